This is an optimization exercise on Yosys and OpenROAD, whose aim is small area, a short achievable clock period and few clock cycles per item, not a production implementation. At most, simulation tests tie the RTL to the original design; equivalence was not proved. Order is by start time. A run may have started before the one above it ended, and the first run may already hold edits. Some runs may be left out. An edit can pass the tests and still lose a function that they never use. No functional check of the RTL was part of runs 3 to 11, 18, 19, 23, 24, 34, 42, 51, 52, 55 to 58, 60, 62, 63, 70 and 71.

[design/flow/run.sh]
#!/bin/bash
# synth_recipe.tcl (not shown) runs the flow's synth.tcl, then flattens the netlist and writes it again
# the make line also repeats each setting of config.mk as NAME=value (left out here)
make -C /OpenROAD-flow-scripts/flow DESIGN_CONFIG=/design/flow/config.mk WORK_HOME=/design/flow/orfs CLKGATE_MAP_FILE= SYNTH_SCRIPT=/design/flow/synth_recipe.tcl finish
[design/flow/config.mk]
export PLATFORM = sky130hd
export DESIGN_NAME = sqrt_binary_search
export DESIGN_NICKNAME = sqrt_binary_search
export VERILOG_FILES = /design/flow/design.v
export SDC_FILE = /design/flow/constraint.sdc
export NUM_CORES = 4
export LEC_CHECK = 0
export CAP_MARGIN = 20
export CORE_MARGIN = 2
export CORE_UTILIZATION = 40
export SLEW_MARGIN = 20
[design/flow/constraint.sdc]
create_clock -name core_clock -period 11.0 [get_ports {clk}]
set_input_delay 2.2000 -clock core_clock [delete_from_list [all_inputs] [get_ports {clk}]]
set_output_delay 2.2000 -clock core_clock [all_outputs]
set_load 0.01 [all_outputs]
[design/flow/design.v]
module sqrt_binary_search (
    input  logic        clk,
    input  logic        rst,         
    input  logic        valid_in,
    input  logic [15:0] x,           
    output logic [15:0] x_sqrt,      
    output logic        valid_out
);
    typedef enum logic [1:0] {IDLE, PROCESSING, DONE} state_t;
    state_t c_state;
    localparam ITERATIONS = 12;
    logic          [15:0] low, high, mid;
    logic          [23:0] x_reg;       
    logic          [31:0] mid_sq;
    logic unsigned [4:0]  iterations;
    assign mid    = (high + low) >> 1;
    assign mid_sq = mid * mid;
    always_ff @(posedge clk) begin
        if (rst) begin
            c_state   <= IDLE;
            valid_out <= 1'b0;
        end else begin
            case (c_state)
                IDLE: begin
                    valid_out  <= 1'b0;
                    iterations <= 0;
                    if (valid_in) begin
                        x_reg   <= {x, 8'd0};
                        high    <= 16'd4096;
                        low     <= 16'd0;
                        c_state <= PROCESSING;
                    end
                end
                PROCESSING: begin
                    iterations <= iterations + 1;
                    if (mid_sq == {8'd0, x_reg}) begin
                        low     <= mid;
                        c_state <= DONE;
                    end else begin
                        if (mid_sq < {8'd0, x_reg}) begin
                            low <= mid;
                        end else begin
                            high <= mid;
                        end
                        if (iterations == ITERATIONS - 1) begin
                            c_state <= DONE;
                        end
                    end
                end
                DONE: begin
                    valid_out <= 1'b1;
                    x_sqrt    <= low;
                    c_state   <= IDLE;
                end
                default: c_state <= IDLE;
            endcase
        end
    end
endmodule
==> results of run 1 <==
==> synthesized netlist by cell type (all sizes together), types with 6 or more instances <==
cell type and instances:
inv 211, fa 140, ha 120, nor2 108, nand2 90, edfxtp 66, a21oi 49, xnor2 29
o21ai 21, nand3 17, a21o 15, xor2 14, buf 9, clkbuf 8, and2 7, nand4 7
nor3 7, a31oi 6, and3 6, o21a 6, o31ai 6
==> metrics by stage <==
stage | utilization, % | area [um2] | cells
2_1_floorplan | - | 9700 | 1003
3_3_place_gp | 44.4 | 10500 | 1356
3_5_place_dp | 44.4 | 10500 | 1356
4_1_cts | 45.9 | 10800 | 1372
5_1_grt | 45.9 | 10800 | 1372
6_report | 45.9 | 10800 | 1372
==> routing by layer <==
| metal | track usage [%] | vias to the layer above |
|---|---|---|
| met4 | 5.50 | 0 |
| li1 | - | 3314 |
| met2 | 29.4 | 185 |
| met5 | 0 | - |
| met1 | 24.7 | 3329 |
| met3 | 2.34 | 33 |
==> area by class of cell <==
| type | instances | area share (%) |
|---|---|---|
| repair buffers | 51 | 4.32 |
| well taps | 319 | 3.68 |
| inverters | 215 | 7.45 |
| clock inverters | 7 | 1.12 |
| clock buffers | 9 | 2.08 |
| multi-input cells | 702 | 62.5 |
| flip-flops and latches | 69 | 18.8 |
==> path summary, 6_finish.rpt <==
| kind | end | slack (ns) |
|---|---|---|
| setup / recovery | low[12] | 0.93 |
| hold / removal | x_sqrt[4] | 0.46 |
| setup reg to reg | low[12] | 0.93 |
| hold reg to reg | x_sqrt[4] | 0.46 |
==> worst max-delay path, delay by kind of cell, from the launching register on <==
family                     cells  cell delay, ns
adders and majority gates      9            4.07
AOI/OAI and AO/OA             10            2.17
DFF                            1            0.41
buffers and inverters          5            0.87
xor gates and xnor gates       2            0.59
and+or+nand+nor               11            1.65
==> kinds of logic after synthesis <==
group	Yosys count
DFF	69
other	1
buffers and inverters	232
adders and majority gates	260
and+or+nand+nor	263
muxes	3
AOI/OAI and AO/OA	132
xor gates and xnor gates	43
==> flow_results.org, run 1 <==
** STA
- Of the available clock period, the critical path in the final layout requires 91.6%.
- Minimum setup slack in the final design :: between 0.9 and 1 ns
- Max-Slew Margin vs Limit :: 32.8%
- For the pin with the worst max-slew slack, the measured transition is roughly 1.0 ns.
- Setup Skew :: around 0.015 ns
- Clock period minus final worst setup slack :: 10.07 ns
- Maximum operating frequency :: between 0.09 and 0.1 GHz
- Setup repair after global routing left no endpoint under its margin.
- Number of endpoints with negative hold slack in the final report :: 0
- Hold timing on the final database bottoms out at a slack of 0.457 ns.
- Final-report max-slew violation count :: 0
- Setup violators final :: 0
- Adding up every negative setup slack in the final design gives 0 ns.

** Route
- The final layout contains routed wiring with a total length of 21700 um.
- Routed metal-1 wirelength :: approximately 10000 um
- In the routed design, unresolved DRC markers number 0.
- Antenna violation net count after detailed routing :: 0
- Uppermost layer routed :: met4
- The routed layout has a little under 7k vias.
- Initial DRT Pass Iterations :: 5
- Amount of wire on met2 after detailed routing :: around 10000 um
- Via-per-instance ratio :: ~5
- Detailed-route wire length per cell :: 15.9 um
- The detailed router finished its first iteration with between 400 and 500 violations.
- The routed design uses ~1000 um of met3 wire.

** Die
- Effective utilization at floorplan :: roughly two fifths
- The die covers roughly 26000 um2.
- Total core area :: ~24000 um2
- Chip Height :: approximately 160 um
- Top-level I/O count :: 36
- Row count :: 56
- Measured along the x axis, the die boundary spans 160 um.

** Finish
- Total area of sequential cells :: 2040 um2
- The register with the most flip-flops in the layout has 16 of them.
- Cells with a size suffix above 1 make up 5.60% of the layout.
- The repair_antennas step left the layout with diodes totalling 0.
- Summing all multi-input logic gate instances after layout gives a little under 7000 um2.
- Leading cell type in the layout, fill and taps excluded :: sky130_fd_sc_hd__inv_1
- Area added between synthesis and finish :: 11.7%
- Net count of the finished layout :: approximately 1.3k
- The library cells used most frequently in the layout, excluding fill and tap cells, are sky130_fd_sc_hd__inv_1 (205), sky130_fd_sc_hd__fa_1 (140), sky130_fd_sc_hd__ha_1 (120).
- FILL cells :: approximately 2.2k

** Yosys
- Prevailing post-synth register cell :: sky130_fd_sc_hd__edfxtp_1
- Share of synthesized flip-flops with an asynchronous set or reset :: 0%
- Synthesized flop and latch total :: around 70
- Summing the areas of all xor and xnor instances in the mapped netlist gives roughly 4.0% of the synthesized area.
- Top-area cell type share of the netlist area :: ~29%
- Compound-cell area share of the yosys netlist :: under 10%
- Combinational family with the most area after synthesis :: adder cells
- After Yosys synthesis, and, or, nand and nor cells account for 11.9% of the synthesized area.
- Counting every instance in the synthesized netlist gives about 1.0k.
- The synthesized netlist contains between 60 and 70 unique library cells.
- Sequential element share of the synthesized area :: around a fifth
- Share of cell area taken by muxes after synthesis :: 0.335%
- Total standard cell area after synthesis :: around 9700 um2
- A synthesized cell averages slightly below 10 um2.
- For this run, the number of Yosys warnings is 1.
- In the post-synthesis netlist, the biggest area contributors are sky130_fd_sc_hd__fa_1 (29%), sky130_fd_sc_hd__edfxtp_1 (20%), sky130_fd_sc_hd__ha_1 (15%).
- Counting flops with a built-in enable in the synthesized netlist gives 66.
- Of all cell types, the one taking the most synthesized area is sky130_fd_sc_hd__fa_1.
- The synthesized netlist devotes ~44% of its cell area to adder and majority cells.

** Critical path
- By instance count, the cell type seen most on the critical path is sky130_fd_sc_hd__fa_1.
- The number of cells on the worst reg-to-reg path is 37.
- In this run the worst path has a maximum fanout of 15.
- Critical-path top delay cell :: sky130_fd_sc_hd__fa_1
- On the worst path, the slowest cell contributes a delay of between 0.5 and 0.6 ns.
- Data arrives at the worst endpoint at a little over 10 ns.
- In this run the worst setup path begins at low[0].
- Critical path required time :: 11.02 ns
- R2R Path Start :: low[0]
- STA classifies the critical path startpoint as a register.
- Critical setup path kind :: register to register
- The worst setup path is captured at a register.

** Global route
- Number of global-route vias before repair :: 7100
- Largest net degree at the start of global routing :: 21
- Antenna violations before repair :: 0
- Summed over all layers, the global routing overflow is 0.
- Overall routing resource usage :: between 10% and 20%
- The first global-routing pass estimated between 30000 and 40000 um of wire.

** Hold path
- Hold WC Path Type :: register to register
- Hold depth :: 0
- In this run the most critical hold path is launched from low[4].

** CTS
- TritonCTS built the clock tree.
- TritonCTS created 9 clock buffers.
- Hold-fix buffers at CTS :: 0
- Number of gates resized after CTS :: 0
- After clock tree synthesis, the clock-pin slew on the worst setup and hold paths is roughly 0.060 ns.
- In this run the deepest clock path goes through 2 buffers.
- The number of setup buffers added after CTS is 0.
- CTS H-Tree Depth :: 3
- CTS saw roughly 70 sinks.
- Cell chosen for the clock root :: sky130_fd_sc_hd__clkbuf_16
- Skew-Pair Late Insertion Delay :: about 0.35 ns

** Run
- Across the run, the number of max-cap violations was 0.

** Place
- OpenSTA, run right after detailed placement, puts the worst setup slack at approximately 1.0 ns.
- The count of buffers added on input and output ports is 34.
- Detailed placement HPWL :: around 18000 um
- At the end of routability-driven placement, the weighted congestion stood at between 0.8 and 0.9.

** Outcome
- Result of the run :: timing/DRC/antenna clean
Testbench counts, summed over its fixed seeds: cycles 3,664,952, items 262,144.
Power of run 1 is not shown: default switching activity piles up to over one toggle a cycle in this logic, so the estimate is an artifact.
==> run 2: changes to the inputs <==
==> design/flow/design.v (replaced) <==
module sqrt_binary_search (
    input  logic        clk,
    input  logic        rst,         
    input  logic        valid_in,
    input  logic [15:0] x,           
    output logic [15:0] x_sqrt,      
    output logic        valid_out
);
    wire [2:0] s_a0 = {1'b0, x[15:14]};
    wire [3:0] s_d0 = {1'b0, s_a0} - {2'b00, 2'b01};
    wire s_g0 = ~s_d0[3];
    wire [0:0] s_q1 = s_g0;
    wire [1:0] s_r1 = s_g0 ? s_d0[1:0] : s_a0[1:0];
    wire [3:0] s_a1 = {s_r1, x[13:12]};
    wire [4:0] s_d1 = {1'b0, s_a1} - {2'b00, {s_q1, 2'b01}};
    wire s_g1 = ~s_d1[4];
    wire [1:0] s_q2 = {s_q1, s_g1};
    wire [2:0] s_r2 = s_g1 ? s_d1[2:0] : s_a1[2:0];
    wire [4:0] s_a2 = {s_r2, x[11:10]};
    wire [5:0] s_d2 = {1'b0, s_a2} - {2'b00, {s_q2, 2'b01}};
    wire s_g2 = ~s_d2[5];
    wire [2:0] s_q3 = {s_q2, s_g2};
    wire [3:0] s_r3 = s_g2 ? s_d2[3:0] : s_a2[3:0];
    wire [5:0] s_a3 = {s_r3, x[9:8]};
    wire [6:0] s_d3 = {1'b0, s_a3} - {2'b00, {s_q3, 2'b01}};
    wire s_g3 = ~s_d3[6];
    wire [3:0] s_q4 = {s_q3, s_g3};
    wire [4:0] s_r4 = s_g3 ? s_d3[4:0] : s_a3[4:0];
    wire [6:0] s_a4 = {s_r4, x[7:6]};
    wire [7:0] s_d4 = {1'b0, s_a4} - {2'b00, {s_q4, 2'b01}};
    wire s_g4 = ~s_d4[7];
    wire [4:0] s_q5 = {s_q4, s_g4};
    wire [5:0] s_r5 = s_g4 ? s_d4[5:0] : s_a4[5:0];
    wire [7:0] s_a5 = {s_r5, x[5:4]};
    wire [8:0] s_d5 = {1'b0, s_a5} - {2'b00, {s_q5, 2'b01}};
    wire s_g5 = ~s_d5[8];
    wire [5:0] s_q6 = {s_q5, s_g5};
    wire [6:0] s_r6 = s_g5 ? s_d5[6:0] : s_a5[6:0];
    logic [5:0] q_r;
    logic [6:0] r_r;
    logic [3:0] x_r;
    logic v_r;
    always_ff @(posedge clk) begin
        if (rst) v_r <= 1'b0;
        else     v_r <= valid_in;
        q_r <= s_q6;
        r_r <= s_r6;
        x_r <= x[3:0];
    end
    wire [8:0] t_a6 = {r_r, x_r[3:2]};
    wire [9:0] t_d6 = {1'b0, t_a6} - {2'b00, {q_r, 2'b01}};
    wire t_g6 = ~t_d6[9];
    wire [6:0] t_q7 = {q_r, t_g6};
    wire [7:0] t_r7 = t_g6 ? t_d6[7:0] : t_a6[7:0];
    wire [9:0] t_a7 = {t_r7, x_r[1:0]};
    wire [10:0] t_d7 = {1'b0, t_a7} - {2'b00, {t_q7, 2'b01}};
    wire t_g7 = ~t_d7[10];
    wire [7:0] t_q8 = {t_q7, t_g7};
    wire [8:0] t_r8 = t_g7 ? t_d7[8:0] : t_a7[8:0];
    wire [10:0] t_a8 = {t_r8, 2'b00};
    wire [11:0] t_d8 = {1'b0, t_a8} - {2'b00, {t_q8, 2'b01}};
    wire t_g8 = ~t_d8[11];
    wire [8:0] t_q9 = {t_q8, t_g8};
    wire [9:0] t_r9 = t_g8 ? t_d8[9:0] : t_a8[9:0];
    wire [11:0] t_a9 = {t_r9, 2'b00};
    wire [12:0] t_d9 = {1'b0, t_a9} - {2'b00, {t_q9, 2'b01}};
    wire t_g9 = ~t_d9[12];
    wire [9:0] t_q10 = {t_q9, t_g9};
    wire [10:0] t_r10 = t_g9 ? t_d9[10:0] : t_a9[10:0];
    wire [12:0] t_a10 = {t_r10, 2'b00};
    wire [13:0] t_d10 = {1'b0, t_a10} - {2'b00, {t_q10, 2'b01}};
    wire t_g10 = ~t_d10[13];
    wire [10:0] t_q11 = {t_q10, t_g10};
    wire [11:0] t_r11 = t_g10 ? t_d10[11:0] : t_a10[11:0];
    wire [13:0] t_a11 = {t_r11, 2'b00};
    wire [14:0] t_d11 = {1'b0, t_a11} - {2'b00, {t_q11, 2'b01}};
    wire t_g11 = ~t_d11[14];
    wire [11:0] t_q12 = {t_q11, t_g11};
    assign x_sqrt    = {4'd0, t_q12};
    assign valid_out = v_r;
endmodule
==> flow_results.org, run 2 <==
** Die
- The initial core utilization is 40.8% (-0.25 points).

** STA
- Period utilization :: 106% (+14 points)
- Clock period minus final worst setup slack :: 11.65 ns (+1.58 ns)
- Setup violators final :: 1 (+1)
- The count of final hold-check violations came to 0 (unchanged).
- Final-report max-slew violation count :: 0 (unchanged)
- The post-route worst hold slack is 2.35 ns (+1.90 ns).
- The post-route worst setup slack came to -0.654 ns (-1.58 ns).
- Maximum operating frequency :: 0.0858 GHz (-14%)

** Place
- The count of port buffers added during placement is 31 (-8.8%).
- Instance area after placement :: 5830 um2 (-44%)
- The global placement routability congestion came to 0.850 (-3.1%).

** Yosys
- Post-synth EDFFs :: 0 (-100%)
- The number of library cell types mapped by synthesis came to 73 (+7.4%).
- Yosys attributes the largest share of cell area to sky130_fd_sc_hd__ha_1 (20%), sky130_fd_sc_hd__dfxtp_1 (8.7%), sky130_fd_sc_hd__a21oi_1 (5.9%).
- The synthesized area per cell was 7.80 um2 (-19%).
- Instance count of the mapped netlist :: 533 (-47%)
- Top-area cell type share of the netlist area :: 20.5% (-8.4 points)
- The most common cell in the synthesized netlist is sky130_fd_sc_hd__ha_1.
- Total standard cell area after synthesis :: 4160 um2 (-57%)
- Sequential element share of the synthesized area :: 8.67% (-12 points)
- Share of synthesized flip-flops with an asynchronous set or reset :: 0% (unchanged)
- The biggest area contributor in the post-synthesis netlist is sky130_fd_sc_hd__ha_1.

** Finish
- The share of the core filled with cells in the final layout was 60.9% (+15 points).
- The library cell used most frequently in the layout, excluding fill and tap cells, is sky130_fd_sc_hd__buf_4.
- Fraction of layout cells with a size suffix above 1 :: 37.2% (+32 points)
- Total inserted antenna cells :: 0 (unchanged)

** CTS
- TritonCTS built the clock tree.
- Clock buffer count from CTS :: 3 (-6)
- The level count of the clock H-tree came to 1 (-2).

** Route
- Via count :: 4423 (-36%)
- The number of remaining DRC errors came to 0 (unchanged).
- The mean number of vias per cell was 5.35 (+6.9%).
- Initial DRT Pass Iterations :: 4 (-1)
- Detailed-route wire length per cell :: 14.9 um (-5.9%)
- Antenna violation net count after detailed routing :: 0 (unchanged)

** Critical path
- The worst setup path is launched from a register.
- In this design, the critical path's most frequently occurring cell is sky130_fd_sc_hd__ha_4.
- Critical setup path kind :: register to output pin
- The peak per-stage delay on the critical path came to 0.36 ns (-0.19 ns).
- Kind of capture point of the worst setup path :: output pin
- The largest fanout of any net on the critical path was 8 (-7).

** Global route
- Wire length of the first global-routing pass :: 20900 um (-42%)
- The total global-route track usage is 22.5% (+4.6 points).
- The pin count of the biggest net entering global routing came to 13 (-38%).
- Number of global-route vias before repair :: 4598 (-35%)
- The initial antenna violation count is 0 (unchanged).

** Outcome
- Result of the run :: finished with violations
- Layout Check Fails :: setup timing
==> run 2: cell count changes after synthesis, moves of 8 or more <==
cell                       before  now
sky130_fd_sc_hd__fa_1         140    2
sky130_fd_sc_hd__buf_4          2   10
sky130_fd_sc_hd__inv_1        205   47
sky130_fd_sc_hd__mux2_4         0    8
sky130_fd_sc_hd__o21ai_0       16   24
sky130_fd_sc_hd__mux2_2         2   12
sky130_fd_sc_hd__nor2_1       104   43
sky130_fd_sc_hd__dfxtp_1        3   18
sky130_fd_sc_hd__edfxtp_1      66    0
sky130_fd_sc_hd__ha_1         120   68
sky130_fd_sc_hd__nand2_1       90   20
==> run 2: final timing paths <==
| kind | from | end | slack [ns] | cells after the start |
|---|---|---|---|---|
| max | q_r[1] | x_sqrt[0] | -0.65 | 51 |
| min | x[2] | x_r[2] | 2.35 | 1 |
==> run 2: layout make-up <==
| type | instances | area, um2 |
|---|---|---|
| tap | 136 | 170 |
| fill | 891 | 3980 |
| clock buffer | 4 | 45.0 |
| multi-input combinational | 450 | 4010 |
| sequential | 18 | 378 |
| inverter | 49 | 218 |
| timing repair buffer | 170 | 1390 |
==> run 2: repair_timing <==
item	in CTS	in global routing
setup buffers	7	3
endpoints found under the setup margin	2	2
pin swaps	13	21
gates cloned	1	0
gates resized for setup	30	19
==> run 2: cell families after synthesis <==
logic type	synth area share, %
compound gates	27.2
xor+xnor	8.85
fa+ha+maj	21.4
buf+inv	7.79
flops	8.67
mux	7.91
other cells	0.0902
simple gates	18.0
==> run 2: layer usage <==
metal  up-vias  GRT usage, %  wire length [um]
li1       2266             -                 -
met1      2077          27.1              5570
met2        64          42.6              6240
met3        16          1.96               307
met4         0          5.92               206
met5         -             0                 0
Testbench counts for the RTL of run 2, summed over its fixed seeds: cycles 262,148, items 262,144.
Power of run 2 is left out for the same reason.
==> run 3: changes to the inputs <==
--- a/design/flow/design.v
+++ b/design/flow/design.v
@@ -37,24 +37,24 @@
     wire [5:0] s_q6 = {s_q5, s_g5};
     wire [6:0] s_r6 = s_g5 ? s_d5[6:0] : s_a5[6:0];
-    logic [5:0] q_r;
-    logic [6:0] r_r;
-    logic [3:0] x_r;
+    wire [8:0] s_a6 = {s_r6, x[3:2]};
+    wire [9:0] s_d6 = {1'b0, s_a6} - {2'b00, {s_q6, 2'b01}};
+    wire s_g6 = ~s_d6[9];
+    wire [6:0] s_q7 = {s_q6, s_g6};
+    wire [7:0] s_r7 = s_g6 ? s_d6[7:0] : s_a6[7:0];
+    logic [6:0] q_r;
+    logic [7:0] r_r;
+    logic [1:0] x_r;
     logic v_r;
     always_ff @(posedge clk) begin
         if (rst) v_r <= 1'b0;
         else     v_r <= valid_in;
-        q_r <= s_q6;
-        r_r <= s_r6;
-        x_r <= x[3:0];
+        q_r <= s_q7;
+        r_r <= s_r7;
+        x_r <= x[1:0];
     end
-    wire [8:0] t_a6 = {r_r, x_r[3:2]};
-    wire [9:0] t_d6 = {1'b0, t_a6} - {2'b00, {q_r, 2'b01}};
-    wire t_g6 = ~t_d6[9];
-    wire [6:0] t_q7 = {q_r, t_g6};
-    wire [7:0] t_r7 = t_g6 ? t_d6[7:0] : t_a6[7:0];
-    wire [9:0] t_a7 = {t_r7, x_r[1:0]};
-    wire [10:0] t_d7 = {1'b0, t_a7} - {2'b00, {t_q7, 2'b01}};
+    wire [9:0] t_a7 = {r_r, x_r[1:0]};
+    wire [10:0] t_d7 = {1'b0, t_a7} - {2'b00, {q_r, 2'b01}};
     wire t_g7 = ~t_d7[10];
-    wire [7:0] t_q8 = {t_q7, t_g7};
+    wire [7:0] t_q8 = {q_r, t_g7};
     wire [8:0] t_r8 = t_g7 ? t_d7[8:0] : t_a7[8:0];
     wire [10:0] t_a8 = {t_r8, 2'b00};
--- a/design/flow/config.mk
+++ b/design/flow/config.mk
@@ -9,3 +9,4 @@
 export CORE_MARGIN = 2
 export CORE_UTILIZATION = 40
+export SETUP_SLACK_MARGIN = 3
 export SLEW_MARGIN = 20
==> flow_results.org, run 3 <==
** Yosys
- The share of async-settable or async-resettable flops after synthesis was 0% (unchanged).
- The biggest area contributor in the post-synthesis netlist is sky130_fd_sc_hd__ha_1.
- The number of enable flip-flop cells after synthesis was 0 (unchanged).
- Mean cell area of the mapped netlist :: 7.48 um2 (-4.1%)
- The fraction of synthesized cell area taken by the top area cell type is 21.7% (+1.2 points).
- Sequential element share of the synthesized area :: 9.19% (+0.53 points)
- In the post-synthesis netlist, the biggest area contributors are sky130_fd_sc_hd__ha_1 (22%), sky130_fd_sc_hd__dfxtp_1 (9.2%), sky130_fd_sc_hd__a21oi_1 (5.2%).
- Most frequently used cell type in the post-synthesis netlist :: sky130_fd_sc_hd__ha_1
- Yosys cell types :: 66 (-9.6%)
- The number of standard cells after synthesis came to 524 (-1.7%).

** Critical path
- STA classifies the critical path startpoint as a register.
- The most numerous cell type found on the critical path is sky130_fd_sc_hd__buf_4.
- STA classifies the critical path endpoint as an output pin.
- Critical setup path kind :: register to output pin
- The largest fanout of any net on the critical path came to 7 (-1).
- The peak per-stage delay on the critical path is 0.37 ns (about the same).

** STA
- The top achievable clock speed is 0.0948 GHz (+11%).
- The minimum clock period after layout came to 10.54 ns (-1.11 ns).
- The final worst-path cycle share is 95.9% (-10 points).
- Final-report max-slew violation count :: 0 (unchanged)
- The final setup violation count was 0 (-1).
- Number of endpoints with negative hold slack in the final report :: 0 (unchanged)
- Hold Slack :: 2.32 ns (-0.0308 ns)

** Global route
- The total global-route track usage was 22.6% (+0.11 points).
- Antenna violations before repair :: 0 (unchanged)
- The pin count of the biggest net entering global routing was 12 (-1).
- Wire length of the first global-routing pass :: 19500 um (-7.0%)

** Place
- Port Buf Inserts :: 31 (unchanged)
- Instance area after placement :: 4760 um2 (-18%)
- The global placement routability congestion is 0.829 (-2.4%).

** Route
- The number of remaining DRC errors came to 0 (unchanged).
- Via count :: 4331 (-2.1%)
- The mean number of vias per cell came to 5.44 (+1.7%).
- The final routed wire length divided by cell count came to 15.9 um (+6.8%).
- Initial DRT Pass Iterations :: 4 (unchanged)
- For this block, the initial DRC count from the detailed router was about 120.
- The remaining antenna violation count after routing is 0 (unchanged).

** CTS
- Setup bufs post-CTS :: 81 (+74)
- Clock buffer count from CTS :: 3 (unchanged)
- Number of gates resized after CTS :: 110 (+270%)
- TritonCTS built the clock tree.
- CTS H-Tree Depth :: 1 (unchanged)

** Outcome
- Result of the run :: timing/DRC/antenna clean

** Die
- Die area :: 10600 um2
- Effective utilization at floorplan :: 40.7% (-0.16 points)

** Finish
- Fraction of layout cells with a size suffix above 1 :: 42.1% (+4.9 points)
- Leaving out fill and tap cells, the most frequent cell in the layout is sky130_fd_sc_hd__buf_4.

** Hold path
- Hold_sp :: x[14]
- The depth of the worst hold-timing path was 2 (+1).
==> run 3: metrics by stage <==
stage	cells	utilization (%)	setup slack, ns
detailed placement	691	49.4	-0.0238
floorplan	527	-	1.07
CTS	776	60.1	0.695
global placement	691	49.4	0.159
global route	796	64.5	0.0700
finish	796	64.5	0.456
==> run 3: cell families (layout without fill, tap and decap cells) <==
family                   after synthesis  after routing  share of synthesized area [%]
other                                  1              4                         0.0957
XOR/XNOR                              38             38                           8.49
AO/OA/AOI/OAI                        154            154                           26.9
multiplexers                          16             16                           4.69
flip-flops                            18             18                           9.19
buffers and inverters                 70            206                           7.88
adder cells (fa/ha/maj)               70             70                           22.7
AND/OR/NAND/NOR                      157            157                           20.0
==> run 3: worst max path at each step <==
| stage | start | end | slack [ns] | depth (start not counted) |
|---|---|---|---|---|
| after floorplan | q_r[5] | x_sqrt[0] | 1.07 | 47 |
| after global placement | x[12] | r_r[6] | 0.16 | 40 |
| after detailed placement | x[12] | r_r[6] | -0.02 | 42 |
| after CTS | q_r[5] | x_sqrt[0] | 0.70 | 45 |
| after global routing | q_r[5] | x_sqrt[0] | 0.07 | 43 |
| final | q_r[5] | x_sqrt[0] | 0.46 | 49 |
==> run 3: layout make-up <==
| class | count | area (um2) |
|---|---|---|
| clock buffer | 4 | 55.1 |
| fill | 811 | 3420 |
| sequential | 18 | 372 |
| tap | 133 | 166 |
| timing repair buffer | 149 | 1270 |
| inverter | 53 | 251 |
| multi-input combinational | 439 | 4110 |
==> run 3: per-layer routing <==
layer	track usage [%]	up-vias	part of all wire [%]
li1	-	2158	-
met1	27.1	2076	43
met2	42.6	77	53
met3	2.85	20	2.7
met4	5.36	0	1.9
met5	0	-	0
Power of run 3 is left out for the same reason.
==> run 4: changes to the inputs <==
--- a/design/flow/config.mk
+++ b/design/flow/config.mk
@@ -9,4 +9,3 @@
 export CORE_MARGIN = 2
 export CORE_UTILIZATION = 40
-export SETUP_SLACK_MARGIN = 3
 export SLEW_MARGIN = 20
==> flow_results.org, run 4 <==
** Outcome
- The run finished with no timing, DRC or antenna violations.

** Yosys
- Sequential element share of the synthesized area :: 9.19% (unchanged)
- Instance count of the mapped netlist :: 524 (unchanged)
- Most frequently used cell type in the post-synthesis netlist :: sky130_fd_sc_hd__ha_1
- The synthesized area per cell was 7.48 um2 (unchanged).
- Post-synth EDFFs :: 0 (unchanged)

** Finish
- Signal buffers :: 78 (-48%)
- The non-clock inverter count in the final layout is 53 (unchanged).
- Layout sequential cell count :: 18 (unchanged)
- The number of multi-input combinational cells was 439 (unchanged).
- Total area of sequential cells :: 362 um2 (-2.7%)
- The share of the core filled with cells in the final layout was 50.5% (-14 points).
- The area used by multi-input combinational logic was 3410 um2 (-17%).
- The share of cells above drive strength 1 was 18.8% (-23 points).
- The fraction of area in registers came to 7.43% (+1.5 points).
- Clock Buffer Count :: 4 (unchanged)
- The total of fill cells in the finished design is 982 (+21%).
- Largest class :: multi-input combinational cells

** Place
- The count of port buffers added during placement came to 31 (unchanged).

** Global route
- The pin count of the biggest net entering global routing was 14 (+2).
- Overall routing resource usage :: 20.7% (-1.9 points)
- Antenna violations before repair :: 0 (unchanged)

** CTS
- CTS tree :: yes
- The clock buffer count from CTS is 3 (unchanged).

** Critical path
- Largest incremental delay on the critical path :: 0.34 ns (-0.03 ns)
- Most frequent CP cell :: sky130_fd_sc_hd__a21oi_2
- CP Max Fanout :: 6 (-1)
- Kind of launch point of the worst setup path :: register
- The worst setup path is captured at an output pin.

** Route
- The total routed wire length on the met1 layer came to 5070 um (-6.1%).
- Via-per-instance ratio :: 5.37 (-1.4%)
- # DRC :: 0 (unchanged)
- Uppermost layer routed :: met4
- The met2 wire length came to 5370 um (-20%).
- The final routed wire length divided by cell count is 14.9 um (-6.4%).
- The total iterations of the first detailed-routing run came to 4 (unchanged).
- Iteration-0 DRC count of the detailed router :: 126 (+6.8%)
- Antenna violation net count after detailed routing :: 0 (unchanged)
- Via count :: 3891 (-10%)

** Die
- The initial core utilization came to 40.7% (unchanged).
- The number of well taps came to 133 (unchanged).
- Die area :: 10600 um2 (unchanged)

** STA
- The top achievable clock speed was 0.0958 GHz (+0.98%).
- Final-report max-slew violation count :: 0 (unchanged)
- The minimum clock period after layout came to 10.44 ns (-0.102 ns).
- The final worst-path cycle share is 94.9% (-0.93 points).
- Number of endpoints with negative hold slack in the final report :: 0 (unchanged)
- The final setup violation count is 0 (unchanged).

** Hold path
- The depth of the worst hold-timing path came to 1 (-1).
[run 4: what timing repair did]
item | CTS | global route
pin swaps | 5 | 10
gates resized for setup | 12 | 29
gates cloned | 0 | 0
setup endpoints to repair | 1 | 10
setup buffers | 4 | 5
[run 4: metal layers]
metal,up-vias,global-route usage (%)
li1,2012,-
met1,1823,26.0
met2,40,37.8
met3,16,2.51
met4,0,4.45
met5,-,0
[run 4: through the flow]
| stage | hold slack, ns | cell area [um2] | std cells | worst slack (ns) |
|---|---|---|---|---|
| 2_1_floorplan | 2.23 | 3930 | 527 | 0.0220 |
| 3_3_place_gp | 2.66 | 4590 | 712 | 0.0120 |
| 3_5_place_dp | 2.67 | 4590 | 712 | -0.0701 |
| 4_1_cts | 2.39 | 4720 | 720 | 0.00620 |
| 5_1_grt | 2.39 | 4870 | 725 | 0.000590 |
| 6_report | 2.38 | 4870 | 725 | 0.558 |
[run 4: cells by family after synthesis]
group | after synthesis | synth area share, %
xor gates and xnor gates | 38 | 8.49
adders and majority gates | 70 | 22.7
muxes | 16 | 4.69
DFF | 18 | 9.19
and+or+nand+nor | 157 | 20.0
buffers and inverters | 70 | 7.88
AOI/OAI and AO/OA | 154 | 26.9
other | 1 | 0.0957
[run 4: worst max-delay path by stage]
stage	start	end	depth (start not counted)	slack [ns]
6_report	q_r[1]	x_sqrt[0]	45	0.56
4_1_cts	q_r[5]	x_sqrt[0]	44	0.006
3_5_place_dp	q_r[5]	x_sqrt[0]	43	-0.07
2_1_floorplan	q_r[0]	x_sqrt[0]	47	0.02
5_1_grt	x[13]	r_r[6]	44	0.0006
3_3_place_gp	x[12]	r_r[2]	41	0.01
Power of run 4 is left out for the same reason.
==> run 5: changes to the inputs <==
--- a/design/flow/config.mk
+++ b/design/flow/config.mk
@@ -6,4 +6,5 @@
 export NUM_CORES = 4
 export LEC_CHECK = 0
+export ABC_AREA = 1
 export CAP_MARGIN = 20
 export CORE_MARGIN = 2
==> flow_results.org, run 5 <==
** Route
- The total iterations of the first detailed-routing run was 6 (+2).
- The via count is 3675 (-5.6%).
- The detailed router's first-iteration violation count is 136 (+7.9%).
- # DRC :: 0 (unchanged)
- Detailed-route wire length per cell :: 12.5 um (-16%)
- The remaining antenna violation count after routing came to 0 (unchanged).
- The mean number of vias per cell was 4.91 (-8.5%).

** Yosys
- Post-synth EDFFs :: 0 (unchanged)
- Sequential element share of the synthesized area :: 9.35% (+0.16 points)
- Instance count of the mapped netlist :: 574 (+9.5%)
- Most frequently used cell type in the post-synthesis netlist :: sky130_fd_sc_hd__nand2_1
- Share of synthesized flip-flops with an asynchronous set or reset :: 0%
- Total standard cell area after synthesis :: approximately 3900 um2
- Mean cell area of the mapped netlist :: 6.71 um2 (-10%)

** CTS
- TritonCTS built the clock tree.
- CTS clk-pin slew, worst paths :: around 0.06 ns
- Clock buffer count from CTS :: 3 (unchanged)

** Place
- The setup slack at placement is 0.327 ns (+0.397 ns).
- The count of port buffers added during placement came to 31 (unchanged).
- The post-placement cell area came to 4330 um2 (-5.7%).
- Instance count after placement with tap cells included :: 734 (+3.1%)

** Finish
- Final design instance area without fill :: 4610 um2 (-5.3%)
- Final Util :: 49.6% (-0.87 points)
- The final cell count without fillers is 748 (+3.2%).
- In the layout the commonest cells are sky130_fd_sc_hd__nand2_1 (122), sky130_fd_sc_hd__inv_1 (79), sky130_fd_sc_hd__ha_1 (63).
- The share of cells above drive strength 1 is 16.2% (-2.6 points).
- FILL cells :: 968 (-1.4%)
- Flip-flop count of the largest register after layout :: 8

** STA
- The top achievable clock speed is 0.0973 GHz (+1.6%).
- The count of pins over their slew limit came to 0 (unchanged).
- Setup violators final :: 0 (unchanged)
- Minimum setup slack in the final design :: 0.721 ns (+0.163 ns)
- Number of endpoints with negative hold slack in the final report :: 0 (unchanged)
- Period utilization :: 93.4% (-1.5 points)
- Hold Slack :: 2.41 ns (+0.0303 ns)
- The minimum clock period after layout was 10.28 ns (-0.163 ns).

** Die
- Die width :: between 100 and 150 um
- The initial core utilization came to 41.5% (+0.83 points).
- Die area :: 10400 um2 (-1.7%)
- Chip Height :: about 100 um

** Critical path
- Most frequent CP cell :: sky130_fd_sc_hd__nand2_1
- STA classifies the critical path endpoint as an output pin.
- STA classifies the critical path startpoint as a register.
- Largest incremental delay on the critical path :: 0.47 ns (+0.13 ns)
- CP Max Fanout :: 13 (+7)

** Global route
- Largest net degree at the start of global routing :: 15 (+1)
- The total global-route track usage is 18.7% (-1.9 points).
- The initial antenna violation count is 0 (unchanged).

** Outcome
- The run finished with no timing, DRC or antenna violations.
[run 5: logic make-up after synthesis]
group           count (synthesis)  share of synthesized area (%)
other cells                     1                         0.0973
flops                          18                           9.35
fa+ha+maj                      70                           23.1
buf+inv                       107                           11.7
xor+xnor                       34                           7.92
mux                             1                          0.260
compound gates                108                           16.1
simple gates                  235                           31.4
[run 5: worst max-delay path, delay by kind of cell, from the launching register on]
| kind | cells | cell delay [ns] |
|---|---|---|
| AOI/OAI and AO/OA | 14 | 2.05 |
| and+or+nand+nor | 23 | 1.91 |
| buffers and inverters | 11 | 1.63 |
| adders and majority gates | 5 | 1.60 |
| DFF | 1 | 0.36 |
| xor gates and xnor gates | 1 | 0.28 |
[run 5: worst paths after layout]
kind                from  cells past startpoint  slack, ns         to
setup / recovery  q_r[3]                     54       0.72  x_sqrt[0]
hold / removal      x[0]                      1       2.41     x_r[0]
[run 5: what timing repair did]
action | in CTS | in global routing
setup endpoints to repair | 0 | 1
gates resized for setup | 0 | 37
buffers inserted | 0 | 10
[run 5: layer usage]
layer  GRT usage [%]  wire [um]  vias up
met5               0          0        -
li1                -          -     1974
met1            21.7       4030     1657
met4            4.10        128        0
met2            37.4       5040       36
met3            1.03        157        8
[run 5: final cells by class]
class / count / area, um2 / share of cell area [%]
Sequential cell: 18 / 360 / 7.82
Clock buffer: 4 / 55.1 / 1.20
Multi-Input combinational cell: 452 / 3190 / 69.3
Timing Repair Buffer: 51 / 460 / 9.99
Tap cell: 129 / 161 / 3.50
Inverter: 94 / 379 / 8.23
Power of run 5 is left out for the same reason.
==> run 6: changes to the inputs <==
--- a/design/flow/design.v
+++ b/design/flow/design.v
@@ -42,24 +42,22 @@
     wire [6:0] s_q7 = {s_q6, s_g6};
     wire [7:0] s_r7 = s_g6 ? s_d6[7:0] : s_a6[7:0];
-    logic [6:0] q_r;
-    logic [7:0] r_r;
-    logic [1:0] x_r;
+    wire [9:0] s_a7 = {s_r7, x[1:0]};
+    wire [10:0] s_d7 = {1'b0, s_a7} - {2'b00, {s_q7, 2'b01}};
+    wire s_g7 = ~s_d7[10];
+    wire [7:0] s_q8 = {s_q7, s_g7};
+    wire [8:0] s_r8 = s_g7 ? s_d7[8:0] : s_a7[8:0];
+    logic [7:0] q_r;
+    logic [8:0] r_r;
     logic v_r;
     always_ff @(posedge clk) begin
         if (rst) v_r <= 1'b0;
         else     v_r <= valid_in;
-        q_r <= s_q7;
-        r_r <= s_r7;
-        x_r <= x[1:0];
+        q_r <= s_q8;
+        r_r <= s_r8;
     end
-    wire [9:0] t_a7 = {r_r, x_r[1:0]};
-    wire [10:0] t_d7 = {1'b0, t_a7} - {2'b00, {q_r, 2'b01}};
-    wire t_g7 = ~t_d7[10];
-    wire [7:0] t_q8 = {q_r, t_g7};
-    wire [8:0] t_r8 = t_g7 ? t_d7[8:0] : t_a7[8:0];
-    wire [10:0] t_a8 = {t_r8, 2'b00};
-    wire [11:0] t_d8 = {1'b0, t_a8} - {2'b00, {t_q8, 2'b01}};
+    wire [10:0] t_a8 = {r_r, 2'b00};
+    wire [11:0] t_d8 = {1'b0, t_a8} - {2'b00, {q_r, 2'b01}};
     wire t_g8 = ~t_d8[11];
-    wire [8:0] t_q9 = {t_q8, t_g8};
+    wire [8:0] t_q9 = {q_r, t_g8};
     wire [9:0] t_r9 = t_g8 ? t_d8[9:0] : t_a8[9:0];
     wire [11:0] t_a9 = {t_r9, 2'b00};
==> flow_results.org, run 6 <==
** CTS
- The clock-pin slew of the registers on the worst-case setup and hold paths is 0.06 ns (about the same).
- Clock buffer count from CTS :: 3 (unchanged)
- TritonCTS built the clock tree.

** Die
- Die area :: 10800 um2 (+3.2%)
- Effective utilization at floorplan :: 40.9% (-0.59 points)
- Chip Height :: 104 um (+1.6%)
- Top-level I/O count :: 36
- The width of the die came to 104 um (+1.6%).

** Place
- The post-placement cell area came to 4400 um2 (+1.6%).
- Instance count after placement with tap cells included :: 795 (+8.3%)
- Post-Place Worst Slack :: -0.204 ns (-0.531 ns)

** Yosys
- After synthesis, the largest family of logic cells by area is simple AND/OR/NAND/NOR gates.
- Instance count of the mapped netlist :: 639 (+11%)
- Share of synthesized flip-flops with an asynchronous set or reset :: 0% (unchanged)
- Xor/xnor share of the synthesized area :: 7.92% (about the same)
- The area fraction in compound gates after synthesis was 13.7% (-2.4 points).
- The total standard cell area after synthesis came to 3980 um2 (+3.3%).
- Share of synthesized cell area in and, or, nand and nor gates :: 34.1% (+2.7 points)
- Most frequently used cell type in the post-synthesis netlist :: sky130_fd_sc_hd__nand2_1
- Share of cell area taken by muxes after synthesis :: 0.251% (-0.0083 points)
- The number of enable flip-flop cells after synthesis was 0 (unchanged).
- The arithmetic-cell share of the synthesized area counting full adders, half adders and majority gates is 22.4% (-0.74 points).
- Ranking of synthesized cells by area :: sky130_fd_sc_hd__ha_1 (21%), sky130_fd_sc_hd__nand2_1 (15%), sky130_fd_sc_hd__inv_1 (9.8%)
- Mean cell area of the mapped netlist :: 6.23 um2 (-7.2%)

** STA
- Setup violators final :: 0 (unchanged)
- The post-route worst setup slack came to 0.858 ns (+0.137 ns).
- Maximum operating frequency :: 0.0986 GHz (+1.3%)
- Number of endpoints with negative hold slack in the final report :: 0 (unchanged)

** Global route
- Antenna violations before repair :: 0 (unchanged)
- The total global-route track usage is 17.6% (-1.2 points).

** Outcome
- The run finished with no timing, DRC or antenna violations.

** Critical path
- Largest incremental delay on the critical path :: 0.45 ns (-0.02 ns)
- Kind of capture point of the worst setup path :: register
- Kind of launch point of the worst setup path :: input port
- Most frequent CP cell :: sky130_fd_sc_hd__nand2_1
- CP Max Fanout :: 12 (-1)

** Route
- The total iterations of the first detailed-routing run is 4 (-2).
- The mean number of vias per cell was 4.81 (-2.0%).
- The final routed wire length divided by cell count was 11.8 um (-5.8%).
- The detailed router's first-iteration violation count was 112 (-18%).
- The number of remaining DRC errors is 0 (unchanged).
- The via count is 3967 (+7.9%).

** Finish
- Final design instance area without fill :: 4710 um2 (+2.2%)
- Highest-count cells in the layout ignoring fill and taps :: sky130_fd_sc_hd__nand2_1 (164), sky130_fd_sc_hd__inv_1 (98), sky130_fd_sc_hd__ha_1 (66)
- The share of cells above drive strength 1 is 12.4% (-3.7 points).
- The number of flip-flops under the largest register name was 9 (+1).
- The share of the core filled with cells in the final layout is 48.4% (-1.2 points).

** Hold path
- Hold depth :: 3 (+2)

** Run
- Number of violations of the max-capacitance limit :: 0
[run 6: cell count changes in the layout (fill, tap and decap cells not counted), moves of 7 or more]
cell	before	now
sky130_fd_sc_hd__nand2_1	122	164
sky130_fd_sc_hd__inv_1	79	98
sky130_fd_sc_hd__o21ai_0	27	43
sky130_fd_sc_hd__nor2_1	24	38
sky130_fd_sc_hd__nand3_1	32	42
sky130_fd_sc_hd__o21ai_1	17	8
sky130_fd_sc_hd__xor2_1	20	28
sky130_fd_sc_hd__o21bai_1	7	0
[run 6: repair_timing]
| action | 4_1_cts | 5_1_grt |
|---|---|---|
| endpoints found under the setup margin | 0 | 11 |
| resized for setup | 0 | 23 |
| buffers inserted | 0 | 24 |
[run 6: final cells by class]
| class | instances | area, um2 | share of cell area [%] |
|---|---|---|---|
| clock buffer | 4 | 55.1 | 1.17 |
| inverter | 109 | 430 | 9.14 |
| multi-input combinational | 502 | 3180 | 67.6 |
| sequential | 18 | 360 | 7.65 |
| tap | 133 | 166 | 3.53 |
| timing repair buffer | 57 | 508 | 10.8 |
| timing repair inverter | 1 | 5.00 | 0.106 |
[run 6: final timing paths]
path / start / end / slack [ns]
max: x[13] / r_r[1] / 0.86
min: valid_in / v_r / 2.47
[run 6: critical path, delay by kind of cell]
kind / cells / cell delay, ns
adder cells (fa/ha/maj): 7 / 2.23
buffers and inverters: 17 / 2.05
AND/OR/NAND/NOR: 29 / 2.63
AO/OA/AOI/OAI: 8 / 1.14
[run 6: layer usage]
metal	global-route usage (%)	part of all wire (%)	vias up	wire, um
met5	0	0	-	0
met4	2.99	1.4	0	134
met3	1.01	1.6	12	152
met2	34.2	51	45	4930
met1	21.3	46	1750	4490
li1	-	-	2160	-
Power of run 6 is left out for the same reason.
--- run 7: outline of the changes from run 6 ---
design/flow/design.v: 79 -> 892 lines; modules unchanged: 0
  sqrt_binary_search: edited, 79 -> 892 lines, shown in part
==> module sqrt_binary_search, changes in run 7, first 44 of 938 lines <==
@@ -8,71 +8,884 @@
 );
     wire [2:0] s_a0 = {1'b0, x[15:14]};
-    wire [3:0] s_d0 = {1'b0, s_a0} - {2'b00, 2'b01};
-    wire s_g0 = ~s_d0[3];
-    wire [0:0] s_q1 = s_g0;
-    wire [1:0] s_r1 = s_g0 ? s_d0[1:0] : s_a0[1:0];
+    wire [2:0] s_t0 = {1'd0, 2'b01};
+    wire [2:0] s_g0_0 = ~s_a0 & s_t0;
+    wire [2:0] s_p0_0 = ~s_a0 | s_t0;
+    wire [2:0] s_g0_1, s_p0_1;
+    assign s_g0_1[0] = s_g0_0[0];
+    assign s_p0_1[0] = s_p0_0[0];
+    assign s_g0_1[1] = s_g0_0[1] | (s_p0_0[1] & s_g0_0[0]);
+    assign s_p0_1[1] = s_p0_0[1] & s_p0_0[0];
+    assign s_g0_1[2] = s_g0_0[2];
+    assign s_p0_1[2] = s_p0_0[2];
+    wire [2:0] s_g0_2, s_p0_2;
+    assign s_g0_2[0] = s_g0_1[0];
+    assign s_p0_2[0] = s_p0_1[0];
+    assign s_g0_2[1] = s_g0_1[1];
+    assign s_p0_2[1] = s_p0_1[1];
+    assign s_g0_2[2] = s_g0_1[2] | (s_p0_1[2] & s_g0_1[1]);
+    assign s_p0_2[2] = s_p0_1[2] & s_p0_1[1];
+    wire s_ge0 = ~s_g0_2[2];
+    wire [0:0] s_q1 = s_ge0;
+    wire [1:0] s_b0 = {s_g0_2[0:0], 1'b0};
+    wire [1:0] s_r1 = s_ge0 ? (s_a0[1:0] ^ (s_t0[1:0] ^ s_b0)) : s_a0[1:0];
     wire [3:0] s_a1 = {s_r1, x[13:12]};
-    wire [4:0] s_d1 = {1'b0, s_a1} - {2'b00, {s_q1, 2'b01}};
-    wire s_g1 = ~s_d1[4];
-    wire [1:0] s_q2 = {s_q1, s_g1};
-    wire [2:0] s_r2 = s_g1 ? s_d1[2:0] : s_a1[2:0];
+    wire [3:0] s_t1 = {1'b0, s_q1, 2'b01};
+    wire [3:0] s_g1_0 = ~s_a1 & s_t1;
+    wire [3:0] s_p1_0 = ~s_a1 | s_t1;
+    wire [3:0] s_g1_1, s_p1_1;
+    assign s_g1_1[0] = s_g1_0[0];
+    assign s_p1_1[0] = s_p1_0[0];
+    assign s_g1_1[1] = s_g1_0[1] | (s_p1_0[1] & s_g1_0[0]);
+    assign s_p1_1[1] = s_p1_0[1] & s_p1_0[0];
+    assign s_g1_1[2] = s_g1_0[2];
+    assign s_p1_1[2] = s_p1_0[2];
+    assign s_g1_1[3] = s_g1_0[3] | (s_p1_0[3] & s_g1_0[2]);
==> flow_results.org, run 7 <==
** Outcome
- The run finished with no timing, DRC or antenna violations.

** Die
- The number of I/O pins was 36 (unchanged).
- The width of the die came to 107 um (+2.8%).
- The die height is 107 um (+2.8%).
- Die area :: 11400 um2 (+5.6%)
- Effective utilization at floorplan :: 41.0% (+0.083 points)

** STA
- Number of endpoints with negative hold slack in the final report :: 0 (unchanged)
- The top achievable clock speed was 0.112 GHz (+13%).

** Hold path
- Hold_sp :: x[1]
- For hold timing, the worst endpoint is x_r[1].
- The depth of the worst hold-timing path was 1 (-2).

** Yosys
- Compound-cell area share of the yosys netlist :: 8.23% (-5.5 points)
- Post-synth EDFFs :: 0 (unchanged)
- Total standard cell area after synthesis :: 4210 um2 (+5.8%)
- The share of async-settable or async-resettable flops after synthesis is 0% (unchanged).
- Mean cell area of the mapped netlist :: 5.87 um2 (-5.8%)
- For this run, the number of Yosys warnings is 1.
- Xor/xnor share of the synthesized area :: 8.70% (+0.78 points)
- Share of cell area taken by muxes after synthesis :: 0% (-0.25 points)
- Among all cell types in the netlist, the one instantiated most often is sky130_fd_sc_hd__nand2_1.
- By area the synthesized netlist is led by sky130_fd_sc_hd__nand2_1 (22%), sky130_fd_sc_hd__nand3_1 (11%), sky130_fd_sc_hd__inv_1 (8.7%).
- The number of standard cells after synthesis was 718 (+12%).
- Synthesized-area fraction occupied by adder cells :: 10.8% (-12 points)
- Share of synthesized cell area in and, or, nand and nor gates :: 49.0% (+15 points)

** Finish
- The number of flip-flops under the largest register name came to 8 (-1).
- Fraction of layout cells with a size suffix above 1 :: 13.1% (+0.70 points)
- Total inserted antenna cells :: 0
- The largest registers in the layout are r_r x8, q_r x7, x_r x2.
- The top cell types in the final layout, fill and taps aside, are sky130_fd_sc_hd__nand2_1 (246), sky130_fd_sc_hd__inv_1 (98), sky130_fd_sc_hd__nand3_1 (89).

** Critical path
- Kind of capture point of the worst setup path :: output pin
- Kind of launch point of the worst setup path :: register
- In this design, the largest share of critical-path delay is due to simple AND/OR/NAND/NOR gates.
- CP Max Fanout :: 17 (+5)
- Worst path bufs/invs :: 9 (-8)
- Most frequent CP cell :: sky130_fd_sc_hd__nand2_1
- The peak per-stage delay on the critical path was 0.52 ns (+0.07 ns).

** Route
- Via-per-instance ratio :: 4.97 (+3.3%)
- The via count was 4345 (+9.5%).
- Initial DRT Pass Iterations :: 5 (+1)
- The number of remaining DRC errors was 0 (unchanged).
- The final routed wire length divided by cell count came to 12.0 um (+2.0%).

** CTS
- The clock-pin slew of the registers on the worst-case setup and hold paths came to 0.07 ns (about the same).
- The post-cts resize count came to 0 (unchanged).
- Clock buffer count from CTS :: 3 (unchanged)
- Setup bufs post-CTS :: 0 (unchanged)
- TritonCTS built the clock tree.

** Global route
- Antenna violations before repair :: 0 (unchanged)
- Overall routing resource usage :: 18.7% (+1.2 points)

** Place
- Instance count after placement with tap cells included :: 871 (+9.6%)
==> run 7: logic make-up after synthesis <==
kind of cell | count (synthesis)
AOI/OAI and AO/OA | 52
xor gates and xnor gates | 41
adders and majority gates | 32
buffers and inverters | 136
DFF | 18
other | 1
and+or+nand+nor | 438
==> run 7: final cells by class <==
| cell class | count | area, um2 | share of cell area, % |
|---|---|---|---|
| Sequential cell | 18 | 360 | 7.86 |
| Timing Repair Buffer | 31 | 310 | 6.77 |
| Clock buffer | 3 | 41.3 | 0.901 |
| Multi-Input combinational cell | 567 | 3250 | 70.9 |
| Tap cell | 136 | 170 | 3.71 |
| Inverter | 119 | 452 | 9.85 |
==> run 7: worst max path at each step <==
stage               startpoint         to  cells after the start
floorplan               q_r[4]  x_sqrt[0]                     43
global placement         x[12]     r_r[5]                     43
detailed placement       x[12]     r_r[5]                     43
CTS                     x_r[0]  x_sqrt[0]                     46
global route            q_r[5]  x_sqrt[0]                     41
finish                  x_r[0]  x_sqrt[0]                     46
==> run 7: metrics by stage <==
step	utilization, %	setup WS (ns)	cell area (um2)
6_report	44.6	2.04	4580
4_1_cts	44.6	2.04	4580
2_1_floorplan	-	3.40	4220
3_5_place_dp	44.2	1.93	4540
5_1_grt	44.6	1.44	4580
3_3_place_gp	44.2	2.00	4540
==> run 7: per-layer routing <==
| layer | vias to the layer above | share of wire [%] | GRT usage (%) |
|---|---|---|---|
| li1 | 2280 | - | - |
| met1 | 1956 | 46 | 23.8 |
| met2 | 105 | 49 | 35.6 |
| met3 | 4 | 4.4 | 2.01 |
| met4 | 0 | 0.27 | 0.835 |
| met5 | - | 0 | 0 |
Power of run 7 is left out for the same reason.
--- run 8: outline of the changes from run 7 ---
design/flow/design.v: 892 -> 890 lines; modules unchanged: 0
  sqrt_binary_search: edited, 892 -> 890 lines, shown in part
==> module sqrt_binary_search, changes in run 8, first 41 of 1090 lines <==
@@ -16,6 +16,6 @@
     assign s_g0_1[1] = s_g0_0[1] | (s_p0_0[1] & s_g0_0[0]);
     assign s_p0_1[1] = s_p0_0[1] & s_p0_0[0];
-    assign s_g0_1[2] = s_g0_0[2];
-    assign s_p0_1[2] = s_p0_0[2];
+    assign s_g0_1[2] = s_g0_0[2] | (s_p0_0[2] & s_g0_0[1]);
+    assign s_p0_1[2] = s_p0_0[2] & s_p0_0[1];
     wire [2:0] s_g0_2, s_p0_2;
     assign s_g0_2[0] = s_g0_1[0];
@@ -23,6 +23,6 @@
     assign s_g0_2[1] = s_g0_1[1];
     assign s_p0_2[1] = s_p0_1[1];
-    assign s_g0_2[2] = s_g0_1[2] | (s_p0_1[2] & s_g0_1[1]);
-    assign s_p0_2[2] = s_p0_1[2] & s_p0_1[1];
+    assign s_g0_2[2] = s_g0_1[2] | (s_p0_1[2] & s_g0_1[0]);
+    assign s_p0_2[2] = s_p0_1[2] & s_p0_1[0];
     wire s_ge0 = ~s_g0_2[2];
     wire [0:0] s_q1 = s_ge0;
@@ -38,6 +38,6 @@
     assign s_g1_1[1] = s_g1_0[1] | (s_p1_0[1] & s_g1_0[0]);
     assign s_p1_1[1] = s_p1_0[1] & s_p1_0[0];
-    assign s_g1_1[2] = s_g1_0[2];
-    assign s_p1_1[2] = s_p1_0[2];
+    assign s_g1_1[2] = s_g1_0[2] | (s_p1_0[2] & s_g1_0[1]);
+    assign s_p1_1[2] = s_p1_0[2] & s_p1_0[1];
     assign s_g1_1[3] = s_g1_0[3] | (s_p1_0[3] & s_g1_0[2]);
     assign s_p1_1[3] = s_p1_0[3] & s_p1_0[2];
@@ -47,6 +47,6 @@
     assign s_g1_2[1] = s_g1_1[1];
     assign s_p1_2[1] = s_p1_1[1];
-    assign s_g1_2[2] = s_g1_1[2] | (s_p1_1[2] & s_g1_1[1]);
-    assign s_p1_2[2] = s_p1_1[2] & s_p1_1[1];
+    assign s_g1_2[2] = s_g1_1[2] | (s_p1_1[2] & s_g1_1[0]);
+    assign s_p1_2[2] = s_p1_1[2] & s_p1_1[0];
     assign s_g1_2[3] = s_g1_1[3] | (s_p1_1[3] & s_g1_1[1]);
     assign s_p1_2[3] = s_p1_1[3] & s_p1_1[1];
@@ -64,10 +64,10 @@
     assign s_g2_1[1] = s_g2_0[1] | (s_p2_0[1] & s_g2_0[0]);
     assign s_p2_1[1] = s_p2_0[1] & s_p2_0[0];
-    assign s_g2_1[2] = s_g2_0[2];
-    assign s_p2_1[2] = s_p2_0[2];
==> flow_results.org, run 8 <==
** Yosys
- Share of cell area taken by muxes after synthesis :: 0.226% (+0.23 points)
- The commonest cells after synthesis are sky130_fd_sc_hd__nand2_1 (265), sky130_fd_sc_hd__inv_1 (110), sky130_fd_sc_hd__nand3_1 (81).
- The yosys synthesis warning count came to 1 (unchanged).
- The total standard cell area after synthesis came to 4440 um2 (+5.3%).
- The number of enable flip-flop cells after synthesis was 0 (unchanged).
- Share of synthesized cell area in and, or, nand and nor gates :: 53.1% (+4.1 points)
- Yosys instantiated no cell more often than sky130_fd_sc_hd__nand2_1.
- Compound-cell area share of the yosys netlist :: 9.92% (+1.7 points)
- The share of async-settable or async-resettable flops after synthesis came to 0% (unchanged).
- Instance count of the mapped netlist :: 807 (+12%)
- The synthesized area per cell came to 5.50 um2 (-6.3%).
- The xor and xnor area share after synthesis came to 8.37% (-0.33 points).
- Synthesized-area fraction occupied by adder cells :: 6.20% (-4.6 points)

** Route
- Detailed-route wire length per cell :: 12.7 um (+6.1%)
- Antenna violation net count after detailed routing :: 0
- The mean number of vias per cell was 5.11 (+2.8%).
- The via count is 4949 (+14%).
- The number of remaining DRC errors is 0 (unchanged).
- The total iterations of the first detailed-routing run came to 5 (unchanged).

** Critical path
- Kind of launch point of the worst setup path :: register
- The peak per-stage delay on the critical path came to 0.59 ns (+0.07 ns).
- CP Max Fanout :: 17 (unchanged)
- STA classifies the critical path endpoint as an output pin.

** STA
- The post-route worst setup slack is 1.55 ns (-0.492 ns).
- Number of endpoints with negative hold slack in the final report :: 0 (unchanged)
- The top achievable clock speed is 0.106 GHz (-5.2%).

** Die
- The initial core utilization was 40.9% (-0.051 points).
- The width of the die was 109 um (+2.5%).
- Die area :: 12000 um2 (+5.1%)
- The die height came to 109 um (+2.5%).
- The number of I/O pins is 36 (unchanged).

** Place
- The number of placed cells counting well taps came to 964 (+11%).
- Port Buf Inserts :: 31
- Post-Place Worst Slack :: 1.72 ns (-0.218 ns)

** Finish
- Flip-flop count of the largest register after layout :: 9 (+1)
- The area occupied by registers came to 360 um2 (unchanged).
- Fraction of layout cells with a size suffix above 1 :: 11.4% (-1.8 points)
- Total inserted antenna cells :: 0 (unchanged)
- Leaving out fill and tap cells, the most frequent cells in the layout are sky130_fd_sc_hd__nand2_1 (265), sky130_fd_sc_hd__inv_1 (110), sky130_fd_sc_hd__nand3_1 (81).
- Multi-input gate area :: 3470 um2 (+6.7%)
- The largest registers in the layout are r_r x9, q_r x8, v_r x1.

** Outcome
- Result of the run :: timing/DRC/antenna clean

** CTS
- Number of gates resized after CTS :: 0 (unchanged)
- The count of buffers added by post-CTS timing repair for setup was 0 (unchanged).
- CTS clk-pin slew, worst paths :: 0.08 ns (about the same)
- Clock buffer count from CTS :: 3 (unchanged)

** Global route
- The total global-route track usage is 21.5% (+2.8 points).
- Largest net degree at the start of global routing :: 18
- Antenna violations before repair :: 0 (unchanged)
run 8: cell count changes after synthesis, sizes merged, moves of 8 or more:
cell   previous run  this run
fa                8         0
nand2           289       308
or2               0        10
nor2             33        74
o21ai            28        44
run 8: worst paths after layout:
path | startpoint | to | slack [ns] | cells after the start
min | valid_in | v_r | 2.45 | 3
max | q_r[3] | x_sqrt[0] | 1.55 | 29
run 8: metrics by stage:
stage,util [%],area [um2],hold WS [ns]
2_1_floorplan,-,4450,2.27
3_3_place_gp,44.2,4790,2.72
3_5_place_dp,44.2,4790,2.73
4_1_cts,44.7,4840,2.44
5_1_grt,44.7,4840,2.49
6_report,44.7,4840,2.45
run 8: kinds of logic after synthesis:
family | after synthesis
and+or+nand+nor | 506
buffers and inverters | 141
AOI/OAI and AO/OA | 78
xor gates and xnor gates | 40
adders and majority gates | 22
DFF | 18
other | 1
muxes | 1
run 8: routing by layer:
metal	track usage, %	wire (um)	up-vias	share of wire [%]
li1	-	-	2568	-
met1	29.2	5920	2243	48
met2	37.8	5710	124	46
met3	2.19	621	14	5.0
met4	2.71	93	0	0.75
met5	0	0	-	0
run 8: area by class of cell:
cell class / count / share of cell area [%]
inverter: 124 / 9.77
timing repair buffer: 31 / 6.41
clock buffer: 4 / 1.14
multi-input combinational: 651 / 71.6
tap: 140 / 3.62
sequential: 18 / 7.44
run 8: critical path, delay by kind of cell (launching register included):
family / cells / cell delay, ns
compound gates: 6 / 1.93
flops: 1 / 0.59
simple gates: 17 / 2.52
buf+inv: 6 / 1.95
Power of run 8 is left out for the same reason.
==> run 9: changes to the inputs <==
==> design/flow/design.v: back to that of run 7 <==
--- a/design/flow/config.mk
+++ b/design/flow/config.mk
@@ -9,4 +9,4 @@
 export CAP_MARGIN = 20
 export CORE_MARGIN = 2
-export CORE_UTILIZATION = 40
+export CORE_UTILIZATION = 55
 export SLEW_MARGIN = 20
==> flow_results.org, run 9 <==
** Outcome
- Result of the run :: timing/DRC/antenna clean

** Route
- Routed metal-1 wirelength :: 4230 um (-29%)
- Routed signal wires occupy layers up through met4.
- Detailed-route wire length per cell :: 12.7 um (-0.16%)
- Antenna violation net count after detailed routing :: 0 (unchanged)
- The mean number of vias per cell is 5.22 (+2.1%).
- The met2 wire length was 5610 um (-1.8%).
- WL met3 :: 301 um (-52%)
- Via count :: 4369 (-12%)

** Finish
- Total inserted antenna cells :: 0 (unchanged)
- Registers with the highest flip-flop counts :: r_r x8, q_r x7, x_r x2
- Number of cells in the finished layout apart from fillers :: roughly 840
- The area used by multi-input combinational logic was 3250 um2 (-6.3%).
- Fraction of layout cells with a size suffix above 1 :: 13.1% (+1.8 points)
- The number of flip-flops under the largest register name came to 8 (-1).
- The library cells used most frequently in the layout, excluding fill and tap cells, are sky130_fd_sc_hd__nand2_1 (246), sky130_fd_sc_hd__inv_1 (98), sky130_fd_sc_hd__nand3_1 (89).
- Total area of sequential cells :: 360 um2 (unchanged)

** Global route
- The fraction of met3 tracks used by global routing is 0.996% (-1.2 points).
- In this run the most used layer during global routing was met2.
- The initial antenna violation count was 0 (unchanged).
- Met1 usage :: 28.0% (-1.1 points)
- Overall routing resource usage :: 26.6% (+5.0 points)
- The met2 track demand over resource is 52.3% (+15 points).
- Largest net degree at the start of global routing :: 18 (unchanged)

** CTS
- The count of buffers added by post-CTS timing repair for setup came to 0 (unchanged).
- Number of gates resized after CTS :: 0 (unchanged)
- The clock-pin slew of the registers on the worst-case setup and hold paths was 0.06 ns (-0.02 ns).
- Clock buffer count from CTS :: 3 (unchanged)

** STA
- The count of final hold-check violations came to 0 (unchanged).
- The top achievable clock speed came to 0.111 GHz (+5.4%).

** Yosys
- The yosys synthesis warning count was 1 (unchanged).
- The number of standard cells after synthesis was 718 (-11%).
- The synthesized area per cell is 5.87 um2 (+6.7%).
- The share of async-settable or async-resettable flops after synthesis was 0% (unchanged).
- Post-synth EDFFs :: 0 (unchanged)
- Commonest cells in the synthesized netlist :: sky130_fd_sc_hd__nand2_1 (246), sky130_fd_sc_hd__inv_1 (98), sky130_fd_sc_hd__nand3_1 (89)

** Die
- The die height came to 91.5 um (-16%).
- Row count :: 31
- The width of the die was 91.5 um (-16%).
- Top-level I/O count :: 36 (unchanged)
- The die area came to 8380 um2 (-30%).

** Place
- Instance count after placement with tap cells included :: 834 (-13%)
- The setup slack at placement is 1.86 ns (+0.149 ns).

** Critical path
- The worst setup path is launched from a register.
- Kind of capture point of the worst setup path :: output pin
- Largest incremental delay on the critical path :: 0.52 ns (-0.07 ns)
- In this run the worst setup path begins at q_r[3].
- CP Max Fanout :: 14 (-3)

** Hold path
- The worst hold path begins at x[1].
run 9: cells by family after synthesis:
logic type / count (synthesis) / synth area share, %
AND/OR/NAND/NOR: 438 / 49.0
buffers and inverters: 136 / 14.6
AO/OA/AOI/OAI: 52 / 8.23
XOR/XNOR: 41 / 8.70
adder cells (fa/ha/maj): 32 / 10.8
flip-flops: 18 / 8.55
other: 1 / 0.0890
run 9: worst min-delay path by stage:
stage | cells after the start | slack [ns] | end
after global placement | 1 | 2.67 | x_r[0]
after detailed placement | 1 | 2.65 | x_r[1]
after floorplan | 0 | 2.23 | x_r[0]
after global routing | 1 | 2.39 | x_r[0]
after CTS | 1 | 2.39 | x_r[1]
final | 1 | 2.39 | x_r[1]
run 9: per-stage QoR:
| stage | area (um2) | util, % | hold WS [ns] |
|---|---|---|---|
| global route | 4540 | 61.9 | 2.39 |
| floorplan | 4220 | - | 2.23 |
| global placement | 4500 | 61.3 | 2.67 |
| detailed placement | 4500 | 61.3 | 2.65 |
| CTS | 4540 | 61.9 | 2.39 |
| finish | 4540 | 61.9 | 2.39 |
run 9: critical path: cells and delay by family (launching register included):
| family | cells | cell delay (ns) |
|---|---|---|
| adders and majority gates | 5 | 1.55 |
| DFF | 1 | 0.47 |
| and+or+nand+nor | 25 | 2.55 |
| buffers and inverters | 6 | 1.09 |
| AOI/OAI and AO/OA | 3 | 0.50 |
| xor gates and xnor gates | 2 | 0.33 |
run 9: cell type report:
| type | count | area share (%) |
|---|---|---|
| well taps | 99 | 2.73 |
| multi-input cells | 567 | 71.6 |
| clock buffers | 3 | 0.910 |
| flip-flops and latches | 18 | 7.94 |
| inverters | 119 | 9.95 |
| repair buffers | 31 | 6.84 |
Power of run 9 is left out for the same reason.
==> run 10: changes to the inputs <==
--- a/design/flow/config.mk
+++ b/design/flow/config.mk
@@ -9,4 +9,4 @@
 export CAP_MARGIN = 20
 export CORE_MARGIN = 2
-export CORE_UTILIZATION = 55
+export CORE_UTILIZATION = 75
 export SLEW_MARGIN = 20
==> flow_results.org, run 10 <==
** Outcome
- Result of the run :: timing/DRC/antenna clean

** Die
- Die area :: 6230 um2 (-26%)
- Top-level I/O count :: 36 (unchanged)
- Row count :: 27 (-13%)
- Chip Height :: 78.9 um (-14%)
- Die width :: 78.9 um (-14%)

** Place
- The number of placed cells counting well taps was 807 (-3.2%).
- Instance area after placement :: 4460 um2 (-0.75%)
- Detailed placement HPWL :: 9180 um
- Post-Place Worst Slack :: 1.95 ns (+0.0816 ns)

** STA
- Maximum operating frequency :: 0.111 GHz (-0.31%)
- Hold Slack :: 2.39 ns (+0.00152 ns)
- Number of endpoints with negative hold slack in the final report :: 0 (unchanged)

** Global route
- The pin count of the biggest net entering global routing was 18 (unchanged).
- Wire length of the first global-routing pass :: between 15000 and 20000 um
- Antenna violations before repair :: 0 (unchanged)
- Overall routing resource usage :: 36.5% (+9.9 points)
- For this run the aggregate overflow at the end of global routing stands at 0.

** Yosys
- Instance count of the mapped netlist :: 718 (unchanged)
- Warning count from the yosys run :: 1 (unchanged)
- Post-synth EDFFs :: 0 (unchanged)
- sky130_fd_sc_hd__nand2_1 takes more of the synthesized area than any other cell.
- By count the netlist is led by sky130_fd_sc_hd__nand2_1 (246), sky130_fd_sc_hd__inv_1 (98), sky130_fd_sc_hd__nand3_1 (89).
- The synthesized area per cell is 5.87 um2 (unchanged).
- The share of async-settable or async-resettable flops after synthesis came to 0% (unchanged).

** Finish
- The share of cells above drive strength 1 came to 13.1% (unchanged).
- Final design instance area without fill :: 4500 um2 (-0.74%)
- Highest-count cells in the layout ignoring fill and taps :: sky130_fd_sc_hd__nand2_1 (246), sky130_fd_sc_hd__inv_1 (98), sky130_fd_sc_hd__nand3_1 (89)
- The number of flip-flops under the largest register name is 8 (unchanged).
- In the final layout, the registers with the most flip-flops are r_r x8, q_r x7, x_r x2.
- Total inserted antenna cells :: 0 (unchanged)
- The final cell count without fillers came to 810 (-3.2%).
- Final Util :: 82.3% (+20 points)

** Critical path
- The largest fanout of any net on the critical path came to 17 (+3).
- Largest incremental delay on the critical path :: 0.52 ns (about the same)
- The critical path in this run is classified as register to output pin.
- Kind of launch point of the worst setup path :: register
- Kind of capture point of the worst setup path :: output pin

** Hold path
- Hold depth :: 1 (unchanged)
- For hold timing, the worst endpoint is x_r[0].
- Hold_sp :: x[0]

** CTS
- The clock buffer count from CTS was 3 (unchanged).
- Setup bufs post-CTS :: 0 (unchanged)
- For this design, the CTS-stage hold fixing added 0 buffers.
- CTS clk-pin slew, worst paths :: 0.06 ns (about the same)

** Route
- The final routed wire length divided by cell count was 13.4 um (+5.1%).
- Iteration-0 DRC count of the detailed router :: 260
- The mean number of vias per cell was 5.69 (+9.1%).
- The via count is 4612 (+5.6%).
## run 10: worst max path at each step
stage,start,endpoint,depth (start not counted)
floorplan,q_r[4],x_sqrt[0],43
global route,x_r[0],x_sqrt[0],46
detailed placement,x[12],r_r[5],43
CTS,x_r[0],x_sqrt[0],46
global placement,x[12],r_r[5],43
finish,x_r[0],x_sqrt[0],46
## run 10: final cells by class
type                            instances  area (um2)  share of cell area, %
Multi-Input combinational cell        567        3250                   72.2
Inverter                              119         452                   10.0
Sequential cell                        18         360                   8.00
Timing Repair Buffer                   31         310                   6.89
Tap cell                               72        90.1                   2.00
Clock buffer                            3        41.3                  0.917
## run 10: critical path: cells and delay by family (launching register included)
kind | cells | cell delay (ns)
AND/OR/NAND/NOR | 29 | 3.01
AO/OA/AOI/OAI | 1 | 0.21
adder cells (fa/ha/maj) | 6 | 1.60
buffers and inverters | 9 | 1.17
XOR/XNOR | 1 | 0.17
flip-flops | 1 | 0.37
## run 10: logic make-up (layout without fill, tap and decap cells)
| family | count (synthesis) | count (layout) | share of synthesized area, % |
|---|---|---|---|
| simple gates | 438 | 438 | 49.0 |
| buf+inv | 136 | 153 | 14.6 |
| compound gates | 52 | 52 | 8.23 |
| xor+xnor | 41 | 41 | 8.70 |
| fa+ha+maj | 32 | 32 | 10.8 |
| flops | 18 | 18 | 8.55 |
| other cells | 1 | 4 | 0.0890 |
## run 10: routing by layer
layer  track usage [%]  up-vias  routed length, um
met2              70.2      207               5460
li1                  -     2279                  -
met5                 0        -                  0
met3              3.52       80                499
met4              27.1        0                889
met1              35.8     2046               3990
Power of run 10 is left out for the same reason.
--- run 11: outline of the changes from run 10 ---
design/flow/design.v: 892 -> 882 lines; modules unchanged: 0
  sqrt_binary_search: edited, 892 -> 882 lines, shown in part
==> module sqrt_binary_search, changes in run 11, first 45 of 1173 lines <==
@@ -8,7 +8,7 @@
 );
     wire [2:0] s_a0 = {1'b0, x[15:14]};
-    wire [2:0] s_t0 = {1'd0, 2'b01};
-    wire [2:0] s_g0_0 = ~s_a0 & s_t0;
-    wire [2:0] s_p0_0 = ~s_a0 | s_t0;
+    wire [2:0] s_o0 = 3'b111;
+    wire [2:0] s_g0_0 = s_a0 & s_o0;
+    wire [2:0] s_p0_0 = s_a0 | s_o0;
     wire [2:0] s_g0_1, s_p0_1;
     assign s_g0_1[0] = s_g0_0[0];
@@ -16,6 +16,6 @@
     assign s_g0_1[1] = s_g0_0[1] | (s_p0_0[1] & s_g0_0[0]);
     assign s_p0_1[1] = s_p0_0[1] & s_p0_0[0];
-    assign s_g0_1[2] = s_g0_0[2];
-    assign s_p0_1[2] = s_p0_0[2];
+    assign s_g0_1[2] = s_g0_0[2] | (s_p0_0[2] & s_g0_0[1]);
+    assign s_p0_1[2] = s_p0_0[2] & s_p0_0[1];
     wire [2:0] s_g0_2, s_p0_2;
     assign s_g0_2[0] = s_g0_1[0];
@@ -23,14 +23,13 @@
     assign s_g0_2[1] = s_g0_1[1];
     assign s_p0_2[1] = s_p0_1[1];
-    assign s_g0_2[2] = s_g0_1[2] | (s_p0_1[2] & s_g0_1[1]);
-    assign s_p0_2[2] = s_p0_1[2] & s_p0_1[1];
-    wire s_ge0 = ~s_g0_2[2];
-    wire [0:0] s_q1 = s_ge0;
-    wire [1:0] s_b0 = {s_g0_2[0:0], 1'b0};
-    wire [1:0] s_r1 = s_ge0 ? (s_a0[1:0] ^ (s_t0[1:0] ^ s_b0)) : s_a0[1:0];
-    wire [3:0] s_a1 = {s_r1, x[13:12]};
-    wire [3:0] s_t1 = {1'b0, s_q1, 2'b01};
-    wire [3:0] s_g1_0 = ~s_a1 & s_t1;
-    wire [3:0] s_p1_0 = ~s_a1 | s_t1;
+    assign s_g0_2[2] = s_g0_1[2] | (s_p0_1[2] & s_g0_1[0]);
+    assign s_p0_2[2] = s_p0_1[2] & s_p0_1[0];
+    wire [2:0] s_c0 = {s_g0_2[1:0], 1'b0};
+    wire [2:0] s_r1 = s_a0 ^ (s_o0 ^ s_c0);
+    wire [0:0] s_q1 = ~s_r1[2];
+    wire [3:0] s_a1 = {s_r1[1:0], x[13:12]};
+    wire [3:0] s_o1 = {s_q1[0], s_q1 ^ {1{s_q1[0]}}, 2'b11};
+    wire [3:0] s_g1_0 = s_a1 & s_o1;
+    wire [3:0] s_p1_0 = s_a1 | s_o1;
     wire [3:0] s_g1_1, s_p1_1;
     assign s_g1_1[0] = s_g1_0[0];
@@ -38,6 +37,6 @@
--- a/design/flow/config.mk
+++ b/design/flow/config.mk
@@ -9,4 +9,4 @@
 export CAP_MARGIN = 20
 export CORE_MARGIN = 2
-export CORE_UTILIZATION = 75
+export CORE_UTILIZATION = 40
 export SLEW_MARGIN = 20
==> flow_results.org, run 11 <==
** Finish
- Leaving out fill and tap cells, the most frequent cells in the layout are sky130_fd_sc_hd__nand2_1 (274), sky130_fd_sc_hd__inv_1 (98), sky130_fd_sc_hd__nand3_1 (76).
- The number of antenna cells inserted is 0 (unchanged).
- The share of cells above drive strength 1 came to 13.4% (+0.27 points).
- In the final layout, the registers with the most flip-flops are r_r x8, q_r x7, x_r x2.
- Total area of sequential cells :: 360 um2 (unchanged)
- The number of flip-flops under the largest register name is 8 (unchanged).
- Compared with the post-synthesis result, the final layout area differs by 9.19%.
- Leaving out fill and tap cells, the most frequent cell in the layout is sky130_fd_sc_hd__nand2_1.
- The area used by multi-input combinational logic was 3320 um2 (+2.2%).

** Yosys
- Post-synth EDFFs :: 0 (unchanged)
- The synthesized area per cell was 5.70 um2 (-2.9%).
- Instance count of the mapped netlist :: 745 (+3.8%)
- Commonest cells in the synthesized netlist :: sky130_fd_sc_hd__nand2_1 (274), sky130_fd_sc_hd__inv_1 (98), sky130_fd_sc_hd__nand3_1 (76)
- Share of synthesized flip-flops with an asynchronous set or reset :: 0% (unchanged)
- Most frequently used cell type in the post-synthesis netlist :: sky130_fd_sc_hd__nand2_1
- Cell type contributing the most total cell area after synthesis :: sky130_fd_sc_hd__nand2_1
- Warning count from the yosys run :: 1 (unchanged)

** Die
- Die area :: 11500 um2 (+84%)
- The number of I/O pins came to 36 (unchanged).
- The number of rows in the core area was 37 (+37%).
- Die width :: 107 um (+36%)
- After floorplanning, the core was sized to cover about 10000 um2.
- The die height is 107 um (+36%).

** Route
- The mean number of vias per cell came to 4.87 (-15%).
- The detailed router's first-iteration violation count came to 279 (+7.3%).
- The final routed wire length divided by cell count came to 12.6 um (-5.9%).
- The via count came to 4400 (-4.6%).

** Critical path
- The critical path is of the register to output pin type.
- The worst setup path is captured at an output pin.
- Largest incremental delay on the critical path :: 0.81 ns (+0.29 ns)
- CP Max Fanout :: 17 (unchanged)
- The sum of buffers and inverters on the critical path came to 4 (-5).
- Kind of launch point of the worst setup path :: register
- On the critical path the largest part of the delay comes from simple AND/OR/NAND/NOR gates.

** CTS
- CTS built an H-tree with a depth of 1.
- The number of hold buffers added after cts was 0 (unchanged).
- The clock-pin slew of the registers on the worst-case setup and hold paths came to 0.07 ns (about the same).
- The clock buffer count from CTS is 3 (unchanged).
- The count of buffers added by post-CTS timing repair for setup is 0 (unchanged).

** Global route
- The initial antenna violation count is 0 (unchanged).
- Wire length of the first global-routing pass :: 19400 um (+3.8%)
- The leftover overflow at the end of global routing was 0 (unchanged).
- Largest net degree at the start of global routing :: 18 (unchanged)
- Overall routing resource usage :: 20.7% (-16 points)

** STA
- Adding up every negative setup slack in the final design gives 0 ns.
- The top achievable clock speed was 0.110 GHz (-1.4%).
- Number of endpoints with negative hold slack in the final report :: 0 (unchanged)

** Outcome
- Result of the run :: timing/DRC/antenna clean

** Place
- Detailed placement HPWL :: 9250 um (+0.80%)
==> run 11: final timing paths <==
check	slack (ns)	end	cells past startpoint	from
worst max-delay path	1.87	x_sqrt[0]	45	q_r[0]
worst min-delay path	2.39	x_r[0]	1	x[0]
==> run 11: final cells by class <==
cell class	instances	share of cell area, %
clock buffers	4	1.19
inverters	111	9.04
multi-input cells	604	71.6
flip-flops and latches	18	7.77
well taps	136	3.67
repair buffers	31	6.69
==> run 11: metal layers <==
| metal | up-vias | GRT usage (%) | part of all wire, % |
|---|---|---|---|
| met1 | 1978 | 27.5 | 48 |
| met4 | 0 | 3.71 | 1.3 |
| met2 | 66 | 36.3 | 47 |
| li1 | 2342 | - | - |
| met3 | 14 | 2.37 | 3.7 |
| met5 | - | 0 | 0 |
==> run 11: cell families after synthesis <==
logic type | Yosys count | synth area share [%]
buffers and inverters | 126 | 13.6
AND/OR/NAND/NOR | 493 | 57.0
adder cells (fa/ha/maj) | 10 | 3.12
flip-flops | 18 | 8.49
other | 1 | 0.0883
AO/OA/AOI/OAI | 41 | 5.98
XOR/XNOR | 56 | 11.7
==> run 11: through the flow <==
step	area (um2)	hold slack, ns	cells	utilization, %	setup slack, ns
2_1_floorplan	4260	2.23	748	-	3.79
3_3_place_gp	4580	2.67	900	44.4	2.36
3_5_place_dp	4580	2.66	900	44.4	2.20
4_1_cts	4640	2.38	904	44.9	1.91
5_1_grt	4640	2.40	904	44.9	1.20
6_report	4640	2.39	904	44.9	1.87
Power of run 11 is left out for the same reason.
--- run 12: outline of the changes from run 11 ---
design/flow/design.v: 882 -> 882 lines; modules unchanged: 0
  sqrt_binary_search: edited, 882 -> 882 lines, shown in part
==> module sqrt_binary_search, changes in run 12, first 40 of 980 lines <==
@@ -16,6 +16,6 @@
     assign s_g0_1[1] = s_g0_0[1] | (s_p0_0[1] & s_g0_0[0]);
     assign s_p0_1[1] = s_p0_0[1] & s_p0_0[0];
-    assign s_g0_1[2] = s_g0_0[2] | (s_p0_0[2] & s_g0_0[1]);
-    assign s_p0_1[2] = s_p0_0[2] & s_p0_0[1];
+    assign s_g0_1[2] = s_g0_0[2];
+    assign s_p0_1[2] = s_p0_0[2];
     wire [2:0] s_g0_2, s_p0_2;
     assign s_g0_2[0] = s_g0_1[0];
@@ -23,6 +23,6 @@
     assign s_g0_2[1] = s_g0_1[1];
     assign s_p0_2[1] = s_p0_1[1];
-    assign s_g0_2[2] = s_g0_1[2] | (s_p0_1[2] & s_g0_1[0]);
-    assign s_p0_2[2] = s_p0_1[2] & s_p0_1[0];
+    assign s_g0_2[2] = s_g0_1[2] | (s_p0_1[2] & s_g0_1[1]);
+    assign s_p0_2[2] = s_p0_1[2] & s_p0_1[1];
     wire [2:0] s_c0 = {s_g0_2[1:0], 1'b0};
     wire [2:0] s_r1 = s_a0 ^ (s_o0 ^ s_c0);
@@ -37,6 +37,6 @@
     assign s_g1_1[1] = s_g1_0[1] | (s_p1_0[1] & s_g1_0[0]);
     assign s_p1_1[1] = s_p1_0[1] & s_p1_0[0];
-    assign s_g1_1[2] = s_g1_0[2] | (s_p1_0[2] & s_g1_0[1]);
-    assign s_p1_1[2] = s_p1_0[2] & s_p1_0[1];
+    assign s_g1_1[2] = s_g1_0[2];
+    assign s_p1_1[2] = s_p1_0[2];
     assign s_g1_1[3] = s_g1_0[3] | (s_p1_0[3] & s_g1_0[2]);
     assign s_p1_1[3] = s_p1_0[3] & s_p1_0[2];
@@ -46,6 +46,6 @@
     assign s_g1_2[1] = s_g1_1[1];
     assign s_p1_2[1] = s_p1_1[1];
-    assign s_g1_2[2] = s_g1_1[2] | (s_p1_1[2] & s_g1_1[0]);
-    assign s_p1_2[2] = s_p1_1[2] & s_p1_1[0];
+    assign s_g1_2[2] = s_g1_1[2] | (s_p1_1[2] & s_g1_1[1]);
+    assign s_p1_2[2] = s_p1_1[2] & s_p1_1[1];
     assign s_g1_2[3] = s_g1_1[3] | (s_p1_1[3] & s_g1_1[1]);
     assign s_p1_2[3] = s_p1_1[3] & s_p1_1[1];
@@ -62,10 +62,10 @@
     assign s_g2_1[1] = s_g2_0[1] | (s_p2_0[1] & s_g2_0[0]);
     assign s_p2_1[1] = s_p2_0[1] & s_p2_0[0];
-    assign s_g2_1[2] = s_g2_0[2] | (s_p2_0[2] & s_g2_0[1]);
==> flow_results.org, run 12 <==
** Global route
- The leftover overflow at the end of global routing was 0 (unchanged).
- The global routing usage on met1 was 23.9% (-3.6 points).
- After global routing, the most crowded layer is met2.
- The pin count of the biggest net entering global routing was 16 (-2).
- Antenna violations before repair :: 0 (unchanged)
- Overall routing resource usage :: 18.9% (-1.8 points)

** Finish
- Clock buffers and inverters, area share :: 1.34% (+0.15 points)
- The area occupied by registers came to 360 um2 (unchanged).
- Compared with the post-synthesis result, the final layout area differs by 12.2%.
- In the layout the commonest cells are sky130_fd_sc_hd__nand2_1 (194), sky130_fd_sc_hd__inv_1 (102), sky130_fd_sc_hd__nand3_1 (69).
- Clock Buffer Count :: 4 (unchanged)
- Layout sequential cell count :: 18 (unchanged)
- The number of antenna cells inserted is 0 (unchanged).
- Multi-input gate area :: 2830 um2 (-15%)
- Share of cell area taken by multi-input logic gates :: 68.8% (-2.9 points)
- The non-clock inverter count in the final layout was 113 (+1.8%).
- Multi-input combinational cell count :: 471 (-22%)
- The number of signal-net buffers in the layout was 31 (unchanged).
- Leaving out fill and tap cells, the most frequent cell in the layout is sky130_fd_sc_hd__nand2_1.

** Yosys
- Share of synthesized flip-flops with an asynchronous set or reset :: 0% (unchanged)
- The number of enable flip-flop cells after synthesis was 0 (unchanged).
- Most frequently used cell type in the post-synthesis netlist :: sky130_fd_sc_hd__nand2_1
- Instance count of the mapped netlist :: 606 (-19%)
- The largest total area in the synthesized netlist belongs to sky130_fd_sc_hd__nand2_1.

** Route
- The mean number of vias per cell came to 4.78 (-1.7%).
- The met2 wire length came to 4300 um (-19%).
- Via count :: 3564 (-19%)
- Detailed-route wire length per cell :: 11.7 um (-6.8%)
- WL met3 :: 180 um (-57%)
- Routed metal-1 wirelength :: 4100 um (-26%)

** STA
- Fin Setup TNS :: 0 ns (unchanged)
- The top achievable clock speed came to 0.106 GHz (-3.3%).
- The count of final hold-check violations came to 0 (unchanged).

** Die
- The width of the die was 99.8 um (-6.7%).
- The die area is 9970 um2 (-13%).
- The number of well taps was 108 (-21%).
- Chip Height :: 99.8 um (-6.7%)
- Row count :: 34 (-8.1%)
- The area of the core region is 8810 um2 (-15%).

** Critical path
- CP Max Fanout :: 15 (-2)
- STA classifies the critical path endpoint as an output pin.
- STA classifies the critical path startpoint as a register.

** CTS
- The level count of the clock H-tree came to 1 (unchanged).
- The number of hold buffers added after cts came to 0 (unchanged).
- Setup bufs post-CTS :: 0 (unchanged)
- CTS clk-pin slew, worst paths :: 0.07 ns (about the same)
- Clock buffer count from CTS :: 3 (unchanged)

** Outcome
- Result of the run :: timing/DRC/antenna clean

** Hold path
- The worst hold path terminates at x_r[1].
run 12: per-stage QoR:
stage                     hold WS [ns]  area, um2  util (%)  worst slack (ns)  instances
after global routing              2.38       4120      46.8             0.678        745
after detailed placement          2.66       4070      46.2              1.84        741
after floorplan                   2.23       3680         -              3.18        609
after global placement            2.66       4070      46.2              2.05        741
final                             2.39       4120      46.8              1.56        745
after CTS                         2.39       4120      46.8              1.56        745
run 12: worst max-delay path by stage:
stage               startpoint        end  slack (ns)  cells after the start
floorplan               q_r[0]  x_sqrt[0]        3.18                     40
global placement        q_r[0]  x_sqrt[0]        2.05                     43
detailed placement      q_r[0]  x_sqrt[0]        1.84                     45
CTS                     q_r[0]  x_sqrt[0]        1.56                     45
global route            q_r[0]  x_sqrt[0]        0.68                     45
finish                  q_r[0]  x_sqrt[0]        1.56                     45
run 12: critical path: cells and delay by family (launching register included):
family                   cells  cell delay [ns]
AND/OR/NAND/NOR             31             3.38
adder cells (fa/ha/maj)      2             0.62
buffers and inverters        6             0.89
flip-flops                   1             0.69
XOR/XNOR                     2             0.57
AO/OA/AOI/OAI                4             0.83
run 12: logic make-up (layout without fill, tap and decap cells):
kind of cell               count (synthesis)  after routing  share of synthesized area (%)
and+or+nand+nor                          360            360                           48.4
buffers and inverters                    120            148                           13.4
AOI/OAI and AO/OA                         34             34                           5.76
adders and majority gates                 24             24                           10.2
xor gates and xnor gates                  49             49                           12.4
DFF                                       18             18                           9.81
other                                      1              4                          0.102
Testbench counts for the RTL of run 12, summed over its fixed seeds: cycles 262,148, items 262,144.
Power of run 12 is left out for the same reason.
==> run 13: changes to the inputs <==
==> design/flow/flow/run.sh (new file) <==
#!/bin/bash
set -e
cp standard.sh standard_sh.log
cp synth_recipe.tcl synth_recipe_tcl.log
export BUFFER_PORTS_ARGS="-buffer_cell sky130_fd_sc_hd__buf_2"
bash standard.sh > standard.log 2>&1
==> design/flow/standard.sh (new file) <==
#!/bin/bash
# synth_recipe.tcl (not shown) runs the flow's synth.tcl, then flattens the netlist and writes it again
# the make line also repeats each setting of config.mk as NAME=value (left out here)
make -C /OpenROAD-flow-scripts/flow DESIGN_CONFIG=/design/flow/config.mk WORK_HOME=/design/flow/orfs CLKGATE_MAP_FILE= SYNTH_SCRIPT=/design/flow/synth_recipe.tcl "${@:-finish}"
removed: design/flow/run.sh
==> flow_results.org, run 13 <==
** Outcome
- The flow ran to the end and the layout has no timing, DRC or antenna violations.

** Place
- The post-placement cell area was 3910 um2 (-3.8%).

** Finish
- Fraction of layout cells with a size suffix above 1 :: about 17%
- Highest-count cells in the layout ignoring fill and taps :: sky130_fd_sc_hd__nand2_1 (194), sky130_fd_sc_hd__inv_1 (102), sky130_fd_sc_hd__nand3_1 (69)
- Total inserted antenna cells :: 0 (unchanged)
- The area occupied by registers was 360 um2 (unchanged).
- Area added between synthesis and finish :: 7.97%
- Counting the fill cells in the layout gives slightly above 900.
- Leading cell type in the layout, fill and taps excluded :: sky130_fd_sc_hd__nand2_1
- The area used by multi-input combinational logic is 2830 um2 (unchanged).
- The design area is 3970 um2 (-3.8%).

** CTS
- The clock buffer count from CTS came to 3 (unchanged).
- CTS H-Tree Depth :: 1 (unchanged)
- Setup bufs post-CTS :: 0 (unchanged)
- The number of hold buffers added after cts came to 0 (unchanged).
- TritonCTS sink count :: 18
- The clock-pin slew of the registers on the worst-case setup and hold paths is 0.07 ns (about the same).
- The root buffer cell chosen for the clock tree is sky130_fd_sc_hd__clkbuf_8.
- CTS max path bufs :: 2

** Global route
- The initial antenna violation count came to 0 (unchanged).
- The pin count of the biggest net entering global routing came to 16 (unchanged).
- The total global-route track usage came to 18.8% (-0.11 points).
- The leftover overflow at the end of global routing is 0 (unchanged).
- Wire length of the first global-routing pass :: 15500 um

** Yosys
- The share of async-settable or async-resettable flops after synthesis was 0% (unchanged).
- The number of standard cells after synthesis is 606 (unchanged).
- The number of enable flip-flop cells after synthesis was 0 (unchanged).
- Cell type contributing the most total cell area after synthesis :: sky130_fd_sc_hd__nand2_1
- Most frequently used cell type in the post-synthesis netlist :: sky130_fd_sc_hd__nand2_1
- Synthesized flop and latch total :: 18

** Hold path
- Worst hold endpoint :: x_r[1]

** Route
- Via count :: 3610 (+1.3%)
- The mean number of vias per cell was 4.85 (+1.3%).
- After detailed routing, the number of remaining DRC violations is 0.
- Detailed-route wire length per cell :: 11.6 um (-0.83%)

** Die
- The die area is 9970 um2 (unchanged).
- The area of the core region was 8810 um2 (unchanged).
- The width of the die is 99.8 um (unchanged).
- Row count :: 34 (unchanged)
- The die height came to 99.8 um (unchanged).

** STA
- Number of endpoints with negative hold slack in the final report :: 0 (unchanged)
- Maximum operating frequency :: 0.111 GHz (+4.5%)
- Fin Setup TNS :: 0 ns (unchanged)

** Critical path
- Start point of the critical path :: q_r[0]
- Capturing instance or port of the critical path :: x_sqrt[0]
- Kind of capture point of the worst setup path :: output pin
- Kind of launch point of the worst setup path :: register
- CP Max Fanout :: 15 (unchanged)

** Run
- Number of violations of the max-capacitance limit :: 0
## run 13: changes by cell type in the layout (fill, tap and decap cells not counted)
| cell | delta |
|---|---|
| sky130_fd_sc_hd__buf_2 | +31 |
| sky130_fd_sc_hd__clkdlybuf4s50_1 | -31 |
## run 13: stage by stage
stage / worst slack [ns] / cells / utilization (%) / hold slack (ns)
2_1_floorplan: 3.18 / 609 / - / 2.23
3_3_place_gp: 2.47 / 741 / 44.4 / 2.31
3_5_place_dp: 2.28 / 741 / 44.4 / 2.30
4_1_cts: 1.98 / 745 / 45.0 / 2.04
5_1_grt: 1.02 / 745 / 45.0 / 2.03
6_report: 1.97 / 745 / 45.0 / 2.04
## run 13: cells by family (layout without fill, tap and decap cells)
group           Yosys count  after routing  synth area share (%)
other cells               1              4                 0.102
xor+xnor                 49             49                  12.4
simple gates            360            360                  48.4
fa+ha+maj                24             24                  10.2
compound gates           34             34                  5.76
flops                    18             18                  9.81
buf+inv                 120            148                  13.4
## run 13: area by class of cell
class / instances / share of cell area, %
Clock buffer: 4 / 1.39
Sequential cell: 18 / 9.09
Tap cell: 108 / 3.41
Inverter: 113 / 10.8
Multi-Input combinational cell: 471 / 71.5
Timing Repair Buffer: 31 / 3.91
## run 13: per-layer routing
layer	vias up	wire length, um	global-route usage, %
met4	0	157	5.90
met2	51	4260	34.2
met3	13	194	1.11
li1	1928	-	-
met5	-	0	0
met1	1618	4060	23.8
## run 13: worst max-delay path: cells and delay by family (launching register included)
family / cells / cell delay [ns]
xor+xnor: 6 / 1.55
flops: 1 / 0.70
compound gates: 2 / 0.36
simple gates: 25 / 2.48
buf+inv: 4 / 0.41
fa+ha+maj: 3 / 1.07
Power of run 13 is left out for the same reason.
==> run 14: changes to the inputs <==
--- a/design/flow/config.mk
+++ b/design/flow/config.mk
@@ -10,3 +10,4 @@
 export CORE_MARGIN = 2
 export CORE_UTILIZATION = 40
+export SETUP_SLACK_MARGIN = 2
 export SLEW_MARGIN = 20
==> flow_results.org, run 14 <==
** Route
- The final routed wire length divided by cell count is 11.8 um (+1.4%).
- The number of remaining DRC errors came to 0 (unchanged).
- Via-per-instance ratio :: 4.85 (+0.13%)
- The via count was 3673 (+1.7%).

** Finish
- Area added between synthesis and finish :: 12.9%
- In the final design, more cell area goes to multi-input combinational cells than to any other class.
- Layout sequential cell count :: 18 (unchanged)
- The total of fill cells in the finished design is 925 (-0.43%).
- Highest-count cells in the layout ignoring fill and taps :: sky130_fd_sc_hd__nand2_1 (194), sky130_fd_sc_hd__inv_1 (100), sky130_fd_sc_hd__nand3_1 (69)
- The number of multi-input combinational cells came to 472 (+0.21%).
- Multi-input gate area :: 2910 um2 (+2.5%)
- The area occupied by registers is 369 um2 (+2.4%).
- Number of cells in the finished layout apart from fillers :: 757 (+1.6%)
- The design area was 4150 um2 (+4.5%).
- Clock buffers and inverters, area share :: 1.33% (-0.060 points)
- Logic inverters :: 113 (unchanged)
- The portion of the layout cell area used by non-clock buffers came to 6.03% (+2.1 points).
- The number of antenna cells inserted was 0 (unchanged).
- Clock Buffer Count :: 4 (unchanged)
- Share of cell area taken by multi-input logic gates :: 70.1% (-1.4 points)

** CTS
- Clock buffer count from CTS :: 3 (unchanged)
- CTS clk-pin slew, worst paths :: 0.07 ns (about the same)
- Cell chosen for the clock root :: sky130_fd_sc_hd__clkbuf_8
- Hold-fix buffers at CTS :: 0 (unchanged)
- CTS H-Tree Depth :: 1 (unchanged)
- TritonCTS sink count :: 18 (unchanged)

** Global route
- The pin count of the biggest net entering global routing came to 16 (unchanged).
- Antenna violations before repair :: 0 (unchanged)
- Overall overflow remaining after global route :: 0 (unchanged)
- The wire length of the first global-routing pass is 15500 um (unchanged).

** Die
- Die area :: 9970 um2 (unchanged)
- The width of the die is 99.8 um (unchanged).
- The area of the core region is 8810 um2 (unchanged).
- The number of well taps came to 108 (unchanged).
- The die height came to 99.8 um (unchanged).

** Run
- Number of violations of the max-capacitance limit :: 0 (unchanged)

** Critical path
- The largest fanout of any net on the critical path came to 8 (-7).
- STA classifies the critical path endpoint as an output pin.

** Yosys
- Synthesized flop and latch total :: 18 (unchanged)
- Instance count of the mapped netlist :: 606 (unchanged)
- Post-synth EDFFs :: 0 (unchanged)
- The share of async-settable or async-resettable flops after synthesis came to 0% (unchanged).

** STA
- Hold Slack :: 2.04 ns (-0.000350 ns)
- Maximum operating frequency :: 0.118 GHz (+6.9%)
- Fin Setup TNS :: 0 ns (unchanged)
- Number of endpoints with negative hold slack in the final report :: 0 (unchanged)

** Place
- The post-placement cell area is 3910 um2 (unchanged).
- Instance count after placement with tap cells included :: 741 (unchanged)

** Outcome
- The flow ran to the end and the layout has no timing, DRC or antenna violations.
-- run 14: kinds of logic after synthesis --
| kind of cell | Yosys count | synth area share [%] |
|---|---|---|
| AND/OR/NAND/NOR | 360 | 48.4 |
| buffers and inverters | 120 | 13.4 |
| XOR/XNOR | 49 | 12.4 |
| AO/OA/AOI/OAI | 34 | 5.76 |
| adder cells (fa/ha/maj) | 24 | 10.2 |
| flip-flops | 18 | 9.81 |
| other | 1 | 0.102 |
-- run 14: layer usage --
layer / track usage [%] / vias up / routed length (um)
met3: 1.11 / 12 / 334
met5: 0 / - / 0
met2: 34.2 / 80 / 4430
met4: 5.90 / 0 / 140
met1: 23.8 / 1631 / 4030
li1: - / 1950 / -
-- run 14: stage by stage --
step | setup slack (ns) | utilization, %
after floorplan | 3.18 | -
after global placement | 2.47 | 44.4
after detailed placement | 2.28 | 44.4
after CTS | 2.12 | 45.1
after global routing | 1.98 | 47.1
final | 2.55 | 47.1
-- run 14: repair_timing --
item | CTS | global route
resized for setup | 1 | 20
pin swaps | 0 | 10
setup buffers | 0 | 11
endpoints found under the setup margin | 1 | 2
cloned | 0 | 1
-- run 14: worst max-delay path, delay by kind of cell (launching register included) --
kind                       cells  cell delay, ns
and+or+nand+nor               30            2.89
xor gates and xnor gates       2            0.48
DFF                            1            0.39
AOI/OAI and AO/OA              3            0.27
adders and majority gates      3            1.40
buffers and inverters          5            0.57
-- run 14: worst paths after layout --
kind / cells after the start / slack (ns) / to / from
worst max-delay path: 43 / 2.55 / x_sqrt[0] / q_r[3]
worst min-delay path: 1 / 2.04 / x_r[1] / x[1]
Power of run 14 is left out for the same reason.
==> run 15: changes to the inputs <==
--- a/design/flow/config.mk
+++ b/design/flow/config.mk
@@ -10,4 +10,4 @@
 export CORE_MARGIN = 2
 export CORE_UTILIZATION = 40
-export SETUP_SLACK_MARGIN = 2
+export SETUP_SLACK_MARGIN = 3
 export SLEW_MARGIN = 20
==> flow_results.org, run 15 <==
** Yosys
- Instance count of the mapped netlist :: 606 (unchanged)
- In the post-synthesis netlist, the biggest area contributors are sky130_fd_sc_hd__nand2_1 (20%), sky130_fd_sc_hd__inv_1 (10%), sky130_fd_sc_hd__dfxtp_1 (9.8%).
- Share of synthesized flip-flops with an asynchronous set or reset :: 0% (unchanged)
- The number of enable flip-flop cells after synthesis came to 0 (unchanged).
- Synthesized flop and latch total :: 18 (unchanged)
- For this run, the leading register cell type out of synthesis is sky130_fd_sc_hd__dfxtp_1.

** Hold path
- The depth of the worst hold-timing path was 1 (unchanged).
- Hold_sp :: x[1]
- For hold timing, the worst endpoint is x_r[1].

** Global route
- Largest net degree at the start of global routing :: 12 (-4)
- Met2 Resource Use GR :: 36.2% (+2.0 points)
- Met1 usage :: 24.8% (+1.0 points)
- The wire length of the first global-routing pass was 16600 um (+6.8%).
- The fraction of met3 tracks used by global routing is 0.975% (-0.14 points).
- Antenna violations before repair :: 0 (unchanged)
- The leftover overflow at the end of global routing came to 0 (unchanged).

** Route
- Detailed-route wire length per cell :: 13.1 um (+11%)
- The met2 wire length came to 5540 um (+25%).
- Via-per-instance ratio :: 5.02 (+3.5%)
- Routed metal-1 wirelength :: 4400 um (+9.1%)
- In this run the top signal layer used is met4.
- WL met3 :: 258 um (-23%)
- # DRC :: 0 (unchanged)
- The via count came to 4028 (+9.7%).

** Critical path
- The largest fanout of any net on the critical path came to 8 (unchanged).
- The worst setup path is captured at an output pin.
- Among cell families on the critical path, the largest total delay comes from simple AND/OR/NAND/NOR gates.
- Worst path bufs/invs :: 11 (+6)

** CTS
- The clock buffer count from CTS is 3 (unchanged).
- Hold-fix buffers at CTS :: 0 (unchanged)
- The number of clock sinks came to 18 (unchanged).
- The tree is rooted in a sky130_fd_sc_hd__clkbuf_8.
- The clock-pin slew of the registers on the worst-case setup and hold paths is 0.06 ns (about the same).

** Finish
- Area added between synthesis and finish :: 40.7%
- The design area came to 5170 um2 (+25%).
- Leading cell type in the layout, fill and taps excluded :: sky130_fd_sc_hd__nand2_1
- FILL cells :: 779 (-16%)
- Highest-count cells in the layout ignoring fill and taps :: sky130_fd_sc_hd__nand2_1 (146), sky130_fd_sc_hd__inv_1 (90), sky130_fd_sc_hd__nand2_2 (62)

** Die
- Die width :: 99.8 um (unchanged)
- The area of the core region was 8810 um2 (unchanged).
- The die area came to 9970 um2 (unchanged).

** STA
- The top achievable clock speed is 0.124 GHz (+4.5%).
- The summed negative setup slack over all endpoints is 0 ns (unchanged).
- The post-route worst setup slack came to 2.91 ns (+0.361 ns).
- The count of final hold-check violations came to 0 (unchanged).

** Outcome
- Result of the run :: timing/DRC/antenna clean

** Run
- The max capacitance violation total was 0 (unchanged).

** Place
- The post-placement cell area is 3910 um2 (unchanged).
- Post-Place Worst Slack :: 2.28 ns (unchanged)
## run 15: cell counts after synthesis
Identical to the previous run, type by type.
## run 15: worst max-delay path by stage
stage	cells after the start	end	from	slack, ns
6_report	42	x_sqrt[0]	q_r[0]	2.91
3_3_place_gp	39	x_sqrt[0]	q_r[0]	2.47
5_1_grt	44	x_sqrt[0]	q_r[0]	2.59
2_1_floorplan	40	x_sqrt[0]	q_r[0]	3.18
4_1_cts	46	x_sqrt[0]	q_r[0]	2.98
3_5_place_dp	40	x_sqrt[0]	q_r[0]	2.28
## run 15: timing repair
item / 4_1_cts / 5_1_grt
cloned: 2 / 1
pin swaps: 31 / 71
resized for setup: 61 / 126
endpoints found under the setup margin: 3 / 6
setup buffers: 25 / 29
## run 15: stage by stage
step	std cells	hold slack (ns)	util, %
floorplan	609	2.23	-
global placement	741	2.31	44.4
detailed placement	741	2.30	44.4
CTS	772	2.04	50.2
global route	802	2.03	58.7
finish	802	2.05	58.7
## run 15: cell families (layout without fill, tap and decap cells)
family | Yosys count | count (layout) | synth area share [%]
AOI/OAI and AO/OA | 34 | 34 | 5.76
xor gates and xnor gates | 49 | 49 | 12.4
adders and majority gates | 24 | 24 | 10.2
buffers and inverters | 120 | 202 | 13.4
DFF | 18 | 18 | 9.81
other | 1 | 4 | 0.102
and+or+nand+nor | 360 | 363 | 48.4
## run 15: layout make-up
cell class	count	area, um2	area share (%)
inverters	113	447	8.64
multi-input cells	474	3550	68.7
repair buffers	85	599	11.6
well taps	108	135	2.61
clock buffers	4	55.1	1.06
flip-flops and latches	18	382	7.38
Power of run 15 is left out for the same reason.
==> run 16: changes to the inputs <==
--- a/design/flow/config.mk
+++ b/design/flow/config.mk
@@ -10,4 +10,4 @@
 export CORE_MARGIN = 2
 export CORE_UTILIZATION = 40
-export SETUP_SLACK_MARGIN = 3
+export SETUP_SLACK_MARGIN = 2.5
 export SLEW_MARGIN = 20
==> flow_results.org, run 16 <==
** Critical path
- Kind of capture point of the worst setup path :: output pin
- The largest fanout of any net on the critical path came to 8 (unchanged).
- Critical setup path kind :: register to output pin

** Global route
- Largest net degree at the start of global routing :: 16 (+4)
- Met2 Resource Use GR :: 34.7% (-1.5 points)
- The leftover overflow at the end of global routing is 0 (unchanged).
- The global routing usage on met1 is 24.0% (-0.76 points).
- Antenna violations before repair :: 0 (unchanged)
- The wire length of the first global-routing pass was 15700 um (-5.5%).

** Finish
- The largest registers in the layout are r_r x8, q_r x7, x_r x2.
- FILL cells :: 878 (+13%)
- Area added between synthesis and finish :: 23.4%
- Final Util :: 51.5% (-7.2 points)
- Leading cell type in the layout, fill and taps excluded :: sky130_fd_sc_hd__nand2_1

** Outcome
- Result of the run :: timing/DRC/antenna clean

** Route
- Detailed-route wire length per cell :: 12.2 um (-6.8%)
- Initial DRT Pass Iterations :: 4
- Uppermost layer routed :: met4
- The number of remaining DRC errors came to 0 (unchanged).
- Via-per-instance ratio :: 4.90 (-2.5%)
- Amount of wire on met2 after detailed routing :: 4750 um (-14%)
- The wire length on met3 was 318 um (+23%).
- The via count is 3790 (-5.9%).

** Hold path
- Worst hold endpoint :: x_r[1]
- The startpoint identified for the worst hold timing path is x[1].
- The depth of the worst hold-timing path was 1 (unchanged).

** Yosys
- Warning count from the yosys run :: 1
- For this run, the leading register cell type out of synthesis is sky130_fd_sc_hd__dfxtp_1.
- The number of enable flip-flop cells after synthesis is 0 (unchanged).
- The number of standard cells after synthesis came to 606 (unchanged).
- The share of async-settable or async-resettable flops after synthesis came to 0% (unchanged).
- Yosys attributes the largest share of cell area to sky130_fd_sc_hd__nand2_1 (20%), sky130_fd_sc_hd__inv_1 (10%), sky130_fd_sc_hd__dfxtp_1 (9.8%).
- Yosys cell types :: between 40 and 50
- The register bit count reported by yosys came to 18 (unchanged).

** STA
- The post-route worst hold slack came to 2.04 ns (-0.00835 ns).
- Max-Slew Margin vs Limit :: between 40% and 50%
- The top achievable clock speed came to 0.122 GHz (-1.4%).
- The count of final hold-check violations was 0 (unchanged).

** CTS
- Hold-fix buffers at CTS :: 0 (unchanged)
- The longest clock path from root to sink contains 2 buffers.
- The clock buffer count from CTS was 3 (unchanged).
- The clock-pin slew of the registers on the worst-case setup and hold paths is 0.07 ns (about the same).
- TritonCTS sink count :: 18 (unchanged)
- Cell chosen for the clock root :: sky130_fd_sc_hd__clkbuf_8

** Die
- The die area was 9970 um2 (unchanged).
- Total core area :: 8810 um2 (unchanged)
- The width of the die came to 99.8 um (unchanged).
- The initialized floorplan defines 34 standard-cell rows.

** Run
- Number of violations of the max-capacitance limit :: 0 (unchanged)
run 16: worst max path at each step:
stage | end | slack (ns) | depth (start not counted)
after floorplan | x_sqrt[0] | 3.18 | 40
after global placement | x_sqrt[0] | 2.47 | 39
after detailed placement | x_sqrt[0] | 2.28 | 40
after CTS | x_sqrt[0] | 2.52 | 42
after global routing | x_sqrt[0] | 2.39 | 46
final | x_sqrt[0] | 2.80 | 42
run 16: cell type report:
cell class	count	area (um2)	area share, %
clock buffer	4	55.1	1.21
tap	108	135	2.98
inverter	113	437	9.63
timing repair buffer	59	398	8.77
sequential	18	382	8.42
multi-input combinational	472	3130	69.0
run 16: through the flow:
step                      instance area, um2  worst slack, ns  cells
after global routing                    4530             2.39    774
after CTS                               4050             2.52    748
after floorplan                         3680             3.18    609
final                                   4530             2.80    774
after global placement                  3910             2.47    741
after detailed placement                3910             2.28    741
run 16: worst max-delay path: cells and delay by family, from the launching register on:
family          cells  cell delay [ns]
xor+xnor            3             0.59
fa+ha+maj           2             0.72
simple gates       27             2.72
compound gates      4             0.56
flops               1             0.43
buf+inv             6             0.70
run 16: what timing repair did:
item                                    in CTS  in global routing
endpoints found under the setup margin       1                  4
pin swaps                                    5                 33
gates cloned                                 0                  1
resized for setup                           17                 63
setup buffers                                3                 25
run 16: cell families after synthesis:
kind of cell             after synthesis  synth area share [%]
AND/OR/NAND/NOR                      360                  48.4
buffers and inverters                120                  13.4
XOR/XNOR                              49                  12.4
AO/OA/AOI/OAI                         34                  5.76
adder cells (fa/ha/maj)               24                  10.2
flip-flops                            18                  9.81
other                                  1                 0.102
Power of run 16 is left out for the same reason.
==> run 17: changes to the inputs <==
--- a/design/flow/config.mk
+++ b/design/flow/config.mk
@@ -10,4 +10,4 @@
 export CORE_MARGIN = 2
 export CORE_UTILIZATION = 40
-export SETUP_SLACK_MARGIN = 2.5
+export SETUP_SLACK_MARGIN = 1.5
 export SLEW_MARGIN = 20
==> flow_results.org, run 17 <==
** STA
- The worst max-slew margin expressed relative to the limit came to 56.3% (+8.6 points).
- Number of endpoints with negative hold slack in the final report :: 0 (unchanged)
- Clock period minus final worst setup slack :: between 8 and 9 ns
- Maximum operating frequency :: 0.115 GHz (-5.7%)
- Setup violations remaining at the end of the flow were counted as 0.

** Global route
- Overall overflow remaining after global route :: 0 (unchanged)
- Met1 usage :: 23.8% (-0.28 points)
- Largest net degree at the start of global routing :: 16 (unchanged)
- The met2 track demand over resource is 34.2% (-0.52 points).
- Wire length of the first global-routing pass :: 15500 um (-0.96%)
- Antenna violations before repair :: 0 (unchanged)

** CTS
- The clock tree buffer depth came to 2 (unchanged).
- The number of hold buffers added after cts was 0 (unchanged).
- Cell chosen for the clock root :: sky130_fd_sc_hd__clkbuf_8
- The clock buffer count from CTS came to 3 (unchanged).
- Number of gates resized after CTS :: 0 (-17)
- The clock-pin slew of the registers on the worst-case setup and hold paths came to 0.07 ns (about the same).
- TritonCTS sink count :: 18 (unchanged)
- The count of buffers added by post-CTS timing repair for setup came to 0 (-3).

** Finish
- The total of fill cells in the finished design is 929 (+5.8%).
- The largest registers in the layout are r_r x8, q_r x7, x_r x2.
- Leading cell type in the layout, fill and taps excluded :: sky130_fd_sc_hd__nand2_1
- Relative to the synthesized area, the layout overhead comes to 8.55%.

** Critical path
- The largest fanout of any net on the critical path was 15 (+7).
- Kind of capture point of the worst setup path :: output pin
- Critical setup path kind :: register to output pin
- The sum of buffers and inverters on the critical path came to 3 (-3).
- Top Family by Delay on Critical Path :: simple AND/OR/NAND/NOR gates

** Yosys
- Ranking of synthesized cells by area :: sky130_fd_sc_hd__nand2_1 (20%), sky130_fd_sc_hd__inv_1 (10%), sky130_fd_sc_hd__dfxtp_1 (9.8%)
- Instance count of the mapped netlist :: 606 (unchanged)
- A synthesized cell averages between 6 and 7 um2.
- The register bit count reported by yosys is 18 (unchanged).
- Share of synthesized flip-flops with an asynchronous set or reset :: 0% (unchanged)
- The yosys synthesis warning count is 1 (unchanged).
- Most frequently used cell type in the post-synthesis netlist :: sky130_fd_sc_hd__nand2_1
- The number of enable flip-flop cells after synthesis came to 0 (unchanged).
- Yosys cell types :: 41 (unchanged)
- Among all flip-flop cells after synthesis, the most frequent one is sky130_fd_sc_hd__dfxtp_1.

** Outcome
- Result of the run :: timing/DRC/antenna clean

** Route
- Via-per-instance ratio :: 4.84 (-1.1%)
- Via count :: 3608 (-4.8%)
- Initial DRT Pass Iterations :: 4 (unchanged)
- The final routed wire length divided by cell count is 11.6 um (-5.1%).
- The number of remaining DRC errors is 0 (unchanged).

** Die
- Total core area :: 8810 um2 (unchanged)
- Die area :: 9970 um2 (unchanged)
- Die width :: 99.8 um (unchanged)
- The number of rows in the core area was 34 (unchanged).

** Run
- The max capacitance violation total was 0 (unchanged).
[run 17: cell counts after synthesis]
No cell type changed its count.
[run 17: cell families after synthesis]
logic type               count (synthesis)  synth area share (%)
AND/OR/NAND/NOR                        360                  48.4
buffers and inverters                  120                  13.4
XOR/XNOR                                49                  12.4
AO/OA/AOI/OAI                           34                  5.76
adder cells (fa/ha/maj)                 24                  10.2
flip-flops                              18                  9.81
other                                    1                 0.102
[run 17: metrics by stage]
step / std cells / setup slack, ns / area [um2] / utilization [%] / hold WS (ns)
CTS: 745 / 1.98 / 3970 / 45.0 / 2.04
detailed placement: 741 / 2.28 / 3910 / 44.4 / 2.30
finish: 745 / 2.30 / 3990 / 45.3 / 2.04
global placement: 741 / 2.47 / 3910 / 44.4 / 2.31
global route: 745 / 1.50 / 3990 / 45.3 / 2.03
floorplan: 609 / 3.18 / 3680 / - / 2.23
[run 17: layout make-up]
type	count	area, um2	share of cell area (%)
timing repair buffer	31	155	3.89
clock buffer	4	55.1	1.38
sequential	18	369	9.26
multi-input combinational	471	2850	71.4
inverter	113	427	10.7
tap	108	135	3.39
[run 17: worst paths after layout]
kind	startpoint	end	slack [ns]	cells after the start
max	q_r[0]	x_sqrt[0]	2.30	39
min	x[1]	x_r[1]	2.04	1
[run 17: routing by layer]
metal	wire [um]	part of all wire, %
met3	241	2.8
met1	3970	46
met4	121	1.4
met5	0	0
met2	4310	50
Power of run 17 is left out for the same reason.
==> run 18: changes to the inputs <==
--- a/design/flow/design.v
+++ b/design/flow/design.v
@@ -332,5 +332,6 @@
     wire [8:0] s_r7 = s_a6 ^ (s_o6 ^ s_c6);
     wire [6:0] s_q7 = {s_q6, ~s_r7[8]};
-    logic [6:0] q_r;
+    logic s_r;                
+    logic [5:0] o_r;      
     logic [8:0] r_r;
     logic [1:0] x_r;
@@ -339,10 +340,12 @@
         if (rst) v_r <= 1'b0;
         else     v_r <= valid_in;
-        q_r <= s_q7;
+        s_r <= s_q7[0];
+        o_r <= s_q7[6:1] ^ {6{s_q7[0]}};
         r_r <= s_r7;
         x_r <= x[1:0];
     end
+    wire [6:0] q_r = {o_r ^ {6{s_r}}, s_r};
     wire [9:0] t_a7 = {r_r[7:0], x_r[1:0]};
-    wire [9:0] t_o7 = {q_r[0], q_r ^ {7{q_r[0]}}, 2'b11};
+    wire [9:0] t_o7 = {s_r, o_r, 1'b0, 2'b11};
     wire [9:0] t_g7_0 = t_a7 & t_o7;
     wire [9:0] t_p7_0 = t_a7 | t_o7;
==> flow_results.org, run 18 <==
** CTS
- Number of gates resized after CTS :: 0 (unchanged)
- TritonCTS sink count :: 18 (unchanged)
- Cell chosen for the clock root :: sky130_fd_sc_hd__clkbuf_8
- The clock-pin slew of the registers on the worst-case setup and hold paths came to 0.06 ns (about the same).
- The clock buffer count from CTS came to 3 (unchanged).
- The number of hold buffers added after cts is 0 (unchanged).

** Die
- The area of the core region is 9280 um2 (+5.4%).
- Die area :: 10400 um2 (+4.3%)
- Chip Height :: approximately 100 um
- 36 I/O pins were placed.
- Row count :: 35 (+2.9%)
- Die width :: 102 um (+2.1%)

** Finish
- Area added between synthesis and finish :: 8.58% (about the same)
- In the final layout, the registers with the most flip-flops are r_r x8, o_r x6, x_r x2.
- FILL cells :: 1034 (+11%)
- Leading cell type in the layout, fill and taps excluded :: sky130_fd_sc_hd__nand2_1
- The design area is 4170 um2 (+4.5%).

** STA
- The minimum clock period after layout came to 8.65 ns (-0.0519 ns).
- Number of endpoints with negative hold slack in the final report :: 0 (unchanged)
- Max-Slew Margin vs Limit :: 48.9% (-7.5 points)
- The top achievable clock speed was 0.116 GHz (+0.60%).
- The final setup violation count was 0 (unchanged).

** Outcome
- The run finished with no timing, DRC or antenna violations.

** Route
- The mean number of vias per cell was 4.63 (-4.4%).
- Detailed-route wire length per cell :: 11.0 um (-5.1%)
- The via count is 3770 (+4.5%).
- Initial DRT Pass Iterations :: 4 (unchanged)
- The number of remaining DRC errors came to 0 (unchanged).

** Yosys
- Ranking of synthesized cells by area :: sky130_fd_sc_hd__nand2_1 (22%), sky130_fd_sc_hd__inv_1 (12%), sky130_fd_sc_hd__nand3_1 (11%)
- The most used flip-flop cell after synthesis is sky130_fd_sc_hd__dfxtp_1.
- Commonest cells in the synthesized netlist :: sky130_fd_sc_hd__nand2_1 (221), sky130_fd_sc_hd__inv_1 (120), sky130_fd_sc_hd__nand3_1 (83)
- Synthesized flop and latch total :: 18 (unchanged)
- Warning count from the yosys run :: 1 (unchanged)
- Share of synthesized flip-flops with an asynchronous set or reset :: 0% (unchanged)
- Mean cell area of the mapped netlist :: 5.87 um2 (-3.2%)
- Most frequently used cell type in the post-synthesis netlist :: sky130_fd_sc_hd__nand2_1
- The number of enable flip-flop cells after synthesis is 0 (unchanged).
- Instance count of the mapped netlist :: 654 (+7.9%)
- The number of library cell types mapped by synthesis came to 41 (unchanged).

** Critical path
- Kind of capture point of the worst setup path :: output pin
- By startpoint and endpoint, the worst setup path is classified as register to output pin.
- The largest fanout of any net on the critical path was 11 (-4).

** Place
- Instance area after placement :: 4110 um2 (+5.1%)

** Hold path
- The depth of the worst hold-timing path was 1 (unchanged).

** Run
- The max capacitance violation total came to 0 (unchanged).

** Global route
- Largest net degree at the start of global routing :: 16 (unchanged)
- The wire length of the first global-routing pass was 15800 um (+2.0%).
- The initial antenna violation count was 0 (unchanged).
- The leftover overflow at the end of global routing was 0 (unchanged).
==> run 18: path summary, 6_finish.rpt <==
path,end,slack [ns],start
worst min-delay path,x_r[1],2.05,x[1]
worst max-delay path,x_sqrt[0],2.35,x_r[0]
==> run 18: logic make-up after synthesis <==
logic type	count (synthesis)	synth area share, %
adders and majority gates	25	10.0
xor gates and xnor gates	49	11.4
and+or+nand+nor	399	50.4
DFF	18	9.39
buffers and inverters	133	13.9
other	1	0.0978
AOI/OAI and AO/OA	29	4.79
==> run 18: final cells by class <==
type	instances	area share, %
multi-input cells	506	70.9
inverters	125	11.3
flip-flops and latches	18	8.65
repair buffers	32	3.91
well taps	129	3.88
clock buffers	4	1.32
==> run 18: per-stage QoR <==
step / util (%) / instances / setup WS (ns)
after floorplan: - / 657 / 3.33
after global placement: 44.3 / 810 / 2.84
after detailed placement: 44.3 / 810 / 2.64
after CTS: 44.9 / 814 / 2.35
after global routing: 44.9 / 814 / 1.60
final: 44.9 / 814 / 2.35
==> run 18: worst max-delay path: cells and delay by family (launching register included) <==
family | cells | cell delay, ns
flip-flops | 1 | 0.35
AND/OR/NAND/NOR | 24 | 2.35
buffers and inverters | 9 | 0.82
AO/OA/AOI/OAI | 2 | 0.28
XOR/XNOR | 3 | 0.72
adder cells (fa/ha/maj) | 5 | 1.67
==> run 18: per-layer routing <==
metal / GRT usage, % / share of wire [%] / vias to the layer above
met5: 0 / 0 / -
met4: 2.15 / 0.99 / 0
met3: 2.05 / 3.5 / 8
met2: 31.3 / 45 / 54
met1: 26.0 / 50 / 1659
li1: - / - / 2049
Power of run 18 is left out for the same reason.
==> run 19: changes to the inputs <==
--- a/design/flow/design.v
+++ b/design/flow/design.v
@@ -332,111 +332,109 @@
     wire [8:0] s_r7 = s_a6 ^ (s_o6 ^ s_c6);
     wire [6:0] s_q7 = {s_q6, ~s_r7[8]};
+    wire [9:0] s_a7 = {s_r7[7:0], x[1:0]};
+    wire [9:0] s_o7 = {s_q7[0], s_q7 ^ {7{s_q7[0]}}, 2'b11};
+    wire [9:0] s_g7_0 = s_a7 & s_o7;
+    wire [9:0] s_p7_0 = s_a7 | s_o7;
+    wire [9:0] s_g7_1, s_p7_1;
+    assign s_g7_1[0] = s_g7_0[0];
+    assign s_p7_1[0] = s_p7_0[0];
+    assign s_g7_1[1] = s_g7_0[1] | (s_p7_0[1] & s_g7_0[0]);
+    assign s_p7_1[1] = s_p7_0[1] & s_p7_0[0];
+    assign s_g7_1[2] = s_g7_0[2];
+    assign s_p7_1[2] = s_p7_0[2];
+    assign s_g7_1[3] = s_g7_0[3] | (s_p7_0[3] & s_g7_0[2]);
+    assign s_p7_1[3] = s_p7_0[3] & s_p7_0[2];
+    assign s_g7_1[4] = s_g7_0[4];
+    assign s_p7_1[4] = s_p7_0[4];
+    assign s_g7_1[5] = s_g7_0[5] | (s_p7_0[5] & s_g7_0[4]);
+    assign s_p7_1[5] = s_p7_0[5] & s_p7_0[4];
+    assign s_g7_1[6] = s_g7_0[6];
+    assign s_p7_1[6] = s_p7_0[6];
+    assign s_g7_1[7] = s_g7_0[7] | (s_p7_0[7] & s_g7_0[6]);
+    assign s_p7_1[7] = s_p7_0[7] & s_p7_0[6];
+    assign s_g7_1[8] = s_g7_0[8];
+    assign s_p7_1[8] = s_p7_0[8];
+    assign s_g7_1[9] = s_g7_0[9] | (s_p7_0[9] & s_g7_0[8]);
+    assign s_p7_1[9] = s_p7_0[9] & s_p7_0[8];
+    wire [9:0] s_g7_2, s_p7_2;
+    assign s_g7_2[0] = s_g7_1[0];
+    assign s_p7_2[0] = s_p7_1[0];
+    assign s_g7_2[1] = s_g7_1[1];
+    assign s_p7_2[1] = s_p7_1[1];
+    assign s_g7_2[2] = s_g7_1[2] | (s_p7_1[2] & s_g7_1[1]);
+    assign s_p7_2[2] = s_p7_1[2] & s_p7_1[1];
+    assign s_g7_2[3] = s_g7_1[3] | (s_p7_1[3] & s_g7_1[1]);
+    assign s_p7_2[3] = s_p7_1[3] & s_p7_1[1];
+    assign s_g7_2[4] = s_g7_1[4];
+    assign s_p7_2[4] = s_p7_1[4];
+    assign s_g7_2[5] = s_g7_1[5];
+    assign s_p7_2[5] = s_p7_1[5];
+    assign s_g7_2[6] = s_g7_1[6] | (s_p7_1[6] & s_g7_1[5]);
+    assign s_p7_2[6] = s_p7_1[6] & s_p7_1[5];
+    assign s_g7_2[7] = s_g7_1[7] | (s_p7_1[7] & s_g7_1[5]);
+    assign s_p7_2[7] = s_p7_1[7] & s_p7_1[5];
+    assign s_g7_2[8] = s_g7_1[8];
+    assign s_p7_2[8] = s_p7_1[8];
+    assign s_g7_2[9] = s_g7_1[9];
+    assign s_p7_2[9] = s_p7_1[9];
+    wire [9:0] s_g7_3, s_p7_3;
+    assign s_g7_3[0] = s_g7_2[0];
+    assign s_p7_3[0] = s_p7_2[0];
+    assign s_g7_3[1] = s_g7_2[1];
+    assign s_p7_3[1] = s_p7_2[1];
+    assign s_g7_3[2] = s_g7_2[2];
+    assign s_p7_3[2] = s_p7_2[2];
+    assign s_g7_3[3] = s_g7_2[3];
+    assign s_p7_3[3] = s_p7_2[3];
+    assign s_g7_3[4] = s_g7_2[4] | (s_p7_2[4] & s_g7_2[3]);
+    assign s_p7_3[4] = s_p7_2[4] & s_p7_2[3];
+    assign s_g7_3[5] = s_g7_2[5] | (s_p7_2[5] & s_g7_2[3]);
+    assign s_p7_3[5] = s_p7_2[5] & s_p7_2[3];
+    assign s_g7_3[6] = s_g7_2[6] | (s_p7_2[6] & s_g7_2[3]);
+    assign s_p7_3[6] = s_p7_2[6] & s_p7_2[3];
+    assign s_g7_3[7] = s_g7_2[7] | (s_p7_2[7] & s_g7_2[3]);
+    assign s_p7_3[7] = s_p7_2[7] & s_p7_2[3];
+    assign s_g7_3[8] = s_g7_2[8];
+    assign s_p7_3[8] = s_p7_2[8];
+    assign s_g7_3[9] = s_g7_2[9];
+    assign s_p7_3[9] = s_p7_2[9];
+    wire [9:0] s_g7_4, s_p7_4;
+    assign s_g7_4[0] = s_g7_3[0];
+    assign s_p7_4[0] = s_p7_3[0];
+    assign s_g7_4[1] = s_g7_3[1];
+    assign s_p7_4[1] = s_p7_3[1];
+    assign s_g7_4[2] = s_g7_3[2];
+    assign s_p7_4[2] = s_p7_3[2];
+    assign s_g7_4[3] = s_g7_3[3];
+    assign s_p7_4[3] = s_p7_3[3];
+    assign s_g7_4[4] = s_g7_3[4];
+    assign s_p7_4[4] = s_p7_3[4];
+    assign s_g7_4[5] = s_g7_3[5];
+    assign s_p7_4[5] = s_p7_3[5];
+    assign s_g7_4[6] = s_g7_3[6];
+    assign s_p7_4[6] = s_p7_3[6];
+    assign s_g7_4[7] = s_g7_3[7];
+    assign s_p7_4[7] = s_p7_3[7];
+    assign s_g7_4[8] = s_g7_3[8] | (s_p7_3[8] & s_g7_3[7]);
+    assign s_p7_4[8] = s_p7_3[8] & s_p7_3[7];
+    assign s_g7_4[9] = s_g7_3[9] | (s_p7_3[9] & s_g7_3[7]);
+    assign s_p7_4[9] = s_p7_3[9] & s_p7_3[7];
+    wire [9:0] s_c7 = {s_g7_4[8:0], 1'b0};
+    wire [9:0] s_r8 = s_a7 ^ (s_o7 ^ s_c7);
+    wire [7:0] s_q8 = {s_q7, ~s_r8[9]};
     logic s_r;                
-    logic [5:0] o_r;      
-    logic [8:0] r_r;
-    logic [1:0] x_r;
+    logic [6:0] o_r;      
+    logic [9:0] r_r;
     logic v_r;
     always_ff @(posedge clk) begin
         if (rst) v_r <= 1'b0;
         else     v_r <= valid_in;
-        s_r <= s_q7[0];
-        o_r <= s_q7[6:1] ^ {6{s_q7[0]}};
-        r_r <= s_r7;
-        x_r <= x[1:0];
+        s_r <= s_q8[0];
+        o_r <= s_q8[7:1] ^ {7{s_q8[0]}};
+        r_r <= s_r8;
     end
-    wire [6:0] q_r = {o_r ^ {6{s_r}}, s_r};
-    wire [9:0] t_a7 = {r_r[7:0], x_r[1:0]};
-    wire [9:0] t_o7 = {s_r, o_r, 1'b0, 2'b11};
-    wire [9:0] t_g7_0 = t_a7 & t_o7;
-    wire [9:0] t_p7_0 = t_a7 | t_o7;
-    wire [9:0] t_g7_1, t_p7_1;
-    assign t_g7_1[0] = t_g7_0[0];
-    assign t_p7_1[0] = t_p7_0[0];
-    assign t_g7_1[1] = t_g7_0[1] | (t_p7_0[1] & t_g7_0[0]);
-    assign t_p7_1[1] = t_p7_0[1] & t_p7_0[0];
-    assign t_g7_1[2] = t_g7_0[2];
-    assign t_p7_1[2] = t_p7_0[2];
-    assign t_g7_1[3] = t_g7_0[3] | (t_p7_0[3] & t_g7_0[2]);
-    assign t_p7_1[3] = t_p7_0[3] & t_p7_0[2];
-    assign t_g7_1[4] = t_g7_0[4];
-    assign t_p7_1[4] = t_p7_0[4];
-    assign t_g7_1[5] = t_g7_0[5] | (t_p7_0[5] & t_g7_0[4]);
-    assign t_p7_1[5] = t_p7_0[5] & t_p7_0[4];
-    assign t_g7_1[6] = t_g7_0[6];
-    assign t_p7_1[6] = t_p7_0[6];
-    assign t_g7_1[7] = t_g7_0[7] | (t_p7_0[7] & t_g7_0[6]);
-    assign t_p7_1[7] = t_p7_0[7] & t_p7_0[6];
-    assign t_g7_1[8] = t_g7_0[8];
-    assign t_p7_1[8] = t_p7_0[8];
-    assign t_g7_1[9] = t_g7_0[9] | (t_p7_0[9] & t_g7_0[8]);
-    assign t_p7_1[9] = t_p7_0[9] & t_p7_0[8];
-    wire [9:0] t_g7_2, t_p7_2;
-    assign t_g7_2[0] = t_g7_1[0];
-    assign t_p7_2[0] = t_p7_1[0];
-    assign t_g7_2[1] = t_g7_1[1];
-    assign t_p7_2[1] = t_p7_1[1];
-    assign t_g7_2[2] = t_g7_1[2] | (t_p7_1[2] & t_g7_1[1]);
-    assign t_p7_2[2] = t_p7_1[2] & t_p7_1[1];
-    assign t_g7_2[3] = t_g7_1[3] | (t_p7_1[3] & t_g7_1[1]);
-    assign t_p7_2[3] = t_p7_1[3] & t_p7_1[1];
-    assign t_g7_2[4] = t_g7_1[4];
-    assign t_p7_2[4] = t_p7_1[4];
-    assign t_g7_2[5] = t_g7_1[5];
-    assign t_p7_2[5] = t_p7_1[5];
-    assign t_g7_2[6] = t_g7_1[6] | (t_p7_1[6] & t_g7_1[5]);
-    assign t_p7_2[6] = t_p7_1[6] & t_p7_1[5];
-    assign t_g7_2[7] = t_g7_1[7] | (t_p7_1[7] & t_g7_1[5]);
-    assign t_p7_2[7] = t_p7_1[7] & t_p7_1[5];
-    assign t_g7_2[8] = t_g7_1[8];
-    assign t_p7_2[8] = t_p7_1[8];
-    assign t_g7_2[9] = t_g7_1[9];
-    assign t_p7_2[9] = t_p7_1[9];
-    wire [9:0] t_g7_3, t_p7_3;
-    assign t_g7_3[0] = t_g7_2[0];
-    assign t_p7_3[0] = t_p7_2[0];
-    assign t_g7_3[1] = t_g7_2[1];
-    assign t_p7_3[1] = t_p7_2[1];
-    assign t_g7_3[2] = t_g7_2[2];
-    assign t_p7_3[2] = t_p7_2[2];
-    assign t_g7_3[3] = t_g7_2[3];
-    assign t_p7_3[3] = t_p7_2[3];
-    assign t_g7_3[4] = t_g7_2[4] | (t_p7_2[4] & t_g7_2[3]);
-    assign t_p7_3[4] = t_p7_2[4] & t_p7_2[3];
-    assign t_g7_3[5] = t_g7_2[5] | (t_p7_2[5] & t_g7_2[3]);
-    assign t_p7_3[5] = t_p7_2[5] & t_p7_2[3];
-    assign t_g7_3[6] = t_g7_2[6] | (t_p7_2[6] & t_g7_2[3]);
-    assign t_p7_3[6] = t_p7_2[6] & t_p7_2[3];
-    assign t_g7_3[7] = t_g7_2[7] | (t_p7_2[7] & t_g7_2[3]);
-    assign t_p7_3[7] = t_p7_2[7] & t_p7_2[3];
-    assign t_g7_3[8] = t_g7_2[8];
-    assign t_p7_3[8] = t_p7_2[8];
-    assign t_g7_3[9] = t_g7_2[9];
-    assign t_p7_3[9] = t_p7_2[9];
-    wire [9:0] t_g7_4, t_p7_4;
-    assign t_g7_4[0] = t_g7_3[0];
-    assign t_p7_4[0] = t_p7_3[0];
-    assign t_g7_4[1] = t_g7_3[1];
-    assign t_p7_4[1] = t_p7_3[1];
-    assign t_g7_4[2] = t_g7_3[2];
-    assign t_p7_4[2] = t_p7_3[2];
-    assign t_g7_4[3] = t_g7_3[3];
-    assign t_p7_4[3] = t_p7_3[3];
-    assign t_g7_4[4] = t_g7_3[4];
-    assign t_p7_4[4] = t_p7_3[4];
-    assign t_g7_4[5] = t_g7_3[5];
-    assign t_p7_4[5] = t_p7_3[5];
-    assign t_g7_4[6] = t_g7_3[6];
-    assign t_p7_4[6] = t_p7_3[6];
-    assign t_g7_4[7] = t_g7_3[7];
-    assign t_p7_4[7] = t_p7_3[7];
-    assign t_g7_4[8] = t_g7_3[8] | (t_p7_3[8] & t_g7_3[7]);
-    assign t_p7_4[8] = t_p7_3[8] & t_p7_3[7];
-    assign t_g7_4[9] = t_g7_3[9] | (t_p7_3[9] & t_g7_3[7]);
-    assign t_p7_4[9] = t_p7_3[9] & t_p7_3[7];
-    wire [9:0] t_c7 = {t_g7_4[8:0], 1'b0};
-    wire [9:0] t_r8 = t_a7 ^ (t_o7 ^ t_c7);
-    wire [7:0] t_q8 = {q_r, ~t_r8[9]};
-    wire [10:0] t_a8 = {t_r8[8:0], 2'b00};
-    wire [10:0] t_o8 = {t_q8[0], t_q8 ^ {8{t_q8[0]}}, 2'b11};
+    wire [7:0] q_r = {o_r ^ {7{s_r}}, s_r};
+    wire [10:0] t_a8 = {r_r[8:0], 2'b00};
+    wire [10:0] t_o8 = {s_r, o_r, 1'b0, 2'b11};
     wire [10:0] t_g8_0 = t_a8 & t_o8;
     wire [10:0] t_p8_0 = t_a8 | t_o8;
@@ -535,5 +533,5 @@
     wire [10:0] t_c8 = {t_g8_4[9:0], 1'b0};
     wire [10:0] t_r9 = t_a8 ^ (t_o8 ^ t_c8);
-    wire [8:0] t_q9 = {t_q8, ~t_r9[10]};
+    wire [8:0] t_q9 = {q_r, ~t_r9[10]};
     wire [11:0] t_a9 = {t_r9[9:0], 2'b00};
     wire [11:0] t_o9 = {t_q9[0], t_q9 ^ {9{t_q9[0]}}, 2'b11};
==> flow_results.org, run 19 <==
** Yosys
- Sorting the synthesized cells by how often they occur yields sky130_fd_sc_hd__nand2_1 (203), sky130_fd_sc_hd__inv_1 (109), sky130_fd_sc_hd__nand3_1 (68).
- The number of enable flip-flop cells after synthesis came to 0 (unchanged).
- The synthesized area per cell was 6.11 um2 (+4.2%).
- Synthesized flop and latch total :: 18 (unchanged)
- Ranked by total cell area, the synthesized netlist is headed by sky130_fd_sc_hd__nand2_1 (19%), sky130_fd_sc_hd__inv_1 (10%), sky130_fd_sc_hd__dfxtp_1 (9.2%).
- Instance count of the mapped netlist :: 640 (-2.1%)
- The number of library cell types mapped by synthesis came to 44 (+7.3%).
- Prevailing post-synth register cell :: sky130_fd_sc_hd__dfxtp_1
- Among all cell types in the netlist, the one instantiated most often is sky130_fd_sc_hd__nand2_1.
- The yosys synthesis warning count was 1 (unchanged).
- The share of async-settable or async-resettable flops after synthesis was 0% (unchanged).

** Place
- In this run the tool buffered the top-level ports with 31 buffer cells.

** Route
- Routed metal-1 wirelength :: 4360 um (-3.5%)
- The number of remaining DRC errors came to 0 (unchanged).
- Via-per-instance ratio :: 4.75 (+2.5%)
- The met2 wire length was 4150 um (+2.6%).
- The wire length on met3 was 296 um (-6.3%).
- Via count :: 3813 (+1.1%)
- The final routed wire length divided by cell count is 11.0 um (about the same).
- Uppermost layer routed :: met4

** STA
- Number of endpoints with negative hold slack in the final report :: 0 (unchanged)
- Maximum operating frequency :: 0.113 GHz (-2.6%)
- Max-Slew Margin vs Limit :: 53.6% (+4.7 points)
- The minimum clock period after layout came to 8.88 ns (+0.229 ns).
- Worst Tran Pin Value :: 0.694 ns
- The final setup violation count came to 0 (unchanged).

** Run
- Number of violations of the max-capacitance limit :: 0 (unchanged)

** Die
- The die area is 10600 um2 (+1.9%).
- Total core area :: 9640 um2 (+3.8%)
- Row count :: 36 (+2.9%)
- The number of I/O pins was 36 (unchanged).

** Finish
- In the final layout, the registers with the most flip-flops are r_r x9, o_r x7.
- Total inserted antenna cells :: 0
- The library cell used most frequently in the layout, excluding fill and tap cells, is sky130_fd_sc_hd__nand2_1.

** Critical path
- The worst setup path is captured at a register.
- The largest fanout of any net on the critical path was 9 (-2).
- The setup path with the least slack is of type input port to register.
- Kind of launch point of the worst setup path :: input port
- Start point of the critical path :: x[12]

** CTS
- The number of hold buffers added after cts is 0 (unchanged).
- TritonCTS sink count :: 18 (unchanged)
- Clock buffer count from CTS :: 3 (unchanged)
- Cell chosen for the clock root :: sky130_fd_sc_hd__clkbuf_8

** Global route
- Largest net degree at the start of global routing :: 15 (-1)
- Antenna violations before repair :: 0 (unchanged)
- The wire length of the first global-routing pass came to 15000 um (-5.1%).
- The leftover overflow at the end of global routing is 0 (unchanged).

** Hold path
- The startpoint identified for the worst hold timing path is rst.

** Outcome
- The flow ran to the end and the layout has no timing, DRC or antenna violations.
[run 19: area by class of cell]
class	count	area (um2)
clock buffers	4	55.1
repair buffers	31	155
fillers	1054	5380
multi-input cells	503	3090
flip-flops and latches	18	360
inverters	114	428
well taps	133	166
[run 19: kinds of logic after synthesis]
kind of cell | Yosys count | synth area share, %
adders and majority gates | 26 | 10.4
and+or+nand+nor | 391 | 49.9
AOI/OAI and AO/OA | 25 | 4.03
buffers and inverters | 122 | 12.6
other | 1 | 0.0958
xor gates and xnor gates | 57 | 13.8
DFF | 18 | 9.21
[run 19: metrics by stage]
step	utilization [%]	instance area [um2]	hold slack, ns	instances	worst slack (ns)
after floorplan	-	3920	2.27	643	2.53
after global placement	43.4	4180	2.35	799	1.93
after detailed placement	43.4	4180	2.36	799	1.70
after CTS	43.9	4240	2.09	803	1.94
after global routing	44.2	4260	2.09	803	1.52
final	44.2	4260	2.10	803	2.12
[run 19: critical path: cells and delay by family]
kind | cells | cell delay [ns]
xor gates and xnor gates | 5 | 1.14
adders and majority gates | 5 | 1.90
buffers and inverters | 3 | 0.25
and+or+nand+nor | 38 | 3.54
[run 19: worst paths after layout]
kind	cells after the start	slack, ns	endpoint
setup / recovery	51	2.12	o_r[4]
hold / removal	2	2.10	v_r
[run 19: layer usage]
metal	GRT usage (%)	vias to the layer above
li1	-	2016
met1	23.9	1727
met2	30.4	66
met3	1.49	4
met4	1.62	0
met5	0	-
[run 19: timing repair]
action,CTS,global route
endpoints found under the hold margin,0,0
resized for setup,0,5
setup endpoints to repair,0,8
Power of run 19 is left out for the same reason.
==> run 20: changes to the inputs <==
--- a/design/flow/design.v
+++ b/design/flow/design.v
@@ -423,6 +423,5 @@
     wire [9:0] s_r8 = s_a7 ^ (s_o7 ^ s_c7);
     wire [7:0] s_q8 = {s_q7, ~s_r8[9]};
-    logic s_r;                
-    logic [6:0] o_r;      
+    logic [7:0] q_r;
     logic [9:0] r_r;
     logic v_r;
@@ -430,11 +429,9 @@
         if (rst) v_r <= 1'b0;
         else     v_r <= valid_in;
-        s_r <= s_q8[0];
-        o_r <= s_q8[7:1] ^ {7{s_q8[0]}};
+        q_r <= s_q8;
         r_r <= s_r8;
     end
-    wire [7:0] q_r = {o_r ^ {7{s_r}}, s_r};
     wire [10:0] t_a8 = {r_r[8:0], 2'b00};
-    wire [10:0] t_o8 = {s_r, o_r, 1'b0, 2'b11};
+    wire [10:0] t_o8 = {q_r[0], q_r ^ {8{q_r[0]}}, 2'b11};
     wire [10:0] t_g8_0 = t_a8 & t_o8;
     wire [10:0] t_p8_0 = t_a8 | t_o8;
==> flow_results.org, run 20 <==
** Yosys
- Compound-cell area share of the yosys netlist :: 4.74% (+0.71 points)
- Share of synthesized flip-flops with an asynchronous set or reset :: 0% (unchanged)
- The yosys synthesis warning count came to 1 (unchanged).
- Share of cell area taken by muxes after synthesis :: 0% (unchanged)
- Sorting the synthesized cells by how often they occur yields sky130_fd_sc_hd__nand2_1 (203), sky130_fd_sc_hd__inv_1 (107), sky130_fd_sc_hd__nand3_1 (78).
- Ranking of synthesized cells by area :: sky130_fd_sc_hd__nand2_1 (21%), sky130_fd_sc_hd__inv_1 (11%), sky130_fd_sc_hd__nand3_1 (11%)
- The register bit count reported by yosys came to 18 (unchanged).
- The arithmetic-cell share of the synthesized area counting full adders, half adders and majority gates came to 10.2% (-0.21 points).
- In the post-synthesis netlist, the cell with the most instances is sky130_fd_sc_hd__nand2_1.
- Share of synthesized cell area in and, or, nand and nor gates :: 47.9% (-2.0 points)
- Among all flip-flop cells after synthesis, the most frequent one is sky130_fd_sc_hd__dfxtp_1.
- The synthesized area per cell is 5.93 um2 (-2.9%).
- Xor/xnor share of the synthesized area :: 13.5% (-0.28 points)

** STA
- Worst Tran Pin Value :: 0.614 ns (-0.0793 ns)
- The count of final hold-check violations is 0 (unchanged).
- Max-Slew Margin vs Limit :: 59.0% (+5.4 points)
- The top achievable clock speed is 0.115 GHz (+2.4%).
- Clock period minus final worst setup slack :: 8.67 ns (-0.205 ns)
- Minimum setup slack in the final design :: 2.33 ns (+0.205 ns)

** Route
- # DRC :: 0 (unchanged)
- Detailed-route wire length per cell :: 10.6 um (-3.8%)
- Via count :: 3682 (-3.4%)
- Via-per-instance ratio :: 4.83 (+1.6%)

** Place
- Instance area after placement :: 3910 um2 (-6.4%)
- Post-Place Worst Slack :: 2.14 ns (+0.438 ns)
- The count of port buffers added during placement came to 31 (unchanged).

** Critical path
- Critical setup path kind :: input port to register
- Broken down by cell family, the worst path's largest delay share belongs to simple AND/OR/NAND/NOR gates.
- Total number of cells along the worst setup path :: 46 (-9.8%)
- The largest fanout of any net on the critical path is 8 (-1).
- The critical path ends at q_r[0].
- The worst setup path is captured at a register.
- The sum of buffers and inverters on the critical path came to 5 (+2).

** Global route
- The leftover overflow at the end of global routing came to 0 (unchanged).
- The initial antenna violation count was 0 (unchanged).
- Largest net degree at the start of global routing :: 14 (-1)
- The wire length of the first global-routing pass came to 14400 um (-4.0%).

** Die
- The die area was 10000 um2 (-5.3%).
- Top-level I/O count :: 36 (unchanged)
- Row count :: 35 (-2.8%)

** Outcome
- The flow ran to the end and the layout has no timing, DRC or antenna violations.

** CTS
- Clock buffer count from CTS :: 3 (unchanged)
- Cell chosen for the clock root :: sky130_fd_sc_hd__clkbuf_8
- TritonCTS sink count :: 18 (unchanged)
- Number of gates resized after CTS :: 0 (unchanged)

** Finish
- Total inserted antenna cells :: 0 (unchanged)
- Leading cell type in the layout, fill and taps excluded :: sky130_fd_sc_hd__nand2_1
- The largest registers in the layout are r_r x9, q_r x8, v_r x1.

** Run
- Number of violations of the max-capacitance limit :: 0 (unchanged)
run 20: per-stage QoR:
| step | util [%] | std cells | hold WS [ns] |
|---|---|---|---|
| 2_1_floorplan | - | 626 | 2.27 |
| 6_report | 43.5 | 763 | 2.09 |
| 3_3_place_gp | 42.9 | 759 | 2.35 |
| 5_1_grt | 43.5 | 763 | 2.10 |
| 3_5_place_dp | 42.9 | 759 | 2.36 |
| 4_1_cts | 43.5 | 763 | 2.09 |
run 20: worst min path at each step:
stage,start,end,slack (ns),depth (start not counted)
3_3_place_gp,rst,v_r,2.35,2
5_1_grt,rst,v_r,2.10,2
6_report,rst,v_r,2.09,2
4_1_cts,rst,v_r,2.09,2
3_5_place_dp,rst,v_r,2.36,2
2_1_floorplan,rst,v_r,2.27,1
run 20: final cells by class:
| cell class | count | area, um2 |
|---|---|---|
| clock buffers | 4 | 55.1 |
| fillers | 989 | 5140 |
| inverters | 112 | 420 |
| multi-input cells | 487 | 2840 |
| flip-flops and latches | 18 | 360 |
| well taps | 111 | 139 |
| repair buffers | 31 | 155 |
run 20: routing by layer:
layer  track usage (%)  part of all wire (%)  up-vias  routed length, um
met5                 0                     0        -                  0
met4              4.95                   1.6        0                131
met3             0.836                   2.1       12                173
li1                  -                     -     1968                  -
met1              21.1                    46     1641               3680
met2              31.6                    51       61               4100
Testbench counts for the RTL of run 20, summed over its fixed seeds: cycles 262,148, items 262,144.
Power of run 20 is left out for the same reason.
==> run 21: changes to the inputs <==
==> design/flow/design.v: back to that of run 12 <==
==> design/flow/flow/run.sh (replaced) <==
#!/bin/bash
# The standard layout (standard.sh), with two changes:
#  - no adder-cell mapping in synthesis (ADDER_MAP_FILE empty): ABC maps the
#    adders from plain gates instead of the slow ha/fa cells;
#  - buf_2 cells as the port buffers (buffer_ports otherwise picks the slow
#    clkdlybuf4s50_1).
set -e
export ADDER_MAP_FILE=
export BUFFER_PORTS_ARGS="-buffer_cell sky130_fd_sc_hd__buf_2"
bash standard.sh > standard.log 2>&1
==> flow_results.org, run 21 <==
** Outcome
- Result of the run :: timing/DRC/antenna clean

** Critical path
- Kind of capture point of the worst setup path :: output pin
- Critical path required time :: 8.80 ns
- STA classifies the critical path startpoint as a register.
- Critical setup path kind :: register to output pin
- CP Max Fanout :: 16 (+8)

** Finish
- From synthesis to final layout, the design area changed by 6.88%.
- The largest registers in the layout are r_r x8, q_r x7, x_r x2.
- Leaving out fill and tap cells, the most frequent cell in the layout is sky130_fd_sc_hd__nand2_1.
- Highest-count cells in the layout ignoring fill and taps :: sky130_fd_sc_hd__nand2_1 (240), sky130_fd_sc_hd__inv_1 (80), sky130_fd_sc_hd__nand3_1 (77)
- Total inserted antenna cells :: 0 (unchanged)

** Place
- The count of port buffers added during placement came to 31 (unchanged).

** Die
- The number of I/O pins was 36 (unchanged).
- Row count :: 35 (unchanged)
- Die area :: 10400 um2 (+3.7%)

** Route
- The via count was 3921 (+6.5%).
- The final routed wire length divided by cell count came to 11.5 um (+8.5%).
- # DRC :: 0 (unchanged)
- Via-per-instance ratio :: 4.75 (-1.5%)
- Iteration-0 DRC count of the detailed router :: 140

** Global route
- The leftover overflow at the end of global routing came to 0 (unchanged).
- The pin count of the biggest net entering global routing came to 17 (+3).
- Antenna violations before repair :: 0 (unchanged)
- The number of global-route vias before repair came to 3765.
- The wire length of the first global-routing pass was 16600 um (+15%).

** Yosys
- Instance count of the mapped netlist :: 669
- Warning count from the yosys run :: 1 (unchanged)
- For this run, the leading register cell type out of synthesis is sky130_fd_sc_hd__dfxtp_1.
- Mean cell area of the mapped netlist :: 5.74 um2 (-3.3%)
- The register bit count reported by yosys came to 18 (unchanged).
- sky130_fd_sc_hd__nand2_1 is the most common cell in the netlist.
- Sequential element share of the synthesized area :: 9.39%
- By area the synthesized netlist is led by sky130_fd_sc_hd__nand2_1 (23%), sky130_fd_sc_hd__nand3_1 (10%), sky130_fd_sc_hd__dfxtp_1 (9.4%).
- The synthesized netlist occupies a cell area of about 3800 um2.
- The share of async-settable or async-resettable flops after synthesis is 0% (unchanged).
- By count the netlist is led by sky130_fd_sc_hd__nand2_1 (240), sky130_fd_sc_hd__inv_1 (80), sky130_fd_sc_hd__nand3_1 (77).

** STA
- Max-Slew Margin vs Limit :: 53.2% (-5.8 points)
- RSZ-0062 raised after global routing :: no
- Worst Tran Pin Value :: 0.701 ns (+0.0869 ns)
- Maximum operating frequency :: 0.122 GHz (+5.6%)
- Number of endpoints with negative hold slack in the final report :: 0 (unchanged)
- The minimum clock period after layout was 8.21 ns (-0.463 ns).

** CTS
- The clock passes through at most 2 buffers.
- CTS built an H-tree with a depth of 1.
- The clock buffer count from CTS was 3 (unchanged).
- TritonCTS sink count :: 18 (unchanged)
- Number of gates resized after CTS :: 0 (unchanged)
- Cell chosen for the clock root :: sky130_fd_sc_hd__clkbuf_8

** Run
- The max capacitance violation total is 0 (unchanged).
[run 21: path summary, 6_finish.rpt]
kind / startpoint / to / slack [ns] / cells past startpoint
max: q_r[0] / x_sqrt[0] / 2.79 / 50
min: x[0] / x_r[0] / 2.04 / 1
[run 21: final cells by class]
| class | count | area, um2 |
|---|---|---|
| Inverter | 93 | 353 |
| Clock buffer | 4 | 55.1 |
| Tap cell | 129 | 161 |
| Multi-Input combinational cell | 550 | 3020 |
| Timing Repair Buffer | 31 | 155 |
| Sequential cell | 18 | 360 |
| Fill cell | 1009 | 5180 |
[run 21: stage by stage]
step	cell area (um2)	setup slack [ns]	instances	util (%)	hold slack, ns
CTS	4100	2.82	825	44.2	2.04
finish	4100	2.79	825	44.2	2.04
floorplan	3850	4.24	672	-	2.23
global placement	4050	3.26	821	43.6	2.31
global route	4100	2.11	825	44.2	2.04
detailed placement	4050	3.11	821	43.6	2.30
[run 21: cell families after synthesis]
kind of cell    after synthesis  share of synthesized area [%]
fa+ha+maj                     1                          0.261
compound gates               29                           4.92
buf+inv                     104                           12.3
flops                        18                           9.39
other cells                   1                         0.0977
xor+xnor                     61                           14.5
simple gates                455                           58.5
[run 21: routing by layer]
metal | GRT usage, % | vias to the layer above | routed length [um]
met4 | 5.54 | 0 | 207
met1 | 24.1 | 1706 | 4290
li1 | - | 2112 | -
met2 | 35.9 | 84 | 4600
met5 | 0 | - | 0
met3 | 1.78 | 19 | 383
[run 21: critical path, delay by kind of cell, from the launching register on]
family	cells	cell delay [ns]
buffers and inverters	5	0.67
and+or+nand+nor	44	4.14
DFF	1	0.77
AOI/OAI and AO/OA	1	0.19
Testbench counts for the RTL of run 21, summed over its fixed seeds: cycles 262,148, items 262,144.
Power of run 21 is left out for the same reason.
==> run 22: changes to the inputs <==
==> design/flow/design.v: back to that of run 20 <==
==> flow_results.org, run 22 <==
** STA
- Maximum operating frequency :: 0.127 GHz (+4.5%)
- Clock period minus final worst setup slack :: 7.86 ns (-0.352 ns)
- Max-Slew Margin vs Limit :: 59.9% (+6.7 points)
- Number of endpoints with negative hold slack in the final report :: 0 (unchanged)
- The worst-margin pin slew is 0.600 ns (-0.101 ns).

** Critical path
- Kind of capture point of the worst setup path :: output pin
- The worst setup path is of the register to output pin kind.
- STA classifies the critical path startpoint as a register.
- The cell family contributing the most delay on the critical path is simple AND/OR/NAND/NOR gates.

** Yosys
- The register bit count reported by yosys was 18 (unchanged).
- The portion of the post-synthesis area used by sequential elements was 9.58% (+0.20 points).
- The most common cell in the synthesized netlist is sky130_fd_sc_hd__nand2_1.
- The area fraction in compound gates after synthesis was 8.19% (+3.3 points).
- Share of cell area taken by muxes after synthesis :: 0% (unchanged)
- Share of synthesized flip-flops with an asynchronous set or reset :: 0% (unchanged)
- The yosys synthesis warning count came to 1 (unchanged).
- Ranking of synthesized cells by area :: sky130_fd_sc_hd__nand2_1 (25%), sky130_fd_sc_hd__xor2_1 (12%), sky130_fd_sc_hd__nand3_1 (9.7%)
- In the synthesized netlist, the cells that appear most often are sky130_fd_sc_hd__nand2_1 (249), sky130_fd_sc_hd__inv_1 (86), sky130_fd_sc_hd__nand3_1 (73).
- Total standard cell area after synthesis :: 3760 um2 (-2.1%)
- The number of standard cells after synthesis came to 675 (+0.90%).
- In the synthesized netlist the dominant register cell turns out to be sky130_fd_sc_hd__dfxtp_1.
- The share of synthesized cell area in and, or, nand and nor gates is 52.1% (-6.4 points).
- The xor and xnor area share after synthesis is 18.5% (+4.0 points).

** Finish
- The total of fill cells in the finished design came to 1017 (+0.79%).
- The library cell used most frequently in the layout, excluding fill and tap cells, is sky130_fd_sc_hd__nand2_1.
- The area used by multi-input combinational logic is 2980 um2 (-1.4%).
- Area added between synthesis and finish :: 7.52%
- Total inserted antenna cells :: 0 (unchanged)

** CTS
- The post-cts resize count is 0 (unchanged).
- The number of clock sinks is 18 (unchanged).
- Clock buffer count from CTS :: 3 (unchanged)
- The clock tree buffer depth was 2 (unchanged).
- Cell chosen for the clock root :: sky130_fd_sc_hd__clkbuf_8
- CTS H-Tree Depth :: 1 (unchanged)

** Global route
- Number of global-route vias before repair :: 3761 (-0.11%)
- The pin count of the biggest net entering global routing was 16 (-1).
- The initial antenna violation count was 0 (unchanged).
- Overall overflow remaining after global route :: 0 (unchanged)
- The wire length of the first global-routing pass was 16200 um (-2.5%).

** Outcome
- The flow ran to the end and the layout has no timing, DRC or antenna violations.

** Route
- Via-per-instance ratio :: 4.88 (+2.7%)
- Iteration-0 DRC count of the detailed router :: 81 (-42%)
- Detailed-route wire length per cell :: 11.4 um (-0.80%)
- # DRC :: 0 (unchanged)
- The via count is 3972 (+1.3%).

** Hold path
- The path with the worst hold slack has its endpoint at v_r.

** Place
- The count of port buffers added during placement is 31 (unchanged).

** Run
- Number of violations of the max-capacitance limit :: 0 (unchanged)

** Die
- The number of rows in the core area came to 35 (unchanged).
## run 22: cell types whose count changed in the layout (fill, tap and decap cells not counted), sizes merged, moves of 2 or more
| cell | change |
|---|---|
| o21bai | -2 |
| a31oi | +2 |
| xnor2 | +2 |
| nand2 | -27 |
| nor2 | +8 |
| nand3b | -3 |
| nand4 | +3 |
| nand3 | -11 |
| o21ai | +11 |
| xor2 | +12 |
| a21oi | +10 |
| inv | +3 |
## run 22: how the worst max path moves through the flow
stage,cells after the start,endpoint
global placement,42,x_sqrt[0]
finish,42,x_sqrt[0]
detailed placement,42,x_sqrt[0]
floorplan,42,x_sqrt[0]
global route,45,x_sqrt[0]
CTS,42,x_sqrt[0]
## run 22: area by class of cell
type | count | share of cell area (%)
tap | 111 | 3.44
multi-input combinational | 555 | 73.6
timing repair buffer | 31 | 3.84
sequential | 18 | 8.91
inverter | 95 | 8.82
clock buffer | 4 | 1.36
## run 22: per-stage QoR
step	utilization [%]	hold WS, ns	instance area, um2	instances	worst slack [ns]
6_report	44.0	2.09	4040	814	3.14
5_1_grt	44.0	2.10	4040	814	2.35
4_1_cts	44.0	2.08	4040	814	3.11
3_5_place_dp	43.4	2.36	3990	810	3.38
3_3_place_gp	43.4	2.35	3990	810	3.59
2_1_floorplan	-	2.26	3770	678	4.44
## run 22: routing by layer
metal	GRT usage (%)	vias up	share of wire [%]	routed length, um
met5	0	-	0	0
met4	6.96	0	2.7	255
met3	0.693	18	1.9	178
met2	37.3	60	51	4730
met1	22.2	1751	44	4120
li1	-	2143	-	-
Testbench counts for the RTL of run 22, summed over its fixed seeds: cycles 262,148, items 262,144.
Power of run 22 is left out for the same reason.
==> run 23: changes to the inputs <==
--- a/design/flow/design.v
+++ b/design/flow/design.v
@@ -423,114 +423,114 @@
     wire [9:0] s_r8 = s_a7 ^ (s_o7 ^ s_c7);
     wire [7:0] s_q8 = {s_q7, ~s_r8[9]};
-    logic [7:0] q_r;
-    logic [9:0] r_r;
+    wire [10:0] s_a8 = {s_r8[8:0], 2'b00};
+    wire [10:0] s_o8 = {s_q8[0], s_q8 ^ {8{s_q8[0]}}, 2'b11};
+    wire [10:0] s_g8_0 = s_a8 & s_o8;
+    wire [10:0] s_p8_0 = s_a8 | s_o8;
+    wire [10:0] s_g8_1, s_p8_1;
+    assign s_g8_1[0] = s_g8_0[0];
+    assign s_p8_1[0] = s_p8_0[0];
+    assign s_g8_1[1] = s_g8_0[1] | (s_p8_0[1] & s_g8_0[0]);
+    assign s_p8_1[1] = s_p8_0[1] & s_p8_0[0];
+    assign s_g8_1[2] = s_g8_0[2];
+    assign s_p8_1[2] = s_p8_0[2];
+    assign s_g8_1[3] = s_g8_0[3] | (s_p8_0[3] & s_g8_0[2]);
+    assign s_p8_1[3] = s_p8_0[3] & s_p8_0[2];
+    assign s_g8_1[4] = s_g8_0[4];
+    assign s_p8_1[4] = s_p8_0[4];
+    assign s_g8_1[5] = s_g8_0[5] | (s_p8_0[5] & s_g8_0[4]);
+    assign s_p8_1[5] = s_p8_0[5] & s_p8_0[4];
+    assign s_g8_1[6] = s_g8_0[6];
+    assign s_p8_1[6] = s_p8_0[6];
+    assign s_g8_1[7] = s_g8_0[7] | (s_p8_0[7] & s_g8_0[6]);
+    assign s_p8_1[7] = s_p8_0[7] & s_p8_0[6];
+    assign s_g8_1[8] = s_g8_0[8];
+    assign s_p8_1[8] = s_p8_0[8];
+    assign s_g8_1[9] = s_g8_0[9] | (s_p8_0[9] & s_g8_0[8]);
+    assign s_p8_1[9] = s_p8_0[9] & s_p8_0[8];
+    assign s_g8_1[10] = s_g8_0[10];
+    assign s_p8_1[10] = s_p8_0[10];
+    wire [10:0] s_g8_2, s_p8_2;
+    assign s_g8_2[0] = s_g8_1[0];
+    assign s_p8_2[0] = s_p8_1[0];
+    assign s_g8_2[1] = s_g8_1[1];
+    assign s_p8_2[1] = s_p8_1[1];
+    assign s_g8_2[2] = s_g8_1[2] | (s_p8_1[2] & s_g8_1[1]);
+    assign s_p8_2[2] = s_p8_1[2] & s_p8_1[1];
+    assign s_g8_2[3] = s_g8_1[3] | (s_p8_1[3] & s_g8_1[1]);
+    assign s_p8_2[3] = s_p8_1[3] & s_p8_1[1];
+    assign s_g8_2[4] = s_g8_1[4];
+    assign s_p8_2[4] = s_p8_1[4];
+    assign s_g8_2[5] = s_g8_1[5];
+    assign s_p8_2[5] = s_p8_1[5];
+    assign s_g8_2[6] = s_g8_1[6] | (s_p8_1[6] & s_g8_1[5]);
+    assign s_p8_2[6] = s_p8_1[6] & s_p8_1[5];
+    assign s_g8_2[7] = s_g8_1[7] | (s_p8_1[7] & s_g8_1[5]);
+    assign s_p8_2[7] = s_p8_1[7] & s_p8_1[5];
+    assign s_g8_2[8] = s_g8_1[8];
+    assign s_p8_2[8] = s_p8_1[8];
+    assign s_g8_2[9] = s_g8_1[9];
+    assign s_p8_2[9] = s_p8_1[9];
+    assign s_g8_2[10] = s_g8_1[10] | (s_p8_1[10] & s_g8_1[9]);
+    assign s_p8_2[10] = s_p8_1[10] & s_p8_1[9];
+    wire [10:0] s_g8_3, s_p8_3;
+    assign s_g8_3[0] = s_g8_2[0];
+    assign s_p8_3[0] = s_p8_2[0];
+    assign s_g8_3[1] = s_g8_2[1];
+    assign s_p8_3[1] = s_p8_2[1];
+    assign s_g8_3[2] = s_g8_2[2];
+    assign s_p8_3[2] = s_p8_2[2];
+    assign s_g8_3[3] = s_g8_2[3];
+    assign s_p8_3[3] = s_p8_2[3];
+    assign s_g8_3[4] = s_g8_2[4] | (s_p8_2[4] & s_g8_2[3]);
+    assign s_p8_3[4] = s_p8_2[4] & s_p8_2[3];
+    assign s_g8_3[5] = s_g8_2[5] | (s_p8_2[5] & s_g8_2[3]);
+    assign s_p8_3[5] = s_p8_2[5] & s_p8_2[3];
+    assign s_g8_3[6] = s_g8_2[6] | (s_p8_2[6] & s_g8_2[3]);
+    assign s_p8_3[6] = s_p8_2[6] & s_p8_2[3];
+    assign s_g8_3[7] = s_g8_2[7] | (s_p8_2[7] & s_g8_2[3]);
+    assign s_p8_3[7] = s_p8_2[7] & s_p8_2[3];
+    assign s_g8_3[8] = s_g8_2[8];
+    assign s_p8_3[8] = s_p8_2[8];
+    assign s_g8_3[9] = s_g8_2[9];
+    assign s_p8_3[9] = s_p8_2[9];
+    assign s_g8_3[10] = s_g8_2[10];
+    assign s_p8_3[10] = s_p8_2[10];
+    wire [10:0] s_g8_4, s_p8_4;
+    assign s_g8_4[0] = s_g8_3[0];
+    assign s_p8_4[0] = s_p8_3[0];
+    assign s_g8_4[1] = s_g8_3[1];
+    assign s_p8_4[1] = s_p8_3[1];
+    assign s_g8_4[2] = s_g8_3[2];
+    assign s_p8_4[2] = s_p8_3[2];
+    assign s_g8_4[3] = s_g8_3[3];
+    assign s_p8_4[3] = s_p8_3[3];
+    assign s_g8_4[4] = s_g8_3[4];
+    assign s_p8_4[4] = s_p8_3[4];
+    assign s_g8_4[5] = s_g8_3[5];
+    assign s_p8_4[5] = s_p8_3[5];
+    assign s_g8_4[6] = s_g8_3[6];
+    assign s_p8_4[6] = s_p8_3[6];
+    assign s_g8_4[7] = s_g8_3[7];
+    assign s_p8_4[7] = s_p8_3[7];
+    assign s_g8_4[8] = s_g8_3[8] | (s_p8_3[8] & s_g8_3[7]);
+    assign s_p8_4[8] = s_p8_3[8] & s_p8_3[7];
+    assign s_g8_4[9] = s_g8_3[9] | (s_p8_3[9] & s_g8_3[7]);
+    assign s_p8_4[9] = s_p8_3[9] & s_p8_3[7];
+    assign s_g8_4[10] = s_g8_3[10] | (s_p8_3[10] & s_g8_3[7]);
+    assign s_p8_4[10] = s_p8_3[10] & s_p8_3[7];
+    wire [10:0] s_c8 = {s_g8_4[9:0], 1'b0};
+    wire [10:0] s_r9 = s_a8 ^ (s_o8 ^ s_c8);
+    wire [8:0] s_q9 = {s_q8, ~s_r9[10]};
+    logic [8:0] q_r;
+    logic [10:0] r_r;
     logic v_r;
     always_ff @(posedge clk) begin
         if (rst) v_r <= 1'b0;
         else     v_r <= valid_in;
-        q_r <= s_q8;
-        r_r <= s_r8;
+        q_r <= s_q9;
+        r_r <= s_r9;
     end
-    wire [10:0] t_a8 = {r_r[8:0], 2'b00};
-    wire [10:0] t_o8 = {q_r[0], q_r ^ {8{q_r[0]}}, 2'b11};
-    wire [10:0] t_g8_0 = t_a8 & t_o8;
-    wire [10:0] t_p8_0 = t_a8 | t_o8;
-    wire [10:0] t_g8_1, t_p8_1;
-    assign t_g8_1[0] = t_g8_0[0];
-    assign t_p8_1[0] = t_p8_0[0];
-    assign t_g8_1[1] = t_g8_0[1] | (t_p8_0[1] & t_g8_0[0]);
-    assign t_p8_1[1] = t_p8_0[1] & t_p8_0[0];
-    assign t_g8_1[2] = t_g8_0[2];
-    assign t_p8_1[2] = t_p8_0[2];
-    assign t_g8_1[3] = t_g8_0[3] | (t_p8_0[3] & t_g8_0[2]);
-    assign t_p8_1[3] = t_p8_0[3] & t_p8_0[2];
-    assign t_g8_1[4] = t_g8_0[4];
-    assign t_p8_1[4] = t_p8_0[4];
-    assign t_g8_1[5] = t_g8_0[5] | (t_p8_0[5] & t_g8_0[4]);
-    assign t_p8_1[5] = t_p8_0[5] & t_p8_0[4];
-    assign t_g8_1[6] = t_g8_0[6];
-    assign t_p8_1[6] = t_p8_0[6];
-    assign t_g8_1[7] = t_g8_0[7] | (t_p8_0[7] & t_g8_0[6]);
-    assign t_p8_1[7] = t_p8_0[7] & t_p8_0[6];
-    assign t_g8_1[8] = t_g8_0[8];
-    assign t_p8_1[8] = t_p8_0[8];
-    assign t_g8_1[9] = t_g8_0[9] | (t_p8_0[9] & t_g8_0[8]);
-    assign t_p8_1[9] = t_p8_0[9] & t_p8_0[8];
-    assign t_g8_1[10] = t_g8_0[10];
-    assign t_p8_1[10] = t_p8_0[10];
-    wire [10:0] t_g8_2, t_p8_2;
-    assign t_g8_2[0] = t_g8_1[0];
-    assign t_p8_2[0] = t_p8_1[0];
-    assign t_g8_2[1] = t_g8_1[1];
-    assign t_p8_2[1] = t_p8_1[1];
-    assign t_g8_2[2] = t_g8_1[2] | (t_p8_1[2] & t_g8_1[1]);
-    assign t_p8_2[2] = t_p8_1[2] & t_p8_1[1];
-    assign t_g8_2[3] = t_g8_1[3] | (t_p8_1[3] & t_g8_1[1]);
-    assign t_p8_2[3] = t_p8_1[3] & t_p8_1[1];
-    assign t_g8_2[4] = t_g8_1[4];
-    assign t_p8_2[4] = t_p8_1[4];
-    assign t_g8_2[5] = t_g8_1[5];
-    assign t_p8_2[5] = t_p8_1[5];
-    assign t_g8_2[6] = t_g8_1[6] | (t_p8_1[6] & t_g8_1[5]);
-    assign t_p8_2[6] = t_p8_1[6] & t_p8_1[5];
-    assign t_g8_2[7] = t_g8_1[7] | (t_p8_1[7] & t_g8_1[5]);
-    assign t_p8_2[7] = t_p8_1[7] & t_p8_1[5];
-    assign t_g8_2[8] = t_g8_1[8];
-    assign t_p8_2[8] = t_p8_1[8];
-    assign t_g8_2[9] = t_g8_1[9];
-    assign t_p8_2[9] = t_p8_1[9];
-    assign t_g8_2[10] = t_g8_1[10] | (t_p8_1[10] & t_g8_1[9]);
-    assign t_p8_2[10] = t_p8_1[10] & t_p8_1[9];
-    wire [10:0] t_g8_3, t_p8_3;
-    assign t_g8_3[0] = t_g8_2[0];
-    assign t_p8_3[0] = t_p8_2[0];
-    assign t_g8_3[1] = t_g8_2[1];
-    assign t_p8_3[1] = t_p8_2[1];
-    assign t_g8_3[2] = t_g8_2[2];
-    assign t_p8_3[2] = t_p8_2[2];
-    assign t_g8_3[3] = t_g8_2[3];
-    assign t_p8_3[3] = t_p8_2[3];
-    assign t_g8_3[4] = t_g8_2[4] | (t_p8_2[4] & t_g8_2[3]);
-    assign t_p8_3[4] = t_p8_2[4] & t_p8_2[3];
-    assign t_g8_3[5] = t_g8_2[5] | (t_p8_2[5] & t_g8_2[3]);
-    assign t_p8_3[5] = t_p8_2[5] & t_p8_2[3];
-    assign t_g8_3[6] = t_g8_2[6] | (t_p8_2[6] & t_g8_2[3]);
-    assign t_p8_3[6] = t_p8_2[6] & t_p8_2[3];
-    assign t_g8_3[7] = t_g8_2[7] | (t_p8_2[7] & t_g8_2[3]);
-    assign t_p8_3[7] = t_p8_2[7] & t_p8_2[3];
-    assign t_g8_3[8] = t_g8_2[8];
-    assign t_p8_3[8] = t_p8_2[8];
-    assign t_g8_3[9] = t_g8_2[9];
-    assign t_p8_3[9] = t_p8_2[9];
-    assign t_g8_3[10] = t_g8_2[10];
-    assign t_p8_3[10] = t_p8_2[10];
-    wire [10:0] t_g8_4, t_p8_4;
-    assign t_g8_4[0] = t_g8_3[0];
-    assign t_p8_4[0] = t_p8_3[0];
-    assign t_g8_4[1] = t_g8_3[1];
-    assign t_p8_4[1] = t_p8_3[1];
-    assign t_g8_4[2] = t_g8_3[2];
-    assign t_p8_4[2] = t_p8_3[2];
-    assign t_g8_4[3] = t_g8_3[3];
-    assign t_p8_4[3] = t_p8_3[3];
-    assign t_g8_4[4] = t_g8_3[4];
-    assign t_p8_4[4] = t_p8_3[4];
-    assign t_g8_4[5] = t_g8_3[5];
-    assign t_p8_4[5] = t_p8_3[5];
-    assign t_g8_4[6] = t_g8_3[6];
-    assign t_p8_4[6] = t_p8_3[6];
-    assign t_g8_4[7] = t_g8_3[7];
-    assign t_p8_4[7] = t_p8_3[7];
-    assign t_g8_4[8] = t_g8_3[8] | (t_p8_3[8] & t_g8_3[7]);
-    assign t_p8_4[8] = t_p8_3[8] & t_p8_3[7];
-    assign t_g8_4[9] = t_g8_3[9] | (t_p8_3[9] & t_g8_3[7]);
-    assign t_p8_4[9] = t_p8_3[9] & t_p8_3[7];
-    assign t_g8_4[10] = t_g8_3[10] | (t_p8_3[10] & t_g8_3[7]);
-    assign t_p8_4[10] = t_p8_3[10] & t_p8_3[7];
-    wire [10:0] t_c8 = {t_g8_4[9:0], 1'b0};
-    wire [10:0] t_r9 = t_a8 ^ (t_o8 ^ t_c8);
-    wire [8:0] t_q9 = {q_r, ~t_r9[10]};
-    wire [11:0] t_a9 = {t_r9[9:0], 2'b00};
-    wire [11:0] t_o9 = {t_q9[0], t_q9 ^ {9{t_q9[0]}}, 2'b11};
+    wire [11:0] t_a9 = {r_r[9:0], 2'b00};
+    wire [11:0] t_o9 = {q_r[0], q_r ^ {9{q_r[0]}}, 2'b11};
     wire [11:0] t_g9_0 = t_a9 & t_o9;
     wire [11:0] t_p9_0 = t_a9 | t_o9;
@@ -637,5 +637,5 @@
     wire [11:0] t_c9 = {t_g9_4[10:0], 1'b0};
     wire [11:0] t_r10 = t_a9 ^ (t_o9 ^ t_c9);
-    wire [9:0] t_q10 = {t_q9, ~t_r10[11]};
+    wire [9:0] t_q10 = {q_r, ~t_r10[11]};
     wire [12:0] t_a10 = {t_r10[10:0], 2'b00};
     wire [12:0] t_o10 = {t_q10[0], t_q10 ^ {10{t_q10[0]}}, 2'b11};
==> flow_results.org, run 23 <==
** Outcome
- Result of the run :: timing/DRC/antenna clean

** Yosys
- The total standard cell area after synthesis is 3640 um2 (-3.1%).
- Most frequently used cell type in the post-synthesis netlist :: sky130_fd_sc_hd__nand2_1
- Synthesized flop and latch total :: 18 (unchanged)
- Ranked by instance count, the synthesized netlist is headed by sky130_fd_sc_hd__nand2_1 (187), sky130_fd_sc_hd__inv_1 (79), sky130_fd_sc_hd__xor2_1 (60).
- Warning count from the yosys run :: 1 (unchanged)
- The share of async-settable or async-resettable flops after synthesis was 0% (unchanged).
- Ranking of synthesized cells by area :: sky130_fd_sc_hd__nand2_1 (19%), sky130_fd_sc_hd__xor2_1 (14%), sky130_fd_sc_hd__dfxtp_1 (9.9%)

** Global route
- The wire length of the first global-routing pass is 14800 um (-8.6%).
- Met1 usage :: 22.0% (-0.24 points)
- Antenna violations before repair :: 0 (unchanged)
- The fraction of met3 tracks used by global routing came to 0.492% (-0.20 points).
- Largest net degree at the start of global routing :: 16 (unchanged)
- Number of global-route vias before repair :: 3355 (-11%)
- GRT busiest layer :: met2
- Met2 Resource Use GR :: 34.3% (-3.1 points)

** Place
- The setup slack at placement is 2.23 ns (-1.15 ns).
- The number of placed cells counting well taps was 738 (-8.9%).
- The count of port buffers added during placement is 31 (unchanged).
- Instance area after placement :: 3870 um2 (-2.8%)

** Finish
- The layout clock buffer count came to 4 (unchanged).
- Final design instance area without fill :: 3930 um2 (-2.7%)
- The count of flip-flops and latches came to 18 (unchanged).
- Share of cell area taken by multi-input logic gates :: 73.2% (-0.48 points)
- Leading cell type in the layout, fill and taps excluded :: sky130_fd_sc_hd__nand2_1
- The final cell count without fillers was 742 (-8.8%).
- The number of antenna cells inserted was 0 (unchanged).
- The portion of the layout cell area used by non-clock buffers was 3.94% (+0.11 points).
- Signal buffers :: 31 (unchanged)
- Final Util :: 44.9% (+0.93 points)
- Clock buffers and inverters, area share :: 1.40% (+0.038 points)

** Route
- The total routed wire length on the met1 layer came to 3770 um (-8.4%).
- After detailed routing, no signal wire sits above met4.
- The met2 wire length is 4350 um (-8.2%).
- The detailed router's first-iteration violation count came to 103 (+27%).
- WL met3 :: 223 um (+25%)
- The number of remaining DRC errors came to 0 (unchanged).
- Via-per-instance ratio :: 4.83 (-1.0%)
- Via count :: 3583 (-9.8%)

** Die
- Row count :: 34 (-2.9%)
- The number of well taps was 108 (-2.7%).

** Run
- Number of violations of the max-capacitance limit :: 0 (unchanged)

** CTS
- CTS H-Tree Depth :: 1 (unchanged)
- The root buffer cell chosen for the clock tree is sky130_fd_sc_hd__clkbuf_8.
- The post-cts resize count is 0 (unchanged).
- The clock tree buffer depth was 2 (unchanged).

** Critical path
- STA classifies the critical path startpoint as a register.
- Top Family by Delay on Critical Path :: simple AND/OR/NAND/NOR gates

** STA
- Hold Slack :: 2.09 ns (+0.00536 ns)
==> run 23: cell types whose count changed after synthesis, moves of 3 or more <==
| cell | previous run | this run |
|---|---|---|
| sky130_fd_sc_hd__o21ai_1 | 5 | 1 |
| sky130_fd_sc_hd__xnor2_1 | 19 | 26 |
| sky130_fd_sc_hd__inv_1 | 86 | 79 |
| sky130_fd_sc_hd__nand3_1 | 73 | 55 |
| sky130_fd_sc_hd__nand2_1 | 249 | 187 |
| sky130_fd_sc_hd__o21ai_0 | 12 | 6 |
| sky130_fd_sc_hd__xor2_1 | 51 | 60 |
| sky130_fd_sc_hd__inv_4 | 0 | 3 |
| sky130_fd_sc_hd__nand3_4 | 1 | 4 |
| sky130_fd_sc_hd__nand2_2 | 14 | 26 |
| sky130_fd_sc_hd__nor2_1 | 45 | 39 |
| sky130_fd_sc_hd__a22oi_1 | 0 | 3 |
==> run 23: worst max-delay path by stage <==
| stage | start | end | depth (start not counted) |
|---|---|---|---|
| floorplan | q_r[0] | x_sqrt[0] | 48 |
| global placement | q_r[0] | x_sqrt[0] | 47 |
| detailed placement | q_r[0] | x_sqrt[0] | 47 |
| CTS | q_r[0] | x_sqrt[0] | 47 |
| global route | q_r[2] | x_sqrt[0] | 48 |
| finish | q_r[2] | x_sqrt[0] | 47 |
==> run 23: logic make-up (layout without fill, tap and decap cells) <==
logic type      after synthesis  count (layout)  synth area share (%)
other cells                   1               4                 0.103
xor+xnor                     90              90                  22.8
simple gates                354             354                  48.2
compound gates               42              42                  7.59
flops                        18              18                  9.89
buf+inv                     100             126                  11.5
Power of run 23 is left out for the same reason.
==> run 24: changes to the inputs <==
==> design/flow/design.v: back to that of run 19 <==
==> flow_results.org, run 24 <==
** Outcome
- The run finished with no timing, DRC or antenna violations.

** Route
- Iteration-0 DRC count of the detailed router :: 131 (+27%)
- The mean number of vias per cell is 4.82 (-0.28%).
- The via count came to 4016 (+12%).
- Antenna violation net count after detailed routing :: 0
- The number of remaining DRC errors was 0 (unchanged).

** Die
- Chip Height :: roughly 100 um
- The number of rows in the core area came to 36 (+5.9%).
- Die area :: approximately 11000 um2

** Yosys
- The yosys synthesis warning count was 1 (unchanged).
- Yosys cell types :: 42
- Total standard cell area after synthesis :: 3890 um2 (+6.9%)
- The share of async-settable or async-resettable flops after synthesis was 0% (unchanged).
- Most frequently used cell type in the post-synthesis netlist :: sky130_fd_sc_hd__nand2_1
- Commonest cells in the synthesized netlist :: sky130_fd_sc_hd__nand2_1 (226), sky130_fd_sc_hd__inv_1 (85), sky130_fd_sc_hd__nand3_1 (73)
- Sequential element share of the synthesized area :: just over 9%
- Instance count of the mapped netlist :: between 600 and 700
- The register bit count reported by yosys is 18 (unchanged).
- Ranking of synthesized cells by area :: sky130_fd_sc_hd__nand2_1 (22%), sky130_fd_sc_hd__xor2_1 (10%), sky130_fd_sc_hd__nand3_1 (9.4%)
- After synthesis, the mean cell area works out to a little under 6 um2.

** Global route
- The initial antenna violation count was 0 (unchanged).
- For this run the aggregate overflow at the end of global routing stands at 0.
- The number of global-route vias before repair came to 3636 (+8.4%).
- Largest net degree at the start of global routing :: 14 (-2)
- The wire length of the first global-routing pass was 15900 um (+7.0%).

** Critical path
- Kind of launch point of the worst setup path :: register
- On the critical path the largest part of the delay comes from simple AND/OR/NAND/NOR gates.
- In this run the worst path has a maximum fanout of 13.
- In this run the worst setup path begins at o_r[0].
- Counting stages on the worst path, the most repeated cell is sky130_fd_sc_hd__nand2_1.

** CTS
- Cell chosen for the clock root :: sky130_fd_sc_hd__clkbuf_8
- TritonCTS built the clock tree.
- The level count of the clock H-tree came to 1 (unchanged).
- The post-cts resize count was 0 (unchanged).
- Hold-fix buffers at CTS :: 0
- The clock tree buffer depth came to 2 (unchanged).

** STA
- Hold Slack :: 2.09 ns (-0.000350 ns)
- Period utilization :: just over 70%
- At the pin with the least slew margin, the transition time is about 0.57 ns.
- The count of final hold-check violations came to 0.

** Place
- Weighted congestion reported at the end of routability-driven placement :: about 0.9
- Port Buf Inserts :: 31 (unchanged)
- The post-placement cell area came to 4130 um2 (+6.6%).

** Finish
- The register with the most flip-flops in the layout has 9 of them.
- The design area was 4180 um2 (+6.4%).
- After the last flow step, the layout net total stands at around 720.
- The number of antenna cells inserted was 0 (unchanged).
- Leading cell type in the layout, fill and taps excluded :: sky130_fd_sc_hd__nand2_1

** Run
- Number of violations of the max-capacitance limit :: 0 (unchanged)
run 24: cell count changes in the layout (fill, tap and decap cells not counted), moves of 4 or more:
cell / previous run / this run
sky130_fd_sc_hd__xor2_1: 60 / 46
sky130_fd_sc_hd__o21ai_1: 1 / 5
sky130_fd_sc_hd__nand3_1: 55 / 73
sky130_fd_sc_hd__nor2_2: 2 / 7
sky130_fd_sc_hd__nor2_1: 39 / 43
sky130_fd_sc_hd__nand2_1: 186 / 226
sky130_fd_sc_hd__nand3b_1: 3 / 9
sky130_fd_sc_hd__inv_1: 79 / 85
run 24: through the flow:
step	util, %	setup slack [ns]	cells
floorplan	-	4.54	676
global placement	43.0	3.54	830
detailed placement	43.0	3.36	830
CTS	43.6	3.06	834
global route	43.6	2.34	834
finish	43.6	3.04	834
run 24: per-layer routing:
layer  up-vias  wire, um  track usage (%)
met2        73      4680             34.1
met3         7       364            0.475
li1       2149         -                -
met4         0        76             3.18
met1      1787      4480             24.4
met5         -         0                0
run 24: logic make-up (layout without fill, tap and decap cells):
group	after synthesis	in the layout	synth area share, %
buffers and inverters	106	131	12.1
DFF	18	18	9.25
and+or+nand+nor	427	427	52.4
AOI/OAI and AO/OA	43	43	6.94
xor gates and xnor gates	78	78	19.2
other	1	4	0.0963
run 24: layout make-up:
type / count / area [um2] / area share, %
Multi-Input combinational cell: 552 / 3070 / 73.4
Clock buffer: 4 / 55.1 / 1.32
Inverter: 96 / 374 / 8.94
Timing Repair Buffer: 31 / 155 / 3.71
Tap cell: 133 / 166 / 3.98
Sequential cell: 18 / 360 / 8.61
run 24: final timing paths:
check	end	slack (ns)	cells after the start
max	x_sqrt[0]	3.04	44
min	v_r	2.09	2
Power of run 24 is left out for the same reason.
==> run 25: changes to the inputs <==
--- a/design/flow/design.v
+++ b/design/flow/design.v
@@ -423,6 +423,5 @@
     wire [9:0] s_r8 = s_a7 ^ (s_o7 ^ s_c7);
     wire [7:0] s_q8 = {s_q7, ~s_r8[9]};
-    logic s_r;                
-    logic [6:0] o_r;      
+    logic [7:0] q_r;
     logic [9:0] r_r;
     logic v_r;
@@ -430,11 +429,9 @@
         if (rst) v_r <= 1'b0;
         else     v_r <= valid_in;
-        s_r <= s_q8[0];
-        o_r <= s_q8[7:1] ^ {7{s_q8[0]}};
+        q_r <= s_q8;
         r_r <= s_r8;
     end
-    wire [7:0] q_r = {o_r ^ {7{s_r}}, s_r};
     wire [10:0] t_a8 = {r_r[8:0], 2'b00};
-    wire [10:0] t_o8 = {s_r, o_r, 1'b0, 2'b11};
+    wire [10:0] t_o8 = {q_r[0], q_r ^ {8{q_r[0]}}, 2'b11};
     wire [10:0] t_g8_0 = t_a8 & t_o8;
     wire [10:0] t_p8_0 = t_a8 | t_o8;
--- a/design/flow/config.mk
+++ b/design/flow/config.mk
@@ -10,4 +10,4 @@
 export CORE_MARGIN = 2
 export CORE_UTILIZATION = 40
-export SETUP_SLACK_MARGIN = 1.5
+export SETUP_SLACK_MARGIN = 4.5
 export SLEW_MARGIN = 20
==> flow_results.org, run 25 <==
** Outcome
- Result of the run :: timing/DRC/antenna clean

** Place
- Instance count after placement with tap cells included :: 810 (-2.4%)
- The global placement routability congestion was 0.874 (-3.8%).
- The post-placement cell area came to 4000 um2 (-3.1%).
- Port Buf Inserts :: 31 (unchanged)
- Detailed placement HPWL :: between 7000 and 8000 um

** Global route
- Largest net degree at the start of global routing :: 11 (-3)
- GRT busiest layer :: met2
- The wire length of the first global-routing pass came to 17600 um (+11%).
- GR Layer Usage met3 :: 2.64% (+2.2 points)
- The met2 track demand over resource is 38.1% (+4.0 points).
- Overall overflow remaining after global route :: 0 (unchanged)
- Number of global-route vias before repair :: 4045 (+11%)
- The global routing usage on met1 is 26.1% (+1.7 points).
- Global routing used between 20% and 30% of the available tracks across all layers.

** Yosys
- Commonest cells in the synthesized netlist :: sky130_fd_sc_hd__nand2_1 (249), sky130_fd_sc_hd__inv_1 (86), sky130_fd_sc_hd__nand3_1 (73)
- The number of standard cells after synthesis was 675 (+0.30%).
- The register bit count reported by yosys is 18 (unchanged).
- Most frequently used cell type in the post-synthesis netlist :: sky130_fd_sc_hd__nand2_1
- Sorting the synthesized cells by area gives the leading types as sky130_fd_sc_hd__nand2_1 (25%), sky130_fd_sc_hd__xor2_1 (12%), sky130_fd_sc_hd__nand3_1 (9.7%).
- The synthesized area per cell came to 5.57 um2 (-3.7%).
- The yosys synthesis warning count came to 1 (unchanged).
- Sequential element share of the synthesized area :: 9.58% (+0.33 points)
- Total standard cell area after synthesis :: 3760 um2 (-3.4%)

** Finish
- Net count of the finished layout :: 799 (+11%)
- Flip-flop count of the largest register after layout :: 9 (unchanged)
- Leading cell type in the layout, fill and taps excluded :: sky130_fd_sc_hd__nand2_1
- Final design instance area without fill :: 5700 um2 (+36%)
- The share of the core filled with cells in the final layout came to 62.0% (+18 points).
- Total inserted antenna cells :: 0 (unchanged)
- The final cell count without fillers is 890 (+6.7%).

** Die
- The number of rows in the core area came to 35 (-2.8%).
- Chip Height :: 101 um (-1.7%)

** STA
- Period utilization :: 64.8% (-7.6 points)
- The count of final hold-check violations came to 0 (unchanged).

** Critical path
- Top Family by Delay on Critical Path :: simple AND/OR/NAND/NOR gates
- The largest fanout of any net on the critical path was 6 (-7).
- Most frequent CP cell :: sky130_fd_sc_hd__nand2_1
- The worst setup path is launched from a register.

** Route
- The detailed router's first-iteration violation count came to 134 (+2.3%).
- The via count was 4485 (+12%).
- Via-per-instance ratio :: 5.04 (+4.7%)
- Antenna violation net count after detailed routing :: 0 (unchanged)
- # DRC :: 0 (unchanged)

** CTS
- TritonCTS built the clock tree.
- CTS max path bufs :: 2 (unchanged)
- The tree is rooted in a sky130_fd_sc_hd__clkbuf_8.
- The number of hold buffers added after cts came to 0 (unchanged).

** Run
- Number of violations of the max-capacitance limit :: 0 (unchanged)
-- run 25: metrics by stage --
step	hold WS, ns	setup slack, ns
6_report	2.08	3.88
3_3_place_gp	2.36	3.63
3_5_place_dp	2.36	3.43
5_1_grt	2.08	3.43
2_1_floorplan	2.26	4.45
4_1_cts	2.08	3.91
-- run 25: final cells by class --
type	count	area, um2
inverters	95	362
well taps	111	139
flip-flops and latches	18	375
repair buffers	104	774
fillers	793	3500
multi-input cells	558	3990
clock buffers	4	55.1
-- run 25: path summary, 6_finish.rpt --
path / to / from / depth (start not counted)
worst max-delay path: x_sqrt[0] / q_r[0] / 41
worst min-delay path: v_r / rst / 2
-- run 25: cells by family (layout without fill, tap and decap cells) --
family	Yosys count	in the layout	share of synthesized area [%]
xor gates and xnor gates	75	75	18.5
buffers and inverters	105	203	11.5
AOI/OAI and AO/OA	48	48	8.19
DFF	18	18	9.58
other	1	4	0.0997
and+or+nand+nor	428	431	52.1
-- run 25: repair_timing --
item / CTS / global route
cloned: 3 / 0
hold endpoints to repair: 0 / 0
setup buffers: 36 / 37
setup endpoints to repair: 7 / 9
gates resized for setup: 77 / 178
pin swaps: 44 / 107
-- run 25: layer usage --
metal  share of wire (%)  routed length [um]
met1                  43                5140
met2                  52                6210
met3                 3.2                 382
met4                 1.7                 202
met5                   0                   0
Testbench counts for the RTL of run 25, summed over its fixed seeds: cycles 262,148, items 262,144.
Power of run 25 is left out for the same reason.
==> run 26: changes to the inputs <==
--- a/design/flow/config.mk
+++ b/design/flow/config.mk
@@ -10,4 +10,4 @@
 export CORE_MARGIN = 2
 export CORE_UTILIZATION = 40
-export SETUP_SLACK_MARGIN = 4.5
+export SETUP_SLACK_MARGIN = 3.5
 export SLEW_MARGIN = 20
==> flow_results.org, run 26 <==
** STA
- The count of final hold-check violations was 0 (unchanged).
- Period utilization :: 67.0% (+2.2 points)
- The post-route worst setup slack came to 3.64 ns (-0.241 ns).
- The post-route worst hold slack is 2.09 ns (+0.00420 ns).

** Global route
- The wire length of the first global-routing pass came to 16300 um (-7.5%).
- Number of global-route vias before repair :: 3771 (-6.8%)
- The total global-route track usage was 19.3% (-1.6 points).
- The leftover overflow at the end of global routing is 0 (unchanged).

** Yosys
- The number of standard cells after synthesis was 675 (unchanged).
- Ranked by total cell area, the synthesized netlist is headed by sky130_fd_sc_hd__nand2_1 (25%), sky130_fd_sc_hd__xor2_1 (12%), sky130_fd_sc_hd__nand3_1 (9.7%).
- Commonest cells in the synthesized netlist :: sky130_fd_sc_hd__nand2_1 (249), sky130_fd_sc_hd__inv_1 (86), sky130_fd_sc_hd__nand3_1 (73)
- The synthesized area per cell was 5.57 um2 (unchanged).
- The portion of the post-synthesis area used by sequential elements is 9.58% (unchanged).
- Warning count from the yosys run :: 1 (unchanged)
- Total standard cell area after synthesis :: 3760 um2 (unchanged)
- The synthesized design devotes to its leading area cell type around 25% of total area.
- Most frequently used cell type in the post-synthesis netlist :: sky130_fd_sc_hd__nand2_1

** Critical path
- Kind of launch point of the worst setup path :: register
- The largest fanout of any net on the critical path is 8 (+2).
- Most frequent CP cell :: sky130_fd_sc_hd__nand2_1

** Run
- Number of violations of the max-capacitance limit :: 0 (unchanged)

** Finish
- The area occupied by registers came to 370 um2 (-1.3%).
- Leaving out fill and tap cells, the most frequent cell in the layout is sky130_fd_sc_hd__nand2_1.
- Final Util :: 49.7% (-12 points)
- Area added between synthesis and finish :: 21.5%
- Net count of the finished layout :: 753 (-5.8%)
- The number of flip-flops under the largest register name came to 9 (unchanged).
- Total inserted antenna cells :: 0 (unchanged)
- FILL cells :: 953 (+20%)
- Multi-input gate area :: 3290 um2 (-18%)
- The design area is 4570 um2 (-20%).

** Route
- The remaining antenna violation count after routing came to 0 (unchanged).
- Iteration-0 DRC count of the detailed router :: 120 (-10%)
- Via-per-instance ratio :: 4.90 (-2.8%)
- Via count :: 4136 (-7.8%)

** Hold path
- The startpoint identified for the worst hold timing path is rst.
- Hold depth :: 2 (unchanged)

** CTS
- TritonCTS built the clock tree.
- CTS H-Tree Depth :: 1
- The tree is rooted in a sky130_fd_sc_hd__clkbuf_8.
- CTS max path bufs :: 2 (unchanged)

** Place
- The count of port buffers added during placement came to 31 (unchanged).
- Post-Place Worst Slack :: 3.38 ns (-0.0487 ns)
- The number of placed cells counting well taps is 810 (unchanged).
- Weighted congestion reported at the end of routability-driven placement :: 0.832 (-4.9%)
- Instance area after placement :: 3990 um2 (-0.34%)

** Die
- Row count :: 35 (unchanged)
- The region available for standard cell placement spans roughly 9000 um2.

** Outcome
- The run finished with no timing, DRC or antenna violations.
-- run 26: layout make-up --
cell class | instances | area share (%)
Multi-Input combinational cell | 558 | 72.0
Sequential cell | 18 | 8.11
Timing Repair Buffer | 58 | 7.83
Inverter | 95 | 7.81
Tap cell | 111 | 3.04
Clock buffer | 4 | 1.21
-- run 26: cell families (layout without fill, tap and decap cells) --
family                 Yosys count  count (layout)  share of synthesized area (%)
AND/OR/NAND/NOR                428             431                           52.1
buffers and inverters          105             157                           11.5
XOR/XNOR                        75              75                           18.5
AO/OA/AOI/OAI                   48              48                           8.19
flip-flops                      18              18                           9.58
other                            1               4                         0.0997
-- run 26: critical path, delay by kind of cell, from the launching register on --
family	cells	cell delay, ns
simple gates	33	3.10
flops	1	0.41
compound gates	4	0.61
buf+inv	7	0.60
xor+xnor	1	0.18
-- run 26: worst max path at each step --
stage	startpoint	end	slack [ns]	depth (start not counted)
6_report	q_r[0]	x_sqrt[0]	3.64	45
5_1_grt	q_r[0]	x_sqrt[0]	3.26	46
4_1_cts	q_r[3]	x_sqrt[0]	3.52	44
3_5_place_dp	q_r[0]	x_sqrt[0]	3.38	42
3_3_place_gp	q_r[0]	x_sqrt[0]	3.59	42
2_1_floorplan	q_r[1]	x_sqrt[0]	4.44	42
-- run 26: repair_timing --
item	4_1_cts	5_1_grt
pin swaps	0	26
hold buffers	0	0
endpoints found under the setup margin	1	3
buffers inserted	0	27
gates cloned	0	3
resized for setup	4	63
-- run 26: layer usage --
layer	track usage, %	vias up	part of all wire (%)
li1	-	2207	-
met3	0.693	14	2.5
met1	22.2	1849	42
met2	37.5	66	54
met5	0	-	0
met4	6.96	0	1.8
Power of run 26 is left out for the same reason.
==> run 27: changes to the inputs <==
--- a/design/flow/config.mk
+++ b/design/flow/config.mk
@@ -9,5 +9,6 @@
 export CAP_MARGIN = 20
 export CORE_MARGIN = 2
-export CORE_UTILIZATION = 40
-export SETUP_SLACK_MARGIN = 3.5
+export CORE_UTILIZATION = 65
+export PLACE_DENSITY = 0.85
+export SETUP_SLACK_MARGIN = 1.5
 export SLEW_MARGIN = 20
==> flow_results.org, run 27 <==
** CTS
- Setup bufs post-CTS :: 0 (unchanged)
- The number of hold buffers added after cts was 0 (unchanged).
- The clock tree buffer depth came to 2 (unchanged).
- Number of gates resized after CTS :: 0 (-4)
- Cell chosen for the clock root :: sky130_fd_sc_hd__clkbuf_8
- CTS tree :: yes

** STA
- The post-route worst hold slack is 2.10 ns (+0.0113 ns).
- Final-report max-slew violation count :: 0
- The post-route worst setup slack is 2.97 ns (-0.664 ns).
- Setup violations remaining at the end of the flow were counted as 0.
- The count of final hold-check violations was 0 (unchanged).
- Fin Setup TNS :: 0 ns

** Place
- Post-Place Worst Slack :: 3.36 ns (-0.0199 ns)
- Instance area after placement :: 3940 um2 (-1.2%)
- The count of port buffers added during placement came to 31 (unchanged).
- Weighted congestion reported at the end of routability-driven placement :: 0.951 (+14%)

** Finish
- The number of flip-flops under the largest register name was 9 (unchanged).
- The total of fill cells in the finished design came to 506 (-47%).
- The net count of the finished layout was 723 (-4.0%).
- Final design instance area without fill :: 3980 um2 (-13%)
- Total inserted antenna cells :: 0 (unchanged)
- Leading cell type in the layout, fill and taps excluded :: sky130_fd_sc_hd__nand2_1

** Critical path
- Kind of capture point of the worst setup path :: output pin
- The critical path starts at q_r[0].
- Capturing instance or port of the critical path :: x_sqrt[0]
- The largest fanout of any net on the critical path is 15 (+7).

** Yosys
- The number of standard cells after synthesis came to 675 (unchanged).
- Ranked by total cell area, the synthesized netlist is headed by sky130_fd_sc_hd__nand2_1 (25%), sky130_fd_sc_hd__xor2_1 (12%), sky130_fd_sc_hd__nand3_1 (9.7%).
- Mean cell area of the mapped netlist :: 5.57 um2 (unchanged)
- Total standard cell area after synthesis :: 3760 um2 (unchanged)
- Warning count from the yosys run :: 1 (unchanged)
- Most frequently used cell type in the post-synthesis netlist :: sky130_fd_sc_hd__nand2_1
- Share of synthesized flip-flops with an asynchronous set or reset :: 0%
- The commonest cells after synthesis are sky130_fd_sc_hd__nand2_1 (249), sky130_fd_sc_hd__inv_1 (86), sky130_fd_sc_hd__nand3_1 (73).
- The fraction of synthesized cell area taken by the top area cell type was 24.9% (unchanged).
- Sequential element share of the synthesized area :: 9.58% (unchanged)

** Global route
- The wire length of the first global-routing pass is 15500 um (-4.5%).
- The leftover overflow at the end of global routing came to 0 (unchanged).
- After global routing, the most crowded layer is met2.
- The global routing usage on met1 came to 29.8% (+7.5 points).
- The fraction of met3 tracks used by global routing came to 1.80% (+1.1 points).
- Overall routing resource usage :: 29.5% (+10 points)

** Route
- Via count :: 4134 (-0.048%)
- Antenna violation net count after detailed routing :: 0 (unchanged)
- Via-per-instance ratio :: 5.34 (+9.0%)

** Outcome
- Result of the run :: timing/DRC/antenna clean

** Die
- The number of rows in the core area came to 27 (-23%).
- The area of the core region is 5540 um2 (-40%).

** Run
- The max capacitance violation total is 0 (unchanged).
==> run 27: stage by stage <==
step | cells | utilization [%]
2_1_floorplan | 678 | -
3_3_place_gp | 771 | 71.1
3_5_place_dp | 771 | 71.1
4_1_cts | 774 | 71.8
5_1_grt | 774 | 71.8
6_report | 774 | 71.8
==> run 27: per-layer routing <==
| layer | up-vias | wire (um) |
|---|---|---|
| met5 | - | 0 |
| met3 | 47 | 305 |
| met1 | 1809 | 3590 |
| met4 | 0 | 481 |
| met2 | 128 | 4700 |
| li1 | 2150 | - |
==> run 27: kinds of logic after synthesis <==
logic type             Yosys count  share of synthesized area, %
buffers and inverters          105                          11.5
AO/OA/AOI/OAI                   48                          8.19
XOR/XNOR                        75                          18.5
other                            1                        0.0997
AND/OR/NAND/NOR                428                          52.1
flip-flops                      18                          9.58
==> run 27: worst max-delay path: cells and delay by family, from the launching register on <==
kind / cells / cell delay (ns)
AO/OA/AOI/OAI: 3 / 0.44
buffers and inverters: 7 / 0.47
flip-flops: 1 / 0.74
AND/OR/NAND/NOR: 34 / 3.93
==> run 27: area by class of cell <==
cell class | count | area, um2 | share of cell area, %
repair buffers | 31 | 155 | 3.90
flip-flops and latches | 18 | 360 | 9.05
clock buffers | 3 | 41.3 | 1.04
multi-input cells | 555 | 2980 | 74.8
inverters | 95 | 357 | 8.96
well taps | 72 | 90.1 | 2.26
==> run 27: worst min path at each step <==
stage	startpoint	to	slack, ns	cells after the start
2_1_floorplan	x[0]	r_r[0]	2.26	1
3_3_place_gp	rst	v_r	2.35	2
3_5_place_dp	rst	v_r	2.36	2
4_1_cts	rst	v_r	2.09	2
5_1_grt	rst	v_r	2.11	2
6_report	rst	v_r	2.10	2
Power of run 27 is left out for the same reason.
==> run 28: changes to the inputs <==
--- a/design/flow/config.mk
+++ b/design/flow/config.mk
@@ -9,5 +9,5 @@
 export CAP_MARGIN = 20
 export CORE_MARGIN = 2
-export CORE_UTILIZATION = 65
+export CORE_UTILIZATION = 40
 export PLACE_DENSITY = 0.85
 export SETUP_SLACK_MARGIN = 1.5
==> flow_results.org, run 28 <==
** Outcome
- The run finished with no timing, DRC or antenna violations.

** Critical path
- The worst setup path is of the register to output pin kind.
- The sum of buffers and inverters on the critical path is 6 (-1).
- CP Max Fanout :: 15 (unchanged)
- Kind of capture point of the worst setup path :: output pin

** Yosys
- Synthesized flop and latch total :: 18
- Mean cell area of the mapped netlist :: 5.57 um2 (unchanged)
- The yosys synthesis warning count came to 1 (unchanged).
- Xor/xnor share of the synthesized area :: 18.5% (unchanged)
- Share of cell area taken by muxes after synthesis :: 0% (unchanged)
- By area, the combinational part of the netlist is dominated by simple AND/OR/NAND/NOR gates.
- Share of synthesized flip-flops with an asynchronous set or reset :: 0% (unchanged)
- The fraction of synthesized cell area taken by the top area cell type was 24.9% (unchanged).
- Most frequently used cell type in the post-synthesis netlist :: sky130_fd_sc_hd__nand2_1
- Ranking of synthesized cells by area :: sky130_fd_sc_hd__nand2_1 (25%), sky130_fd_sc_hd__xor2_1 (12%), sky130_fd_sc_hd__nand3_1 (9.7%)
- Instance count of the mapped netlist :: 675 (unchanged)
- The share of synthesized cell area in and, or, nand and nor gates was 52.1% (unchanged).
- The portion of the post-synthesis area used by sequential elements was 9.58% (unchanged).
- Compound-cell area share of the yosys netlist :: 8.19% (unchanged)
- The total standard cell area after synthesis was 3760 um2 (unchanged).
- Synthesized-area fraction occupied by adder cells :: 0% (unchanged)

** STA
- The final setup violation count was 0 (unchanged).
- The count of pins over their slew limit is 0 (unchanged).
- The count of final hold-check violations is 0 (unchanged).
- Hold Slack :: 2.10 ns (-0.00148 ns)

** Finish
- The library cell used most frequently in the layout, excluding fill and tap cells, is sky130_fd_sc_hd__nand2_1.
- Flip-flop count of the largest register after layout :: 9 (unchanged)
- The net count of the finished layout came to 723 (unchanged).
- The number of antenna cells inserted was 0 (unchanged).
- Number of cells in the finished layout apart from fillers :: 813 (+5.0%)

** Run
- The max capacitance violation total came to 0 (unchanged).

** Global route
- The number of global-route vias before repair was around 3.4k.
- Entering global routing, the biggest net connects 16 pins.
- Overall routing resource usage :: 16.7% (-13 points)
- The wire length of the first global-routing pass is 14300 um (-7.7%).
- Overall overflow remaining after global route :: 0 (unchanged)

** Route
- The remaining antenna violation count after routing is 0 (unchanged).
- The via count was 3949 (-4.5%).

** CTS
- The count of buffers added by post-CTS timing repair for setup is 0 (unchanged).
- After clock tree synthesis, the clock-pin slew on the worst setup and hold paths is roughly 0.060 ns.
- Clock tree synthesis selected as its root buffer the cell sky130_fd_sc_hd__clkbuf_8.
- Number of gates resized after CTS :: 0 (unchanged)
- TritonCTS built the clock tree.
- Hold-fix buffers at CTS :: 0 (unchanged)

** Place
- The number of placed cells counting well taps is 810 (+5.1%).
- The count of port buffers added during placement came to 31 (unchanged).
- Post-Place Worst Slack :: 3.52 ns (+0.161 ns)
- The global placement routability congestion was 0.938 (-1.3%).

** Die
- The number of rows in the core area came to 35 (+30%).
==> run 28: cell counts after synthesis <==
No cell type changed its count.
==> run 28: layout make-up <==
type	count	area [um2]
inverters	95	357
clock buffers	3	41.3
fillers	985	5170
well taps	111	139
multi-input cells	555	2980
flip-flops and latches	18	360
repair buffers	31	155
==> run 28: kinds of logic (layout without fill, tap and decap cells) <==
logic type / count (synthesis) / after routing
AO/OA/AOI/OAI: 48 / 48
XOR/XNOR: 75 / 75
buffers and inverters: 105 / 129
flip-flops: 18 / 18
other: 1 / 4
AND/OR/NAND/NOR: 428 / 428
==> run 28: worst paths after layout <==
check  cells after the start    from        end  slack, ns
max                       45  q_r[0]  x_sqrt[0]       3.25
min                        2     rst        v_r       2.10
==> run 28: stage by stage <==
stage               util, %  cell area [um2]
finish                 43.8             4030
global placement       43.4             3990
CTS                    43.8             4030
global route           43.8             4030
floorplan                 -             3770
detailed placement     43.4             3990
==> run 28: routing by layer <==
layer | track usage (%) | part of all wire [%]
met5 | 0 | 0
met4 | 5.41 | 1.8
met3 | 0.624 | 5.2
met2 | 30.7 | 47
met1 | 20.9 | 46
Power of run 28 is left out for the same reason.
==> run 29: changes to the inputs <==
--- a/design/flow/config.mk
+++ b/design/flow/config.mk
@@ -11,4 +11,5 @@
 export CORE_UTILIZATION = 40
 export PLACE_DENSITY = 0.85
-export SETUP_SLACK_MARGIN = 1.5
+export SETUP_SLACK_MARGIN = 3.5
 export SLEW_MARGIN = 20
+export TNS_END_PERCENT = 5
==> flow_results.org, run 29 <==
** Outcome
- The run finished with no timing, DRC or antenna violations.

** Global route
- The wire length of the first global-routing pass came to 14400 um (+0.29%).
- The leftover overflow at the end of global routing is 0 (unchanged).
- Met1 usage :: 20.8% (-0.084 points)
- Met2 Resource Use GR :: 30.9% (+0.21 points)
- The number of global-route vias before repair is 3450 (+0.26%).
- The fraction of met3 tracks used by global routing was 0.763% (+0.14 points).
- The pin count of the biggest net entering global routing came to 16 (unchanged).
- After global routing, the most crowded layer is met2.
- Overall routing resource usage :: 16.7% (+0.043 points)

** Hold path
- Hold depth :: 2 (unchanged)

** Yosys
- Ranking of synthesized cells by area :: sky130_fd_sc_hd__nand2_1 (25%), sky130_fd_sc_hd__xor2_1 (12%), sky130_fd_sc_hd__nand3_1 (9.7%)
- Warning count from the yosys run :: 1 (unchanged)
- The portion of the post-synthesis area used by sequential elements is 9.58% (unchanged).
- The total standard cell area after synthesis came to 3760 um2 (unchanged).
- Share of synthesized flip-flops with an asynchronous set or reset :: 0% (unchanged)
- Instance count of the mapped netlist :: 675 (unchanged)
- Synthesized flop and latch total :: 18 (unchanged)
- The fraction of synthesized cell area taken by the top area cell type is 24.9% (unchanged).
- Mean cell area of the mapped netlist :: 5.57 um2 (unchanged)

** Finish
- The area occupied by registers came to 370 um2 (+2.8%).
- Multi-input gate area :: 3290 um2 (+11%)
- The share of the core filled with cells in the final layout was 49.1% (+5.3 points).
- The final cell count without fillers is 838 (+3.1%).
- Flip-flop count of the largest register after layout :: 9 (unchanged)
- In the layout the commonest cells are sky130_fd_sc_hd__nand2_1 (230), sky130_fd_sc_hd__inv_1 (86), sky130_fd_sc_hd__nand3_1 (67).
- The library cell used most frequently in the layout, excluding fill and tap cells, is sky130_fd_sc_hd__nand2_1.
- The total of fill cells in the finished design was 912 (-7.4%).
- The number of antenna cells inserted came to 0 (unchanged).
- Net count of the finished layout :: 748 (+3.5%)

** Place
- Instance count after placement with tap cells included :: 810 (unchanged)
- Port Buf Inserts :: 31 (unchanged)

** CTS
- The number of hold buffers added after cts came to 0 (unchanged).
- Clock tree synthesis selected as its root buffer the cell sky130_fd_sc_hd__clkbuf_8.
- Counting every sink on the clock net gives 18.
- CTS tree :: yes
- The clock-pin slew of the registers on the worst-case setup and hold paths was 0.06 ns (about the same).

** STA
- The final setup violation count came to 0 (unchanged).
- The count of pins over their slew limit came to 0 (unchanged).
- Number of endpoints with negative hold slack in the final report :: 0 (unchanged)

** Route
- The via count was 4222 (+6.9%).
- In this run the top signal layer used is met4.
- Routed metal-1 wirelength :: 4070 um (+7.7%)
- WL met3 :: 468 um (+9.6%)
- The remaining antenna violation count after routing was 0 (unchanged).

** Critical path
- The largest fanout of any net on the critical path came to 9 (-6).
- The worst setup path is captured at an output pin.

** Die
- The number of rows in the core area was 35 (unchanged).

** Run
- Number of violations of the max-capacitance limit :: 0 (unchanged)
==> run 29: cell counts after synthesis <==
Identical to the previous run, type by type.
==> run 29: worst max-delay path, delay by kind of cell, from the launching register on <==
family | cells | cell delay (ns)
buffers and inverters | 8 | 0.83
AO/OA/AOI/OAI | 5 | 0.89
flip-flops | 1 | 0.41
AND/OR/NAND/NOR | 23 | 2.34
XOR/XNOR | 2 | 0.60
==> run 29: cell families after synthesis <==
group                  synth area share [%]
XOR/XNOR                               18.5
flip-flops                             9.58
other                                0.0997
buffers and inverters                  11.5
AO/OA/AOI/OAI                          8.19
AND/OR/NAND/NOR                        52.1
==> run 29: timing repair <==
action,CTS,global route
setup buffers,0,21
cloned,0,4
endpoints found under the hold margin,0,0
endpoints found under the setup margin,1,1
gates resized for setup,3,64
pin swaps,0,25
==> run 29: final cells by class <==
| class | count | area share [%] |
|---|---|---|
| clock buffer | 3 | 0.915 |
| inverter | 95 | 7.90 |
| multi-input combinational | 559 | 72.9 |
| sequential | 18 | 8.20 |
| tap | 111 | 3.08 |
| timing repair buffer | 52 | 7.01 |
==> run 29: worst paths after layout <==
kind,from,to,slack (ns)
max,q_r[0],x_sqrt[0],3.46
min,rst,v_r,2.09
==> run 29: metrics by stage <==
step                      worst slack, ns  instance area, um2  hold WS (ns)
after floorplan                      4.44                3770          2.26
final                                3.46                4510          2.09
after CTS                            3.55                4030          2.09
after detailed placement             3.52                3990          2.36
after global routing                 3.12                4510          2.09
after global placement               3.71                3990          2.35
Power of run 29 is left out for the same reason.
==> run 30: changes to the inputs <==
--- a/design/flow/flow/run.sh
+++ b/design/flow/flow/run.sh
@@ -8,3 +8,4 @@
 export ADDER_MAP_FILE=
 export BUFFER_PORTS_ARGS="-buffer_cell sky130_fd_sc_hd__buf_2"
+export RECOVER_POWER=100
 bash standard.sh > standard.log 2>&1
--- a/design/flow/config.mk
+++ b/design/flow/config.mk
@@ -11,5 +11,4 @@
 export CORE_UTILIZATION = 40
 export PLACE_DENSITY = 0.85
-export SETUP_SLACK_MARGIN = 3.5
+export SETUP_SLACK_MARGIN = 3.0
 export SLEW_MARGIN = 20
-export TNS_END_PERCENT = 5
==> flow_results.org, run 30 <==
** Outcome
- Result of the run :: timing/DRC/antenna clean

** Die
- The number of rows in the core area was 35 (unchanged).
- After floorplanning, the core was sized to cover a little over 9000 um2.

** Route
- After detailed routing, the number of remaining DRC violations is 0.
- The via count came to 3907 (-7.5%).
- After the first detailed-routing iteration, the DRC count stood at between 100 and 150.
- Antenna violation net count after detailed routing :: 0 (unchanged)

** Finish
- The number of flip-flops under the largest register name is 9 (unchanged).
- The number of antenna cells inserted is 0 (unchanged).
- The net count of the finished layout came to 723 (-3.3%).
- Leaving out fill and tap cells, the most frequent cell in the layout is sky130_fd_sc_hd__nand2_1.
- Highest-count cells in the layout ignoring fill and taps :: sky130_fd_sc_hd__nand2_1 (260), sky130_fd_sc_hd__inv_1 (86), sky130_fd_sc_hd__nand3_1 (76)

** Yosys
- The area fraction in compound gates after synthesis is 8.19% (unchanged).
- Share of cell area taken by muxes after synthesis :: 0% (unchanged)
- After synthesis, the largest family of logic cells by area is simple AND/OR/NAND/NOR gates.
- Xor/xnor share of the synthesized area :: 18.5% (unchanged)
- The total standard cell area after synthesis is 3760 um2 (unchanged).
- By area the synthesized netlist is led by sky130_fd_sc_hd__nand2_1 (25%), sky130_fd_sc_hd__xor2_1 (12%), sky130_fd_sc_hd__nand3_1 (9.7%).
- Share of synthesized flip-flops with an asynchronous set or reset :: 0% (unchanged)
- Mean cell area of the mapped netlist :: 5.57 um2 (unchanged)
- The arithmetic-cell share of the synthesized area counting full adders, half adders and majority gates was 0% (unchanged).
- The yosys synthesis warning count is 1 (unchanged).
- The share of synthesized cell area in and, or, nand and nor gates came to 52.1% (unchanged).
- The fraction of synthesized cell area taken by the top area cell type was 24.9% (unchanged).
- Synthesized flop and latch total :: 18 (unchanged)
- Sequential element share of the synthesized area :: 9.58% (unchanged)

** Critical path
- The largest fanout of any net on the critical path came to 15 (+6).
- Kind of capture point of the worst setup path :: output pin
- Critical setup path kind :: register to output pin
- Most frequent CP cell :: sky130_fd_sc_hd__nand2_1
- Critical path required time :: between 8 and 9 ns

** STA
- The count of pins over their slew limit came to 0 (unchanged).
- The count of final hold-check violations came to 0 (unchanged).
- Hold Slack :: 2.09 ns (-0.000340 ns)
- Setup violators final :: 0 (unchanged)

** CTS
- The number of clock sinks is 18 (unchanged).
- The clock-pin slew of the registers on the worst-case setup and hold paths was 0.06 ns (about the same).
- The number of hold buffers added after cts was 0 (unchanged).
- The cell sitting at the root of the clock tree is a sky130_fd_sc_hd__clkbuf_8.

** Place
- The count of port buffers added during placement was 31 (unchanged).
- Routability-driven placement finished with a final weighted congestion of between 0.9 and 1.

** Global route
- The pin count of the biggest net entering global routing came to 16 (unchanged).
- Overall routing resource usage :: 16.7% (-0.043 points)
- The leftover overflow at the end of global routing is 0 (unchanged).
- Number of global-route vias before repair :: 3441 (-0.26%)
- The wire length of the first global-routing pass is 14300 um (-0.29%).

** Hold path
- The path class of the tightest hold or removal check is input port to register.
- Hold depth :: 2 (unchanged)

** Run
- The max capacitance violation total was 0 (unchanged).
==> run 30: cell counts after synthesis <==
No cell type changed its count.
==> run 30: stage by stage <==
stage / worst slack, ns / std cells / utilization [%] / cell area [um2]
2_1_floorplan: 4.44 / 678 / - / 3770
3_3_place_gp: 3.71 / 810 / 43.4 / 3990
3_5_place_dp: 3.52 / 810 / 43.4 / 3990
4_1_cts: 3.24 / 813 / 43.8 / 4030
5_1_grt: 2.09 / 813 / 43.1 / 3960
6_report: 2.84 / 813 / 43.1 / 3960
==> run 30: worst max-delay path, delay by kind of cell (launching register included) <==
family	cells	cell delay (ns)
flops	1	0.75
compound gates	3	0.43
simple gates	38	4.20
buf+inv	5	0.31
==> run 30: layout make-up <==
class | instances | area [um2]
fillers | 1009 | 5240
inverters | 95 | 357
flip-flops and latches | 18 | 360
clock buffers | 3 | 41.3
repair buffers | 31 | 146
well taps | 111 | 139
multi-input cells | 555 | 2920
==> run 30: routing by layer <==
layer | GRT usage, % | routed length, um | vias up
met2 | 30.7 | 3890 | 84
met5 | 0 | 0 | -
met1 | 20.9 | 3910 | 1663
met3 | 0.624 | 340 | 10
met4 | 5.41 | 135 | 0
li1 | - | - | 2150
==> run 30: worst paths after layout <==
check	start	endpoint
min	rst	v_r
max	q_r[0]	x_sqrt[0]
==> run 30: repair_timing <==
| item | in CTS | in global routing |
|---|---|---|
| buffers inserted | 0 | 0 |
| gates resized for setup | 0 | 7 |
| setup endpoints to repair | 0 | 1 |
==> run 30: kinds of logic after synthesis <==
| logic type | count (synthesis) |
|---|---|
| compound gates | 48 |
| xor+xnor | 75 |
| buf+inv | 105 |
| flops | 18 |
| other cells | 1 |
| simple gates | 428 |
Power of run 30 is left out for the same reason.
==> run 31: changes to the inputs <==
--- a/design/flow/flow/run.sh
+++ b/design/flow/flow/run.sh
@@ -8,4 +8,4 @@
 export ADDER_MAP_FILE=
 export BUFFER_PORTS_ARGS="-buffer_cell sky130_fd_sc_hd__buf_2"
-export RECOVER_POWER=100
+export SETUP_MOVE_SEQUENCE=sizeup,swap
 bash standard.sh > standard.log 2>&1
--- a/design/flow/config.mk
+++ b/design/flow/config.mk
@@ -11,4 +11,4 @@
 export CORE_UTILIZATION = 40
 export PLACE_DENSITY = 0.85
-export SETUP_SLACK_MARGIN = 3.0
+export SETUP_SLACK_MARGIN = 3.5
 export SLEW_MARGIN = 20
==> flow_results.org, run 31 <==
** Finish
- Final Util :: 46.4% (+3.4 points)
- The final cell count without fillers is 813 (unchanged).
- The number of flip-flops under the largest register name was 9 (unchanged).
- In the layout the commonest cells are sky130_fd_sc_hd__nand2_1 (231), sky130_fd_sc_hd__inv_1 (86), sky130_fd_sc_hd__nand3_1 (69).
- Leading cell type in the layout, fill and taps excluded :: sky130_fd_sc_hd__nand2_1
- Total inserted antenna cells :: 0 (unchanged)
- Net count of the finished layout :: 723 (unchanged)

** STA
- Setup violators final :: 0 (unchanged)
- The post-route worst setup slack is 3.66 ns (+0.821 ns).
- The count of pins over their slew limit came to 0 (unchanged).

** CTS
- Setup bufs post-CTS :: 0 (unchanged)
- In this run the clock root is driven by a sky130_fd_sc_hd__clkbuf_8.
- The clock-pin slew of the registers on the worst-case setup and hold paths is 0.06 ns (about the same).
- Hold-fix buffers at CTS :: 0 (unchanged)

** Critical path
- The path length in cells of the critical path was 42 (-8.7%).
- Kind of capture point of the worst setup path :: output pin
- Capturing instance or port of the critical path :: x_sqrt[0]
- The cell that appears most often on the critical path is sky130_fd_sc_hd__nand2_1.
- The largest fanout of any net on the critical path is 15 (unchanged).
- Worst path bufs/invs :: 6 (+1)
- Top Family by Delay on Critical Path :: simple AND/OR/NAND/NOR gates
- Critical path required time :: 8.80 ns (about the same)

** Place
- The setup slack at placement came to 3.52 ns (unchanged).
- The count of port buffers added during placement came to 31 (unchanged).
- Weighted congestion reported at the end of routability-driven placement :: 0.938 (unchanged)
- The number of placed cells counting well taps was 810 (unchanged).

** Global route
- Overall overflow remaining after global route :: 0 (unchanged)
- The pin count of the biggest net entering global routing is 16 (unchanged).
- After global routing, the most crowded layer is met2.
- Number of global-route vias before repair :: 3450 (+0.26%)
- The wire length of the first global-routing pass was 14400 um (+0.29%).
- GR Layer Usage met3 :: 0.763% (+0.14 points)
- Met1 usage :: 20.8% (-0.084 points)
- Overall routing resource usage :: 16.7% (+0.043 points)

** Route
- The via count came to 4009 (+2.6%).
- The detailed router's first-iteration violation count is 131 (-9.0%).
- Antenna violation net count after detailed routing :: 0 (unchanged)

** Yosys
- Synthesized flop and latch total :: 18 (unchanged)
- The share of async-settable or async-resettable flops after synthesis was 0% (unchanged).
- Total standard cell area after synthesis :: 3760 um2 (unchanged)
- Sequential element share of the synthesized area :: 9.58% (unchanged)
- Ranking of synthesized cells by area :: sky130_fd_sc_hd__nand2_1 (25%), sky130_fd_sc_hd__xor2_1 (12%), sky130_fd_sc_hd__nand3_1 (9.7%)
- The synthesized area per cell was 5.57 um2 (unchanged).
- The fraction of synthesized cell area taken by the top area cell type was 24.9% (unchanged).
- Warning count from the yosys run :: 1 (unchanged)

** Die
- The area of the core region was 9200 um2 (unchanged).

** Hold path
- Hold depth :: 2 (unchanged)

** Outcome
- Result of the run :: timing/DRC/antenna clean

** Run
- The max capacitance violation total came to 0 (unchanged).
==> run 31: cell counts after synthesis <==
No cell type changed its count.
==> run 31: final cells by class <==
class	count	area (um2)
Clock buffer	3	41.3
Fill cell	955	4930
Timing Repair Buffer	31	155
Tap cell	111	139
Inverter	95	359
Sequential cell	18	368
Multi-Input combinational cell	555	3210
==> run 31: metrics by stage <==
stage	cell area, um2	hold WS [ns]
after floorplan	3770	2.26
after global placement	3990	2.35
after detailed placement	3990	2.36
after CTS	4030	2.09
after global routing	4270	2.09
final	4270	2.10
==> run 31: how the worst min path moves through the flow <==
stage / from / end / slack, ns
2_1_floorplan: x[0] / r_r[0] / 2.26
3_3_place_gp: rst / v_r / 2.35
3_5_place_dp: rst / v_r / 2.36
4_1_cts: rst / v_r / 2.09
5_1_grt: rst / v_r / 2.09
6_report: rst / v_r / 2.10
==> run 31: per-layer routing <==
layer  vias up  share of wire [%]
met5         -                  0
met4         0                2.2
met3        17                4.3
met2        99                 48
met1      1736                 45
li1       2157                  -
==> run 31: timing repair <==
action / in CTS / in global routing
pin swaps: 0 / 27
resized for setup: 3 / 53
setup endpoints to repair: 1 / 1
==> run 31: cells by family (layout without fill, tap and decap cells) <==
group           after synthesis  in the layout  synth area share (%)
compound gates               48             48                  8.19
xor+xnor                     75             75                  18.5
buf+inv                     105            129                  11.5
flops                        18             18                  9.58
other cells                   1              4                0.0997
simple gates                428            428                  52.1
Power of run 31 is left out for the same reason.
==> run 32: changes to the inputs <==
--- a/design/flow/config.mk
+++ b/design/flow/config.mk
@@ -11,4 +11,4 @@
 export CORE_UTILIZATION = 40
 export PLACE_DENSITY = 0.85
-export SETUP_SLACK_MARGIN = 3.5
+export SETUP_SLACK_MARGIN = 4.2
 export SLEW_MARGIN = 20
==> flow_results.org, run 32 <==
** STA
- Maximum operating frequency :: roughly 0.14 GHz
- Setup violators final :: 0 (unchanged)
- The count of pins over their slew limit came to 0 (unchanged).

** Place
- Port Buf Inserts :: 31 (unchanged)
- Weighted congestion reported at the end of routability-driven placement :: 0.938 (unchanged)

** Finish
- The net count of the finished layout was 723 (unchanged).
- The number of flip-flops under the largest register name came to 9 (unchanged).
- FILL cells :: 873 (-8.6%)
- Leading cell type in the layout, fill and taps excluded :: sky130_fd_sc_hd__nand2_1
- Highest-count cells in the layout ignoring fill and taps :: sky130_fd_sc_hd__nand2_1 (183), sky130_fd_sc_hd__inv_1 (82), sky130_fd_sc_hd__nand2_2 (57)
- Final Util :: 52.0% (+5.6 points)
- The number of antenna cells inserted was 0 (unchanged).

** Run
- Number of violations of the max-capacitance limit :: 0 (unchanged)

** Critical path
- The largest fanout of any net on the critical path is 15 (unchanged).
- Worst path bufs/invs :: 4 (-2)
- The required time at the endpoint of the critical path is 8.80 ns (about the same).
- The worst setup path is captured at an output pin.
- The path length in cells of the critical path is 42 (unchanged).
- Most frequent CP cell :: sky130_fd_sc_hd__nand2_1

** Route
- Aggregate routed wire length :: 9830 um
- The met2 wire length came to 5110 um (+23%).
- Uppermost layer routed :: met4
- Routed metal-1 wirelength :: 4150 um (+6.9%)
- The detailed router's first-iteration violation count was 118 (-9.9%).
- The via count came to 4140 (+3.3%).
- WL met3 :: 395 um (+7.6%)
- The remaining antenna violation count after routing is 0 (unchanged).

** Yosys
- Top-area cell type share of the netlist area :: 24.9% (unchanged)
- Synthesized flop and latch total :: 18 (unchanged)
- sky130_fd_sc_hd__nand2_1 takes more of the synthesized area than any other cell.
- Share of synthesized flip-flops with an asynchronous set or reset :: 0% (unchanged)
- Ranking of synthesized cells by area :: sky130_fd_sc_hd__nand2_1 (25%), sky130_fd_sc_hd__xor2_1 (12%), sky130_fd_sc_hd__nand3_1 (9.7%)
- The most used flip-flop cell after synthesis is sky130_fd_sc_hd__dfxtp_1.
- The synthesized area per cell came to 5.57 um2 (unchanged).
- The total standard cell area after synthesis was 3760 um2 (unchanged).
- The yosys synthesis warning count came to 1 (unchanged).
- The portion of the post-synthesis area used by sequential elements came to 9.58% (unchanged).

** Global route
- The number of global-route vias before repair is 3483 (+0.96%).
- The total global-route track usage came to 17.0% (+0.23 points).
- The wire length of the first global-routing pass is 14600 um (+1.6%).
- The global routing usage on met1 is 21.1% (+0.34 points).
- The leftover overflow at the end of global routing is 0 (unchanged).
- The fraction of met3 tracks used by global routing was 0.693% (-0.069 points).
- Largest net degree at the start of global routing :: 16 (unchanged)

** Outcome
- The run finished with no timing, DRC or antenna violations.

** CTS
- Hold-fix buffers at CTS :: 0 (unchanged)
- Cell chosen for the clock root :: sky130_fd_sc_hd__clkbuf_8
- The clock-pin slew of the registers on the worst-case setup and hold paths came to 0.06 ns (about the same).

** Die
- The area of the core region is 9200 um2 (unchanged).
run 32: layout make-up:
| type | count | area [um2] | share of cell area (%) |
|---|---|---|---|
| inverters | 95 | 363 | 7.58 |
| clock buffers | 3 | 41.3 | 0.863 |
| well taps | 111 | 139 | 2.90 |
| repair buffers | 31 | 158 | 3.29 |
| multi-input cells | 555 | 3720 | 77.7 |
| flip-flops and latches | 18 | 368 | 7.69 |
run 32: logic make-up (layout without fill, tap and decap cells):
family | Yosys count | in the layout | synth area share [%]
AOI/OAI and AO/OA | 48 | 48 | 8.19
xor gates and xnor gates | 75 | 75 | 18.5
buffers and inverters | 105 | 129 | 11.5
DFF | 18 | 18 | 9.58
other | 1 | 4 | 0.0997
and+or+nand+nor | 428 | 428 | 52.1
run 32: timing repair:
action                                 in CTS  in global routing
resized for setup                          16                168
endpoints found under the hold margin       0                  0
pin swaps                                   8                 63
setup endpoints to repair                   2                  9
gates cloned                                0                  0
run 32: path summary, 6_finish.rpt:
kind | slack (ns) | endpoint | startpoint
max | 3.77 | x_sqrt[0] | q_r[0]
min | 2.09 | v_r | rst
run 32: metrics by stage:
step / worst slack [ns] / instances / hold WS, ns / cell area [um2]
after global routing: 3.32 / 813 / 2.09 / 4790
after detailed placement: 3.52 / 810 / 2.36 / 3990
after floorplan: 4.44 / 678 / 2.26 / 3770
after global placement: 3.71 / 810 / 2.35 / 3990
final: 3.77 / 813 / 2.09 / 4790
after CTS: 3.76 / 813 / 2.09 / 4090
Power of run 32 is left out for the same reason.
==> run 33: changes to the inputs <==
--- a/design/flow/flow/run.sh
+++ b/design/flow/flow/run.sh
@@ -8,4 +8,4 @@
 export ADDER_MAP_FILE=
 export BUFFER_PORTS_ARGS="-buffer_cell sky130_fd_sc_hd__buf_2"
-export SETUP_MOVE_SEQUENCE=sizeup,swap
+export SETUP_MOVE_SEQUENCE=sizeup
 bash standard.sh > standard.log 2>&1
--- a/design/flow/config.mk
+++ b/design/flow/config.mk
@@ -11,4 +11,5 @@
 export CORE_UTILIZATION = 40
 export PLACE_DENSITY = 0.85
-export SETUP_SLACK_MARGIN = 4.2
+export SETUP_SLACK_MARGIN = 3.5
 export SLEW_MARGIN = 20
+export TNS_END_PERCENT = 10
==> flow_results.org, run 33 <==
** CTS
- TritonCTS built the clock tree.
- CTS clk-pin slew, worst paths :: 0.06 ns (about the same)

** Die
- The area of the core region came to 9200 um2 (unchanged).
- From bottom edge to top edge, the die measures a little over 100 um.

** Global route
- The leftover overflow at the end of global routing is 0 (unchanged).
- Largest net degree at the start of global routing :: 16 (unchanged)
- The total global-route track usage was 16.7% (-0.23 points).
- The wire length of the first global-routing pass came to 14400 um (-1.6%).
- The number of global-route vias before repair was 3450 (-0.95%).

** Hold path
- Hold_sp :: rst
- Worst hold endpoint :: v_r

** Route
- Aggregate routed wire length :: 8770 um (-11%)
- The remaining antenna violation count after routing is 0 (unchanged).
- The via count was 4019 (-2.9%).
- Iteration-0 DRC count of the detailed router :: 118 (unchanged)

** STA
- The top achievable clock speed came to 0.139 GHz (+0.46%).
- Final-report max-slew violation count :: 0 (unchanged)
- Hold Slack :: 2.10 ns (+0.00403 ns)
- Setup violators final :: 0 (unchanged)
- The post-route worst setup slack came to 3.80 ns (+0.0331 ns).

** Finish
- Total area of sequential cells :: 368 um2 (unchanged)
- The number of flip-flops under the largest register name is 9 (unchanged).
- In the layout the commonest cells are sky130_fd_sc_hd__nand2_1 (222), sky130_fd_sc_hd__inv_1 (86), sky130_fd_sc_hd__nand3_1 (66).
- FILL cells :: 951 (+8.9%)
- The library cell used most frequently in the layout, excluding fill and tap cells, is sky130_fd_sc_hd__nand2_1.
- Total inserted antenna cells :: 0 (unchanged)

** Place
- Post-Place Worst Slack :: 3.52 ns (unchanged)
- Weighted congestion reported at the end of routability-driven placement :: 0.938 (unchanged)
- Port Buf Inserts :: 31 (unchanged)

** Yosys
- The total standard cell area after synthesis came to 3760 um2 (unchanged).
- The portion of the post-synthesis area used by sequential elements came to 9.58% (unchanged).
- The register bit count reported by yosys is 18 (unchanged).
- The fraction of synthesized cell area taken by the top area cell type is 24.9% (unchanged).
- Most frequently used cell type in the post-synthesis netlist :: sky130_fd_sc_hd__nand2_1
- The synthesized area per cell came to 5.57 um2 (unchanged).
- sky130_fd_sc_hd__nand2_1 takes more of the synthesized area than any other cell.
- Post-synth EDFFs :: 0
- Sorting the synthesized cells by area gives the leading types as sky130_fd_sc_hd__nand2_1 (25%), sky130_fd_sc_hd__xor2_1 (12%), sky130_fd_sc_hd__nand3_1 (9.7%).
- For this run, the leading register cell type out of synthesis is sky130_fd_sc_hd__dfxtp_1.
- The yosys synthesis warning count is 1 (unchanged).

** Critical path
- Top Family by Delay on Critical Path :: simple AND/OR/NAND/NOR gates
- Critical path required time :: 8.80 ns (about the same)
- Total number of cells along the worst setup path :: 41 (-2.4%)
- Most frequent CP cell :: sky130_fd_sc_hd__nand2_1
- The sum of buffers and inverters on the critical path was 7 (+3).
- The worst setup path is of the register to output pin kind.
- The worst setup path is captured at an output pin.
- CP Max Fanout :: 15 (unchanged)

** Outcome
- The flow ran to the end and the layout has no timing, DRC or antenna violations.
## run 33: cell counts after synthesis
Identical to the previous run, type by type.
## run 33: worst max path at each step
stage | from | to
floorplan | q_r[1] | x_sqrt[0]
global placement | q_r[0] | x_sqrt[0]
detailed placement | q_r[0] | x_sqrt[0]
CTS | q_r[0] | x_sqrt[0]
global route | q_r[0] | x_sqrt[0]
finish | q_r[0] | x_sqrt[0]
## run 33: metrics by stage
step                instances  area (um2)  util (%)
global route              813        4340      47.2
detailed placement        810        3990      43.4
finish                    813        4340      47.2
floorplan                 678        3770         -
global placement          810        3990      43.4
CTS                       813        4030      43.9
## run 33: layout make-up
class / count / area share (%)
clock buffers: 3 / 0.951
inverters: 95 / 8.21
multi-input cells: 555 / 75.6
flip-flops and latches: 18 / 8.47
well taps: 111 / 3.20
repair buffers: 31 / 3.57
## run 33: cells by family after synthesis
logic type / Yosys count / synth area share (%)
buffers and inverters: 105 / 11.5
and+or+nand+nor: 428 / 52.1
AOI/OAI and AO/OA: 48 / 8.19
other: 1 / 0.0997
DFF: 18 / 9.58
xor gates and xnor gates: 75 / 18.5
## run 33: repair_timing
item	CTS	global route
setup endpoints to repair	1	1
resized for setup	3	71
hold buffers	0	0
pin swaps	0	0
## run 33: metal layers
metal  vias to the layer above  part of all wire (%)  GRT usage [%]
li1                       2161                     -              -
met1                      1742                    44           20.8
met2                       102                    49           30.9
met3                        14                   4.9          0.763
met4                         0                   2.0           5.30
met5                         -                     0              0
Power of run 33 is left out for the same reason.
==> run 34: changes to the inputs <==
--- a/design/flow/design.v
+++ b/design/flow/design.v
@@ -423,5 +423,6 @@
     wire [9:0] s_r8 = s_a7 ^ (s_o7 ^ s_c7);
     wire [7:0] s_q8 = {s_q7, ~s_r8[9]};
-    logic [7:0] q_r;
+    logic s_r;                
+    logic [6:0] o_r;      
     logic [9:0] r_r;
     logic v_r;
@@ -429,9 +430,11 @@
         if (rst) v_r <= 1'b0;
         else     v_r <= valid_in;
-        q_r <= s_q8;
+        s_r <= s_q8[0];
+        o_r <= s_q8[7:1] ^ {7{s_q8[0]}};
         r_r <= s_r8;
     end
+    wire [7:0] q_r = {o_r ^ {7{s_r}}, s_r};
     wire [10:0] t_a8 = {r_r[8:0], 2'b00};
-    wire [10:0] t_o8 = {q_r[0], q_r ^ {8{q_r[0]}}, 2'b11};
+    wire [10:0] t_o8 = {s_r, o_r, 1'b0, 2'b11};
     wire [10:0] t_g8_0 = t_a8 & t_o8;
     wire [10:0] t_p8_0 = t_a8 | t_o8;
==> flow_results.org, run 34 <==
** STA
- Maximum operating frequency :: 0.139 GHz (about the same)
- Setup violators final :: 0 (unchanged)
- The count of pins over their slew limit was 0 (unchanged).
- Fin Setup TNS :: 0 ns
- The post-route worst hold slack came to 2.09 ns (-0.00280 ns).
- Minimum setup slack in the final design :: 3.81 ns (+0.00646 ns)

** Finish
- Leading cell type in the layout, fill and taps excluded :: sky130_fd_sc_hd__nand2_1
- Fraction of layout cells with a size suffix above 1 :: 23.0%
- Final Util :: 46.3% (-0.95 points)
- Total inserted antenna cells :: 0 (unchanged)
- In the layout the commonest cells are sky130_fd_sc_hd__nand2_1 (206), sky130_fd_sc_hd__inv_1 (84), sky130_fd_sc_hd__nand3_1 (68).
- Number of cells in the finished layout apart from fillers :: 834 (+2.6%)
- Registers with the highest flip-flop counts :: r_r x9, o_r x7
- The number of flip-flops under the largest register name was 9 (unchanged).

** Yosys
- Share of synthesized cell area in and, or, nand and nor gates :: 52.4% (+0.30 points)
- The total standard cell area after synthesis is 3890 um2 (+3.6%).
- After synthesis, the cell types taking the most area are sky130_fd_sc_hd__nand2_1 (22%), sky130_fd_sc_hd__xor2_1 (10%), sky130_fd_sc_hd__nand3_1 (9.4%).
- Xor/xnor share of the synthesized area :: 19.2% (+0.71 points)
- The share of synthesized area spent on multiplexers was 0% (unchanged).
- Mean cell area of the mapped netlist :: 5.79 um2 (+3.9%)
- Combinational family with the most area after synthesis :: simple AND/OR/NAND/NOR gates
- Most frequently used cell type in the post-synthesis netlist :: sky130_fd_sc_hd__nand2_1
- The portion of the post-synthesis area used by sequential elements is 9.25% (-0.33 points).
- Warning count from the yosys run :: 1 (unchanged)
- Prevailing post-synth register cell :: sky130_fd_sc_hd__dfxtp_1
- Cell type contributing the most total cell area after synthesis :: sky130_fd_sc_hd__nand2_1
- The number of enable flip-flop cells after synthesis was 0 (unchanged).

** Critical path
- STA classifies the critical path endpoint as an output pin.
- Critical path required time :: 8.80 ns (about the same)
- Critical setup path kind :: register to output pin
- Most frequent CP cell :: sky130_fd_sc_hd__nand2_2

** Place
- Detailed placement ended at an HPWL of 7290 um.
- Port Buf Inserts :: 31 (unchanged)
- Instance count after placement with tap cells included :: 830 (+2.5%)
- Weighted congestion reported at the end of routability-driven placement :: 0.945 (+0.78%)

** CTS
- Hold-fix buffers at CTS :: 0 (unchanged)
- TritonCTS built the clock tree.

** Route
- Antenna violation net count after detailed routing :: 0 (unchanged)
- Aggregate routed wire length :: 9110 um (+3.8%)
- Via count :: 4084 (+1.6%)
- The detailed router's first-iteration violation count was 141 (+19%).

** Global route
- The wire length of the first global-routing pass came to 15000 um (+4.3%).
- The number of global-route vias before repair is 3629 (+5.2%).
- The total global-route track usage was 17.0% (+0.26 points).
- Overall overflow remaining after global route :: 0 (unchanged)

** Die
- Total core area :: 9590 um2 (+4.3%)
- 36 I/O pins were placed.
- Chip Height :: 103 um (+1.7%)

** Outcome
- Result of the run :: timing/DRC/antenna clean
-- run 34: changes by cell type after synthesis, moves of 5 or more --
cell                       delta
sky130_fd_sc_hd__nand3b_1     +6
sky130_fd_sc_hd__nor2_2       +6
sky130_fd_sc_hd__nand2_1     -23
sky130_fd_sc_hd__xnor2_1      +6
sky130_fd_sc_hd__xor2_1       -5
sky130_fd_sc_hd__nand2_2     +15
-- run 34: what timing repair did --
action                                  4_1_cts  5_1_grt
resized for setup                             5       61
endpoints found under the hold margin         0        0
endpoints found under the setup margin        1        9
-- run 34: worst max-delay path, delay by kind of cell, from the launching register on --
kind / cells / cell delay, ns
buf+inv: 5 / 0.32
xor+xnor: 1 / 0.27
flops: 1 / 0.39
simple gates: 29 / 2.91
compound gates: 6 / 0.84
-- run 34: final timing paths --
kind / start / endpoint / slack (ns) / cells after the start
worst min-delay path: rst / v_r / 2.09 / 2
worst max-delay path: o_r[0] / x_sqrt[0] / 3.81 / 41
-- run 34: layout make-up --
cell class | instances | area [um2]
fillers | 1003 | 5150
flip-flops and latches | 18 | 367
repair buffers | 31 | 155
clock buffers | 4 | 55.1
inverters | 96 | 384
well taps | 133 | 166
multi-input cells | 552 | 3310
-- run 34: routing by layer --
metal / vias up / GRT usage [%] / share of wire, % / wire, um
met5: - / 0 / 0 / 0
met1: 1859 / 20.7 / 44 / 3980
li1: 2135 / - / - / -
met3: 12 / 0.542 / 2.9 / 263
met2: 78 / 31.9 / 52 / 4740
met4: 0 / 5.74 / 1.4 / 127
Power of run 34 is left out for the same reason.
==> run 35: changes to the inputs <==
--- a/design/flow/design.v
+++ b/design/flow/design.v
@@ -423,6 +423,5 @@
     wire [9:0] s_r8 = s_a7 ^ (s_o7 ^ s_c7);
     wire [7:0] s_q8 = {s_q7, ~s_r8[9]};
-    logic s_r;                
-    logic [6:0] o_r;      
+    logic [7:0] q_r;
     logic [9:0] r_r;
     logic v_r;
@@ -430,11 +429,9 @@
         if (rst) v_r <= 1'b0;
         else     v_r <= valid_in;
-        s_r <= s_q8[0];
-        o_r <= s_q8[7:1] ^ {7{s_q8[0]}};
+        q_r <= s_q8;
         r_r <= s_r8;
     end
-    wire [7:0] q_r = {o_r ^ {7{s_r}}, s_r};
     wire [10:0] t_a8 = {r_r[8:0], 2'b00};
-    wire [10:0] t_o8 = {s_r, o_r, 1'b0, 2'b11};
+    wire [10:0] t_o8 = {q_r[0], q_r ^ {8{q_r[0]}}, 2'b11};
     wire [10:0] t_g8_0 = t_a8 & t_o8;
     wire [10:0] t_p8_0 = t_a8 | t_o8;
--- a/design/flow/config.mk
+++ b/design/flow/config.mk
@@ -6,5 +6,5 @@
 export NUM_CORES = 4
 export LEC_CHECK = 0
-export ABC_AREA = 1
+export ABC_AREA = 0
 export CAP_MARGIN = 20
 export CORE_MARGIN = 2
==> flow_results.org, run 35 <==
** Outcome
- The flow ran to the end and the layout has no timing, DRC or antenna violations.

** Finish
- Number of cells in the finished layout apart from fillers :: 961 (+15%)
- The share of cells above drive strength 1 was 17.5% (-5.4 points).
- In the final layout, the registers with the most flip-flops are r_r x9, q_r x8, v_r x1.
- Total inserted antenna cells :: 0 (unchanged)
- The area occupied by registers is 378 um2 (+3.1%).
- The number of flip-flops under the largest register name came to 9 (unchanged).
- The top cell types in the final layout, fill and taps aside, are sky130_fd_sc_hd__xnor2_1 (89), sky130_fd_sc_hd__nor2_1 (69), sky130_fd_sc_hd__nand2_1 (61).
- Leaving out fill and tap cells, the most frequent cell in the layout is sky130_fd_sc_hd__xnor2_1.
- Multi-input gate area :: 5010 um2 (+51%)

** Yosys
- The yosys synthesis warning count came to 1 (unchanged).
- Mean cell area of the mapped netlist :: 7.08 um2 (+22%)
- Sorting the synthesized cells by area gives the leading types as sky130_fd_sc_hd__xnor2_1 (14%), sky130_fd_sc_hd__dfxtp_1 (6.3%), sky130_fd_sc_hd__nor2_1 (4.6%).
- The number of enable flip-flop cells after synthesis was 0 (unchanged).
- The share of synthesized area spent on multiplexers is 5.25% (+5.3 points).
- Share of synthesized cell area in and, or, nand and nor gates :: 28.6% (-24 points)
- Most frequently used cell type in the post-synthesis netlist :: sky130_fd_sc_hd__xnor2_1
- Xor/xnor share of the synthesized area :: 18.1% (-1.0 points)
- The synthesized netlist devotes between 30% and 40% of its cell area to compound gates.
- By area, the combinational part of the netlist is dominated by compound AO/OA/AOI/OAI gates.
- Cell type contributing the most total cell area after synthesis :: sky130_fd_sc_hd__xnor2_1
- The portion of the post-synthesis area used by sequential elements came to 6.33% (-2.9 points).

** Critical path
- The critical path is of the register to output pin type.
- Kind of capture point of the worst setup path :: output pin
- By instance count, the cell type seen most on the critical path is sky130_fd_sc_hd__or4_4.
- Top Family by Delay on Critical Path :: compound AO/OA/AOI/OAI gates
- The sum of buffers and inverters on the critical path was 3 (-2).

** Place
- The global placement routability congestion was 0.922 (-2.4%).
- Instance count after placement with tap cells included :: 957 (+15%)
- Port Buf Inserts :: 31 (unchanged)
- The detailed placement HPWL was 10600 um (+45%).

** STA
- Final-report max-slew violation count :: 0 (unchanged)
- Maximum operating frequency :: 0.104 GHz (-25%)
- The summed negative setup slack over all endpoints was 0 ns (unchanged).
- The final setup violation count was 0 (unchanged).

** Global route
- Overall routing resource usage :: 18.0% (+0.97 points)
- Number of global-route vias before repair :: 5139 (+42%)
- Largest net degree at the start of global routing :: 31
- The leftover overflow at the end of global routing was 0 (unchanged).

** Die
- Total core area :: 13900 um2 (+45%)
- Top-level I/O count :: 36 (unchanged)
- The die height is 123 um (+20%).

** CTS
- Cell chosen for the clock root :: sky130_fd_sc_hd__clkbuf_16
- TritonCTS built the clock tree.
- Hold-fix buffers at CTS :: 0 (unchanged)

** Route
- Via count :: 5764 (+41%)
- The detailed router's first-iteration violation count is 431 (+210%).
- The remaining antenna violation count after routing is 0 (unchanged).
- The post-detailed-routing wire length is 14100 um (+55%).
## run 35: cell types whose count changed in the layout (fill, tap and decap cells not counted), sizes merged, moves of 14 or more
| cell | previous run | this run |
|---|---|---|
| mux2i | 0 | 22 |
| nand2b | 0 | 20 |
| a21oi | 18 | 52 |
| nor2 | 51 | 73 |
| nand2 | 263 | 62 |
| nor3 | 0 | 35 |
| inv | 95 | 28 |
| xnor2 | 25 | 94 |
| a211oi | 0 | 17 |
| nand3 | 87 | 23 |
| o21ai | 16 | 41 |
| or3 | 0 | 14 |
| xor2 | 53 | 17 |
## run 35: cell type report
class                      count  area share (%)
multi-input combinational    694            83.6
sequential                    18            6.31
tap                          180            3.76
timing repair buffer          32            2.71
inverter                      33            2.30
clock buffer                   4            1.32
## run 35: what timing repair did
item,in CTS,in global routing
resized for setup,16,7
endpoints found under the setup margin,9,10
hold endpoints to repair,0,0
## run 35: worst paths after layout
path	start	end	slack [ns]	cells past startpoint
min	rst	v_r	2.10	2
max	q_r[0]	x_sqrt[0]	1.38	24
## run 35: metal layers
metal / share of wire (%) / GRT usage [%]
met4: 1.9 / 4.19
met2: 49 / 31.7
met5: 0 / 0
met1: 45 / 23.7
met3: 4.1 / 1.48
## run 35: per-stage QoR
step           utilization, %  hold slack [ns]  setup slack, ns
5_1_grt                  43.2             2.11             1.06
6_report                 43.2             2.10             1.38
2_1_floorplan               -             2.26             2.65
4_1_cts                  42.9             2.10             1.46
3_5_place_dp             41.9             2.36             1.36
3_3_place_gp             41.9             2.36             1.60
Testbench counts for the RTL of run 35, summed over its fixed seeds: cycles 262,148, items 262,144.
Power of run 35 is left out for the same reason.
==> run 36: changes to the inputs <==
--- a/design/flow/flow/run.sh
+++ b/design/flow/flow/run.sh
@@ -9,3 +9,3 @@
 export BUFFER_PORTS_ARGS="-buffer_cell sky130_fd_sc_hd__buf_2"
 export SETUP_MOVE_SEQUENCE=sizeup
-bash standard.sh > standard.log 2>&1
+bash standard.sh ABC_LOAD_IN_FF=15 finish > standard.log 2>&1
--- a/design/flow/config.mk
+++ b/design/flow/config.mk
@@ -6,5 +6,5 @@
 export NUM_CORES = 4
 export LEC_CHECK = 0
-export ABC_AREA = 0
+export ABC_AREA = 1
 export CAP_MARGIN = 20
 export CORE_MARGIN = 2
==> flow_results.org, run 36 <==
** Critical path
- The most critical setup path has its endpoint at x_sqrt[0].
- Most frequent CP cell :: sky130_fd_sc_hd__nand2_1
- The critical path is of the register to output pin type.
- The sum of buffers and inverters on the critical path is 4 (+1).
- Start point of the critical path :: q_r[0]
- STA puts the critical path data required time at around 8.8 ns.
- Kind of capture point of the worst setup path :: output pin

** Die
- The die height is 104 um (-16%).
- Top-level I/O count :: 36 (unchanged)
- Total core area :: 9680 um2 (-30%)

** STA
- The post-route worst hold slack came to 2.09 ns (-0.00643 ns).
- Minimum setup slack in the final design :: 3.69 ns (+2.31 ns)
- The final setup violation count was 0 (unchanged).
- The summed negative setup slack over all endpoints was 0 ns (unchanged).
- The top achievable clock speed was 0.137 GHz (+32%).
- The count of pins over their slew limit is 0 (unchanged).

** Route
- The detailed router's first-iteration violation count came to 160 (-63%).
- Via count :: 4062 (-30%)

** Finish
- The share of the core filled with cells in the final layout came to 48.2% (+5.0 points).
- Registers with the highest flip-flop counts :: r_r x9, q_r x8, v_r x1
- The number of flip-flops under the largest register name is 9 (unchanged).
- Leading cell type in the layout, fill and taps excluded :: sky130_fd_sc_hd__nand2_1
- The final cell count without fillers came to 835 (-13%).
- The number of antenna cells inserted is 0 (unchanged).
- Total area of sequential cells :: 368 um2 (-2.6%)
- Highest-count cells in the layout ignoring fill and taps :: sky130_fd_sc_hd__nand2_1 (201), sky130_fd_sc_hd__inv_1 (78), sky130_fd_sc_hd__nand3_1 (60)

** Yosys
- The portion of the post-synthesis area used by sequential elements was 9.09% (+2.8 points).
- The number of enable flip-flop cells after synthesis was 0 (unchanged).
- Mean cell area of the mapped netlist :: 5.88 um2 (-17%)
- Cell type contributing the most total cell area after synthesis :: sky130_fd_sc_hd__nand2_1
- By area the synthesized netlist is led by sky130_fd_sc_hd__nand2_1 (22%), sky130_fd_sc_hd__xor2_1 (11%), sky130_fd_sc_hd__dfxtp_1 (9.1%).
- The yosys synthesis warning count is 1 (unchanged).
- By instance count, the leading cell after synthesis is sky130_fd_sc_hd__nand2_1.

** CTS
- The tree is rooted in a sky130_fd_sc_hd__clkbuf_8.
- The number of hold buffers added after cts is 0 (unchanged).
- TritonCTS built the clock tree.

** Place
- The placed instances occupy a cell area of 4200 um2.
- The number of placed cells counting well taps came to 832 (-13%).
- The global placement routability congestion came to 0.920 (-0.29%).
- The count of port buffers added during placement was 31 (unchanged).
- The setup slack at placement came to 3.61 ns (+2.25 ns).
- The detailed placement HPWL is 7240 um (-32%).

** Global route
- The number of global-route vias before repair was 3643 (-29%).
- Overall overflow remaining after global route :: 0 (unchanged)
- Largest net degree at the start of global routing :: 16 (-48%)
- The total global-route track usage came to 16.3% (-1.7 points).

** Hold path
- Hold_sp :: rst
- The depth of the worst hold-timing path is 2 (unchanged).

** Outcome
- Result of the run :: timing/DRC/antenna clean
-- run 36: changes by cell type after synthesis, moves of 18 or more --
cell and delta:
sky130_fd_sc_hd__o21ai_0 -25, sky130_fd_sc_hd__nand2b_1 -19, sky130_fd_sc_hd__a21oi_1 -37, sky130_fd_sc_hd__nor3_1 -31, sky130_fd_sc_hd__nor2_1 -29, sky130_fd_sc_hd__buf_2 -18
sky130_fd_sc_hd__nand2_2 +26, sky130_fd_sc_hd__xnor2_1 -73, sky130_fd_sc_hd__inv_1 +56, sky130_fd_sc_hd__nand3_1 +45, sky130_fd_sc_hd__nand2_1 +170, sky130_fd_sc_hd__clkbuf_1 -22
sky130_fd_sc_hd__xor2_1 +37, sky130_fd_sc_hd__mux2i_1 -22
-- run 36: timing repair --
action | in CTS | in global routing
endpoints found under the setup margin | 1 | 1
resized for setup | 1 | 95
gates cloned | 0 | 0
-- run 36: layout make-up --
type                    count  area share (%)
multi-input cells         555            76.4
well taps                 133            3.57
repair buffers             31            3.46
flip-flops and latches     18            7.88
clock buffers               3           0.885
inverters                  95            7.80
-- run 36: cell families after synthesis --
kind of cell	count (synthesis)	share of synthesized area, %
flip-flops	18	9.09
buffers and inverters	105	11.6
AND/OR/NAND/NOR	428	53.2
other	1	0.0945
AO/OA/AOI/OAI	48	8.49
XOR/XNOR	75	17.5
-- run 36: layer usage --
layer | share of wire (%) | GRT usage (%) | vias to the layer above
li1 | - | - | 2156
met1 | 44 | 20.6 | 1796
met2 | 50 | 29.3 | 85
met3 | 3.3 | 0.944 | 25
met4 | 2.7 | 5.98 | 0
met5 | 0 | 0 | -
Power of run 36 is left out for the same reason.
==> run 37: changes to the inputs <==
--- a/design/flow/flow/run.sh
+++ b/design/flow/flow/run.sh
@@ -9,3 +9,3 @@
 export BUFFER_PORTS_ARGS="-buffer_cell sky130_fd_sc_hd__buf_2"
 export SETUP_MOVE_SEQUENCE=sizeup
-bash standard.sh ABC_LOAD_IN_FF=15 finish > standard.log 2>&1
+bash standard.sh ABC_LOAD_IN_FF=15 ABC_DRIVER_CELL=sky130_fd_sc_hd__buf_2 finish > standard.log 2>&1
==> flow_results.org, run 37 <==
** Critical path
- Kind of capture point of the worst setup path :: output pin
- Start point of the critical path :: q_r[0]
- The most numerous cell type found on the critical path is sky130_fd_sc_hd__nand2_2.
- The sum of buffers and inverters on the critical path came to 5 (+1).
- For this run, the slowest stage of the critical path takes about 0.5 ns.
- Critical setup path kind :: register to output pin
- Critical-path top delay cell :: sky130_fd_sc_hd__dfxtp_4
- Critical path required time :: 8.80 ns (about the same)

** Finish
- The number of flip-flops under the largest register name was 9 (unchanged).
- Leading cell type in the layout, fill and taps excluded :: sky130_fd_sc_hd__nand2_1
- FILL cells :: approximately 1.0k
- Highest-count cells in the layout ignoring fill and taps :: sky130_fd_sc_hd__nand2_1 (193), sky130_fd_sc_hd__inv_1 (77), sky130_fd_sc_hd__nand3_1 (60)
- The largest registers in the layout are r_r x9, q_r x8, v_r x1.
- The number of antenna cells inserted came to 0 (unchanged).

** Die
- In this run the core area contains 36 standard-cell rows.
- The number of I/O pins came to 36 (unchanged).
- Chip Height :: 105 um (+1.3%)
- The area of the core region is 9820 um2 (+1.4%).
- Effective utilization at floorplan :: 41.5%

** Global route
- Number of global-route vias before repair :: 3572 (-1.9%)
- Overall overflow remaining after global route :: 0 (unchanged)
- Largest net degree at the start of global routing :: 16 (unchanged)
- The total global-route track usage is 15.9% (-0.44 points).

** CTS
- TritonCTS built the clock tree.
- Hold-fix buffers at CTS :: 0 (unchanged)
- CTS placed an instance of sky130_fd_sc_hd__clkbuf_8 at the clock tree root.

** STA
- The final setup violation count is 0 (unchanged).
- The top achievable clock speed came to 0.137 GHz (about the same).
- Max-Slew Margin vs Limit :: about two thirds
- The count of pins over their slew limit came to 0 (unchanged).
- The summed negative setup slack over all endpoints was 0 ns (unchanged).

** Yosys
- Sequential element share of the synthesized area :: 8.84% (-0.24 points)
- Mean cell area of the mapped netlist :: 5.97 um2 (+1.5%)
- Summed over all instances, the cell type with the most area after synthesis is sky130_fd_sc_hd__nand2_1.
- The yosys synthesis warning count came to 1 (unchanged).
- Yosys instantiated no cell more often than sky130_fd_sc_hd__nand2_1.
- Top-area cell type share of the netlist area :: about a fifth
- The number of enable flip-flop cells after synthesis is 0 (unchanged).
- Sorting the synthesized cells by area gives the leading types as sky130_fd_sc_hd__nand2_1 (20%), sky130_fd_sc_hd__xor2_1 (11%), sky130_fd_sc_hd__dfxtp_1 (8.8%).
- Commonest cells in the synthesized netlist :: sky130_fd_sc_hd__nand2_1 (222), sky130_fd_sc_hd__inv_1 (79), sky130_fd_sc_hd__nand3_1 (67)

** Place
- Weighted congestion reported at the end of routability-driven placement :: 0.899 (-2.2%)
- Detailed placement HPWL :: 7260 um (+0.28%)
- The count of port buffers added during placement came to 31 (unchanged).

** Route
- The detailed router's first-iteration violation count is 173 (+8.1%).
- Antenna violation net count after detailed routing :: 0
- Via count :: 4073 (+0.27%)

** Hold path
- Hold depth :: 2 (unchanged)
- The startpoint identified for the worst hold timing path is rst.

** Outcome
- Result of the run :: timing/DRC/antenna clean
-- run 37: area by class of cell --
| type | instances | area, um2 | area share (%) |
|---|---|---|---|
| clock buffers | 4 | 55.1 | 1.18 |
| inverters | 95 | 364 | 7.82 |
| multi-input cells | 555 | 3540 | 76.1 |
| flip-flops and latches | 18 | 368 | 7.90 |
| well taps | 133 | 166 | 3.57 |
| repair buffers | 31 | 161 | 3.47 |
-- run 37: logic make-up after synthesis --
family          share of synthesized area, %
xor+xnor                                17.6
other cells                           0.0920
buf+inv                                 12.5
compound gates                          8.08
simple gates                            52.9
flops                                   8.84
-- run 37: through the flow --
stage | cells | worst slack [ns] | instance area (um2) | util [%] | hold WS (ns)
4_1_cts | 836 | 3.62 | 4320 | 43.9 | 2.10
3_5_place_dp | 832 | 3.69 | 4260 | 43.4 | 2.36
2_1_floorplan | 686 | 4.50 | 4090 | - | 2.26
5_1_grt | 836 | 3.35 | 4660 | 47.4 | 2.09
6_report | 836 | 3.69 | 4660 | 47.4 | 2.10
3_3_place_gp | 832 | 3.82 | 4260 | 43.4 | 2.36
-- run 37: repair_timing --
item                       4_1_cts  5_1_grt
pin swaps                        0        0
gates resized for setup          1       81
setup endpoints to repair        1        1
-- run 37: how the worst max path moves through the flow --
stage	end
floorplan	x_sqrt[0]
global placement	x_sqrt[0]
detailed placement	x_sqrt[0]
CTS	x_sqrt[0]
global route	x_sqrt[0]
finish	x_sqrt[0]
-- run 37: layer usage --
metal / vias to the layer above / routed length (um) / global-route usage, %
met2: 84 / 4770 / 28.8
met1: 1826 / 4050 / 20.9
met4: 0 / 119 / 3.52
met3: 8 / 384 / 0.437
li1: 2155 / - / -
met5: - / 0 / 0
Power of run 37 is left out for the same reason.
==> run 38: changes to the inputs <==
--- a/design/flow/flow/run.sh
+++ b/design/flow/flow/run.sh
@@ -9,3 +9,3 @@
 export BUFFER_PORTS_ARGS="-buffer_cell sky130_fd_sc_hd__buf_2"
 export SETUP_MOVE_SEQUENCE=sizeup
-bash standard.sh ABC_LOAD_IN_FF=15 ABC_DRIVER_CELL=sky130_fd_sc_hd__buf_2 finish > standard.log 2>&1
+bash standard.sh ABC_LOAD_IN_FF=1 finish > standard.log 2>&1
==> flow_results.org, run 38 <==
** Critical path
- The worst setup path is of the register to output pin kind.
- Largest incremental delay on the critical path :: 0.50 ns (about the same)
- The largest individual stage delay along the critical path comes from the cell sky130_fd_sc_hd__dfxtp_4.
- Start point of the critical path :: q_r[0]
- Most frequent CP cell :: sky130_fd_sc_hd__nand2_1
- STA classifies the critical path endpoint as an output pin.
- The most critical setup path has its endpoint at x_sqrt[0].

** Global route
- The number of global-route vias before repair was 3509 (-1.8%).
- The leftover overflow at the end of global routing is 0 (unchanged).
- Overall routing resource usage :: 17.2% (+1.3 points)
- The pin count of the biggest net entering global routing came to 16 (unchanged).

** Yosys
- The biggest area contributor in the post-synthesis netlist is sky130_fd_sc_hd__nand2_1.
- In the post-synthesis netlist, the cell with the most instances is sky130_fd_sc_hd__nand2_1.
- The yosys synthesis warning count is 1 (unchanged).
- The commonest cells after synthesis are sky130_fd_sc_hd__nand2_1 (247), sky130_fd_sc_hd__inv_1 (88), sky130_fd_sc_hd__nand3_1 (78).
- Sequential element share of the synthesized area :: 9.69% (+0.84 points)
- The synthesized area per cell came to 5.51 um2 (-7.6%).
- The number of enable flip-flop cells after synthesis was 0 (unchanged).
- The fraction of synthesized cell area taken by the top area cell type came to 24.9% (+4.5 points).

** Route
- Via count :: 4024 (-1.2%)
- Iteration-0 DRC count of the detailed router :: 134 (-23%)
- Antenna violation net count after detailed routing :: 0 (unchanged)

** STA
- The final setup violation count was 0 (unchanged).
- The worst max-slew margin expressed relative to the limit is 64.6% (-2.1 points).
- The count of pins over their slew limit came to 0 (unchanged).
- The top achievable clock speed came to 0.137 GHz (+0.23%).
- For the pin with the worst max-slew slack, the measured transition is 0.531 ns.
- Fin Setup TNS :: 0 ns (unchanged)

** Die
- The initial core utilization came to 40.8% (-0.66 points).
- Chip Height :: 100 um (-4.3%)
- Row count :: 35 (-2.8%)
- Total core area :: 9110 um2 (-7.2%)
- Top-level I/O count :: 36 (unchanged)

** Hold path
- Hold_sp :: rst
- Hold depth :: 2 (unchanged)

** CTS
- Hold-fix buffers at CTS :: 0 (unchanged)
- Cell chosen for the clock root :: sky130_fd_sc_hd__clkbuf_8
- Clock buffer count from CTS :: 3
- TritonCTS built the clock tree.
- Number of gates resized after CTS :: 4 (+3)

** Outcome
- The run finished with no timing, DRC or antenna violations.

** Place
- Port Buf Inserts :: 31 (unchanged)
- The detailed placement HPWL was 7040 um (-3.1%).
- The global placement routability congestion was 0.907 (+0.86%).

** Finish
- Highest-count cells in the layout ignoring fill and taps :: sky130_fd_sc_hd__nand2_1 (220), sky130_fd_sc_hd__inv_1 (86), sky130_fd_sc_hd__nand3_1 (69)
- The number of antenna cells inserted came to 0 (unchanged).
- The library cell used most frequently in the layout, excluding fill and tap cells, is sky130_fd_sc_hd__nand2_1.
- Registers with the highest flip-flop counts :: r_r x9, q_r x8, v_r x1
- Flip-flop count of the largest register after layout :: 9 (unchanged)
-- run 38: cell types whose count changed after synthesis, sizes merged --
| cell | delta |
|---|---|
| buf | -3 |
| clkbuf | -5 |
| clkinv | +1 |
| inv | -1 |
-- run 38: worst max-delay path, delay by kind of cell, from the launching register on --
kind	cells	cell delay (ns)
flops	1	0.50
buf+inv	7	0.41
simple gates	33	3.31
xor+xnor	1	0.19
compound gates	3	0.42
-- run 38: metrics by stage --
stage	setup slack [ns]	hold WS [ns]	utilization (%)	instances	cell area (um2)
after floorplan	4.45	2.26	-	678	3730
after global placement	3.60	2.35	43.3	810	3950
after detailed placement	3.45	2.36	43.3	810	3950
after CTS	3.59	2.10	44.0	814	4010
after global routing	3.30	2.11	48.0	814	4370
final	3.71	2.10	48.0	814	4370
-- run 38: cell families (layout without fill, tap and decap cells) --
logic type / count (synthesis) / in the layout / synth area share [%]
AOI/OAI and AO/OA: 48 / 48 / 8.07
other: 1 / 4 / 0.101
and+or+nand+nor: 428 / 428 / 52.1
DFF: 18 / 18 / 9.69
buffers and inverters: 105 / 130 / 11.7
xor gates and xnor gates: 75 / 75 / 18.3
-- run 38: layout make-up --
| class | count | area (um2) |
|---|---|---|
| clock buffers | 4 | 55.1 |
| fillers | 904 | 4740 |
| inverters | 95 | 359 |
| multi-input cells | 555 | 3290 |
| flip-flops and latches | 18 | 368 |
| well taps | 111 | 139 |
| repair buffers | 31 | 161 |
-- run 38: routing by layer --
metal | vias up | track usage (%) | part of all wire (%)
met5 | - | 0 | 0
met2 | 103 | 33.1 | 51
met1 | 1757 | 20.8 | 42
met3 | 12 | 0.487 | 4.8
li1 | 2152 | - | -
met4 | 0 | 4.53 | 1.6
Power of run 38 is left out for the same reason.
==> run 39: changes to the inputs <==
--- a/design/flow/flow/run.sh
+++ b/design/flow/flow/run.sh
@@ -9,3 +9,3 @@
 export BUFFER_PORTS_ARGS="-buffer_cell sky130_fd_sc_hd__buf_2"
 export SETUP_MOVE_SEQUENCE=sizeup
-bash standard.sh ABC_LOAD_IN_FF=1 finish > standard.log 2>&1
+bash standard.sh  finish > standard.log 2>&1
--- a/design/flow/config.mk
+++ b/design/flow/config.mk
@@ -10,4 +10,6 @@
 export CORE_MARGIN = 2
 export CORE_UTILIZATION = 40
+export CTS_CLUSTER_DIAMETER = 200
+export CTS_CLUSTER_SIZE = 40
 export PLACE_DENSITY = 0.85
 export SETUP_SLACK_MARGIN = 3.5
==> flow_results.org, run 39 <==
** Outcome
- Result of the run :: timing/DRC/antenna clean

** Route
- Via count :: 4019 (-0.12%)
- The detailed router's first-iteration violation count came to 118 (-12%).

** Place
- The post-placement cell area came to 3990 um2 (+1.1%).
- Weighted congestion reported at the end of routability-driven placement :: 0.938 (+3.4%)
- The count of port buffers added during placement is 31 (unchanged).
- Post-Place Worst Slack :: 3.52 ns (+0.0722 ns)

** CTS
- The longest clock path from root to sink contains 2 buffers.
- TritonCTS built the clock tree.
- Number of gates resized after CTS :: 3 (-1)
- CTS placed an instance of sky130_fd_sc_hd__clkbuf_8 at the clock tree root.
- Clock buffer count from CTS :: 3 (unchanged)

** STA
- The count of pins over their slew limit is 0 (unchanged).
- Maximum operating frequency :: 0.139 GHz (+1.3%)
- Max-Slew Margin vs Limit :: 62.6% (-2.0 points)
- Fin Setup TNS :: 0 ns (unchanged)
- Worst Tran Pin Value :: 0.559 ns (+0.0285 ns)
- The post-route worst setup slack was 3.80 ns (+0.0944 ns).
- The final setup violation count is 0 (unchanged).

** Global route
- After global routing, the most crowded layer is met2.
- The pin count of the biggest net entering global routing is 16 (unchanged).
- Met2 Resource Use GR :: 30.9% (-2.2 points)
- The fraction of met3 tracks used by global routing is 0.763% (+0.28 points).
- The leftover overflow at the end of global routing was 0 (unchanged).
- Met1 usage :: 20.8% (about the same)
- Number of global-route vias before repair :: 3450 (-1.7%)
- Overall routing resource usage :: 16.7% (-0.45 points)

** Finish
- FILL cells :: 951 (+5.2%)
- The area used by multi-input combinational logic came to 3280 um2 (-0.15%).
- Leading cell type in the layout, fill and taps excluded :: sky130_fd_sc_hd__nand2_1
- Flip-flop count of the largest register after layout :: 9 (unchanged)
- Final design instance area without fill :: 4340 um2 (-0.63%)
- The largest registers in the layout are r_r x9, q_r x8, v_r x1.
- The number of antenna cells inserted came to 0 (unchanged).
- The library cells used most frequently in the layout, excluding fill and tap cells, are sky130_fd_sc_hd__nand2_1 (222), sky130_fd_sc_hd__inv_1 (86), sky130_fd_sc_hd__nand3_1 (66).

** Die
- Total core area :: 9200 um2 (+0.96%)
- Row count :: 35 (unchanged)
- Effective utilization at floorplan :: 40.9% (+0.046 points)
- Top-level I/O count :: 36 (unchanged)

** Critical path
- Counting stages on the worst path, the most repeated cell is sky130_fd_sc_hd__nand2_1.
- Critical-path top delay cell :: sky130_fd_sc_hd__dfxtp_4
- Largest incremental delay on the critical path :: 0.50 ns (about the same)

** Yosys
- The portion of the post-synthesis area used by sequential elements was 9.58% (-0.10 points).
- Among all cell types in the netlist, the one instantiated most often is sky130_fd_sc_hd__nand2_1.
- Top-area cell type share of the netlist area :: 24.9% (-0.066 points)
- The number of enable flip-flop cells after synthesis came to 0 (unchanged).
- The largest total area in the synthesized netlist belongs to sky130_fd_sc_hd__nand2_1.
- The synthesized area per cell came to 5.57 um2 (+1.1%).
- Commonest cells in the synthesized netlist :: sky130_fd_sc_hd__nand2_1 (249), sky130_fd_sc_hd__inv_1 (86), sky130_fd_sc_hd__nand3_1 (73)
run 39: cell families (layout without fill, tap and decap cells):
family          count (synthesis)  after routing  synth area share [%]
other cells                     1              4                0.0997
flops                          18             18                  9.58
compound gates                 48             48                  8.19
xor+xnor                       75             75                  18.5
buf+inv                       105            129                  11.5
simple gates                  428            428                  52.1
run 39: layer usage:
| layer | vias up | routed length (um) |
|---|---|---|
| met5 | - | 0 |
| met1 | 1742 | 3840 |
| met4 | 0 | 172 |
| li1 | 2161 | - |
| met3 | 14 | 430 |
| met2 | 102 | 4340 |
run 39: stage by stage:
stage	cells	hold WS, ns	util [%]
final	813	2.10	47.2
after global routing	813	2.09	47.2
after CTS	813	2.09	43.9
after detailed placement	810	2.36	43.4
after global placement	810	2.35	43.4
after floorplan	678	2.26	-
run 39: final timing paths:
path                         to  startpoint  slack, ns
worst max-delay path  x_sqrt[0]      q_r[0]       3.80
worst min-delay path        v_r         rst       2.10
run 39: layout make-up:
class	count	share of cell area (%)
multi-input cells	555	75.6
clock buffers	3	0.951
repair buffers	31	3.57
well taps	111	3.20
flip-flops and latches	18	8.47
inverters	95	8.21
run 39: critical path: cells and delay by family, from the launching register on:
kind                   cells  cell delay [ns]
XOR/XNOR                   2             0.37
flip-flops                 1             0.50
AO/OA/AOI/OAI              4             0.60
buffers and inverters      7             0.41
AND/OR/NAND/NOR           28             2.87
Power of run 39 is left out for the same reason.
==> run 40: changes to the inputs <==
==> design/flow/flow/run.sh (replaced) <==
#!/bin/bash
# The standard layout (standard.sh), with these changes:
#  - synthesis: no adder-cell mapping (ADDER_MAP_FILE empty), so ABC maps the
#    adders from plain gates instead of the slow ha/fa cells, and the final ABC
#    mapping uses flow/abc_iter.script (see flow/synth_iter.tcl);
#  - buf_2 cells as the port buffers (buffer_ports otherwise picks the slow
#    clkdlybuf4s50_1);
#  - setup repair only resizes cells (SETUP_MOVE_SEQUENCE=sizeup).
set -e
here=$(pwd)
export ADDER_MAP_FILE=
export BUFFER_PORTS_ARGS="-buffer_cell sky130_fd_sc_hd__buf_2"
export SETUP_MOVE_SEQUENCE=sizeup
bash standard.sh SYNTH_SCRIPT=$here/flow/synth_iter.tcl finish > standard.log 2>&1
==> design/flow/flow/abc_iter.script (new file) <==
strash
dch
map -B 0.9
strash
dch
map -B 0.9
strash
dch
map -B 0.9
strash
dch
map -B 0.9
strash
dch
map -B 0.9
strash
dch
map -B 0.9
topo
stime -c
buffer -c
upsize -c
dnsize -c
==> design/flow/flow/synth_iter.tcl (new file) <==
# The standard flow's synthesis (synth_recipe.tcl, which sources ORFS's synth.tcl) with one
# change: the final technology mapping runs ABC with abc_iter.script, which
# repeats ORFS's area script's strash/dch/map round six times before sizing.
# Everything before it (synth -nofsm -noshare, flip-flop mapping) and after it
# (flatten, renames) is the standard flow's own, so the registers are the standard ones.
set ::abc_iter_script [file normalize [file join [file dirname [info script]] abc_iter.script]]
set ::synth_recipe_tcl [file normalize [file join [file dirname [info script]] .. synth_recipe.tcl]]
proc abc {args} {
  set i [lsearch -exact $args -script]
  if {$i >= 0} { lset args [expr {$i + 1}] $::abc_iter_script }
  yosys abc {*}$args
}
source $::synth_recipe_tcl
--- a/design/flow/config.mk
+++ b/design/flow/config.mk
@@ -10,6 +10,4 @@
 export CORE_MARGIN = 2
 export CORE_UTILIZATION = 40
-export CTS_CLUSTER_DIAMETER = 200
-export CTS_CLUSTER_SIZE = 40
 export PLACE_DENSITY = 0.85
 export SETUP_SLACK_MARGIN = 3.5
==> flow_results.org, run 40 <==
** Outcome
- The flow ran to the end and the layout has no timing, DRC or antenna violations.

** Critical path
- The most numerous cell type found on the critical path is sky130_fd_sc_hd__nand2_1.
- Critical-path top delay cell :: sky130_fd_sc_hd__dfxtp_4
- Largest incremental delay on the critical path :: 0.45 ns (-0.05 ns)
- The sum of buffers and inverters on the critical path is 2 (-5).

** Yosys
- Compound-cell area share of the yosys netlist :: 3.99% (-4.2 points)
- Ranked by total cell area, the synthesized netlist is headed by sky130_fd_sc_hd__nand2_1 (28%), sky130_fd_sc_hd__nand3_1 (12%), sky130_fd_sc_hd__dfxtp_1 (9.6%).
- After synthesis, the largest family of logic cells by area is simple AND/OR/NAND/NOR gates.
- Synthesized-area fraction occupied by adder cells :: 0% (unchanged)
- The share of synthesized area spent on multiplexers came to 0% (unchanged).
- The number of enable flip-flop cells after synthesis was 0 (unchanged).
- Xor/xnor share of the synthesized area :: 11.2% (-7.3 points)
- Most frequently used cell type in the post-synthesis netlist :: sky130_fd_sc_hd__nand2_1
- Sequential element share of the synthesized area :: 9.65% (+0.064 points)
- The fraction of synthesized cell area taken by the top area cell type was 28.3% (+3.5 points).

** CTS
- TritonCTS built the clock tree.
- Clock buffer count from CTS :: 3 (unchanged)
- In this run the clock root is driven by a sky130_fd_sc_hd__clkbuf_8.

** Place
- Weighted congestion reported at the end of routability-driven placement :: 0.920 (-1.9%)
- Port Buf Inserts :: 31 (unchanged)

** Route
- The highest layer touched by signal routing is met4.
- The wire length on met3 came to 207 um (-52%).
- Using the TritonRoute via totals, the vias-per-cell ratio works out to slightly below 5.
- # DRC :: 0
- The detailed router's first-iteration violation count was 145 (+23%).
- Amount of wire on met2 after detailed routing :: 4070 um (-6.2%)
- Via count :: 3952 (-1.7%)

** STA
- Worst Tran Pin Value :: 0.574 ns (+0.0146 ns)
- Final-report max-slew violation count :: 0 (unchanged)
- The summed negative setup slack over all endpoints is 0 ns (unchanged).
- Setup violators final :: 0 (unchanged)
- The top achievable clock speed is 0.146 GHz (+5.0%).

** Die
- Top-level I/O count :: 36 (unchanged)
- The number of rows in the core area is 35 (unchanged).

** Finish
- Multi-input gate area :: 3010 um2 (-8.5%)
- The number of antenna cells inserted was 0 (unchanged).
- In the layout the commonest cells are sky130_fd_sc_hd__nand2_1 (282), sky130_fd_sc_hd__nand3_1 (91), sky130_fd_sc_hd__inv_1 (71).
- Leading cell type in the layout, fill and taps excluded :: sky130_fd_sc_hd__nand2_1
- The number of flip-flops under the largest register name is 9 (unchanged).
- In the final layout, the registers with the most flip-flops are r_r x9, q_r x8, v_r x1.

** Global route
- GRT busiest layer :: met2
- Number of global-route vias before repair :: 3402 (-1.4%)
- The leftover overflow at the end of global routing came to 0 (unchanged).
- GR Layer Usage met3 :: 0.832% (+0.069 points)
- Met1 usage :: 20.1% (-0.63 points)
- The met2 track demand over resource was 31.3% (+0.36 points).
- The pin count of the biggest net entering global routing was 14 (-2).
- The total global-route track usage is 16.6% (-0.18 points).

** Hold path
- Hold depth :: 2
[run 40: changes by cell type after synthesis, moves of 8 or more]
| cell | before | now |
|---|---|---|
| sky130_fd_sc_hd__nand2_2 | 14 | 27 |
| sky130_fd_sc_hd__nor2_1 | 45 | 36 |
| sky130_fd_sc_hd__nand3_2 | 13 | 24 |
| sky130_fd_sc_hd__xor2_1 | 51 | 29 |
| sky130_fd_sc_hd__inv_1 | 86 | 71 |
| sky130_fd_sc_hd__a21oi_1 | 16 | 7 |
| sky130_fd_sc_hd__nand3_1 | 73 | 91 |
| sky130_fd_sc_hd__nand2_1 | 249 | 282 |
| sky130_fd_sc_hd__o21ai_0 | 12 | 4 |
[run 40: cell type report]
cell class,count,area share (%)
timing repair buffer,31,3.85
clock buffer,4,1.37
sequential,18,9.03
multi-input combinational,570,74.5
inverter,82,7.76
tap,111,3.45
[run 40: kinds of logic (layout without fill, tap and decap cells)]
family                    count (synthesis)  count (layout)
DFF                                      18              18
and+or+nand+nor                         497             497
other                                     1               4
buffers and inverters                    89             117
AOI/OAI and AO/OA                        23              23
xor gates and xnor gates                 46              46
[run 40: metrics by stage]
stage | worst slack (ns) | std cells | cell area [um2] | utilization [%]
floorplan | 4.96 | 677 | 3750 | -
global placement | 4.30 | 812 | 3970 | 43.4
detailed placement | 4.13 | 812 | 3970 | 43.4
CTS | 3.84 | 816 | 4030 | 44.0
global route | 3.53 | 816 | 4030 | 44.0
finish | 4.14 | 816 | 4030 | 44.0
[run 40: worst paths after layout]
kind,startpoint,endpoint
setup / recovery,q_r[0],x_sqrt[0]
hold / removal,rst,v_r
Power of run 40 is left out for the same reason.
==> run 41: changes to the inputs <==
==> design/flow/flow/abc_iter.script (replaced) <==
strash
dch
map -B 0.9
strash
dch
map -B 0.9
strash
dch
map -B 0.9
strash
dch
map -B 0.9
topo
stime -c
buffer -c
upsize -c
dnsize -c
--- a/design/flow/flow/synth_iter.tcl
+++ b/design/flow/flow/synth_iter.tcl
@@ -1,5 +1,5 @@
 # The standard flow's synthesis (synth_recipe.tcl, which sources ORFS's synth.tcl) with one
 # change: the final technology mapping runs ABC with abc_iter.script, which
-# repeats ORFS's area script's strash/dch/map round six times before sizing.
+# repeats ORFS's area script's strash/dch/map round 4 times before sizing.
 # Everything before it (synth -nofsm -noshare, flip-flop mapping) and after it
 # (flatten, renames) is the standard flow's own, so the registers are the standard ones.
@@ -9,4 +9,5 @@
   set i [lsearch -exact $args -script]
   if {$i >= 0} { lset args [expr {$i + 1}] $::abc_iter_script }
+  puts "abc: mapping with $::abc_iter_script"
   yosys abc {*}$args
 }
==> flow_results.org, run 41 <==
** CTS
- Clock-pin slew was measured on the worst setup and hold paths at ~0.060 ns.
- In this run, post-CTS hold repair placed 0 buffers.
- The clock buffer count from CTS is 3 (unchanged).
- TritonCTS built the clock tree.
- Cell chosen for the clock root :: sky130_fd_sc_hd__clkbuf_8

** STA
- Final-report max-slew violation count :: 0 (unchanged)
- Fin Setup TNS :: 0 ns (unchanged)
- Maximum operating frequency :: 0.147 GHz (+0.60%)
- The final setup violation count was 0 (unchanged).

** Finish
- FILL cells :: between 900 and 1k
- Highest-count cells in the layout ignoring fill and taps :: sky130_fd_sc_hd__nand2_1 (267), sky130_fd_sc_hd__nand3_1 (94), sky130_fd_sc_hd__inv_1 (68)
- The final layout contains 710 nets.
- The number of flip-flops under the largest register name is 9 (unchanged).
- Registers with the highest flip-flop counts :: r_r x9, q_r x8, v_r x1
- The area used by multi-input combinational logic is 2980 um2 (-0.83%).
- The library cell used most frequently in the layout, excluding fill and tap cells, is sky130_fd_sc_hd__nand2_1.
- Total inserted antenna cells :: 0 (unchanged)
- Final Util :: 45.1% (+1.1 points)
- Across the whole layout, storage elements account for about 360 um2.

** Yosys
- Summed over all instances, the cell type with the most area after synthesis is sky130_fd_sc_hd__nand2_1.
- Post-synth EDFFs :: 0 (unchanged)
- Warning count from the yosys run :: 1
- Sequential element share of the synthesized area :: 9.87% (+0.22 points)
- Ranking of synthesized cells by area :: sky130_fd_sc_hd__nand2_1 (27%), sky130_fd_sc_hd__nand3_1 (13%), sky130_fd_sc_hd__dfxtp_1 (9.9%)
- The fraction of synthesized cell area taken by the top area cell type was 27.4% (-0.90 points).
- Among all cell types in the netlist, the one instantiated most often is sky130_fd_sc_hd__nand2_1.
- Synthesized flop and latch total :: 18

** Place
- Weighted congestion reported at the end of routability-driven placement :: 0.962 (+4.5%)
- Port Buf Inserts :: 31 (unchanged)

** Die
- Chip Height :: 99.6 um
- Top-level I/O count :: 36 (unchanged)
- Row count :: 34 (-2.9%)
- Total core area :: 8810 um2

** Outcome
- The flow ran to the end and the layout has no timing, DRC or antenna violations.

** Global route
- Number of global-route vias before repair :: 3576 (+5.1%)
- Largest net degree at the start of global routing :: 13 (-1)
- The initial antenna violation count was 0.
- The total global-route track usage was 17.5% (+0.94 points).
- Overall overflow remaining after global route :: 0 (unchanged)

** Route
- Iteration-0 DRC count of the detailed router :: 137 (-5.5%)
- The mean number of vias per cell was 4.94 (+2.0%).
- Aggregate routed wire length :: 8580 um
- The via count was 3942 (-0.25%).
- The number of remaining DRC errors was 0 (unchanged).
- Detailed-route wire length per cell :: 10.7 um

** Critical path
- The largest individual stage delay along the critical path comes from the cell sky130_fd_sc_hd__dfxtp_1.
- By instance count, the cell type seen most on the critical path is sky130_fd_sc_hd__nand2_1.
- The peak per-stage delay on the critical path was 0.40 ns (-0.05 ns).
- Worst path bufs/invs :: 4 (+2)
run 41: kinds of logic after synthesis:
kind of cell    count (synthesis)  synth area share (%)
simple gates                  485                  65.0
buf+inv                        82                  9.04
xor+xnor                       48                  11.9
compound gates                 24                  4.08
flops                          18                  9.87
other cells                     1                 0.103
run 41: final cells by class:
cell class / instances / area share [%]
inverters: 76 / 7.18
well taps: 108 / 3.40
repair buffers: 31 / 3.90
clock buffers: 4 / 1.38
flip-flops and latches: 18 / 9.16
multi-input cells: 561 / 75.0
run 41: stage by stage:
stage,area (um2),setup WS [ns],cells
3_5_place_dp,3910,4.22,794
4_1_cts,3960,3.90,798
6_report,3980,4.18,798
3_3_place_gp,3910,4.33,794
5_1_grt,3980,3.54,798
2_1_floorplan,3660,4.97,661
run 41: worst paths after layout:
path	cells after the start	endpoint	startpoint
setup / recovery	42	x_sqrt[0]	q_r[1]
hold / removal	2	v_r	rst
run 41: layer usage:
layer  up-vias  part of all wire, %  GRT usage (%)
met5         -                    0              0
met4         0                  2.4           6.85
met3        21                  3.6           1.41
met2        82                   49           32.6
met1      1710                   45           20.6
li1       2129                    -              -
Power of run 41 is left out for the same reason.
==> run 42: changes to the inputs <==
--- a/design/flow/design.v
+++ b/design/flow/design.v
@@ -423,5 +423,6 @@
     wire [9:0] s_r8 = s_a7 ^ (s_o7 ^ s_c7);
     wire [7:0] s_q8 = {s_q7, ~s_r8[9]};
-    logic [7:0] q_r;
+    logic s_r;                
+    logic [6:0] o_r;      
     logic [9:0] r_r;
     logic v_r;
@@ -429,9 +430,11 @@
         if (rst) v_r <= 1'b0;
         else     v_r <= valid_in;
-        q_r <= s_q8;
+        s_r <= s_q8[0];
+        o_r <= s_q8[7:1] ^ {7{s_q8[0]}};
         r_r <= s_r8;
     end
+    wire [7:0] q_r = {o_r ^ {7{s_r}}, s_r};
     wire [10:0] t_a8 = {r_r[8:0], 2'b00};
-    wire [10:0] t_o8 = {q_r[0], q_r ^ {8{q_r[0]}}, 2'b11};
+    wire [10:0] t_o8 = {s_r, o_r, 1'b0, 2'b11};
     wire [10:0] t_g8_0 = t_a8 & t_o8;
     wire [10:0] t_p8_0 = t_a8 | t_o8;
--- a/design/flow/flow/abc_iter.script
+++ b/design/flow/flow/abc_iter.script
@@ -1,2 +1,14 @@
+strash
+dch
+map -B 0.9
+strash
+dch
+map -B 0.9
+strash
+dch
+map -B 0.9
+strash
+dch
+map -B 0.9
 strash
 dch
--- a/design/flow/flow/synth_iter.tcl
+++ b/design/flow/flow/synth_iter.tcl
@@ -1,5 +1,5 @@
 # The standard flow's synthesis (synth_recipe.tcl, which sources ORFS's synth.tcl) with one
 # change: the final technology mapping runs ABC with abc_iter.script, which
-# repeats ORFS's area script's strash/dch/map round 4 times before sizing.
+# repeats ORFS's area script's strash/dch/map round 8 times before sizing.
 # Everything before it (synth -nofsm -noshare, flip-flop mapping) and after it
 # (flatten, renames) is the standard flow's own, so the registers are the standard ones.
==> flow_results.org, run 42 <==
** Critical path
- Start point of the critical path :: o_r[0]
- Worst path bufs/invs :: 2 (-2)
- Most frequent CP cell :: sky130_fd_sc_hd__nand2_1
- The peak per-stage delay on the critical path came to 0.35 ns (-0.05 ns).
- Critical-path top delay cell :: sky130_fd_sc_hd__xor2_4
- Capturing instance or port of the critical path :: x_sqrt[0]
- CP Max Fanout :: 9

** Die
- For this configuration, the core starts out at a cell density of about two fifths.
- Top-level I/O count :: 36 (unchanged)
- Chip Height :: 98.8 um (-0.78%)
- The area of the core region is 8720 um2 (-0.97%).

** Hold path
- The path with the worst hold slack has its endpoint at v_r.
- The startpoint identified for the worst hold timing path is rst.
- Hold depth :: 2 (unchanged)

** Run
- Number of violations of the max-capacitance limit :: 0

** Place
- The number of placed cells counting well taps was 763 (-3.9%).
- Weighted congestion reported at the end of routability-driven placement :: 0.882 (-8.3%)
- Port Buf Inserts :: 31 (unchanged)

** Global route
- The number of global-route vias before repair was 3088 (-14%).
- The pin count of the biggest net entering global routing came to 13 (unchanged).
- The leftover overflow at the end of global routing was 0 (unchanged).

** Finish
- Number of cells in the finished layout apart from fillers :: 766 (-4.0%)
- The number of antenna cells inserted is 0 (unchanged).
- Leaving out fill and tap cells, the most frequent cell in the layout is sky130_fd_sc_hd__nand2_1.
- Net count of the finished layout :: 679 (-4.4%)
- The total of fill cells in the finished design was 899 (-0.22%).
- Registers with the highest flip-flop counts :: r_r x9, o_r x7
- The number of flip-flops under the largest register name is 9 (unchanged).

** Yosys
- The portion of the post-synthesis area used by sequential elements was 10.0% (+0.16 points).
- Cell type contributing the most total cell area after synthesis :: sky130_fd_sc_hd__nand2_1
- Yosys instantiated no cell more often than sky130_fd_sc_hd__nand2_1.
- Counting instances in the post-synthesis netlist gives the leading cell types as sky130_fd_sc_hd__nand2_1 (250), sky130_fd_sc_hd__inv_1 (68), sky130_fd_sc_hd__nand3_1 (67).
- The yosys synthesis warning count came to 1 (unchanged).
- Post-synth EDFFs :: 0 (unchanged)
- Synthesized flop and latch total :: 18 (unchanged)

** CTS
- CTS clk-pin slew, worst paths :: 0.06 ns (about the same)
- Clock buffer count from CTS :: 3 (unchanged)
- CTS tree :: yes
- The number of hold buffers added after cts is 0 (unchanged).
- Cell chosen for the clock root :: sky130_fd_sc_hd__clkbuf_8

** Outcome
- Result of the run :: timing/DRC/antenna clean

** Route
- Via-per-instance ratio :: 4.70 (-4.8%)
- Detailed-route wire length per cell :: 9.78 um (-9.0%)
- The post-detailed-routing wire length came to 7490 um (-13%).
- The via count was 3603 (-8.6%).
- # DRC :: 0 (unchanged)

** STA
- The summed negative setup slack over all endpoints is 0 ns (unchanged).
- Setup violators final :: 0 (unchanged)
- Final-report max-slew violation count :: 0 (unchanged)
==> run 42: final cells by class <==
cell class / instances / area, um2 / area share [%]
Clock buffer: 3 / 41.3 / 1.05
Multi-Input combinational cell: 533 / 2970 / 75.4
Sequential cell: 18 / 362 / 9.19
Inverter: 73 / 277 / 7.02
Tap cell: 108 / 135 / 3.43
Timing Repair Buffer: 31 / 155 / 3.94
==> run 42: metal layers <==
| metal | track usage (%) | part of all wire [%] | up-vias |
|---|---|---|---|
| met5 | 0 | 0 | - |
| met4 | 5.48 | 1.5 | 0 |
| met3 | 0.496 | 2.1 | 7 |
| met2 | 27.9 | 50 | 50 |
| met1 | 18.6 | 46 | 1551 |
| li1 | - | - | 1995 |
==> run 42: kinds of logic (layout without fill, tap and decap cells) <==
logic type             count (synthesis)  in the layout  share of synthesized area (%)
AO/OA/AOI/OAI                         24             24                           4.39
XOR/XNOR                              62             62                           15.8
buffers and inverters                 79            107                           8.95
flip-flops                            18             18                           10.0
other                                  1              4                          0.104
AND/OR/NAND/NOR                      443            443                           60.7
==> run 42: through the flow <==
stage | util [%] | setup slack, ns | cell area, um2
5_1_grt | 45.1 | 3.44 | 3940
3_5_place_dp | 44.1 | 4.23 | 3850
3_3_place_gp | 44.1 | 4.29 | 3850
4_1_cts | 44.6 | 3.94 | 3890
2_1_floorplan | - | 4.70 | 3600
6_report | 45.1 | 4.02 | 3940
Power of run 42 is left out for the same reason.
==> run 43: changes to the inputs <==
--- a/design/flow/design.v
+++ b/design/flow/design.v
@@ -423,6 +423,5 @@
     wire [9:0] s_r8 = s_a7 ^ (s_o7 ^ s_c7);
     wire [7:0] s_q8 = {s_q7, ~s_r8[9]};
-    logic s_r;                
-    logic [6:0] o_r;      
+    logic [7:0] q_r;
     logic [9:0] r_r;
     logic v_r;
@@ -430,11 +429,9 @@
         if (rst) v_r <= 1'b0;
         else     v_r <= valid_in;
-        s_r <= s_q8[0];
-        o_r <= s_q8[7:1] ^ {7{s_q8[0]}};
+        q_r <= s_q8;
         r_r <= s_r8;
     end
-    wire [7:0] q_r = {o_r ^ {7{s_r}}, s_r};
     wire [10:0] t_a8 = {r_r[8:0], 2'b00};
-    wire [10:0] t_o8 = {s_r, o_r, 1'b0, 2'b11};
+    wire [10:0] t_o8 = {q_r[0], q_r ^ {8{q_r[0]}}, 2'b11};
     wire [10:0] t_g8_0 = t_a8 & t_o8;
     wire [10:0] t_p8_0 = t_a8 | t_o8;
--- a/design/flow/config.mk
+++ b/design/flow/config.mk
@@ -11,5 +11,5 @@
 export CORE_UTILIZATION = 40
 export PLACE_DENSITY = 0.85
-export SETUP_SLACK_MARGIN = 3.5
+export SETUP_SLACK_MARGIN = 4.4
 export SLEW_MARGIN = 20
 export TNS_END_PERCENT = 10
==> flow_results.org, run 43 <==
** Outcome
- Result of the run :: timing/DRC/antenna clean

** CTS
- TritonCTS built the clock tree.
- The clock buffer count from CTS came to 3 (unchanged).
- CTS clk-pin slew, worst paths :: 0.06 ns (about the same)
- Cell chosen for the clock root :: sky130_fd_sc_hd__clkbuf_8

** Yosys
- The yosys synthesis warning count was 1 (unchanged).
- Sequential element share of the synthesized area :: 10.1% (+0.081 points)
- Cell type contributing the most total cell area after synthesis :: sky130_fd_sc_hd__nand2_1
- The synthesized design devotes to its leading area cell type slightly below 30% of total area.
- Post-synth EDFFs :: 0 (unchanged)
- The register bit count reported by yosys is 18 (unchanged).
- In the post-synthesis netlist, the cell with the most instances is sky130_fd_sc_hd__nand2_1.

** Critical path
- Most frequent CP cell :: sky130_fd_sc_hd__nand2_1
- The largest fanout of any net on the critical path was 12 (+3).
- Kind of launch point of the worst setup path :: register
- For this design, the slowest cell found on the critical path is sky130_fd_sc_hd__dfxtp_4.
- The sum of buffers and inverters on the critical path is 3 (+1).
- The critical path in this run is classified as register to output pin.
- The peak per-stage delay on the critical path is 0.47 ns (+0.12 ns).
- Capturing instance or port of the critical path :: x_sqrt[0]
- In this design, the largest share of critical-path delay is due to simple AND/OR/NAND/NOR gates.

** Global route
- The pin count of the biggest net entering global routing was 13 (unchanged).
- Number of global-route vias before repair :: 3736 (+21%)
- The leftover overflow at the end of global routing is 0 (unchanged).

** Die
- Top-level I/O count :: 36 (unchanged)
- Chip Height :: 98.4 um (-0.38%)
- The initial core utilization is 41.1% (-0.13 points).
- Total core area :: 8680 um2 (-0.49%)

** Route
- The final routed wire length divided by cell count is 12.3 um (+26%).
- The mean number of vias per cell was 5.16 (+9.8%).
- The via count was 4125 (+14%).
- The post-detailed-routing wire length came to 9840 um (+31%).
- The number of remaining DRC errors came to 0 (unchanged).

** Place
- Detailed placement ended at an HPWL of 7170 um.
- Weighted congestion reported at the end of routability-driven placement :: 0.909 (+3.0%)
- The count of port buffers added during placement was 31 (unchanged).

** STA
- RSZ-0062 raised after global routing :: yes
- The final setup violation count is 0 (unchanged).
- Final-report max-slew violation count :: 0 (unchanged)

** Finish
- The number of antenna cells inserted is 0 (unchanged).
- Compared with the post-synthesis result, the final layout area differs by 21.8%.
- The largest registers in the layout are r_r x9, q_r x8, v_r x1.
- The top cell types in the final layout, fill and taps aside, are sky130_fd_sc_hd__nand2_1 (248), sky130_fd_sc_hd__inv_1 (72), sky130_fd_sc_hd__nand3_1 (64).
- Flip-flop count of the largest register after layout :: 9 (unchanged)
- Net count of the finished layout :: 711 (+4.7%)

** Hold path
- The startpoint identified for the worst hold timing path is rst.
- The path with the worst hold slack has its endpoint at v_r.
- Hold depth :: 2 (unchanged)

** Run
- Number of violations of the max-capacitance limit :: 0 (unchanged)
## run 43: final cells by class
class                           count  area, um2
Timing Repair Buffer               31        155
Multi-Input combinational cell    555       3300
Clock buffer                        4       55.1
Inverter                           83        317
Tap cell                          108        135
Fill cell                         894       4340
Sequential cell                    18        375
## run 43: per-layer routing
metal / GRT usage [%] / wire length [um] / vias to the layer above
li1: - / - / 2118
met1: 22.1 / 3850 / 1816
met2: 34.6 / 5110 / 142
met3: 1.15 / 459 / 49
met4: 7.59 / 423 / 0
met5: 0 / 0 / -
## run 43: cell families (layout without fill, tap and decap cells)
group | count (synthesis) | in the layout | synth area share (%)
and+or+nand+nor | 484 | 484 | 64.6
buffers and inverters | 88 | 118 | 9.79
xor gates and xnor gates | 48 | 48 | 11.8
AOI/OAI and AO/OA | 19 | 19 | 3.58
DFF | 18 | 18 | 10.1
other | 1 | 4 | 0.105
## run 43: metrics by stage
step	hold slack, ns	instances	setup slack (ns)	area (um2)	util (%)
after floorplan	2.26	661	5.10	3580	-
after global placement	2.36	795	4.47	3830	44.1
final	2.10	799	4.24	4340	50.0
after CTS	2.10	799	4.42	4060	46.8
after detailed placement	2.36	795	4.33	3830	44.1
after global routing	2.10	799	3.92	4340	50.0
## run 43: what timing repair did
action	CTS	global route
gates cloned	0	0
setup endpoints to repair	1	1
hold buffers	0	0
gates resized for setup	44	58
Testbench counts for the RTL of run 43, summed over its fixed seeds: cycles 262,148, items 262,144.
Power of run 43 is left out for the same reason.
==> run 44: changes to the inputs <==
--- a/design/flow/config.mk
+++ b/design/flow/config.mk
@@ -11,5 +11,5 @@
 export CORE_UTILIZATION = 40
 export PLACE_DENSITY = 0.85
-export SETUP_SLACK_MARGIN = 4.4
+export SETUP_SLACK_MARGIN = 0.0
 export SLEW_MARGIN = 20
 export TNS_END_PERCENT = 10
==> flow_results.org, run 44 <==
** Finish
- Total inserted antenna cells :: 0 (unchanged)
- Highest-count cells in the layout ignoring fill and taps :: sky130_fd_sc_hd__nand2_1 (275), sky130_fd_sc_hd__nand3_1 (85), sky130_fd_sc_hd__inv_1 (74)
- The total of fill cells in the finished design is 975 (+9.1%).
- Net count of the finished layout :: 711 (unchanged)
- The largest registers in the layout are r_r x9, q_r x8, v_r x1.
- Flip-flop count of the largest register after layout :: 9 (unchanged)
- The area growth from synthesis to layout is 8.95%.

** Yosys
- Top-area cell type share of the netlist area :: 29.0% (unchanged)
- Share of synthesized flip-flops with an asynchronous set or reset :: 0%
- sky130_fd_sc_hd__nand2_1 takes more of the synthesized area than any other cell.
- Post-synth EDFFs :: 0 (unchanged)
- The register bit count reported by yosys is 18 (unchanged).
- Commonest cells in the synthesized netlist :: sky130_fd_sc_hd__nand2_1 (275), sky130_fd_sc_hd__nand3_1 (85), sky130_fd_sc_hd__inv_1 (74)
- Most frequently used cell type in the post-synthesis netlist :: sky130_fd_sc_hd__nand2_1
- The portion of the post-synthesis area used by sequential elements came to 10.1% (unchanged).
- Warning count from the yosys run :: 1 (unchanged)

** Die
- The area of the core region came to 8680 um2 (unchanged).
- Top-level I/O count :: 36 (unchanged)
- Effective utilization at floorplan :: 41.1% (unchanged)
- Die width :: just under 100 um
- The die height came to 98.4 um (unchanged).

** CTS
- Hold-fix buffers at CTS :: 0 (unchanged)
- The clock-pin slew of the registers on the worst-case setup and hold paths is 0.06 ns (about the same).
- The clock buffer count from CTS came to 3 (unchanged).
- TritonCTS built the clock tree.
- The post-cts resize count came to 0 (-100%).
- The root buffer cell chosen for the clock tree is sky130_fd_sc_hd__clkbuf_8.

** Route
- Detailed-route wire length per cell :: 10.6 um (-14%)
- The mean number of vias per cell is 4.87 (-5.7%).
- The via count is 3891 (-5.7%).
- The number of remaining DRC errors was 0 (unchanged).

** Hold path
- Hold_sp :: rst

** STA
- Setup repair after global routing left no endpoint under its margin.
- The post-route worst hold slack came to 2.10 ns (-0.000310 ns).
- The final setup violation count came to 0 (unchanged).
- Final-report max-slew violation count :: 0 (unchanged)

** Critical path
- The largest fanout of any net on the critical path is 12 (unchanged).
- Critical setup path kind :: register to output pin
- On the critical path, the stage with the largest delay is an instance of sky130_fd_sc_hd__dfxtp_1.
- Most frequent CP cell :: sky130_fd_sc_hd__nand2_1
- Kind of launch point of the worst setup path :: register

** Global route
- Largest net degree at the start of global routing :: 13 (unchanged)
- Overall overflow remaining after global route :: 0 (unchanged)
- Number of global-route vias before repair :: 3587 (-4.0%)

** Run
- The max capacitance violation total is 0 (unchanged).

** Place
- Detailed placement HPWL :: 7170 um (unchanged)
- The global placement routability congestion was 0.909 (unchanged).
- Port Buf Inserts :: 31 (unchanged)

** Outcome
- The run finished with no timing, DRC or antenna violations.
run 44: path summary, 6_finish.rpt:
kind | endpoint | cells after the start
setup / recovery | x_sqrt[0] | 41
hold / removal | v_r | 2
run 44: metal layers:
| metal | vias to the layer above | routed length [um] | track usage (%) |
|---|---|---|---|
| met3 | 14 | 371 | 0.644 |
| met1 | 1681 | 3660 | 21.7 |
| met4 | 0 | 189 | 5.90 |
| met5 | - | 0 | 0 |
| li1 | 2105 | - | - |
| met2 | 91 | 4280 | 32.5 |
run 44: cell families (layout without fill, tap and decap cells):
family,count (synthesis),in the layout,synth area share (%)
AND/OR/NAND/NOR,484,484,64.6
buffers and inverters,88,118,9.79
XOR/XNOR,48,48,11.8
AO/OA/AOI/OAI,19,19,3.58
flip-flops,18,18,10.1
other,1,4,0.105
run 44: area by class of cell:
cell class | count | area (um2) | share of cell area, %
inverter | 83 | 312 | 8.02
timing repair buffer | 31 | 155 | 3.99
sequential | 18 | 360 | 9.28
multi-input combinational | 555 | 2870 | 73.8
tap | 108 | 135 | 3.48
clock buffer | 4 | 55.1 | 1.42
run 44: worst max-delay path: cells and delay by family (launching register included):
kind / cells / cell delay (ns)
DFF: 1 / 0.61
and+or+nand+nor: 37 / 3.55
buffers and inverters: 4 / 0.40
run 44: metrics by stage:
stage          cell area (um2)  worst slack, ns  util (%)  instances
2_1_floorplan             3580             5.10         -        661
3_3_place_gp              3830             4.47      44.1        795
3_5_place_dp              3830             4.33      44.1        795
4_1_cts                   3880             4.04      44.8        799
5_1_grt                   3880             3.35      44.8        799
6_report                  3880             3.99      44.8        799
Power of run 44 is left out for the same reason.
==> run 45: changes to the inputs <==
--- a/design/flow/config.mk
+++ b/design/flow/config.mk
@@ -11,5 +11,5 @@
 export CORE_UTILIZATION = 40
 export PLACE_DENSITY = 0.85
-export SETUP_SLACK_MARGIN = 0.0
+export SETUP_SLACK_MARGIN = 2.5
 export SLEW_MARGIN = 20
 export TNS_END_PERCENT = 10
==> flow_results.org, run 45 <==
** Outcome
- The run finished with no timing, DRC or antenna violations.

** Yosys
- The area fraction in compound gates after synthesis came to 3.58% (unchanged).
- The xor and xnor area share after synthesis was 11.8% (unchanged).
- Warning count from the yosys run :: 1 (unchanged)
- Sequential element share of the synthesized area :: 10.1% (unchanged)
- Combinational family with the most area after synthesis :: simple AND/OR/NAND/NOR gates
- The fraction of synthesized cell area taken by the top area cell type is 29.0% (unchanged).
- Share of synthesized flip-flops with an asynchronous set or reset :: 0% (unchanged)
- Share of synthesized cell area in and, or, nand and nor gates :: 64.6% (unchanged)
- Share of cell area taken by muxes after synthesis :: 0% (unchanged)
- The most common cell in the synthesized netlist is sky130_fd_sc_hd__nand2_1.
- Cell type contributing the most total cell area after synthesis :: sky130_fd_sc_hd__nand2_1
- Post-synth EDFFs :: 0 (unchanged)
- Synthesized flop and latch total :: 18 (unchanged)

** Finish
- In the final layout, the registers with the most flip-flops are r_r x9, q_r x8, v_r x1.
- Multi-input gate area :: 2870 um2 (unchanged)
- The area occupied by registers is 360 um2 (unchanged).
- The total of fill cells in the finished design was 975 (unchanged).
- Flip-flop count of the largest register after layout :: 9 (unchanged)
- Highest-count cells in the layout ignoring fill and taps :: sky130_fd_sc_hd__nand2_1 (275), sky130_fd_sc_hd__nand3_1 (85), sky130_fd_sc_hd__inv_1 (74)
- The number of antenna cells inserted is 0 (unchanged).
- The net count of the finished layout was 711 (unchanged).

** Critical path
- The worst setup path is launched from a register.
- CP Max Fanout :: 12 (unchanged)
- The critical path is of the register to output pin type.
- Total number of cells along the worst setup path :: 41 (unchanged)
- The slowest stage of the critical path is the sky130_fd_sc_hd__dfxtp_1 cell.
- Worst path bufs/invs :: 4 (unchanged)

** Place
- Port Buf Inserts :: 31 (unchanged)
- Detailed placement HPWL :: 7170 um (unchanged)
- The global placement routability congestion is 0.909 (unchanged).

** Die
- The area of the core region was 8680 um2 (unchanged).
- The initial core utilization came to 41.1% (unchanged).
- The width of the die came to 98.4 um (unchanged).
- The number of I/O pins came to 36 (unchanged).

** CTS
- The tree is rooted in a sky130_fd_sc_hd__clkbuf_8.
- The clock buffer count from CTS was 3 (unchanged).
- TritonCTS built the clock tree.
- The number of hold buffers added after cts is 0 (unchanged).

** Global route
- Largest net degree at the start of global routing :: 13 (unchanged)
- The leftover overflow at the end of global routing came to 0 (unchanged).

** Hold path
- Hold depth :: 2 (unchanged)

** STA
- The count of pins over their slew limit is 0 (unchanged).
- Setup repair after global routing left no endpoint under its margin.
- The post-route worst setup slack came to 3.99 ns (unchanged).

** Route
- Via-per-instance ratio :: 4.87 (unchanged)
- The number of remaining DRC errors came to 0 (unchanged).
- Detailed-route wire length per cell :: 10.6 um (unchanged)

** Run
- Number of violations of the max-capacitance limit :: 0 (unchanged)
[run 45: path summary, 6_finish.rpt]
check | from | endpoint | slack (ns)
hold / removal | rst | v_r | 2.10
setup / recovery | q_r[0] | x_sqrt[0] | 3.99
[run 45: cell type report]
type	count	share of cell area, %
multi-input combinational	555	73.8
inverter	83	8.02
tap	108	3.48
timing repair buffer	31	3.99
sequential	18	9.28
clock buffer	4	1.42
[run 45: cells by family (layout without fill, tap and decap cells)]
group | count (synthesis) | after routing
AND/OR/NAND/NOR | 484 | 484
flip-flops | 18 | 18
AO/OA/AOI/OAI | 19 | 19
other | 1 | 4
buffers and inverters | 88 | 118
XOR/XNOR | 48 | 48
[run 45: through the flow]
stage               hold slack (ns)  instance area [um2]  std cells
floorplan                      2.26                 3580        661
global placement               2.36                 3830        795
detailed placement             2.36                 3830        795
CTS                            2.10                 3880        799
global route                   2.10                 3880        799
finish                         2.10                 3880        799
[run 45: per-layer routing]
layer  global-route usage [%]  part of all wire (%)  vias to the layer above
met5                        0                     0                        -
met4                     5.90                   2.2                        0
met3                    0.644                   4.4                       14
met2                     32.5                    50                       91
met1                     21.7                    43                     1681
li1                         -                     -                     2105
Power of run 45 is left out for the same reason.
==> run 46: changes to the inputs <==
--- a/design/flow/config.mk
+++ b/design/flow/config.mk
@@ -11,5 +11,5 @@
 export CORE_UTILIZATION = 40
 export PLACE_DENSITY = 0.85
-export SETUP_SLACK_MARGIN = 2.5
+export SETUP_SLACK_MARGIN = 3.5
 export SLEW_MARGIN = 20
 export TNS_END_PERCENT = 10
==> flow_results.org, run 46 <==
** CTS
- CTS placed an instance of sky130_fd_sc_hd__clkbuf_8 at the clock tree root.
- Clock buffer count from CTS :: 3 (unchanged)
- TritonCTS built the clock tree.
- The number of hold buffers added after cts is 0 (unchanged).
- CTS built an H-tree with a depth of 1.

** Finish
- Area added between synthesis and finish :: 8.99%
- The final cell count without fillers is 799 (unchanged).
- The number of antenna cells inserted came to 0 (unchanged).
- Flip-flop count of the largest register after layout :: 9 (unchanged)
- The total of fill cells in the finished design was 975 (unchanged).
- The design area was 3880 um2 (about the same).
- In the final layout, the registers with the most flip-flops are r_r x9, q_r x8, v_r x1.
- Highest-count cells in the layout ignoring fill and taps :: sky130_fd_sc_hd__nand2_1 (275), sky130_fd_sc_hd__nand3_1 (85), sky130_fd_sc_hd__inv_1 (74)
- Net count of the finished layout :: 711 (unchanged)

** Hold path
- The depth of the worst hold-timing path came to 2 (unchanged).

** Route
- Detailed-route wire length per cell :: 10.6 um (-0.52%)
- # DRC :: 0 (unchanged)
- The mean number of vias per cell is 4.89 (+0.44%).

** Global route
- The pin count of the biggest net entering global routing came to 13 (unchanged).
- The met2 track demand over resource came to 32.5% (unchanged).
- Met1 usage :: 21.7% (unchanged)

** Outcome
- Result of the run :: timing/DRC/antenna clean

** Critical path
- The slowest stage of the critical path is the sky130_fd_sc_hd__dfxtp_1 cell.
- CP Max Fanout :: 7 (-5)
- The critical path is of the register to output pin type.
- The worst setup path is launched from a register.
- Start point of the critical path :: q_r[1]
- The path length in cells of the critical path came to 41 (unchanged).
- Capturing instance or port of the critical path :: x_sqrt[0]

** Yosys
- Of all cell types, the one taking the most synthesized area is sky130_fd_sc_hd__nand2_1.
- The portion of the post-synthesis area used by sequential elements was 10.1% (unchanged).
- The number of enable flip-flop cells after synthesis was 0 (unchanged).
- The yosys synthesis warning count was 1 (unchanged).
- Share of synthesized flip-flops with an asynchronous set or reset :: 0% (unchanged)
- The fraction of synthesized cell area taken by the top area cell type was 29.0% (unchanged).
- Most frequently used cell type in the post-synthesis netlist :: sky130_fd_sc_hd__nand2_1
- The register bit count reported by yosys came to 18 (unchanged).

** Run
- The max capacitance violation total was 0 (unchanged).

** Die
- Die area :: about 9700 um2
- The number of I/O pins is 36 (unchanged).
- The width of the die is 98.4 um (unchanged).
- The area of the core region is 8680 um2 (unchanged).
- The initial core utilization is 41.1% (unchanged).

** Place
- Port Buf Inserts :: 31 (unchanged)
- The post-placement cell area is 3830 um2 (unchanged).
- Detailed placement HPWL :: 7170 um (unchanged)
- Instance count after placement with tap cells included :: 795 (unchanged)

** STA
- Final-report max-slew violation count :: 0 (unchanged)
- Setup repair after global routing left no endpoint under its margin.
[run 46: worst min path at each step]
stage / from / slack [ns] / to
final: rst / 2.10 / v_r
after global placement: rst / 2.36 / v_r
after CTS: rst / 2.10 / v_r
after detailed placement: rst / 2.36 / v_r
after global routing: rst / 2.10 / v_r
after floorplan: x[0] / 2.26 / r_r[0]
[run 46: final cells by class]
class	instances	area (um2)	share of cell area, %
multi-input combinational	555	2870	73.8
sequential	18	362	9.31
inverter	83	312	8.02
timing repair buffer	31	155	3.99
tap	108	135	3.48
clock buffer	4	55.1	1.42
[run 46: routing by layer]
metal | routed length [um] | vias to the layer above | share of wire (%)
met3 | 392 | 22 | 4.6
met5 | 0 | - | 0
li1 | - | 2105 | -
met4 | 216 | 0 | 2.6
met1 | 3610 | 1676 | 43
met2 | 4240 | 105 | 50
[run 46: per-stage QoR]
stage	hold WS, ns	setup WS, ns
4_1_cts	2.10	4.04
2_1_floorplan	2.26	5.10
5_1_grt	2.10	3.56
6_report	2.10	4.17
3_5_place_dp	2.36	4.33
3_3_place_gp	2.36	4.47
[run 46: cells by family after synthesis]
logic type      count (synthesis)  synth area share [%]
flops                          18                  10.1
compound gates                 19                  3.58
xor+xnor                       48                  11.8
simple gates                  484                  64.6
buf+inv                        88                  9.79
other cells                     1                 0.105
Power of run 46 is left out for the same reason.
==> run 47: too many edits to list; what changed since run 46 <==
design/flow/design.v: 880 -> 886 lines; modules unchanged: 0
  sqrt_head: new, 416 lines, not shown
  sqrt_tail: new, 447 lines, shown in part
  sqrt_binary_search: edited, 880 -> 23 lines
==> module sqrt_tail as of run 47, first 50 of 447 lines <==
module sqrt_tail (
    input  logic [7:0] q,
    input  logic [9:0] r,
    output logic [11:0] root
);
    wire [10:0] a8 = {r[8:0], 2'b00};
    wire [10:0] o8 = {q[0], q ^ {8{q[0]}}, 2'b11};
    wire [10:0] g8_0 = a8 & o8;
    wire [10:0] p8_0 = a8 | o8;
    wire [10:0] g8_1, p8_1;
    assign g8_1[0] = g8_0[0];
    assign p8_1[0] = p8_0[0];
    assign g8_1[1] = g8_0[1] | (p8_0[1] & g8_0[0]);
    assign p8_1[1] = p8_0[1] & p8_0[0];
    assign g8_1[2] = g8_0[2];
    assign p8_1[2] = p8_0[2];
    assign g8_1[3] = g8_0[3] | (p8_0[3] & g8_0[2]);
    assign p8_1[3] = p8_0[3] & p8_0[2];
    assign g8_1[4] = g8_0[4];
    assign p8_1[4] = p8_0[4];
    assign g8_1[5] = g8_0[5] | (p8_0[5] & g8_0[4]);
    assign p8_1[5] = p8_0[5] & p8_0[4];
    assign g8_1[6] = g8_0[6];
    assign p8_1[6] = p8_0[6];
    assign g8_1[7] = g8_0[7] | (p8_0[7] & g8_0[6]);
    assign p8_1[7] = p8_0[7] & p8_0[6];
    assign g8_1[8] = g8_0[8];
    assign p8_1[8] = p8_0[8];
    assign g8_1[9] = g8_0[9] | (p8_0[9] & g8_0[8]);
    assign p8_1[9] = p8_0[9] & p8_0[8];
    assign g8_1[10] = g8_0[10];
    assign p8_1[10] = p8_0[10];
    wire [10:0] g8_2, p8_2;
    assign g8_2[0] = g8_1[0];
    assign p8_2[0] = p8_1[0];
    assign g8_2[1] = g8_1[1];
    assign p8_2[1] = p8_1[1];
    assign g8_2[2] = g8_1[2] | (p8_1[2] & g8_1[1]);
    assign p8_2[2] = p8_1[2] & p8_1[1];
    assign g8_2[3] = g8_1[3] | (p8_1[3] & g8_1[1]);
    assign p8_2[3] = p8_1[3] & p8_1[1];
    assign g8_2[4] = g8_1[4];
    assign p8_2[4] = p8_1[4];
    assign g8_2[5] = g8_1[5];
    assign p8_2[5] = p8_1[5];
    assign g8_2[6] = g8_1[6] | (p8_1[6] & g8_1[5]);
    assign p8_2[6] = p8_1[6] & p8_1[5];
    assign g8_2[7] = g8_1[7] | (p8_1[7] & g8_1[5]);
    assign p8_2[7] = p8_1[7] & p8_1[5];
    assign g8_2[8] = g8_1[8];
==> module sqrt_binary_search as of run 47 <==
module sqrt_binary_search (
    input  logic        clk,
    input  logic        rst,         
    input  logic        valid_in,
    input  logic [15:0] x,           
    output logic [15:0] x_sqrt,      
    output logic        valid_out
);
    logic [7:0] q_d, q_r;
    logic [9:0] r_d, r_r;
    logic        v_r;
    logic [11:0] root;
    sqrt_head head (.x(x), .q(q_d), .r(r_d));
    always_ff @(posedge clk) begin
        if (rst) v_r <= 1'b0;
        else     v_r <= valid_in;
        q_r <= q_d;
        r_r <= r_d;
    end
    sqrt_tail tail (.q(q_r), .r(r_r), .root(root));
    assign x_sqrt    = {4'd0, root};
    assign valid_out = v_r;
endmodule
--- a/design/flow/config.mk
+++ b/design/flow/config.mk
@@ -13,3 +13,4 @@
 export SETUP_SLACK_MARGIN = 3.5
 export SLEW_MARGIN = 20
+export SYNTH_HIERARCHICAL = 1
 export TNS_END_PERCENT = 10
==> flow_results.org, run 47 <==
** Outcome
- The flow ran to the end and the layout has no timing, DRC or antenna violations.

** Global route
- The number of global-route vias before repair was 4094.
- Overall overflow remaining after global route :: 0
- The initial antenna violation count was 0.
- Overall routing resource usage :: between 10% and 20%
- Wire length of the first global-routing pass :: 17100 um
- Largest net degree at the start of global routing :: 14 (+1)

** Finish
- Flip-flop count of the largest register after layout :: 9 (unchanged)
- In the layout the commonest cells are sky130_fd_sc_hd__nand2_1 (275), sky130_fd_sc_hd__nand3_1 (114), sky130_fd_sc_hd__inv_1 (80).
- The largest registers in the layout are r_r x9, q_r x8, v_r x1.
- Net count of the finished layout :: 770 (+8.3%)
- Leading cell type in the layout, fill and taps excluded :: sky130_fd_sc_hd__nand2_1
- Total inserted antenna cells :: 0 (unchanged)
- Area added between synthesis and finish :: 6.69%
- The post-route netlist has 19.2% of its cells at a drive strength greater than 1.

** Critical path
- The worst setup path is launched from a register.
- The largest fanout of any net on the critical path is 13 (+6).
- Kind of capture point of the worst setup path :: output pin
- The slowest stage of the critical path belongs to the cell sky130_fd_sc_hd__dfxtp_1.
- The cell that appears most often on the critical path is sky130_fd_sc_hd__nand2_1.
- Crit path DAT :: between 4 and 5 ns
- Critical setup path kind :: register to output pin
- For this run, the slowest stage of the critical path takes 0.61 ns.
- STA puts the critical path data required time at 8.80 ns.

** STA
- RSZ-0062 raised after global routing :: no
- Dividing the final minimum period by the clock period gives roughly three fifths.
- The count of pins over their slew limit was 0 (unchanged).
- Fin Setup TNS :: 0 ns
- For this run, the top clock speed supported by timing is ~0.15 GHz.
- Clock period minus final worst setup slack :: 6.75 ns
- Setup violators final :: 0
- Number of endpoints with negative hold slack in the final report :: 0

** Route
- The number of remaining DRC errors was 0 (unchanged).
- The mean number of vias per cell was 4.88 (-0.27%).
- For this block, the initial DRC count from the detailed router was 217.
- Initial DRT Pass Iterations :: 5
- Via count :: about 4.3k
- For this block, the routed nets add up to between 9000 and 10000 um of wire.
- Antenna violation net count after detailed routing :: 0
- The final routed wire length divided by cell count is 11.0 um (+3.8%).

** Place
- Detailed placement HPWL :: 8010 um (+12%)
- Port Buf Inserts :: 31 (unchanged)
- Routability-driven placement finished with a final weighted congestion of 0.982.

** Die
- The area of the core region was 9820 um2 (+13%).
- Top-level I/O count :: 36 (unchanged)
- Effective utilization at floorplan :: 41.5% (+0.45 points)
- The die is about 100 um tall.
- The die area was 11000 um2 (+14%).
- The floorplan has 36 rows.
- The width of the die came to 105 um (+6.7%).

** Run
- Number of violations of the max-capacitance limit :: 0 (unchanged)

** Hold path
- Hold depth :: 2 (unchanged)
- The min-delay analysis places its worst path in the category input port to register.

** Yosys
- Mean cell area of the mapped netlist :: roughly 5.6 um2
- Total standard cell area after synthesis :: approximately 4100 um2
- After technology mapping, the gate count stands at 728.
- The yosys synthesis warning count is 7 (+6).

** CTS
- CTS placed an instance of sky130_fd_sc_hd__clkbuf_8 at the clock tree root.
- TritonCTS built the clock tree.
- TritonCTS sink count :: 18
- CTS max path bufs :: 2
- Post-CTS timing repair inserted 0 buffers for setup.
- Hold-fix buffers at CTS :: 0 (unchanged)
- After clock tree synthesis, the clock-pin slew on the worst setup and hold paths is approximately 0.06 ns.
- The number of gates resized after CTS was 0.
- The clock buffer count from CTS was 3 (unchanged).
- The level count of the clock H-tree came to 1 (unchanged).
==> run 47: cell count changes in the layout (fill, tap and decap cells not counted), sizes merged, moves of 4 or more <==
cell    before  now
nand4        7    2
inv         82   97
a21o         1    5
nand2      317  326
a21boi       0    4
nand3      102  135
nor2        42   50
xor2        31   22
==> run 47: final timing paths <==
kind	from	end	slack, ns
worst max-delay path	q_r[0]	x_sqrt[0]	4.25
worst min-delay path	rst	v_r	2.10
==> run 47: metrics by stage <==
step	instance area (um2)	util, %	setup WS, ns	hold WS, ns	cells
after detailed placement	4300	43.7	4.55	2.37	879
after global placement	4300	43.7	4.67	2.36	879
after global routing	4350	44.3	3.66	2.10	883
after floorplan	4090	-	5.37	2.26	731
after CTS	4350	44.3	4.27	2.09	883
final	4350	44.3	4.25	2.10	883
==> run 47: worst max-delay path: cells and delay by family (launching register included) <==
family,cells,cell delay (ns)
AO/OA/AOI/OAI,1,0.06
buffers and inverters,3,0.40
flip-flops,1,0.61
AND/OR/NAND/NOR,32,3.19
==> run 47: cell type report <==
class                           instances  area, um2
Multi-Input combinational cell        600       3250
Sequential cell                        18        360
Clock buffer                            4       55.1
Inverter                               97        364
Timing Repair Buffer                   31        155
Tap cell                              133        166
Fill cell                            1062       5470
==> run 47: routing by layer <==
layer	wire length (um)	track usage, %	share of wire [%]	vias up
met3	627	1.75	6.5	31
li1	-	-	-	2305
met2	4550	31.8	47	120
met1	4250	22.6	44	1851
met5	0	0	0	-
met4	274	7.52	2.8	0
Testbench counts for the RTL of run 47, summed over its fixed seeds: cycles 262,148, items 262,144.
Power of run 47 is left out for the same reason.
==> run 48: changes to the inputs <==
--- a/design/flow/config.mk
+++ b/design/flow/config.mk
@@ -10,7 +10,7 @@
 export CORE_MARGIN = 2
 export CORE_UTILIZATION = 40
-export PLACE_DENSITY = 0.85
+export GPL_ROUTABILITY_DRIVEN = 0
+export PLACE_DENSITY = 0.95
 export SETUP_SLACK_MARGIN = 3.5
 export SLEW_MARGIN = 20
-export SYNTH_HIERARCHICAL = 1
 export TNS_END_PERCENT = 10
==> flow_results.org, run 48 <==
** Critical path
- Kind of capture point of the worst setup path :: output pin
- On the critical path, the stage with the largest delay is an instance of sky130_fd_sc_hd__dfxtp_4.
- Kind of launch point of the worst setup path :: register
- Critical path required time :: 8.80 ns (about the same)
- Critical setup path kind :: register to output pin
- Crit path DAT :: 4.87 ns (+0.32 ns)
- Largest incremental delay on the critical path :: 0.46 ns (-0.15 ns)

** Die
- Effective utilization at floorplan :: 41.9% (+0.32 points)
- The width of the die is 97.2 um (-7.4%).
- The number of rows in the core area came to 33 (-8.3%).
- The area of the core region was 8300 um2 (-15%).

** CTS
- The clock-pin slew of the registers on the worst-case setup and hold paths was 0.07 ns (about the same).
- The post-cts resize count came to 0 (unchanged).
- The root buffer cell chosen for the clock tree is sky130_fd_sc_hd__clkbuf_8.
- CTS H-Tree Depth :: 1 (unchanged)
- CTS max path bufs :: 2 (unchanged)

** Global route
- The number of global-route vias before repair is 3570 (-13%).
- Overall routing resource usage :: 17.3% (-0.85 points)
- The pin count of the biggest net entering global routing came to 15 (+1).
- Met1 usage :: 20.3% (-2.2 points)
- The global routing stage identified its most utilized layer as met2.
- The leftover overflow at the end of global routing is 0 (unchanged).
- The wire length of the first global-routing pass is 14300 um (-16%).

** Route
- Iteration-0 DRC count of the detailed router :: 139 (-36%)
- The number of remaining DRC errors came to 0 (unchanged).
- Initial DRT Pass Iterations :: 4 (-1)
- Detailed-route wire length per cell :: 10.6 um (-3.4%)

** Place
- Port Buf Inserts :: 31 (unchanged)

** Finish
- Final Util :: 46.1% (+1.8 points)
- The area occupied by registers came to 365 um2 (+1.4%).
- The area used by multi-input combinational logic came to 2820 um2 (-13%).
- In the final layout, the registers with the most flip-flops are r_r x9, q_r x8, v_r x1.
- The number of flip-flops under the largest register name came to 9 (unchanged).
- Total inserted antenna cells :: 0 (unchanged)
- Highest-count cells in the layout ignoring fill and taps :: sky130_fd_sc_hd__nand2_1 (268), sky130_fd_sc_hd__nand3_1 (80), sky130_fd_sc_hd__inv_1 (75)
- Area added between synthesis and finish :: 10.2%

** STA
- Hold Slack :: 2.09 ns (-0.0127 ns)
- The minimum clock period after layout came to 7.07 ns (+0.317 ns).
- Number of endpoints with negative hold slack in the final report :: 0 (unchanged)
- RSZ-0062 raised after global routing :: no
- Setup violators final :: 0 (unchanged)
- Fin Setup TNS :: 0 ns (unchanged)
- Maximum operating frequency :: 0.142 GHz (-4.5%)
- The final worst-path cycle share is 64.2% (+2.9 points).

** Outcome
- The flow ran to the end and the layout has no timing, DRC or antenna violations.

** Hold path
- The tightest min-delay check is of the input port to register type.

** Yosys
- Total standard cell area after synthesis :: 3470 um2 (-15%)
- The number of standard cells after synthesis was 645 (-11%).

** Run
- Number of violations of the max-capacitance limit :: 0 (unchanged)
==> run 48: final timing paths <==
kind	slack, ns	cells after the start	endpoint	from
setup / recovery	3.93	38	x_sqrt[0]	q_r[0]
hold / removal	2.09	2	v_r	rst
==> run 48: cells by family (layout without fill, tap and decap cells) <==
kind of cell,Yosys count,in the layout,synth area share (%)
and+or+nand+nor,456,456,60.1
xor gates and xnor gates,57,57,14.6
buffers and inverters,87,115,10.3
DFF,18,18,10.4
AOI/OAI and AO/OA,26,26,4.54
other,1,4,0.108
==> run 48: area by class of cell <==
type	instances	area share [%]
clock buffers	4	1.44
inverters	80	7.88
multi-input cells	543	73.6
flip-flops and latches	18	9.55
well taps	105	3.43
repair buffers	31	4.05
==> run 48: metrics by stage <==
| step | area, um2 | setup slack [ns] | instances |
|---|---|---|---|
| 2_1_floorplan | 3480 | 4.81 | 648 |
| 3_3_place_gp | 3710 | 4.21 | 777 |
| 3_5_place_dp | 3710 | 3.91 | 777 |
| 4_1_cts | 3770 | 3.60 | 781 |
| 5_1_grt | 3830 | 3.40 | 781 |
| 6_report | 3830 | 3.93 | 781 |
==> run 48: layer usage <==
| layer | routed length [um] | part of all wire, % | vias to the layer above |
|---|---|---|---|
| met2 | 4050 | 49 | 125 |
| met4 | 208 | 2.5 | 0 |
| met5 | 0 | 0 | - |
| met3 | 461 | 5.6 | 20 |
| met1 | 3580 | 43 | 1690 |
| li1 | - | - | 2075 |
==> run 48: critical path, delay by kind of cell, from the launching register on <==
family | cells | cell delay (ns)
and+or+nand+nor | 32 | 3.42
xor gates and xnor gates | 1 | 0.18
buffers and inverters | 2 | 0.17
DFF | 1 | 0.46
AOI/OAI and AO/OA | 3 | 0.35
Power of run 48 is left out for the same reason.
==> run 49: changes to the inputs <==
--- a/design/flow/config.mk
+++ b/design/flow/config.mk
@@ -9,5 +9,5 @@
 export CAP_MARGIN = 20
 export CORE_MARGIN = 2
-export CORE_UTILIZATION = 40
+export CORE_UTILIZATION = 60
 export GPL_ROUTABILITY_DRIVEN = 0
 export PLACE_DENSITY = 0.95
==> flow_results.org, run 49 <==
** Outcome
- The flow ran to the end and the layout has no timing, DRC or antenna violations.

** Route
- Iteration-0 DRC count of the detailed router :: 300 (+120%)
- The highest metal layer carrying signal wires in the routed design is met4.
- The total iterations of the first detailed-routing run was 5 (+1).
- WL met3 :: 594 um (+29%)
- The met2 wire length came to 4460 um (+10%).
- Antenna violation net count after detailed routing :: 0
- # DRC :: 0 (unchanged)
- The total routed wire length on the met1 layer was 3610 um (+0.98%).

** Critical path
- The required time at the endpoint of the critical path came to 8.80 ns (about the same).
- Kind of capture point of the worst setup path :: output pin
- Kind of launch point of the worst setup path :: register
- Critical setup path kind :: register to output pin
- The peak per-stage delay on the critical path came to 0.45 ns (about the same).
- The critical path arrival is 5.01 ns (+0.14 ns).
- Among all stages on the critical path, the largest delay is contributed by sky130_fd_sc_hd__dfxtp_4.
- Top Family by Delay on Critical Path :: simple AND/OR/NAND/NOR gates

** STA
- Fin Setup TNS :: 0 ns (unchanged)
- Period utilization :: 65.6% (+1.3 points)
- The top achievable clock speed was 0.139 GHz (-2.0%).
- Number of endpoints with negative hold slack in the final report :: 0 (unchanged)
- Setup violators final :: 0 (unchanged)
- Setup repair after global routing left no endpoint under its margin.
- Clock period minus final worst setup slack :: 7.21 ns (+0.148 ns)
- Hold Slack :: 2.09 ns (+0.00550 ns)

** Global route
- The total global-route track usage was 29.7% (+12 points).
- The pin count of the biggest net entering global routing came to 15 (unchanged).
- The wire length of the first global-routing pass came to 15500 um (+8.2%).
- The leftover overflow at the end of global routing was 0 (unchanged).

** Die
- Die width :: 80.1 um (-18%)
- The number of rows in the core area came to 27 (-18%).
- Effective utilization at floorplan :: 62.7% (+21 points)

** Place
- The count of port buffers added during placement was 31 (unchanged).
- The post-placement cell area is 3670 um2 (-1.1%).
- Detailed placement HPWL :: about 7000 um
- The setup slack at placement is 3.80 ns (-0.109 ns).
- The number of placed cells counting well taps was 744 (-4.2%).

** CTS
- CTS H-Tree Depth :: 1 (unchanged)
- CTS max path bufs :: 2 (unchanged)
- Cell chosen for the clock root :: sky130_fd_sc_hd__clkbuf_8
- The clock-pin slew of the registers on the worst-case setup and hold paths was 0.07 ns (about the same).

** Finish
- Number of cells in the finished layout apart from fillers :: 748 (-4.2%)
- Relative to the synthesized area, the layout overhead comes to 8.72%.
- The number of flip-flops under the largest register name came to 9 (unchanged).
- The number of antenna cells inserted came to 0 (unchanged).
- The share of the core filled with cells in the final layout was 68.2% (+22 points).

** Hold path
- Hold WC Path Type :: input port to register

** Yosys
- The number of standard cells after synthesis was 645 (unchanged).

** Run
- Number of violations of the max-capacitance limit :: 0 (unchanged)
[run 49: changes by cell type in the layout (fill, tap and decap cells not counted)]
cell	before	now
sky130_fd_sc_hd__nand3_2	14	12
sky130_fd_sc_hd__nand2_2	16	17
sky130_fd_sc_hd__a21oi_2	2	1
sky130_fd_sc_hd__a21oi_1	5	6
sky130_fd_sc_hd__o21ai_4	0	1
sky130_fd_sc_hd__o21ai_2	3	2
sky130_fd_sc_hd__xor2_1	27	28
sky130_fd_sc_hd__nand3_1	80	82
sky130_fd_sc_hd__xor2_2	2	1
sky130_fd_sc_hd__nor2_1	35	34
sky130_fd_sc_hd__nor2_2	6	7
sky130_fd_sc_hd__nand2_1	268	267
[run 49: layer usage]
layer	global-route usage, %	up-vias
met3	3.26	39
li1	-	2064
met2	55.6	188
met4	17.1	0
met1	31.8	1832
met5	0	-
[run 49: area by class of cell]
class,instances,area (um2)
multi-input combinational,543,2810
fill,502,1760
sequential,18,365
inverter,80,302
timing repair buffer,31,155
tap,72,90.1
clock buffer,4,55.1
[run 49: worst paths after layout]
| check | from | endpoint | slack (ns) | depth (start not counted) |
|---|---|---|---|---|
| setup / recovery | q_r[0] | x_sqrt[0] | 3.79 | 41 |
| hold / removal | rst | v_r | 2.09 | 2 |
[run 49: kinds of logic after synthesis]
logic type | Yosys count | share of synthesized area [%]
other cells | 1 | 0.108
flops | 18 | 10.4
compound gates | 26 | 4.54
simple gates | 456 | 60.1
xor+xnor | 57 | 14.6
buf+inv | 87 | 10.3
[run 49: timing repair]
action | CTS | global route
resized for setup | 0 | 15
buffers inserted | 0 | 0
setup endpoints to repair | 0 | 1
Power of run 49 is left out for the same reason.
==> run 50: changes to the inputs <==
--- a/design/flow/config.mk
+++ b/design/flow/config.mk
@@ -9,7 +9,6 @@
 export CAP_MARGIN = 20
 export CORE_MARGIN = 2
-export CORE_UTILIZATION = 60
-export GPL_ROUTABILITY_DRIVEN = 0
-export PLACE_DENSITY = 0.95
+export CORE_UTILIZATION = 40
+export PLACE_DENSITY = 0.85
 export SETUP_SLACK_MARGIN = 3.5
 export SLEW_MARGIN = 20
==> flow_results.org, run 50 <==
** Die
- Number of well taps :: 105 (+46%)
- The number of rows in the core area was 33 (+22%).
- Effective utilization at floorplan :: 41.9% (-21 points)

** Route
- The total iterations of the first detailed-routing run is 5 (unchanged).
- The detailed router's first-iteration violation count is 137 (-54%).
- The total routed wire length on the met1 layer came to 3460 um (-4.1%).
- Antenna violation net count after detailed routing :: 0 (unchanged)
- Uppermost layer routed :: met4

** Global route
- The fraction of met3 tracks used by global routing came to 0.719% (-2.5 points).
- In this run the most used layer during global routing was met2.
- Overall routing resource usage :: 16.0% (-14 points)
- The pin count of the biggest net entering global routing was 15 (unchanged).
- The leftover overflow at the end of global routing was 0 (unchanged).

** STA
- Period utilization :: 62.8% (-2.8 points)
- Clock period minus final worst setup slack :: 6.91 ns (-0.305 ns)
- Setup repair after global routing left no endpoint under its margin.
- Maximum operating frequency :: 0.145 GHz (+4.4%)
- The final setup violation count came to 0 (unchanged).
- The count of final hold-check violations came to 0 (unchanged).

** Place
- The count of port buffers added during placement is 31 (unchanged).
- The detailed placement HPWL was 6430 um (-9.8%).

** Finish
- Sequential fraction of total cell area :: 9.59% (-0.083 points)
- The number of flip-flops under the largest register name came to 9 (unchanged).
- Multi-input combinational cell count :: 543 (unchanged)
- Area added between synthesis and finish :: 9.65%
- The area used by multi-input combinational logic is 2800 um2 (-0.31%).
- Largest class :: multi-input combinational cells
- The multi-input combinational area share is 73.5% (-0.87 points).
- The non-clock inverter count in the final layout was 80 (unchanged).
- Clock Buffer Count :: 4 (unchanged)
- Total inserted antenna cells :: 0 (unchanged)
- Signal buffers :: 31 (unchanged)
- The count of flip-flops and latches is 18 (unchanged).
- The area occupied by registers came to 365 um2 (unchanged).
- Clock buffers and inverters, area share :: 1.45% (-0.012 points)

** Critical path
- Critical path required time :: 8.80 ns (about the same)
- Critical-path top delay cell :: sky130_fd_sc_hd__dfxtp_4
- In this design, the largest share of critical-path delay is due to simple AND/OR/NAND/NOR gates.
- The critical path arrival was 4.71 ns (-0.30 ns).
- STA classifies the critical path startpoint as a register.
- Critical setup path kind :: register to output pin
- The worst setup path is captured at an output pin.

** Hold path
- The worst hold path terminates at v_r.
- The path class of the tightest hold or removal check is input port to register.
- In this run the most critical hold path is launched from rst.
- Hold depth :: 2 (unchanged)

** Outcome
- The flow ran to the end and the layout has no timing, DRC or antenna violations.

** CTS
- The clock-pin slew of the registers on the worst-case setup and hold paths is 0.06 ns (about the same).
- Setup bufs post-CTS :: 0 (unchanged)
[run 50: cell types whose count changed in the layout (fill, tap and decap cells not counted)]
cell	change
sky130_fd_sc_hd__nand2_1	+3
sky130_fd_sc_hd__nand2_2	-3
sky130_fd_sc_hd__nor2_1	-1
sky130_fd_sc_hd__o21ai_2	+1
sky130_fd_sc_hd__o21ai_4	-1
sky130_fd_sc_hd__nor2_2	+1
sky130_fd_sc_hd__a21oi_2	+1
sky130_fd_sc_hd__a21oi_1	-1
[run 50: per-stage QoR]
stage	hold WS (ns)	setup slack [ns]	util (%)	cells	cell area, um2
floorplan	2.26	4.81	-	648	3480
global placement	2.35	4.15	44.8	777	3710
detailed placement	2.36	3.92	44.8	777	3710
CTS	2.09	3.61	45.4	781	3770
global route	2.10	3.50	45.9	781	3810
finish	2.10	4.09	45.9	781	3810
[run 50: logic make-up (layout without fill, tap and decap cells)]
kind of cell / Yosys count / count (layout) / share of synthesized area, %
and+or+nand+nor: 456 / 456 / 60.1
buffers and inverters: 87 / 115 / 10.3
other: 1 / 4 / 0.108
AOI/OAI and AO/OA: 26 / 26 / 4.54
DFF: 18 / 18 / 10.4
xor gates and xnor gates: 57 / 57 / 14.6
[run 50: how the worst max path moves through the flow]
stage | start | end | slack, ns | cells after the start
global placement | q_r[0] | x_sqrt[0] | 4.15 | 40
floorplan | q_r[0] | x_sqrt[0] | 4.81 | 40
finish | q_r[0] | x_sqrt[0] | 4.09 | 41
global route | q_r[0] | x_sqrt[0] | 3.50 | 41
detailed placement | q_r[0] | x_sqrt[0] | 3.92 | 40
CTS | q_r[0] | x_sqrt[0] | 3.61 | 40
Power of run 50 is left out for the same reason.
==> run 51: changes to the inputs <==
--- a/design/flow/design.v
+++ b/design/flow/design.v
@@ -1,6 +1,6 @@
 module sqrt_head (
     input  logic [15:0] x,
-    output logic [7:0] q,      
-    output logic [9:0] r       
+    output logic [8:0] q,      
+    output logic [10:0] r       
 );
     wire [2:0] a0 = {1'b0, x[15:14]};
@@ -412,14 +412,6 @@
     wire [9:0] r8 = a7 ^ o7 ^ {g7_4[8:0], 1'b0};
     wire [7:0] q8 = {q7, ~r8[9]};
-    assign q = q8;
-    assign r = r8;
-endmodule
-module sqrt_tail (
-    input  logic [7:0] q,
-    input  logic [9:0] r,
-    output logic [11:0] root
-);
-    wire [10:0] a8 = {r[8:0], 2'b00};
-    wire [10:0] o8 = {q[0], q ^ {8{q[0]}}, 2'b11};
+    wire [10:0] a8 = {r8[8:0], 2'b00};
+    wire [10:0] o8 = {q8[0], q8 ^ {8{q8[0]}}, 2'b11};
     wire [10:0] g8_0 = a8 & o8;
     wire [10:0] p8_0 = a8 | o8;
@@ -517,7 +509,15 @@
     assign p8_4[10] = p8_3[10] & p8_3[7];
     wire [10:0] r9 = a8 ^ o8 ^ {g8_4[9:0], 1'b0};
-    wire [8:0] q9 = {q, ~r9[10]};
-    wire [11:0] a9 = {r9[9:0], 2'b00};
-    wire [11:0] o9 = {q9[0], q9 ^ {9{q9[0]}}, 2'b11};
+    wire [8:0] q9 = {q8, ~r9[10]};
+    assign q = q9;
+    assign r = r9;
+endmodule
+module sqrt_tail (
+    input  logic [8:0] q,
+    input  logic [10:0] r,
+    output logic [11:0] root
+);
+    wire [11:0] a9 = {r[9:0], 2'b00};
+    wire [11:0] o9 = {q[0], q ^ {9{q[0]}}, 2'b11};
     wire [11:0] g9_0 = a9 & o9;
     wire [11:0] p9_0 = a9 | o9;
@@ -623,5 +623,5 @@
     assign p9_4[11] = p9_3[11] & p9_3[7];
     wire [11:0] r10 = a9 ^ o9 ^ {g9_4[10:0], 1'b0};
-    wire [9:0] q10 = {q9, ~r10[11]};
+    wire [9:0] q10 = {q, ~r10[11]};
     wire [12:0] a10 = {r10[10:0], 2'b00};
     wire [12:0] o10 = {q10[0], q10 ^ {10{q10[0]}}, 2'b11};
@@ -870,6 +870,6 @@
     output logic        valid_out
 );
-    logic [7:0] q_d, q_r;
-    logic [9:0] r_d, r_r;
+    logic [8:0] q_d, q_r;
+    logic [10:0] r_d, r_r;
     logic        v_r;
     logic [11:0] root;
==> flow_results.org, run 51 <==
** Yosys
- Synthesized-area fraction occupied by adder cells :: 0% (unchanged)
- The xor and xnor area share after synthesis was 18.5% (+3.9 points).
- Of the synthesized area, sequential elements account for between 10% and 20%.
- Post-synth EDFFs :: 0
- Combinational family with the most area after synthesis :: simple AND/OR/NAND/NOR gates
- Compound-cell area share of the yosys netlist :: 5.52% (+0.98 points)
- The share of synthesized cell area in and, or, nand and nor gates is 54.5% (-5.6 points).
- Summed over all instances, the cell type with the most area after synthesis is sky130_fd_sc_hd__nand2_1.
- Share of cell area taken by muxes after synthesis :: 0.331% (+0.33 points)
- For this run, the number of Yosys warnings is 1.
- Prevailing post-synth register cell :: sky130_fd_sc_hd__dfxtp_1

** Global route
- Largest net degree at the start of global routing :: 15 (unchanged)
- The leftover overflow at the end of global routing was 0 (unchanged).
- The total global-route track usage is 16.2% (+0.23 points).

** STA
- The minimum clock period after layout is 7.08 ns (+0.174 ns).
- Setup repair after global routing could not meet its margin everywhere.
- The post-route worst hold slack was 2.09 ns (-0.00364 ns).
- The top achievable clock speed was 0.141 GHz (-2.5%).
- The final setup violation count was 0 (unchanged).
- Period utilization :: 64.4% (+1.6 points)
- Number of endpoints with negative hold slack in the final report :: 0 (unchanged)

** Place
- Detailed placement HPWL :: 6050 um (-5.9%)
- The count of port buffers added during placement was 31 (unchanged).
- The post-placement cell area was 3640 um2 (-1.9%).

** Finish
- Final Util :: 47.5% (+1.6 points)
- Final design instance area without fill :: 3900 um2 (+2.5%)
- From synthesis to final layout, the design area changed by 14.7%.
- The number of antenna cells inserted is 0 (unchanged).
- Flip-flop count of the largest register after layout :: 9 (unchanged)

** Route
- The remaining antenna violation count after routing is 0 (unchanged).
- Using the TritonRoute via totals, the vias-per-cell ratio works out to 4.71.
- The total routed wire length on the met1 layer came to 3250 um (-6.2%).
- The detailed router's first-iteration violation count was 127 (-7.3%).
- Initial DRT Pass Iterations :: 4 (-1)
- Aggregate routed wire length :: 7360 um

** Run
- The tool flagged a number of max-cap violations equal to 0.

** Critical path
- The critical path arrival came to 4.88 ns (+0.17 ns).
- Kind of launch point of the worst setup path :: register
- Kind of capture point of the worst setup path :: output pin
- Critical path required time :: 8.80 ns (about the same)
- The critical path is of the register to output pin type.
- Critical-path top delay cell :: sky130_fd_sc_hd__dfxtp_4

** CTS
- The clock-pin slew of the registers on the worst-case setup and hold paths is 0.06 ns (about the same).
- The count of buffers added by post-CTS timing repair for setup came to 0 (unchanged).
- Clock buffer count from CTS :: 3

** Die
- The number of rows in the core area was 33 (unchanged).
- The initial core utilization came to 41.4% (-0.45 points).

** Outcome
- The run finished with no timing, DRC or antenna violations.

** Hold path
- The path class of the tightest hold or removal check is input port to register.
[run 51: cell count changes after synthesis, sizes merged, moves of 5 or more]
cell / before / now
nand2: 293 / 257
nor2: 41 / 27
xor2: 29 / 39
nand3: 96 / 87
nand4: 8 / 0
o21ai: 14 / 9
[run 51: worst paths after layout]
path   start  cells past startpoint   endpoint  slack, ns
min      rst                      2        v_r       2.09
max   q_r[0]                     38  x_sqrt[0]       3.92
[run 51: metrics by stage]
stage	std cells	worst slack, ns
floorplan	592	4.38
global placement	721	3.45
detailed placement	721	3.21
CTS	725	3.55
global route	725	3.40
finish	725	3.92
[run 51: layer usage]
metal / vias to the layer above / global-route usage (%)
met5: - / 0
li1: 1880 / -
met2: 51 / 30.2
met3: 11 / 0.548
met1: 1470 / 18.9
met4: 0 / 7.74
[run 51: final cells by class]
type / instances / area (um2) / share of cell area, %
repair buffers: 32 / 175 / 4.49
inverters: 77 / 294 / 7.53
flip-flops and latches: 18 / 364 / 9.33
clock buffers: 4 / 55.1 / 1.41
multi-input cells: 489 / 2880 / 73.9
well taps: 105 / 131 / 3.37
[run 51: cell families after synthesis]
family,count (synthesis)
AO/OA/AOI/OAI,27
buffers and inverters,85
AND/OR/NAND/NOR,386
flip-flops,18
multiplexers,1
other,1
XOR/XNOR,71
[run 51: worst max-delay path, delay by kind of cell, from the launching register on]
family / cells / cell delay [ns]
buffers and inverters: 3 / 0.41
xor gates and xnor gates: 5 / 0.89
AOI/OAI and AO/OA: 7 / 0.87
and+or+nand+nor: 23 / 2.04
DFF: 1 / 0.41
Power of run 51 is left out for the same reason.
==> run 52: changes to the inputs <==
--- a/design/flow/design.v
+++ b/design/flow/design.v
@@ -1,6 +1,6 @@
 module sqrt_head (
     input  logic [15:0] x,
-    output logic [8:0] q,      
-    output logic [10:0] r       
+    output logic [6:0] q,      
+    output logic [8:0] r       
 );
     wire [2:0] a0 = {1'b0, x[15:14]};
@@ -322,6 +322,15 @@
     wire [8:0] r7 = a6 ^ o6 ^ {g6_4[7:0], 1'b0};
     wire [6:0] q7 = {q6, ~r7[8]};
-    wire [9:0] a7 = {r7[7:0], x[1:0]};
-    wire [9:0] o7 = {q7[0], q7 ^ {7{q7[0]}}, 2'b11};
+    assign q = q7;
+    assign r = r7;
+endmodule
+module sqrt_tail (
+    input  logic [6:0] q,
+    input  logic [8:0] r,
+    input  logic [1:0] xl,     
+    output logic [11:0] root
+);
+    wire [9:0] a7 = {r[7:0], xl[1:0]};
+    wire [9:0] o7 = {q[0], q ^ {7{q[0]}}, 2'b11};
     wire [9:0] g7_0 = a7 & o7;
     wire [9:0] p7_0 = a7 | o7;
@@ -411,5 +420,5 @@
     assign p7_4[9] = p7_3[9] & p7_3[7];
     wire [9:0] r8 = a7 ^ o7 ^ {g7_4[8:0], 1'b0};
-    wire [7:0] q8 = {q7, ~r8[9]};
+    wire [7:0] q8 = {q, ~r8[9]};
     wire [10:0] a8 = {r8[8:0], 2'b00};
     wire [10:0] o8 = {q8[0], q8 ^ {8{q8[0]}}, 2'b11};
@@ -510,14 +519,6 @@
     wire [10:0] r9 = a8 ^ o8 ^ {g8_4[9:0], 1'b0};
     wire [8:0] q9 = {q8, ~r9[10]};
-    assign q = q9;
-    assign r = r9;
-endmodule
-module sqrt_tail (
-    input  logic [8:0] q,
-    input  logic [10:0] r,
-    output logic [11:0] root
-);
-    wire [11:0] a9 = {r[9:0], 2'b00};
-    wire [11:0] o9 = {q[0], q ^ {9{q[0]}}, 2'b11};
+    wire [11:0] a9 = {r9[9:0], 2'b00};
+    wire [11:0] o9 = {q9[0], q9 ^ {9{q9[0]}}, 2'b11};
     wire [11:0] g9_0 = a9 & o9;
     wire [11:0] p9_0 = a9 | o9;
@@ -623,5 +624,5 @@
     assign p9_4[11] = p9_3[11] & p9_3[7];
     wire [11:0] r10 = a9 ^ o9 ^ {g9_4[10:0], 1'b0};
-    wire [9:0] q10 = {q, ~r10[11]};
+    wire [9:0] q10 = {q9, ~r10[11]};
     wire [12:0] a10 = {r10[10:0], 2'b00};
     wire [12:0] o10 = {q10[0], q10 ^ {10{q10[0]}}, 2'b11};
@@ -870,6 +871,7 @@
     output logic        valid_out
 );
-    logic [8:0] q_d, q_r;
-    logic [10:0] r_d, r_r;
+    logic [6:0] q_d, q_r;
+    logic [8:0] r_d, r_r;
+    logic [1:0] x_r;
     logic        v_r;
     logic [11:0] root;
@@ -880,6 +882,7 @@
         q_r <= q_d;
         r_r <= r_d;
+        x_r <= x[1:0];
     end
-    sqrt_tail tail (.q(q_r), .r(r_r), .root(root));
+    sqrt_tail tail (.q(q_r), .r(r_r), .xl(x_r), .root(root));
     assign x_sqrt    = {4'd0, root};
     assign valid_out = v_r;
==> flow_results.org, run 52 <==
** Finish
- The portion of the layout cell area used by non-clock buffers is 3.38% (-1.1 points).
- Clock buffers and inverters, area share :: 1.20% (-0.21 points)
- The final cell count without fillers is 808 (+11%).
- Layout sequential cell count :: 18 (unchanged)
- Area added between synthesis and finish :: 26.4%
- Sequential fraction of total cell area :: 8.31% (-1.0 points)
- The design area is 4590 um2 (+18%).
- The area used by multi-input combinational logic came to 3510 um2 (+22%).
- The multi-input combinational area share was 76.4% (+2.5 points).
- Total inserted antenna cells :: 0 (unchanged)
- Total area of sequential cells :: 382 um2 (+4.8%)
- The non-clock inverter count in the final layout is 92 (+19%).
- The number of multi-input combinational cells was 555 (+13%).

** Route
- The mean number of vias per cell came to 5.14 (+9.3%).
- The remaining antenna violation count after routing came to 0 (unchanged).
- Initial DRT Pass Iterations :: 6 (+2)

** Yosys
- The most used flip-flop cell after synthesis is sky130_fd_sc_hd__dfxtp_1.
- Post-synth EDFFs :: 0 (unchanged)
- Share of cell area taken by muxes after synthesis :: 0.310% (-0.021 points)
- Combinational family with the most area after synthesis :: simple AND/OR/NAND/NOR gates
- Xor/xnor share of the synthesized area :: 13.7% (-4.8 points)
- Cell type contributing the most total cell area after synthesis :: sky130_fd_sc_hd__nand2_1
- The yosys synthesis warning count came to 1 (unchanged).

** Outcome
- The flow ran to the end and the layout has no timing, DRC or antenna violations.

** STA
- The count of final hold-check violations was 0 (unchanged).
- The final worst-path cycle share came to 68.3% (+3.9 points).
- Clock period minus final worst setup slack :: 7.51 ns (+0.428 ns)
- Maximum operating frequency :: 0.133 GHz (-5.7%)
- RSZ-0062 raised after global routing :: yes
- The final setup violation count is 0 (unchanged).

** Place
- The count of port buffers added during placement came to 31 (unchanged).
- Detailed placement HPWL :: 7260 um (+20%)
- The post-placement cell area came to 3870 um2 (+6.4%).

** Die
- Row count :: 34 (+3.0%)
- The number of well taps was 108 (+2.9%).

** Run
- The max capacitance violation total is 0 (unchanged).

** Global route
- Met1 usage :: 23.1% (+4.2 points)
- GRT busiest layer :: met2
- The pin count of the biggest net entering global routing is 14 (-1).
- GR Layer Usage met3 :: 1.34% (+0.79 points)

** Critical path
- The slowest stage of the critical path belongs to the cell sky130_fd_sc_hd__dfxtp_4.
- Critical setup path kind :: register to output pin
- Top Family by Delay on Critical Path :: simple AND/OR/NAND/NOR gates
- Crit path DAT :: 5.31 ns (+0.43 ns)
- Total number of cells along the worst setup path :: 48 (+26%)

** CTS
- Clock buffer count from CTS :: 3 (unchanged)
- In this run the clock root is driven by a sky130_fd_sc_hd__clkbuf_8.
- The clock-pin slew of the registers on the worst-case setup and hold paths was 0.07 ns (about the same).

** Hold path
- Hold WC Path Type :: input port to register
-- run 52: cell types whose count changed in the layout (fill, tap and decap cells not counted), moves of 8 or more --
cell and delta:
sky130_fd_sc_hd__inv_1 +20, sky130_fd_sc_hd__nand2_4 +23, sky130_fd_sc_hd__nand3_2 +10, sky130_fd_sc_hd__nor2_1 +11
sky130_fd_sc_hd__nor2_2 +8, sky130_fd_sc_hd__xnor2_1 -12
-- run 52: metrics by stage --
stage / hold slack (ns) / setup WS [ns] / utilization [%]
6_report: 2.05 / 3.49 / 52.4
2_1_floorplan: 2.23 / 4.40 / -
4_1_cts: 2.05 / 3.51 / 45.3
3_5_place_dp: 2.31 / 3.39 / 44.2
5_1_grt: 2.04 / 3.10 / 52.4
3_3_place_gp: 2.30 / 3.46 / 44.2
-- run 52: worst min path at each step --
stage,startpoint,endpoint,cells past startpoint
6_report,x[1],x_r[1],1
5_1_grt,x[1],x_r[1],1
4_1_cts,x[1],x_r[1],1
3_5_place_dp,x[1],x_r[1],1
3_3_place_gp,x[0],x_r[0],1
2_1_floorplan,x[0],x_r[0],0
-- run 52: repair_timing --
action,in CTS,in global routing
cloned,0,0
endpoints found under the setup margin,1,2
hold endpoints to repair,0,0
setup buffers,0,0
gates resized for setup,14,146
-- run 52: routing by layer --
metal | vias to the layer above | share of wire (%)
met5 | - | 0
met4 | 0 | 3.4
met3 | 33 | 3.7
met2 | 113 | 52
met1 | 1882 | 41
li1 | 2128 | -
Power of run 52 is left out for the same reason.
==> run 53: changes to the inputs <==
--- a/design/flow/design.v
+++ b/design/flow/design.v
@@ -1,6 +1,6 @@
 module sqrt_head (
     input  logic [15:0] x,
-    output logic [6:0] q,      
-    output logic [8:0] r       
+    output logic [7:0] q,      
+    output logic [9:0] r       
 );
     wire [2:0] a0 = {1'b0, x[15:14]};
@@ -322,15 +322,6 @@
     wire [8:0] r7 = a6 ^ o6 ^ {g6_4[7:0], 1'b0};
     wire [6:0] q7 = {q6, ~r7[8]};
-    assign q = q7;
-    assign r = r7;
-endmodule
-module sqrt_tail (
-    input  logic [6:0] q,
-    input  logic [8:0] r,
-    input  logic [1:0] xl,     
-    output logic [11:0] root
-);
-    wire [9:0] a7 = {r[7:0], xl[1:0]};
-    wire [9:0] o7 = {q[0], q ^ {7{q[0]}}, 2'b11};
+    wire [9:0] a7 = {r7[7:0], x[1:0]};
+    wire [9:0] o7 = {q7[0], q7 ^ {7{q7[0]}}, 2'b11};
     wire [9:0] g7_0 = a7 & o7;
     wire [9:0] p7_0 = a7 | o7;
@@ -420,7 +411,15 @@
     assign p7_4[9] = p7_3[9] & p7_3[7];
     wire [9:0] r8 = a7 ^ o7 ^ {g7_4[8:0], 1'b0};
-    wire [7:0] q8 = {q, ~r8[9]};
-    wire [10:0] a8 = {r8[8:0], 2'b00};
-    wire [10:0] o8 = {q8[0], q8 ^ {8{q8[0]}}, 2'b11};
+    wire [7:0] q8 = {q7, ~r8[9]};
+    assign q = q8;
+    assign r = r8;
+endmodule
+module sqrt_tail (
+    input  logic [7:0] q,
+    input  logic [9:0] r,
+    output logic [11:0] root
+);
+    wire [10:0] a8 = {r[8:0], 2'b00};
+    wire [10:0] o8 = {q[0], q ^ {8{q[0]}}, 2'b11};
     wire [10:0] g8_0 = a8 & o8;
     wire [10:0] p8_0 = a8 | o8;
@@ -518,5 +517,5 @@
     assign p8_4[10] = p8_3[10] & p8_3[7];
     wire [10:0] r9 = a8 ^ o8 ^ {g8_4[9:0], 1'b0};
-    wire [8:0] q9 = {q8, ~r9[10]};
+    wire [8:0] q9 = {q, ~r9[10]};
     wire [11:0] a9 = {r9[9:0], 2'b00};
     wire [11:0] o9 = {q9[0], q9 ^ {9{q9[0]}}, 2'b11};
@@ -871,7 +870,6 @@
     output logic        valid_out
 );
-    logic [6:0] q_d, q_r;
-    logic [8:0] r_d, r_r;
-    logic [1:0] x_r;
+    logic [7:0] q_d, q_r;
+    logic [9:0] r_d, r_r;
     logic        v_r;
     logic [11:0] root;
@@ -882,7 +880,6 @@
         q_r <= q_d;
         r_r <= r_d;
-        x_r <= x[1:0];
     end
-    sqrt_tail tail (.q(q_r), .r(r_r), .xl(x_r), .root(root));
+    sqrt_tail tail (.q(q_r), .r(r_r), .root(root));
     assign x_sqrt    = {4'd0, root};
     assign valid_out = v_r;
--- a/design/flow/config.mk
+++ b/design/flow/config.mk
@@ -11,5 +11,5 @@
 export CORE_UTILIZATION = 40
 export PLACE_DENSITY = 0.85
-export SETUP_SLACK_MARGIN = 3.5
+export SETUP_SLACK_MARGIN = 4.0
 export SLEW_MARGIN = 20
 export TNS_END_PERCENT = 10
==> flow_results.org, run 53 <==
** Critical path
- Start point of the critical path :: q_r[3]
- In this design, the stage delay of the slowest critical-path cell is roughly 0.48 ns.
- The worst setup path is launched from a register.
- For the worst setup path, the data required time is 8.80 ns.
- Crit path DAT :: 4.59 ns (-0.72 ns)
- The critical path is of the register to output pin type.
- Kind of capture point of the worst setup path :: output pin
- Critical-path top delay cell :: sky130_fd_sc_hd__dfxtp_1

** Run
- Number of violations of the max-capacitance limit :: 0 (unchanged)

** STA
- The count of pins over their slew limit is 0.
- Number of endpoints with negative hold slack in the final report :: 0 (unchanged)
- Period utilization :: 61.7% (-6.6 points)
- The minimum clock period after layout is 6.79 ns (-0.722 ns).
- Setup repair after global routing left no endpoint under its margin.
- Setup violators final :: 0 (unchanged)
- Maximum operating frequency :: 0.147 GHz (+11%)

** Finish
- Total inserted antenna cells :: 0 (unchanged)
- Area added between synthesis and finish :: 17.9%

** Yosys
- After synthesis, the share of flip-flops with an asynchronous set or reset is 0%.
- In the synthesized netlist the dominant register cell turns out to be sky130_fd_sc_hd__dfxtp_1.
- The share of synthesized area spent on multiplexers is 0% (-0.31 points).
- Combinational family with the most area after synthesis :: simple AND/OR/NAND/NOR gates
- Post-synth EDFFs :: 0 (unchanged)
- Warning count from the yosys run :: 1 (unchanged)
- The xor and xnor area share after synthesis was 14.6% (+0.88 points).
- The synthesized design spends more area on one cell type than any other, namely sky130_fd_sc_hd__nand2_1.
- Synthesis inferred 18 register bits.
- Compound-cell area share of the yosys netlist :: between 4 and 5%
- Most frequently used cell type in the post-synthesis netlist :: sky130_fd_sc_hd__nand2_1
- Sequential elements use roughly a tenth of the synthesized area.

** CTS
- The clock buffer count from CTS was 3 (unchanged).
- The clock-pin slew of the registers on the worst-case setup and hold paths came to 0.06 ns (about the same).
- Cell chosen for the clock root :: sky130_fd_sc_hd__clkbuf_8

** Hold path
- Hold WC Path Type :: input port to register
- The startpoint identified for the worst hold timing path is rst.
- The depth of the worst hold-timing path came to 2 (+1).
- The path with the worst hold slack has its endpoint at v_r.

** Route
- Via-per-instance ratio :: 4.91 (-4.5%)
- Antenna violation net count after detailed routing :: 0 (unchanged)
- The total iterations of the first detailed-routing run was 5 (-1).

** Global route
- The pin count of the biggest net entering global routing was 15 (+1).
- Wire length of the first global-routing pass :: about 13000 um

** Place
- Port Buf Inserts :: 31 (unchanged)
- The detailed placement HPWL was 6430 um (-11%).
- Weighted congestion reported at the end of routability-driven placement :: 0.945

** Outcome
- The flow ran to the end and the layout has no timing, DRC or antenna violations.

** Die
- Effective utilization at floorplan :: about two fifths
- Total core area :: around 8300 um2
- Row count :: 33 (-2.9%)
-- run 53: area by class of cell --
| class | instances | area [um2] |
|---|---|---|
| clock buffers | 4 | 55.1 |
| fillers | 810 | 4200 |
| inverters | 80 | 302 |
| multi-input cells | 543 | 3090 |
| flip-flops and latches | 18 | 367 |
| well taps | 105 | 131 |
| repair buffers | 31 | 155 |
-- run 53: what timing repair did --
action                                  CTS  global route
resized for setup                         4            79
pin swaps                                 0             0
gates cloned                              0             0
endpoints found under the setup margin    1             1
endpoints found under the hold margin     0             0
buffers inserted                          0             0
-- run 53: per-stage QoR --
| stage | hold WS, ns | worst slack (ns) | util (%) | instances | instance area (um2) |
|---|---|---|---|---|---|
| after floorplan | 2.26 | 4.81 | - | 648 | 3480 |
| after global routing | 2.10 | 3.79 | 49.3 | 781 | 4100 |
| after global placement | 2.35 | 4.15 | 44.8 | 777 | 3710 |
| after CTS | 2.10 | 4.02 | 45.5 | 781 | 3780 |
| after detailed placement | 2.36 | 3.92 | 44.8 | 777 | 3710 |
| final | 2.10 | 4.21 | 49.3 | 781 | 4100 |
-- run 53: layer usage --
metal  global-route usage, %  up-vias  share of wire [%]
met3                   0.719       12                2.9
met4                    5.74        0                1.7
met1                    20.6     1697                 45
met2                    28.3       64                 51
li1                        -     2062                  -
met5                       0        -                  0
-- run 53: worst max-delay path, delay by kind of cell, from the launching register on --
family / cells / cell delay (ns)
compound gates: 2 / 0.35
buf+inv: 3 / 0.22
flops: 1 / 0.48
simple gates: 33 / 3.04
xor+xnor: 1 / 0.22
Testbench counts for the RTL of run 53, summed over its fixed seeds: cycles 262,148, items 262,144.
Power of run 53 is left out for the same reason.
==> run 54: changes to the inputs <==
--- a/design/flow/config.mk
+++ b/design/flow/config.mk
@@ -10,6 +10,8 @@
 export CORE_MARGIN = 2
 export CORE_UTILIZATION = 40
+export CTS_BUF_LIST = sky130_fd_sc_hd__clkbuf_4
+export CTS_CLUSTER_SIZE = 20
 export PLACE_DENSITY = 0.85
-export SETUP_SLACK_MARGIN = 4.0
+export SETUP_SLACK_MARGIN = 3.5
 export SLEW_MARGIN = 20
 export TNS_END_PERCENT = 10
==> flow_results.org, run 54 <==
** Outcome
- Result of the run :: timing/DRC/antenna clean

** Route
- The mean number of vias per cell was 4.81 (-2.1%).
- The remaining antenna violation count after routing was 0 (unchanged).
- The total iterations of the first detailed-routing run is 5 (unchanged).

** Yosys
- The share of synthesized area spent on multiplexers was 0% (unchanged).
- Most frequently used cell type in the post-synthesis netlist :: sky130_fd_sc_hd__nand2_1
- The share of async-settable or async-resettable flops after synthesis is 0% (unchanged).
- Prevailing post-synth register cell :: sky130_fd_sc_hd__dfxtp_1
- Combinational family with the most area after synthesis :: simple AND/OR/NAND/NOR gates
- The number of enable flip-flop cells after synthesis was 0 (unchanged).
- Sequential element share of the synthesized area :: 10.4% (unchanged)
- The register bit count reported by yosys came to 18 (unchanged).
- Warning count from the yosys run :: 1 (unchanged)
- The xor and xnor area share after synthesis was 14.6% (unchanged).

** Finish
- FILL cells :: 857 (+5.8%)
- The share of the core filled with cells in the final layout was 45.6% (-3.7 points).
- Number of cells in the finished layout apart from fillers :: 782 (+0.13%)
- The design area came to 3780 um2 (-7.6%).

** STA
- Clock period minus final worst setup slack :: 6.92 ns (+0.131 ns)
- RSZ-0062 raised after global routing :: no
- The final worst-path cycle share came to 62.9% (+1.2 points).
- Maximum operating frequency :: 0.145 GHz (-1.9%)
- Number of endpoints with negative hold slack in the final report :: 0 (unchanged)
- Minimum setup slack in the final design :: 4.08 ns (-0.131 ns)
- Setup violators final :: 0 (unchanged)

** Place
- The global placement routability congestion is 0.945 (unchanged).
- The count of port buffers added during placement came to 31 (unchanged).
- The setup slack at placement is 3.92 ns (unchanged).
- Instance count after placement with tap cells included :: 777 (unchanged)
- The post-placement cell area is 3710 um2 (unchanged).
- The detailed placement HPWL came to 6430 um (unchanged).

** Global route
- Largest net degree at the start of global routing :: 15 (unchanged)
- The wire length of the first global-routing pass came to 13200 um (-0.68%).

** CTS
- Setup bufs post-CTS :: 0 (unchanged)
- The clock buffer count from CTS came to 3 (unchanged).
- CTS clk-pin slew, worst paths :: 0.09 ns (+0.03 ns)
- The post-cts resize count is 0 (-4).

** Critical path
- The worst setup path is of the register to output pin kind.
- Kind of launch point of the worst setup path :: register
- Largest incremental delay on the critical path :: 0.45 ns (-0.03 ns)
- The required time at the endpoint of the critical path is 8.80 ns (about the same).
- Critical-path top delay cell :: sky130_fd_sc_hd__dfxtp_4
- Kind of capture point of the worst setup path :: output pin
- The critical path arrival came to 4.72 ns (+0.13 ns).

** Die
- Effective utilization at floorplan :: 41.9% (unchanged)
- The number of rows in the core area was 33 (unchanged).
- The area of the core region came to 8300 um2 (unchanged).

** Run
- Number of violations of the max-capacitance limit :: 0 (unchanged)

** Hold path
- Hold depth :: 2 (unchanged)
==> run 54: cell types whose count changed in the layout (fill, tap and decap cells not counted), moves of 7 or more <==
cell / before / now
sky130_fd_sc_hd__nand3_1: 69 / 82
sky130_fd_sc_hd__nand2_1: 241 / 269
sky130_fd_sc_hd__nand2_2: 35 / 15
sky130_fd_sc_hd__nand3_2: 24 / 12
sky130_fd_sc_hd__nand2_4: 16 / 9
==> run 54: worst paths after layout <==
| check | start | end |
|---|---|---|
| max | q_r[0] | x_sqrt[0] |
| min | rst | v_r |
==> run 54: worst max-delay path, delay by kind of cell (launching register included) <==
family | cells | cell delay [ns]
DFF | 1 | 0.45
AOI/OAI and AO/OA | 4 | 0.62
and+or+nand+nor | 33 | 3.09
buffers and inverters | 4 | 0.27
==> run 54: layout make-up <==
cell class | instances | area [um2] | area share [%]
multi-input combinational | 543 | 2800 | 74.0
sequential | 18 | 365 | 9.65
inverter | 80 | 302 | 7.97
timing repair buffer | 31 | 155 | 4.10
tap | 105 | 131 | 3.47
clock buffer | 3 | 22.5 | 0.595
clock inverter | 1 | 3.75 | 0.0992
antenna | 1 | 2.50 | 0.0661
==> run 54: metal layers <==
layer / vias up / routed length [um] / part of all wire (%) / track usage, %
li1: 2068 / - / - / -
met1: 1599 / 3540 / 46 / 20.3
met2: 77 / 3590 / 47 / 28.2
met3: 16 / 289 / 3.8 / 0.719
met4: 0 / 201 / 2.6 / 5.96
met5: - / 0 / 0 / 0
Power of run 54 is left out for the same reason.
==> run 55: too many edits to list; what changed since run 54 <==
design/flow/design.v: 886 -> 2010 lines; modules unchanged: 0
  sqrt_binary_search: edited, 23 -> 2010 lines, shown in part
  removed: sqrt_head, sqrt_tail
==> module sqrt_binary_search, changes in run 55, first 47 of 2014 lines <==
@@ -7,17 +7,2004 @@
     output logic        valid_out
 );
-    logic [7:0] q_d, q_r;
-    logic [9:0] r_d, r_r;
-    logic        v_r;
-    logic [11:0] root;
-    sqrt_head head (.x(x), .q(q_d), .r(r_d));
+    wire [2:0] s_a0 = {1'b0, x[15:14]};
+    wire [2:0] s_o0 = 3'b111;
+    wire [2:0] s_g0_0 = s_a0 & s_o0;
+    wire [2:0] s_p0_0 = s_a0 | s_o0;
+    wire [2:0] s_g0_1, s_p0_1;
+    assign s_g0_1[0] = s_g0_0[0];
+    assign s_p0_1[0] = s_p0_0[0];
+    assign s_g0_1[1] = s_g0_0[1] | (s_p0_0[1] & s_g0_0[0]);
+    assign s_p0_1[1] = s_p0_0[1] & s_p0_0[0];
+    assign s_g0_1[2] = s_g0_0[2];
+    assign s_p0_1[2] = s_p0_0[2];
+    wire [2:0] s_g0_2, s_p0_2;
+    assign s_g0_2[0] = s_g0_1[0];
+    assign s_p0_2[0] = s_p0_1[0];
+    assign s_g0_2[1] = s_g0_1[1];
+    assign s_p0_2[1] = s_p0_1[1];
+    assign s_g0_2[2] = s_g0_1[2] | (s_p0_1[2] & s_g0_1[1]);
+    assign s_p0_2[2] = s_p0_1[2] & s_p0_1[1];
+    wire [2:0] s_c0 = {s_g0_2[1:0], 1'b0};
+    wire [2:0] s_r1 = s_a0 ^ (s_o0 ^ s_c0);
+    wire [0:0] s_q1 = ~s_r1[2];
+    wire [3:0] s_a1 = {s_r1[1:0], x[13:12]};
+    wire [3:0] s_o1 = {s_q1[0], s_q1 ^ {1{s_q1[0]}}, 2'b11};
+    wire [3:0] s_g1_0 = s_a1 & s_o1;
+    wire [3:0] s_p1_0 = s_a1 | s_o1;
+    wire [3:0] s_g1_1, s_p1_1;
+    assign s_g1_1[0] = s_g1_0[0];
+    assign s_p1_1[0] = s_p1_0[0];
+    assign s_g1_1[1] = s_g1_0[1] | (s_p1_0[1] & s_g1_0[0]);
+    assign s_p1_1[1] = s_p1_0[1] & s_p1_0[0];
+    assign s_g1_1[2] = s_g1_0[2];
+    assign s_p1_1[2] = s_p1_0[2];
+    assign s_g1_1[3] = s_g1_0[3];
+    assign s_p1_1[3] = s_p1_0[3];
+    wire [3:0] s_g1_2, s_p1_2;
+    assign s_g1_2[0] = s_g1_1[0];
+    assign s_p1_2[0] = s_p1_1[0];
+    assign s_g1_2[1] = s_g1_1[1];
+    assign s_p1_2[1] = s_p1_1[1];
--- a/design/flow/config.mk
+++ b/design/flow/config.mk
@@ -10,6 +10,4 @@
 export CORE_MARGIN = 2
 export CORE_UTILIZATION = 40
-export CTS_BUF_LIST = sky130_fd_sc_hd__clkbuf_4
-export CTS_CLUSTER_SIZE = 20
 export PLACE_DENSITY = 0.85
 export SETUP_SLACK_MARGIN = 3.5
==> flow_results.org, run 55 <==
** Critical path
- The required time at the endpoint of the critical path came to 8.80 ns (about the same).
- Critical setup path kind :: register to output pin
- Critical-path top delay cell :: sky130_fd_sc_hd__dfxtp_4
- Kind of launch point of the worst setup path :: register
- The critical path arrival is 4.85 ns (+0.13 ns).
- Kind of capture point of the worst setup path :: output pin

** Die
- The number of well taps came to 105 (unchanged).
- The die is 96.3 um tall.
- The initial core utilization was 41.4% (-0.42 points).
- The area of the core region was 8220 um2 (-1.0%).

** Route
- The remaining antenna violation count after routing came to 0 (unchanged).
- The total iterations of the first detailed-routing run was 4 (-1).
- Uppermost layer routed :: met4
- The mean number of vias per cell came to 4.72 (-1.9%).
- The met2 wire length came to 3930 um (+9.3%).
- Routed metal-1 wirelength :: 3240 um (-8.6%)

** Yosys
- Warning count from the yosys run :: 1 (unchanged)
- Most frequently used cell type in the post-synthesis netlist :: sky130_fd_sc_hd__nand2_1
- The portion of the post-synthesis area used by sequential elements was 10.6% (+0.21 points).
- The netlist uses 31 different library cells.
- The number of enable flip-flop cells after synthesis came to 0 (unchanged).

** Global route
- The pin count of the biggest net entering global routing was 12 (-3).
- Wire length of the first global-routing pass :: 12200 um (-7.4%)

** STA
- Period utilization :: 64.1% (+1.2 points)
- The minimum clock period after layout is 7.05 ns (+0.130 ns).
- Maximum operating frequency :: 0.142 GHz (-1.8%)
- The final setup violation count is 0 (unchanged).
- Number of endpoints with negative hold slack in the final report :: 0 (unchanged)

** Place
- The count of port buffers added during placement was 31 (unchanged).
- The global placement routability congestion came to 0.983 (+4.0%).

** Finish
- Logic inverters :: 74 (-7.5%)
- The clock-cell share of area came to 1.07% (+0.38 points).
- Cells with a size suffix above 1 make up 24.4% of the layout.
- The number of signal-net buffers in the layout was 31 (unchanged).
- Non-clock buffers, area share :: 4.03% (-0.069 points)
- Ranked by total area, the top cell class in this layout is multi-input combinational cells.
- The count of flip-flops and latches was 18 (unchanged).
- The number of multi-input combinational cells came to 489 (-9.9%).
- Sequential fraction of total cell area :: 9.55% (-0.098 points)
- Total inserted antenna cells :: 0 (-1)
- Multi-input gate area :: 2870 um2 (+2.4%)
- The area occupied by registers was 368 um2 (+0.69%).

** Hold path
- The worst hold path begins at rst.
- Worst hold endpoint :: v_r

** CTS
- The count of buffers added by post-CTS timing repair for setup was 0 (unchanged).
- The clock buffer count from CTS came to 3 (unchanged).
- The clock-pin slew of the registers on the worst-case setup and hold paths came to 0.06 ns (-0.03 ns).

** Outcome
- Result of the run :: timing/DRC/antenna clean

** Run
- The max capacitance violation total is 0 (unchanged).
run 55: metal layers:
metal	track usage [%]	up-vias
met5	0	-
met1	17.9	1500
met3	0.861	13
met2	32.3	42
li1	-	1842
met4	6.07	0
run 55: metrics by stage:
step                setup slack, ns  std cells  area, um2  hold WS (ns)  util [%]
floorplan                      4.64        586       3420          2.26         -
global placement               3.85        717       3660          2.36      44.6
detailed placement             3.78        717       3660          2.36      44.6
CTS                            3.68        720       3710          2.09      45.1
global route                   3.45        720       3850          2.10      46.9
finish                         3.95        720       3850          2.10      46.9
run 55: how the worst max path moves through the flow:
stage / end / slack, ns / startpoint / cells past startpoint
floorplan: x_sqrt[0] / 4.64 / q_r[0] / 45
global placement: x_sqrt[0] / 3.85 / q_r[0] / 46
detailed placement: x_sqrt[0] / 3.78 / q_r[0] / 46
CTS: x_sqrt[0] / 3.68 / q_r[0] / 46
global route: x_sqrt[0] / 3.45 / q_r[0] / 50
finish: x_sqrt[0] / 3.95 / q_r[0] / 48
run 55: kinds of logic after synthesis:
| family | Yosys count | share of synthesized area [%] |
|---|---|---|
| AOI/OAI and AO/OA | 17 | 3.31 |
| xor gates and xnor gates | 77 | 20.0 |
| buffers and inverters | 79 | 9.48 |
| DFF | 18 | 10.6 |
| other | 1 | 0.110 |
| and+or+nand+nor | 391 | 56.5 |
run 55: worst max-delay path: cells and delay by family (launching register included):
family,cells,cell delay (ns)
xor gates and xnor gates,1,0.21
DFF,1,0.44
buffers and inverters,3,0.25
and+or+nand+nor,44,3.68
Power of run 55 is left out for the same reason.
## Run 56: large edit since run 55, in outline
design/flow/design.v: 2010 -> 1176 lines; modules unchanged: 0
  sqrt_binary_search: edited, 2010 -> 1176 lines, shown in part
==> module sqrt_binary_search, changes in run 56, first 46 of 1967 lines <==
@@ -39,6 +39,6 @@
     assign s_g1_1[2] = s_g1_0[2];
     assign s_p1_1[2] = s_p1_0[2];
-    assign s_g1_1[3] = s_g1_0[3];
-    assign s_p1_1[3] = s_p1_0[3];
+    assign s_g1_1[3] = s_g1_0[3] | (s_p1_0[3] & s_g1_0[2]);
+    assign s_p1_1[3] = s_p1_0[3] & s_p1_0[2];
     wire [3:0] s_g1_2, s_p1_2;
     assign s_g1_2[0] = s_g1_1[0];
@@ -46,8 +46,8 @@
     assign s_g1_2[1] = s_g1_1[1];
     assign s_p1_2[1] = s_p1_1[1];
-    assign s_g1_2[2] = s_g1_1[2] | (s_p1_1[2] & s_g1_1[1]);
-    assign s_p1_2[2] = s_p1_1[2] & s_p1_1[1];
-    assign s_g1_2[3] = s_g1_1[3];
-    assign s_p1_2[3] = s_p1_1[3];
+    assign s_g1_2[2] = s_g1_1[2];
+    assign s_p1_2[2] = s_p1_1[2];
+    assign s_g1_2[3] = s_g1_1[3] | (s_p1_1[3] & s_g1_1[1]);
+    assign s_p1_2[3] = s_p1_1[3] & s_p1_1[1];
     wire [3:0] s_g1_3, s_p1_3;
     assign s_g1_3[0] = s_g1_2[0];
@@ -55,8 +55,8 @@
     assign s_g1_3[1] = s_g1_2[1];
     assign s_p1_3[1] = s_p1_2[1];
-    assign s_g1_3[2] = s_g1_2[2];
-    assign s_p1_3[2] = s_p1_2[2];
-    assign s_g1_3[3] = s_g1_2[3] | (s_p1_2[3] & s_g1_2[2]);
-    assign s_p1_3[3] = s_p1_2[3] & s_p1_2[2];
+    assign s_g1_3[2] = s_g1_2[2] | (s_p1_2[2] & s_g1_2[1]);
+    assign s_p1_3[2] = s_p1_2[2] & s_p1_2[1];
+    assign s_g1_3[3] = s_g1_2[3];
+    assign s_p1_3[3] = s_p1_2[3];
     wire [3:0] s_c1 = {s_g1_3[2:0], 1'b0};
     wire [3:0] s_r2 = s_a1 ^ (s_o1 ^ s_c1);
@@ -73,6 +73,6 @@
     assign s_g2_1[2] = s_g2_0[2];
     assign s_p2_1[2] = s_p2_0[2];
-    assign s_g2_1[3] = s_g2_0[3];
-    assign s_p2_1[3] = s_p2_0[3];
+    assign s_g2_1[3] = s_g2_0[3] | (s_p2_0[3] & s_g2_0[2]);
+    assign s_p2_1[3] = s_p2_0[3] & s_p2_0[2];
     assign s_g2_1[4] = s_g2_0[4];
     assign s_p2_1[4] = s_p2_0[4];
@@ -82,8 +82,8 @@
     assign s_g2_2[1] = s_g2_1[1];
==> flow_results.org, run 56 <==
** Outcome
- Result of the run :: timing/DRC/antenna clean

** Route
- Initial DRT Pass Iterations :: 5 (+1)
- The total routed wire length on the met1 layer came to 4140 um (+28%).
- Uppermost layer routed :: met4
- The mean number of vias per cell came to 4.88 (+3.5%).
- WL met3 :: between 400 and 500 um
- The remaining antenna violation count after routing is 0 (unchanged).
- The routed layout has slightly above 4k vias.
- Amount of wire on met2 after detailed routing :: 4320 um (+10%)

** Finish
- The library cell used most frequently in the layout, excluding fill and tap cells, is sky130_fd_sc_hd__nand2_1.
- The number of antenna cells inserted came to 0 (unchanged).
- Compared with the post-synthesis result, the final layout area differs by 9.20%.
- The share of cells above drive strength 1 was 19.2% (-5.2 points).
- The share of the core filled with cells in the final layout is 45.0% (-1.9 points).

** STA
- The final worst-path cycle share came to 62.9% (-1.2 points).
- Maximum operating frequency :: 0.145 GHz (+1.9%)
- The count of final hold-check violations is 0 (unchanged).
- The final setup violation count came to 0 (unchanged).

** Global route
- In the global route stage, overall resource usage came out at around 18%.
- Met2 Resource Use GR :: 30.9% (-1.4 points)
- The fraction of met3 tracks used by global routing was 0.828% (-0.033 points).
- Met1 usage :: 23.2% (+5.3 points)
- met2 is the most crowded layer.
- Wire length of the first global-routing pass :: 15200 um (+24%)

** Place
- Port Buf Inserts :: 31 (unchanged)
- The global placement routability congestion came to 0.927 (-5.7%).

** Die
- Effective utilization at floorplan :: 41.2% (-0.23 points)
- The area of the core region is 9240 um2 (+12%).
- The die height was 102 um (+5.5%).

** Critical path
- The cell family contributing the most delay on the critical path is simple AND/OR/NAND/NOR gates.
- The worst setup path is launched from a register.
- Kind of capture point of the worst setup path :: output pin
- Critical setup path kind :: register to output pin
- The sum of buffers and inverters on the critical path came to 2 (-1).
- Critical-path top delay cell :: sky130_fd_sc_hd__dfxtp_2
- The critical path arrival was 4.72 ns (-0.13 ns).
- Critical path required time :: 8.80 ns (about the same)

** Yosys
- Prevailing post-synth register cell :: sky130_fd_sc_hd__dfxtp_1
- Cell type contributing the most total cell area after synthesis :: sky130_fd_sc_hd__nand2_1
- The number of enable flip-flop cells after synthesis came to 0 (unchanged).
- Warning count from the yosys run :: 1 (unchanged)
- In the post-synthesis netlist, the cell with the most instances is sky130_fd_sc_hd__nand2_1.
- Sequential element share of the synthesized area :: 9.46% (-1.1 points)
- After technology mapping, the gate count stands at 685.
- The number of library cell types mapped by synthesis was 32 (+3.2%).

** Run
- Number of violations of the max-capacitance limit :: 0 (unchanged)

** CTS
- Clock buffer count from CTS :: 3 (unchanged)
- The count of buffers added by post-CTS timing repair for setup is 0 (unchanged).
- The clock-pin slew of the registers on the worst-case setup and hold paths came to 0.07 ns (about the same).
-- run 56: cell count changes after synthesis, sizes merged, moves of 16 or more --
| cell | previous run | this run |
|---|---|---|
| nand3 | 70 | 146 |
| xor2 | 64 | 35 |
| inv | 73 | 94 |
| nor2 | 29 | 50 |
| nand2 | 260 | 276 |
| or2 | 22 | 6 |
-- run 56: final timing paths --
check / start / to / slack (ns) / depth (start not counted)
worst max-delay path: q_r[2] / x_sqrt[0] / 4.08 / 41
worst min-delay path: rst / v_r / 2.09 / 2
-- run 56: what timing repair did --
action                                  in CTS  in global routing
gates resized for setup                      0                 10
hold buffers                                 0                  0
endpoints found under the setup margin       0                  1
-- run 56: logic make-up (layout without fill, tap and decap cells) --
family | after synthesis | in the layout | synth area share (%)
and+or+nand+nor | 487 | 487 | 63.9
buffers and inverters | 102 | 129 | 10.9
xor gates and xnor gates | 51 | 51 | 11.9
AOI/OAI and AO/OA | 26 | 26 | 3.71
DFF | 18 | 18 | 9.46
other | 1 | 4 | 0.0985
-- run 56: stage by stage --
stage | hold slack, ns | cell area [um2] | setup WS [ns] | cells
floorplan | 2.26 | 3820 | 4.85 | 688
global placement | 2.36 | 4070 | 4.08 | 840
detailed placement | 2.36 | 4070 | 3.90 | 840
CTS | 2.09 | 4130 | 3.60 | 844
global route | 2.10 | 4160 | 3.50 | 844
finish | 2.09 | 4160 | 4.08 | 844
-- run 56: final cells by class --
class | count | area, um2 | area share, %
multi-input combinational | 568 | 3070 | 73.8
sequential | 18 | 367 | 8.82
inverter | 94 | 353 | 8.49
tap | 129 | 161 | 3.88
timing repair buffer | 31 | 155 | 3.73
clock buffer | 4 | 55.1 | 1.32
Power of run 56 is left out for the same reason.
--- run 57: outline of the changes from run 56 ---
design/flow/design.v: 1176 -> 892 lines; modules unchanged: 0
  sqrt_head: new, 418 lines, not shown
  sqrt_tail: new, 449 lines, shown in part
  sqrt_binary_search: edited, 1176 -> 25 lines
==> module sqrt_tail as of run 57, first 51 of 449 lines <==
module sqrt_tail (
    input  logic       s,
    input  logic [6:0] o,
    input  logic [9:0] r,
    output logic [11:0] root
);
    wire [7:0] q = {o ^ {7{s}}, s};
    wire [10:0] a8 = {r[8:0], 2'b00};
    wire [10:0] o8 = {s, o, 1'b0, 2'b11};
    wire [10:0] g8_0 = a8 & o8;
    wire [10:0] p8_0 = a8 | o8;
    wire [10:0] g8_1, p8_1;
    assign g8_1[0] = g8_0[0];
    assign p8_1[0] = p8_0[0];
    assign g8_1[1] = g8_0[1] | (p8_0[1] & g8_0[0]);
    assign p8_1[1] = p8_0[1] & p8_0[0];
    assign g8_1[2] = g8_0[2];
    assign p8_1[2] = p8_0[2];
    assign g8_1[3] = g8_0[3] | (p8_0[3] & g8_0[2]);
    assign p8_1[3] = p8_0[3] & p8_0[2];
    assign g8_1[4] = g8_0[4];
    assign p8_1[4] = p8_0[4];
    assign g8_1[5] = g8_0[5] | (p8_0[5] & g8_0[4]);
    assign p8_1[5] = p8_0[5] & p8_0[4];
    assign g8_1[6] = g8_0[6];
    assign p8_1[6] = p8_0[6];
    assign g8_1[7] = g8_0[7] | (p8_0[7] & g8_0[6]);
    assign p8_1[7] = p8_0[7] & p8_0[6];
    assign g8_1[8] = g8_0[8];
    assign p8_1[8] = p8_0[8];
    assign g8_1[9] = g8_0[9] | (p8_0[9] & g8_0[8]);
    assign p8_1[9] = p8_0[9] & p8_0[8];
    assign g8_1[10] = g8_0[10];
    assign p8_1[10] = p8_0[10];
    wire [10:0] g8_2, p8_2;
    assign g8_2[0] = g8_1[0];
    assign p8_2[0] = p8_1[0];
    assign g8_2[1] = g8_1[1];
    assign p8_2[1] = p8_1[1];
    assign g8_2[2] = g8_1[2] | (p8_1[2] & g8_1[1]);
    assign p8_2[2] = p8_1[2] & p8_1[1];
    assign g8_2[3] = g8_1[3] | (p8_1[3] & g8_1[1]);
    assign p8_2[3] = p8_1[3] & p8_1[1];
    assign g8_2[4] = g8_1[4];
    assign p8_2[4] = p8_1[4];
    assign g8_2[5] = g8_1[5];
    assign p8_2[5] = p8_1[5];
    assign g8_2[6] = g8_1[6] | (p8_1[6] & g8_1[5]);
    assign p8_2[6] = p8_1[6] & p8_1[5];
    assign g8_2[7] = g8_1[7] | (p8_1[7] & g8_1[5]);
    assign p8_2[7] = p8_1[7] & p8_1[5];
==> module sqrt_binary_search as of run 57 <==
module sqrt_binary_search (
    input  logic        clk,
    input  logic        rst,         
    input  logic        valid_in,
    input  logic [15:0] x,           
    output logic [15:0] x_sqrt,      
    output logic        valid_out
);
    logic        s_d, s_r;
    logic [6:0] o_d, o_r;
    logic [9:0] r_d, r_r;
    logic        v_r;
    logic [11:0] root;
    sqrt_head head (.x(x), .s(s_d), .o(o_d), .r(r_d));
    always_ff @(posedge clk) begin
        if (rst) v_r <= 1'b0;
        else     v_r <= valid_in;
        s_r <= s_d;
        o_r <= o_d;
        r_r <= r_d;
    end
    sqrt_tail tail (.s(s_r), .o(o_r), .r(r_r), .root(root));
    assign x_sqrt    = {4'd0, root};
    assign valid_out = v_r;
endmodule
--- a/design/flow/flow/abc_iter.script
+++ b/design/flow/flow/abc_iter.script
@@ -1,8 +1,2 @@
-strash
-dch
-map -B 0.9
-strash
-dch
-map -B 0.9
 strash
 dch
==> flow_results.org, run 57 <==
** Route
- Uppermost layer routed :: met4
- WL met3 :: 233 um (-45%)
- Amount of wire on met2 after detailed routing :: 4040 um (-6.5%)
- Via-per-instance ratio :: 4.77 (-2.3%)
- Routed metal-1 wirelength :: 3620 um (-13%)
- Initial DRT Pass Iterations :: 4 (-1)
- Antenna violation net count after detailed routing :: 0 (unchanged)

** Critical path
- By startpoint and endpoint, the worst setup path is classified as register to output pin.
- Critical-path top delay cell :: sky130_fd_sc_hd__dfxtp_1
- The sum of buffers and inverters on the critical path was 3 (+1).
- The worst setup path is launched from a register.

** STA
- The count of final hold-check violations is 0 (unchanged).
- Setup violators final :: 0 (unchanged)
- The top achievable clock speed came to 0.147 GHz (+1.4%).

** Finish
- Total inserted antenna cells :: 0 (unchanged)
- The biggest slice of the area belongs to multi-input combinational cells.
- The clock-cell share of area is 1.35% (+0.022 points).
- The number of signal-net buffers in the layout was 31 (unchanged).
- The layout clock buffer count was 4 (unchanged).
- The library cell used most frequently in the layout, excluding fill and tap cells, is sky130_fd_sc_hd__nand2_1.
- The number of multi-input combinational cells is 557 (-1.9%).
- Fraction of layout cells with a size suffix above 1 :: 17.3% (-1.9 points)
- Total area of sequential cells :: 360 um2 (-1.7%)
- Layout sequential cell count :: 18 (unchanged)
- Share of cell area taken by multi-input logic gates :: 73.2% (-0.59 points)
- The area growth from synthesis to layout is 8.14%.

** Yosys
- Prevailing post-synth register cell :: sky130_fd_sc_hd__dfxtp_1
- Sequential element share of the synthesized area :: 9.53% (+0.063 points)
- Yosys cell types :: 36 (+13%)
- Instance count of the mapped netlist :: 681 (-0.58%)
- By instance count, the leading cell after synthesis is sky130_fd_sc_hd__nand2_1.

** Place
- Port Buf Inserts :: 31 (unchanged)
- Weighted congestion reported at the end of routability-driven placement :: 0.949 (+2.4%)
- The post-placement cell area came to 4040 um2 (-0.95%).

** Die
- The die height was 101 um (-0.32%).
- The initial core utilization is 41.1% (-0.076 points).
- The area of the core region is 9200 um2 (-0.47%).
- Number of well taps :: 111 (-14%)

** Hold path
- Worst hold endpoint :: v_r
- Hold depth :: 2 (unchanged)
- Hold_sp :: rst

** CTS
- The clock buffer count from CTS came to 3 (unchanged).
- The count of buffers added by post-CTS timing repair for setup was 0 (unchanged).
- Number of gates resized after CTS :: 0 (unchanged)

** Global route
- In this run the most used layer during global routing was met2.
- The global routing usage on met1 is 19.1% (-4.0 points).
- Overall routing resource usage :: 16.4% (-1.2 points)
- The wire length of the first global-routing pass is 14400 um (-5.2%).

** Outcome
- Result of the run :: timing/DRC/antenna clean
-- run 57: cell count changes after synthesis, moves of 4 or more --
cell                      delta
sky130_fd_sc_hd__inv_1       +9
sky130_fd_sc_hd__nand2_4     +5
sky130_fd_sc_hd__xnor2_1     +7
sky130_fd_sc_hd__nand4_1     +4
sky130_fd_sc_hd__nand3_2    -10
sky130_fd_sc_hd__a21oi_1     -7
sky130_fd_sc_hd__nand2_2     -6
sky130_fd_sc_hd__o21ai_0     -6
sky130_fd_sc_hd__nand3_1    -33
sky130_fd_sc_hd__nand2_1    +28
-- run 57: stage by stage --
stage	setup WS, ns	std cells	util, %	hold slack [ns]
after detailed placement	4.46	819	43.9	2.36
after floorplan	5.04	684	-	2.26
final	4.18	823	44.5	2.09
after global placement	4.59	819	43.9	2.35
after global routing	3.66	823	44.5	2.09
after CTS	4.16	823	44.5	2.09
-- run 57: how the worst max path moves through the flow --
stage                 from   endpoint  slack, ns  cells past startpoint
CTS                 o_r[0]  x_sqrt[0]       4.16                     41
detailed placement  o_r[0]  x_sqrt[0]       4.46                     41
floorplan           o_r[0]  x_sqrt[0]       5.04                     37
finish              o_r[0]  x_sqrt[0]       4.18                     41
global route        o_r[0]  x_sqrt[0]       3.66                     43
global placement    o_r[0]  x_sqrt[0]       4.59                     41
-- run 57: cell families after synthesis --
family                    count (synthesis)  share of synthesized area (%)
and+or+nand+nor                         473                           60.6
buffers and inverters                   109                           11.6
xor gates and xnor gates                 58                           14.0
AOI/OAI and AO/OA                        22                           4.10
DFF                                      18                           9.53
other                                     1                         0.0991
Power of run 57 is left out for the same reason.
==> run 58: changes to the inputs <==
--- a/design/flow/flow/abc_iter.script
+++ b/design/flow/flow/abc_iter.script
@@ -1,2 +1,8 @@
+strash
+dch
+map -B 0.9
+strash
+dch
+map -B 0.9
 strash
 dch
==> flow_results.org, run 58 <==
** Yosys
- Sequential element share of the synthesized area :: 9.20% (-0.32 points)
- The number of standard cells after synthesis is 694 (+1.9%).
- Most frequently used cell type in the post-synthesis netlist :: sky130_fd_sc_hd__nand2_1
- Yosys cell types :: 36 (unchanged)
- Prevailing post-synth register cell :: sky130_fd_sc_hd__dfxtp_1

** STA
- The final setup violation count was 0 (unchanged).
- Number of endpoints with negative hold slack in the final report :: 0 (unchanged)
- The top achievable clock speed is 0.148 GHz (+1.2%).
- Minimum setup slack in the final design :: 4.25 ns (+0.0780 ns)
- Setup repair after global routing left no endpoint under its margin.
- Hold Slack :: 2.10 ns (+0.00870 ns)

** Finish
- Number of cells in the finished layout apart from fillers :: 857 (+4.1%)
- Total inserted antenna cells :: 0 (unchanged)
- Final Util :: 44.0% (-0.50 points)
- Area added between synthesis and finish :: 8.28%
- Total area of sequential cells :: 362 um2 (+0.35%)
- Fraction of layout cells with a size suffix above 1 :: 20.4% (+3.2 points)
- The library cell used most frequently in the layout, excluding fill and tap cells, is sky130_fd_sc_hd__nand2_1.

** Place
- Instance count after placement with tap cells included :: 853 (+4.2%)
- The count of port buffers added during placement came to 31 (unchanged).
- Post-Place Worst Slack :: 4.45 ns (-0.0138 ns)
- Instance area after placement :: 4180 um2 (+3.7%)
- The global placement routability congestion came to 0.948 (-0.13%).

** Route
- The total routed wire length on the met1 layer is 3770 um (+4.1%).
- The met2 wire length is 4130 um (+2.2%).
- The final layout contains routed wiring with a total length of about 8000 um.
- Initial DRT Pass Iterations :: 5 (+1)
- The wire length on met3 is 233 um (unchanged).
- The remaining antenna violation count after routing was 0 (unchanged).
- Uppermost layer routed :: met4
- The mean number of vias per cell came to 4.64 (-2.7%).

** Die
- Effective utilization at floorplan :: 40.6% (-0.51 points)
- Total core area :: 9640 um2 (+4.8%)
- The die height was 103 um (+1.7%).

** CTS
- No sink is reached through more buffers than the 2 on the longest clock path.
- Number of gates resized after CTS :: 0 (unchanged)
- Hold-fix buffers at CTS :: 0
- The clock buffer count from CTS came to 3 (unchanged).

** Critical path
- Start point of the critical path :: o_r[0]
- In this run the worst setup path terminates at x_sqrt[0].
- Of all nets on the critical path, the largest fanout is 11.
- The worst setup path is launched from a register.
- Critical-path top delay cell :: sky130_fd_sc_hd__dfxtp_2

** Global route
- Antenna violations before repair :: 0
- The global routing usage on met1 was 20.1% (+0.91 points).
- Overall routing resource usage :: 16.0% (-0.33 points)
- GRT busiest layer :: met2
- The wire length of the first global-routing pass came to 14400 um (about the same).

** Outcome
- Result of the run :: timing/DRC/antenna clean
==> run 58: cell types whose count changed in the layout (fill, tap and decap cells not counted), moves of 2 or more <==
| cell | before | now |
|---|---|---|
| sky130_fd_sc_hd__nand2_2 | 22 | 40 |
| sky130_fd_sc_hd__nor2_2 | 2 | 6 |
| sky130_fd_sc_hd__nor2_1 | 45 | 40 |
| sky130_fd_sc_hd__nand2_8 | 0 | 2 |
| sky130_fd_sc_hd__inv_1 | 89 | 78 |
| sky130_fd_sc_hd__a31oi_1 | 2 | 0 |
| sky130_fd_sc_hd__nand3_1 | 81 | 83 |
| sky130_fd_sc_hd__a21oi_1 | 1 | 5 |
==> run 58: layout make-up <==
type | count | share of cell area [%]
Inverter | 93 | 8.53
Tap cell | 133 | 3.93
Sequential cell | 18 | 8.53
Clock buffer | 4 | 1.30
Multi-Input combinational cell | 578 | 74.1
Timing Repair Buffer | 31 | 3.66
==> run 58: how the worst min path moves through the flow <==
stage,startpoint,end,slack (ns),cells after the start
after CTS,rst,v_r,2.10,2
after detailed placement,rst,v_r,2.36,2
after global routing,rst,v_r,2.10,2
after global placement,rst,v_r,2.35,2
after floorplan,x[0],r_r[0],2.26,1
final,rst,v_r,2.10,2
==> run 58: cells by family after synthesis <==
group | count (synthesis) | synth area share [%]
other | 1 | 0.0958
xor gates and xnor gates | 57 | 13.1
buffers and inverters | 101 | 10.9
and+or+nand+nor | 494 | 62.7
AOI/OAI and AO/OA | 23 | 3.93
DFF | 18 | 9.20
==> run 58: critical path: cells and delay by family, from the launching register on <==
family	cells	cell delay, ns
AOI/OAI and AO/OA	2	0.24
DFF	1	0.40
and+or+nand+nor	34	3.35
buffers and inverters	4	0.32
Power of run 58 is left out for the same reason.
==> run 59: changes to the inputs <==
--- a/design/flow/design.v
+++ b/design/flow/design.v
@@ -1,6 +1,5 @@
 module sqrt_head (
     input  logic [15:0] x,
-    output logic       s,          
-    output logic [6:0] o,      
+    output logic [7:0] q,      
     output logic [9:0] r       
 );
@@ -413,17 +412,14 @@
     wire [9:0] r8 = a7 ^ o7 ^ {g7_4[8:0], 1'b0};
     wire [7:0] q8 = {q7, ~r8[9]};
-    assign s = q8[0];
-    assign o = q8[7:1] ^ {7{q8[0]}};
+    assign q = q8;
     assign r = r8;
 endmodule
 module sqrt_tail (
-    input  logic       s,
-    input  logic [6:0] o,
+    input  logic [7:0] q,
     input  logic [9:0] r,
     output logic [11:0] root
 );
-    wire [7:0] q = {o ^ {7{s}}, s};
     wire [10:0] a8 = {r[8:0], 2'b00};
-    wire [10:0] o8 = {s, o, 1'b0, 2'b11};
+    wire [10:0] o8 = {q[0], q ^ {8{q[0]}}, 2'b11};
     wire [10:0] g8_0 = a8 & o8;
     wire [10:0] p8_0 = a8 | o8;
@@ -874,18 +870,16 @@
     output logic        valid_out
 );
-    logic        s_d, s_r;
-    logic [6:0] o_d, o_r;
+    logic [7:0] q_d, q_r;
     logic [9:0] r_d, r_r;
     logic        v_r;
     logic [11:0] root;
-    sqrt_head head (.x(x), .s(s_d), .o(o_d), .r(r_d));
+    sqrt_head head (.x(x), .q(q_d), .r(r_d));
     always_ff @(posedge clk) begin
         if (rst) v_r <= 1'b0;
         else     v_r <= valid_in;
-        s_r <= s_d;
-        o_r <= o_d;
+        q_r <= q_d;
         r_r <= r_d;
     end
-    sqrt_tail tail (.s(s_r), .o(o_r), .r(r_r), .root(root));
+    sqrt_tail tail (.q(q_r), .r(r_r), .root(root));
     assign x_sqrt    = {4'd0, root};
     assign valid_out = v_r;
--- a/design/flow/flow/abc_iter.script
+++ b/design/flow/flow/abc_iter.script
@@ -1,8 +1,2 @@
-strash
-dch
-map -B 0.9
-strash
-dch
-map -B 0.9
 strash
 dch
==> flow_results.org, run 59 <==
** Route
- Signal routing reaches up to met4.
- WL met3 :: 349 um (+50%)
- The met2 wire length was 3750 um (-9.2%).
- The mean number of vias per cell came to 4.85 (+4.5%).
- Iteration-0 DRC count of the detailed router :: approximately 170
- Initial DRT Pass Iterations :: 5 (unchanged)
- The total routed wire length on the met1 layer was 3540 um (-6.1%).
- The remaining antenna violation count after routing is 0 (unchanged).
- The post-detailed-routing wire length came to 7750 um (-5.4%).

** STA
- RSZ-0062 raised after global routing :: no
- The top achievable clock speed came to 0.144 GHz (-2.8%).
- Setup violators final :: 0 (unchanged)
- The count of final hold-check violations was 0 (unchanged).
- Worst Tran Pin Value :: between 0.6 and 0.7 ns

** Critical path
- Total number of cells along the worst setup path :: 39 (-2.5%)
- Top Family by Delay on Critical Path :: simple AND/OR/NAND/NOR gates
- The critical path ends at x_sqrt[0].
- Kind of launch point of the worst setup path :: register
- The sum of buffers and inverters on the critical path came to 3 (-1).
- Critical-path top delay cell :: sky130_fd_sc_hd__dfxtp_1
- The largest fanout of any net on the critical path is 13 (+2).
- Start point of the critical path :: q_r[1]
- At the worst endpoint, the required time is between 8 and 9 ns.

** CTS
- Number of gates resized after CTS :: 0 (unchanged)
- The number of hold buffers added after cts came to 0 (unchanged).
- The clock buffer count from CTS was 3 (unchanged).
- CTS max path bufs :: 2 (unchanged)
- CTS tree :: yes

** Finish
- Highest-count cells in the layout ignoring fill and taps :: sky130_fd_sc_hd__nand2_1 (287), sky130_fd_sc_hd__nand3_1 (86), sky130_fd_sc_hd__inv_1 (74)
- Leaving out fill and tap cells, the most frequent cell in the layout is sky130_fd_sc_hd__nand2_1.
- The share of cells above drive strength 1 came to 13.0% (-7.4 points).
- The largest registers in the layout are r_r x9, q_r x8, v_r x1.

** Place
- The post-placement cell area is 3700 um2 (-12%).
- The global placement routability congestion came to 0.916 (-3.4%).
- The count of port buffers added during placement was 31 (unchanged).

** Yosys
- Yosys cell types :: 30 (-17%)
- The number of standard cells after synthesis was 652 (-6.1%).
- The portion of the post-synthesis area used by sequential elements came to 10.4% (+1.2 points).
- Prevailing post-synth register cell :: sky130_fd_sc_hd__dfxtp_1
- By instance count, the leading cell after synthesis is sky130_fd_sc_hd__nand2_1.
- Mean cell area of the mapped netlist :: roughly 5.3 um2

** Global route
- The initial antenna violation count is 0 (unchanged).
- Overall routing resource usage :: 16.2% (+0.13 points)
- Wire length of the first global-routing pass :: 13400 um (-7.1%)

** Die
- The die height was 97.0 um (-5.7%).
- The initial core utilization was 41.7% (+1.1 points).
- Die area :: around 9400 um2
- Total core area :: 8300 um2 (-14%)

** Outcome
- Result of the run :: timing/DRC/antenna clean
run 59: how the worst min path moves through the flow:
stage	from	endpoint	slack, ns	depth (start not counted)
after floorplan	x[0]	r_r[0]	2.26	1
after global placement	rst	v_r	2.35	2
after detailed placement	rst	v_r	2.36	2
after CTS	rst	v_r	2.10	2
after global routing	rst	v_r	2.11	2
final	rst	v_r	2.10	2
run 59: stage by stage:
step	util (%)	cells	hold WS, ns	setup WS (ns)
2_1_floorplan	-	655	2.26	4.81
4_1_cts	45.2	788	2.10	3.72
6_report	45.6	788	2.10	4.06
5_1_grt	45.6	788	2.11	3.50
3_5_place_dp	44.6	784	2.36	4.02
3_3_place_gp	44.6	784	2.35	4.20
run 59: layer usage:
layer | vias up | GRT usage (%)
met1 | 1649 | 20.3
met3 | 10 | 1.01
met4 | 0 | 4.98
li1 | 2081 | -
met5 | - | 0
met2 | 84 | 29.4
run 59: cell families after synthesis:
family / after synthesis / share of synthesized area (%)
XOR/XNOR: 57 / 14.9
buffers and inverters: 84 / 10.1
AO/OA/AOI/OAI: 23 / 3.80
AND/OR/NAND/NOR: 469 / 60.7
other: 1 / 0.108
flip-flops: 18 / 10.4
run 59: final cells by class:
type	instances	area share (%)
clock buffer	4	1.46
inverter	77	7.67
multi-input combinational	553	73.6
sequential	18	9.66
tap	105	3.47
timing repair buffer	31	4.10
Testbench counts for the RTL of run 59, summed over its fixed seeds: cycles 262,148, items 262,144.
Power of run 59 is left out for the same reason.
==> run 60: changes to the inputs <==
--- a/design/flow/design.v
+++ b/design/flow/design.v
@@ -1,5 +1,6 @@
 module sqrt_head (
     input  logic [15:0] x,
-    output logic [7:0] q,      
+    output logic       s,          
+    output logic [6:0] o,      
     output logic [9:0] r       
 );
@@ -412,14 +413,17 @@
     wire [9:0] r8 = a7 ^ o7 ^ {g7_4[8:0], 1'b0};
     wire [7:0] q8 = {q7, ~r8[9]};
-    assign q = q8;
+    assign s = q8[0];
+    assign o = q8[7:1] ^ {7{q8[0]}};
     assign r = r8;
 endmodule
 module sqrt_tail (
-    input  logic [7:0] q,
+    input  logic       s,
+    input  logic [6:0] o,
     input  logic [9:0] r,
     output logic [11:0] root
 );
+    wire [7:0] q = {o ^ {7{s}}, s};
     wire [10:0] a8 = {r[8:0], 2'b00};
-    wire [10:0] o8 = {q[0], q ^ {8{q[0]}}, 2'b11};
+    wire [10:0] o8 = {s, o, 1'b0, 2'b11};
     wire [10:0] g8_0 = a8 & o8;
     wire [10:0] p8_0 = a8 | o8;
@@ -870,16 +874,18 @@
     output logic        valid_out
 );
-    logic [7:0] q_d, q_r;
+    logic        s_d, s_r;
+    logic [6:0] o_d, o_r;
     logic [9:0] r_d, r_r;
     logic        v_r;
     logic [11:0] root;
-    sqrt_head head (.x(x), .q(q_d), .r(r_d));
+    sqrt_head head (.x(x), .s(s_d), .o(o_d), .r(r_d));
     always_ff @(posedge clk) begin
         if (rst) v_r <= 1'b0;
         else     v_r <= valid_in;
-        q_r <= q_d;
+        s_r <= s_d;
+        o_r <= o_d;
         r_r <= r_d;
     end
-    sqrt_tail tail (.q(q_r), .r(r_r), .root(root));
+    sqrt_tail tail (.s(s_r), .o(o_r), .r(r_r), .root(root));
     assign x_sqrt    = {4'd0, root};
     assign valid_out = v_r;
--- a/design/flow/flow/abc_iter.script
+++ b/design/flow/flow/abc_iter.script
@@ -1,2 +1,14 @@
+strash
+dch
+map -B 0.9
+strash
+dch
+map -B 0.9
+strash
+dch
+map -B 0.9
+strash
+dch
+map -B 0.9
 strash
 dch
==> flow_results.org, run 60 <==
** Yosys
- The number of library cell types mapped by synthesis was 40 (+33%).
- The portion of the post-synthesis area used by sequential elements is 9.54% (-0.87 points).
- The synthesized area per cell came to 5.47 um2 (+3.1%).
- Instance count of the mapped netlist :: 690 (+5.8%)
- The xor and xnor area share after synthesis was 13.2% (-1.7 points).
- Most frequently used cell type in the post-synthesis netlist :: sky130_fd_sc_hd__nand2_1
- The area fraction in compound gates after synthesis was 4.21% (+0.41 points).
- The share of synthesized cell area in and, or, nand and nor gates came to 62.0% (+1.3 points).
- Post-synth EDFFs :: 0
- Combinational family with the most area after synthesis :: simple AND/OR/NAND/NOR gates
- Prevailing post-synth register cell :: sky130_fd_sc_hd__dfxtp_1
- The arithmetic-cell share of the synthesized area counting full adders, half adders and majority gates is 0% (unchanged).

** Critical path
- Kind of launch point of the worst setup path :: register
- Top Family by Delay on Critical Path :: simple AND/OR/NAND/NOR gates
- Crit path DAT :: around 4.6 ns
- The largest individual stage delay along the critical path comes from the cell sky130_fd_sc_hd__dfxtp_2.
- Worst path bufs/invs :: 3 (unchanged)
- By startpoint and endpoint, the worst setup path is classified as register to output pin.
- Critical path required time :: 8.80 ns (about the same)
- CP Max Fanout :: 14 (+1)

** Route
- Aggregate routed wire length :: 8250 um (+6.5%)
- Iteration-0 DRC count of the detailed router :: 190 (+14%)
- The mean number of vias per cell was 4.79 (-1.4%).
- Antenna violation net count after detailed routing :: 0 (unchanged)

** CTS
- Number of gates resized after CTS :: 0 (unchanged)
- CTS max path bufs :: 2 (unchanged)
- CTS tree :: yes
- CTS clk-pin slew, worst paths :: 0.06 ns
- Clock buffer count from CTS :: 3 (unchanged)
- The number of hold buffers added after cts came to 0 (unchanged).

** STA
- Number of endpoints with negative hold slack in the final report :: 0 (unchanged)
- Max-Slew Margin vs Limit :: 61.1%
- Setup violators final :: 0 (unchanged)
- The top achievable clock speed is 0.147 GHz (+2.2%).
- Worst Tran Pin Value :: 0.583 ns (-0.0909 ns)
- RSZ-0062 raised after global routing :: no

** Finish
- The share of cells above drive strength 1 is 17.2% (+4.2 points).
- Highest-count cells in the layout ignoring fill and taps :: sky130_fd_sc_hd__nand2_1 (276), sky130_fd_sc_hd__nand3_1 (84), sky130_fd_sc_hd__inv_1 (75)
- Registers with the highest flip-flop counts :: r_r x9, o_r x7

** Place
- Weighted congestion reported at the end of routability-driven placement :: 0.955 (+4.3%)
- The count of port buffers added during placement came to 31 (unchanged).

** Global route
- The total global-route track usage came to 16.6% (+0.43 points).
- The initial antenna violation count was 0 (unchanged).
- The wire length of the first global-routing pass was 14600 um (+9.1%).

** Die
- Top-level I/O count :: 36
- The area of the core region is 9200 um2 (+11%).
- Die area :: 10200 um2 (+8.7%)
- Chip Height :: 101 um (+4.3%)

** Outcome
- Result of the run :: timing/DRC/antenna clean
==> run 60: changes by cell type in the layout (fill, tap and decap cells not counted), sizes merged, moves of 3 or more <==
cell | previous run | this run
a21o | 2 | 5
and2 | 0 | 4
inv | 76 | 94
nand2 | 305 | 311
nand3 | 95 | 102
nor2 | 41 | 51
o21ai | 13 | 6
or2 | 11 | 8
xor2 | 33 | 30
==> run 60: layer usage <==
metal	GRT usage, %	vias up	wire (um)
met3	0.276	8	318
met4	3.43	0	67
li1	-	2181	-
met2	30.4	84	3990
met1	21.8	1704	3870
met5	0	-	0
==> run 60: layout make-up <==
cell class,count,area (um2)
flip-flops and latches,18,362
repair buffers,31,155
clock buffers,4,55.1
well taps,111,139
multi-input cells,573,3010
inverters,94,353
fillers,979,5120
==> run 60: final timing paths <==
path / start / end / slack, ns / cells past startpoint
setup / recovery: o_r[0] / x_sqrt[0] / 4.21 / 39
hold / removal: rst / v_r / 2.09 / 2
==> run 60: kinds of logic after synthesis <==
| group | count (synthesis) |
|---|---|
| xor+xnor | 56 |
| flops | 18 |
| other cells | 1 |
| simple gates | 491 |
| buf+inv | 102 |
| compound gates | 22 |
==> run 60: metrics by stage <==
stage	cell area, um2	utilization, %	instances	setup WS (ns)	hold slack (ns)
global route	4080	44.3	831	3.57	2.09
global placement	4020	43.7	827	4.49	2.35
finish	4080	44.3	831	4.21	2.09
CTS	4080	44.3	831	4.10	2.09
floorplan	3790	-	693	5.01	2.26
detailed placement	4020	43.7	827	4.38	2.36
Power of run 60 is left out for the same reason.
==> run 61: changes to the inputs <==
--- a/design/flow/design.v
+++ b/design/flow/design.v
@@ -1,6 +1,5 @@
 module sqrt_head (
     input  logic [15:0] x,
-    output logic       s,          
-    output logic [6:0] o,      
+    output logic [7:0] q,      
     output logic [9:0] r       
 );
@@ -413,17 +412,14 @@
     wire [9:0] r8 = a7 ^ o7 ^ {g7_4[8:0], 1'b0};
     wire [7:0] q8 = {q7, ~r8[9]};
-    assign s = q8[0];
-    assign o = q8[7:1] ^ {7{q8[0]}};
+    assign q = q8;
     assign r = r8;
 endmodule
 module sqrt_tail (
-    input  logic       s,
-    input  logic [6:0] o,
+    input  logic [7:0] q,
     input  logic [9:0] r,
     output logic [11:0] root
 );
-    wire [7:0] q = {o ^ {7{s}}, s};
     wire [10:0] a8 = {r[8:0], 2'b00};
-    wire [10:0] o8 = {s, o, 1'b0, 2'b11};
+    wire [10:0] o8 = {q[0], q ^ {8{q[0]}}, 2'b11};
     wire [10:0] g8_0 = a8 & o8;
     wire [10:0] p8_0 = a8 | o8;
@@ -874,18 +870,16 @@
     output logic        valid_out
 );
-    logic        s_d, s_r;
-    logic [6:0] o_d, o_r;
+    logic [7:0] q_d, q_r;
     logic [9:0] r_d, r_r;
     logic        v_r;
     logic [11:0] root;
-    sqrt_head head (.x(x), .s(s_d), .o(o_d), .r(r_d));
+    sqrt_head head (.x(x), .q(q_d), .r(r_d));
     always_ff @(posedge clk) begin
         if (rst) v_r <= 1'b0;
         else     v_r <= valid_in;
-        s_r <= s_d;
-        o_r <= o_d;
+        q_r <= q_d;
         r_r <= r_d;
     end
-    sqrt_tail tail (.s(s_r), .o(o_r), .r(r_r), .root(root));
+    sqrt_tail tail (.q(q_r), .r(r_r), .root(root));
     assign x_sqrt    = {4'd0, root};
     assign valid_out = v_r;
==> flow_results.org, run 61 <==
** Place
- Instance area after placement :: 3830 um2 (-4.7%)
- Instance count after placement with tap cells included :: 783 (-5.3%)
- The global placement routability congestion was 0.961 (+0.55%).
- The setup slack at placement came to 4.09 ns (-0.296 ns).

** Yosys
- The portion of the post-synthesis area used by sequential elements came to 10.0% (+0.47 points).
- Synthesized flop and latch total :: 18
- Most frequently used cell type in the post-synthesis netlist :: sky130_fd_sc_hd__nand2_1
- Post-synth EDFFs :: 0 (unchanged)
- Instance count of the mapped netlist :: 649 (-5.9%)

** STA
- Worst Tran Pin Value :: 0.703 ns (+0.120 ns)
- Setup repair after global routing left no endpoint under its margin.
- The count of final hold-check violations was 0 (unchanged).
- The top achievable clock speed was 0.145 GHz (-1.4%).
- Setup violators final :: 0 (unchanged)
- The post-route worst hold slack was 2.09 ns (-0.000140 ns).

** Hold path
- Hold_sp :: rst
- Worst hold endpoint :: v_r

** Critical path
- CP Max Fanout :: 11 (-3)
- Critical-path top delay cell :: sky130_fd_sc_hd__dfxtp_1
- Critical setup path kind :: register to output pin
- Kind of launch point of the worst setup path :: register
- Worst path bufs/invs :: 2 (-1)
- Crit path DAT :: 4.69 ns (+0.10 ns)
- The required time at the endpoint of the critical path is 8.80 ns (about the same).
- Top Family by Delay on Critical Path :: simple AND/OR/NAND/NOR gates

** Finish
- FILL cells :: 929 (-5.1%)
- The share of cells above drive strength 1 is 17.6% (+0.33 points).
- Final design instance area without fill :: 3910 um2 (-4.2%)
- Registers with the highest flip-flop counts :: r_r x9, q_r x8, v_r x1
- The final cell count without fillers is 786 (-5.4%).
- The share of the core filled with cells in the final layout is 44.8% (+0.45 points).
- Highest-count cells in the layout ignoring fill and taps :: sky130_fd_sc_hd__nand2_1 (258), sky130_fd_sc_hd__nand3_1 (88), sky130_fd_sc_hd__inv_1 (74)

** Global route
- The total global-route track usage is 17.2% (+0.66 points).
- The initial antenna violation count was 0 (unchanged).
- The global routing usage on met1 came to 21.4% (-0.41 points).
- met2 is the most crowded layer.
- The met2 track demand over resource is 30.7% (+0.30 points).

** CTS
- CTS clk-pin slew, worst paths :: 0.06 ns (about the same)
- The clock buffer count from CTS came to 3 (unchanged).
- TritonCTS built the clock tree.
- CTS max path bufs :: 2 (unchanged)

** Route
- Aggregate routed wire length :: 8130 um (-1.4%)
- The detailed router's first-iteration violation count was 123 (-35%).
- Antenna violation net count after detailed routing :: 0 (unchanged)
- The mean number of vias per cell was 4.85 (+1.4%).

** Die
- Total core area :: 8720 um2 (-5.2%)
- Chip Height :: 98.8 um (-2.3%)
- The die area came to 9770 um2 (-4.6%).

** Outcome
- Result of the run :: timing/DRC/antenna clean
## run 61: how the worst max path moves through the flow
| stage | from | to | slack (ns) | cells past startpoint |
|---|---|---|---|---|
| 2_1_floorplan | q_r[1] | x_sqrt[0] | 4.82 | 38 |
| 5_1_grt | q_r[0] | x_sqrt[0] | 3.51 | 39 |
| 3_3_place_gp | q_r[0] | x_sqrt[0] | 4.25 | 36 |
| 3_5_place_dp | q_r[0] | x_sqrt[0] | 4.09 | 36 |
| 4_1_cts | q_r[0] | x_sqrt[0] | 3.78 | 36 |
| 6_report | q_r[2] | x_sqrt[0] | 4.11 | 37 |
## run 61: timing repair
item / CTS / global route
hold buffers: 0 / 0
resized for setup: 0 / 9
setup endpoints to repair: 0 / 1
## run 61: kinds of logic after synthesis
logic type / Yosys count / synth area share [%]
XOR/XNOR: 54 / 13.6
AND/OR/NAND/NOR: 463 / 61.2
AO/OA/AOI/OAI: 23 / 4.66
other: 1 / 0.104
flip-flops: 18 / 10.0
buffers and inverters: 90 / 10.5
## run 61: final cells by class
class / instances / area [um2] / share of cell area, %
Sequential cell: 18 / 365 / 9.36
Multi-Input combinational cell: 544 / 2900 / 74.2
Timing Repair Buffer: 31 / 155 / 3.97
Clock buffer: 3 / 41.3 / 1.06
Tap cell: 108 / 135 / 3.46
Inverter: 82 / 309 / 7.91
## run 61: metal layers
metal	share of wire, %	wire length (um)
met4	3.1	251
met3	3.9	320
met5	0	0
met2	48	3930
met1	45	3630
Testbench counts for the RTL of run 61, summed over its fixed seeds: cycles 262,148, items 262,144.
Power of run 61 is left out for the same reason.
## Run 62: large edit since run 61, in outline
design/flow/design.v: 886 -> 1220 lines; modules unchanged: 0
  sqrt_binary_search: edited, 23 -> 1220 lines, shown in part
  removed: sqrt_head, sqrt_tail
==> module sqrt_binary_search, changes in run 62, first 47 of 1224 lines <==
@@ -7,17 +7,1214 @@
     output logic        valid_out
 );
-    logic [7:0] q_d, q_r;
-    logic [9:0] r_d, r_r;
-    logic        v_r;
-    logic [11:0] root;
-    sqrt_head head (.x(x), .q(q_d), .r(r_d));
+    wire [2:0] s_a0 = {1'b0, x[15:14]};
+    wire [2:0] s_o0 = 3'b111;
+    wire [2:0] s_g0_0 = s_a0 & s_o0;
+    wire [2:0] s_p0_0 = s_a0 | s_o0;
+    wire [2:0] s_g0_1, s_p0_1;
+    assign s_g0_1[0] = s_g0_0[0];
+    assign s_p0_1[0] = s_p0_0[0];
+    assign s_g0_1[1] = s_g0_0[1] | (s_p0_0[1] & s_g0_0[0]);
+    assign s_p0_1[1] = s_p0_0[1] & s_p0_0[0];
+    assign s_g0_1[2] = s_g0_0[2];
+    assign s_p0_1[2] = s_p0_0[2];
+    wire [2:0] s_g0_2, s_p0_2;
+    assign s_g0_2[0] = s_g0_1[0];
+    assign s_p0_2[0] = s_p0_1[0];
+    assign s_g0_2[1] = s_g0_1[1];
+    assign s_p0_2[1] = s_p0_1[1];
+    assign s_g0_2[2] = s_g0_1[2] | (s_p0_1[2] & s_g0_1[1]);
+    assign s_p0_2[2] = s_p0_1[2] & s_p0_1[1];
+    wire [2:0] s_c0 = {s_g0_2[1:0], 1'b0};
+    wire [2:0] s_r1 = s_a0 ^ (s_o0 ^ s_c0);
+    wire [0:0] s_q1 = ~s_r1[2];
+    wire [3:0] s_a1 = {s_r1[1:0], x[13:12]};
+    wire [3:0] s_o1 = {s_q1[0], s_q1 ^ {1{s_q1[0]}}, 2'b11};
+    wire [3:0] s_g1_0 = s_a1 & s_o1;
+    wire [3:0] s_p1_0 = s_a1 | s_o1;
+    wire [3:0] s_g1_1, s_p1_1;
+    assign s_g1_1[0] = s_g1_0[0];
+    assign s_p1_1[0] = s_p1_0[0];
+    assign s_g1_1[1] = s_g1_0[1] | (s_p1_0[1] & s_g1_0[0]);
+    assign s_p1_1[1] = s_p1_0[1] & s_p1_0[0];
+    assign s_g1_1[2] = s_g1_0[2];
+    assign s_p1_1[2] = s_p1_0[2];
+    assign s_g1_1[3] = s_g1_0[3];
+    assign s_p1_1[3] = s_p1_0[3];
+    wire [3:0] s_g1_2, s_p1_2;
+    assign s_g1_2[0] = s_g1_1[0];
+    assign s_p1_2[0] = s_p1_1[0];
+    assign s_g1_2[1] = s_g1_1[1];
+    assign s_p1_2[1] = s_p1_1[1];
--- a/design/flow/flow/abc_iter.script
+++ b/design/flow/flow/abc_iter.script
@@ -1,8 +1,2 @@
-strash
-dch
-map -B 0.9
-strash
-dch
-map -B 0.9
 strash
 dch
==> flow_results.org, run 62 <==
** Place
- Weighted congestion reported at the end of routability-driven placement :: 0.877 (-8.7%)
- Instance area after placement :: 3660 um2 (-4.5%)
- The number of placed cells counting well taps was 741 (-5.4%).
- The setup slack at placement is 3.82 ns (-0.268 ns).

** Critical path
- Critical-path top delay cell :: sky130_fd_sc_hd__dfxtp_4
- The largest fanout of any net on the critical path was 13 (+2).
- The critical path arrival was 4.99 ns (+0.30 ns).
- STA classifies the critical path startpoint as a register.
- The worst setup path is of the register to output pin kind.
- Critical path required time :: 8.80 ns (about the same)

** Finish
- Final design instance area without fill :: 3990 um2 (+2.3%)
- The share of the core filled with cells in the final layout is 48.4% (+3.6 points).
- The share of cells above drive strength 1 was 23.0% (+5.4 points).
- The final cell count without fillers came to 745 (-5.2%).
- Total area of sequential cells :: 368 um2 (+0.69%)
- Multi-input gate area :: 3000 um2 (+3.4%)
- Leaving out fill and tap cells, the most frequent cells in the layout are sky130_fd_sc_hd__nand2_1 (229), sky130_fd_sc_hd__inv_1 (67), sky130_fd_sc_hd__nand3_1 (61).
- FILL cells :: 840 (-9.6%)

** STA
- Setup repair after global routing could not meet its margin everywhere.
- The worst-margin pin slew is 0.672 ns (-0.0307 ns).
- Maximum operating frequency :: 0.139 GHz (-4.2%)
- Number of endpoints with negative hold slack in the final report :: 0 (unchanged)
- The post-route worst hold slack is 2.10 ns (+0.00260 ns).
- Setup violators final :: 0 (unchanged)

** Route
- The detailed router's first-iteration violation count came to 99 (-20%).
- Via-per-instance ratio :: 4.86 (about the same)
- The remaining antenna violation count after routing is 0 (unchanged).
- The post-detailed-routing wire length came to 8140 um (about the same).

** Yosys
- Most frequently used cell type in the post-synthesis netlist :: sky130_fd_sc_hd__nand2_1
- The number of enable flip-flop cells after synthesis was 0 (unchanged).
- Instance count of the mapped netlist :: 608 (-6.3%)
- Sequential element share of the synthesized area :: 10.6% (+0.56 points)

** Die
- Row count :: 33
- The die area is 9270 um2 (-5.0%).
- Total core area :: 8260 um2 (-5.3%)
- Effective utilization at floorplan :: a little over 40%
- Chip Height :: 96.3 um (-2.6%)

** Global route
- Antenna violations before repair :: 0 (unchanged)
- The total global-route track usage came to 17.0% (-0.26 points).

** CTS
- CTS max path bufs :: 2 (unchanged)
- CTS clk-pin slew, worst paths :: 0.06 ns (about the same)
- The post-cts resize count was 0 (unchanged).
- Clock buffer count from CTS :: 3 (unchanged)
- CTS tree :: yes
- The number of hold buffers added after cts is 0 (unchanged).

** Hold path
- In this run the most critical hold path is launched from rst.
- Worst hold endpoint :: v_r
- Hold WC Path Type :: input port to register

** Outcome
- The flow ran to the end and the layout has no timing, DRC or antenna violations.
## run 62: cell types whose count changed in the layout (fill, tap and decap cells not counted), sizes merged, moves of 5 or more
cell	change
nand2	-12
a21o	+5
xor2	+8
nor2	-9
inv	-6
o21ai	-6
nand3	-19
## run 62: cell type report
cell class              count  share of cell area (%)
inverters                  74                    7.02
repair buffers             31                    4.04
well taps                 105                    3.29
multi-input cells         513                    75.1
flip-flops and latches     18                    9.21
clock buffers               4                    1.38
## run 62: worst max path at each step
stage	startpoint	endpoint	slack (ns)
after floorplan	q_r[1]	x_sqrt[0]	4.53
final	q_r[0]	x_sqrt[0]	3.81
after global placement	q_r[0]	x_sqrt[0]	3.97
after detailed placement	q_r[0]	x_sqrt[0]	3.82
after global routing	q_r[0]	x_sqrt[0]	3.37
after CTS	q_r[0]	x_sqrt[0]	3.53
## run 62: worst max-delay path, delay by kind of cell, from the launching register on
| family | cells | cell delay (ns) |
|---|---|---|
| compound gates | 4 | 0.65 |
| buf+inv | 1 | 0.12 |
| simple gates | 37 | 3.49 |
| flops | 1 | 0.47 |
## run 62: metal layers
layer,up-vias,share of wire (%),track usage (%)
met2,86,49,31.7
met5,-,0,0
li1,1940,-,-
met4,0,3.9,6.81
met3,27,4.3,1.33
met1,1565,43,19.9
## run 62: logic make-up (layout without fill, tap and decap cells)
family | count (synthesis) | count (layout) | share of synthesized area [%]
AND/OR/NAND/NOR | 420 | 420 | 58.3
buffers and inverters | 80 | 109 | 9.58
XOR/XNOR | 61 | 61 | 15.9
AO/OA/AOI/OAI | 27 | 27 | 5.21
flip-flops | 18 | 18 | 10.6
other | 1 | 4 | 0.110
multiplexers | 1 | 1 | 0.330
Power of run 62 is left out for the same reason.
==> run 63: too many edits to list; what changed since run 62 <==
design/flow/design.v: 1220 -> 991 lines; modules unchanged: 0
  sqrt_binary_search: edited, 1220 -> 991 lines, shown in part
==> module sqrt_binary_search, changes in run 63, first 46 of 755 lines <==
@@ -39,6 +39,6 @@
     assign s_g1_1[2] = s_g1_0[2];
     assign s_p1_1[2] = s_p1_0[2];
-    assign s_g1_1[3] = s_g1_0[3];
-    assign s_p1_1[3] = s_p1_0[3];
+    assign s_g1_1[3] = s_g1_0[3] | (s_p1_0[3] & s_g1_0[2]);
+    assign s_p1_1[3] = s_p1_0[3] & s_p1_0[2];
     wire [3:0] s_g1_2, s_p1_2;
     assign s_g1_2[0] = s_g1_1[0];
@@ -46,8 +46,8 @@
     assign s_g1_2[1] = s_g1_1[1];
     assign s_p1_2[1] = s_p1_1[1];
-    assign s_g1_2[2] = s_g1_1[2] | (s_p1_1[2] & s_g1_1[1]);
-    assign s_p1_2[2] = s_p1_1[2] & s_p1_1[1];
-    assign s_g1_2[3] = s_g1_1[3];
-    assign s_p1_2[3] = s_p1_1[3];
+    assign s_g1_2[2] = s_g1_1[2];
+    assign s_p1_2[2] = s_p1_1[2];
+    assign s_g1_2[3] = s_g1_1[3] | (s_p1_1[3] & s_g1_1[1]);
+    assign s_p1_2[3] = s_p1_1[3] & s_p1_1[1];
     wire [3:0] s_g1_3, s_p1_3;
     assign s_g1_3[0] = s_g1_2[0];
@@ -55,8 +55,8 @@
     assign s_g1_3[1] = s_g1_2[1];
     assign s_p1_3[1] = s_p1_2[1];
-    assign s_g1_3[2] = s_g1_2[2];
-    assign s_p1_3[2] = s_p1_2[2];
-    assign s_g1_3[3] = s_g1_2[3] | (s_p1_2[3] & s_g1_2[2]);
-    assign s_p1_3[3] = s_p1_2[3] & s_p1_2[2];
+    assign s_g1_3[2] = s_g1_2[2] | (s_p1_2[2] & s_g1_2[1]);
+    assign s_p1_3[2] = s_p1_2[2] & s_p1_2[1];
+    assign s_g1_3[3] = s_g1_2[3];
+    assign s_p1_3[3] = s_p1_2[3];
     wire [3:0] s_c1 = {s_g1_3[2:0], 1'b0};
     wire [3:0] s_r2 = s_a1 ^ (s_o1 ^ s_c1);
@@ -73,6 +73,6 @@
     assign s_g2_1[2] = s_g2_0[2];
     assign s_p2_1[2] = s_p2_0[2];
-    assign s_g2_1[3] = s_g2_0[3];
-    assign s_p2_1[3] = s_p2_0[3];
+    assign s_g2_1[3] = s_g2_0[3] | (s_p2_0[3] & s_g2_0[2]);
+    assign s_p2_1[3] = s_p2_0[3] & s_p2_0[2];
     assign s_g2_1[4] = s_g2_0[4];
     assign s_p2_1[4] = s_p2_0[4];
@@ -82,8 +82,8 @@
     assign s_g2_2[1] = s_g2_1[1];
==> flow_results.org, run 63 <==
** Finish
- Compared with the post-synthesis result, the final layout area differs by 8.71%.
- In the layout the commonest cells are sky130_fd_sc_hd__nand2_1 (255), sky130_fd_sc_hd__nand3_1 (79), sky130_fd_sc_hd__inv_1 (72).
- Net count of the finished layout :: roughly 740
- The total of fill cells in the finished design came to 996 (+19%).
- Leading cell type in the layout, fill and taps excluded :: sky130_fd_sc_hd__nand2_1
- The share of cells above drive strength 1 came to 26.2% (+3.2 points).

** CTS
- Post-CTS timing repair inserted 0 buffers for setup.
- Number of gates resized after CTS :: 0 (unchanged)
- Hold-fix buffers at CTS :: 0 (unchanged)
- CTS tree :: yes
- The clock-pin slew of the registers on the worst-case setup and hold paths is 0.06 ns (about the same).
- The clock buffer count from CTS is 3 (unchanged).
- The clock tree buffer depth was 2 (unchanged).

** Critical path
- STA classifies the critical path startpoint as a register.
- Among cell families on the critical path, the largest total delay comes from simple AND/OR/NAND/NOR gates.
- Critical-path top delay cell :: sky130_fd_sc_hd__dfxtp_2
- The required time at the endpoint of the critical path came to 8.80 ns (about the same).
- Worst path bufs/invs :: 2 (+1)
- The worst setup path is of the register to output pin kind.
- CP Max Fanout :: 12 (-1)
- The critical path arrival was 4.53 ns (-0.46 ns).

** Route
- Detailed-route wire length per cell :: approximately 9.9 um
- The detailed router's first-iteration violation count was 108 (+9.1%).
- Aggregate routed wire length :: 8390 um (+3.1%)
- Via-per-instance ratio :: 4.71 (-3.1%)
- Initial DRT Pass Iterations :: 4
- Antenna violation net count after detailed routing :: 0 (unchanged)

** Yosys
- Counting instances in the post-synthesis netlist gives the leading cell types as sky130_fd_sc_hd__nand2_1 (255), sky130_fd_sc_hd__nand3_1 (79), sky130_fd_sc_hd__inv_1 (72).
- After synthesis the netlist holds a flip-flop and latch count of 18.
- The portion of the post-synthesis area used by sequential elements is 9.12% (-1.5 points).
- The number of standard cells after synthesis came to 683 (+12%).
- The number of enable flip-flop cells after synthesis was 0 (unchanged).
- Most frequently used cell type in the post-synthesis netlist :: sky130_fd_sc_hd__nand2_1

** Global route
- The total global-route track usage was 17.0% (+0.046 points).
- Antenna violations before repair :: 0 (unchanged)

** Die
- The number of rows in the core area came to 36 (+9.1%).
- The die area was 10700 um2 (+15%).
- The initial core utilization came to 40.8% (-0.47 points).
- Total core area :: 9680 um2 (+17%)
- The die height is 103 um (+7.4%).

** Run
- Number of violations of the max-capacitance limit :: 0

** STA
- Clock period minus final worst setup slack :: a little under 7 ns
- Setup violators final :: 0 (unchanged)
- Number of endpoints with negative hold slack in the final report :: 0 (unchanged)
- RSZ-0062 raised after global routing :: no
- Maximum operating frequency :: 0.149 GHz (+6.8%)

** Outcome
- The run finished with no timing, DRC or antenna violations.

** Place
- The global placement routability congestion is 0.945 (+7.7%).

** Hold path
- The tightest min-delay check is of the input port to register type.
[run 63: cells by family (layout without fill, tap and decap cells)]
logic type,after synthesis,after routing,share of synthesized area (%)
other,1,4,0.0949
AOI/OAI and AO/OA,20,20,3.23
DFF,18,18,9.12
buffers and inverters,97,126,10.3
xor gates and xnor gates,51,51,12.0
and+or+nand+nor,496,496,65.3
[run 63: routing by layer]
metal	up-vias	track usage, %	wire length (um)
li1	2177	-	-
met1	1741	20.4	3830
met2	54	31.3	4120
met3	20	0.874	199
met4	0	7.39	249
met5	-	0	0
[run 63: through the flow]
stage               hold WS [ns]  area [um2]  worst slack, ns  cells  util (%)
detailed placement          2.36        4240             4.36    844      43.8
floorplan                   2.26        3960             5.05    686         -
CTS                         2.08        4290             4.07    848      44.3
finish                      2.09        4300             4.27    848      44.4
global route                2.11        4300             3.65    848      44.4
global placement            2.36        4240             4.48    844      43.8
[run 63: path summary, 6_finish.rpt]
check                  start         to  slack, ns  cells past startpoint
worst max-delay path  q_r[0]  x_sqrt[0]       4.27                     37
worst min-delay path     rst        v_r       2.09                      2
[run 63: area by class of cell]
type	count	area (um2)	share of cell area, %
well taps	133	166	3.87
multi-input cells	571	3200	74.4
inverters	91	362	8.42
clock buffers	4	55.1	1.28
repair buffers	31	155	3.61
flip-flops and latches	18	362	8.42
Power of run 63 is left out for the same reason.
==> run 64: changes to the inputs <==
==> design/flow/design.v: back to that of run 47 <==
--- a/design/flow/flow/abc_iter.script
+++ b/design/flow/flow/abc_iter.script
@@ -22,8 +22,8 @@
 strash
 dch
-map -B 0.9
+map -B 0.9 -D 4000
 topo
 stime -c
 buffer -c
-upsize -c
-dnsize -c
+upsize -c -D 4000
+dnsize -c -D 4000
--- a/design/flow/flow/synth_iter.tcl
+++ b/design/flow/flow/synth_iter.tcl
@@ -1,5 +1,6 @@
 # The standard flow's synthesis (synth_recipe.tcl, which sources ORFS's synth.tcl) with one
 # change: the final technology mapping runs ABC with abc_iter.script, which
-# repeats ORFS's area script's strash/dch/map round 8 times before sizing.
+# repeats ORFS's area script's strash/dch/map round 8 times, the last one and the sizing
+# aimed at a 4000 ps delay target (area recovery below it).
 # Everything before it (synth -nofsm -noshare, flip-flop mapping) and after it
 # (flatten, renames) is the standard flow's own, so the registers are the standard ones.
==> flow_results.org, run 64 <==
** Outcome
- Result of the run :: timing/DRC/antenna clean

** STA
- Hold Slack :: 2.09 ns (+0.00135 ns)
- The final setup violation count is 0 (unchanged).
- Clock period minus final worst setup slack :: 6.99 ns (+0.257 ns)
- The count of final hold-check violations came to 0 (unchanged).
- The top achievable clock speed is 0.143 GHz (-3.7%).

** Place
- Instance count after placement with tap cells included :: 777 (-7.9%)
- Weighted congestion reported at the end of routability-driven placement :: 0.893 (-5.5%)

** Yosys
- Sequential element share of the synthesized area :: 10.8% (+1.7 points)
- Share of synthesized cell area in and, or, nand and nor gates :: 58.6% (-6.7 points)
- The number of enable flip-flop cells after synthesis came to 0 (unchanged).
- Compound-cell area share of the yosys netlist :: 4.52% (+1.3 points)
- After synthesis, the most frequently instantiated cells are sky130_fd_sc_hd__nand2_1 (286), sky130_fd_sc_hd__nand3_1 (93), sky130_fd_sc_hd__inv_1 (80).
- Synthesized-area fraction occupied by adder cells :: 0% (unchanged)
- Share of cell area taken by muxes after synthesis :: 0% (unchanged)
- In the post-synthesis netlist, the cell with the most instances is sky130_fd_sc_hd__nand2_1.
- The number of standard cells after synthesis came to 645 (-5.6%).
- The xor and xnor area share after synthesis was 15.2% (+3.3 points).

** Die
- The number of rows in the core area is 33 (-8.3%).
- The initial core utilization is 40.9% (+0.054 points).
- Total core area :: 8130 um2 (-16%)
- The die area is 9050 um2 (-15%).

** CTS
- The clock-pin slew of the registers on the worst-case setup and hold paths is 0.06 ns (about the same).
- Clock buffer count from CTS :: 3 (unchanged)
- The clock tree buffer depth is 2 (unchanged).
- The count of buffers added by post-CTS timing repair for setup came to 0 (unchanged).

** Hold path
- Hold WC Path Type :: input port to register
- In this run the most critical hold path is launched from rst.

** Finish
- Area added between synthesis and finish :: 12.0%
- Leaving out fill and tap cells, the most frequent cell in the layout is sky130_fd_sc_hd__nand2_1.
- Highest-count cells in the layout ignoring fill and taps :: sky130_fd_sc_hd__nand2_1 (277), sky130_fd_sc_hd__nand3_1 (87), sky130_fd_sc_hd__inv_1 (80)
- The share of the core filled with cells in the final layout came to 45.7% (+1.4 points).
- The net count of the finished layout came to 696 (-5.3%).
- Fraction of layout cells with a size suffix above 1 :: 12.4% (-14 points)

** Critical path
- Start point of the critical path :: q_r[0]
- The critical path is of the register to output pin type.
- Critical path required time :: 8.80 ns (about the same)
- Kind of launch point of the worst setup path :: register
- The largest fanout of any net on the critical path came to 14 (+2).
- The critical path arrival was 4.79 ns (+0.26 ns).
- Critical-path top delay cell :: sky130_fd_sc_hd__dfxtp_4

** Route
- Aggregate routed wire length :: 7820 um (-6.8%)
- The total iterations of the first detailed-routing run was 6 (+2).
- The detailed router's first-iteration violation count is 147 (+36%).
- Detailed-route wire length per cell :: 10.0 um (+1.2%)
- The mean number of vias per cell came to 4.95 (+5.1%).

** Run
- Number of violations of the max-capacitance limit :: 0 (unchanged)

** Global route
- Antenna violations before repair :: 0 (unchanged)
- Overall routing resource usage :: 17.7% (+0.70 points)
run 64: changes by cell type after synthesis, sizes merged, moves of 2 or more:
cell and change:
nand3 -13, buf +2, xnor2 +9, xor2 -3
inv -9, nand2 -45, nand4 +3, nor2 +7
or2 +7, o21ai +6, nand3b +2
run 64: area by class of cell:
class,instances,area (um2)
Multi-Input combinational cell,543,2710
Timing Repair Buffer,31,155
Tap cell,105,131
Clock buffer,4,55.1
Sequential cell,18,365
Inverter,80,300
Fill cell,880,4410
run 64: worst paths after layout:
kind | slack, ns | end | depth (start not counted)
worst max-delay path | 4.01 | x_sqrt[0] | 40
worst min-delay path | 2.09 | v_r | 2
run 64: logic make-up (layout without fill, tap and decap cells):
family	Yosys count	after routing
simple gates	456	456
compound gates	26	26
other cells	1	4
flops	18	18
buf+inv	87	115
xor+xnor	57	57
run 64: critical path, delay by kind of cell (launching register included):
family,cells,cell delay (ns)
AND/OR/NAND/NOR,34,3.36
flip-flops,1,0.44
AO/OA/AOI/OAI,3,0.50
buffers and inverters,3,0.22
run 64: what timing repair did:
item | CTS | global route
hold buffers | 0 | 0
hold endpoints to repair | 0 | 0
cloned | 0 | 0
endpoints found under the setup margin | 1 | 1
resized for setup | 1 | 28
run 64: stage by stage:
step	setup slack, ns	instance area (um2)
global route	3.46	3720
finish	4.01	3720
detailed placement	3.71	3570
CTS	3.62	3620
floorplan	4.65	3330
global placement	3.84	3570
run 64: metal layers:
metal	vias to the layer above	global-route usage, %	share of wire (%)
met5	-	0	0
met1	1672	20.9	43
met2	115	32.1	48
li1	2060	-	-
met4	0	9.06	2.5
met3	16	1.11	5.7
Testbench counts for the RTL of run 64, summed over its fixed seeds: cycles 262,148, items 262,144.
Power of run 64 is left out for the same reason.
==> run 65: changes to the inputs <==
==> design/flow/flow/abc_iter.script (replaced) <==
strash
dch
map -B 0.9
strash
dch
map -B 0.9
strash
dch
map -B 0.9
strash
dch
map -B 0.9
strash
dch
map -B 0.9
strash
dch
map -B 0.9
strash
dch
map -B 0.9
strash
dch
map -B 0.9 -D 4600
topo
stime -c
buffer -c
upsize -c -D 4600
dnsize -c -D 4600
--- a/design/flow/flow/synth_iter.tcl
+++ b/design/flow/flow/synth_iter.tcl
@@ -2,5 +2,5 @@
 # change: the final technology mapping runs ABC with abc_iter.script, which
 # repeats ORFS's area script's strash/dch/map round 8 times, the last one and the sizing
-# aimed at a 4000 ps delay target (area recovery below it).
+# aimed at a 4600 ps delay target (area recovery below it).
 # Everything before it (synth -nofsm -noshare, flip-flop mapping) and after it
 # (flatten, renames) is the standard flow's own, so the registers are the standard ones.
==> flow_results.org, run 65 <==
** Outcome
- Result of the run :: timing/DRC/antenna clean

** Finish
- From synthesis to final layout, the design area changed by 13.1%.
- The net count of the finished layout came to 696 (unchanged).
- The share of cells above drive strength 1 came to 11.7% (-0.74 points).
- In the layout the commonest cells are sky130_fd_sc_hd__nand2_1 (280), sky130_fd_sc_hd__nand3_1 (88), sky130_fd_sc_hd__inv_1 (80).
- The share of the core filled with cells in the final layout is 47.1% (+1.4 points).

** Route
- The total routed wire length on the met1 layer is 3440 um (+1.3%).
- WL met3 :: 377 um (-15%)
- The highest metal layer carrying signal wires in the routed design is met4.
- Via-per-instance ratio :: 4.95 (about the same)
- Aggregate routed wire length :: 7850 um (+0.36%)
- The met2 wire length was 3710 um (-2.0%).
- The detailed router's first-iteration violation count is 132 (-10%).
- Initial DRT Pass Iterations :: 5 (-1)
- The final routed wire length divided by cell count came to 10.1 um (+0.74%).

** CTS
- The count of buffers added by post-CTS timing repair for setup came to 0 (unchanged).
- CTS clk-pin slew, worst paths :: 0.06 ns (about the same)
- Clock buffer count from CTS :: 3 (unchanged)
- CTS max path bufs :: 2 (unchanged)

** Yosys
- Commonest cells in the synthesized netlist :: sky130_fd_sc_hd__nand2_1 (293), sky130_fd_sc_hd__nand3_1 (96), sky130_fd_sc_hd__inv_1 (80)
- The number of standard cells after synthesis was 645 (unchanged).
- The number of different library cells used by synthesis comes to 18.
- Most frequently used cell type in the post-synthesis netlist :: sky130_fd_sc_hd__nand2_1
- Synthesized flop and latch total :: 18
- The portion of the post-synthesis area used by sequential elements was 11.1% (+0.23 points).
- The number of enable flip-flop cells after synthesis is 0 (unchanged).

** Die
- Total core area :: 7810 um2 (-4.0%)
- Die area :: 8870 um2 (-2.0%)
- Row count :: 32 (-3.0%)

** STA
- The final setup violation count was 0 (unchanged).
- The post-route worst hold slack was 2.09 ns (-0.00147 ns).
- The minimum clock period after layout is 7.08 ns (+0.0892 ns).
- Maximum operating frequency :: 0.141 GHz (-1.3%)
- Number of endpoints with negative hold slack in the final report :: 0 (unchanged)

** Run
- The max capacitance violation total came to 0 (unchanged).

** Global route
- The number of global-route vias before repair came to between 3k and 4k.
- The initial antenna violation count is 0 (unchanged).
- Overall routing resource usage :: 17.6% (-0.086 points)

** Place
- Instance count after placement with tap cells included :: 774 (-0.39%)
- The global placement routability congestion came to 1.13 (+26%).

** Critical path
- The worst setup path is launched from a register.
- Top Family by Delay on Critical Path :: simple AND/OR/NAND/NOR gates
- The required time at the endpoint of the critical path was 8.80 ns (about the same).
- The sum of buffers and inverters on the critical path was 4 (+1).
- Among all stages on the critical path, the largest delay is contributed by sky130_fd_sc_hd__dfxtp_4.
- The largest fanout of any net on the critical path came to 14 (unchanged).
- The critical path arrival is 4.88 ns (+0.09 ns).
- Critical setup path kind :: register to output pin

** Hold path
- Hold WC Path Type :: input port to register
## run 65: cell types whose count changed after synthesis, moves of 3 or more
cell / change
sky130_fd_sc_hd__o21ai_0: +3
sky130_fd_sc_hd__nand2_2: -6
sky130_fd_sc_hd__nand3_2: -3
sky130_fd_sc_hd__nor2_1: +3
sky130_fd_sc_hd__nor2_2: -3
sky130_fd_sc_hd__nand2_1: +7
sky130_fd_sc_hd__nand3_1: +3
## run 65: what timing repair did
item,in CTS,in global routing
resized for setup,5,33
gates cloned,0,0
endpoints found under the setup margin,1,8
## run 65: cells by family after synthesis
family | after synthesis | share of synthesized area, %
AOI/OAI and AO/OA | 26 | 4.38
xor gates and xnor gates | 57 | 15.3
buffers and inverters | 87 | 10.6
DFF | 18 | 11.1
other | 1 | 0.115
and+or+nand+nor | 456 | 58.5
## run 65: layout make-up
| cell class | count | area (um2) |
|---|---|---|
| fill | 823 | 4130 |
| multi-input combinational | 543 | 2680 |
| sequential | 18 | 365 |
| inverter | 80 | 300 |
| timing repair buffer | 31 | 155 |
| tap | 102 | 128 |
| clock buffer | 4 | 55.1 |
## run 65: metal layers
metal,track usage [%],up-vias
met1,21.2,1644
met5,0,-
met3,0.963,28
met2,31.2,111
met4,9.78,0
li1,-,2067
## run 65: worst paths after layout
| path | start | endpoint | slack (ns) | cells past startpoint |
|---|---|---|---|---|
| worst max-delay path | q_r[0] | x_sqrt[0] | 3.92 | 41 |
| worst min-delay path | rst | v_r | 2.09 | 2 |
## run 65: through the flow
stage	instance area, um2	setup slack [ns]
after floorplan	3270	4.31
after global placement	3500	3.39
after detailed placement	3500	3.27
after CTS	3570	3.57
after global routing	3680	3.43
final	3680	3.92
Power of run 65 is left out for the same reason.
==> run 66: changes to the inputs <==
==> design/flow/flow/abc_iter.script (replaced) <==
strash
dch
map -B 0.9
strash
dch
map -B 0.9
strash
dch
map -B 0.9
strash
dch
map -B 0.9
strash
dch
map -B 0.9
strash
dch
map -B 0.9
strash
dch
map -B 0.9
strash
dch
map -B 0.9 -D 5000
topo
stime -c
buffer -c
upsize -c -D 5000
dnsize -c -D 5000
--- a/design/flow/flow/synth_iter.tcl
+++ b/design/flow/flow/synth_iter.tcl
@@ -2,5 +2,5 @@
 # change: the final technology mapping runs ABC with abc_iter.script, which
 # repeats ORFS's area script's strash/dch/map round 8 times, the last one and the sizing
-# aimed at a 4600 ps delay target (area recovery below it).
+# aimed at a 5000 ps delay target (area recovery below it).
 # Everything before it (synth -nofsm -noshare, flip-flop mapping) and after it
 # (flatten, renames) is the standard flow's own, so the registers are the standard ones.
==> flow_results.org, run 66 <==
** Outcome
- The flow ran to the end and the layout has no timing, DRC or antenna violations.

** Critical path
- Critical-path top delay cell :: sky130_fd_sc_hd__dfxtp_4
- Largest incremental delay on the critical path :: between 0.4 and 0.5 ns
- Crit path DAT :: 4.84 ns (-0.04 ns)
- Critical setup path kind :: register to output pin
- Kind of launch point of the worst setup path :: register
- CP Max Fanout :: 14 (unchanged)

** CTS
- Setup bufs post-CTS :: 0 (unchanged)
- TritonCTS sink count :: 18
- The clock-pin slew of the registers on the worst-case setup and hold paths is 0.06 ns (about the same).
- The clock tree buffer depth is 2 (unchanged).

** Place
- Weighted congestion reported at the end of routability-driven placement :: 1.08 (-3.9%)
- The post-placement cell area is 3500 um2 (unchanged).

** STA
- Number of endpoints with negative hold slack in the final report :: 0 (unchanged)
- The minimum clock period after layout was 7.04 ns (-0.0351 ns).
- The post-route worst hold slack is 2.10 ns (+0.00836 ns).
- RSZ-0062 raised after global routing :: yes
- Setup violators final :: 0 (unchanged)
- Maximum operating frequency :: 0.142 GHz (+0.50%)

** Yosys
- The number of library cell types mapped by synthesis is 19 (+1).
- The portion of the post-synthesis area used by sequential elements came to 11.1% (+0.013 points).
- In the synthesized netlist, the cells that appear most often are sky130_fd_sc_hd__nand2_1 (293), sky130_fd_sc_hd__nand3_1 (96), sky130_fd_sc_hd__inv_1 (80).
- Ranking of synthesized cells by area :: sky130_fd_sc_hd__nand2_1 (34%), sky130_fd_sc_hd__nand3_1 (15%), sky130_fd_sc_hd__dfxtp_1 (11%)
- Most frequently used cell type in the post-synthesis netlist :: sky130_fd_sc_hd__nand2_1
- Dividing the synthesized area by the synthesized cell count gives a little over 5 um2.
- The register bit count reported by yosys is 18 (unchanged).
- Post-synth EDFFs :: 0 (unchanged)
- For this run, the number of Yosys warnings is 1.
- The number of standard cells after synthesis is 645 (unchanged).

** Run
- Number of violations of the max-capacitance limit :: 0 (unchanged)

** Route
- Via-per-instance ratio :: 4.84 (-2.1%)
- Detailed-route wire length per cell :: 9.81 um (-2.8%)
- Aggregate routed wire length :: 7640 um (-2.8%)
- The detailed router's first-iteration violation count was 159 (+20%).
- Initial DRT Pass Iterations :: 4 (-1)

** Die
- Total core area :: 7810 um2 (unchanged)
- Die area :: 8860 um2 (-0.12%)
- Chip Height :: 94.1 um
- Row count :: 32 (unchanged)

** Finish
- The share of cells above drive strength 1 is 10.7% (-1.0 points).
- Area added between synthesis and finish :: 12.6%
- Highest-count cells in the layout ignoring fill and taps :: sky130_fd_sc_hd__nand2_1 (283), sky130_fd_sc_hd__nand3_1 (89), sky130_fd_sc_hd__inv_1 (80)
- Final design instance area without fill :: 3660 um2 (-0.54%)
- The net count of the finished layout came to 696 (unchanged).
- FILL cells :: 808 (-1.8%)

** Global route
- Number of global-route vias before repair :: 3276 (-0.55%)
- Antenna violations before repair :: 0 (unchanged)
- Overall routing resource usage :: 17.5% (-0.12 points)

** Hold path
- Hold WC Path Type :: input port to register
==> run 66: what timing repair did <==
action | 4_1_cts | 5_1_grt
gates resized for setup | 5 | 27
hold endpoints to repair | 0 | 0
hold buffers | 0 | 0
setup endpoints to repair | 1 | 8
==> run 66: final timing paths <==
path / start / to / cells past startpoint
setup / recovery: q_r[0] / x_sqrt[0] / 37
hold / removal: rst / v_r / 2
==> run 66: logic make-up after synthesis <==
logic type	Yosys count	share of synthesized area, %
other	1	0.115
DFF	18	11.1
xor gates and xnor gates	57	15.4
AOI/OAI and AO/OA	26	4.39
and+or+nand+nor	456	58.5
buffers and inverters	87	10.5
==> run 66: critical path, delay by kind of cell (launching register included) <==
kind	cells	cell delay, ns
buffers and inverters	4	0.37
xor gates and xnor gates	2	0.53
DFF	1	0.46
AOI/OAI and AO/OA	3	0.50
and+or+nand+nor	28	2.75
==> run 66: cell type report <==
cell class                 count  area (um2)  area share, %
tap                          102         128           3.49
inverter                      80         300           8.20
multi-input combinational    543        2660           72.6
timing repair buffer          31         155           4.24
clock buffer                   4        55.1           1.50
sequential                    18         365           9.98
==> run 66: through the flow <==
stage / std cells / util [%] / setup WS [ns]
3_5_place_dp: 774 / 44.9 / 3.27
5_1_grt: 778 / 46.9 / 3.43
2_1_floorplan: 648 / - / 4.13
6_report: 778 / 46.9 / 3.96
4_1_cts: 778 / 45.7 / 3.59
3_3_place_gp: 774 / 44.9 / 3.36
==> run 66: routing by layer <==
layer | GRT usage [%] | part of all wire, %
met1 | 21.4 | 45
met4 | 7.25 | 2.5
met3 | 0.963 | 4.3
met5 | 0 | 0
met2 | 31.7 | 48
Power of run 66 is left out for the same reason.
==> run 67: changes to the inputs <==
==> design/flow/flow/abc_iter.script (replaced) <==
strash
dch
map -B 0.9
strash
dch
map -B 0.9
strash
dch
map -B 0.9
strash
dch
map -B 0.9
strash
dch
map -B 0.9
strash
dch
map -B 0.9
strash
dch
map -B 0.9
strash
dch
map -B 0.9 -D 4300
topo
stime -c
buffer -c
upsize -c -D 4300
dnsize -c -D 4300
--- a/design/flow/flow/synth_iter.tcl
+++ b/design/flow/flow/synth_iter.tcl
@@ -2,5 +2,5 @@
 # change: the final technology mapping runs ABC with abc_iter.script, which
 # repeats ORFS's area script's strash/dch/map round 8 times, the last one and the sizing
-# aimed at a 5000 ps delay target (area recovery below it).
+# aimed at a 4300 ps delay target (area recovery below it).
 # Everything before it (synth -nofsm -noshare, flip-flop mapping) and after it
 # (flatten, renames) is the standard flow's own, so the registers are the standard ones.
==> flow_results.org, run 67 <==
** Route
- Iteration-0 DRC count of the detailed router :: 147 (-7.5%)
- Aggregate routed wire length :: 7830 um (+2.6%)
- The total iterations of the first detailed-routing run was 4 (unchanged).

** Hold path
- Hold WC Path Type :: input port to register
- The depth of the worst hold-timing path is 2 (unchanged).

** Finish
- Net count of the finished layout :: 696 (unchanged)
- Highest-count cells in the layout ignoring fill and taps :: sky130_fd_sc_hd__nand2_1 (273), sky130_fd_sc_hd__nand3_1 (89), sky130_fd_sc_hd__inv_1 (79)
- Total area of sequential cells :: 365 um2 (unchanged)
- Multi-input gate area :: 2700 um2 (+1.4%)
- The area growth from synthesis to layout is 12.9%.
- FILL cells :: 881 (+9.0%)

** Critical path
- Largest incremental delay on the critical path :: 0.45 ns (about the same)
- Total number of cells along the worst setup path :: 38 (+2.7%)
- In this design, the largest share of critical-path delay is due to simple AND/OR/NAND/NOR gates.
- The largest fanout of any net on the critical path came to 14 (unchanged).
- On the critical path, the stage with the largest delay is an instance of sky130_fd_sc_hd__dfxtp_4.
- The critical path arrival came to 4.77 ns (-0.07 ns).
- Critical setup path kind :: register to output pin
- Worst path bufs/invs :: 3 (-1)

** Yosys
- Share of synthesized cell area in and, or, nand and nor gates :: 58.4% (-0.13 points)
- Sequential element share of the synthesized area :: 11.0% (-0.097 points)
- The area fraction in compound gates after synthesis was 4.46% (+0.076 points).
- Yosys cell types :: 22 (+3)
- After synthesis, the most frequently instantiated cells are sky130_fd_sc_hd__nand2_1 (289), sky130_fd_sc_hd__nand3_1 (96), sky130_fd_sc_hd__inv_1 (80).
- The arithmetic-cell share of the synthesized area counting full adders, half adders and majority gates was 0% (unchanged).
- The register bit count reported by yosys was 18 (unchanged).
- The xor and xnor area share after synthesis came to 15.2% (-0.13 points).
- Combinational family with the most area after synthesis :: simple AND/OR/NAND/NOR gates
- The most common cell in the synthesized netlist is sky130_fd_sc_hd__nand2_1.
- The synthesized area per cell came to 5.08 um2 (+0.89%).

** CTS
- The number of hold buffers added after cts came to 0 (unchanged).
- CTS clk-pin slew, worst paths :: 0.07 ns (about the same)
- TritonCTS sink count :: 18 (unchanged)
- The clock tree buffer depth is 2 (unchanged).
- Setup bufs post-CTS :: 0 (unchanged)

** STA
- The top achievable clock speed came to 0.143 GHz (+1.1%).
- The minimum clock period after layout came to 6.97 ns (-0.0747 ns).
- Setup repair after global routing could not meet its margin everywhere.

** Global route
- The total global-route track usage was 17.0% (-0.54 points).
- The initial antenna violation count was 0 (unchanged).
- Number of global-route vias before repair :: 3171 (-3.2%)

** Place
- Weighted congestion reported at the end of routability-driven placement :: 0.974 (-10%)
- The post-placement cell area was 3520 um2 (+0.57%).

** Die
- Row count :: 33 (+3.1%)
- The die height came to 94.5 um (+0.42%).
- The area of the core region came to 8090 um2 (+3.7%).
- The die area came to 8940 um2 (+0.85%).

** Run
- Number of violations of the max-capacitance limit :: 0 (unchanged)

** Outcome
- The run finished with no timing, DRC or antenna violations.
run 67: kinds of logic after synthesis:
kind of cell	after synthesis
and+or+nand+nor	456
buffers and inverters	87
xor gates and xnor gates	57
AOI/OAI and AO/OA	26
DFF	18
other	1
run 67: final cells by class:
type,count,share of cell area (%)
Clock buffer,4,1.49
Multi-Input combinational cell,543,72.8
Timing Repair Buffer,31,4.19
Sequential cell,18,9.87
Tap cell,105,3.55
Inverter,80,8.11
run 67: routing by layer:
metal  global-route usage, %  up-vias  share of wire, %
met1                    21.1     1651                45
met5                       0        -                 0
met2                    31.0       90                48
met4                    5.56        0               2.1
li1                        -     2061                 -
met3                    1.12       18               5.1
run 67: path summary, 6_finish.rpt:
check,end,slack (ns),startpoint
max,x_sqrt[0],4.03,q_r[0]
min,v_r,2.10,rst
run 67: metrics by stage:
step / std cells / utilization (%) / worst slack, ns / hold slack [ns]
6_report: 781 / 45.7 / 4.03 / 2.10
5_1_grt: 781 / 45.7 / 3.41 / 2.10
4_1_cts: 781 / 44.3 / 3.54 / 2.09
3_5_place_dp: 777 / 43.5 / 3.42 / 2.36
3_3_place_gp: 777 / 43.5 / 3.72 / 2.35
2_1_floorplan: 648 / - / 4.36 / 2.26
Power of run 67 is left out for the same reason.
==> run 68: changes to the inputs <==
--- a/design/flow/config.mk
+++ b/design/flow/config.mk
@@ -11,5 +11,5 @@
 export CORE_UTILIZATION = 40
 export PLACE_DENSITY = 0.85
-export SETUP_SLACK_MARGIN = 3.5
+export SETUP_SLACK_MARGIN = 4.1
 export SLEW_MARGIN = 20
 export TNS_END_PERCENT = 10
==> flow_results.org, run 68 <==
** Die
- Die area :: 8940 um2 (unchanged)
- In this run the horizontal extent of the chip is 94.5 um.
- The number of rows in the core area was 33 (unchanged).
- The area of the core region was 8090 um2 (unchanged).
- Chip Height :: 94.5 um (unchanged)

** Route
- The total iterations of the first detailed-routing run was 4 (unchanged).
- Aggregate routed wire length :: 8890 um (+13%)
- After detailed routing, the number of vias per cell comes to 5.08.

** Critical path
- STA classifies the critical path startpoint as a register.
- The critical path arrival is 4.66 ns (-0.11 ns).
- CP Max Fanout :: 14 (unchanged)
- The worst setup path is of the register to output pin kind.
- Top Family by Delay on Critical Path :: simple AND/OR/NAND/NOR gates
- The sum of buffers and inverters on the critical path came to 3 (unchanged).
- Largest incremental delay on the critical path :: 0.47 ns (+0.02 ns)
- Critical-path top delay cell :: sky130_fd_sc_hd__dfxtp_4

** Hold path
- Hold_sp :: rst
- The depth of the worst hold-timing path was 2 (unchanged).
- Hold WC Path Type :: input port to register
- Worst hold endpoint :: v_r

** Finish
- The register with the most flip-flops in the layout has 9 of them.
- The net count of the finished layout is 696 (unchanged).
- From synthesis to final layout, the design area changed by 26.1%.

** Yosys
- The register bit count reported by yosys was 18 (unchanged).
- The most common cell in the synthesized netlist is sky130_fd_sc_hd__nand2_1.
- By count the netlist is led by sky130_fd_sc_hd__nand2_1 (289), sky130_fd_sc_hd__nand3_1 (96), sky130_fd_sc_hd__inv_1 (80).
- Sequential element share of the synthesized area :: 11.0% (unchanged)
- Mean cell area of the mapped netlist :: 5.08 um2 (unchanged)

** STA
- Number of endpoints with negative hold slack in the final report :: 0
- Setup repair after global routing could not meet its margin everywhere.
- Clock period minus final worst setup slack :: 6.86 ns (-0.114 ns)
- The top achievable clock speed was 0.146 GHz (+1.7%).

** Global route
- The initial antenna violation count is 0 (unchanged).
- The global routing usage on met1 was 21.6% (+0.48 points).
- met2 is the most crowded layer.
- The fraction of met3 tracks used by global routing came to 1.04% (-0.080 points).
- Met2 Resource Use GR :: 31.8% (+0.77 points)
- Number of global-route vias before repair :: 3241 (+2.2%)
- Overall routing resource usage :: 17.5% (+0.50 points)

** Place
- The global placement routability congestion came to 0.974 (unchanged).

** CTS
- The number of hold buffers added after cts came to 0 (unchanged).
- The count of buffers added by post-CTS timing repair for setup is 0 (unchanged).
- The clock-pin slew of the registers on the worst-case setup and hold paths was 0.07 ns (about the same).
- In this run the clock root is driven by a sky130_fd_sc_hd__clkbuf_8.
- The clock tree buffer depth came to 2 (unchanged).
- TritonCTS sink count :: 18 (unchanged)
- In this run the number of H-tree levels came out at 1.

** Run
- Number of violations of the max-capacitance limit :: 0 (unchanged)

** Outcome
- Result of the run :: timing/DRC/antenna clean
run 68: timing repair:
| action | in CTS | in global routing |
|---|---|---|
| gates resized for setup | 30 | 105 |
| setup endpoints to repair | 5 | 9 |
| hold endpoints to repair | 0 | 0 |
run 68: worst max path at each step:
stage / depth (start not counted) / slack (ns) / end / startpoint
3_3_place_gp: 40 / 3.72 / x_sqrt[0] / q_r[0]
5_1_grt: 36 / 3.80 / x_sqrt[0] / q_r[0]
2_1_floorplan: 40 / 4.36 / x_sqrt[0] / q_r[0]
3_5_place_dp: 40 / 3.42 / x_sqrt[0] / q_r[0]
6_report: 40 / 4.14 / x_sqrt[0] / q_r[0]
4_1_cts: 37 / 4.10 / r_r[8] / x[12]
run 68: per-stage QoR:
step / setup slack [ns] / cells / hold WS, ns / instance area, um2 / util (%)
detailed placement: 3.42 / 777 / 2.36 / 3520 / 43.5
finish: 4.14 / 781 / 2.09 / 4140 / 51.1
global route: 3.80 / 781 / 2.10 / 4140 / 51.1
global placement: 3.72 / 777 / 2.35 / 3520 / 43.5
floorplan: 4.36 / 648 / 2.26 / 3290 / -
CTS: 4.10 / 781 / 2.09 / 3680 / 45.4
run 68: area by class of cell:
type	instances	area, um2
tap	105	131
timing repair buffer	31	155
sequential	18	367
multi-input combinational	543	3130
fill	820	3960
inverter	80	300
clock buffer	4	55.1
run 68: logic make-up after synthesis:
logic type	synth area share, %
other	0.114
AND/OR/NAND/NOR	58.4
buffers and inverters	10.8
AO/OA/AOI/OAI	4.46
flip-flops	11.0
XOR/XNOR	15.2
run 68: layer usage:
layer,up-vias,share of wire (%)
li1,2065,-
met1,1758,42
met2,111,50
met3,31,4.1
met4,0,3.4
met5,-,0
Power of run 68 is left out for the same reason.
==> run 69: changes to the inputs <==
--- a/design/flow/config.mk
+++ b/design/flow/config.mk
@@ -11,5 +11,5 @@
 export CORE_UTILIZATION = 40
 export PLACE_DENSITY = 0.85
-export SETUP_SLACK_MARGIN = 4.1
+export SETUP_SLACK_MARGIN = 4.3
 export SLEW_MARGIN = 20
 export TNS_END_PERCENT = 10
==> flow_results.org, run 69 <==
** Finish
- Multi-input gate area :: 3240 um2 (+3.5%)
- Flip-flop count of the largest register after layout :: 9 (unchanged)
- Net count of the finished layout :: 696 (unchanged)
- The total of fill cells in the finished design is 794 (-3.2%).
- The area occupied by registers is 367 um2 (unchanged).
- Area added between synthesis and finish :: 29.5%
- The library cells used most frequently in the layout, excluding fill and tap cells, are sky130_fd_sc_hd__nand2_1 (245), sky130_fd_sc_hd__inv_1 (77), sky130_fd_sc_hd__nand3_1 (71).
- The design area is 4250 um2 (+2.7%).

** CTS
- The clock tree buffer depth came to 2 (unchanged).
- CTS clk-pin slew, worst paths :: 0.07 ns (about the same)
- The number of clock sinks is 18 (unchanged).
- Setup bufs post-CTS :: 0 (unchanged)
- The level count of the clock H-tree is 1 (unchanged).

** Die
- The number of rows in the core area was 33 (unchanged).
- Total core area :: 8090 um2 (unchanged)
- The width of the die is 94.5 um (unchanged).
- Die area :: 8940 um2 (unchanged)
- Chip Height :: 94.5 um (unchanged)

** Global route
- The number of global-route vias before repair is 3316 (+2.3%).
- The initial antenna violation count came to 0 (unchanged).
- Overall routing resource usage :: 18.2% (+0.71 points)

** Yosys
- The commonest cells after synthesis are sky130_fd_sc_hd__nand2_1 (289), sky130_fd_sc_hd__nand3_1 (96), sky130_fd_sc_hd__inv_1 (80).
- The synthesized area per cell came to 5.08 um2 (unchanged).
- Most frequently used cell type in the post-synthesis netlist :: sky130_fd_sc_hd__nand2_1
- The portion of the post-synthesis area used by sequential elements is 11.0% (unchanged).
- The register bit count reported by yosys is 18 (unchanged).
- Warning count from the yosys run :: 1

** STA
- Setup repair after global routing could not meet its margin everywhere.
- Clock period minus final worst setup slack :: 6.84 ns (-0.0158 ns)
- Setup violators final :: 0
- Maximum operating frequency :: 0.146 GHz (+0.23%)
- Final-report max-slew violation count :: 0
- Minimum setup slack in the final design :: 4.16 ns (+0.0158 ns)
- Number of endpoints with negative hold slack in the final report :: 0 (unchanged)

** Critical path
- Crit path DAT :: 4.64 ns (-0.02 ns)
- The worst setup path is launched from a register.
- STA classifies the critical path endpoint as an output pin.
- Largest incremental delay on the critical path :: 0.48 ns (about the same)
- CP Max Fanout :: 14 (unchanged)
- Critical setup path kind :: register to output pin
- The slowest stage of the critical path is the sky130_fd_sc_hd__dfxtp_4 cell.

** Place
- Post-Place Worst Slack :: 3.42 ns (unchanged)
- Instance area after placement :: 3520 um2 (unchanged)
- Weighted congestion reported at the end of routability-driven placement :: 0.974 (unchanged)

** Hold path
- Hold WC Path Type :: input port to register

** Outcome
- Result of the run :: timing/DRC/antenna clean

** Route
- The post-detailed-routing wire length was 9040 um (+1.7%).
- Via-per-instance ratio :: 5.11 (+0.71%)

** Run
- Number of violations of the max-capacitance limit :: 0 (unchanged)
run 69: cell counts after synthesis:
Identical to the previous run, type by type.
run 69: kinds of logic (layout without fill, tap and decap cells):
group,after synthesis,in the layout,share of synthesized area [%]
AND/OR/NAND/NOR,456,456,58.4
buffers and inverters,87,115,10.8
XOR/XNOR,57,57,15.2
AO/OA/AOI/OAI,26,26,4.46
flip-flops,18,18,11.0
other,1,4,0.114
run 69: metal layers:
layer / vias to the layer above / wire (um) / GRT usage, %
met2: 106 / 4590 / 33.5
met3: 29 / 379 / 1.04
met5: - / 0 / 0
met1: 1793 / 3790 / 22.5
li1: 2065 / - / -
met4: 0 / 278 / 5.92
run 69: what timing repair did:
action	in CTS	in global routing
resized for setup	59	96
hold buffers	0	0
endpoints found under the setup margin	8	9
run 69: worst max-delay path: cells and delay by family, from the launching register on:
family / cells / cell delay (ns)
buffers and inverters: 4 / 0.31
AOI/OAI and AO/OA: 4 / 0.63
and+or+nand+nor: 33 / 2.96
DFF: 1 / 0.48
run 69: worst paths after layout:
check / cells after the start / from / to
hold / removal: 2 / rst / v_r
setup / recovery: 41 / q_r[0] / x_sqrt[0]
run 69: cell type report:
cell class | count | share of cell area, %
clock buffers | 4 | 1.30
inverters | 80 | 7.07
multi-input cells | 543 | 76.2
flip-flops and latches | 18 | 8.64
well taps | 105 | 3.09
repair buffers | 31 | 3.65
run 69: per-stage QoR:
stage | cells | utilization (%) | hold slack, ns
after floorplan | 648 | - | 2.26
after detailed placement | 777 | 43.5 | 2.36
after global routing | 781 | 52.5 | 2.10
after global placement | 777 | 43.5 | 2.35
after CTS | 781 | 46.8 | 2.09
final | 781 | 52.5 | 2.09
Power of run 69 is left out for the same reason.
==> run 70: changes to the inputs <==
--- a/design/flow/design.v
+++ b/design/flow/design.v
@@ -1,6 +1,6 @@
 module sqrt_head (
     input  logic [15:0] x,
-    output logic [7:0] q,      
-    output logic [9:0] r       
+    output logic [8:0] q,      
+    output logic [10:0] r       
 );
     wire [2:0] a0 = {1'b0, x[15:14]};
@@ -412,14 +412,6 @@
     wire [9:0] r8 = a7 ^ o7 ^ {g7_4[8:0], 1'b0};
     wire [7:0] q8 = {q7, ~r8[9]};
-    assign q = q8;
-    assign r = r8;
-endmodule
-module sqrt_tail (
-    input  logic [7:0] q,
-    input  logic [9:0] r,
-    output logic [11:0] root
-);
-    wire [10:0] a8 = {r[8:0], 2'b00};
-    wire [10:0] o8 = {q[0], q ^ {8{q[0]}}, 2'b11};
+    wire [10:0] a8 = {r8[8:0], 2'b00};
+    wire [10:0] o8 = {q8[0], q8 ^ {8{q8[0]}}, 2'b11};
     wire [10:0] g8_0 = a8 & o8;
     wire [10:0] p8_0 = a8 | o8;
@@ -517,7 +509,15 @@
     assign p8_4[10] = p8_3[10] & p8_3[7];
     wire [10:0] r9 = a8 ^ o8 ^ {g8_4[9:0], 1'b0};
-    wire [8:0] q9 = {q, ~r9[10]};
-    wire [11:0] a9 = {r9[9:0], 2'b00};
-    wire [11:0] o9 = {q9[0], q9 ^ {9{q9[0]}}, 2'b11};
+    wire [8:0] q9 = {q8, ~r9[10]};
+    assign q = q9;
+    assign r = r9;
+endmodule
+module sqrt_tail (
+    input  logic [8:0] q,
+    input  logic [10:0] r,
+    output logic [11:0] root
+);
+    wire [11:0] a9 = {r[9:0], 2'b00};
+    wire [11:0] o9 = {q[0], q ^ {9{q[0]}}, 2'b11};
     wire [11:0] g9_0 = a9 & o9;
     wire [11:0] p9_0 = a9 | o9;
@@ -623,5 +623,5 @@
     assign p9_4[11] = p9_3[11] & p9_3[7];
     wire [11:0] r10 = a9 ^ o9 ^ {g9_4[10:0], 1'b0};
-    wire [9:0] q10 = {q9, ~r10[11]};
+    wire [9:0] q10 = {q, ~r10[11]};
     wire [12:0] a10 = {r10[10:0], 2'b00};
     wire [12:0] o10 = {q10[0], q10 ^ {10{q10[0]}}, 2'b11};
@@ -870,6 +870,6 @@
     output logic        valid_out
 );
-    logic [7:0] q_d, q_r;
-    logic [9:0] r_d, r_r;
+    logic [8:0] q_d, q_r;
+    logic [10:0] r_d, r_r;
     logic        v_r;
     logic [11:0] root;
==> design/flow/flow/abc_iter.script (replaced) <==
strash
dch
map -B 0.9
strash
dch
map -B 0.9
strash
dch
map -B 0.9
strash
dch
map -B 0.9
strash
dch
map -B 0.9
strash
dch
map -B 0.9
strash
dch
map -B 0.9
strash
dch
map -B 0.9 -D 5000
topo
stime -c
buffer -c
upsize -c -D 5000
dnsize -c -D 5000
--- a/design/flow/flow/synth_iter.tcl
+++ b/design/flow/flow/synth_iter.tcl
@@ -2,5 +2,5 @@
 # change: the final technology mapping runs ABC with abc_iter.script, which
 # repeats ORFS's area script's strash/dch/map round 8 times, the last one and the sizing
-# aimed at a 4300 ps delay target (area recovery below it).
+# aimed at a 5000 ps delay target (area recovery below it).
 # Everything before it (synth -nofsm -noshare, flip-flop mapping) and after it
 # (flatten, renames) is the standard flow's own, so the registers are the standard ones.
--- a/design/flow/config.mk
+++ b/design/flow/config.mk
@@ -11,5 +11,5 @@
 export CORE_UTILIZATION = 40
 export PLACE_DENSITY = 0.85
-export SETUP_SLACK_MARGIN = 4.3
+export SETUP_SLACK_MARGIN = 3.5
 export SLEW_MARGIN = 20
 export TNS_END_PERCENT = 10
==> flow_results.org, run 70 <==
** Outcome
- The run finished with no timing, DRC or antenna violations.

** Yosys
- Most frequently used cell type in the post-synthesis netlist :: sky130_fd_sc_hd__nand2_1
- By count the netlist is led by sky130_fd_sc_hd__nand2_1 (254), sky130_fd_sc_hd__nand3_1 (84), sky130_fd_sc_hd__inv_1 (76).
- The register bit count reported by yosys is 18 (unchanged).
- Mean cell area of the mapped netlist :: 5.31 um2 (+4.4%)
- The yosys synthesis warning count was 1 (unchanged).

** Route
- Aggregate routed wire length :: 7920 um (-12%)
- The met2 wire length was 4070 um (-11%).
- Routed metal-1 wirelength :: 3280 um (-13%)
- Uppermost layer routed :: met4
- The wire length on met3 came to 403 um (+6.3%).
- The mean number of vias per cell is 4.86 (-4.9%).

** CTS
- The level count of the clock H-tree came to 1 (unchanged).
- Hold-fix buffers at CTS :: 0 (unchanged)
- The clock-pin slew of the registers on the worst-case setup and hold paths is 0.07 ns (about the same).
- CTS max path bufs :: 2 (unchanged)
- TritonCTS sink count :: 18 (unchanged)

** Global route
- GR Layer Usage met3 :: 1.14% (+0.10 points)
- The initial antenna violation count was 0 (unchanged).
- The total global-route track usage is 17.1% (-1.1 points).
- GRT busiest layer :: met2
- The global routing usage on met1 is 20.3% (-2.2 points).
- Number of global-route vias before repair :: 3044 (-8.2%)

** Critical path
- The peak per-stage delay on the critical path is 0.53 ns (+0.05 ns).
- The slowest stage of the critical path belongs to the cell sky130_fd_sc_hd__dfxtp_1.
- The largest fanout of any net on the critical path came to 12 (-2).
- Kind of launch point of the worst setup path :: register
- Critical setup path kind :: register to output pin

** Die
- The area of the core region came to 7650 um2 (-5.5%).
- Row count :: 32 (-3.0%)
- Die width :: 92.4 um (-2.3%)
- The die area is 8540 um2 (-4.5%).

** Finish
- Flip-flop count of the largest register after layout :: 9 (unchanged)
- The share of the core filled with cells in the final layout came to 49.6% (-2.9 points).
- The design area was 3790 um2 (-11%).
- Number of cells in the finished layout apart from fillers :: 723 (-7.4%)
- Net count of the finished layout :: 641 (-7.9%)

** STA
- The minimum clock period after layout is 7.14 ns (+0.295 ns).
- The count of pins over their slew limit was 0 (unchanged).
- Hold Slack :: 2.09 ns (-0.00208 ns)
- The top achievable clock speed was 0.140 GHz (-4.1%).
- The post-route worst setup slack came to 3.86 ns (-0.295 ns).
- The final setup violation count is 0 (unchanged).
- Number of endpoints with negative hold slack in the final report :: 0 (unchanged)
- Setup repair after global routing could not meet its margin everywhere.

** Place
- Instance area after placement :: 3390 um2 (-3.9%)
- The setup slack at placement is 2.94 ns (-0.477 ns).

** Hold path
- The tightest min-delay check is of the input port to register type.

** Run
- The max capacitance violation total is 0 (unchanged).
run 70: cell types whose count changed after synthesis, moves of 4 or more:
cell	delta
sky130_fd_sc_hd__a21oi_1	-5
sky130_fd_sc_hd__inv_1	-4
sky130_fd_sc_hd__nand2_1	-35
sky130_fd_sc_hd__nand3_1	-12
sky130_fd_sc_hd__nand3b_1	-4
sky130_fd_sc_hd__nand4_1	-8
sky130_fd_sc_hd__nor2_1	-13
sky130_fd_sc_hd__o21ai_0	-4
sky130_fd_sc_hd__xnor2_1	+4
sky130_fd_sc_hd__xor2_1	+10
run 70: area by class of cell:
cell class,instances,area [um2]
Tap cell,102,128
Inverter,77,295
Multi-Input combinational cell,489,2770
Sequential cell,18,364
Fill cell,784,3850
Timing Repair Buffer,33,181
Clock buffer,4,55.1
run 70: final timing paths:
| path | start | end | slack [ns] | cells after the start |
|---|---|---|---|---|
| setup / recovery | q_r[2] | x_sqrt[0] | 3.86 | 39 |
| hold / removal | rst | v_r | 2.09 | 2 |
run 70: cell families (layout without fill, tap and decap cells):
kind of cell	Yosys count	in the layout	synth area share, %
multiplexers	1	1	0.360
XOR/XNOR	71	71	19.9
AND/OR/NAND/NOR	386	386	51.8
AO/OA/AOI/OAI	27	27	5.48
buffers and inverters	85	114	10.8
other	1	4	0.120
flip-flops	18	18	11.5
run 70: critical path, delay by kind of cell (launching register included):
family | cells | cell delay, ns
simple gates | 24 | 2.06
xor+xnor | 5 | 0.78
compound gates | 6 | 0.69
buf+inv | 4 | 0.61
flops | 1 | 0.53
run 70: repair_timing:
action,4_1_cts,5_1_grt
gates cloned,0,0
resized for setup,3,90
setup endpoints to repair,7,10
Power of run 70 is left out for the same reason.
==> run 71: changes to the inputs <==
==> design/flow/flow/abc_iter.script (replaced) <==
strash
dch
map -B 0.9
strash
dch
map -B 0.9
strash
dch
map -B 0.9
strash
dch
map -B 0.9
strash
dch
map -B 0.9
strash
dch
map -B 0.9
strash
dch
map -B 0.9
strash
dch
map -B 0.9 -D 4300
topo
stime -c
buffer -c
upsize -c -D 4300
dnsize -c -D 4300
--- a/design/flow/flow/synth_iter.tcl
+++ b/design/flow/flow/synth_iter.tcl
@@ -2,5 +2,5 @@
 # change: the final technology mapping runs ABC with abc_iter.script, which
 # repeats ORFS's area script's strash/dch/map round 8 times, the last one and the sizing
-# aimed at a 5000 ps delay target (area recovery below it).
+# aimed at a 4300 ps delay target (area recovery below it).
 # Everything before it (synth -nofsm -noshare, flip-flop mapping) and after it
 # (flatten, renames) is the standard flow's own, so the registers are the standard ones.
==> flow_results.org, run 71 <==
** Yosys
- By area, the combinational part of the netlist is dominated by simple AND/OR/NAND/NOR gates.
- Commonest cells in the synthesized netlist :: sky130_fd_sc_hd__nand2_1 (235), sky130_fd_sc_hd__nand3_1 (68), sky130_fd_sc_hd__inv_1 (65)
- Mean cell area of the mapped netlist :: 5.75 um2 (+8.4%)
- Share of synthesized cell area in and, or, nand and nor gates :: 54.3% (+2.6 points)
- The area fraction in compound gates after synthesis is 5.54% (+0.055 points).
- Synthesized flop and latch total :: 18 (unchanged)
- Cell type contributing the most total cell area after synthesis :: sky130_fd_sc_hd__nand2_1
- The arithmetic-cell share of the synthesized area counting full adders, half adders and majority gates came to 0% (unchanged).
- Share of cell area taken by muxes after synthesis :: 0.332% (-0.028 points)
- Most frequently used cell type in the post-synthesis netlist :: sky130_fd_sc_hd__nand2_1
- The yosys synthesis warning count was 1 (unchanged).

** Die
- The width of the die was 96.1 um (+3.9%).
- Die area :: 9230 um2 (+8.0%)
- Total core area :: 8220 um2 (+7.4%)
- The number of rows in the core area was 33 (+3.1%).

** Critical path
- Kind of launch point of the worst setup path :: register
- Critical setup path kind :: register to output pin
- Largest incremental delay on the critical path :: 0.42 ns (-0.11 ns)
- Critical-path top delay cell :: sky130_fd_sc_hd__dfxtp_4
- CP Max Fanout :: 14 (+2)
- Capturing instance or port of the critical path :: x_sqrt[0]

** STA
- Clock period minus final worst setup slack :: 7.08 ns (-0.0516 ns)
- Maximum operating frequency :: 0.141 GHz (+0.73%)
- The count of pins over their slew limit was 0 (unchanged).
- The count of final hold-check violations is 0 (unchanged).
- RSZ-0062 raised after global routing :: yes
- The final setup violation count is 0 (unchanged).
- Dividing the final minimum period by the clock period gives between 60 and 70%.

** Finish
- Final design instance area without fill :: 3840 um2 (+1.3%)
- The net count of the finished layout was 641 (unchanged).
- The number of flip-flops under the largest register name is 9 (unchanged).
- Highest-count cells in the layout ignoring fill and taps :: sky130_fd_sc_hd__nand2_1 (220), sky130_fd_sc_hd__nand3_1 (65), sky130_fd_sc_hd__inv_1 (62)
- FILL cells :: 873 (+11%)

** Hold path
- Hold WC Path Type :: input port to register
- In this run the most critical hold path is launched from rst.

** CTS
- The clock tree buffer depth came to 2 (unchanged).
- The clock-pin slew of the registers on the worst-case setup and hold paths is 0.06 ns (about the same).
- TritonCTS sink count :: 18 (unchanged)
- CTS H-Tree Depth :: 1 (unchanged)
- TritonCTS built the clock tree.
- Number of gates resized after CTS :: 1 (-2)
- Hold-fix buffers at CTS :: 0 (unchanged)

** Run
- Number of violations of the max-capacitance limit :: 0 (unchanged)

** Global route
- Overall routing resource usage :: 16.8% (-0.26 points)
- The initial antenna violation count was 0 (unchanged).
- The number of global-route vias before repair was 3095 (+1.7%).

** Route
- Aggregate routed wire length :: 7610 um (-3.9%)
- Detailed-route wire length per cell :: 10.5 um

** Outcome
- The flow ran to the end and the layout has no timing, DRC or antenna violations.
## run 71: final cells by class
class                           instances  area, um2  share of cell area (%)
Multi-Input combinational cell        489       2820                    73.3
Timing Repair Buffer                   33        178                    4.62
Sequential cell                        18        367                    9.54
Tap cell                              105        131                    3.42
Inverter                               77        294                    7.65
Clock buffer                            4       55.1                    1.43
## run 71: logic make-up (layout without fill, tap and decap cells)
family	after synthesis	after routing
mux	1	1
xor+xnor	71	71
other cells	1	4
compound gates	27	27
buf+inv	85	114
flops	18	18
simple gates	386	386
## run 71: worst min path at each step
stage / to / cells after the start
final: v_r / 2
after CTS: v_r / 2
after detailed placement: v_r / 2
after global routing: v_r / 2
after global placement: v_r / 2
after floorplan: r_r[2] / 1
## run 71: per-layer routing
layer / track usage (%) / vias up / part of all wire, %
met5: 0 / - / 0
met4: 7.26 / 0 / 3.0
met3: 1.25 / 23 / 3.7
met2: 31.8 / 71 / 51
met1: 19.1 / 1488 / 43
li1: - / 1879 / -
## run 71: worst max-delay path, delay by kind of cell, from the launching register on
family | cells | cell delay [ns]
and+or+nand+nor | 22 | 1.91
AOI/OAI and AO/OA | 7 | 0.89
xor gates and xnor gates | 5 | 0.76
buffers and inverters | 4 | 0.65
DFF | 1 | 0.42
## run 71: stage by stage
step / instances / hold WS, ns / util, % / worst slack [ns]
floorplan: 592 / 2.26 / - / 4.38
global placement: 722 / 2.36 / 44.3 / 3.79
detailed placement: 722 / 2.36 / 44.3 / 3.66
CTS: 726 / 2.09 / 45.0 / 3.58
global route: 726 / 2.10 / 46.8 / 3.41
finish: 726 / 2.09 / 46.8 / 3.92
Power of run 71 is left out for the same reason.

==> separate check: timing with driven ports <==
No port has a modelled driver above. Below, the same layouts with a new extraction and two added sets of constraints. Step 1 assumes that a clkbuf_16 drives the clock port and a buf_2 every other input. Step 2, shift: input delay + t, output delay - t, t = (earliest + latest rising clock arrival at the registers) / 2. This alone moves slack from input paths to output paths. Three values: ideal ports, drivers, drivers and shift; two values: the first two.
run	shift t [ns]	setup WS [ns]	latest minus earliest clock arrival (ns)	worst slew at a driven data input, ns	cell pins on the clock port's net
run 1	0.389	0.928 / 0.928 / 0.928	0.015 / 0.015	0.03	1
run 2	0.308	-0.654 / -0.682 / -0.374	0.005 / 0.005	0.03	1
run 3	0.286	0.456 / 0.427 / 0.714	0.009 / 0.009	0.06	1
run 4	0.285	0.558 / 0.529 / 0.382	0.010 / 0.010	0.04	1
run 5	0.272	0.721 / 0.695 / 0.967	0.000 / 0.000	0.04	1
run 6	0.276	0.858 / 0.859 / 0.583	0.013 / 0.012	0.03	1
run 7	0.276	2.042 / 2.015 / 1.991	0.003 / 0.003	0.03	1
run 8	0.283	1.549 / 1.522 / 1.655	0.010 / 0.010	0.03	1
run 9	0.274	2.031 / 2.006 / 1.865	0.000 / 0.000	0.04	1
run 10	0.270	2.002 / 1.978 / 1.889	0.005 / 0.004	0.04	1
run 11	0.282	1.870 / 1.838 / 2.121	0.006 / 0.007	0.03	1
run 12	0.269	1.557 / 1.533 / 1.802	0.003 / 0.003	0.03	1
run 13	0.279	1.966 / 1.944 / 2.223	0.001 / 0.002	0.03	1
run 14	0.279	2.552 / 2.531 / 2.753	0.001 / 0.002	0.03	1
run 15	0.273	2.914 / 2.890 / 3.080	0.002 / 0.002	0.03	1
run 16	0.279	2.795 / 2.773 / 2.971	0.002 / 0.002	0.03	1
run 17	0.279	2.300 / 2.278 / 2.557	0.002 / 0.002	0.03	1
run 18	0.270	2.352 / 2.329 / 2.599	0.004 / 0.004	0.03	1
run 19	0.273	2.123 / 2.130 / 1.858	0.002 / 0.001	0.04	1
run 20	0.269	2.328 / 2.333 / 2.064	0.006 / 0.006	0.03	1
run 21	0.274	2.791 / 2.766 / 3.040	0.004 / 0.004	0.04	1
run 22	0.276	3.143 / 3.117 / 3.392	0.007 / 0.007	0.03	1
run 23	0.280	2.517 / 2.491 / 2.772	0.003 / 0.003	0.03	1
run 24	0.272	3.039 / 3.018 / 3.290	0.002 / 0.002	0.04	1
run 25	0.285	3.876 / 3.851 / 4.083	0.003 / 0.002	0.06	1
run 26	0.278	3.635 / 3.609 / 3.886	0.007 / 0.007	0.03	1
run 27	0.269	2.972 / 2.947 / 3.216	0.001 / 0.002	0.03	1
run 28	0.275	3.255 / 3.230 / 3.505	0.004 / 0.004	0.03	1
run 29	0.276	3.458 / 3.433 / 3.709	0.002 / 0.003	0.03	1
run 30	0.276	2.837 / 2.812 / 2.916	0.003 / 0.003	0.03	1
run 31	0.275	3.657 / 3.633 / 3.908	0.003 / 0.004	0.03	1
run 32	0.279	3.767 / 3.742 / 3.954	0.003 / 0.003	0.04	1
run 33	0.276	3.800 / 3.775 / 3.938	0.003 / 0.003	0.03	1
run 34	0.279	3.806 / 3.780 / 3.886	0.004 / 0.003	0.03	1
run 35	0.280	1.381 / 1.350 / 1.629	0.001 / 0.001	0.03	1
run 36	0.278	3.688 / 3.662 / 3.939	0.001 / 0.001	0.03	1
run 37	0.275	3.689 / 3.660 / 3.935	0.004 / 0.004	0.03	1
run 38	0.272	3.705 / 3.678 / 3.939	0.001 / 0.002	0.03	1
run 39	0.276	3.800 / 3.775 / 3.938	0.003 / 0.003	0.03	1
run 40	0.275	4.141 / 4.117 / 4.392	0.002 / 0.002	0.03	1
run 41	0.277	4.182 / 4.160 / 4.437	0.003 / 0.003	0.04	1
run 42	0.274	4.016 / 3.990 / 4.264	0.001 / 0.002	0.03	1
run 43	0.272	4.242 / 4.215 / 4.486	0.003 / 0.003	0.03	1
run 44	0.273	3.990 / 3.962 / 4.235	0.002 / 0.002	0.03	1
run 45	0.273	3.990 / 3.962 / 4.235	0.002 / 0.002	0.03	1
run 46	0.274	4.170 / 4.141 / 4.415	0.004 / 0.004	0.03	1
run 47	0.278	4.251 / 4.226 / 4.504	0.000 / 0.000	0.03	1
run 48	0.286	3.934 / 3.907 / 4.193	0.003 / 0.003	0.03	1
run 49	0.284	3.787 / 3.758 / 4.043	0.005 / 0.005	0.04	1
run 50	0.277	4.092 / 4.066 / 4.343	0.008 / 0.008	0.03	1
run 51	0.278	3.918 / 3.890 / 3.864	0.001 / 0.001	0.03	1
run 52	0.269	3.490 / 3.470 / 3.739	0.007 / 0.007	0.03	1
run 53	0.275	4.211 / 4.185 / 4.460	0.008 / 0.008	0.03	1
run 54	0.313	4.081 / 4.054 / 4.367	0.012 / 0.012	0.03	1
run 55	0.273	3.951 / 3.927 / 4.200	0.002 / 0.002	0.04	1
run 56	0.284	4.081 / 4.051 / 4.336	0.004 / 0.005	0.03	1
run 57	0.277	4.176 / 4.151 / 4.427	0.002 / 0.001	0.03	1
run 58	0.268	4.254 / 4.230 / 4.498	0.004 / 0.003	0.04	1
run 59	0.272	4.059 / 4.033 / 4.305	0.005 / 0.004	0.03	1
run 60	0.267	4.208 / 4.188 / 4.455	0.003 / 0.002	0.04	1
run 61	0.276	4.112 / 4.086 / 4.362	0.001 / 0.000	0.03	1
run 62	0.272	3.808 / 3.782 / 4.054	0.001 / 0.002	0.03	1
run 63	0.282	4.266 / 4.239 / 4.521	0.002 / 0.002	0.03	1
run 64	0.282	4.009 / 3.980 / 3.981	0.001 / 0.002	0.03	1
run 65	0.281	3.920 / 3.893 / 3.882	0.001 / 0.001	0.03	1
run 66	0.272	3.955 / 3.927 / 3.935	0.003 / 0.002	0.03	1
run 67	0.273	4.030 / 4.005 / 3.969	0.002 / 0.002	0.03	1
run 68	0.276	4.143 / 4.118 / 4.345	0.003 / 0.003	0.03	1
run 69	0.276	4.159 / 4.134 / 4.277	0.004 / 0.004	0.03	1
run 70	0.280	3.864 / 3.836 / 3.742	0.002 / 0.002	0.03	1
run 71	0.276	3.916 / 3.889 / 3.861	0.001 / 0.001	0.03	1
For run 6, which loses most, drivers alone change the setup slack by +0.001 ns; drivers and shift together by -0.275 ns.
